This is an optimization exercise on Yosys and OpenROAD, whose aim is small area, not a production implementation. Where RTL was checked, it was by simulation tests only, not by an equivalence proof against the original. Order is by start time. A run may have started before the one above it ended, and the first run may already hold edits. Not every run is shown, and edits may drop behaviour that the tests do not exercise. Function not checked in runs 5, 17 and 36: the RTL went through the layout flow alone. Power is estimated from default activity; no workload was simulated.

===== flow/config.mk =====
export PLATFORM = sky130hd
export DESIGN_NAME = LDST_SEQUENCER
export DESIGN_NICKNAME = LDST_SEQUENCER
export VERILOG_FILES = /design/flow/design.v
export SDC_FILE = /design/flow/constraint.sdc
export NUM_CORES = 4
export LEC_CHECK = 0
export CAP_MARGIN = 20
export CORE_MARGIN = 2
export CORE_UTILIZATION = 40
export SLEW_MARGIN = 20

===== flow/constraint.sdc =====
create_clock -name core_clock -period 3.5 [get_ports {clock}]
set_input_delay 0.7000 -clock core_clock [delete_from_list [all_inputs] [get_ports {clock}]]
set_output_delay 0.7000 -clock core_clock [all_outputs]
set_load 0.01 [all_outputs]

===== flow/design.v =====
module LDST_SEQUENCER (
    input           clock,
    input           clock_enable,
    input           reset,
    output  [15:0]  instruction_bus_address,
    input   [12:0]  instruction_bus_data,
    output  [7:0]   io_bus_address,
    output  [7:0]   io_bus_data_out,
    input   [7:0]   io_bus_data_in,
    output          io_bus_out,
    output          io_bus_in
);
    wire    transfer        = ~|instruction_bus_data[11:10];
    wire    immediate       = instruction_bus_data[9];
    wire    load            = transfer & ~instruction_bus_data[8];
    wire    store           = transfer &  instruction_bus_data[8];
    wire    subroutine      = ~instruction_bus_data[11] & instruction_bus_data[10];
    wire    call            = subroutine & ~instruction_bus_data[8];
    wire    ret             = subroutine &  instruction_bus_data[8];
    wire    jump            = instruction_bus_data[11];
    wire    internal_select = ~|instruction_bus_data[7:2];
    wire    select_reg_a    = internal_select & (instruction_bus_data[1:0] == 2'b00);
    wire    select_reg_b    = internal_select & (instruction_bus_data[1:0] == 2'b01);
    wire    select_flags    = internal_select & (instruction_bus_data[1:0] == 2'b10);
    wire    select_alu      = internal_select & (instruction_bus_data[1:0] == 2'b11);
    wire    [7:0]   load_data;
    reg     [7:0]   reg_work;
    always @(posedge clock, posedge reset) begin
        if (reset)
            reg_work    <= 8'h00;
        else if (clock_enable & load)
            reg_work    <= immediate ? instruction_bus_data[7:0] : load_data;
        else
            reg_work    <= reg_work;
    end
    reg     [7:0]   reg_a;
    reg     [7:0]   reg_b;
    reg             overflow_flag;
    reg             carry_flag;
    reg             zero_flag;
    reg     [7:0]   alu_op;
    wire            alu_wb;
    wire            alu_wb_overflow_flag;
    wire            alu_wb_carry_flag;
    wire            alu_wb_zero_flag;
    always @(posedge clock, posedge reset) begin
        if (reset)
            reg_a   <= 8'h00;
        else if (clock_enable & store & select_reg_a)
            reg_a   <= reg_work;
        else
            reg_a   <= reg_a;
    end
    wire    [7:0]   reg_a_load = select_reg_a ? reg_a : 8'h00;
    always @(posedge clock, posedge reset) begin
        if (reset)
            reg_b   <= 8'h00;
        else if (clock_enable & store & select_reg_b)
            reg_b   <= reg_work;
        else
            reg_b   <= reg_b;
    end
    wire    [7:0]   reg_b_load = select_reg_b ? reg_b : 8'h00;
    always @(posedge clock, posedge reset) begin
        if (reset)
            {overflow_flag, carry_flag, zero_flag} <= 3'b000;
        else if (clock_enable & store & select_flags)
            {overflow_flag, carry_flag, zero_flag} <= reg_work[2:0];
        else if (clock_enable & alu_wb)
            {overflow_flag, carry_flag, zero_flag} <= {alu_wb_overflow_flag, alu_wb_carry_flag, alu_wb_zero_flag};
        else
            {overflow_flag, carry_flag, zero_flag} <= {overflow_flag, carry_flag, zero_flag};
    end
    wire    [7:0]   flags       = {5'b00000, overflow_flag, carry_flag, zero_flag};
    wire    [7:0]   flags_load  = select_flags ? flags : 8'h00;
    always @(posedge clock, posedge reset) begin
        if (reset)
            alu_op  <= 8'h00;
        else if (clock_enable & store & select_alu)
            alu_op  <= reg_work;
        else
            alu_op  <= alu_op;
    end
    wire    alu_op_and                      = alu_op[7:5] == 3'b000;
    wire    alu_op_or                       = alu_op[7:5] == 3'b001;
    wire    alu_op_xor                      = alu_op[7:5] == 3'b010;
    wire    alu_op_add                      = alu_op[7:5] == 3'b100;
    wire    alu_op_shl                      = alu_op[7:5] == 3'b101;
    wire    alu_op_shr                      = alu_op[7:6] == 2'b11;
    wire    alu_opf_op2_zero                = alu_op[3];
    wire    alu_opf_not                     = alu_op[2];
    wire    alu_opf_neg                     = alu_op[1];
    wire    alu_opf_carry                   = alu_op[0];
    wire    update_carry                    = alu_op[7];
    wire    update_overflow                 = alu_op_add;
    wire    [7:0]   alu_op1                 = reg_a;
    wire    [7:0]   alu_op2_tmp             = alu_opf_op2_zero ? 8'h00 : reg_b;
    wire    [7:0]   alu_op2                 = alu_opf_neg ? ~alu_op2_tmp : alu_op2_tmp;
    wire            alu_carry               = alu_opf_neg ? ~(alu_opf_carry & ~carry_flag) : (alu_opf_carry & carry_flag);
    wire    [7:0]   alu_result_and          = alu_op_and  ? (alu_op1 & alu_op2) : 8'h00;
    wire    [7:0]   alu_result_or           = alu_op_or   ? (alu_op1 | alu_op2) : 8'h00;
    wire    [7:0]   alu_result_xor          = alu_op_xor  ? (alu_op1 ^ alu_op2) : 8'h00;
    wire    [7:0]   alu_result_add;
    wire            alu_result_add_carry;
    assign  {alu_result_add_carry, alu_result_add}  = alu_op_add ? ({1'b0, alu_op1} + {1'b0, alu_op2} + alu_carry) : 9'h000;
    wire    alu_result_add_overflow                 = alu_op_add & ~(alu_op1[7] ^ alu_op2[7]) & (alu_op1[7] ^ alu_result_add[7]);
    wire    [7:0]   alu_result_shl;
    wire            alu_result_shl_carry;
    assign  {alu_result_shl_carry, alu_result_shl}  = alu_op_shl ? {alu_op1, alu_carry} : 9'h000;
    wire    [7:0]   alu_result_shr;
    wire            alu_result_shr_carry;
    assign  {alu_result_shr, alu_result_shr_carry}  = alu_op_shr ? {(alu_carry | (alu_op[5] & alu_op1[7])), alu_op1} : 9'h000;
    wire    [7:0]   alu_result_mux          = alu_result_and | alu_result_or | alu_result_xor | alu_result_add | alu_result_shl | alu_result_shr;
    wire    [7:0]   alu_result              = alu_opf_not ? ~alu_result_mux : alu_result_mux;
    assign          alu_wb_carry_flag       = (~update_carry & carry_flag) | alu_result_add_carry | alu_result_shl_carry | alu_result_shr_carry;
    assign          alu_wb_overflow_flag    = (~update_overflow & overflow_flag) | alu_result_add_overflow;
    assign          alu_wb_zero_flag        = ~|alu_result;
    assign          alu_wb                  = io_bus_in & select_alu;
    wire    [7:0]   alu_load                = select_alu ? alu_result : 8'h00;
    reg     [15:0]  instruction_counter;
    wire    [15:0]  next_step;
    wire            jump_instruction;
    wire    [15:0]  jump_instruction_count;
    assign  next_step = instruction_counter + 1'b1;
    always @(posedge clock, posedge reset) begin
        if (reset)
            instruction_counter <= 16'h0000;
        else if (clock_enable)
            if (~jump_instruction)
                instruction_counter <= next_step;
            else
                instruction_counter <= jump_instruction_count;
        else
            instruction_counter <= instruction_counter;
    end
    reg     [15:0]  stack[0:3];
    always @(posedge clock, posedge reset) begin
        if (reset) begin
            stack[0]    <= 16'h0000;
            stack[1]    <= 16'h0000;
            stack[2]    <= 16'h0000;
            stack[3]    <= 16'h0000;
        end
        else if (clock_enable & call) begin
            stack[0]    <= next_step;
            stack[1]    <= stack[0];
            stack[2]    <= stack[1];
            stack[3]    <= stack[2];
        end
        else if (clock_enable & ret) begin
            stack[0]    <= stack[1];
            stack[1]    <= stack[2];
            stack[2]    <= stack[3];
            stack[3]    <= 16'h0000;
        end
        else begin
            stack[0]    <= stack[0];
            stack[1]    <= stack[1];
            stack[2]    <= stack[2];
            stack[3]    <= stack[3];
        end
    end
    assign  jump_instruction = (jump & (|(flags[2:0] & instruction_bus_data[10:8]) | ~|instruction_bus_data[10:8])) | call | ret;
    assign  jump_instruction_count = ret ? stack[0] : {reg_work, instruction_bus_data[7:0]};
    assign  instruction_bus_address = instruction_counter;
    assign  load_data               = internal_select ? (reg_a_load | reg_b_load | flags_load | alu_load) : io_bus_data_in;
    assign  io_bus_address          = instruction_bus_data[7:0];
    assign  io_bus_data_out         = reg_work;
    assign  io_bus_in               = load & ~immediate;
    assign  io_bus_out              = store;
endmodule

===== flow/run.sh =====
#!/bin/bash
# synth_recipe.tcl (not shown) runs the flow's synth.tcl, then flattens the netlist and writes it again
# the make line also repeats each setting of config.mk as NAME=value (left out here)
make -C /OpenROAD-flow-scripts/flow DESIGN_CONFIG=/design/flow/config.mk WORK_HOME=/design/flow/orfs CLKGATE_MAP_FILE= SYNTH_SCRIPT=/design/flow/synth_recipe.tcl finish

==> results of run 1 <==
[power groups by stage]
stage          Combinational (mW)  Clock, mW  Sequential (mW)
2_1_floorplan               0.411          0             1.70
3_3_place_gp                0.697          0             1.74
3_5_place_dp                0.706          0             1.74
4_1_cts                     0.710       1.84             1.72
5_1_grt                     0.790       1.91             1.75
6_report                    0.701       1.81             1.72
[per-layer routing]
metal | vias up | routed length, um | track usage (%)
met5 | - | 0 | 0
met4 | 0 | 267 | 6.35
met3 | 17 | 680 | 4.56
met2 | 95 | 8580 | 33.5
met1 | 2663 | 8600 | 27.3
li1 | 2907 | - | -
[flip-flops by register name, indices dropped and copies added, names as in the netlist]
signal and flops:
reg_b 8, stack 64, zero_flag 1, reg_work 8
overflow_flag 1, alu_op 7, carry_flag 1, reg_a 8
instruction_counter 16
[kinds of logic (layout without fill, tap and decap cells)]
logic type | count (synthesis) | in the layout | share of synthesized area [%]
buffers and inverters | 97 | 144 | 5.72
AO/OA/AOI/OAI | 208 | 208 | 17.7
adder cells (fa/ha/maj) | 19 | 19 | 3.53
AND/OR/NAND/NOR | 262 | 262 | 17.4
flip-flops | 114 | 114 | 39.9
XOR/XNOR | 33 | 33 | 4.04
multiplexers | 77 | 77 | 11.8
[layout make-up]
type                            instances  area share [%]
Multi-Input combinational cell        599            45.7
Sequential cell                       114            33.4
Timing Repair Buffer                   79            9.00
Clock buffer                           21            5.27
Tap cell                              225            3.30
Clock inverter                         11            1.86
Inverter                               33            1.49
[cell usage in the layout (no fill, tap or decap), drive strengths merged, types with 27 or more instances in the layout]
cell type      Yosys  layout
nand2b            28      28
dfrtp            114     114
nor2              32      32
mux2i             52      52
xnor2             27      27
o21ai            101     101
a21oi             37      37
clkdlybuf4s50      0      55
inv               33      33
nand2            126     126
[cell usage after synthesis, types with 3 or more instances]
cell type  number
nand3_1        22
a22o_1          4
xor2_1          6
inv_1          33
xnor2_1        27
or3_1           3
mux2_1         20
nand2_1       126
a221oi_1        5
a221o_1         4
dfrtp_1       114
nand2b_1       28
nor2b_1         8
nor2_1         32
o21ai_1         4
buf_2           6
nor3b_1         4
a31oi_1         4
clkbuf_1       44
and2_1          4
a22oi_1         4
mux2i_1        51
o21ai_0        97
o21a_1          4
ha_1           17
and3b_1         3
and3_1         12
a211oi_1        4
o211ai_1       12
nor3_1          7
o22ai_1         3
buf_1           5
a21oi_1        37
o2bb2ai_1       3
o31ai_1         4
buf_4           8
[critical path, delay by kind of cell, from the launching register on]
| kind | cells | cell delay, ps |
|---|---|---|
| adder cells (fa/ha/maj) | 2 | 840 |
| AO/OA/AOI/OAI | 3 | 800 |
| buffers and inverters | 1 | 80 |
| multiplexers | 1 | 470 |
| flip-flops | 1 | 370 |
| XOR/XNOR | 1 | 180 |
| AND/OR/NAND/NOR | 3 | 380 |
[worst paths after layout]
check	startpoint	end	slack, ps
min in group asynchronous	reset	stack[2][2]	760
min	stack[3][4]	stack[3][4]	480
max	alu_op[3]	zero_flag	290
max reg2reg	alu_op[3]	zero_flag	290
min reg2reg	stack[3][4]	stack[3][4]	480
max in group asynchronous	reset	zero_flag	2050
==> summary.txt, run 1 <==
Floorplanning
  • # rows: 48
  • Die Wd: between 100 and 150 um
  • Initial Utilization: around two fifths
  • Die outline area: 19000 sq um
  • I/O pin cnt: just under 60
  • DIE HEIGHT: ~140 um
  • Core area: roughly 17000 sq um

Drt
  • Routed len/inst: around 17 um
  • Drt pass-1 iters: 4
  • DRC viols: 0
  • Final wirelength: 18.1 mm
  • Via density: 5.25
  • DRT antenna net count: 0
  • Routed via count: 5682
  • Initial DRC count: between 300 and 400

Cells and area
  • Nets@finish: 887
  • Fillers: 1679
  • Core Util, Final: around half
  • Reg area: around 2900 sq um
  • Multi-input gate area: between 3000 and 4000 sq um
  • Area growth, synth to finish: 19.4%
  • ANT cells: 0
  • Design Area, Final: 8540 sq um
  • Share of post-route cells with drive strength above 1: between 7 and 8%
  • Non-Filler Instances: 1082

Timing
  • Setup WS post-layout: 293 ps
  • Final setup violation count: 0
  • Fmax: 0.312 GHz
  • Period minus WS final: 3210 ps
  • Clk_skew: about 18 ps
  • Hold Vio Cnt, Final: 0
  • Period utilisation layout: 91.6%
  • Unrepaired setup endpoints after global routing: no
  • Rel. slew slack: 35.4%
  • Slew @ Worst Pin: 969 ps
  • Setup TNS: 0 ps
  • Hold Slack: between 400 and 500 ps
  • Pins over their slew limit: 0

Place
  • Port bufs: 56
  • Cells after DPL: about 1100
  • GPL Wtd Cong: between 0.8 and 0.9
  • HPWL Detailed: around 13 mm
  • Pre-CTS WS: 212 ps
  • Placement-stage cell area: around 8000 sq um

Clock tree
  • # hold bufs at CTS: 0
  • Cts repair resizes: 0
  • Clock Sinks: 114
  • Post-CTS setup repair buffer count: 0
  • Num CTS Buffers: 17
  • Clk pin slew, worst setup/hold paths: 50 ps
  • Clock tree from TritonCTS: done
  • Clock latency on the worst-skew pair: roughly 420 ps
  • Clock buffer depth: 2
  • # H-tree levels: 4
  • Clock root buffer: clkbuf_16

Yosys
  • Top post-synthesis cells by area: dfrtp_1, mux2i_1, o21ai_0
  • Yosys cell types: between 60 and 70
  • Syn_nets: 853
  • Seq cells post-synth: roughly 110
  • Post-synth EDFFs: 0
  • Main flop type after synthesis: dfrtp_1
  • FFs w/ async S/R, synth: 100%
  • Synth Area per Inst: about 8.8 sq um
  • Synthesized area: a little over 7000 sq um
  • Syn Inst Count: 810
  • Sequential area share after synthesis: between 30 and 40%
  • Synth top area share: between 30% and 40%
  • Warnings, synthesis: 2
  • Leading area contributor after synthesis: dfrtp_1

Global route
  • GR Util All Layers: 20.5%
  • Antenna violations before repair: 1
  • Largest net degree at the start of global routing: a little over 80
  • Number of global-route vias before repair: approximately 5500
  • Global route overflow: 0
  • First-pass GRT wire length: 29.8 mm

Setup path
  • Crit path DAT: between 3000 and 4000 ps
  • Crit-path max cell delay: between 400 and 500 ps
  • Crit end category: flop
  • Crit-path max FO: 3
  • Crit path top cell by count: fa_1
  • Worst EP required: 3840 ps
  • Worst path slowest cell: mux4_2
  • Crit path cell chain: nand2b_1, xnor2_1, fa_1, inv_1, fa_1, mux4_2, a21oi_1, nand3_1, o32ai_1, o2111ai_1, nand2_1
  • Critical path type: flop to flop
  • Startpoint Class: flop
  • Worst reg2reg path depth: 11

Pwr
  • Clk pwr share: between 40% and 50%
  • Switching share of power: about 28%
  • Reg power frac: roughly two fifths
  • Pwr per Cell Area: between 400 and 500 nW/um^2
  • Logic gate share of total power: about 17%
  • Overall Power: roughly 4.2 mW
  • Internal: just over 3 mW
  • LEAKAGE: 3.72 nW
  • Switching power: approximately 1.2 mW
  • Maximum VDD drop: between 0.0003 and 0.0004 V

Hold path
  • Worst hold path depth: 2
  • Hold WC Path Type: flop to flop

Run status
  • Status: finished clean

Flow run
  • # Max-Cap Violations: 0
==> run 2, diff against run 1 <==
==> flow/design.v (replaced) <==
module LDST_SEQUENCER (
    input           clock,
    input           clock_enable,
    input           reset,
    output  [15:0]  instruction_bus_address,
    input   [12:0]  instruction_bus_data,
    output  [7:0]   io_bus_address,
    output  [7:0]   io_bus_data_out,
    input   [7:0]   io_bus_data_in,
    output          io_bus_out,
    output          io_bus_in
);
    wire    [11:0]  ins = instruction_bus_data[11:0];
    wire    [7:0]   d   = ins[7:0];
    wire    transfer    = ~ins[11] & ~ins[10];
    wire    load        = transfer & ~ins[8];
    wire    store       = transfer &  ins[8];
    wire    ld_bus      = load & ~ins[9];
    wire    subroutine  = ~ins[11] & ins[10];
    wire    call        = subroutine & ~ins[8];
    wire    ret         = subroutine &  ins[8];
    wire    internal    = ~|d[7:2];
    wire    sel_a       = internal & (d[1:0] == 2'd0);
    wire    sel_b       = internal & (d[1:0] == 2'd1);
    wire    sel_f       = internal & (d[1:0] == 2'd2);
    wire    sel_alu     = internal & (d[1:0] == 2'd3);
    wire    ex_store    = clock_enable & store;
    wire    ex_load     = clock_enable & load;
    reg     [7:0]   work;
    reg     [7:0]   reg_a;
    reg     [7:0]   reg_b;
    reg     [7:0]   alu_op;
    reg             flag_o, flag_c, flag_z;
    reg     [15:0]  pc;
    wire    [7:0]   op2     = alu_op[3] ? {8{alu_op[1]}} : (reg_b ^ {8{alu_op[1]}});
    wire            cin     = alu_op[1] ? ~(alu_op[0] & ~flag_c) : (alu_op[0] & flag_c);
    wire    [7:0]   g       = reg_a & op2;
    wire    [7:0]   p       = reg_a ^ op2;
    wire    [8:0]   sum     = {1'b0, reg_a} + {1'b0, op2} + {8'd0, cin};
    reg     [7:0]   res_mux;
    reg             c_out;
    always @(*) begin
        c_out = flag_c;
        case (alu_op[7:5])
            3'b000: res_mux = g;
            3'b001: res_mux = g | p;
            3'b010: res_mux = p;
            3'b011: res_mux = 8'h00;
            3'b100: begin res_mux = sum[7:0]; c_out = sum[8]; end
            3'b101: begin res_mux = {reg_a[6:0], cin}; c_out = reg_a[7]; end
            default: begin res_mux = {cin | (alu_op[5] & reg_a[7]), reg_a[7:1]}; c_out = reg_a[0]; end
        endcase
    end
    wire    [7:0]   alu_res = res_mux ^ {8{alu_op[2]}};
    wire            is_add  = alu_op[7:5] == 3'b100;
    wire            o_out   = is_add ? (~(reg_a[7] ^ op2[7]) & (reg_a[7] ^ sum[7])) : flag_o;
    wire            z_out   = ~|alu_res;
    wire    [7:0]   int_data =  ({8{sel_a}} & reg_a)
                              | ({8{sel_b}} & reg_b)
                              | ({8{sel_f}} & {5'd0, flag_o, flag_c, flag_z})
                              | ({8{sel_alu}} & alu_res);
    wire    [7:0]   load_data = ins[9] ? d : (internal ? int_data : io_bus_data_in);
    always @(posedge clock, posedge reset) begin
        if (reset)
            work <= 8'h00;
        else if (ex_load)
            work <= load_data;
    end
    always @(posedge clock, posedge reset) begin
        if (reset) begin
            reg_a  <= 8'h00;
            reg_b  <= 8'h00;
            alu_op <= 8'h00;
        end else begin
            if (ex_store & sel_a)   reg_a  <= work;
            if (ex_store & sel_b)   reg_b  <= work;
            if (ex_store & sel_alu) alu_op <= work;
        end
    end
    always @(posedge clock, posedge reset) begin
        if (reset)
            {flag_o, flag_c, flag_z} <= 3'b000;
        else if (ex_store & sel_f)
            {flag_o, flag_c, flag_z} <= work[2:0];
        else if (ex_load & ~ins[9] & sel_alu)
            {flag_o, flag_c, flag_z} <= {o_out, c_out, z_out};
    end
    reg     [15:0]  st0, st1, st2, st3;
    reg     [3:0]   valid;
    wire            push    = clock_enable & call;
    wire            pop     = clock_enable & ret;
    wire    [15:0]  pc_inc  = pc + {15'd0, clock_enable};
    wire            hold    = ~push & ~pop;
    always @(posedge clock) begin
        st0 <= ({16{push}} & pc_inc) | ({16{pop}} & st1) | ({16{hold}} & st0);
        st1 <= ({16{push}} & st0)    | ({16{pop}} & st2) | ({16{hold}} & st1);
        st2 <= ({16{push}} & st1)    | ({16{pop}} & st3) | ({16{hold}} & st2);
        if (push)
            st3 <= st2;
    end
    always @(posedge clock, posedge reset) begin
        if (reset)
            valid <= 4'd0;
        else if (push)
            valid <= {valid[2:0], 1'b1};
        else if (pop)
            valid <= {1'b0, valid[3:1]};
    end
    wire    taken   = ins[11] & (~|ins[10:8] | |(ins[10:8] & {flag_o, flag_c, flag_z}));
    wire    [15:0]  ret_addr = valid[0] ? st0 : 16'h0000;
    always @(posedge clock, posedge reset) begin
        if (reset)
            pc <= 16'h0000;
        else if (clock_enable & ret)
            pc <= ret_addr;
        else if (clock_enable & (call | taken))
            pc <= {work, d};
        else
            pc <= pc_inc;
    end
    assign  instruction_bus_address = pc;
    assign  io_bus_address          = d;
    assign  io_bus_data_out         = work;
    assign  io_bus_out              = store;
    assign  io_bus_in               = ld_bus;
endmodule
==> run 2 against run 1 <==
  * Final area is 6.2% lower
  * Non-clock buffer count is 2 lower
  * Sequential power is 11% higher
  * Combinational power is 16% higher
  * Sequential share of layout area is 1.4 points higher
  * Critical path type unchanged
  * First-iteration DRC count is 14% higher
  * Setup slack worse by 36 ps
==> summary.txt, run 2 <==
Timing
  • Clk_skew: 9.46 ps (-8.72 ps)
  • Setup WS post-layout: 257 ps (-36.0 ps)
  • Rel. slew slack: 37.0% (+1.7 points)
  • Unrepaired setup endpoints after global routing: no
  • Final setup violation count: 0 (unchanged)
  • Hold Vio Cnt, Final: 0 (unchanged)
  • Setup TNS: 0 ps (unchanged)
  • Fmax: 0.308 GHz (-1.1%)
  • Pins over their slew limit: 0 (unchanged)
  • Slew @ Worst Pin: 944 ps (-24.9 ps)
  • Period minus WS final: 3240 ps (+36.0 ps)
  • Period utilisation layout: 92.7% (+1.0 points)

Drt
  • Via density: 5.44 (+3.7%)
  • Final wirelength: 17.8 mm (-1.6%)
  • Routed via count: 5422 (-4.6%)
  • Routed len/inst: 17.9 um (+6.9%)
  • Drt pass-1 iters: 4 (unchanged)
  • Initial DRC count: 361 (+14%)
  • DRC viols: 0 (unchanged)
  • DRT antenna net count: 0 (unchanged)

Cells and area
  • Core Util, Final: 48.7% (-0.37 points)
  • ANT cells: 0 (unchanged)
  • Non-Filler Instances: 996 (-7.9%)
  • Commonest cells after routing, fill and taps aside: o21ai_0, nand2_1, mux2i_1
  • Area growth, synth to finish: 19.9%
  • Nets@finish: 807 (-9.0%)
  • Commonest non-fill, non-tap cell in the layout: o21ai_0
  • Fillers: 1559 (-7.1%)
  • Multi-input gate area: 3540 sq um (-9.1%)
  • Reg area: 2790 sq um (-2.1%)
  • Share of post-route cells with drive strength above 1: 11.2% (+3.3 points)

Setup path
  • Crit-path max cell delay: 490 ps (+20 ps)
  • Startpoint Class: flop
  • Crit-path max FO: 4 (+1)
  • Worst EP required: 3790 ps (-50 ps)
  • Crit end category: flop
  • Crit path cell chain: nand2b_1, xnor2_1, fa_1, fa_1, mux4_2, o21ai_2, xnor2_1, mux4_2, nor2_1, o21ai_1
  • Crit path DAT: 3540 ps (about the same)
  • Worst path slowest cell: mux4_2
  • Critical path type: flop to flop

Yosys
  • Commonest cells in the netlist: o21ai_0, nand2_1, mux2i_1
  • Sequential area share after synthesis: 41.8% (+1.9 points)
  • Yosys cell types: 61 (-7.6%)
  • FFs w/ async S/R, synth: 45.8% (-54 points)
  • Post-synth EDFFs: 16 (+16)
  • Top-count cell post-synth: o21ai_0
  • Top post-synthesis cells by area: dfrtp_1, dfxtp_1, mux2i_1
  • Main flop type after synthesis: dfrtp_1
  • Seq cells post-synth: 118 (+3.5%)
  • Synth Area per Inst: 9.28 sq um (+5.0%)
  • Synthesized area: 6680 sq um (-6.6%)
  • Warnings, synthesis: 1 (-1)
  • Syn_nets: 764 (-10%)
  • Syn Inst Count: 720 (-11%)
  • Leading area contributor after synthesis: dfrtp_1
  • Synth top area share: 20.2% (-20 points)

Global route
  • First-pass GRT wire length: 28.5 mm (-4.3%)
  • Antenna violations before repair: 0 (-1)
  • GR Util All Layers: 20.7% (+0.12 points)
  • Largest net degree at the start of global routing: 87 (+7.4%)
  • Number of global-route vias before repair: 5143 (-7.2%)
  • Global route overflow: 0 (unchanged)

Clock tree
  • Num CTS Buffers: 17 (unchanged)
  • Clock buffer depth: 2 (unchanged)
  • # hold bufs at CTS: 0 (unchanged)
  • # H-tree levels: 4 (unchanged)
  • Cts repair resizes: 0 (unchanged)
  • Clock root buffer: clkbuf_16
  • Clock Sinks: 118 (+3.5%)
  • Post-CTS setup repair buffer count: 0 (unchanged)
  • Clk pin slew, worst setup/hold paths: 50 ps (about the same)
  • Clock latency on the worst-skew pair: 420 ps (about the same)
  • Clock tree from TritonCTS: done

Floorplanning
  • # rows: 47 (-2.1%)
  • Initial Utilization: 40.6% (-0.51 points)
  • I/O pin cnt: 58 (unchanged)
  • DIE HEIGHT: 133 um (-3.3%)
  • Die Wd: 133 um (-3.3%)
  • Core area: 16500 sq um (-5.5%)
  • Die outline area: 17800 sq um (-6.4%)

Place
  • Pre-CTS WS: 265 ps (+53.7 ps)
  • Port bufs: 56 (unchanged)
  • GPL Wtd Cong: 0.913 (+6.6%)
  • HPWL Detailed: 12.7 mm (-1.8%)
  • Cells after DPL: 964 (-8.2%)

Pwr
  • Overall Power: 4.43 mW (+4.7%)
  • Maximum VDD drop: 0.000343 V (+2.4%)
  • LEAKAGE: 3.24 nW (-13%)
  • Pwr per Cell Area: 553 nW/um^2 (+12%)

Flow run
  • # Max-Cap Violations: 0 (unchanged)

Hold path
  • Hold WC Path Type: flop to flop

Run status
  • Status: finished clean
[run 2: cell types whose count changed after synthesis, moves of 15 or more]
| cell | change |
|---|---|
| mux2_2 | +16 |
| dfrtp_1 | -60 |
| mux2_1 | -20 |
| dfxtp_1 | +48 |
| edfxtp_1 | +16 |
| nand2_1 | -46 |
| nand2b_1 | -15 |
[run 2: final timing paths]
path | startpoint | endpoint | slack (ps) | cells after the start
worst max register to register | alu_op[3] | work[1] | 260 | 10
worst min register to register | st2[0] | st3[0] | 460 | 0
worst min-delay path | st2[0] | st3[0] | 460 | 0
max in group asynchronous | reset | alu_op[7] | 2200 | 3
worst max-delay path | alu_op[3] | work[1] | 260 | 10
min in group asynchronous | reset | alu_op[0] | 800 | 3
[run 2: layer usage]
metal / GRT usage (%) / part of all wire, % / up-vias
met5: 0 / 0 / -
met4: 6.03 / 1.4 / 0
met3: 4.34 / 4.6 / 16
met2: 30.5 / 44 / 132
met1: 30.5 / 51 / 2645
li1: - / - / 2629
[run 2: logic make-up after synthesis]
| family | after synthesis | share of synthesized area [%] |
|---|---|---|
| and+or+nand+nor | 214 | 15.3 |
| AOI/OAI and AO/OA | 172 | 15.1 |
| DFF | 118 | 41.8 |
| muxes | 87 | 14.3 |
| buffers and inverters | 77 | 5.28 |
| xor gates and xnor gates | 32 | 4.20 |
| adders and majority gates | 20 | 3.97 |
[run 2: cell type report]
class                           instances  area share, %
Inverter                               24           1.12
Clock buffer                           20           5.70
Tap cell                              220           3.44
Clock inverter                         12           1.61
Timing Repair Buffer                   77           9.06
Sequential cell                       118           34.9
Multi-Input combinational cell        525           44.2
[run 2: critical path, delay by kind of cell, from the launching register on]
family,cells,cell delay (ps)
multiplexers,2,970
adder cells (fa/ha/maj),2,910
flip-flops,1,410
AND/OR/NAND/NOR,2,290
XOR/XNOR,2,280
AO/OA/AOI/OAI,2,280
[run 2: report_power, final]
group          switching [mW]  internal, mW
Clock                   0.622          1.08
Combinational           0.391         0.423
Sequential              0.275          1.64
Total                    1.29          3.14
[run 2: through the flow]
stage               cell area [sq um]  hold slack, ps
global placement                 7430             440
global route                     8010             470
CTS                              8010             459
detailed placement               7430             445
floorplan                        6680             430
finish                           8010             463
==> run 3, diff against run 2 <==
==> flow/flow/run.sh (new file) <==
#!/bin/bash
# Own layout flow: the standard ORFS flow, with an area-oriented synthesis
# (no full/half-adder extraction, an area-mapping ABC script), small port
# buffers and a clock tree without dummy loads. Each tool's output goes to a
# log of its own in this folder.
set -euo pipefail
W=$(pwd)
F=$W/flow

# Synthesis script: ORFS's synth.tcl with the ABC script swapped for ours.
sed -e "s|log_cmd abc {\*}\$abc_args|log_cmd abc -script $F/area.abc {*}[lrange \$abc_args 2 end]|" \
    "$FLOW_HOME/scripts/synth.tcl" > "$W/own_synth_body.tcl"
grep -q "area.abc" "$W/own_synth_body.tcl"
sed -e "s|\$::env(SCRIPTS_DIR)/synth.tcl|$W/own_synth_body.tcl|" synth_recipe.tcl > "$W/own_synth.tcl"
grep -q own_synth_body "$W/own_synth.tcl"

# standard.sh with our synthesis script and extra knobs.
# flow/knobs.txt: one extra make variable assignment per line.
EXTRA="ADDER_MAP_FILE="
while IFS= read -r line; do
  [[ -z "$line" || "$line" == \#* ]] && continue
  EXTRA="$EXTRA '$line'"
done < "$F/knobs.txt"
sed -e "s|SYNTH_SCRIPT=[^ ]*|SYNTH_SCRIPT=$W/own_synth.tcl $EXTRA|" standard.sh > "$W/own_standard.sh"
grep -q own_synth "$W/own_standard.sh"

bash "$W/own_standard.sh" finish > "$W/flow_make.log" 2>&1
==> flow/flow/area.abc (new file) <==
strash
dch -f
amap
topo
stime -c
==> flow/flow/knobs.txt (new file) <==
BUFFER_PORTS_ARGS=-buffer_cell sky130_fd_sc_hd__buf_1
CTS_ARGS=-sink_clustering_enable -repair_clock_nets -dont_use_dummy_load -buf_list sky130_fd_sc_hd__clkbuf_4
==> flow/standard.sh (new file) <==
#!/bin/bash
# synth_recipe.tcl (not shown) runs the flow's synth.tcl, then flattens the netlist and writes it again
# the make line also repeats each setting of config.mk as NAME=value (left out here)
make -C /OpenROAD-flow-scripts/flow DESIGN_CONFIG=/design/flow/config.mk WORK_HOME=/design/flow/orfs CLKGATE_MAP_FILE= SYNTH_SCRIPT=/design/flow/synth_recipe.tcl "${@:-finish}"
--- a/flow/config.mk
+++ b/flow/config.mk
@@ -10,2 +10,3 @@
 export CORE_UTILIZATION = 40
+export SETUP_SLACK_MARGIN = 0.1
 export SLEW_MARGIN = 20
removed: flow/run.sh
==> run 3 against run 2 <==
  * The layout now fails its checks (negative setup slack)
  * Global-route usage rose by 2.8 points
  * Clock power is 63% lower
  * Routed wire length shrank 4.1%
  * Worst hold slack got worse by 87 ps
  * Count of clock-buffer cells in the layout is 3 lower
  * Highest routed layer unchanged
  * Non-clock buffer count rose by 40
  * Sequential share of layout area increased by 5.8 points
==> summary.txt, run 3 <==
Run status
  • Status: complete, but fails checks
  • Fail Reasons: negative setup slack

Place
  • GPL Wtd Cong: 0.843 (-7.7%)
  • Port bufs: 56 (unchanged)
  • Cells after DPL: 920 (-4.6%)
  • HPWL Detailed: 11.8 mm (-7.1%)

Timing
  • Fmax: 0.285 GHz (-7.6%)
  • Final setup violation count: 1 (+1)
  • Rel. slew slack: 53.0% (+16 points)
  • Slew @ Worst Pin: 706 ps (-239 ps)
  • Clk_skew: 44.2 ps (+34.8 ps)
  • Unrepaired setup endpoints after global routing: yes
  • Pins over their slew limit: 0 (unchanged)
  • Period minus WS final: 3510 ps (+266 ps)
  • Period utilisation layout: 100% (+7.6 points)
  • Hold Vio Cnt, Final: 0 (unchanged)
  • Setup WS post-layout: -9.37 ps (-266 ps)
  • Hold Slack: 376 ps (-86.7 ps)

Pwr
  • Reg power frac: 55.1% (+12 points)
  • Overall Power: 3.31 mW (-25%)
  • Internal: 2.23 mW (-29%)
  • Maximum VDD drop: 0.000342 V (-0.47%)
  • Pwr per Cell Area: 482 nW/um^2 (-13%)
  • Switching power: 1.08 mW (-16%)
  • LEAKAGE: 2.51 nW (-23%)
  • Switching share of power: 32.7% (+3.6 points)
  • Logic gate share of total power: 25.7% (+7.3 points)
  • Clk pwr share: 19.2% (-19 points)

Setup path
  • Critical path launch point: alu_op[1]
  • Critical path type: flop to flop
  • Startpoint Class: flop
  • Worst r2r dst: work[7]
  • R2R Path Start: alu_op[1]
  • Flop-to-flop setup slack: -9 ps (-270 ps)
  • Worst reg2reg path depth: 19 (+9)
  • Worst EP required: 3830 ps (+40 ps)
  • Crit-path max FO: 4 (unchanged)
  • Crit end category: flop
  • Setup crit end: work[7]
  • Crit path DAT: 3840 ps (+300 ps)

Floorplanning
  • I/O pin cnt: 58 (unchanged)
  • Initial Utilization: 40.6% (about the same)
  • Die Wd: 122 um (-8.3%)
  • Die outline area: 14900 sq um (-16%)
  • DIE HEIGHT: 122 um (-8.3%)
  • # rows: 43 (-8.5%)
  • Core area: 13800 sq um (-16%)

Global route
  • First-pass GRT wire length: 27.2 mm (-4.5%)
  • GR Util All Layers: 23.5% (+2.8 points)
  • Number of global-route vias before repair: 5374 (+4.5%)
  • Largest net degree at the start of global routing: 55 (-37%)
  • Global route overflow: 0 (unchanged)
  • Antenna violations before repair: 1 (+1)

Drt
  • Via density: 5.79 (+6.3%)
  • DRT antenna net count: 0 (unchanged)
  • Final wirelength: 17.1 mm (-4.1%)
  • Initial DRC count: 409 (+13%)
  • Routed len/inst: 18.0 um (+0.29%)
  • Drt pass-1 iters: 8 (+4)
  • DRC viols: 0 (unchanged)
  • Routed via count: 5509 (+1.6%)

Cells and area
  • Nets@finish: 797 (-1.2%)
  • Reg area: 2790 sq um (unchanged)
  • Area growth, synth to finish: 22.9%
  • Commonest cells after routing, fill and taps aside: clkinv_1, nor2_1, buf_4
  • Share of post-route cells with drive strength above 1: 17.3% (+6.0 points)
  • Fillers: 1389 (-11%)
  • Commonest non-fill, non-tap cell in the layout: clkinv_1
  • Multi-input gate area: 2660 sq um (-25%)
  • Non-Filler Instances: 952 (-4.4%)
  • Core Util, Final: 49.9% (+1.2 points)

Clock tree
  • Clk pin slew, worst setup/hold paths: 120 ps (+70 ps)
  • Clock tree from TritonCTS: done
  • Clock root buffer: clkbuf_4
  • Clock latency on the worst-skew pair: 500 ps (+80 ps)
  • # H-tree levels: 4 (unchanged)
  • Clock Sinks: 118 (unchanged)
  • # hold bufs at CTS: 0 (unchanged)
  • Clock buffer depth: 2 (unchanged)
  • Num CTS Buffers: 17 (unchanged)

Flow run
  • # Max-Cap Violations: 0 (unchanged)

Yosys
  • Synth top area share: 24.2% (+4.0 points)
  • Post-synth EDFFs: 16 (unchanged)
  • FFs w/ async S/R, synth: 45.8% (unchanged)
  • Syn Inst Count: 645 (-10%)
  • Synthesized area: 5590 sq um (-16%)
  • Syn_nets: 669 (-12%)
  • Commonest cells in the netlist: clkinv_1, nor2_1, o22ai_1
  • Yosys cell types: 35 (-43%)
  • Synth Area per Inst: 8.66 sq um (-6.6%)
  • Main flop type after synthesis: dfrtp_1
  • Sequential area share after synthesis: 50.0% (+8.2 points)
  • Top post-synthesis cells by area: dfrtp_1, dfxtp_1, edfxtp_1
  • Leading area contributor after synthesis: dfrtp_1
  • Top-count cell post-synth: clkinv_1
  • Seq cells post-synth: 118 (unchanged)
  • Warnings, synthesis: 1 (unchanged)

Hold path
  • Hold WC Path Type: input pin to asynchronous set/reset pin
==> run 3: cell count changes in the layout (fill, tap and decap cells not counted), moves of 33 or more <==
| cell | change |
|---|---|
| clkinv_1 | +92 |
| mux2i_1 | -64 |
| buf_1 | +56 |
| clkdlybuf4s50_1 | -55 |
| o21ai_0 | -48 |
| o22ai_1 | +47 |
| buf_4 | +39 |
| nand2_1 | -33 |
==> run 3: per-layer routing <==
metal	wire [um]	track usage (%)	vias up
li1	-	-	2635
met1	7380	30.0	2678
met2	8600	40.1	168
met3	787	4.21	28
met4	345	7.83	0
met5	0	0	-
==> run 3: how the worst min path moves through the flow <==
stage / startpoint / endpoint / slack (ps) / cells after the start
after floorplan: st2[0] / st3[0] / 430 / 0
after global placement: st2[13] / st3[13] / 440 / 0
after detailed placement: st2[3] / st3[3] / 450 / 0
after CTS: reset / pc[10] / 360 / 3
after global routing: reset / pc[14] / 380 / 3
final: reset / pc[14] / 380 / 3
==> run 3: cell type report <==
class	instances	area share (%)
timing repair buffer	117	9.84
tap	180	3.28
antenna	1	0.0364
multi-input combinational	419	38.8
inverter	100	5.54
sequential	118	40.7
clock buffer	17	1.86
==> run 3: cells by family (layout without fill, tap and decap cells) <==
logic type | count (synthesis) | in the layout | synth area share [%]
buffers and inverters | 108 | 234 | 7.79
DFF | 118 | 118 | 50.0
AOI/OAI and AO/OA | 258 | 258 | 30.3
xor gates and xnor gates | 2 | 2 | 0.314
and+or+nand+nor | 159 | 159 | 11.6
other | 0 | 1 | 0
==> run 3: critical path, cell delays in order (launching register included) <==
cell,delay (ps)
dfrtp_1,440
nor2_2,180
a21oi_4,80
o22ai_2,260
nand2_1,120
buf_4,150
buf_4,130
o221ai_2,250
a31oi_2,160
buf_4,170
a221oi_2,300
a2111oi_2,100
a22oi_2,270
nand2_1,100
o21ai_2,90
o221ai_1,130
a21oi_1,150
nor2_1,50
a21oi_1,120
o22ai_1,110
==> run 3: power by group through the flow <==
stage               Sequential [mW]  Clock [mW]  Combinational, mW
global route                   1.85       0.715              0.952
floorplan                      1.84           0              0.490
global placement               1.84           0              0.756
CTS                            1.82       0.657              0.829
detailed placement             1.85           0              0.782
finish                         1.82       0.637              0.849
==> run 3: metrics by stage <==
step	setup slack [ps]	area (sq um)	setup TNS, ps
final	-9.37	6870	-9.37
after global routing	-210	6870	-844
after CTS	62.6	6730	0
after detailed placement	-313	6360	-1470
after global placement	-166	6360	-672
after floorplan	110	5630	0
==> run 3: repair_timing <==
action | CTS | global route
gates resized for setup | 46 | 25
setup buffers | 10 | 4
pin swaps | 19 | 20
endpoints found under the setup margin | 6 | 7
==> run 4, diff against run 3 <==
--- a/flow/config.mk
+++ b/flow/config.mk
@@ -10,2 +10,3 @@
 export CORE_UTILIZATION = 40
+export GPL_TIMING_DRIVEN = 0
 export SETUP_SLACK_MARGIN = 0.1
==> run 4 against run 3 <==
  * Still fails the layout checks on negative setup slack
  * Synthesized cell count stayed put
  * Sequential power hardly changed
  * Routed wire length rose by 2.3%
  * Clock skew shrank 14 ps
  * Sequential cell count unchanged
  * Die area is the same
  * Global-route usage is 0.62 points higher
  * Count of clock-buffer cells in the layout unchanged
  * First-iteration DRC count up 11%
  * Critical path depth is 2 higher
  * Via count grew 0.22%
==> summary.txt, run 4 <==
Run status
  • Fail Reasons: negative setup slack
  • Status: complete, but fails checks

Pwr
  • Overall Power: 3.31 mW (about the same)
  • Pwr per Cell Area: 484 nW/um^2 (+0.33%)
  • Maximum VDD drop: 0.000325 V (-4.7%)
  • LEAKAGE: 2.43 nW (-3.3%)

Yosys
  • Synth top area share: 24.2% (unchanged)
  • Synthesized area: 5590 sq um (unchanged)
  • Commonest cells in the netlist: clkinv_1, nor2_1, o22ai_1
  • Syn_nets: 669 (unchanged)
  • Synth Area per Inst: 8.66 sq um (unchanged)
  • Leading area contributor after synthesis: dfrtp_1
  • Post-synth EDFFs: 16 (unchanged)
  • Top post-synthesis cells by area: dfrtp_1, dfxtp_1, edfxtp_1
  • Syn Inst Count: 645 (unchanged)
  • Sequential area share after synthesis: 50.0% (unchanged)
  • FFs w/ async S/R, synth: 45.8% (unchanged)
  • Yosys cell types: 35 (unchanged)
  • Top-count cell post-synth: clkinv_1
  • Seq cells post-synth: 118 (unchanged)
  • Main flop type after synthesis: dfrtp_1
  • Warnings, synthesis: 1 (unchanged)

Clock tree
  • Num CTS Buffers: 17 (unchanged)
  • Clock Sinks: 118 (unchanged)
  • # hold bufs at CTS: 0 (unchanged)
  • # H-tree levels: 4 (unchanged)
  • Clock buffer depth: 2 (unchanged)
  • Clock root buffer: clkbuf_4
  • Clock tree from TritonCTS: done
  • Clock latency on the worst-skew pair: 530 ps (+30 ps)
  • Clk pin slew, worst setup/hold paths: 110 ps (about the same)

Cells and area
  • Fillers: 1370 (-1.4%)
  • Area growth, synth to finish: 22.5%
  • Share of post-route cells with drive strength above 1: 16.5% (-0.74 points)
  • Multi-input gate area: 2740 sq um (+2.9%)
  • Commonest cells after routing, fill and taps aside: clkinv_1, nor2_1, buf_1
  • Commonest non-fill, non-tap cell in the layout: clkinv_1
  • Reg area: 2790 sq um (about the same)
  • Nets@finish: 777 (-2.5%)
  • Design Area, Final: 6840 sq um (-0.35%)

Setup path
  • Startpoint Class: flop
  • Worst reg2reg path depth: 21 (+2)
  • Crit path DAT: 3900 ps (+60 ps)
  • Worst EP required: 3870 ps (+40 ps)
  • Crit-path max FO: 7 (+3)
  • R2R Path Start: alu_op[1]
  • Worst r2r dst: work[7]
  • Critical path type: flop to flop
  • Flop-to-flop setup slack: -40 ps (-30 ps)
  • Crit end category: flop

Floorplanning
  • Die outline area: 14900 sq um (unchanged)
  • Die Wd: 122 um (unchanged)
  • I/O pin cnt: 58 (unchanged)
  • # rows: 43 (unchanged)
  • Core area: 13800 sq um (unchanged)
  • DIE HEIGHT: 122 um (unchanged)
  • Initial Utilization: 40.6% (unchanged)

Place
  • HPWL Detailed: 11.5 mm (-2.6%)
  • Placement-stage cell area: 6100 sq um (-4.0%)
  • Port bufs: 56 (unchanged)
  • GPL Wtd Cong: 0.906 (+7.5%)

Drt
  • Via density: 5.92 (+2.4%)
  • DRC viols: 0 (unchanged)
  • Final wirelength: 17.5 mm (+2.3%)
  • Drt pass-1 iters: 5 (-3)
  • Initial DRC count: 454 (+11%)
  • Routed via count: 5521 (+0.22%)
  • Routed len/inst: 18.8 um (+4.5%)
  • DRT antenna net count: 0 (unchanged)

Timing
  • Period utilisation layout: 101% (+0.78 points)
  • Setup WS post-layout: -36.8 ps (-27.4 ps)
  • Unrepaired setup endpoints after global routing: yes
  • Setup TNS: -49.3 ps (-40.0 ps)
  • Rel. slew slack: 29.4% (-24 points)
  • Hold Vio Cnt, Final: 0 (unchanged)
  • Clk_skew: 30.7 ps (-13.5 ps)
  • Pins over their slew limit: 0 (unchanged)
  • Fmax: 0.283 GHz (-0.77%)
  • Final setup violation count: 2 (+1)
  • Period minus WS final: 3540 ps (+27.4 ps)
  • Slew @ Worst Pin: 1050 ps (+348 ps)

Global route
  • Busiest grt layer: met2
  • Antenna violations before repair: 1 (unchanged)
  • GR Util met1: 30.6% (+0.53 points)
  • Number of global-route vias before repair: 5326 (-0.89%)
  • Met2 Usage GRT: 39.6% (-0.49 points)
  • First-pass GRT wire length: 27.3 mm (+0.33%)
  • GR Util All Layers: 24.1% (+0.62 points)
  • Met3 Use GR: 5.81% (+1.6 points)
  • Largest net degree at the start of global routing: 43 (-22%)
  • Global route overflow: 0 (unchanged)

Hold path
  • Hold WC Path Type: input pin to asynchronous set/reset pin

Flow run
  • # Max-Cap Violations: 0 (unchanged)
## run 4: cell types whose count changed in the layout (fill, tap and decap cells not counted), sizes merged
cell,previous run,this run
nor2,81,83
buf,117,95
inv,3,2
clkinvlp,0,1
## run 4: layout make-up
cell class / count / area share [%]
Sequential cell: 118 / 40.8
Multi-Input combinational cell: 421 / 40.1
Timing Repair Buffer: 87 / 7.31
Inverter: 100 / 5.74
Tap cell: 180 / 3.29
Clock buffer: 17 / 1.86
Buffer: 8 / 0.878
Antenna cell: 1 / 0.0366
## run 4: worst max path at each step
stage / startpoint / cells after the start / slack, ps / endpoint
2_1_floorplan: alu_op[1] / 22 / 110 / work[6]
3_3_place_gp: clock_enable / 7 / -2020 / valid[0]
3_5_place_dp: clock_enable / 10 / -1580 / pc[9]
4_1_cts: alu_op[1] / 22 / -30 / work[6]
5_1_grt: alu_op[1] / 23 / -270 / work[6]
6_report: alu_op[1] / 21 / -40 / work[7]
## run 4: repair_timing
action                                  in CTS  in global routing
gates resized for setup                     58                 34
setup buffers                               14                 15
endpoints found under the setup margin      91                 48
gates cloned                                 2                  0
pin swaps                                   34                 16
## run 4: per-stage QoR
stage	util [%]	cells	worst slack, ps	hold WS, ps
2_1_floorplan	-	645	110	430
3_3_place_gp	44.0	881	-2020	442
3_5_place_dp	44.3	883	-1580	447
4_1_cts	47.7	916	-30.7	70.7
5_1_grt	49.7	932	-272	81.2
6_report	49.7	932	-36.8	98.9
## run 4: worst max-delay path: stages, from the launching register on
cell,delay (ps)
dfrtp_2,450
buf_6,130
a21oi_4,150
buf_12,150
o22ai_4,80
o21ai_2,200
nor2_4,60
a21oi_4,140
buf_6,130
o221ai_4,120
a31oi_4,280
inv_2,70
a221oi_2,260
a2111oi_1,80
a22oi_1,270
nand2_1,80
o21ai_1,120
o221ai_1,150
a21oi_1,150
nor2_1,50
a21oi_1,160
o22ai_1,90
## run 4: kinds of logic after synthesis
logic type	Yosys count	share of synthesized area [%]
simple gates	159	11.6
flops	118	50.0
xor+xnor	2	0.314
buf+inv	108	7.79
compound gates	258	30.3
## run 4: report_power, final
part           switching (mW)  internal (mW)  leakage, nW
clock network           0.429          0.222       0.0782
logic                   0.500          0.342         1.20
registers               0.172           1.65         1.15
## run 4: metal layers
metal / share of wire (%) / vias to the layer above / wire length [um]
met1: 43 / 2708 / 7530
met2: 50 / 187 / 8690
met3: 5.5 / 25 / 961
met4: 1.9 / 0 / 330
met5: 0 / - / 0
li1: - / 2601 / -
==> run 5, diff against run 4 <==
--- a/flow/design.v
+++ b/flow/design.v
@@ -38,20 +38,23 @@
     wire    [7:0]   p       = reg_a ^ op2;
-    wire    [8:0]   sum     = {1'b0, reg_a} + {1'b0, op2} + {8'd0, cin};
-    reg     [7:0]   res_mux;
-    reg             c_out;
-    always @(*) begin
-        c_out = flag_c;
-        case (alu_op[7:5])
-            3'b000: res_mux = g;
-            3'b001: res_mux = g | p;
-            3'b010: res_mux = p;
-            3'b011: res_mux = 8'h00;
-            3'b100: begin res_mux = sum[7:0]; c_out = sum[8]; end
-            3'b101: begin res_mux = {reg_a[6:0], cin}; c_out = reg_a[7]; end
-            default: begin res_mux = {cin | (alu_op[5] & reg_a[7]), reg_a[7:1]}; c_out = reg_a[0]; end
-        endcase
-    end
-    wire    [7:0]   alu_res = res_mux ^ {8{alu_op[2]}};
-    wire            is_add  = alu_op[7:5] == 3'b100;
-    wire            o_out   = is_add ? (~(reg_a[7] ^ op2[7]) & (reg_a[7] ^ sum[7])) : flag_o;
+    wire    [8:0]   c;
+    assign  c[0] = cin;
+    genvar  i;
+    generate
+        for (i = 0; i < 8; i = i + 1) begin : carry_chain
+            assign c[i+1] = g[i] | (p[i] & c[i]);
+        end
+    endgenerate
+    wire    [2:0]   fn      = alu_op[7:5];
+    wire            sel_p   = (fn == 3'b001) | (fn == 3'b010) | (fn == 3'b100);
+    wire            sel_g   = (fn == 3'b000) | (fn == 3'b001);
+    wire            is_add  = (fn == 3'b100);
+    wire            is_shl  = (fn == 3'b101);
+    wire            is_shr  = fn[2] & fn[1];
+    wire    [7:0]   logic_res = ({8{sel_p}} & p) ^ (({8{sel_g}} & g) | ({8{is_add}} & c[7:0]));
+    wire    [7:0]   shl_res   = {reg_a[6:0], cin};
+    wire    [7:0]   shr_res   = {cin | (alu_op[5] & reg_a[7]), reg_a[7:1]};
+    wire    [7:0]   res_mux   = is_shl ? shl_res : (is_shr ? shr_res : logic_res);
+    wire    [7:0]   alu_res   = res_mux ^ {8{alu_op[2]}};
+    wire            c_out   = is_add ? c[8] : (is_shl ? reg_a[7] : (is_shr ? reg_a[0] : flag_c));
+    wire            o_out   = is_add ? (~(reg_a[7] ^ op2[7]) & (reg_a[7] ^ logic_res[7])) : flag_o;
     wire            z_out   = ~|alu_res;
--- a/flow/config.mk
+++ b/flow/config.mk
@@ -10,4 +10,3 @@
 export CORE_UTILIZATION = 40
-export GPL_TIMING_DRIVEN = 0
-export SETUP_SLACK_MARGIN = 0.1
+export SETUP_SLACK_MARGIN = 0.2
 export SLEW_MARGIN = 20
==> run 5 against run 4 <==
  * Still fails the layout checks on negative setup slack
  * Area after synthesis down 2.2%
  * Die area down 2.1%
  * Non-clock buffer count up 6
  * Critical path depth up 1
  * Synthesized cell count down 1.4%
  * Register-to-register slack worse by 40 ps
  * Largest power group unchanged
==> summary.txt, run 5 <==
Drt
  • DRC viols: 0 (unchanged)
  • Routed len/inst: 18.0 um (-4.4%)
  • Initial DRC count: 483 (+6.4%)
  • Routed via count: 5279 (-4.4%)
  • Via density: 5.73 (-3.3%)
  • Final wirelength: 16.6 mm (-5.4%)
  • Drt pass-1 iters: 5 (unchanged)
  • DRT antenna net count: 0 (unchanged)

Cells and area
  • ANT cells: 0 (-1)
  • Commonest cells after routing, fill and taps aside: clkinv_1, nor2_1, nand2_1
  • Reg area: 2790 sq um (about the same)
  • Nets@finish: 772 (-0.64%)
  • Area growth, synth to finish: 18.4%
  • Share of post-route cells with drive strength above 1: 12.9% (-3.6 points)
  • Commonest non-fill, non-tap cell in the layout: clkinv_1
  • Multi-input gate area: 2410 sq um (-12%)
  • Fillers: 1256 (-8.3%)
  • Core Util, Final: 48.7% (-1.0 points)

Global route
  • GR Util All Layers: 23.5% (-0.64 points)
  • Largest net degree at the start of global routing: 46 (+7.0%)
  • First-pass GRT wire length: 26.3 mm (-3.8%)
  • Global route overflow: 0 (unchanged)
  • Antenna violations before repair: 0 (-1)
  • Number of global-route vias before repair: 4975 (-6.6%)

Clock tree
  • Clock tree from TritonCTS: done
  • Clock latency on the worst-skew pair: 500 ps (-30 ps)
  • Clk pin slew, worst setup/hold paths: 90 ps (-20 ps)
  • Num CTS Buffers: 17 (unchanged)
  • Clock buffer depth: 2 (unchanged)
  • # H-tree levels: 4 (unchanged)
  • Clock root buffer: clkbuf_4
  • Clock Sinks: 118 (unchanged)

Yosys
  • Synthesized area: 5470 sq um (-2.2%)
  • FFs w/ async S/R, synth: 45.8% (unchanged)
  • Syn_nets: 660 (-1.3%)
  • Yosys cell types: 34 (-2.9%)
  • Seq cells post-synth: 118 (unchanged)
  • Synth top area share: 24.7% (+0.54 points)
  • Main flop type after synthesis: dfrtp_1
  • Synth Area per Inst: 8.60 sq um (-0.79%)
  • Warnings, synthesis: 1 (unchanged)
  • Top post-synthesis cells by area: dfrtp_1, dfxtp_1, edfxtp_1
  • Commonest cells in the netlist: clkinv_1, nor2_1, nand2_1
  • Leading area contributor after synthesis: dfrtp_1
  • Syn Inst Count: 636 (-1.4%)
  • Top-count cell post-synth: clkinv_1
  • Sequential area share after synthesis: 51.1% (+1.1 points)
  • Post-synth EDFFs: 16 (unchanged)

Timing
  • Period utilisation layout: 102% (+1.2 points)
  • Final setup violation count: 2 (unchanged)
  • Pins over their slew limit: 0 (unchanged)
  • Fmax: 0.280 GHz (-1.1%)
  • Hold Vio Cnt, Final: 0 (unchanged)
  • Setup WS post-layout: -77.6 ps (-40.8 ps)
  • Rel. slew slack: 26.3% (-3.1 points)
  • Clk_skew: 19.5 ps (-11.2 ps)
  • Unrepaired setup endpoints after global routing: yes
  • Slew @ Worst Pin: 1100 ps (+43.8 ps)
  • Period minus WS final: 3580 ps (+40.8 ps)
  • Hold Slack: 190 ps (+91.6 ps)

Setup path
  • Crit path cell chain: clkinv_2, a22oi_2, o22ai_2, nand2_1, a21o_1, a21o_1, a21o_1, a21o_1, a21o_1, a21o_1, a21oi_2, buf_4, buf_4, buf_4, buf_4, buf_4, buf_4, buf_4, nor2_1, o311ai_1, o211ai_1, o21ai_0
  • Flop-to-flop setup slack: -80 ps (-40 ps)
  • Crit path top cell by count: buf_4
  • Worst reg2reg path depth: 22 (+4.8%)
  • Largest delay share family, worst path: compound AO/OA/AOI/OAI gates
  • R2R Path Start: alu_op[1]
  • Crit end category: flop
  • Worst path slowest cell: dfrtp_1
  • Crit path DAT: 3980 ps (+80 ps)
  • Crit-path max cell delay: 430 ps (-20 ps)
  • Crit-path max FO: 3 (-4)
  • Critical path type: flop to flop
  • Startpoint Class: flop
  • Worst r2r dst: flag_c
  • Buf/Inv on CP: 8 (+4)
  • Worst EP required: 3910 ps (+40 ps)

Pwr
  • Internal: 2.10 mW (-4.8%)
  • LEAKAGE: 2.42 nW (-0.34%)
  • Clk pwr share: 21.1% (+1.5 points)
  • Pwr per Cell Area: 478 nW/um^2 (-1.1%)
  • Reg power frac: 57.6% (+2.7 points)
  • Maximum VDD drop: 0.000274 V (-16%)
  • Switching power: 991 uW (-10%)
  • Switching share of power: 32.0% (-1.2 points)
  • Logic gate share of total power: 21.3% (-4.1 points)

Run status
  • Fail Reasons: negative setup slack
  • Status: complete, but fails checks

Place
  • Pre-CTS WS: -144 ps (+1430 ps)
  • HPWL Detailed: 11.4 mm (-0.26%)
  • GPL Wtd Cong: 0.899 (-0.73%)
  • Port bufs: 56 (unchanged)

Floorplanning
  • Die Wd: 121 um (-1.1%)
  • I/O pin cnt: 58 (unchanged)
  • DIE HEIGHT: 121 um (-1.1%)
  • Initial Utilization: 41.1% (+0.55 points)
  • Core area: 13300 sq um (-3.5%)
  • Die outline area: 14600 sq um (-2.1%)
  • # rows: 42 (-2.3%)

Hold path
  • Hold WC Path Type: input pin to asynchronous set/reset pin

Flow run
  • # Max-Cap Violations: 0 (unchanged)
-- run 5: changes by cell type in the layout (fill, tap and decap cells not counted), moves of 5 or more --
| cell | change |
|---|---|
| o22ai_1 | +6 |
| nor2_2 | -5 |
| o21ai_2 | -5 |
| a21oi_1 | +8 |
| a21o_1 | +5 |
| o221ai_1 | +6 |
| buf_4 | +11 |
| nand2_1 | +18 |
| nor2_1 | +6 |
| a22oi_1 | -13 |
-- run 5: metrics by stage --
stage | cell area, sq um | cells | total power, mW | setup TNS [ps]
final | 6470 | 922 | 3.10 | -89.1
after global routing | 6470 | 922 | 3.28 | -1210
after CTS | 6350 | 920 | 3.10 | -18.5
after detailed placement | 6100 | 891 | 2.44 | -381
after global placement | 6100 | 891 | 2.41 | -180
after floorplan | 5490 | 636 | 2.20 | 0
-- run 5: worst max-delay path by stage --
stage                     startpoint     end  slack, ps  cells past startpoint
after floorplan            alu_op[1]  flag_z        200                     23
after global placement     alu_op[1]  flag_z        -90                     23
after detailed placement   alu_op[1]  flag_z       -140                     23
after CTS                  alu_op[1]  flag_z        -20                     23
after global routing       alu_op[1]  flag_c       -300                     22
final                      alu_op[1]  flag_c        -80                     22
-- run 5: final cells by class --
class,count,share of cell area [%]
clock buffers,17,1.97
inverters,97,5.68
multi-input cells,413,37.3
flip-flops and latches,118,43.1
well taps,176,3.40
repair buffers,101,8.53
-- run 5: power by group through the flow --
stage,registers (mW),logic [mW],clock network (mW)
6_report,1.78,0.660,0.652
5_1_grt,1.81,0.744,0.723
4_1_cts,1.77,0.645,0.680
3_5_place_dp,1.80,0.636,0
3_3_place_gp,1.79,0.617,0
2_1_floorplan,1.79,0.403,0
-- run 5: metal layers --
layer / global-route usage, % / wire, um
met1: 31.7 / 7290
met2: 36.0 / 7710
met3: 5.73 / 1140
met4: 9.59 / 415
met5: 0 / 0
-- run 5: repair_timing --
item / CTS / global route
cloned: 0 / 0
pin swaps: 17 / 10
buffers inserted: 12 / 2
hold buffers: 0 / 0
setup endpoints to repair: 4 / 17
hold endpoints to repair: 0 / 0
resized for setup: 13 / 23
-- run 5: worst register-to-register path, delay by kind of cell (launching register included) --
family / cells / cell delay (ps)
compound gates: 12 / 2180
simple gates: 2 / 120
buf+inv: 8 / 750
flops: 1 / 430
-- run 5: cell families after synthesis --
family          Yosys count  synth area share (%)
buf+inv                 105                  7.76
flops                   118                  51.1
simple gates            171                  12.6
xor+xnor                  1                 0.160
compound gates          241                  28.4
==> run 6, diff against run 5 <==
--- a/flow/design.v
+++ b/flow/design.v
@@ -42,4 +42,7 @@
     generate
-        for (i = 0; i < 8; i = i + 1) begin : carry_chain
-            assign c[i+1] = g[i] | (p[i] & c[i]);
+        for (i = 0; i < 8; i = i + 2) begin : carry_chain
+            wire    gg = g[i+1] | (p[i+1] & g[i]);
+            wire    pp = p[i+1] & p[i];
+            assign  c[i+1] = g[i] | (p[i] & c[i]);
+            assign  c[i+2] = gg | (pp & c[i]);
         end
@@ -52,9 +55,12 @@
     wire            is_shr  = fn[2] & fn[1];
-    wire    [7:0]   logic_res = ({8{sel_p}} & p) ^ (({8{sel_g}} & g) | ({8{is_add}} & c[7:0]));
+    wire    [7:0]   inv     = {8{alu_op[2]}};
+    wire    [7:0]   pre_res   = ({8{sel_p}} & p) ^ inv;
+    wire    [7:0]   k         = ({8{sel_g}} & g) | ({8{is_add}} & c[7:0]);
     wire    [7:0]   shl_res   = {reg_a[6:0], cin};
     wire    [7:0]   shr_res   = {cin | (alu_op[5] & reg_a[7]), reg_a[7:1]};
-    wire    [7:0]   res_mux   = is_shl ? shl_res : (is_shr ? shr_res : logic_res);
-    wire    [7:0]   alu_res   = res_mux ^ {8{alu_op[2]}};
+    wire    [7:0]   sh_res    = (is_shl ? shl_res : shr_res) ^ inv;
+    wire            is_sh     = is_shl | is_shr;
+    wire    [7:0]   alu_res   = is_sh ? sh_res : (pre_res ^ k);
     wire            c_out   = is_add ? c[8] : (is_shl ? reg_a[7] : (is_shr ? reg_a[0] : flag_c));
-    wire            o_out   = is_add ? (~(reg_a[7] ^ op2[7]) & (reg_a[7] ^ logic_res[7])) : flag_o;
+    wire            o_out   = is_add ? (~(reg_a[7] ^ op2[7]) & (reg_a[7] ^ p[7] ^ c[7])) : flag_o;
     wire            z_out   = ~|alu_res;
@@ -62,5 +68,5 @@
                               | ({8{sel_b}} & reg_b)
-                              | ({8{sel_f}} & {5'd0, flag_o, flag_c, flag_z})
-                              | ({8{sel_alu}} & alu_res);
+                              | ({8{sel_f}} & {5'd0, flag_o, flag_c, flag_z});
     wire    [7:0]   load_data = ins[9] ? d : (internal ? int_data : io_bus_data_in);
+    wire            ld_alu    = ex_load & ~ins[9] & sel_alu;
     always @(posedge clock, posedge reset) begin
@@ -68,2 +74,4 @@
             work <= 8'h00;
+        else if (ld_alu)
+            work <= alu_res;
         else if (ex_load)
@@ -87,3 +95,3 @@
             {flag_o, flag_c, flag_z} <= work[2:0];
-        else if (ex_load & ~ins[9] & sel_alu)
+        else if (ld_alu)
             {flag_o, flag_c, flag_z} <= {o_out, c_out, z_out};
--- a/flow/config.mk
+++ b/flow/config.mk
@@ -10,3 +10,3 @@
 export CORE_UTILIZATION = 40
-export SETUP_SLACK_MARGIN = 0.2
+export SETUP_SLACK_MARGIN = 0.1
 export SLEW_MARGIN = 20
==> run 6 against run 5 <==
  * The run now finishes clean
  * Non-clock buffer count is 6 higher
  * Routed wire length up 1.9%
  * Fmax rose by 5.7%
  * Setup slack improved by 190 ps
  * Count of clock-buffer cells in the layout stayed put
  * Sequential share of layout area is 1.5 points lower
  * Cell count up 3.9%
==> summary.txt, run 6 <==
Run status
  • Status: finished clean

Timing
  • Slew @ Worst Pin: 821 ps (-277 ps)
  • Fmax: 0.295 GHz (+5.7%)
  • Period minus WS final: 3380 ps (-193 ps)
  • Pins over their slew limit: 0 (unchanged)
  • Unrepaired setup endpoints after global routing: yes
  • Setup TNS: 0 ps (+89.1 ps)
  • Setup WS post-layout: 116 ps (+193 ps)
  • Hold Vio Cnt, Final: 0 (unchanged)
  • Clk_skew: 30.4 ps (+10.9 ps)
  • Period utilisation layout: 96.7% (-5.5 points)
  • Final setup violation count: 0 (-2)
  • Rel. slew slack: 43.9% (+18 points)

Clock tree
  • Clock Sinks: 118 (unchanged)
  • Clock latency on the worst-skew pair: 510 ps (about the same)
  • Clock tree from TritonCTS: done
  • # H-tree levels: 4 (unchanged)
  • # hold bufs at CTS: 0 (unchanged)
  • Clock root buffer: clkbuf_4
  • Clock buffer depth: 2 (unchanged)
  • Num CTS Buffers: 17 (unchanged)
  • Clk pin slew, worst setup/hold paths: 90 ps (about the same)

Floorplanning
  • Die outline area: 15000 sq um (+2.6%)
  • Initial Utilization: 40.8% (-0.35 points)
  • # rows: 43 (+2.4%)
  • Core area: 13800 sq um (+3.6%)
  • DIE HEIGHT: 122 um (+1.3%)
  • I/O pin cnt: 58 (unchanged)
  • Die Wd: 122 um (+1.3%)

Drt
  • Final wirelength: 16.9 mm (+1.9%)
  • Initial DRC count: 438 (-9.3%)
  • Routed via count: 5501 (+4.2%)
  • Via density: 5.74 (+0.29%)
  • Routed len/inst: 17.6 um (-1.9%)
  • DRC viols: 0 (unchanged)
  • Drt pass-1 iters: 5 (unchanged)
  • DRT antenna net count: 0 (unchanged)

Setup path
  • Crit path top cell by count: buf_4
  • Crit-path max FO: 4 (+1)
  • Crit path DAT: 3810 ps (-170 ps)
  • Startpoint Class: flop
  • Largest delay share family, worst path: compound AO/OA/AOI/OAI gates
  • Critical path type: flop to flop
  • Worst path slowest cell: or4_4
  • Crit path cell chain: buf_4, a22oi_2, buf_6, buf_4, o22ai_1, nand2_1, o21ai_1, o21ai_0, nor2_1, a21oi_2, nand2_1, o21ai_2, buf_4, nor2_1, a21oi_2, o22ai_2, or4_4, nor4_4, a221o_1
  • Buf/Inv on CP: 4 (-4)
  • Worst EP required: 3920 ps (about the same)
  • Crit end category: flop
  • Crit-path max cell delay: 510 ps (+80 ps)

Yosys
  • Syn Inst Count: 661 (+3.9%)
  • Leading area contributor after synthesis: dfrtp_1
  • Commonest cells in the netlist: clkinv_1, nor2_1, o21ai_0
  • FFs w/ async S/R, synth: 45.8% (unchanged)
  • Synthesized area: 5620 sq um (+2.7%)
  • Warnings, synthesis: 1 (unchanged)
  • Syn_nets: 685 (+3.8%)
  • Synth Area per Inst: 8.50 sq um (-1.2%)
  • Synth top area share: 24.1% (-0.66 points)
  • Sequential area share after synthesis: 49.7% (-1.4 points)
  • Post-synth EDFFs: 16 (unchanged)
  • Main flop type after synthesis: dfrtp_1
  • Top post-synthesis cells by area: dfrtp_1, dfxtp_1, edfxtp_1
  • Seq cells post-synth: 118 (unchanged)
  • Yosys cell types: 36 (+5.9%)
  • Top-count cell post-synth: clkinv_1

Cells and area
  • Commonest cells after routing, fill and taps aside: clkinv_1, nor2_1, o21ai_0
  • Design Area, Final: 6700 sq um (+3.5%)
  • Commonest non-fill, non-tap cell in the layout: clkinv_1
  • Core Util, Final: 48.6% (about the same)
  • Nets@finish: 803 (+4.0%)
  • Share of post-route cells with drive strength above 1: 13.6% (+0.77 points)
  • Non-Filler Instances: 958 (+3.9%)
  • Area growth, synth to finish: 19.3%
  • Fillers: 1369 (+9.0%)

Global route
  • Number of global-route vias before repair: 5214 (+4.8%)
  • First-pass GRT wire length: 26.6 mm (+1.4%)
  • Antenna violations before repair: 1 (+1)
  • Largest net degree at the start of global routing: 46 (unchanged)
  • Global route overflow: 0 (unchanged)
  • GR Util All Layers: 23.3% (-0.20 points)

Place
  • Placement-stage cell area: 6370 sq um (+4.5%)
  • Cells after DPL: 932 (+4.6%)
  • HPWL Detailed: 12.0 mm (+5.1%)
  • Pre-CTS WS: -69.2 ps (+75.0 ps)
  • Port bufs: 56 (unchanged)
  • GPL Wtd Cong: 1.01 (+12%)

Pwr
  • LEAKAGE: 2.46 nW (+1.8%)
  • Pwr per Cell Area: 465 nW/um^2 (-2.8%)
  • Maximum VDD drop: 0.000277 V (+1.3%)

Flow run
  • # Max-Cap Violations: 0 (unchanged)

Hold path
  • Hold WC Path Type: input pin to asynchronous set/reset pin
[run 6: cell count changes in the layout (fill, tap and decap cells not counted), sizes merged, moves of 4 or more]
cell / delta
nor3: +5
o21ai: +16
clkinv: +10
o221ai: -11
buf: +6
a222oi: +4
nor2: -4
nand2: -7
a21o: -6
[run 6: power breakdown]
part	switching [mW]	internal, mW	total [mW]	leakage (nW)
registers	0.170	1.62	1.79	1.13
logic	0.398	0.277	0.676	1.26
clock network	0.425	0.222	0.646	0.0782
total	0.993	2.12	3.11	2.46
[run 6: cell type report]
cell class	count	area [sq um]	share of cell area [%]
antenna	1	2.50	0.0373
clock buffer	17	128	1.90
inverter	107	415	6.20
multi-input combinational	428	2540	37.9
sequential	118	2790	41.7
tap	180	225	3.36
timing repair buffer	107	597	8.91
[run 6: worst paths after layout]
kind,startpoint,cells after the start,slack (ps),end
setup / recovery,alu_op[1],19,120,flag_z
hold / removal,reset,2,230,reg_a[1]
setup reg to reg,alu_op[1],19,120,flag_z
hold reg to reg,st2[11],0,470,st3[11]
max in group asynchronous,reset,3,2610,pc[12]
min in group core_clock,st2[11],0,470,st3[11]
[run 6: logic make-up after synthesis]
logic type	count (synthesis)	synth area share, %
buf+inv	115	8.22
simple gates	170	12.5
compound gates	254	28.9
flops	118	49.7
xor+xnor	4	0.624
[run 6: what timing repair did]
| item | in CTS | in global routing |
|---|---|---|
| resized for setup | 22 | 21 |
| setup buffers | 4 | 4 |
| setup endpoints to repair | 1 | 6 |
| pin swaps | 14 | 13 |
[run 6: layer usage]
metal | track usage (%) | routed length, um
met2 | 38.9 | 8200
met5 | 0 | 0
met4 | 8.76 | 311
met1 | 29.7 | 7070
met3 | 4.69 | 1290
[run 6: through the flow]
step	hold slack, ps	power [mW]
2_1_floorplan	430	2.21
3_3_place_gp	442	2.43
3_5_place_dp	442	2.47
4_1_cts	206	3.12
5_1_grt	229	3.30
6_report	232	3.11
==> run 7, diff against run 6 <==
==> flow/flow/area.abc (replaced) <==
strash; dch -f; map -D 3000; topo; stime -c; buffer -p; upsize -D 3000; dnsize -D 3000
==> run 7 against run 6 <==
  * Cell count increased by 3.5%
  * Synthesized cell count increased by 12%
  * Die area increased by 4.3%
  * Area after synthesis increased by 4.4%
  * Still clean on timing, DRC and antenna
  * Critical path type unchanged
  * Via count decreased by 0.31%
  * Routed wire length increased by 1.6%
  * Largest cell class unchanged
  * Fmax increased by 13%
  * First-iteration DRC count decreased by 8.7%
  * Critical path depth decreased by 1
  * Sequential cell count unchanged
  * Clock power about the same
==> summary.txt, run 7 <==
Run status
  • Status: finished clean

Drt
  • DRT antenna net count: 0 (unchanged)
  • Initial DRC count: 400 (-8.7%)
  • DRC viols: 0 (unchanged)
  • Routed via count: 5484 (-0.31%)
  • Drt pass-1 iters: 5 (unchanged)
  • Routed len/inst: 17.3 um (-1.9%)
  • Final wirelength: 17.1 mm (+1.6%)
  • Via density: 5.53 (-3.7%)

Setup path
  • Startpoint Class: flop
  • Critical path type: flop to flop
  • Crit path DAT: 3350 ps (-460 ps)
  • Crit-path max FO: 8 (+4)
  • Worst EP required: 3860 ps (-60 ps)
  • Crit end category: flop

Global route
  • GR Util met1: 28.8% (-0.85 points)
  • First-pass GRT wire length: 27.4 mm (+2.9%)
  • Met2 Usage GRT: 35.9% (-3.0 points)
  • Antenna violations before repair: 1 (unchanged)
  • Number of global-route vias before repair: 5285 (+1.4%)
  • Global route overflow: 0 (unchanged)
  • Busiest grt layer: met2
  • Met3 Use GR: 4.02% (-0.67 points)
  • Largest net degree at the start of global routing: 47 (+2.2%)
  • GR Util All Layers: 22.0% (-1.3 points)

Pwr
  • Maximum VDD drop: 0.000177 V (-36%)
  • Switching power: 982 uW (-1.1%)
  • LEAKAGE: 2.78 nW (+13%)
  • Clk pwr share: 21.1% (+0.3 points)
  • Pwr per Cell Area: 467 nW/um^2 (+0.40%)
  • Reg power frac: 58.7% (+1.2 points)
  • Logic gate share of total power: 20.1% (-1.6 points)
  • Switching share of power: 32.1% (+0.17 points)
  • Internal: 2.08 mW (-1.9%)

Floorplanning
  • Initial Utilization: 40.6% (-0.12 points)
  • # rows: 44 (+2.3%)
  • Die Wd: 125 um (+2.1%)
  • Core area: 14400 sq um (+4.7%)
  • DIE HEIGHT: 125 um (+2.1%)
  • Die outline area: 15600 sq um (+4.3%)
  • I/O pin cnt: 58 (unchanged)

Timing
  • Final setup violation count: 0 (unchanged)
  • Setup WS post-layout: 510 ps (+394 ps)
  • Setup TNS: 0 ps (unchanged)
  • Slew @ Worst Pin: 849 ps (+28.4 ps)
  • Clk_skew: 34.8 ps (+4.47 ps)
  • Period minus WS final: 2990 ps (-394 ps)
  • Fmax: 0.334 GHz (+13%)
  • Hold Vio Cnt, Final: 0 (unchanged)
  • Unrepaired setup endpoints after global routing: no
  • Period utilisation layout: 85.4% (-11 points)
  • Pins over their slew limit: 0 (unchanged)
  • Rel. slew slack: 43.3% (-0.56 points)

Clock tree
  • Clock latency on the worst-skew pair: 520 ps (about the same)
  • Clock tree from TritonCTS: done
  • Num CTS Buffers: 17 (unchanged)
  • Clk pin slew, worst setup/hold paths: 90 ps (about the same)
  • # hold bufs at CTS: 0 (unchanged)
  • # H-tree levels: 4 (unchanged)
  • Clock Sinks: 118 (unchanged)
  • Clock buffer depth: 2 (unchanged)
  • Clock root buffer: clkbuf_4

Flow run
  • # Max-Cap Violations: 0 (unchanged)

Yosys
  • Synth Area per Inst: 7.94 sq um (-6.5%)
  • Top-count cell post-synth: nand2_1
  • Synth top area share: 23.0% (-1.0 points)
  • Yosys cell types: 36 (unchanged)
  • Sequential area share after synthesis: 47.6% (-2.1 points)
  • Syn Inst Count: 738 (+12%)
  • Warnings, synthesis: 1 (unchanged)
  • Top post-synthesis cells by area: dfrtp_1, dfxtp_1, o21ai_0
  • Synthesized area: 5860 sq um (+4.4%)
  • Commonest cells in the netlist: nand2_1, o21ai_0, inv_1
  • Seq cells post-synth: 118 (unchanged)
  • Leading area contributor after synthesis: dfrtp_1
  • Main flop type after synthesis: dfrtp_1
  • Post-synth EDFFs: 16 (unchanged)
  • Syn_nets: 762 (+11%)
  • FFs w/ async S/R, synth: 45.8% (unchanged)

Place
  • Port bufs: 56 (unchanged)
  • GPL Wtd Cong: 0.995 (-1.7%)
  • Pre-CTS WS: 20.6 ps (+89.9 ps)
  • HPWL Detailed: 12.4 mm (+3.1%)

Cells and area
  • Commonest non-fill, non-tap cell in the layout: nand2_1
  • Commonest cells after routing, fill and taps aside: nand2_1, o21ai_0, inv_1
  • Core Util, Final: 45.5% (-3.1 points)
  • Nets@finish: 833 (+3.7%)
  • Area growth, synth to finish: 12.0%
  • Share of post-route cells with drive strength above 1: 8.05% (-5.6 points)

Hold path
  • Hold WC Path Type: input pin to asynchronous set/reset pin
==> run 7: cells by family after synthesis <==
| logic type | synth area share [%] |
|---|---|
| compound gates | 24.9 |
| xor+xnor | 3.14 |
| buf+inv | 9.16 |
| flops | 47.6 |
| simple gates | 15.2 |
==> run 7: per-stage QoR <==
stage	power [mW]	cells	cell area [sq um]	hold slack [ps]
finish	3.06	992	6570	336
global route	3.25	992	6570	385
detailed placement	2.44	974	6410	449
global placement	2.41	974	6410	443
floorplan	2.18	738	5860	431
CTS	3.08	991	6530	354
==> run 7: metal layers <==
| metal | vias up | routed length [um] | share of wire (%) |
|---|---|---|---|
| met4 | 0 | 481 | 2.8 |
| met2 | 188 | 8130 | 47 |
| met1 | 2619 | 7470 | 44 |
| li1 | 2642 | - | - |
| met3 | 35 | 1060 | 6.2 |
| met5 | - | 0 | 0 |
==> run 7: path summary, 6_finish.rpt <==
path                            from  endpoint  slack, ps  cells past startpoint
max in group asynchronous      reset  valid[2]       2460                      3
setup / recovery           alu_op[1]   work[7]        510                     18
min in group core_clock       st2[9]    st3[9]        440                      0
setup reg to reg           alu_op[1]   work[7]        510                     18
hold reg to reg               st2[9]    st3[9]        440                      0
hold / removal                 reset     pc[0]        340                      2
==> run 7: layout make-up <==
type | instances | area, sq um
Fill cell | 1486 | 7860
Sequential cell | 118 | 2790
Multi-Input combinational cell | 485 | 2580
Timing Repair Buffer | 90 | 465
Inverter | 97 | 364
Tap cell | 184 | 230
Clock buffer | 17 | 128
Antenna cell | 1 | 2.50
==> run 7: power by group through the flow <==
stage                     clock (mW)  sequential, mW  combinational [mW]
after floorplan                    0            1.79               0.394
after global placement             0            1.82               0.596
after detailed placement           0            1.82               0.613
after CTS                      0.666            1.79               0.616
after global routing           0.719            1.82               0.705
final                          0.647            1.80               0.617
==> run 7: timing repair <==
item                       4_1_cts  5_1_grt
setup endpoints to repair        0        5
gates resized for setup          0        7
setup buffers                    0        0
==> run 7: critical path, cell delays in order (launching register included) <==
cell and delay (ps):
dfrtp_1 410, xnor2_1 130, buf_4 160, a21oi_2 190, nor2_1 80, inv_1 100, nand2_1 100, o211ai_1 180
nand2_1 100, o21ai_1 200, a221oi_2 110, a21oi_1 180, nand2_1 60, o21ai_0 90, xor2_1 170, o22ai_1 80
buf_4 190, a221oi_1 220, o21ai_0 110
==> run 8, diff against run 7 <==
--- a/flow/config.mk
+++ b/flow/config.mk
@@ -10,2 +10,3 @@
 export CORE_UTILIZATION = 40
+export GPL_TIMING_DRIVEN = 0
 export SETUP_SLACK_MARGIN = 0.1
==> run 8 against run 7 <==
  * Still clean
  * Worst hold slack worse by 72 ps
  * Via count up 2.7%
  * Utilization down 0.26 points
  * Sequential power about the same
  * Fmax down 4.3%
  * Non-clock buffer count up 4
  * Routed wire length up 7.8%
  * Largest cell class unchanged
  * Highest routed layer unchanged
==> summary.txt, run 8 <==
Setup path
  • Critical path launch point: alu_op[1]
  • Critical path type: flop to flop
  • Worst EP required: 3910 ps (+50 ps)
  • Crit-path max FO: 8 (unchanged)
  • Crit end category: flop
  • Startpoint Class: flop
  • R2R Path Start: alu_op[1]
  • Crit path DAT: 3530 ps (+180 ps)

Global route
  • Number of global-route vias before repair: 5301 (+0.30%)
  • First-pass GRT wire length: 28.7 mm (+4.7%)
  • Largest net degree at the start of global routing: 55 (+17%)
  • GR Util All Layers: 23.7% (+1.6 points)
  • Antenna violations before repair: 1 (unchanged)
  • Global route overflow: 0 (unchanged)

Timing
  • Pins over their slew limit: 0 (unchanged)
  • Hold Vio Cnt, Final: 0 (unchanged)
  • Final setup violation count: 0 (unchanged)
  • Clk_skew: 45.1 ps (+10.3 ps)
  • Slew @ Worst Pin: 1060 ps (+210 ps)
  • Setup WS post-layout: 376 ps (-134 ps)
  • Setup TNS: 0 ps (unchanged)
  • Rel. slew slack: 28.8% (-14 points)
  • Unrepaired setup endpoints after global routing: no
  • Period utilisation layout: 89.3% (+3.8 points)
  • Fmax: 0.320 GHz (-4.3%)
  • Period minus WS final: 3120 ps (+134 ps)

Clock tree
  • Clock root buffer: clkbuf_4
  • # hold bufs at CTS: 0 (unchanged)
  • Clock tree from TritonCTS: done
  • Clock Sinks: 118 (unchanged)
  • Clk pin slew, worst setup/hold paths: 90 ps (about the same)
  • Num CTS Buffers: 17 (unchanged)
  • # H-tree levels: 4 (unchanged)
  • Clock latency on the worst-skew pair: 550 ps (+30 ps)
  • Clock buffer depth: 2 (unchanged)

Yosys
  • Compound-gate portion of the synthesized area: 24.9% (unchanged)
  • Post-synthesis simple-gate area fraction: 15.2% (unchanged)
  • Main flop type after synthesis: dfrtp_1
  • FFs w/ async S/R, synth: 45.8% (unchanged)
  • Leading area contributor after synthesis: dfrtp_1
  • Yosys cell types: 36 (unchanged)
  • Sequential area share after synthesis: 47.6% (unchanged)
  • Warnings, synthesis: 1 (unchanged)
  • Synthesized area: 5860 sq um (unchanged)
  • Synth Area per Inst: 7.94 sq um (unchanged)
  • Synth top area share: 23.0% (unchanged)
  • Largest family of logic cells by synthesized area: compound AO/OA/AOI/OAI gates
  • Post-synth EDFFs: 16 (unchanged)
  • Top post-synthesis cells by area: dfrtp_1, dfxtp_1, o21ai_0
  • Mux contribution to synthesized area: 0% (unchanged)
  • Synth Area in Adders: 0% (unchanged)
  • Commonest cells in the netlist: nand2_1, o21ai_0, inv_1
  • Xor-xnor portion of the synthesized cell area: 3.14% (unchanged)
  • Seq cells post-synth: 118 (unchanged)
  • Top-count cell post-synth: nand2_1
  • Syn_nets: 762 (unchanged)
  • Syn Inst Count: 738 (unchanged)

Pwr
  • Maximum VDD drop: 0.000160 V (-9.8%)
  • Pwr per Cell Area: 473 nW/um^2 (+1.5%)
  • Overall Power: 3.09 mW (+0.87%)
  • LEAKAGE: 2.69 nW (-3.2%)

Drt
  • Final wirelength: 18.5 mm (+7.8%)
  • DRC viols: 0 (unchanged)
  • Via density: 5.65 (+2.3%)
  • Routed len/inst: 18.6 um (+7.4%)
  • Routed via count: 5632 (+2.7%)
  • Drt pass-1 iters: 5 (unchanged)
  • DRT antenna net count: 0 (unchanged)
  • Initial DRC count: 417 (+4.3%)

Floorplanning
  • DIE HEIGHT: 125 um (unchanged)
  • Die Wd: 125 um (unchanged)
  • I/O pin cnt: 58 (unchanged)
  • Die outline area: 15600 sq um (unchanged)
  • Initial Utilization: 40.6% (unchanged)
  • # rows: 44 (unchanged)
  • Core area: 14400 sq um (unchanged)

Place
  • Port bufs: 55 (-1.8%)
  • HPWL Detailed: 13.6 mm (+10%)
  • Placement-stage cell area: 6300 sq um (-1.6%)
  • Pre-CTS WS: -837 ps (-857 ps)
  • GPL Wtd Cong: 0.943 (-5.2%)

Flow run
  • # Max-Cap Violations: 0 (unchanged)

Hold path
  • Hold WC Path Type: input pin to asynchronous set/reset pin

Cells and area
  • Commonest cells after routing, fill and taps aside: nand2_1, o21ai_0, inv_1
  • Area growth, synth to finish: 11.4%
  • Commonest non-fill, non-tap cell in the layout: nand2_1
  • Core Util, Final: 45.3% (-0.26 points)
  • Share of post-route cells with drive strength above 1: 5.80% (-2.3 points)
  • Nets@finish: 837 (+0.48%)
  • Design Area, Final: 6530 sq um (-0.57%)

Run status
  • Status: finished clean
## run 8: layout make-up
class	instances	area, sq um
inverter	97	367
tap	184	230
antenna	1	2.50
timing repair buffer	56	215
buffer	38	174
multi-input combinational	485	2620
sequential	118	2790
fill	1482	7900
clock buffer	17	128
## run 8: logic make-up (layout without fill, tap and decap cells)
logic type,after synthesis,after routing
xor gates and xnor gates,21,21
DFF,118,118
AOI/OAI and AO/OA,241,241
other,0,1
and+or+nand+nor,223,223
buffers and inverters,135,208
## run 8: final timing paths
path / cells past startpoint / slack (ps) / end
max: 14 / 380 / work[6]
min: 2 / 260 / flag_c
max reg2reg: 14 / 380 / work[6]
min reg2reg: 0 / 460 / st3[9]
max in group asynchronous: 2 / 2720 / alu_op[5]
min in group core_clock: 0 / 460 / st3[9]
## run 8: power by group
group          switching, mW  leakage, nW  internal (mW)
Sequential             0.180         1.22           1.61
Combinational          0.397         1.39          0.236
Clock                  0.441       0.0782          0.221
## run 8: worst max-delay path, stage by stage, from the launching register on
cell,delay (ps)
dfrtp_1,460
xnor2_4,310
nand2_1,70
o21ai_0,110
inv_1,70
nor2_1,200
nor2_1,120
a21oi_1,150
o21ai_1,130
a221oi_2,340
o22ai_1,140
o21ai_0,350
nand2_1,170
a221oi_1,270
o21ai_0,110
## run 8: timing repair
item | 4_1_cts | 5_1_grt
gates resized for setup | 7 | 16
pin swaps | 1 | 1
endpoints found under the setup margin | 11 | 17
buffers inserted | 0 | 1
## run 8: routing by layer
layer,track usage (%),share of wire [%],vias to the layer above
li1,-,-,2646
met1,29.9,43,2672
met2,37.7,46,252
met3,5.48,6.5,62
met4,12.7,4.4,0
met5,0,0,-
## run 8: through the flow
step,cells,hold WS (ps)
2_1_floorplan,738,431
3_3_place_gp,977,442
3_5_place_dp,977,449
4_1_cts,994,253
5_1_grt,996,296
6_report,996,264
==> run 9, diff against run 8 <==
==> flow/flow/area.abc (replaced) <==
strash; dch -f; map -D 4000; topo; stime -c; buffer -p; upsize -D 4000; dnsize -D 4000
==> run 9 against run 8 <==
  * Routed wire length is the same
  * Critical path depth is the same
  * Non-clock buffer count is the same
  * Sequential share of layout area is the same
  * Fmax is the same
  * Largest cell class unchanged
  * Still clean
  * Critical endpoint unchanged
==> summary.txt, run 9 <==
Run status
  • Status: finished clean

Yosys
  • Synthesized area: 5860 sq um (unchanged)
  • Leading area contributor after synthesis: dfrtp_1
  • Synth Area in Adders: 0% (unchanged)
  • Largest family of logic cells by synthesized area: compound AO/OA/AOI/OAI gates
  • Synth Area per Inst: 7.94 sq um (unchanged)
  • FFs w/ async S/R, synth: 45.8% (unchanged)
  • Post-synthesis simple-gate area fraction: 15.2% (unchanged)
  • Seq cells post-synth: 118 (unchanged)
  • Xor-xnor portion of the synthesized cell area: 3.14% (unchanged)
  • Commonest cells in the netlist: nand2_1, o21ai_0, inv_1
  • Compound-gate portion of the synthesized area: 24.9% (unchanged)
  • Top-count cell post-synth: nand2_1
  • Mux contribution to synthesized area: 0% (unchanged)
  • Synth top area share: 23.0% (unchanged)
  • Warnings, synthesis: 1 (unchanged)
  • Yosys cell types: 36 (unchanged)
  • Syn_nets: 762 (unchanged)
  • Post-synth EDFFs: 16 (unchanged)
  • Sequential area share after synthesis: 47.6% (unchanged)
  • Syn Inst Count: 738 (unchanged)
  • Top post-synthesis cells by area: dfrtp_1, dfxtp_1, o21ai_0
  • Main flop type after synthesis: dfrtp_1

Global route
  • Antenna violations before repair: 1 (unchanged)
  • Global route overflow: 0 (unchanged)
  • Number of global-route vias before repair: 5301 (unchanged)
  • First-pass GRT wire length: 28.7 mm (unchanged)
  • GR Util All Layers: 23.7% (unchanged)
  • Largest net degree at the start of global routing: 55 (unchanged)

Pwr
  • Maximum VDD drop: 0.000160 V (unchanged)
  • LEAKAGE: 2.69 nW (unchanged)
  • Clk pwr share: 21.4% (about the same)
  • Switching share of power: 32.9% (unchanged)
  • Internal: 2.07 mW (unchanged)
  • Pwr per Cell Area: 473 nW/um^2 (unchanged)
  • Logic gate share of total power: 20.5% (about the same)
  • Overall Power: 3.09 mW (unchanged)
  • Switching power: 1.02 mW (unchanged)
  • Reg power frac: 58.1% (about the same)

Timing
  • Slew @ Worst Pin: 1060 ps (unchanged)
  • Period minus WS final: 3120 ps (unchanged)
  • Clk_skew: 45.1 ps (unchanged)
  • Hold Slack: 264 ps (unchanged)
  • Final setup violation count: 0 (unchanged)
  • Period utilisation layout: 89.3% (unchanged)
  • Setup TNS: 0 ps (unchanged)
  • Hold Vio Cnt, Final: 0 (unchanged)
  • Pins over their slew limit: 0 (unchanged)
  • Rel. slew slack: 28.8% (unchanged)
  • Fmax: 0.320 GHz (unchanged)
  • Unrepaired setup endpoints after global routing: no

Clock tree
  • Clock root buffer: clkbuf_4
  • Num CTS Buffers: 17 (unchanged)
  • Clk pin slew, worst setup/hold paths: 90 ps (about the same)
  • # H-tree levels: 4 (unchanged)
  • Clock tree from TritonCTS: done
  • Clock Sinks: 118 (unchanged)
  • Clock latency on the worst-skew pair: 550 ps (about the same)
  • Clock buffer depth: 2 (unchanged)

Floorplanning
  • I/O pin cnt: 58 (unchanged)
  • Die Wd: 125 um (unchanged)
  • Core area: 14400 sq um (unchanged)
  • # rows: 44 (unchanged)
  • Initial Utilization: 40.6% (unchanged)
  • Die outline area: 15600 sq um (unchanged)
  • DIE HEIGHT: 125 um (unchanged)

Setup path
  • Startpoint Class: flop
  • Worst path slowest cell: dfrtp_1
  • Crit path top cell by count: o21ai_0
  • Crit path DAT: 3530 ps (about the same)
  • Critical path type: flop to flop
  • Buf/Inv on CP: 1 (unchanged)
  • Crit-path max cell delay: 460 ps (about the same)
  • Worst EP required: 3910 ps (about the same)
  • Crit end category: flop
  • Largest delay share family, worst path: compound AO/OA/AOI/OAI gates
  • Crit-path max FO: 8 (unchanged)
  • Crit path cell chain: xnor2_4, nand2_1, o21ai_0, inv_1, nor2_1, nor2_1, a21oi_1, o21ai_1, a221oi_2, o22ai_1, o21ai_0, nand2_1, a221oi_1, o21ai_0

Place
  • GPL Wtd Cong: 0.943 (unchanged)
  • HPWL Detailed: 13.6 mm (unchanged)
  • Port bufs: 55 (unchanged)

Drt
  • Final wirelength: 18.5 mm (unchanged)
  • DRT antenna net count: 0 (unchanged)
  • DRC viols: 0 (unchanged)
  • Via density: 5.65 (unchanged)
  • Drt pass-1 iters: 5 (unchanged)
  • Routed via count: 5632 (unchanged)
  • Initial DRC count: 417 (unchanged)
  • Routed len/inst: 18.6 um (unchanged)

Cells and area
  • Commonest non-fill, non-tap cell in the layout: nand2_1
  • Commonest cells after routing, fill and taps aside: nand2_1, o21ai_0, inv_1
  • Share of post-route cells with drive strength above 1: 5.80% (unchanged)
  • Nets@finish: 837 (unchanged)
  • Area growth, synth to finish: 11.4% (unchanged)
  • Core Util, Final: 45.3% (unchanged)

Hold path
  • Hold WC Path Type: input pin to asynchronous set/reset pin

Flow run
  • # Max-Cap Violations: 0 (unchanged)
## run 9: timing repair
item | 4_1_cts | 5_1_grt
pin swaps | 1 | 1
hold buffers | 0 | 0
endpoints found under the setup margin | 11 | 17
resized for setup | 7 | 16
buffers inserted | 0 | 1
## run 9: area by class of cell
cell class | instances | area (sq um)
antenna | 1 | 2.50
tap | 184 | 230
multi-input combinational | 485 | 2620
inverter | 97 | 367
timing repair buffer | 56 | 215
sequential | 118 | 2790
fill | 1482 | 7900
buffer | 38 | 174
clock buffer | 17 | 128
## run 9: power groups by stage
| stage | clock network, mW | registers (mW) | logic, mW |
|---|---|---|---|
| floorplan | 0 | 1.79 | 0.394 |
| global placement | 0 | 1.81 | 0.588 |
| detailed placement | 0 | 1.82 | 0.604 |
| CTS | 0.680 | 1.79 | 0.611 |
| global route | 0.736 | 1.82 | 0.713 |
| finish | 0.662 | 1.79 | 0.634 |
## run 9: path summary, 6_finish.rpt
path                                 from   endpoint  slack, ps  cells after the start
worst min register to register     st2[9]     st3[9]        460                      0
worst min-delay path                reset     flag_c        260                      2
worst max register to register  alu_op[1]    work[6]        380                     14
worst max-delay path            alu_op[1]    work[6]        380                     14
min in group core_clock            st2[9]     st3[9]        460                      0
max in group asynchronous           reset  alu_op[5]       2720                      2
## run 9: logic make-up after synthesis
group / Yosys count
buffers and inverters: 135
xor gates and xnor gates: 21
and+or+nand+nor: 223
DFF: 118
AOI/OAI and AO/OA: 241
## run 9: through the flow
step                instances  cell area (sq um)  setup slack [ps]
finish                    996               6530               376
global route              996               6530              62.1
CTS                       994               6460              90.3
detailed placement        977               6300              -837
global placement          977               6300              -730
floorplan                 738               5860               174
## run 9: layer usage
metal	wire, um	GRT usage [%]	vias to the layer above
met4	805	12.7	0
met3	1190	5.48	62
met1	7890	29.9	2672
met5	0	0	-
met2	8590	37.7	252
li1	-	-	2646
==> run 10, diff against run 9 <==
==> flow/flow/area.abc (replaced) <==
strash
dch -f
map -a
amap
topo
stime -c
==> run 10 against run 9 <==
  * Setup slack worse by 270 ps
  * Register-to-register slack worse by 230 ps
  * Critical path depth shrank 4
==> summary.txt, run 10 <==
Run status
  • Status: finished clean

Yosys
  • Leading area contributor after synthesis: dfrtp_1
  • Compound-gate portion of the synthesized area: 30.3% (+5.4 points)
  • Syn Inst Count: 616 (-17%)
  • Commonest cells in the netlist: clkinv_1, nor2_1, a222oi_1
  • Post-synthesis simple-gate area fraction: 9.68% (-5.5 points)
  • Synth Area in Adders: 0% (unchanged)
  • Top post-synthesis cells by area: dfrtp_1, dfxtp_1, a222oi_1
  • Seq cells post-synth: 118 (unchanged)
  • Top-count cell post-synth: clkinv_1
  • Largest family of logic cells by synthesized area: compound AO/OA/AOI/OAI gates
  • FFs w/ async S/R, synth: 45.8% (unchanged)
  • Warnings, synthesis: 1 (unchanged)
  • Xor-xnor portion of the synthesized cell area: 0% (-3.1 points)
  • Post-synth EDFFs: 16 (unchanged)
  • Mux contribution to synthesized area: 0% (unchanged)
  • Synth Area per Inst: 9.09 sq um (+14%)
  • Sequential area share after synthesis: 49.9% (+2.2 points)
  • Syn_nets: 640 (-16%)
  • Synth top area share: 24.1% (+1.1 points)
  • Main flop type after synthesis: dfrtp_1
  • Synthesized area: 5600 sq um (-4.5%)
  • Yosys cell types: 37 (+2.8%)

Floorplanning
  • I/O pin cnt: 58 (unchanged)
  • Core area: 13800 sq um (-4.5%)
  • # rows: 43 (-2.3%)
  • Die outline area: 15000 sq um (-4.4%)
  • Die Wd: 122 um (-2.2%)
  • Initial Utilization: 40.7% (about the same)
  • DIE HEIGHT: 122 um (-2.2%)

Cells and area
  • Commonest non-fill, non-tap cell in the layout: clkinv_1
  • Fillers: 1350 (-8.9%)
  • Nets@finish: 731 (-13%)
  • Share of post-route cells with drive strength above 1: 11.8% (+6.0 points)
  • Area growth, synth to finish: 17.7%
  • Commonest cells after routing, fill and taps aside: clkinv_1, nor2_1, a222oi_1, buf_1, dfrtp_1
  • Core Util, Final: 47.9% (+2.6 points)
  • ANT cells: 0 (-1)

Pwr
  • Overall Power: 3.10 mW (+0.28%)
  • Pwr per Cell Area: 470 nW/um^2 (-0.67%)
  • LEAKAGE: 2.33 nW (-13%)
  • Maximum VDD drop: 0.000272 V (+70%)

Setup path
  • Crit path cell chain: buf_1, or4_1, nor3_4, nand3_1, nor3_4, clkinv_1, nor3_2, or4b_4, nor4_4, a31o_1
  • R2R Path Start: alu_op[1]
  • Flop-to-flop setup slack: 150 ps (-230 ps)
  • Crit-path max cell delay: 600 ps (+140 ps)
  • Crit end category: flop
  • Crit path top cell by count: nor3_4
  • Worst reg2reg path depth: 15 (+1)
  • Worst path slowest cell: or4_1
  • Worst EP required: 3920 ps (about the same)
  • Crit path DAT: 3820 ps (+290 ps)
  • Startpoint Class: input pin
  • Worst r2r dst: flag_z
  • Crit-path max FO: 5 (-3)
  • Critical path type: input pin to flop

Global route
  • Global route overflow: 0 (unchanged)
  • GR Util All Layers: 21.7% (-1.9 points)
  • Antenna violations before repair: 0 (-1)
  • Largest net degree at the start of global routing: 54 (-1.8%)
  • Number of global-route vias before repair: 4947 (-6.7%)
  • First-pass GRT wire length: 25.3 mm (-12%)

Drt
  • Drt pass-1 iters: 6 (+1)
  • Via density: 5.96 (+5.4%)
  • DRT antenna net count: 0 (unchanged)
  • Routed via count: 5276 (-6.3%)
  • DRC viols: 0 (unchanged)
  • Initial DRC count: 560 (+34%)
  • Routed len/inst: 18.4 um (-0.91%)
  • Final wirelength: 16.3 mm (-12%)

Flow run
  • # Max-Cap Violations: 0 (unchanged)

Clock tree
  • Clk pin slew, worst setup/hold paths: 110 ps (+20 ps)
  • # hold bufs at CTS: 0 (unchanged)
  • Clock latency on the worst-skew pair: 510 ps (-40 ps)
  • Clock root buffer: clkbuf_4
  • Clock buffer depth: 2 (unchanged)
  • Clock tree from TritonCTS: done
  • # H-tree levels: 4 (unchanged)
  • Num CTS Buffers: 17 (unchanged)
  • Clock Sinks: 118 (unchanged)

Timing
  • Final setup violation count: 0 (unchanged)
  • Unrepaired setup endpoints after global routing: yes
  • Fmax: 0.295 GHz (-8.0%)
  • Period minus WS final: 3390 ps (+270 ps)
  • Slew @ Worst Pin: 750 ps (-309 ps)
  • Rel. slew slack: 49.8% (+21 points)
  • Clk_skew: 31.1 ps (-14.0 ps)
  • Hold Vio Cnt, Final: 0 (unchanged)
  • Pins over their slew limit: 0 (unchanged)
  • Period utilisation layout: 97.0% (+7.7 points)

Place
  • GPL Wtd Cong: 0.848 (-10%)
  • Port bufs: 56 (+1.8%)
  • HPWL Detailed: 11.3 mm (-17%)

Hold path
  • Hold WC Path Type: input pin to asynchronous set/reset pin
==> run 10: changes by cell type after synthesis, moves of 54 or more <==
cell / change
clkinv_1: +133
a22oi_1: -54
inv_1: -95
o21ai_0: -65
nand2_1: -85
a222oi_1: +56
==> run 10: timing repair <==
| action | in CTS | in global routing |
|---|---|---|
| gates cloned | 0 | 1 |
| gates resized for setup | 19 | 34 |
| setup endpoints to repair | 42 | 39 |
| pin swaps | 5 | 15 |
| setup buffers | 4 | 7 |
| endpoints found under the hold margin | 0 | 0 |
==> run 10: worst max path at each step <==
stage	cells past startpoint	slack, ps	to	from
6_report	10	110	flag_z	instruction_bus_data[3]
2_1_floorplan	9	140	flag_z	instruction_bus_data[2]
4_1_cts	18	40	work[7]	alu_op[1]
5_1_grt	20	-50	work[7]	alu_op[1]
3_3_place_gp	9	-1120	pc[6]	clock_enable
3_5_place_dp	10	-1030	flag_z	clock_enable
==> run 10: worst max-delay path: cells and delay by family <==
kind,cells,cell delay [ps]
AO/OA/AOI/OAI,1,200
buffers and inverters,2,420
AND/OR/NAND/NOR,7,2480
==> run 10: report_power, final <==
| group | leakage [nW] | internal, mW | switching (mW) |
|---|---|---|---|
| registers | 1.12 | 1.62 | 0.204 |
| clock network | 0.0782 | 0.222 | 0.414 |
| logic | 1.13 | 0.278 | 0.361 |
| total | 2.33 | 2.12 | 0.979 |
==> run 10: per-stage QoR <==
step | worst slack (ps) | hold slack, ps | TNS, ps | area (sq um) | cells
2_1_floorplan | 142 | 429 | 0 | 5640 | 616
3_5_place_dp | -1030 | 446 | -29160 | 6170 | 856
5_1_grt | -54.1 | 127 | -54.1 | 6590 | 885
3_3_place_gp | -1120 | 440 | -49340 | 6070 | 852
6_report | 105 | 132 | 0 | 6590 | 885
4_1_cts | 44.7 | 116 | 0 | 6390 | 877
==> run 10: kinds of logic (layout without fill, tap and decap cells) <==
group           Yosys count  in the layout
compound gates          228            228
flops                   118            118
buf+inv                 143            231
simple gates            127            128
==> run 10: area by class of cell <==
cell class	count	area, sq um	area share [%]
Multi-Input combinational cell	356	2470	37.4
Tap cell	180	225	3.42
Clock buffer	17	128	1.94
Buffer	8	60.1	0.911
Sequential cell	118	2790	42.4
Timing Repair Buffer	71	388	5.88
Inverter	135	529	8.03
==> run 10: layer usage <==
metal / global-route usage, % / share of wire, %
met5: 0 / 0
met3: 4.83 / 6.8
met2: 35.7 / 48
met1: 28.6 / 44
met4: 6.75 / 1.2
==> run 11, diff against run 10 <==
==> flow/flow/area.abc (replaced) <==
strash
dch -f
map -D 3000
topo
stime -c
buffer -p
upsize -D 3000
dnsize -D 3000
==> flow/flow/knobs.txt (replaced) <==
BUFFER_PORTS_ARGS=-buffer_cell sky130_fd_sc_hd__buf_1
CTS_ARGS=-sink_clustering_enable -repair_clock_nets -dont_use_dummy_load -buf_list sky130_fd_sc_hd__clkbuf_8 -sink_clustering_size 30 -sink_clustering_max_diameter 100
==> run 11 against run 10 <==
  * Largest cell class unchanged
  * Non-clock buffer count rose by 15
  * Final area rose by 0.78%
  * Clock skew fell by 3.8 ps
  * Cell count increased by 12%
  * Global-route usage grew 1.8 points
  * Area after synthesis up 4.7%
  * Total power rose by 7.4%
==> summary.txt, run 11 <==
Timing
  • Period minus WS final: 3160 ps (-234 ps)
  • Fmax: 0.316 GHz (+7.4%)
  • Pins over their slew limit: 0 (unchanged)
  • Period utilisation layout: 90.3% (-6.7 points)
  • Final setup violation count: 0 (unchanged)
  • Slew @ Worst Pin: 1110 ps (+364 ps)
  • Hold Vio Cnt, Final: 0 (unchanged)
  • Unrepaired setup endpoints after global routing: no
  • Rel. slew slack: 25.1% (-25 points)
  • Clk_skew: 27.3 ps (-3.77 ps)
  • Setup TNS: 0 ps (unchanged)

Yosys
  • Leading area contributor after synthesis: dfrtp_1
  • Synth Area per Inst: 7.94 sq um (-13%)
  • Syn Inst Count: 738 (+20%)
  • Top-count cell post-synth: nand2_1
  • Syn_nets: 762 (+19%)
  • FFs w/ async S/R, synth: 45.8% (unchanged)
  • Warnings, synthesis: 1 (unchanged)
  • Main flop type after synthesis: dfrtp_1
  • Sequential area share after synthesis: 47.6% (-2.2 points)
  • Synthesized area: 5860 sq um (+4.7%)
  • Yosys cell types: 36 (-2.7%)
  • Top post-synthesis cells by area: dfrtp_1, dfxtp_1, o21ai_0
  • Post-synth EDFFs: 16 (unchanged)
  • Seq cells post-synth: 118 (unchanged)
  • Synth top area share: 23.0% (-1.1 points)
  • Commonest cells in the netlist: nand2_1, o21ai_0, inv_1

Pwr
  • Logic gate share of total power: 19.1% (-1.5 points)
  • Switching share of power: 31.5% (-0.10 points)
  • Switching power: 1.05 mW (+7.0%)
  • Reg power frac: 54.0% (-4.8 points)
  • Pwr per Cell Area: 501 nW/um^2 (+6.6%)
  • Clk pwr share: 26.9% (+6.4 points)
  • Internal: 2.28 mW (+7.5%)
  • LEAKAGE: 2.73 nW (+17%)
  • Overall Power: 3.33 mW (+7.4%)
  • Maximum VDD drop: 0.000218 V (-20%)

Drt
  • Initial DRC count: 425 (-24%)
  • Via density: 5.69 (-4.5%)
  • Routed via count: 5665 (+7.4%)
  • Routed len/inst: 18.6 um (+1.2%)
  • Drt pass-1 iters: 5 (-1)
  • DRT antenna net count: 0 (unchanged)
  • DRC viols: 0 (unchanged)
  • Final wirelength: 18.5 mm (+14%)

Cells and area
  • Commonest cells after routing, fill and taps aside: nand2_1, o21ai_0, inv_1
  • Area growth, synth to finish: 13.3%
  • Share of post-route cells with drive strength above 1: 5.92% (-5.9 points)
  • ANT cells: 0 (unchanged)
  • Nets@finish: 837 (+15%)
  • Commonest non-fill, non-tap cell in the layout: nand2_1

Setup path
  • Worst EP required: 3800 ps (-120 ps)
  • Crit-path max FO: 8 (+3)
  • Crit end category: flop
  • Critical path type: flop to flop
  • Startpoint Class: flop
  • Crit path DAT: 3460 ps (-360 ps)

Floorplanning
  • Die outline area: 15600 sq um (+4.6%)
  • # rows: 44 (+2.3%)
  • Die Wd: 125 um (+2.3%)
  • Initial Utilization: 40.6% (about the same)
  • DIE HEIGHT: 125 um (+2.3%)
  • Core area: 14400 sq um (+4.7%)
  • I/O pin cnt: 58 (unchanged)

Global route
  • Busiest grt layer: met2
  • Largest net degree at the start of global routing: 55 (+1.9%)
  • Met3 Use GR: 5.52% (+0.69 points)
  • Met2 Usage GRT: 37.6% (+1.9 points)
  • GR Util met1: 29.6% (+0.98 points)
  • First-pass GRT wire length: 28.6 mm (+13%)
  • GR Util All Layers: 23.5% (+1.8 points)
  • Global route overflow: 0 (unchanged)
  • Number of global-route vias before repair: 5325 (+7.6%)
  • Antenna violations before repair: 0 (unchanged)

Clock tree
  • Clock latency on the worst-skew pair: 440 ps (-70 ps)
  • Clock buffer depth: 2 (unchanged)
  • Clk pin slew, worst setup/hold paths: 60 ps (-50 ps)
  • Num CTS Buffers: 17 (unchanged)
  • Clock Sinks: 118 (unchanged)
  • Clock root buffer: clkbuf_8
  • # H-tree levels: 4 (unchanged)
  • Clock tree from TritonCTS: done
  • # hold bufs at CTS: 0 (unchanged)

Place
  • Port bufs: 55 (-1.8%)
  • HPWL Detailed: 13.6 mm (+21%)
  • GPL Wtd Cong: 0.943 (+11%)

Run status
  • Status: finished clean

Hold path
  • Hold WC Path Type: input pin to asynchronous set/reset pin

Flow run
  • # Max-Cap Violations: 0 (unchanged)
## run 11: what timing repair did
action | CTS | global route
gates resized for setup | 10 | 15
setup buffers | 0 | 1
endpoints found under the setup margin | 15 | 15
pin swaps | 1 | 1
gates cloned | 0 | 0
## run 11: final cells by class
| cell class | instances | area [sq um] |
|---|---|---|
| tap | 184 | 230 |
| timing repair buffer | 56 | 215 |
| buffer | 38 | 174 |
| sequential | 118 | 2790 |
| inverter | 97 | 367 |
| clock buffer | 17 | 234 |
| multi-input combinational | 485 | 2630 |
| fill | 1463 | 7780 |
## run 11: final timing paths
check | slack (ps) | startpoint | cells past startpoint | endpoint
worst max-delay path | 340 | alu_op[1] | 14 | work[6]
worst min-delay path | 370 | reset | 2 | flag_c
worst max register to register | 340 | alu_op[1] | 14 | work[6]
worst min register to register | 460 | st3[7] | 2 | st2[7]
max in group asynchronous | 2630 | reset | 2 | alu_op[7]
min in group core_clock | 460 | st3[7] | 2 | st2[7]
## run 11: power by group through the flow
stage / clock network (mW) / logic [mW] / registers [mW]
floorplan: 0 / 0.394 / 1.79
global placement: 0 / 0.588 / 1.81
detailed placement: 0 / 0.604 / 1.82
CTS: 0.910 / 0.614 / 1.79
global route: 0.969 / 0.714 / 1.82
finish: 0.894 / 0.636 / 1.80
## run 11: per-stage QoR
stage	std cells	utilization [%]	hold WS (ps)	cell area [sq um]	worst slack, ps
2_1_floorplan	738	-	431	5860	174
3_3_place_gp	977	43.7	442	6300	-730
3_5_place_dp	977	43.7	449	6300	-837
4_1_cts	994	45.6	385	6570	110
5_1_grt	995	46.1	429	6640	103
6_report	995	46.1	369	6640	339
## run 11: logic make-up (layout without fill, tap and decap cells)
group	after synthesis	in the layout	share of synthesized area [%]
AOI/OAI and AO/OA	241	241	24.9
xor gates and xnor gates	21	21	3.14
buffers and inverters	135	208	9.16
DFF	118	118	47.6
and+or+nand+nor	223	223	15.2
## run 11: routing by layer
layer	wire, um	up-vias
li1	-	2646
met1	7820	2707
met2	8620	245
met3	1220	67
met4	849	0
met5	0	-
## run 11: critical path: stages (launching register included)
cell	delay [ps]
dfrtp_1	460
xnor2_4	300
nand2_1	70
o21ai_0	110
inv_1	70
nor2_1	200
nor2_1	120
a21oi_1	150
o21ai_1	130
a221oi_2	350
o22ai_1	140
o21ai_0	360
nand2_1	170
a221oi_1	290
o21ai_0	120
==> run 12, diff against run 11 <==
==> flow/flow/knobs.txt (replaced) <==
BUFFER_PORTS_ARGS=-buffer_cell sky130_fd_sc_hd__buf_1
CTS_ARGS=-sink_clustering_enable -repair_clock_nets -dont_use_dummy_load -buf_list sky130_fd_sc_hd__clkbuf_4 -sink_clustering_size 12 -sink_clustering_max_diameter 60
==> run 12 against run 11 <==
  * Routed wire length down 0.18%
  * Utilization shrank 0.79 points
  * Total power shrank 7.1%
  * Setup slack improved by 36 ps
  * Non-clock buffer count unchanged
  * Sequential power about the same
  * First-iteration DRC count is 1.9% lower
  * Clock power down 26%
  * Largest cell class unchanged
==> summary.txt, run 12 <==
Yosys
  • Xor-xnor portion of the synthesized cell area: 3.14% (unchanged)
  • Post-synthesis simple-gate area fraction: 15.2% (unchanged)
  • FFs w/ async S/R, synth: 45.8% (unchanged)
  • Top post-synthesis cells by area: dfrtp_1, dfxtp_1, o21ai_0
  • Sequential area share after synthesis: 47.6% (unchanged)
  • Main flop type after synthesis: dfrtp_1
  • Seq cells post-synth: 118 (unchanged)
  • Synth Area in Adders: 0% (unchanged)
  • Leading area contributor after synthesis: dfrtp_1
  • Commonest cells in the netlist: nand2_1, o21ai_0, inv_1
  • Synthesized area: 5860 sq um (unchanged)
  • Compound-gate portion of the synthesized area: 24.9% (unchanged)
  • Largest family of logic cells by synthesized area: compound AO/OA/AOI/OAI gates
  • Post-synth EDFFs: 16 (unchanged)
  • Syn Inst Count: 738 (unchanged)
  • Warnings, synthesis: 1 (unchanged)
  • Top-count cell post-synth: nand2_1
  • Synth Area per Inst: 7.94 sq um (unchanged)
  • Yosys cell types: 36 (unchanged)
  • Mux contribution to synthesized area: 0% (unchanged)
  • Syn_nets: 762 (unchanged)
  • Synth top area share: 23.0% (unchanged)

Setup path
  • Crit path top cell by count: o21ai_0
  • Crit path cell chain: xnor2_4, nand2_1, o21ai_0, inv_1, nor2_1, nor2_1, a21oi_1, o21ai_1, a221oi_2, o22ai_1, o21ai_0, nand2_1, a221oi_1, o21ai_0
  • Worst r2r dst: work[6]
  • Crit end category: flop
  • Flop-to-flop setup slack: 380 ps (+40 ps)
  • Crit path DAT: 3530 ps (+70 ps)
  • R2R Path Start: alu_op[1]
  • Crit-path max FO: 8 (unchanged)
  • Startpoint Class: flop
  • Critical path launch point: alu_op[1]
  • Critical path type: flop to flop
  • Worst path slowest cell: dfrtp_1
  • Crit-path max cell delay: 460 ps (about the same)
  • Worst EP required: 3910 ps (+110 ps)
  • Worst reg2reg path depth: 14 (unchanged)

Timing
  • Fmax: 0.320 GHz (+1.2%)
  • Clk_skew: 45.1 ps (+17.8 ps)
  • Unrepaired setup endpoints after global routing: no
  • Period utilisation layout: 89.3% (-1.0 points)
  • Slew @ Worst Pin: 1060 ps (-55.1 ps)
  • Rel. slew slack: 28.8% (+3.7 points)
  • Final setup violation count: 0 (unchanged)
  • Hold Vio Cnt, Final: 0 (unchanged)
  • Setup WS post-layout: 376 ps (+36.3 ps)
  • Period minus WS final: 3120 ps (-36.3 ps)
  • Pins over their slew limit: 0 (unchanged)

Floorplanning
  • Die outline area: 15600 sq um (unchanged)
  • DIE HEIGHT: 125 um (unchanged)
  • # rows: 44 (unchanged)
  • I/O pin cnt: 58 (unchanged)
  • Core area: 14400 sq um (unchanged)
  • Die Wd: 125 um (unchanged)
  • Initial Utilization: 40.6% (unchanged)

Clock tree
  • Clock root buffer: clkbuf_4
  • Clock latency on the worst-skew pair: 550 ps (+110 ps)
  • Clk pin slew, worst setup/hold paths: 90 ps (+30 ps)
  • Clock buffer depth: 2 (unchanged)
  • # H-tree levels: 4 (unchanged)
  • Num CTS Buffers: 17 (unchanged)
  • Clock tree from TritonCTS: done
  • Clock Sinks: 118 (unchanged)
  • # hold bufs at CTS: 0 (unchanged)

Cells and area
  • Share of post-route cells with drive strength above 1: 5.80% (-0.12 points)
  • Commonest non-fill, non-tap cell in the layout: nand2_1
  • Area growth, synth to finish: 11.4%
  • Fillers: 1482 (+1.3%)
  • Commonest cells after routing, fill and taps aside: nand2_1, o21ai_0, inv_1
  • Nets@finish: 837 (unchanged)
  • Non-Filler Instances: 996 (+0.10%)

Drt
  • Final wirelength: 18.5 mm (-0.18%)
  • Routed via count: 5632 (-0.58%)
  • Drt pass-1 iters: 5 (unchanged)
  • DRT antenna net count: 0 (unchanged)
  • Via density: 5.65 (-0.68%)
  • Routed len/inst: 18.6 um (-0.28%)
  • DRC viols: 0 (unchanged)
  • Initial DRC count: 417 (-1.9%)

Global route
  • Number of global-route vias before repair: 5301 (-0.45%)
  • Global route overflow: 0 (unchanged)
  • Antenna violations before repair: 1 (+1)
  • Largest net degree at the start of global routing: 55 (unchanged)
  • First-pass GRT wire length: 28.7 mm (+0.39%)
  • GR Util All Layers: 23.7% (+0.12 points)

Pwr
  • Maximum VDD drop: 0.000160 V (-27%)
  • LEAKAGE: 2.69 nW (-1.6%)
  • Pwr per Cell Area: 473 nW/um^2 (-5.5%)
  • Overall Power: 3.09 mW (-7.1%)

Place
  • HPWL Detailed: 13.6 mm (unchanged)
  • GPL Wtd Cong: 0.943 (unchanged)
  • Port bufs: 55 (unchanged)
  • Pre-CTS WS: -837 ps (unchanged)
  • Cells after DPL: 977 (unchanged)

Run status
  • Status: finished clean

Hold path
  • Hold WC Path Type: input pin to asynchronous set/reset pin

Flow run
  • # Max-Cap Violations: 0 (unchanged)
run 12: area by class of cell:
class	instances	area [sq um]	share of cell area, %
multi-input cells	485	2620	40.1
well taps	184	230	3.53
diodes	1	2.50	0.0383
clock buffers	17	128	1.95
flip-flops and latches	118	2790	42.8
plain buffers	38	174	2.66
repair buffers	56	215	3.30
inverters	97	367	5.62
run 12: worst max-delay path by stage:
stage / cells after the start / endpoint
finish: 14 / work[6]
global route: 24 / st0[15]
CTS: 24 / st0[15]
detailed placement: 25 / st0[15]
global placement: 25 / st0[15]
floorplan: 24 / st0[15]
run 12: stage by stage:
step | setup TNS, ps | cell area, sq um | hold slack, ps | util (%)
finish | 0 | 6530 | 264 | 45.3
global route | 0 | 6530 | 296 | 45.3
CTS | 0 | 6460 | 253 | 44.8
detailed placement | -8210 | 6300 | 449 | 43.7
global placement | -11970 | 6300 | 442 | 43.7
floorplan | 0 | 5860 | 431 | -
run 12: cell families (layout without fill, tap and decap cells):
| group | count (synthesis) | after routing |
|---|---|---|
| XOR/XNOR | 21 | 21 |
| AO/OA/AOI/OAI | 241 | 241 |
| buffers and inverters | 135 | 208 |
| other | 0 | 1 |
| flip-flops | 118 | 118 |
| AND/OR/NAND/NOR | 223 | 223 |
run 12: per-layer routing:
metal  global-route usage (%)  share of wire (%)  wire length [um]  vias to the layer above
met1                     29.9                 43              7890                     2672
met5                        0                  0                 0                        -
li1                         -                  -                 -                     2646
met4                     12.7                4.4               805                        0
met2                     37.7                 46              8590                      252
met3                     5.48                6.5              1190                       62
run 12: power breakdown:
group | total (mW) | leakage [nW] | internal, mW | switching, mW
sequential | 1.79 | 1.22 | 1.61 | 0.180
combinational | 0.634 | 1.39 | 0.236 | 0.397
clock | 0.662 | 0.0782 | 0.221 | 0.441
total | 3.09 | 2.69 | 2.07 | 1.02
run 12: repair_timing:
action	4_1_cts	5_1_grt
setup endpoints to repair	11	17
setup buffers	0	1
resized for setup	7	16
endpoints found under the hold margin	0	0
pin swaps	1	1
run 12: critical path, delay by kind of cell (launching register included):
family | cells | cell delay [ps]
AOI/OAI and AO/OA | 8 | 1600
and+or+nand+nor | 4 | 560
buffers and inverters | 1 | 70
DFF | 1 | 460
xor gates and xnor gates | 1 | 310
==> run 13, diff against run 12 <==
==> flow/flow/area.abc (replaced) <==
strash
dch -f
amap
topo
stime -c
buffer -p
upsize -D 3000
dnsize -D 3000
==> flow/flow/knobs.txt (replaced) <==
BUFFER_PORTS_ARGS=-buffer_cell sky130_fd_sc_hd__buf_1
CTS_ARGS=-sink_clustering_enable -repair_clock_nets -dont_use_dummy_load -buf_list sky130_fd_sc_hd__clkbuf_4
==> run 13 against run 12 <==
  * Highest routed layer unchanged
  * Worst hold slack improved by 25 ps
  * Area after synthesis is 2.7% lower
  * Critical endpoint is now flag_z
  * Register-to-register slack got worse by 320 ps
  * Final area rose by 1.2%
  * Still clean on timing, DRC and antenna
  * Sequential share of layout area decreased by 0.48 points
  * Synthesized cell count is 7.3% lower
  * Combinational power grew 5.2%
  * Setup slack got worse by 320 ps
  * Critical path depth is 7 higher
  * Utilization rose by 2.1 points
  * Largest cell class unchanged
  * Non-clock buffer count up 5
  * Die area is 2.6% lower
==> summary.txt, run 13 <==
Yosys
  • Commonest cells in the netlist: inv_1, nor2_1, o21ai_0
  • Synth top area share: 23.7% (+0.63 points)
  • Synthesized area: 5710 sq um (-2.7%)
  • Sequential area share after synthesis: 48.9% (+1.3 points)
  • Syn_nets: 708 (-7.1%)
  • Synth Area per Inst: 8.34 sq um (+5.0%)
  • Top-count cell post-synth: inv_1
  • Leading area contributor after synthesis: dfrtp_1
  • Post-synth EDFFs: 16 (unchanged)
  • Seq cells post-synth: 118 (unchanged)
  • Yosys cell types: 41 (+14%)
  • Top post-synthesis cells by area: dfrtp_1, dfxtp_1, edfxtp_1
  • Warnings, synthesis: 1 (unchanged)
  • Main flop type after synthesis: dfrtp_1
  • FFs w/ async S/R, synth: 45.8% (unchanged)
  • Syn Inst Count: 684 (-7.3%)

Timing
  • Final setup violation count: 0 (unchanged)
  • Fmax: 0.290 GHz (-9.3%)
  • Hold Vio Cnt, Final: 0 (unchanged)
  • Rel. slew slack: 40.2% (+11 points)
  • Clk_skew: 27.3 ps (-17.8 ps)
  • Unrepaired setup endpoints after global routing: yes
  • Setup TNS: 0 ps (unchanged)
  • Period minus WS final: 3440 ps (+320 ps)
  • Period utilisation layout: 98.4% (+9.1 points)
  • Pins over their slew limit: 0 (unchanged)
  • Slew @ Worst Pin: 890 ps (-169 ps)

Cells and area
  • Share of post-route cells with drive strength above 1: 11.0% (+5.2 points)
  • Area growth, synth to finish: 15.8%
  • Commonest non-fill, non-tap cell in the layout: inv_1
  • Fillers: 1401 (-5.5%)
  • Core Util, Final: 47.4% (+2.1 points)
  • Commonest cells after routing, fill and taps aside: inv_1, nor2_1, o21ai_0
  • Nets@finish: 796 (-4.9%)
  • Design Area, Final: 6610 sq um (+1.2%)

Pwr
  • Switching share of power: 31.9% (-1.1 points)
  • Internal: 2.11 mW (+1.7%)
  • Pwr per Cell Area: 468 nW/um^2 (-1.1%)
  • Reg power frac: 57.7% (-0.4 points)
  • Overall Power: 3.09 mW (about the same)
  • Logic gate share of total power: 21.6% (+1.1 points)
  • Clk pwr share: 20.7% (-0.7 points)
  • LEAKAGE: 2.75 nW (+2.2%)
  • Switching power: 985 uW (-3.3%)
  • Maximum VDD drop: 0.000260 V (+63%)

Setup path
  • Largest delay share family, worst path: simple AND/OR/NAND/NOR gates
  • Critical path type: flop to flop
  • Buf/Inv on CP: 4 (+3)
  • Crit-path max cell delay: 480 ps (+20 ps)
  • Crit-path max FO: 4 (-4)
  • Crit path cell chain: inv_6, a22oi_2, buf_6, o22ai_4, nand2_2, buf_4, nand2_1, o22ai_4, inv_2, a21oi_4, nor3_2, nor2_2, a21oi_2, nand2_1, o21ai_2, nor2_1, a21oi_2, o22ai_2, or4_4, nor4_4, a221o_1
  • Crit end category: flop
  • Worst path slowest cell: dfrtp_2
  • Worst EP required: 3930 ps (+20 ps)
  • Startpoint Class: flop
  • Crit path DAT: 3870 ps (+340 ps)

Drt
  • DRT antenna net count: 0 (unchanged)
  • Met2 Wirelength: 9.28 mm (+8.1%)
  • Initial DRC count: 537 (+29%)
  • Drt pass-1 iters: 6 (+1)
  • WL met3: 1.03 mm (-14%)
  • Final wirelength: 18.3 mm (-0.99%)
  • Routed len/inst: 19.2 um (+3.7%)
  • Top sig layer: met4
  • Via density: 5.79 (+2.4%)
  • DRC viols: 0 (unchanged)
  • Routed met1 length: 7.47 mm (-5.4%)
  • Routed via count: 5506 (-2.2%)

Hold path
  • Hold WC Path Type: input pin to asynchronous set/reset pin

Clock tree
  • Clock Sinks: 118 (unchanged)
  • Clock tree from TritonCTS: done
  • # hold bufs at CTS: 0 (unchanged)
  • Clk pin slew, worst setup/hold paths: 100 ps (about the same)
  • Num CTS Buffers: 17 (unchanged)
  • Clock latency on the worst-skew pair: 520 ps (-30 ps)
  • # H-tree levels: 4 (unchanged)
  • Clock root buffer: clkbuf_4
  • Clock buffer depth: 2 (unchanged)

Floorplanning
  • Initial Utilization: 41.0% (+0.30 points)
  • I/O pin cnt: 58 (unchanged)
  • Die outline area: 15200 sq um (-2.6%)
  • Core area: 13900 sq um (-3.4%)
  • Die Wd: 123 um (-1.3%)
  • # rows: 43 (-2.3%)
  • DIE HEIGHT: 123 um (-1.3%)

Global route
  • GR Util All Layers: 25.1% (+1.4 points)
  • Antenna violations before repair: 1 (unchanged)
  • First-pass GRT wire length: 28.7 mm (about the same)
  • Largest net degree at the start of global routing: 55 (unchanged)
  • Global route overflow: 0 (unchanged)
  • Number of global-route vias before repair: 5306 (+0.094%)

Place
  • GPL Wtd Cong: 0.953 (+1.1%)
  • Placement-stage cell area: 6150 sq um (-2.4%)
  • Port bufs: 55 (unchanged)
  • HPWL Detailed: 13.1 mm (-3.8%)

Flow run
  • # Max-Cap Violations: 0 (unchanged)

Run status
  • Status: finished clean
[run 13: changes by cell type in the layout (fill, tap and decap cells not counted), sizes merged, moves of 13 or more]
cell,delta
xor2,-15
a22oi,-40
o221ai,+13
buf,+13
o22ai,+42
o21ai,-37
a21oi,+15
nand2,-54
[run 13: through the flow]
step	hold WS (ps)	setup slack, ps	instances
final	289	55.6	951
after floorplan	430	317	684
after global routing	322	-76.8	951
after global placement	438	-1380	919
after CTS	298	0.229	948
after detailed placement	446	-896	919
[run 13: repair_timing]
| item | CTS | global route |
|---|---|---|
| buffers inserted | 11 | 2 |
| resized for setup | 31 | 29 |
| pin swaps | 16 | 13 |
| endpoints found under the setup margin | 19 | 25 |
| cloned | 1 | 0 |
[run 13: power groups by stage]
stage	Combinational [mW]	Clock, mW	Sequential [mW]
floorplan	0.415	0	1.79
global placement	0.619	0	1.80
detailed placement	0.634	0	1.81
CTS	0.657	0.656	1.78
global route	0.753	0.715	1.81
finish	0.667	0.640	1.78
[run 13: area by class of cell]
type / count / area (sq um) / share of cell area [%]
buffer: 31 / 149 / 2.25
timing repair buffer: 68 / 312 / 4.72
clock buffer: 17 / 128 / 1.93
multi-input combinational: 429 / 2580 / 39.1
tap: 180 / 225 / 3.41
inverter: 107 / 413 / 6.25
antenna: 1 / 2.50 / 0.0379
sequential: 118 / 2790 / 42.3
[run 13: cells by family (layout without fill, tap and decap cells)]
| logic type | Yosys count | after routing | share of synthesized area (%) |
|---|---|---|---|
| other cells | 0 | 1 | 0 |
| flops | 118 | 118 | 48.9 |
| xor+xnor | 4 | 4 | 0.614 |
| compound gates | 254 | 254 | 28.5 |
| simple gates | 170 | 171 | 12.3 |
| buf+inv | 138 | 223 | 9.60 |
[run 13: path summary, 6_finish.rpt]
check                          start         to  slack [ps]  cells past startpoint
max reg2reg                alu_op[1]     flag_z          60                     21
max in group asynchronous      reset  alu_op[1]        2700                      2
max                        alu_op[1]     flag_z          60                     21
min in group core_clock      st2[13]    st3[13]         470                      0
min                            reset     pc[12]         290                      2
min reg2reg                  st2[13]    st3[13]         470                      0
[run 13: worst register-to-register path, stage by stage, from the launching register on]
cell	delay (ps)
dfrtp_2	480
inv_6	100
a22oi_2	80
buf_6	150
o22ai_4	200
nand2_2	120
buf_4	160
nand2_1	90
o22ai_4	80
inv_2	80
a21oi_4	60
nor3_2	130
nor2_2	80
a21oi_2	230
nand2_1	110
o21ai_2	90
nor2_1	80
a21oi_2	180
o22ai_2	120
or4_4	470
nor4_4	140
a221o_1	140
[run 13: metal layers]
layer  vias up  GRT usage, %
met3        39          4.94
li1       2614             -
met2       210          43.3
met1      2643          30.5
met4         0          10.6
met5         -             0
==> run 14, diff against run 13 <==
==> flow/flow/area.abc (replaced) <==
strash
&get -n
&dch -f
&nf -R 1000
&put
topo
buffer -p
upsize -D 3000
dnsize -D 3000
==> run 14 against run 13 <==
  * Critical path depth down 6
  * Via count shrank 8.8%
  * Synthesized cell count is 12% lower
  * Fmax increased by 6.7%
  * Non-clock buffer count is 1 higher
  * Final area shrank 2.7%
  * Sequential cell count is the same
  * Combinational power fell by 7.9%
  * Setup slack better by 220 ps
  * Die area up 1.5%
  * Utilization fell by 1.5 points
  * Sequential power grew 8%
==> summary.txt, run 14 <==
Place
  • GPL Wtd Cong: 0.850 (-11%)
  • HPWL Detailed: 12.2 mm (-7.4%)
  • Port bufs: 54 (-1.8%)
  • Placement-stage cell area: 6230 sq um (+1.3%)
  • Pre-CTS WS: -213 ps (+683 ps)

Yosys
  • Top post-synthesis cells by area: dfrtp_1, dfxtp_1, edfxtp_1
  • Syn Inst Count: 602 (-12%)
  • Yosys cell types: 45 (+9.8%)
  • Post-synth EDFFs: 16 (unchanged)
  • Warnings, synthesis: 1 (unchanged)
  • Commonest cells in the netlist: nand2_1, o21ai_0, dfrtp_1
  • Leading area contributor after synthesis: dfrtp_1
  • Sequential area share after synthesis: 48.2% (-0.73 points)
  • Synth top area share: 23.3% (-0.35 points)
  • Synthesized area: 5790 sq um (+1.5%)
  • Main flop type after synthesis: dfrtp_1
  • Seq cells post-synth: 118 (unchanged)
  • Syn_nets: 626 (-12%)
  • FFs w/ async S/R, synth: 45.8% (unchanged)
  • Top-count cell post-synth: nand2_1
  • Synth Area per Inst: 9.62 sq um (+15%)

Floorplanning
  • I/O pin cnt: 58 (unchanged)
  • # rows: 43 (unchanged)
  • DIE HEIGHT: 124 um (+0.73%)
  • Core area: 14000 sq um (+0.39%)
  • Initial Utilization: 41.4% (+0.46 points)
  • Die Wd: 124 um (+0.73%)
  • Die outline area: 15500 sq um (+1.5%)

Cells and area
  • Commonest non-fill, non-tap cell in the layout: nand2_1
  • Multi-input gate area: 2700 sq um (+4.5%)
  • Area growth, synth to finish: 10.9%
  • Commonest cells after routing, fill and taps aside: nand2_1, o21ai_0, buf_1
  • Design Area, Final: 6420 sq um (-2.7%)
  • Fillers: 1418 (+1.2%)
  • Reg area: 2790 sq um (about the same)
  • ANT cells: 0 (-1)
  • Share of post-route cells with drive strength above 1: 10.7% (-0.37 points)
  • Nets@finish: 701 (-12%)

Timing
  • Period minus WS final: 3230 ps (-216 ps)
  • Pins over their slew limit: 0 (unchanged)
  • Slew @ Worst Pin: 836 ps (-54.3 ps)
  • Period utilisation layout: 92.2% (-6.2 points)
  • Hold Vio Cnt, Final: 0 (unchanged)
  • Setup TNS: 0 ps (unchanged)
  • Rel. slew slack: 44.0% (+3.8 points)
  • Clk_skew: 41.9 ps (+14.6 ps)
  • Unrepaired setup endpoints after global routing: no
  • Final setup violation count: 0 (unchanged)
  • Setup WS post-layout: 272 ps (+216 ps)
  • Fmax: 0.310 GHz (+6.7%)

Pwr
  • Internal: 2.15 mW (+2.1%)
  • Maximum VDD drop: 0.000243 V (-6.6%)
  • Logic gate share of total power: 19.3% (-2.3 points)
  • Clk pwr share: 20.3% (-0.4 points)
  • LEAKAGE: 2.80 nW (+1.9%)
  • Overall Power: 3.18 mW (+2.9%)
  • Switching share of power: 32.4% (+0.52 points)
  • Switching power: 1.03 mW (+4.6%)
  • Pwr per Cell Area: 495 nW/um^2 (+5.8%)
  • Reg power frac: 60.4% (+2.7 points)

Clock tree
  • Clock tree from TritonCTS: done
  • Clk pin slew, worst setup/hold paths: 110 ps (about the same)
  • Num CTS Buffers: 17 (unchanged)
  • Clock root buffer: clkbuf_4
  • Clock latency on the worst-skew pair: 530 ps (about the same)
  • # H-tree levels: 4 (unchanged)
  • Clock Sinks: 118 (unchanged)
  • Clock buffer depth: 2 (unchanged)

Run status
  • Status: finished clean

Drt
  • Routed via count: 5024 (-8.8%)
  • Via density: 5.88 (+1.5%)
  • Drt pass-1 iters: 8 (+2)
  • Routed len/inst: 19.9 um (+3.6%)
  • DRC viols: 0 (unchanged)
  • Final wirelength: 17.0 mm (-6.9%)
  • DRT antenna net count: 0 (unchanged)
  • Initial DRC count: 607 (+13%)

Setup path
  • Worst EP required: 3950 ps (+20 ps)
  • Crit path DAT: 3670 ps (-200 ps)
  • Crit end category: flop
  • Critical path type: flop to flop
  • Startpoint Class: flop
  • Flop-to-flop setup slack: 270 ps (+220 ps)
  • Crit-path max FO: 6 (+2)

Flow run
  • # Max-Cap Violations: 0 (unchanged)

Global route
  • GR Util All Layers: 22.3% (-2.8 points)
  • Antenna violations before repair: 0 (-1)
  • Global route overflow: 0 (unchanged)
  • Largest net degree at the start of global routing: 55 (unchanged)
  • Number of global-route vias before repair: 4803 (-9.5%)
  • First-pass GRT wire length: 27.0 mm (-5.8%)

Hold path
  • Hold WC Path Type: input pin to asynchronous set/reset pin
[run 14: cell types whose count changed after synthesis, moves of 16 or more]
cell	previous run	this run
xnor2_1	1	26
nor2_1	78	27
o221ai_1	16	0
a222oi_1	10	38
inv_1	99	43
o22ai_1	63	5
mux2_2	0	30
a21oi_1	46	26
[run 14: routing by layer]
metal  part of all wire, %  up-vias  global-route usage [%]
li1                      -     2335                       -
met1                    46     2471                    32.0
met2                    43      198                    32.0
met3                   8.6       20                    6.74
met4                   1.5        0                    7.34
met5                     0        -                       0
[run 14: layout make-up]
type / instances / share of cell area (%)
sequential: 118 / 43.5
timing repair buffer: 56 / 3.39
clock buffer: 17 / 1.99
multi-input combinational: 397 / 42.0
inverter: 43 / 2.55
tap: 180 / 3.51
buffer: 44 / 3.08
[run 14: power by group through the flow]
stage                     sequential, mW  clock, mW  combinational (mW)
after floorplan                     1.88          0               0.402
after global placement              1.94          0               0.601
after detailed placement            1.94          0               0.614
after CTS                           1.92      0.661               0.617
after global routing                1.96      0.718               0.693
final                               1.92      0.646               0.614
[run 14: cells by family (layout without fill, tap and decap cells)]
logic type / Yosys count / in the layout / synth area share [%]
buffers and inverters: 87 / 160 / 6.16
AND/OR/NAND/NOR: 139 / 139 / 10.9
flip-flops: 118 / 118 / 48.2
adder cells (fa/ha/maj): 1 / 1 / 0.173
XOR/XNOR: 39 / 39 / 5.90
multiplexers: 41 / 41 / 7.73
AO/OA/AOI/OAI: 177 / 177 / 20.9
[run 14: path summary, 6_finish.rpt]
path | startpoint | cells after the start | to
worst min register to register | st0[1] | 2 | pc[1]
max in group asynchronous | reset | 2 | pc[7]
min in group core_clock | st0[1] | 2 | pc[1]
worst max-delay path | alu_op[3] | 15 | flag_z
worst max register to register | alu_op[3] | 15 | flag_z
worst min-delay path | reset | 2 | pc[9]
[run 14: stage by stage]
stage,hold WS (ps),util (%),std cells
2_1_floorplan,425,-,602
3_3_place_gp,443,44.5,836
3_5_place_dp,452,44.6,836
4_1_cts,261,45.7,853
5_1_grt,296,45.9,855
6_report,278,45.9,855
[run 14: worst max-delay path, stage by stage, from the launching register on]
cell and delay (ps):
dfrtp_1 450, xnor2_4 290, mux2i_2 130, xor2_1 180, o211ai_1 220, o21ai_2 130, o31ai_2 280, nand2_1 80
o21ai_0 100, xnor2_1 100, nand2_1 60, o21ai_0 160, nor4_2 330, nand3_1 160, o2bb2a_1 320, o21ai_0 150
[run 14: timing repair]
item                                    4_1_cts  5_1_grt
setup buffers                                 0        2
endpoints found under the setup margin        6        2
pin swaps                                     1        2
hold buffers                                  0        0
gates resized for setup                       4        6
==> run 15, diff against run 14 <==
==> flow/flow/area.abc (replaced) <==
strash
&get -n
&dch -f
&nf -R 1000 -F 8 -A 4
&put
topo
buffer -p
upsize -D 3000
dnsize -D 3000
==> run 15 against run 14 <==
  * Critical path depth rose by 1
  * Combinational power about the same
  * Worst hold slack better by 17 ps
  * Utilization grew 0.38 points
  * Clock skew about the same
  * Total power barely moved
  * Highest routed layer unchanged
  * Final area increased by 0.82%
  * Still clean on timing, DRC and antenna
  * Synthesized cell count increased by 0.17%
==> summary.txt, run 15 <==
Yosys
  • Synth Area per Inst: 9.60 sq um (-0.25%)
  • Top post-synthesis cells by area: dfrtp_1, dfxtp_1, edfxtp_1
  • Leading area contributor after synthesis: dfrtp_1
  • Main flop type after synthesis: dfrtp_1
  • Synth top area share: 23.3% (about the same)
  • FFs w/ async S/R, synth: 45.8% (unchanged)
  • Synthesized area: 5790 sq um (about the same)
  • Top-count cell post-synth: nand2_1
  • Warnings, synthesis: 1 (unchanged)
  • Commonest cells in the netlist: nand2_1, o21ai_0, dfrtp_1
  • Syn_nets: 627 (+0.16%)
  • Post-synth EDFFs: 16 (unchanged)
  • Syn Inst Count: 603 (+0.17%)
  • Seq cells post-synth: 118 (unchanged)
  • Sequential area share after synthesis: 48.2% (about the same)
  • Yosys cell types: 43 (-4.4%)

Clock tree
  • Clock buffer depth: 2 (unchanged)
  • # hold bufs at CTS: 0 (unchanged)
  • Clock Sinks: 118 (unchanged)
  • Clk pin slew, worst setup/hold paths: 110 ps (about the same)
  • Clock tree from TritonCTS: done
  • # H-tree levels: 4 (unchanged)
  • Clock root buffer: clkbuf_4
  • Clock latency on the worst-skew pair: 520 ps (about the same)
  • Num CTS Buffers: 17 (unchanged)

Floorplanning
  • Die Wd: 124 um (about the same)
  • Core area: 14000 sq um (unchanged)
  • DIE HEIGHT: 124 um (about the same)
  • I/O pin cnt: 58 (unchanged)
  • # rows: 43 (unchanged)
  • Die outline area: 15400 sq um (about the same)
  • Initial Utilization: 41.4% (about the same)

Timing
  • Slew @ Worst Pin: 823 ps (-13.2 ps)
  • Unrepaired setup endpoints after global routing: no
  • Period utilisation layout: 94.7% (+2.5 points)
  • Rel. slew slack: 45.0% (+0.98 points)
  • Pins over their slew limit: 0 (unchanged)
  • Fmax: 0.302 GHz (-2.6%)
  • Period minus WS final: 3320 ps (+87.3 ps)
  • Final setup violation count: 0 (unchanged)
  • Clk_skew: 42.3 ps (+0.349 ps)
  • Hold Slack: 295 ps (+17.3 ps)
  • Hold Vio Cnt, Final: 0 (unchanged)

Drt
  • DRC viols: 0 (unchanged)
  • Final wirelength: 17.2 mm (+1.1%)
  • Drt pass-1 iters: 10 (+2)
  • DRT antenna net count: 0 (unchanged)
  • Via density: 5.87 (about the same)
  • Initial DRC count: 751 (+24%)
  • Routed len/inst: 20.0 um (+0.55%)
  • Routed via count: 5049 (+0.50%)

Cells and area
  • Fillers: 1397 (-1.5%)
  • Area growth, synth to finish: 11.9%
  • Commonest non-fill, non-tap cell in the layout: nand2_1
  • Commonest cells after routing, fill and taps aside: nand2_1, buf_1, o21ai_0
  • Reg area: 2790 sq um (about the same)
  • Nets@finish: 705 (+0.57%)
  • Share of post-route cells with drive strength above 1: 12.4% (+1.7 points)
  • Multi-input gate area: 2720 sq um (+0.70%)

Hold path
  • Hold WC Path Type: input pin to asynchronous set/reset pin

Place
  • HPWL Detailed: 12.1 mm (-0.83%)
  • GPL Wtd Cong: 0.941 (+11%)
  • Port bufs: 54 (unchanged)

Setup path
  • Crit end category: flop
  • Critical path type: flop to flop
  • Crit path DAT: 3770 ps (+100 ps)
  • Startpoint Class: flop
  • Worst EP required: 3960 ps (about the same)
  • Crit-path max FO: 4 (-2)

Global route
  • Busiest grt layer: met2
  • Global route overflow: 0 (unchanged)
  • Met3 Use GR: 5.41% (-1.3 points)
  • GR Util met1: 28.8% (-3.2 points)
  • Number of global-route vias before repair: 4888 (+1.8%)
  • Met2 Usage GRT: 35.7% (+3.7 points)
  • First-pass GRT wire length: 26.8 mm (-0.84%)
  • Largest net degree at the start of global routing: 55 (unchanged)
  • Antenna violations before repair: 1 (+1)
  • GR Util All Layers: 22.2% (-0.084 points)

Pwr
  • Overall Power: 3.18 mW (about the same)
  • Maximum VDD drop: 0.000176 V (-28%)
  • LEAKAGE: 2.81 nW (+0.50%)
  • Pwr per Cell Area: 491 nW/um^2 (-0.74%)

Run status
  • Status: finished clean

Flow run
  • # Max-Cap Violations: 0 (unchanged)
-- run 15: path summary, 6_finish.rpt --
kind | start | end | slack, ps | cells past startpoint
hold reg to reg | st3[13] | st2[13] | 440 | 2
hold / removal | reset | reg_a[7] | 300 | 2
max in group asynchronous | reset | alu_op[1] | 2710 | 2
min in group core_clock | st3[13] | st2[13] | 440 | 2
setup reg to reg | alu_op[1] | flag_z | 180 | 16
setup / recovery | alu_op[1] | flag_z | 180 | 16
-- run 15: where the power goes --
part	switching (mW)	total [mW]	internal, mW
combinational	0.334	0.617	0.282
sequential	0.260	1.91	1.65
clock	0.436	0.658	0.221
-- run 15: final cells by class --
| cell class | count | share of cell area (%) |
|---|---|---|
| sequential | 118 | 43.1 |
| timing repair buffer | 59 | 3.67 |
| inverter | 44 | 2.59 |
| multi-input combinational | 396 | 42.0 |
| buffer | 45 | 3.15 |
| clock buffer | 17 | 1.97 |
| antenna | 1 | 0.0386 |
| tap | 180 | 3.48 |
-- run 15: timing repair --
item | CTS | global route
setup buffers | 3 | 1
pin swaps | 3 | 12
hold endpoints to repair | 0 | 0
resized for setup | 8 | 16
setup endpoints to repair | 7 | 1
-- run 15: through the flow --
stage | setup TNS, ps | worst slack, ps | instances | utilization, % | area (sq um)
6_report | 0 | 185 | 860 | 46.3 | 6480
3_5_place_dp | -3440 | -621 | 838 | 44.5 | 6220
3_3_place_gp | -3680 | -438 | 837 | 44.4 | 6220
5_1_grt | 0 | 83.5 | 860 | 46.3 | 6480
4_1_cts | 0 | 101 | 858 | 45.8 | 6410
2_1_floorplan | 0 | 344 | 603 | - | 5790
-- run 15: cell families after synthesis --
logic type / share of synthesized area (%)
and+or+nand+nor: 10.8
buffers and inverters: 6.29
muxes: 7.57
AOI/OAI and AO/OA: 21.0
xor gates and xnor gates: 5.90
DFF: 48.2
adders and majority gates: 0.173
-- run 15: layer usage --
layer / wire length [um] / share of wire [%] / vias up
li1: - / - / 2343
met1: 7430 / 43 / 2459
met2: 8140 / 47 / 220
met3: 1270 / 7.4 / 27
met4: 395 / 2.3 / 0
met5: 0 / 0 / -
-- run 15: critical path, stage by stage (launching register included) --
cell      delay, ps
dfrtp_2         450
xnor2_4         250
mux2i_2         120
xor2_1          170
o211ai_1        220
o21ai_2         110
o31ai_2         320
buf_4           190
a21oi_1          70
o22ai_1         160
xnor2_1         100
a21oi_1         180
inv_1            90
or4_4           510
nor2_2          110
a21oi_1          50
o21ai_1         150
==> run 16, diff against run 15 <==
==> flow/flow/area.abc (replaced) <==
strash
&get -n
&dch -f
&nf -R 1000
&put
topo
stime -c
==> run 16 against run 15 <==
  * Fmax fell by 0.39%
  * Global-route usage is 1.1 points lower
  * Setup slack worse by 13 ps
  * Clock skew shrank 9.4 ps
  * Clock power fell by 3.6%
  * Critical path type unchanged
  * Largest cell class unchanged
==> summary.txt, run 16 <==
Global route
  • GR Util met1: 27.2% (-1.6 points)
  • GR Util All Layers: 21.1% (-1.1 points)
  • Global route overflow: 0 (unchanged)
  • First-pass GRT wire length: 24.2 mm (-9.6%)
  • Busiest grt layer: met2
  • Met2 Usage GRT: 33.9% (-1.8 points)
  • Antenna violations before repair: 1 (unchanged)
  • Largest net degree at the start of global routing: 57 (+3.6%)
  • Met3 Use GR: 4.80% (-0.62 points)
  • Number of global-route vias before repair: 4624 (-5.4%)

Pwr
  • Clk pwr share: 20.2% (-0.5 points)
  • Maximum VDD drop: 0.000186 V (+5.8%)
  • Switching power: 993 uW (-3.7%)
  • Switching share of power: 31.6% (-0.83 points)
  • LEAKAGE: 2.60 nW (-7.4%)
  • Internal: 2.15 mW (about the same)
  • Logic gate share of total power: 19.5% (about the same)
  • Pwr per Cell Area: 484 nW/um^2 (-1.4%)
  • Reg power frac: 60.3% (+0.3 points)

Clock tree
  • Clock latency on the worst-skew pair: 530 ps (about the same)
  • Num CTS Buffers: 17 (unchanged)
  • Clock buffer depth: 2 (unchanged)
  • Clock Sinks: 118 (unchanged)
  • # H-tree levels: 4 (unchanged)
  • Clock tree from TritonCTS: done
  • Clock root buffer: clkbuf_4
  • Clk pin slew, worst setup/hold paths: 100 ps (about the same)

Timing
  • Final setup violation count: 0 (unchanged)
  • Hold Vio Cnt, Final: 0 (unchanged)
  • Pins over their slew limit: 0 (unchanged)
  • Slew @ Worst Pin: 1000 ps (+179 ps)
  • Hold Slack: 107 ps (-188 ps)
  • Period minus WS final: 3330 ps (+13.0 ps)
  • Rel. slew slack: 32.7% (-12 points)
  • Fmax: 0.300 GHz (-0.39%)
  • Setup TNS: 0 ps (unchanged)
  • Period utilisation layout: 95.1% (+0.37 points)
  • Unrepaired setup endpoints after global routing: no
  • Clk_skew: 32.8 ps (-9.44 ps)

Setup path
  • R2R Path Start: alu_op[1]
  • Startpoint Class: flop
  • Worst path slowest cell: dfrtp_2
  • Crit end category: flop
  • Worst reg2reg path depth: 14 (-2)
  • Crit-path max cell delay: 490 ps (-20 ps)
  • Largest delay share family, worst path: compound AO/OA/AOI/OAI gates
  • Crit path cell chain: xnor2_4, mux2i_2, xor2_2, o211ai_1, o21ai_2, o22ai_1, xnor2_1, a21oi_1, clkinv_1, or3_1, nor4_1, nand3_1, o2bb2a_1, o21ai_0
  • Buf/Inv on CP: 1 (-1)
  • Worst r2r dst: flag_z
  • Worst EP required: 3940 ps (-20 ps)
  • Flop-to-flop setup slack: 170 ps (about the same)
  • Crit path DAT: 3770 ps (about the same)
  • Crit-path max FO: 6 (+2)
  • Critical path type: flop to flop

Yosys
  • Synth top area share: 23.9% (+0.54 points)
  • Seq cells post-synth: 118 (unchanged)
  • Top post-synthesis cells by area: dfrtp_1, dfxtp_1, edfxtp_1
  • Synth Area per Inst: 10.0 sq um (+4.1%)
  • Yosys cell types: 41 (-4.7%)
  • Sequential area share after synthesis: 49.4% (+1.1 points)
  • Post-synth EDFFs: 16 (unchanged)
  • Syn Inst Count: 566 (-6.1%)
  • Top-count cell post-synth: nand2_1
  • Main flop type after synthesis: dfrtp_1
  • Leading area contributor after synthesis: dfrtp_1
  • Synthesized area: 5660 sq um (-2.2%)
  • FFs w/ async S/R, synth: 45.8% (unchanged)
  • Syn_nets: 590 (-5.9%)
  • Warnings, synthesis: 1 (unchanged)
  • Commonest cells in the netlist: nand2_1, o21ai_0, dfrtp_1

Run status
  • Status: finished clean

Floorplanning
  • DIE HEIGHT: 123 um (-1.1%)
  • I/O pin cnt: 58 (unchanged)
  • Core area: 13800 sq um (-1.2%)
  • Initial Utilization: 40.9% (-0.46 points)
  • # rows: 43 (unchanged)
  • Die outline area: 15100 sq um (-2.2%)
  • Die Wd: 123 um (-1.1%)

Place
  • GPL Wtd Cong: 0.876 (-6.9%)
  • Port bufs: 56 (+3.7%)
  • HPWL Detailed: 10.4 mm (-14%)

Flow run
  • # Max-Cap Violations: 0 (unchanged)

Cells and area
  • Share of post-route cells with drive strength above 1: 9.15% (-3.2 points)
  • Fillers: 1271 (-9.0%)
  • Commonest non-fill, non-tap cell in the layout: nand2_1
  • Area growth, synth to finish: 14.8%
  • Commonest cells after routing, fill and taps aside: nand2_1, o21ai_0, buf_1
  • Nets@finish: 682 (-3.3%)

Hold path
  • Hold WC Path Type: input pin to asynchronous set/reset pin

Drt
  • Via density: 5.84 (-0.53%)
  • DRT antenna net count: 0 (unchanged)
  • Routed len/inst: 18.4 um (-8.1%)
  • Initial DRC count: 494 (-34%)
  • Routed via count: 4888 (-3.2%)
  • Final wirelength: 15.4 mm (-11%)
  • Drt pass-1 iters: 9 (-1)
  • DRC viols: 0 (unchanged)
-- run 16: cell count changes in the layout (fill, tap and decap cells not counted), moves of 3 or more --
cell and change:
and2_0 +5, and2_1 -4, buf_4 +5, buf_6 +3, clkbuf_1 -33, clkinv_1 +41, inv_1 -43, mux2_1 +30
mux2_2 -30, mux2i_1 +3, or2_0 +3, or2_2 -4
-- run 16: final cells by class --
cell class                 count  area [sq um]  share of cell area, %
tap                          180           225                   3.47
sequential                   118          2790                   43.0
clock buffer                  17           128                   1.96
antenna                        1          2.50                 0.0385
inverter                      43           168                   2.58
multi-input combinational    398          2750                   42.4
timing repair buffer          72           364                   5.61
buffer                         8          60.1                  0.925
-- run 16: layer usage --
metal	wire length [um]	vias to the layer above
met5	0	-
li1	-	2308
met1	6820	2376
met2	7360	174
met4	424	0
met3	813	30
-- run 16: worst max-delay path by stage --
| stage | slack (ps) | cells after the start | startpoint | end |
|---|---|---|---|---|
| after floorplan | 250 | 12 | alu_op[5] | flag_z |
| after global placement | -730 | 12 | alu_op[5] | flag_z |
| after detailed placement | -650 | 8 | clock_enable | pc[12] |
| after CTS | 120 | 15 | alu_op[1] | flag_z |
| after global routing | 80 | 14 | alu_op[1] | flag_z |
| final | 170 | 14 | alu_op[1] | flag_z |
-- run 16: power by group through the flow --
stage,Clock [mW],Sequential (mW),Combinational [mW]
after floorplan,0,1.89,0.398
after global placement,0,1.91,0.581
after detailed placement,0,1.92,0.611
after CTS,0.661,1.89,0.617
final,0.634,1.90,0.615
after global routing,0.715,1.93,0.699
-- run 16: timing repair --
action | CTS | global route
resized for setup | 7 | 7
endpoints found under the setup margin | 23 | 2
endpoints found under the hold margin | 0 | 0
hold buffers | 0 | 0
buffers inserted | 1 | 10
cloned | 1 | 0
pin swaps | 1 | 4
-- run 16: metrics by stage --
| step | cells | total power, mW | util (%) | worst slack [ps] | instance area [sq um] |
|---|---|---|---|---|---|
| after floorplan | 566 | 2.28 | - | 253 | 5670 |
| after global placement | 802 | 2.49 | 44.2 | -734 | 6110 |
| after detailed placement | 807 | 2.53 | 44.9 | -652 | 6200 |
| after CTS | 826 | 3.17 | 46.2 | 120 | 6380 |
| after global routing | 837 | 3.35 | 47.0 | 80.3 | 6490 |
| final | 837 | 3.15 | 47.0 | 172 | 6490 |
-- run 16: cells by family after synthesis --
kind of cell,share of synthesized area (%)
AOI/OAI and AO/OA,21.5
xor gates and xnor gates,6.04
adders and majority gates,0.177
buffers and inverters,3.91
DFF,49.4
muxes,7.92
and+or+nand+nor,11.1
==> run 17, diff against run 16 <==
--- a/flow/design.v
+++ b/flow/design.v
@@ -55,12 +55,9 @@
     wire            is_shr  = fn[2] & fn[1];
-    wire    [7:0]   inv     = {8{alu_op[2]}};
-    wire    [7:0]   pre_res   = ({8{sel_p}} & p) ^ inv;
-    wire    [7:0]   k         = ({8{sel_g}} & g) | ({8{is_add}} & c[7:0]);
+    wire    [7:0]   logic_res = ({8{sel_p}} & p) ^ (({8{sel_g}} & g) | ({8{is_add}} & c[7:0]));
     wire    [7:0]   shl_res   = {reg_a[6:0], cin};
     wire    [7:0]   shr_res   = {cin | (alu_op[5] & reg_a[7]), reg_a[7:1]};
-    wire    [7:0]   sh_res    = (is_shl ? shl_res : shr_res) ^ inv;
-    wire            is_sh     = is_shl | is_shr;
-    wire    [7:0]   alu_res   = is_sh ? sh_res : (pre_res ^ k);
+    wire    [7:0]   res_mux   = is_shl ? shl_res : (is_shr ? shr_res : logic_res);
+    wire    [7:0]   alu_res   = res_mux ^ {8{alu_op[2]}};
     wire            c_out   = is_add ? c[8] : (is_shl ? reg_a[7] : (is_shr ? reg_a[0] : flag_c));
-    wire            o_out   = is_add ? (~(reg_a[7] ^ op2[7]) & (reg_a[7] ^ p[7] ^ c[7])) : flag_o;
+    wire            o_out   = is_add ? (~(reg_a[7] ^ op2[7]) & (reg_a[7] ^ logic_res[7])) : flag_o;
     wire            z_out   = ~|alu_res;
@@ -68,5 +65,5 @@
                               | ({8{sel_b}} & reg_b)
-                              | ({8{sel_f}} & {5'd0, flag_o, flag_c, flag_z});
+                              | ({8{sel_f}} & {5'd0, flag_o, flag_c, flag_z})
+                              | ({8{sel_alu}} & alu_res);
     wire    [7:0]   load_data = ins[9] ? d : (internal ? int_data : io_bus_data_in);
-    wire            ld_alu    = ex_load & ~ins[9] & sel_alu;
     always @(posedge clock, posedge reset) begin
@@ -74,4 +71,2 @@
             work <= 8'h00;
-        else if (ld_alu)
-            work <= alu_res;
         else if (ex_load)
@@ -95,3 +90,3 @@
             {flag_o, flag_c, flag_z} <= work[2:0];
-        else if (ld_alu)
+        else if (ex_load & ~ins[9] & sel_alu)
             {flag_o, flag_c, flag_z} <= {o_out, c_out, z_out};
@@ -120,3 +115,8 @@
     wire    taken   = ins[11] & (~|ins[10:8] | |(ins[10:8] & {flag_o, flag_c, flag_z}));
-    wire    [15:0]  ret_addr = valid[0] ? st0 : 16'h0000;
+    wire            sel_ret = clock_enable & ret & valid[0];
+    wire            sel_jmp = clock_enable & (call | taken);
+    wire            sel_inc = ~(clock_enable & (ret | call | taken));
+    wire    [15:0]  pc_next = ({16{sel_ret}} & st0)
+                            | ({16{sel_jmp}} & {work, d})
+                            | ({16{sel_inc}} & pc_inc);
     always @(posedge clock, posedge reset) begin
@@ -124,8 +124,4 @@
             pc <= 16'h0000;
-        else if (clock_enable & ret)
-            pc <= ret_addr;
-        else if (clock_enable & (call | taken))
-            pc <= {work, d};
         else
-            pc <= pc_inc;
+            pc <= pc_next;
     end
==> flow/flow/area.abc (replaced) <==
strash
&get -n
&dch -f
&nf -R 1000
&put
topo
buffer -p
upsize -D 3000
dnsize -D 3000
==> run 17 against run 16 <==
  * The layout now fails its checks (negative setup slack)
  * Sequential cell count unchanged
  * Via count down 2.0%
  * First-iteration DRC count fell by 5.9%
  * Clock skew down 1.1 ps
  * Non-clock buffer count is 29 higher
  * Register-to-register slack worse by 290 ps
  * Count of clock-buffer cells in the layout is the same
  * Setup slack worse by 290 ps
  * Worst hold slack better by 180 ps
  * Sequential power decreased by 3%
  * Die area shrank 0.55%
  * Largest cell class unchanged
  * Highest routed layer unchanged
==> summary.txt, run 17 <==
Run status
  • Status: complete, but fails checks
  • Fail Reasons: negative setup slack

Yosys
  • Synth top area share: 24.0% (+0.14 points)
  • Commonest cells in the netlist: o21ai_0, dfrtp_1, dfxtp_1
  • Main flop type after synthesis: dfrtp_1
  • Top post-synthesis cells by area: dfrtp_1, dfxtp_1, edfxtp_1
  • Leading area contributor after synthesis: dfrtp_1
  • Post-synth EDFFs: 16 (unchanged)
  • Syn Inst Count: 574 (+1.4%)
  • Top-count cell post-synth: o21ai_0
  • Warnings, synthesis: 1 (unchanged)
  • Syn_nets: 598 (+1.4%)
  • Yosys cell types: 42 (+2.4%)
  • Synthesized area: 5630 sq um (-0.57%)
  • Synth Area per Inst: 9.80 sq um (-2.0%)
  • Seq cells post-synth: 118 (unchanged)
  • FFs w/ async S/R, synth: 45.8% (unchanged)
  • Sequential area share after synthesis: 49.6% (+0.29 points)

Cells and area
  • Commonest non-fill, non-tap cell in the layout: buf_1
  • ANT cells: 0 (-1)
  • Design Area, Final: 6410 sq um (-1.3%)
  • Non-Filler Instances: 841 (+0.48%)
  • Area growth, synth to finish: 13.9%
  • Nets@finish: 687 (+0.73%)
  • Share of post-route cells with drive strength above 1: 14.2% (+5.1 points)
  • Commonest cells after routing, fill and taps aside: buf_1, o21ai_0, dfrtp_1

Timing
  • Period utilisation layout: 103% (+8.3 points)
  • Period minus WS final: 3620 ps (+289 ps)
  • Pins over their slew limit: 0 (unchanged)
  • Rel. slew slack: 33.0% (+0.32 points)
  • Setup WS post-layout: -118 ps (-289 ps)
  • Hold Vio Cnt, Final: 0 (unchanged)
  • Clk_skew: 31.8 ps (-1.06 ps)
  • Slew @ Worst Pin: 998 ps (-4.11 ps)
  • Unrepaired setup endpoints after global routing: yes
  • Fmax: 0.276 GHz (-8.0%)
  • Final setup violation count: 2 (+2)

Drt
  • Final wirelength: 15.6 mm (+1.3%)
  • Routed via count: 4789 (-2.0%)
  • Routed len/inst: 18.6 um (+0.82%)
  • Initial DRC count: 465 (-5.9%)
  • DRT antenna net count: 0 (unchanged)
  • DRC viols: 0 (unchanged)
  • Via density: 5.69 (-2.5%)
  • Drt pass-1 iters: 6 (-3)

Floorplanning
  • # rows: 43 (unchanged)
  • Die Wd: 123 um (-0.28%)
  • DIE HEIGHT: 123 um (-0.28%)
  • Core area: 13800 sq um (unchanged)
  • Initial Utilization: 40.7% (-0.24 points)
  • I/O pin cnt: 58 (unchanged)
  • Die outline area: 15000 sq um (-0.55%)

Global route
  • First-pass GRT wire length: 24.8 mm (+2.6%)
  • GR Util All Layers: 21.7% (+0.63 points)
  • Global route overflow: 0 (unchanged)
  • Largest net degree at the start of global routing: 55 (-3.5%)
  • Antenna violations before repair: 0 (-1)
  • Number of global-route vias before repair: 4582 (-0.91%)

Place
  • HPWL Detailed: 11.7 mm (+12%)
  • Port bufs: 53 (-5.4%)
  • Cells after DPL: 808 (+0.12%)
  • GPL Wtd Cong: 0.938 (+7.1%)
  • Placement-stage cell area: 6070 sq um (-2.2%)

Pwr
  • Maximum VDD drop: 0.000326 V (+75%)
  • Internal: 2.05 mW (-5.0%)
  • Switching power: 907 uW (-8.7%)
  • Overall Power: 2.95 mW (-6.1%)
  • Switching share of power: 30.7% (-0.84 points)
  • LEAKAGE: 2.69 nW (+3.3%)
  • Reg power frac: 62.7% (+2.4 points)
  • Pwr per Cell Area: 461 nW/um^2 (-4.9%)
  • Logic gate share of total power: 16.0% (-3.5 points)
  • Clk pwr share: 21.3% (+1.1 points)

Clock tree
  • # H-tree levels: 4 (unchanged)
  • Num CTS Buffers: 17 (unchanged)
  • Clk pin slew, worst setup/hold paths: 90 ps (about the same)
  • Clock root buffer: clkbuf_4
  • Clock buffer depth: 2 (unchanged)
  • Clock Sinks: 118 (unchanged)
  • # hold bufs at CTS: 0 (unchanged)
  • Clock tree from TritonCTS: done
  • Clock latency on the worst-skew pair: 510 ps (-20 ps)

Setup path
  • Crit-path max FO: 6 (unchanged)
  • Crit end category: flop
  • Flop-to-flop setup slack: -120 ps (-290 ps)
  • Crit path DAT: 4040 ps (+270 ps)
  • Startpoint Class: flop
  • Critical path type: flop to flop
  • Worst reg2reg path depth: 22 (+8)
  • Worst EP required: 3920 ps (-20 ps)

Flow run
  • # Max-Cap Violations: 0 (unchanged)

Hold path
  • Hold WC Path Type: input pin to asynchronous set/reset pin
run 17: repair_timing:
| action | CTS | global route |
|---|---|---|
| cloned | 0 | 0 |
| gates resized for setup | 16 | 12 |
| pin swaps | 12 | 13 |
| setup endpoints to repair | 5 | 5 |
| setup buffers | 12 | 3 |
run 17: cell type report:
| type | count | area [sq um] |
|---|---|---|
| multi-input combinational | 375 | 2590 |
| timing repair buffer | 70 | 332 |
| buffer | 39 | 180 |
| fill | 1313 | 7420 |
| tap | 180 | 225 |
| inverter | 42 | 160 |
| clock buffer | 17 | 128 |
| sequential | 118 | 2790 |
run 17: critical path, stage by stage (launching register included):
cell,delay [ps]
dfrtp_2,450
xnor2_4,290
buf_6,140
buf_6,80
mux2_2,200
nand2_2,80
maj3_2,350
o31ai_4,80
a31oi_2,160
o21ai_1,150
inv_1,80
buf_4,140
buf_4,120
buf_4,120
buf_4,120
buf_4,120
buf_4,120
buf_4,120
buf_4,120
a21oi_1,150
a2bb2oi_1,90
o21ai_1,120
mux2_4,150
run 17: cells by family (layout without fill, tap and decap cells):
| kind of cell | after synthesis | in the layout | synth area share (%) |
|---|---|---|---|
| muxes | 35 | 35 | 6.89 |
| and+or+nand+nor | 117 | 117 | 9.48 |
| xor gates and xnor gates | 35 | 35 | 5.58 |
| buffers and inverters | 81 | 168 | 5.96 |
| DFF | 118 | 118 | 49.6 |
| adders and majority gates | 1 | 1 | 0.178 |
| AOI/OAI and AO/OA | 187 | 187 | 22.3 |
run 17: path summary, 6_finish.rpt:
kind | end | from
min in group core_clock | st3[11] | st2[11]
setup reg to reg | flag_c | alu_op[1]
hold reg to reg | st3[11] | st2[11]
hold / removal | valid[1] | reset
max in group asynchronous | alu_op[1] | reset
setup / recovery | flag_c | alu_op[1]
run 17: metrics by stage:
| step | TNS, ps | setup WS, ps | util (%) | hold WS [ps] |
|---|---|---|---|---|
| floorplan | 0 | 234 | - | 430 |
| finish | -167 | -118 | 46.3 | 290 |
| detailed placement | -648 | -525 | 43.9 | 453 |
| global placement | -2380 | -444 | 43.8 | 441 |
| CTS | 0 | 17.1 | 45.9 | 268 |
| global route | -593 | -315 | 46.3 | 294 |
run 17: power by group through the flow:
stage	registers (mW)	logic (mW)	clock network, mW
after floorplan	1.82	0.302	0
after global placement	1.86	0.457	0
after detailed placement	1.88	0.469	0
after CTS	1.85	0.474	0.661
after global routing	1.88	0.540	0.718
final	1.85	0.472	0.630
run 17: per-layer routing:
metal	global-route usage (%)	vias to the layer above	wire length (um)
met3	4.79	16	661
met4	6.68	0	228
met5	0	-	0
li1	-	2286	-
met2	36.3	119	7870
met1	28.1	2368	6850
==> run 18, diff against run 17 <==
--- a/flow/design.v
+++ b/flow/design.v
@@ -58,12 +58,23 @@
     wire    [7:0]   shr_res   = {cin | (alu_op[5] & reg_a[7]), reg_a[7:1]};
-    wire    [7:0]   res_mux   = is_shl ? shl_res : (is_shr ? shr_res : logic_res);
+    wire    [7:0]   res_mux   = ({8{is_shl}} & shl_res)
+                              | ({8{is_shr}} & shr_res)
+                              | ({8{~(is_shl | is_shr)}} & logic_res);
     wire    [7:0]   alu_res   = res_mux ^ {8{alu_op[2]}};
-    wire            c_out   = is_add ? c[8] : (is_shl ? reg_a[7] : (is_shr ? reg_a[0] : flag_c));
+    wire            c_out   = (is_add & c[8]) | (is_shl & reg_a[7]) | (is_shr & reg_a[0]) | (~alu_op[7] & flag_c);
     wire            o_out   = is_add ? (~(reg_a[7] ^ op2[7]) & (reg_a[7] ^ logic_res[7])) : flag_o;
     wire            z_out   = ~|alu_res;
-    wire    [7:0]   int_data =  ({8{sel_a}} & reg_a)
-                              | ({8{sel_b}} & reg_b)
-                              | ({8{sel_f}} & {5'd0, flag_o, flag_c, flag_z})
-                              | ({8{sel_alu}} & alu_res);
-    wire    [7:0]   load_data = ins[9] ? d : (internal ? int_data : io_bus_data_in);
+    wire            ld_reg  = ex_load & ~ins[9];
+    wire            w_imm   = ex_load & ins[9];
+    wire            w_io    = ld_reg & ~internal;
+    wire            w_a     = ld_reg & sel_a;
+    wire            w_b     = ld_reg & sel_b;
+    wire            w_f     = ld_reg & sel_f;
+    wire            w_alu   = ld_reg & sel_alu;
+    wire    [7:0]   work_next = ({8{w_imm}} & d)
+                              | ({8{w_io}}  & io_bus_data_in)
+                              | ({8{w_a}}   & reg_a)
+                              | ({8{w_b}}   & reg_b)
+                              | ({8{w_f}}   & {5'd0, flag_o, flag_c, flag_z})
+                              | ({8{w_alu}} & alu_res)
+                              | ({8{~ex_load}} & work);
     always @(posedge clock, posedge reset) begin
@@ -71,4 +82,4 @@
             work <= 8'h00;
-        else if (ex_load)
-            work <= load_data;
+        else
+            work <= work_next;
     end
@@ -90,3 +101,3 @@
             {flag_o, flag_c, flag_z} <= work[2:0];
-        else if (ex_load & ~ins[9] & sel_alu)
+        else if (w_alu)
             {flag_o, flag_c, flag_z} <= {o_out, c_out, z_out};
==> run 18 against run 17 <==
  * The run now finishes clean
  * Non-clock buffer count fell by 6
  * Total power rose by 1.6%
  * Sequential cell count did not move
  * Area after synthesis fell by 1.8%
  * Highest routed layer unchanged
==> summary.txt, run 18 <==
Run status
  • Status: finished clean

Setup path
  • Crit end category: flop
  • Crit path DAT: 3790 ps (-250 ps)
  • Worst EP required: 3930 ps (about the same)
  • Startpoint Class: flop
  • Worst path slowest cell: dfrtp_2
  • Critical path launch point: alu_op[1]
  • Crit path cell chain: xnor2_4, mux2i_4, xor2_2, o211ai_1, o21ai_2, o31ai_4, a31oi_2, o21ai_2, a21oi_2, xnor2_2, a221oi_2, xnor2_2, nor4_4, a21oi_1, o21ai_1
  • R2R Path Start: alu_op[1]
  • Crit-path max cell delay: 450 ps (about the same)
  • Largest delay share family, worst path: compound AO/OA/AOI/OAI gates
  • Crit-path max FO: 5 (-1)
  • Buf/Inv on CP: 0 (-11)
  • Critical path type: flop to flop

Yosys
  • Syn_nets: 565 (-5.5%)
  • Leading area contributor after synthesis: dfrtp_1
  • Post-synth EDFFs: 16 (unchanged)
  • Syn Inst Count: 541 (-5.7%)
  • Warnings, synthesis: 1 (unchanged)
  • Synthesized area: 5520 sq um (-1.8%)
  • Synth Area per Inst: 10.2 sq um (+4.2%)
  • Top post-synthesis cells by area: dfrtp_1, dfxtp_1, edfxtp_1
  • Seq cells post-synth: 118 (unchanged)
  • Commonest cells in the netlist: dfrtp_1, dfxtp_1, a222oi_1
  • Top-count cell post-synth: dfrtp_1
  • Main flop type after synthesis: dfrtp_1
  • Synth top area share: 24.5% (+0.45 points)
  • Yosys cell types: 46 (+9.5%)
  • FFs w/ async S/R, synth: 45.8% (unchanged)
  • Sequential area share after synthesis: 50.6% (+0.92 points)

Cells and area
  • Core Util, Final: 47.2% (+0.87 points)
  • Commonest cells after routing, fill and taps aside: buf_1, dfrtp_1, dfxtp_1
  • Multi-input gate area: 2530 sq um (-2.1%)
  • Design Area, Final: 6300 sq um (-1.7%)
  • Commonest non-fill, non-tap cell in the layout: buf_1
  • Nets@finish: 648 (-5.7%)
  • Reg area: 2790 sq um (unchanged)
  • Share of post-route cells with drive strength above 1: 13.0% (-1.2 points)
  • Fillers: 1315 (+0.15%)
  • ANT cells: 0 (unchanged)
  • Area growth, synth to finish: 14.1%

Pwr
  • Internal: 2.07 mW (+0.98%)
  • Logic gate share of total power: 16.4% (+0.4 points)
  • Pwr per Cell Area: 476 nW/um^2 (+3.4%)
  • Reg power frac: 62.1% (-0.6 points)
  • Maximum VDD drop: 0.000282 V (-13%)
  • Overall Power: 3.00 mW (+1.6%)
  • Clk pwr share: 21.4% (about the same)
  • Switching power: 936 uW (+3.1%)
  • Switching share of power: 31.2% (+0.45 points)
  • LEAKAGE: 2.65 nW (-1.5%)

Floorplanning
  • I/O pin cnt: 58 (unchanged)
  • DIE HEIGHT: 122 um (-0.89%)
  • Core area: 13300 sq um (-3.5%)
  • # rows: 42 (-2.3%)
  • Die outline area: 14800 sq um (-1.8%)
  • Initial Utilization: 41.4% (+0.69 points)
  • Die Wd: 122 um (-0.89%)

Timing
  • Fmax: 0.297 GHz (+7.6%)
  • Final setup violation count: 0 (-2)
  • Hold Vio Cnt, Final: 0 (unchanged)
  • Slew @ Worst Pin: 1090 ps (+93.7 ps)
  • Clk_skew: 32.8 ps (+1.02 ps)
  • Rel. slew slack: 26.7% (-6.3 points)
  • Period minus WS final: 3360 ps (-255 ps)
  • Pins over their slew limit: 0 (unchanged)
  • Period utilisation layout: 96.1% (-7.3 points)
  • Hold Slack: 265 ps (-24.5 ps)
  • Unrepaired setup endpoints after global routing: yes
  • Setup WS post-layout: 138 ps (+255 ps)

Clock tree
  • Clock root buffer: clkbuf_4
  • Clock Sinks: 118 (unchanged)
  • Num CTS Buffers: 17 (unchanged)
  • # hold bufs at CTS: 0 (unchanged)
  • Clk pin slew, worst setup/hold paths: 100 ps (about the same)
  • Clock buffer depth: 2 (unchanged)
  • Clock tree from TritonCTS: done
  • # H-tree levels: 4 (unchanged)
  • Clock latency on the worst-skew pair: 530 ps (+20 ps)

Global route
  • Antenna violations before repair: 0 (unchanged)
  • GR Util met1: 28.0% (-0.12 points)
  • Largest net degree at the start of global routing: 55 (unchanged)
  • GR Util All Layers: 21.7% (about the same)
  • Global route overflow: 0 (unchanged)
  • Met3 Use GR: 5.17% (+0.38 points)
  • Busiest grt layer: met2
  • First-pass GRT wire length: 24.4 mm (-1.6%)
  • Met2 Usage GRT: 34.4% (-1.8 points)
  • Number of global-route vias before repair: 4557 (-0.55%)

Place
  • HPWL Detailed: 11.2 mm (-4.1%)
  • Port bufs: 56 (+5.7%)
  • GPL Wtd Cong: 0.845 (-9.9%)
  • Placement-stage cell area: 5960 sq um (-1.8%)
  • Pre-CTS WS: -758 ps (-233 ps)

Drt
  • DRC viols: 0 (unchanged)
  • Initial DRC count: 501 (+7.7%)
  • Via density: 5.80 (+1.9%)
  • Routed via count: 4631 (-3.3%)
  • Final wirelength: 15.5 mm (-0.44%)
  • Routed len/inst: 19.5 um (+4.9%)
  • DRT antenna net count: 0 (unchanged)
  • Drt pass-1 iters: 5 (-1)

Flow run
  • # Max-Cap Violations: 0 (unchanged)

Hold path
  • Hold WC Path Type: input pin to asynchronous set/reset pin
## run 18: changes by cell type in the layout (fill, tap and decap cells not counted), sizes merged, moves of 6 or more
| cell | change |
|---|---|
| nor3 | +9 |
| nand2 | -6 |
| a221o | +8 |
| a22oi | -7 |
| o21ai | -30 |
| a222oi | +8 |
| a221oi | +10 |
| buf | -6 |
| a21oi | -17 |
## run 18: cell type report
cell class	instances	share of cell area (%)
flip-flops and latches	118	44.3
multi-input cells	342	40.2
repair buffers	64	4.49
well taps	176	3.49
plain buffers	39	2.90
inverters	42	2.54
clock buffers	17	2.03
## run 18: cells by family after synthesis
| group | share of synthesized area [%] |
|---|---|
| AO/OA/AOI/OAI | 21.2 |
| XOR/XNOR | 5.07 |
| adder cells (fa/ha/maj) | 0.181 |
| buffers and inverters | 6.05 |
| flip-flops | 50.6 |
| multiplexers | 6.18 |
| AND/OR/NAND/NOR | 10.7 |
## run 18: what timing repair did
action / 4_1_cts / 5_1_grt
pin swaps: 3 / 11
cloned: 0 / 0
buffers inserted: 3 / 5
setup endpoints to repair: 7 / 2
resized for setup: 14 / 15
## run 18: per-stage QoR
step / instances / setup TNS, ps
2_1_floorplan: 541 / 0
3_3_place_gp: 773 / -1100
3_5_place_dp: 773 / -1230
4_1_cts: 793 / 0
5_1_grt: 798 / 0
6_report: 798 / 0
## run 18: metal layers
metal	routed length (um)	part of all wire [%]
met5	0	0
met4	441	2.8
met2	7400	48
met3	834	5.4
met1	6870	44
## run 18: power groups by stage
stage	Combinational (mW)	Clock, mW	Sequential [mW]
after floorplan	0.312	0	1.83
after global placement	0.476	0	1.88
after detailed placement	0.486	0	1.89
after CTS	0.494	0.667	1.86
after global routing	0.557	0.714	1.89
final	0.493	0.643	1.87
## run 18: worst paths after layout
path	end	slack, ps	cells past startpoint
max in group asynchronous	alu_op[1]	2710	2
worst max register to register	flag_z	140	15
worst min register to register	st2[2]	470	2
worst min-delay path	valid[1]	270	2
worst max-delay path	flag_z	140	15
min in group core_clock	st2[2]	470	2
## run 18: worst register-to-register path, stage by stage (launching register included)
cell and delay [ps]:
dfrtp_2 450, xnor2_4 260, mux2i_4 130, xor2_2 170
o211ai_1 220, o21ai_2 130, o31ai_4 310, a31oi_2 170
o21ai_2 190, a21oi_2 90, xnor2_2 160, a221oi_2 270
xnor2_2 150, nor4_4 350, a21oi_1 70, o21ai_1 170
==> run 19, diff against run 18 <==
--- a/flow/config.mk
+++ b/flow/config.mk
@@ -7,3 +7,3 @@
 export LEC_CHECK = 0
-export CAP_MARGIN = 20
+export CAP_MARGIN = 0
 export CORE_MARGIN = 2
@@ -11,3 +11,3 @@
 export GPL_TIMING_DRIVEN = 0
-export SETUP_SLACK_MARGIN = 0.1
-export SLEW_MARGIN = 20
+export SETUP_SLACK_MARGIN = 0.05
+export SLEW_MARGIN = 0
==> run 19 against run 18 <==
  * Total power shrank 0.33%
  * Still clean
  * Count of clock-buffer cells in the layout is the same
  * Clock power shrank 0.9%
  * Critical path type unchanged
  * Sequential cell count is the same
  * Sequential power is essentially flat
  * Cell count shrank 0.38%
  * Critical path depth is the same
  * First-iteration DRC count shrank 21%
  * Fmax is essentially flat
  * Setup slack gained 1.6 ps
  * Area after synthesis is the same
==> summary.txt, run 19 <==
Run status
  • Status: finished clean

Setup path
  • Crit path cell chain: xnor2_4, mux2i_2, xor2_1, o211ai_1, o21ai_2, o31ai_4, buf_4, a22oi_1, xnor2_1, a221oi_2, xor2_1, nand3_1, nor4_4, a21oi_1, o21ai_1
  • R2R Path Start: alu_op[1]
  • Flop-to-flop setup slack: 140 ps (about the same)
  • Crit end category: flop
  • Crit path DAT: 3790 ps (about the same)
  • Worst r2r dst: flag_z
  • Worst reg2reg path depth: 15 (unchanged)
  • Critical path type: flop to flop
  • Startpoint Class: flop
  • Worst path slowest cell: dfrtp_2
  • Worst EP required: 3930 ps (about the same)
  • Crit path top cell by count: xor2_1
  • Crit-path max cell delay: 450 ps (about the same)
  • Crit-path max FO: 7 (+2)

Timing
  • Period utilisation layout: 96.0% (about the same)
  • Hold Vio Cnt, Final: 0 (unchanged)
  • Setup WS post-layout: 139 ps (+1.59 ps)
  • Clk_skew: 41.5 ps (+8.70 ps)
  • Unrepaired setup endpoints after global routing: no
  • Pins over their slew limit: 0 (unchanged)
  • Hold Slack: 170 ps (-95.1 ps)
  • Period minus WS final: 3360 ps (-1.59 ps)
  • Setup TNS: 0 ps (unchanged)
  • Final setup violation count: 0 (unchanged)
  • Rel. slew slack: 14.7% (-12 points)
  • Fmax: 0.298 GHz (about the same)
  • Slew @ Worst Pin: 1280 ps (+188 ps)

Global route
  • GR Util All Layers: 21.6% (-0.061 points)
  • First-pass GRT wire length: 24.4 mm (-0.20%)
  • Number of global-route vias before repair: 4474 (-1.8%)
  • Largest net degree at the start of global routing: 35 (-36%)
  • Antenna violations before repair: 0 (unchanged)
  • Global route overflow: 0 (unchanged)

Clock tree
  • Clock Sinks: 118 (unchanged)
  • Clock tree from TritonCTS: done
  • Clk pin slew, worst setup/hold paths: 110 ps (about the same)
  • # H-tree levels: 4 (unchanged)
  • Clock buffer depth: 2 (unchanged)
  • Clock root buffer: clkbuf_4
  • Num CTS Buffers: 17 (unchanged)
  • Clock latency on the worst-skew pair: 530 ps (about the same)

Drt
  • Routed via count: 4641 (+0.22%)
  • Initial DRC count: 396 (-21%)
  • DRT antenna net count: 0 (unchanged)
  • Routed len/inst: 19.2 um (-1.2%)
  • Final wirelength: 15.3 mm (-1.6%)
  • Drt pass-1 iters: 8 (+3)
  • Via density: 5.84 (+0.59%)
  • DRC viols: 0 (unchanged)

Floorplanning
  • DIE HEIGHT: 122 um (unchanged)
  • Die outline area: 14800 sq um (unchanged)
  • Initial Utilization: 41.4% (unchanged)
  • Core area: 13300 sq um (unchanged)
  • I/O pin cnt: 58 (unchanged)
  • # rows: 42 (unchanged)
  • Die Wd: 122 um (unchanged)

Cells and area
  • ANT cells: 0 (unchanged)
  • Commonest cells after routing, fill and taps aside: buf_1, dfrtp_1, dfxtp_1
  • Fillers: 1319 (+0.30%)
  • Share of post-route cells with drive strength above 1: 11.1% (-1.9 points)
  • Reg area: 2790 sq um (unchanged)
  • Area growth, synth to finish: 12.6%
  • Nets@finish: 645 (-0.46%)
  • Multi-input gate area: 2480 sq um (-2.0%)
  • Core Util, Final: 46.6% (-0.61 points)
  • Commonest non-fill, non-tap cell in the layout: buf_1

Yosys
  • Synthesized area: 5520 sq um (unchanged)
  • Seq cells post-synth: 118 (unchanged)
  • Syn Inst Count: 541 (unchanged)
  • Yosys cell types: 46 (unchanged)
  • Post-synth EDFFs: 16 (unchanged)
  • Sequential area share after synthesis: 50.6% (unchanged)
  • FFs w/ async S/R, synth: 45.8% (unchanged)
  • Leading area contributor after synthesis: dfrtp_1
  • Syn_nets: 565 (unchanged)
  • Commonest cells in the netlist: dfrtp_1, dfxtp_1, a222oi_1
  • Top-count cell post-synth: dfrtp_1
  • Warnings, synthesis: 1 (unchanged)
  • Synth Area per Inst: 10.2 sq um (unchanged)
  • Synth top area share: 24.5% (unchanged)
  • Main flop type after synthesis: dfrtp_1
  • Top post-synthesis cells by area: dfrtp_1, dfxtp_1, edfxtp_1

Pwr
  • Logic gate share of total power: 16.5% (about the same)
  • Clk pwr share: 21.3% (about the same)
  • Reg power frac: 62.2% (about the same)
  • Pwr per Cell Area: 481 nW/um^2 (+0.97%)
  • Maximum VDD drop: 0.000272 V (-3.8%)
  • Switching power: 924 uW (-1.2%)
  • Internal: 2.07 mW (about the same)
  • Switching share of power: 30.9% (-0.29 points)
  • LEAKAGE: 2.60 nW (-1.8%)

Place
  • GPL Wtd Cong: 0.845 (unchanged)
  • Pre-CTS WS: -770 ps (-11.6 ps)
  • Port bufs: 56 (unchanged)
  • HPWL Detailed: 11.3 mm (+1.2%)

Hold path
  • Hold WC Path Type: input pin to asynchronous set/reset pin

Flow run
  • # Max-Cap Violations: 0 (unchanged)
run 19: cell counts after synthesis:
Identical to the previous run, type by type.
run 19: how the worst max path moves through the flow:
stage | startpoint | end | slack, ps | depth (start not counted)
CTS | alu_op[1] | flag_z | 70 | 14
detailed placement | alu_op[1] | flag_z | -770 | 15
floorplan | alu_op[1] | flag_z | 310 | 15
global placement | alu_op[1] | flag_z | -760 | 15
global route | alu_op[1] | flag_z | 50 | 15
finish | alu_op[1] | flag_z | 140 | 15
run 19: power groups by stage:
stage	clock (mW)	combinational (mW)	sequential (mW)
2_1_floorplan	0	0.312	1.83
3_3_place_gp	0	0.476	1.88
3_5_place_dp	0	0.489	1.89
4_1_cts	0.668	0.497	1.86
5_1_grt	0.718	0.560	1.89
6_report	0.637	0.493	1.86
run 19: what timing repair did:
action	4_1_cts	5_1_grt
hold buffers	0	0
buffers inserted	2	2
setup endpoints to repair	7	1
resized for setup	11	8
pin swaps	3	3
gates cloned	0	0
run 19: kinds of logic (layout without fill, tap and decap cells):
kind of cell | count (synthesis) | count (layout) | share of synthesized area (%)
XOR/XNOR | 32 | 32 | 5.07
AND/OR/NAND/NOR | 125 | 125 | 10.7
AO/OA/AOI/OAI | 153 | 153 | 21.2
multiplexers | 31 | 31 | 6.18
flip-flops | 118 | 118 | 50.6
adder cells (fa/ha/maj) | 1 | 1 | 0.181
buffers and inverters | 81 | 159 | 6.05
run 19: worst max-delay path: cells and delay by family, from the launching register on:
family	cells	cell delay (ps)
AO/OA/AOI/OAI	7	1140
XOR/XNOR	4	870
buffers and inverters	1	160
flip-flops	1	450
multiplexers	1	140
AND/OR/NAND/NOR	2	490
run 19: stage by stage:
step | instances | area (sq um) | total power [mW]
after floorplan | 541 | 5520 | 2.14
after global placement | 773 | 5950 | 2.35
after detailed placement | 774 | 5970 | 2.38
after CTS | 793 | 6180 | 3.02
after global routing | 795 | 6220 | 3.17
final | 795 | 6220 | 2.99
run 19: cell type report:
class | instances | area share, %
clock buffers | 17 | 2.05
flip-flops and latches | 118 | 44.9
plain buffers | 39 | 2.86
well taps | 176 | 3.54
repair buffers | 61 | 4.18
inverters | 42 | 2.53
multi-input cells | 342 | 39.9
run 19: metal layers:
| metal | routed length [um] | GRT usage, % | share of wire, % |
|---|---|---|---|
| met1 | 6570 | 28.1 | 43 |
| met5 | 0 | 0 | 0 |
| met4 | 364 | 9.48 | 2.4 |
| met3 | 893 | 4.18 | 5.8 |
| met2 | 7470 | 35.3 | 49 |
==> run 20, diff against run 19 <==
--- a/flow/config.mk
+++ b/flow/config.mk
@@ -11,3 +11,3 @@
 export GPL_TIMING_DRIVEN = 0
-export SETUP_SLACK_MARGIN = 0.05
+export SETUP_SLACK_MARGIN = 0
 export SLEW_MARGIN = 0
==> run 20 against run 19 <==
  * Highest routed layer unchanged
  * Critical path depth is the same
  * Die area is the same
  * First-iteration DRC count grew 22%
  * Global-route usage is essentially flat
  * Critical endpoint unchanged
  * Sequential share of layout area grew 0.054 points
==> summary.txt, run 20 <==
Yosys
  • Seq cells post-synth: 118 (unchanged)
  • Top post-synthesis cells by area: dfrtp_1, dfxtp_1, edfxtp_1
  • Synthesized area: 5520 sq um (unchanged)
  • Synth top area share: 24.5% (unchanged)
  • Top-count cell post-synth: dfrtp_1
  • Warnings, synthesis: 1 (unchanged)
  • Syn Inst Count: 541 (unchanged)
  • FFs w/ async S/R, synth: 45.8% (unchanged)
  • Yosys cell types: 46 (unchanged)
  • Sequential area share after synthesis: 50.6% (unchanged)
  • Post-synth EDFFs: 16 (unchanged)
  • Syn_nets: 565 (unchanged)
  • Main flop type after synthesis: dfrtp_1
  • Leading area contributor after synthesis: dfrtp_1
  • Commonest cells in the netlist: dfrtp_1, dfxtp_1, a222oi_1
  • Synth Area per Inst: 10.2 sq um (unchanged)

Place
  • GPL Wtd Cong: 0.845 (unchanged)
  • Port bufs: 56 (unchanged)
  • Placement-stage cell area: 5970 sq um (unchanged)
  • HPWL Detailed: 11.3 mm (unchanged)

Setup path
  • Worst path slowest cell: dfrtp_2
  • Flop-to-flop setup slack: 120 ps (-20 ps)
  • Crit-path max FO: 7 (unchanged)
  • Crit path DAT: 3790 ps (about the same)
  • Crit path cell chain: xnor2_4, mux2i_2, xor2_1, o211ai_1, o21ai_2, o31ai_4, buf_4, a22oi_1, xnor2_1, a221oi_2, xor2_1, nand3_1, nor4_4, a21oi_1, o21ai_0
  • Crit path top cell by count: xor2_1
  • Startpoint Class: flop
  • Critical path type: flop to flop
  • Worst EP required: 3910 ps (-20 ps)
  • Crit-path max cell delay: 450 ps (about the same)
  • Crit end category: flop
  • Largest delay share family, worst path: compound AO/OA/AOI/OAI gates
  • Buf/Inv on CP: 1 (unchanged)

Cells and area
  • Area growth, synth to finish: 12.5%
  • Core Util, Final: 46.5% (-0.056 points)
  • Nets@finish: 644 (-0.16%)
  • Fillers: 1318 (-0.076%)
  • ANT cells: 0 (unchanged)
  • Commonest non-fill, non-tap cell in the layout: buf_1
  • Commonest cells after routing, fill and taps aside: buf_1, dfrtp_1, dfxtp_1
  • Share of post-route cells with drive strength above 1: 11.0% (-0.14 points)
  • Design Area, Final: 6210 sq um (-0.12%)

Pwr
  • Pwr per Cell Area: 482 nW/um^2 (+0.18%)
  • Maximum VDD drop: 0.000273 V (+0.43%)
  • LEAKAGE: 2.60 nW (-0.17%)

Global route
  • Global route overflow: 0 (unchanged)
  • First-pass GRT wire length: 24.4 mm (+0.11%)
  • Number of global-route vias before repair: 4474 (unchanged)
  • GR Util All Layers: 21.6% (about the same)
  • Antenna violations before repair: 0 (unchanged)
  • Largest net degree at the start of global routing: 35 (unchanged)

Hold path
  • Hold WC Path Type: input pin to asynchronous set/reset pin

Timing
  • Pins over their slew limit: 0 (unchanged)
  • Period minus WS final: 3380 ps (+17.7 ps)
  • Fmax: 0.296 GHz (-0.52%)
  • Clk_skew: 43.3 ps (+1.84 ps)
  • Rel. slew slack: 14.9% (+0.13 points)
  • Hold Vio Cnt, Final: 0 (unchanged)
  • Hold Slack: 176 ps (+6.58 ps)
  • Final setup violation count: 0 (unchanged)
  • Setup TNS: 0 ps (unchanged)
  • Period utilisation layout: 96.5% (+0.51 points)
  • Slew @ Worst Pin: 1280 ps (-2.00 ps)

Floorplanning
  • Core area: 13300 sq um (unchanged)
  • Die Wd: 122 um (unchanged)
  • Die outline area: 14800 sq um (unchanged)
  • Initial Utilization: 41.4% (unchanged)
  • I/O pin cnt: 58 (unchanged)
  • DIE HEIGHT: 122 um (unchanged)
  • # rows: 42 (unchanged)

Drt
  • Final wirelength: 15.4 mm (+0.46%)
  • DRC viols: 0 (unchanged)
  • Drt pass-1 iters: 8 (unchanged)
  • Routed via count: 4617 (-0.52%)
  • DRT antenna net count: 0 (unchanged)
  • Routed len/inst: 19.4 um (+0.59%)
  • Via density: 5.81 (-0.39%)
  • Initial DRC count: 485 (+22%)

Clock tree
  • Clock root buffer: clkbuf_4
  • Clock tree from TritonCTS: done
  • Num CTS Buffers: 17 (unchanged)
  • Clock latency on the worst-skew pair: 530 ps (about the same)
  • # H-tree levels: 4 (unchanged)
  • Clk pin slew, worst setup/hold paths: 110 ps (about the same)
  • Clock Sinks: 118 (unchanged)
  • Clock buffer depth: 2 (unchanged)

Flow run
  • # Max-Cap Violations: 0 (unchanged)

Run status
  • Status: finished clean
run 20: cell count changes in the layout (fill, tap and decap cells not counted):
cell     delta
o21ai_1     -1
buf_4       -1
o21ai_0     +1
run 20: metrics by stage:
stage	cells	worst slack [ps]	total power [mW]
2_1_floorplan	541	312	2.14
3_3_place_gp	773	-765	2.35
3_5_place_dp	774	-770	2.38
4_1_cts	793	38.0	3.02
5_1_grt	794	-5.75	3.17
6_report	794	122	2.99
run 20: power by group:
group / switching, mW / internal [mW] / leakage [nW]
combinational: 0.264 / 0.229 / 1.26
clock: 0.415 / 0.221 / 0.0782
sequential: 0.247 / 1.62 / 1.26
run 20: worst register-to-register path: stages (launching register included):
cell and delay (ps):
dfrtp_2 450, xnor2_4 280, mux2i_2 140, xor2_1 180
o211ai_1 220, o21ai_2 120, o31ai_4 280, buf_4 160
a22oi_1 80, xnor2_1 200, a221oi_2 210, xor2_1 220
nand3_1 150, nor4_4 330, a21oi_1 60, o21ai_0 190
run 20: layout make-up:
class                   instances  area (sq um)  share of cell area (%)
repair buffers                 60           253                    4.07
multi-input cells             342          2480                    40.0
clock buffers                  17           128                    2.05
inverters                      42           158                    2.54
well taps                     176           220                    3.54
plain buffers                  39           178                    2.86
flip-flops and latches        118          2790                    45.0
run 20: timing repair:
item | CTS | global route
endpoints found under the hold margin | 0 | 0
gates resized for setup | 10 | 8
endpoints found under the setup margin | 5 | 1
hold buffers | 0 | 0
setup buffers | 2 | 1
pin swaps | 3 | 2
run 20: cell families (layout without fill, tap and decap cells):
group	count (synthesis)	after routing	share of synthesized area, %
AOI/OAI and AO/OA	153	153	21.2
xor gates and xnor gates	32	32	5.07
adders and majority gates	1	1	0.181
buffers and inverters	81	158	6.05
DFF	118	118	50.6
muxes	31	31	6.18
and+or+nand+nor	125	125	10.7
run 20: layer usage:
layer  vias to the layer above  GRT usage [%]  routed length (um)
li1                       2178              -                   -
met1                      2262           28.1                6580
met2                       156           35.3                7570
met3                        21           4.23                 908
met4                         0           9.48                 305
met5                         -              0                   0
run 20: final timing paths:
kind,end,start,cells past startpoint
worst max-delay path,flag_z,alu_op[1],15
worst min-delay path,pc[6],reset,2
worst max register to register,flag_z,alu_op[1],15
min in group core_clock,st3[7],st2[7],0
max in group asynchronous,reg_a[1],reset,3
worst min register to register,st3[7],st2[7],0
==> run 21, diff against run 20 <==
==> flow/flow/area.abc (replaced) <==
strash
&get -n
&dch -f
&nf -R 1000
&put
topo
stime -c
--- a/flow/config.mk
+++ b/flow/config.mk
@@ -11,3 +11,3 @@
 export GPL_TIMING_DRIVEN = 0
-export SETUP_SLACK_MARGIN = 0
+export SETUP_SLACK_MARGIN = 0.05
 export SLEW_MARGIN = 0
==> run 21 against run 20 <==
  * Sequential power barely moved
  * Area after synthesis down 2.1%
  * Final area down 0.32%
  * Die area shrank 2.0%
  * Worst hold slack worse by 79 ps
  * Critical path type unchanged
==> summary.txt, run 21 <==
Run status
  • Status: finished clean

Clock tree
  • Clk pin slew, worst setup/hold paths: 100 ps (about the same)
  • Clock buffer depth: 2 (unchanged)
  • Num CTS Buffers: 17 (unchanged)
  • # hold bufs at CTS: 0 (unchanged)
  • Clock Sinks: 118 (unchanged)
  • Clock latency on the worst-skew pair: 530 ps (about the same)
  • Clock root buffer: clkbuf_4
  • Clock tree from TritonCTS: done
  • # H-tree levels: 4 (unchanged)

Floorplanning
  • Die outline area: 14500 sq um (-2.0%)
  • Initial Utilization: 40.8% (-0.55 points)
  • DIE HEIGHT: 120 um (-1.0%)
  • Die Wd: 120 um (-1.0%)
  • I/O pin cnt: 58 (unchanged)
  • Core area: 13200 sq um (-0.79%)
  • # rows: 42 (unchanged)

Setup path
  • Buf/Inv on CP: 1 (unchanged)
  • Crit-path max cell delay: 510 ps (+60 ps)
  • Worst reg2reg path depth: 13 (-2)
  • Crit path cell chain: nor2_1, and2_0, a211oi_4, buf_4, nor2_1, xor2_1, a221oi_1, xnor2_1, nor4_1, nand3_1, nor4_2, a21oi_1, o21ai_1
  • Crit path DAT: 3750 ps (-40 ps)
  • Cell count along the critical path: 13 (-2)
  • Worst path slowest cell: dfrtp_1
  • Critical path type: flop to flop
  • Crit-path max FO: 8 (+1)
  • Crit path top cell by count: nor2_1
  • Largest delay share family, worst path: simple AND/OR/NAND/NOR gates
  • Worst EP required: 3940 ps (+30 ps)
  • Crit end category: flop
  • Startpoint Class: flop

Yosys
  • Synth Area per Inst: 10.6 sq um (+3.8%)
  • Sequential area share after synthesis: 51.7% (+1.1 points)
  • Synth top area share: 25.0% (+0.53 points)
  • Syn Inst Count: 510 (-5.7%)
  • Warnings, synthesis: 1 (unchanged)
  • Main flop type after synthesis: dfrtp_1
  • Post-synthesis simple-gate area fraction: 11.0% (+0.23 points)
  • Compound-gate portion of the synthesized area: 21.7% (+0.46 points)
  • FFs w/ async S/R, synth: 45.8% (unchanged)
  • Seq cells post-synth: 118 (unchanged)
  • Largest family of logic cells by synthesized area: compound AO/OA/AOI/OAI gates
  • Syn_nets: 534 (-5.5%)
  • Synth Area in Adders: 0.185% (+0.0039 points)
  • Xor-xnor portion of the synthesized cell area: 5.18% (+0.11 points)
  • Post-synth EDFFs: 16 (unchanged)
  • Top-count cell post-synth: dfrtp_1
  • Synthesized area: 5410 sq um (-2.1%)
  • Top post-synthesis cells by area: dfrtp_1, dfxtp_1, edfxtp_1
  • Yosys cell types: 42 (-8.7%)
  • Leading area contributor after synthesis: dfrtp_1
  • Mux contribution to synthesized area: 6.32% (+0.13 points)
  • Commonest cells in the netlist: dfrtp_1, dfxtp_1, a222oi_1, clkinv_1, nand2_1

Cells and area
  • Fillers: 1289 (-2.2%)
  • Share of post-route cells with drive strength above 1: 9.06% (-1.9 points)
  • Commonest non-fill, non-tap cell in the layout: buf_1
  • Nets@finish: 622 (-3.4%)
  • Commonest cells after routing, fill and taps aside: buf_1, dfrtp_1, dfxtp_1
  • ANT cells: 0 (unchanged)
  • Core Util, Final: 46.8% (+0.22 points)
  • Area growth, synth to finish: 14.5%

Global route
  • Antenna violations before repair: 0 (unchanged)
  • GR Util All Layers: 21.1% (-0.57 points)
  • Largest net degree at the start of global routing: 53 (+51%)
  • Global route overflow: 0 (unchanged)
  • Number of global-route vias before repair: 4467 (-0.16%)
  • First-pass GRT wire length: 23.7 mm (-3.0%)

Drt
  • Drt pass-1 iters: 9 (+1)
  • Routed len/inst: 18.8 um (-2.6%)
  • Via density: 5.98 (+2.8%)
  • Initial DRC count: 434 (-11%)
  • Routed via count: 4616 (-0.022%)
  • DRT antenna net count: 0 (unchanged)
  • Final wirelength: 14.5 mm (-5.3%)
  • DRC viols: 0 (unchanged)

Timing
  • Pins over their slew limit: 0 (unchanged)
  • Period minus WS final: 3310 ps (-67.5 ps)
  • Clk_skew: 24.3 ps (-19.1 ps)
  • Period utilisation layout: 94.6% (-1.9 points)
  • Slew @ Worst Pin: 1130 ps (-142 ps)
  • Hold Vio Cnt, Final: 0 (unchanged)
  • Fmax: 0.302 GHz (+2.0%)
  • Rel. slew slack: 24.2% (+9.3 points)
  • Final setup violation count: 0 (unchanged)

Place
  • Port bufs: 56 (unchanged)
  • HPWL Detailed: 9.75 mm (-14%)
  • GPL Wtd Cong: 0.858 (+1.5%)

Hold path
  • Hold WC Path Type: input pin to asynchronous set/reset pin

Pwr
  • Pwr per Cell Area: 480 nW/um^2 (-0.41%)
  • Maximum VDD drop: 0.000341 V (+25%)
  • Overall Power: 2.97 mW (-0.73%)
  • LEAKAGE: 2.41 nW (-7.3%)

Flow run
  • # Max-Cap Violations: 0 (unchanged)
==> run 21: cell types whose count changed after synthesis, sizes merged <==
cell	previous run	this run
buf	9	8
clkbuf	30	0
clkinv	1	42
inv	41	0
==> run 21: through the flow <==
| stage | setup WS [ps] | instances | instance area, sq um | hold WS [ps] | TNS, ps |
|---|---|---|---|---|---|
| final | 189 | 772 | 6190 | 97.1 | 0 |
| after global routing | -3.19 | 772 | 6190 | 91.6 | -3.19 |
| after CTS | 83.4 | 764 | 6080 | 71.1 | 0 |
| after detailed placement | -801 | 745 | 5910 | 453 | -4150 |
| after global placement | -1730 | 742 | 5850 | 442 | -103220 |
| after floorplan | 72.4 | 510 | 5420 | 430 | 0 |
==> run 21: path summary, 6_finish.rpt <==
kind / to / slack, ps / start
max: flag_z / 190 / alu_op[6]
min: pc[2] / 100 / reset
max reg2reg: flag_z / 190 / alu_op[6]
min reg2reg: st2[2] / 460 / st3[2]
max in group asynchronous: alu_op[3] / 2870 / reset
min in group core_clock: work[4] / 450 / io_bus_data_in[4]
==> run 21: kinds of logic after synthesis <==
family,Yosys count
simple gates,125
flops,118
compound gates,153
fa+ha+maj,1
xor+xnor,32
buf+inv,50
mux,31
==> run 21: cell type report <==
type | count | area [sq um] | share of cell area (%)
sequential | 118 | 2790 | 45.1
multi-input combinational | 342 | 2490 | 40.2
timing repair buffer | 69 | 339 | 5.48
tap | 176 | 220 | 3.56
inverter | 42 | 164 | 2.65
clock buffer | 17 | 128 | 2.06
buffer | 8 | 60.1 | 0.970
==> run 21: power breakdown <==
group	switching [mW]	internal, mW	leakage (nW)	total [mW]
combinational	0.264	0.230	1.07	0.494
clock	0.415	0.221	0.0782	0.636
sequential	0.224	1.62	1.26	1.84
==> run 21: routing by layer <==
metal | vias up | wire [um] | track usage [%] | part of all wire [%]
met2 | 164 | 6890 | 33.9 | 47
met1 | 2289 | 6500 | 28.2 | 45
li1 | 2146 | - | - | -
met4 | 0 | 210 | 6.76 | 1.4
met5 | - | 0 | 0 | 0
met3 | 17 | 949 | 4.95 | 6.5
==> run 21: repair_timing <==
action | 4_1_cts | 5_1_grt
pin swaps | 2 | 8
gates cloned | 0 | 0
gates resized for setup | 7 | 11
endpoints found under the setup margin | 7 | 1
setup buffers | 2 | 8
==> run 22, diff against run 21 <==
--- a/flow/config.mk
+++ b/flow/config.mk
@@ -9,3 +9,3 @@
 export CORE_MARGIN = 2
-export CORE_UTILIZATION = 40
+export CORE_UTILIZATION = 55
 export GPL_TIMING_DRIVEN = 0
==> run 22 against run 21 <==
  * Area after synthesis unchanged
  * Clock skew up 12 ps
  * Via count down 1.9%
  * Count of clock-buffer cells in the layout unchanged
  * Critical path type unchanged
  * Critical endpoint unchanged
==> summary.txt, run 22 <==
Place
  • Cells after DPL: 702 (-5.8%)
  • Port bufs: 56 (unchanged)
  • GPL Wtd Cong: 0.908 (+5.8%)
  • HPWL Detailed: 9.48 mm (-2.7%)

Cells and area
  • Area growth, synth to finish: 13.0%
  • Commonest non-fill, non-tap cell in the layout: buf_1
  • Core Util, Final: 63.4% (+17 points)
  • Share of post-route cells with drive strength above 1: 8.26% (-0.80 points)
  • Nets@finish: 619 (-0.48%)
  • Non-Filler Instances: 726 (-6.0%)
  • ANT cells: 0 (unchanged)
  • Fillers: 867 (-33%)
  • Commonest cells after routing, fill and taps aside: buf_1, dfrtp_1, dfxtp_1

Floorplanning
  • Die outline area: 10600 sq um (-26%)
  • Die Wd: 103 um (-14%)
  • Initial Utilization: 56.1% (+15 points)
  • # rows: 36 (-14%)
  • DIE HEIGHT: 103 um (-14%)
  • I/O pin cnt: 58 (unchanged)
  • Core area: 9640 sq um (-27%)

Global route
  • First-pass GRT wire length: 22.0 mm (-7.0%)
  • GR Util All Layers: 27.8% (+6.7 points)
  • Antenna violations before repair: 0 (unchanged)
  • Global route overflow: 0 (unchanged)
  • Largest net degree at the start of global routing: 53 (unchanged)
  • Number of global-route vias before repair: 4257 (-4.7%)

Timing
  • Clk_skew: 36.1 ps (+11.9 ps)
  • Slew @ Worst Pin: 1100 ps (-33.4 ps)
  • Final setup violation count: 0 (unchanged)
  • Fmax: 0.305 GHz (+1.1%)
  • Unrepaired setup endpoints after global routing: yes
  • Period minus WS final: 3270 ps (-36.5 ps)
  • Pins over their slew limit: 0 (unchanged)
  • Hold Vio Cnt, Final: 0 (unchanged)
  • Rel. slew slack: 26.5% (+2.3 points)
  • Hold Slack: 110 ps (+12.9 ps)
  • Period utilisation layout: 93.6% (-1.0 points)

Drt
  • Initial DRC count: 377 (-13%)
  • Drt pass-1 iters: 5 (-4)
  • Routed len/inst: 19.7 um (+4.7%)
  • Final wirelength: 14.3 mm (-1.5%)
  • DRC viols: 0 (unchanged)
  • Routed via count: 4530 (-1.9%)
  • DRT antenna net count: 0 (unchanged)
  • Via density: 6.24 (+4.4%)

Setup path
  • Critical path launch point: alu_op[1]
  • Worst EP required: 3930 ps (about the same)
  • Crit path DAT: 3700 ps (-50 ps)
  • Worst reg2reg path depth: 15 (+2)
  • Crit path cell chain: xnor2_4, mux2i_2, xor2_1, o211ai_1, o21ai_2, o31ai_2, buf_4, a22oi_1, xnor2_1, a221oi_2, xor2_1, nand3_1, nor4_4, a21oi_1, o21ai_0
  • Largest delay share family, worst path: compound AO/OA/AOI/OAI gates
  • Crit end category: flop
  • Crit path top cell by count: xor2_1
  • Flop-to-flop setup slack: 230 ps (+40 ps)
  • Buf/Inv on CP: 1 (unchanged)
  • Worst path slowest cell: dfrtp_2
  • Setup crit end: flag_z
  • Worst r2r dst: flag_z
  • R2R Path Start: alu_op[1]
  • Critical path type: flop to flop
  • Cell count along the critical path: 15 (+2)
  • Crit-path max FO: 5 (-3)
  • Startpoint Class: flop
  • Crit-path max cell delay: 470 ps (-40 ps)

Yosys
  • Post-synth EDFFs: 16 (unchanged)
  • Syn_nets: 534 (unchanged)
  • Synth Area per Inst: 10.6 sq um (unchanged)
  • Top post-synthesis cells by area: dfrtp_1, dfxtp_1, edfxtp_1
  • Sequential area share after synthesis: 51.7% (unchanged)
  • Synthesized area: 5410 sq um (unchanged)
  • Yosys cell types: 42 (unchanged)
  • Syn Inst Count: 510 (unchanged)
  • Leading area contributor after synthesis: dfrtp_1
  • Seq cells post-synth: 118 (unchanged)
  • FFs w/ async S/R, synth: 45.8% (unchanged)
  • Warnings, synthesis: 1 (unchanged)
  • Synth top area share: 25.0% (unchanged)
  • Main flop type after synthesis: dfrtp_1
  • Top-count cell post-synth: dfrtp_1
  • Commonest cells in the netlist: dfrtp_1, dfxtp_1, a222oi_1, clkinv_1, nand2_1

Run status
  • Status: finished clean

Pwr
  • LEAKAGE: 2.38 nW (-0.95%)
  • Pwr per Cell Area: 486 nW/um^2 (+1.4%)
  • Maximum VDD drop: 0.000450 V (+32%)

Clock tree
  • Clk pin slew, worst setup/hold paths: 90 ps (about the same)
  • Clock latency on the worst-skew pair: 520 ps (about the same)
  • Num CTS Buffers: 17 (unchanged)
  • Clock root buffer: clkbuf_4
  • # H-tree levels: 4 (unchanged)
  • Clock buffer depth: 2 (unchanged)
  • Clock tree from TritonCTS: done
  • Clock Sinks: 118 (unchanged)

Flow run
  • # Max-Cap Violations: 0 (unchanged)

Hold path
  • Hold WC Path Type: input pin to asynchronous set/reset pin
==> run 22: cell counts after synthesis <==
Identical to the previous run, type by type.
==> run 22: area by class of cell <==
type / count / area, sq um / share of cell area (%)
tap: 133 / 166 / 2.72
buffer: 8 / 60.1 / 0.983
multi-input combinational: 343 / 2490 / 40.8
timing repair buffer: 65 / 305 / 5.00
clock buffer: 17 / 128 / 2.09
inverter: 42 / 164 / 2.68
sequential: 118 / 2790 / 45.7
==> run 22: what timing repair did <==
action,in CTS,in global routing
setup endpoints to repair,7,9
gates resized for setup,7,8
cloned,0,1
hold endpoints to repair,0,0
setup buffers,2,4
pin swaps,3,3
hold buffers,0,0
==> run 22: worst min path at each step <==
stage,startpoint,end,slack (ps),cells past startpoint
6_report,reset,pc[14],110,2
4_1_cts,reset,pc[14],80,2
3_5_place_dp,st2[0],st3[0],450,0
2_1_floorplan,st2[15],st3[15],430,0
5_1_grt,reset,pc[14],80,2
3_3_place_gp,st2[8],st3[8],440,0
==> run 22: kinds of logic after synthesis <==
kind of cell             count (synthesis)  synth area share [%]
adder cells (fa/ha/maj)                  1                 0.185
multiplexers                            31                  6.32
AND/OR/NAND/NOR                        125                  11.0
XOR/XNOR                                32                  5.18
flip-flops                             118                  51.7
AO/OA/AOI/OAI                          153                  21.7
buffers and inverters                   50                  4.03
==> run 22: per-layer routing <==
layer | wire length, um | GRT usage [%] | vias up
met3 | 746 | 7.46 | 18
met4 | 249 | 11.5 | 0
met5 | 0 | 0 | -
li1 | - | - | 2138
met1 | 6370 | 36.1 | 2253
met2 | 6960 | 44.2 | 121
==> run 22: through the flow <==
stage	setup WS [ps]	power [mW]	instance area [sq um]	TNS [ps]
global placement	-1710	2.32	5800	-100990
finish	226	2.97	6110	0
CTS	76.8	2.99	6030	0
floorplan	72.4	2.14	5420	0
global route	3.12	3.15	6110	0
detailed placement	-973	2.35	5850	-8070
==> run 22: worst register-to-register path: stages, from the launching register on <==
cell and delay (ps):
dfrtp_2 470, xnor2_4 250, mux2i_2 110, xor2_1 180, o211ai_1 230, o21ai_2 120
o31ai_2 290, buf_4 170, a22oi_1 90, xnor2_1 180, a221oi_2 190, xor2_1 210
nand3_1 140, nor4_4 340, a21oi_1 70, o21ai_0 170
==> run 22: power breakdown <==
| group | total [mW] | internal (mW) | switching, mW |
|---|---|---|---|
| clock | 0.635 | 0.221 | 0.414 |
| sequential | 1.84 | 1.62 | 0.221 |
| combinational | 0.499 | 0.230 | 0.269 |
| total | 2.97 | 2.07 | 0.904 |
==> run 23, diff against run 22 <==
--- a/flow/config.mk
+++ b/flow/config.mk
@@ -9,3 +9,3 @@
 export CORE_MARGIN = 2
-export CORE_UTILIZATION = 55
+export CORE_UTILIZATION = 70
 export GPL_TIMING_DRIVEN = 0
==> run 23 against run 22 <==
  * Still clean on timing, DRC and antenna
  * Final area shrank 0.33%
  * Routed wire length shrank 0.28%
  * Sequential share of layout area grew 0.15 points
  * Sequential power is essentially flat
  * Utilization grew 17 points
  * Clock power shrank 2%
  * Non-clock buffer count shrank 1
  * Critical path depth is the same
  * Critical endpoint unchanged
  * Highest routed layer unchanged
==> summary.txt, run 23 <==
Global route
  • First-pass GRT wire length: 22.7 mm (+2.9%)
  • Number of global-route vias before repair: 4450 (+4.5%)
  • GR Util All Layers: 34.9% (+7.1 points)
  • Global route overflow: 0 (unchanged)
  • Antenna violations before repair: 0 (unchanged)
  • Largest net degree at the start of global routing: 53 (unchanged)

Pwr
  • Internal: 2.07 mW (about the same)
  • LEAKAGE: 2.39 nW (+0.20%)
  • Logic gate share of total power: 17.1% (+0.3 points)
  • Clk pwr share: 21.0% (-0.4 points)
  • Reg power frac: 61.9% (about the same)
  • Maximum VDD drop: 0.000411 V (-8.6%)
  • Switching power: 902 uW (-0.18%)
  • Pwr per Cell Area: 488 nW/um^2 (+0.34%)
  • Switching share of power: 30.4% (-0.058 points)

Timing
  • Setup WS post-layout: 134 ps (-92.0 ps)
  • Fmax: 0.297 GHz (-2.7%)
  • Clk_skew: 48.6 ps (+12.4 ps)
  • Hold Vio Cnt, Final: 0 (unchanged)
  • Final setup violation count: 0 (unchanged)
  • Rel. slew slack: 21.0% (-5.5 points)
  • Pins over their slew limit: 0 (unchanged)
  • Period utilisation layout: 96.2% (+2.6 points)
  • Hold Slack: 158 ps (+48.5 ps)
  • Slew @ Worst Pin: 1180 ps (+80.7 ps)
  • Period minus WS final: 3370 ps (+92.0 ps)
  • Unrepaired setup endpoints after global routing: no

Floorplanning
  • Die outline area: 8440 sq um (-21%)
  • I/O pin cnt: 58 (unchanged)
  • Core area: 7610 sq um (-21%)
  • # rows: 32 (-11%)
  • Initial Utilization: 71.1% (+15 points)
  • Die Wd: 91.9 um (-11%)
  • DIE HEIGHT: 91.9 um (-11%)

Hold path
  • Hold WC Path Type: input pin to asynchronous set/reset pin

Flow run
  • # Max-Cap Violations: 0 (unchanged)

Run status
  • Status: finished clean

Setup path
  • Setup crit end: flag_z
  • Largest delay share family, worst path: compound AO/OA/AOI/OAI gates
  • Worst reg2reg path depth: 15 (unchanged)
  • Critical path launch point: alu_op[1]
  • Cell count along the critical path: 15 (unchanged)
  • Crit path cell chain: xnor2_4, mux2i_2, xor2_1, o211ai_1, o21ai_2, o31ai_4, a31oi_2, o21ai_1, a21oi_1, xnor2_1, a221oi_2, xnor2_2, nor4_4, a21oi_1, o21ai_1
  • Worst EP required: 3890 ps (-40 ps)
  • Startpoint Class: flop
  • Worst path slowest cell: dfrtp_2
  • R2R Path Start: alu_op[1]
  • Flop-to-flop setup slack: 130 ps (-90 ps)
  • Crit-path max FO: 5 (unchanged)
  • Crit path DAT: 3760 ps (+60 ps)
  • Buf/Inv on CP: 0 (-1)
  • Crit-path max cell delay: 450 ps (-20 ps)
  • Critical path type: flop to flop
  • Crit end category: flop
  • Worst r2r dst: flag_z

Clock tree
  • Clk pin slew, worst setup/hold paths: 110 ps (+20 ps)
  • Clock latency on the worst-skew pair: 500 ps (-20 ps)
  • Clock tree from TritonCTS: done
  • Clock buffer depth: 2 (unchanged)
  • Clock root buffer: clkbuf_4
  • # H-tree levels: 4 (unchanged)
  • Num CTS Buffers: 17 (unchanged)
  • Clock Sinks: 118 (unchanged)
  • # hold bufs at CTS: 0 (unchanged)

Drt
  • Via density: 6.90 (+11%)
  • Final wirelength: 14.3 mm (-0.28%)
  • Initial DRC count: 613 (+63%)
  • Drt pass-1 iters: 6 (+1)
  • Routed len/inst: 20.6 um (+4.5%)
  • DRC viols: 0 (unchanged)
  • DRT antenna net count: 0 (unchanged)
  • Routed via count: 4780 (+5.5%)

Yosys
  • Main flop type after synthesis: dfrtp_1
  • Synthesized area: 5410 sq um (unchanged)
  • Commonest cells in the netlist: dfrtp_1, dfxtp_1, a222oi_1, clkinv_1, nand2_1
  • Synth Area per Inst: 10.6 sq um (unchanged)
  • Sequential area share after synthesis: 51.7% (unchanged)
  • Top post-synthesis cells by area: dfrtp_1, dfxtp_1, edfxtp_1
  • Syn Inst Count: 510 (unchanged)
  • Seq cells post-synth: 118 (unchanged)
  • FFs w/ async S/R, synth: 45.8% (unchanged)
  • Synth top area share: 25.0% (unchanged)
  • Warnings, synthesis: 1 (unchanged)
  • Syn_nets: 534 (unchanged)
  • Top-count cell post-synth: dfrtp_1
  • Leading area contributor after synthesis: dfrtp_1
  • Yosys cell types: 42 (unchanged)
  • Post-synth EDFFs: 16 (unchanged)

Place
  • HPWL Detailed: 9.49 mm (about the same)
  • Pre-CTS WS: -984 ps (-10.5 ps)
  • Port bufs: 56 (unchanged)
  • GPL Wtd Cong: 0.947 (+4.4%)

Cells and area
  • Commonest cells after routing, fill and taps aside: buf_1, dfrtp_1, dfxtp_1
  • Core Util, Final: 80.0% (+17 points)
  • Commonest non-fill, non-tap cell in the layout: buf_1
  • Share of post-route cells with drive strength above 1: 8.63% (+0.37 points)
  • Area growth, synth to finish: 12.6%
  • Nets@finish: 617 (-0.32%)
  • ANT cells: 0 (unchanged)
## run 23: area by class of cell
cell class | count | area (sq um)
sequential | 118 | 2790
multi-input combinational | 342 | 2510
fill | 500 | 1520
timing repair buffer | 64 | 305
inverter | 42 | 164
clock buffer | 17 | 128
tap | 102 | 128
buffer | 8 | 60.1
## run 23: worst register-to-register path: stages, from the launching register on
cell	delay, ps
dfrtp_2	450
xnor2_4	280
mux2i_2	120
xor2_1	180
o211ai_1	230
o21ai_2	130
o31ai_4	290
a31oi_2	160
o21ai_1	190
a21oi_1	100
xnor2_1	200
a221oi_2	280
xnor2_2	140
nor4_4	340
a21oi_1	70
o21ai_1	140
## run 23: kinds of logic after synthesis
logic type	Yosys count	synth area share (%)
XOR/XNOR	32	5.18
adder cells (fa/ha/maj)	1	0.185
buffers and inverters	50	4.03
AND/OR/NAND/NOR	125	11.0
multiplexers	31	6.32
AO/OA/AOI/OAI	153	21.7
flip-flops	118	51.7
## run 23: power by group through the flow
stage          registers [mW]  clock network [mW]  logic, mW
2_1_floorplan            1.83                   0      0.314
3_3_place_gp             1.84                   0      0.464
3_5_place_dp             1.86                   0      0.496
4_1_cts                  1.83               0.634      0.505
5_1_grt                  1.87               0.692      0.565
6_report                 1.84               0.625      0.507
## run 23: worst min path at each step
stage / cells past startpoint / from / end / slack, ps
after floorplan: 0 / st2[15] / st3[15] / 430
after global placement: 0 / st2[14] / st3[14] / 440
after detailed placement: 0 / st2[13] / st3[13] / 450
after CTS: 2 / reset / pc[11] / 150
after global routing: 2 / reset / pc[11] / 140
final: 2 / reset / pc[11] / 160
## run 23: what timing repair did
action / 4_1_cts / 5_1_grt
gates resized for setup: 8 / 13
endpoints found under the hold margin: 0 / 0
pin swaps: 3 / 6
setup buffers: 3 / 1
setup endpoints to repair: 8 / 2
## run 23: through the flow
step                power, mW  cell area, sq um  instances  setup TNS (ps)
floorplan                2.14              5420        510               0
global placement         2.30              5760        668          -97060
detailed placement       2.35              5820        672           -4460
CTS                      2.97              6020        692               0
global route             3.13              6090        693               0
finish                   2.97              6090        693               0
## run 23: routing by layer
layer	track usage [%]	vias up	part of all wire (%)
met4	9.95	0	1.8
met5	0	-	0
met3	7.97	28	8.9
met1	47.3	2356	41
li1	-	2127	-
met2	57.1	269	49
==> run 24, diff against run 23 <==
==> flow/flow/area.abc (replaced) <==
strash
&get -n
&dc2
&dch -f
&nf -R 1000 -p
&put
topo
--- a/flow/config.mk
+++ b/flow/config.mk
@@ -9,3 +9,3 @@
 export CORE_MARGIN = 2
-export CORE_UTILIZATION = 70
+export CORE_UTILIZATION = 55
 export GPL_TIMING_DRIVEN = 0
==> run 24 against run 23 <==
  * Utilization fell by 15 points
  * Final area fell by 0.86%
  * First-iteration DRC count fell by 14%
  * Fmax increased by 3.2%
  * Critical path type unchanged
  * Register-to-register slack improved by 100 ps
  * Clock power about the same
  * Sequential cell count is the same
  * Cell count increased by 3.3%
==> summary.txt, run 24 <==
Setup path
  • R2R Path Start: alu_op[1]
  • Crit path DAT: 3700 ps (-60 ps)
  • Setup crit end: work[7]
  • Critical path launch point: alu_op[1]
  • Worst r2r dst: work[7]
  • Crit end category: flop
  • Cell count along the critical path: 16 (+1)
  • Largest delay share family, worst path: compound AO/OA/AOI/OAI gates
  • Startpoint Class: flop
  • Buf/Inv on CP: 0 (unchanged)
  • Worst EP required: 3940 ps (+50 ps)
  • Worst path slowest cell: dfrtp_2
  • Crit-path max FO: 4 (-1)
  • Crit-path max cell delay: 490 ps (+40 ps)
  • Flop-to-flop setup slack: 240 ps (+100 ps)
  • Worst reg2reg path depth: 16 (+1)
  • Crit path cell chain: xor2_4, a21oi_4, maj3_2, o21ai_2, a21o_1, a21oi_2, o21bai_1, nor2_1, nor3_1, nor2_2, a221oi_1, a31oi_1, a221oi_2, xnor2_1, nand2_1, nand3_1
  • Critical path type: flop to flop

Floorplanning
  • Initial Utilization: 57.3% (-14 points)
  • DIE HEIGHT: 103 um (+12%)
  • I/O pin cnt: 58 (unchanged)
  • Core area: 9330 sq um (+23%)
  • Die Wd: 103 um (+12%)
  • # rows: 35 (+9.4%)
  • Die outline area: 10500 sq um (+25%)

Clock tree
  • Clk pin slew, worst setup/hold paths: 110 ps (about the same)
  • # hold bufs at CTS: 0 (unchanged)
  • Num CTS Buffers: 17 (unchanged)
  • Clock Sinks: 118 (unchanged)
  • Clock buffer depth: 2 (unchanged)
  • Clock latency on the worst-skew pair: 520 ps (+20 ps)
  • # H-tree levels: 4 (unchanged)
  • Clock tree from TritonCTS: done
  • Clock root buffer: clkbuf_4

Drt
  • Via density: 6.45 (-6.5%)
  • Drt pass-1 iters: 8 (+2)
  • DRT antenna net count: 0 (unchanged)
  • Final wirelength: 14.0 mm (-2.0%)
  • Routed len/inst: 19.6 um (-5.1%)
  • DRC viols: 0 (unchanged)
  • Initial DRC count: 525 (-14%)
  • Routed via count: 4617 (-3.4%)

Run status
  • Status: finished clean

Yosys
  • Top post-synthesis cells by area: dfrtp_1, dfxtp_1, edfxtp_1
  • Leading area contributor after synthesis: dfrtp_1
  • FFs w/ async S/R, synth: 45.8% (unchanged)
  • Compound-gate portion of the synthesized area: 23.7% (+2.1 points)
  • Post-synthesis simple-gate area fraction: 11.5% (+0.56 points)
  • Synth top area share: 25.3% (+0.27 points)
  • Warnings, synthesis: 1 (unchanged)
  • Post-synth EDFFs: 16 (unchanged)
  • Syn Inst Count: 504 (-1.2%)
  • Synth Area per Inst: 10.6 sq um (+0.11%)
  • Main flop type after synthesis: dfrtp_1
  • Commonest cells in the netlist: dfrtp_1, dfxtp_1, a222oi_1
  • Synthesized area: 5350 sq um (-1.1%)
  • Mux contribution to synthesized area: 5.03% (-1.3 points)
  • Largest family of logic cells by synthesized area: compound AO/OA/AOI/OAI gates
  • Top-count cell post-synth: dfrtp_1
  • Seq cells post-synth: 118 (unchanged)
  • Syn_nets: 528 (-1.1%)
  • Synth Area in Adders: 0.187% (+0.0020 points)
  • Yosys cell types: 41 (-2.4%)
  • Xor-xnor portion of the synthesized cell area: 3.60% (-1.6 points)
  • Sequential area share after synthesis: 52.2% (+0.56 points)

Timing
  • Fmax: 0.307 GHz (+3.2%)
  • Final setup violation count: 0 (unchanged)
  • Rel. slew slack: 23.6% (+2.6 points)
  • Period utilisation layout: 93.2% (-3.0 points)
  • Pins over their slew limit: 0 (unchanged)
  • Unrepaired setup endpoints after global routing: no
  • Period minus WS final: 3260 ps (-105 ps)
  • Hold Vio Cnt, Final: 0 (unchanged)
  • Setup WS post-layout: 238 ps (+105 ps)
  • Clk_skew: 35.9 ps (-12.7 ps)
  • Slew @ Worst Pin: 1140 ps (-46.3 ps)
  • Setup TNS: 0 ps (unchanged)

Pwr
  • Clk pwr share: 20.4% (-0.6 points)
  • LEAKAGE: 2.38 nW (-0.43%)
  • Switching share of power: 30.4% (+0.095 points)
  • Maximum VDD drop: 0.000373 V (-9.3%)
  • Reg power frac: 61.5% (-0.4 points)
  • Pwr per Cell Area: 505 nW/um^2 (+3.4%)
  • Internal: 2.12 mW (+2.4%)
  • Switching power: 928 uW (+2.9%)
  • Logic gate share of total power: 18.1% (+1.0 points)

Place
  • Pre-CTS WS: -463 ps (+521 ps)
  • Placement-stage cell area: 5770 sq um (-0.90%)
  • GPL Wtd Cong: 0.904 (-4.6%)
  • Port bufs: 56 (unchanged)
  • Cells after DPL: 691 (+2.8%)
  • HPWL Detailed: 9.52 mm (+0.41%)

Flow run
  • # Max-Cap Violations: 0 (unchanged)

Cells and area
  • Commonest cells after routing, fill and taps aside: buf_1, dfrtp_1, dfxtp_1
  • ANT cells: 0 (unchanged)
  • Nets@finish: 613 (-0.65%)
  • Non-Filler Instances: 716 (+3.3%)
  • Design Area, Final: 6040 sq um (-0.86%)
  • Reg area: 2800 sq um (about the same)
  • Commonest non-fill, non-tap cell in the layout: buf_1
  • Fillers: 789 (+58%)
  • Area growth, synth to finish: 12.9%
  • Multi-input gate area: 2430 sq um (-3.3%)
  • Share of post-route cells with drive strength above 1: 9.03% (+0.40 points)

Hold path
  • Hold WC Path Type: input pin to asynchronous set/reset pin

Global route
  • Largest net degree at the start of global routing: 51 (-3.8%)
  • Number of global-route vias before repair: 4317 (-3.0%)
  • First-pass GRT wire length: 21.9 mm (-3.2%)
  • Global route overflow: 0 (unchanged)
  • Antenna violations before repair: 0 (unchanged)
  • GR Util All Layers: 27.5% (-7.4 points)
## run 24: cell count changes in the layout (fill, tap and decap cells not counted), sizes merged, moves of 6 or more
| cell | previous run | this run |
|---|---|---|
| a21oi | 11 | 17 |
| xnor2 | 21 | 9 |
| nor2b | 1 | 7 |
| nand2 | 41 | 25 |
| a21o | 2 | 8 |
| nor2 | 25 | 37 |
## run 24: repair_timing
item	4_1_cts	5_1_grt
pin swaps	1	11
setup buffers	4	4
cloned	0	0
setup endpoints to repair	6	5
gates resized for setup	3	17
## run 24: worst register-to-register path: cells and delay by family (launching register included)
kind	cells	cell delay, ps
XOR/XNOR	2	440
flip-flops	1	490
AND/OR/NAND/NOR	5	550
adder cells (fa/ha/maj)	1	340
AO/OA/AOI/OAI	8	1410
## run 24: stage by stage
step / hold WS, ps / util (%) / power [mW]
2_1_floorplan: 430 / - / 2.22
3_3_place_gp: 440 / 61.3 / 2.41
3_5_place_dp: 445 / 61.9 / 2.44
4_1_cts: 56.9 / 63.8 / 3.06
5_1_grt: 73.9 / 64.7 / 3.22
6_report: 75.9 / 64.7 / 3.05
## run 24: how the worst min path moves through the flow
stage,endpoint,slack [ps]
2_1_floorplan,st3[15],430
3_3_place_gp,st3[13],440
3_5_place_dp,st3[14],450
4_1_cts,pc[7],60
5_1_grt,pc[7],70
6_report,pc[7],80
## run 24: routing by layer
| layer | GRT usage [%] | part of all wire [%] | up-vias |
|---|---|---|---|
| met5 | 0 | 0 | - |
| met3 | 6.31 | 7.3 | 24 |
| li1 | - | - | 2128 |
| met2 | 45.2 | 49 | 184 |
| met4 | 11.2 | 1.9 | 0 |
| met1 | 35.4 | 42 | 2281 |
## run 24: cell type report
| class | count | share of cell area [%] |
|---|---|---|
| flip-flops and latches | 118 | 46.3 |
| multi-input cells | 341 | 40.2 |
| repair buffers | 66 | 5.39 |
| well taps | 129 | 2.67 |
| inverters | 37 | 2.32 |
| clock buffers | 17 | 2.11 |
| plain buffers | 8 | 0.995 |
## run 24: cell families (layout without fill, tap and decap cells)
kind of cell,count (synthesis),in the layout
buf+inv,45,128
compound gates,167,167
mux,24,24
flops,118,118
xor+xnor,22,22
simple gates,127,127
fa+ha+maj,1,1
## run 24: power groups by stage
stage	combinational [mW]	sequential [mW]	clock, mW
final	0.551	1.87	0.623
after global routing	0.619	1.91	0.696
after CTS	0.554	1.87	0.642
after detailed placement	0.549	1.90	0
after global placement	0.527	1.88	0
after floorplan	0.357	1.87	0
==> run 25, diff against run 24 <==
==> flow/flow/knobs.txt (replaced) <==
BUFFER_PORTS_ARGS=-buffer_cell sky130_fd_sc_hd__buf_1
CTS_ARGS=-sink_clustering_enable -repair_clock_nets -dont_use_dummy_load -buf_list sky130_fd_sc_hd__clkbuf_4
RECOVER_POWER=100
--- a/flow/config.mk
+++ b/flow/config.mk
@@ -7,3 +7,3 @@
 export LEC_CHECK = 0
-export CAP_MARGIN = 0
+export CAP_MARGIN = 10
 export CORE_MARGIN = 2
@@ -12,2 +12,2 @@
 export SETUP_SLACK_MARGIN = 0.05
-export SLEW_MARGIN = 0
+export SLEW_MARGIN = 10
==> run 25 against run 24 <==
  * Clock power about the same
  * Register-to-register slack improved by 30 ps
  * Final area decreased by 0.10%
  * Largest cell class unchanged
  * Total power increased by 0.22%
  * Largest power group unchanged
  * Non-clock buffer count unchanged
  * Synthesized cell count unchanged
  * The layout now fails its checks (max-capacitance violations, max-slew violations)
  * Clock skew decreased by 2.4 ps
==> summary.txt, run 25 <==
Yosys
  • Synthesized area: 5350 sq um (unchanged)
  • Warnings, synthesis: 1 (unchanged)
  • Post-synth EDFFs: 16 (unchanged)
  • Compound-gate portion of the synthesized area: 23.7% (unchanged)
  • Syn_nets: 528 (unchanged)
  • Syn Inst Count: 504 (unchanged)
  • Post-synthesis simple-gate area fraction: 11.5% (unchanged)
  • Leading area contributor after synthesis: dfrtp_1
  • Top-count cell post-synth: dfrtp_1
  • Seq cells post-synth: 118 (unchanged)
  • FFs w/ async S/R, synth: 45.8% (unchanged)
  • Mux contribution to synthesized area: 5.03% (unchanged)
  • Largest family of logic cells by synthesized area: compound AO/OA/AOI/OAI gates
  • Top post-synthesis cells by area: dfrtp_1, dfxtp_1, edfxtp_1
  • Synth Area in Adders: 0.187% (unchanged)
  • Sequential area share after synthesis: 52.2% (unchanged)
  • Main flop type after synthesis: dfrtp_1
  • Synth Area per Inst: 10.6 sq um (unchanged)
  • Yosys cell types: 41 (unchanged)
  • Commonest cells in the netlist: dfrtp_1, dfxtp_1, a222oi_1
  • Xor-xnor portion of the synthesized cell area: 3.60% (unchanged)
  • Synth top area share: 25.3% (unchanged)

Clock tree
  • Num CTS Buffers: 17 (unchanged)
  • # hold bufs at CTS: 0 (unchanged)
  • Clock root buffer: clkbuf_4
  • Clock latency on the worst-skew pair: 500 ps (-20 ps)
  • Clock Sinks: 118 (unchanged)
  • # H-tree levels: 4 (unchanged)
  • Clock buffer depth: 2 (unchanged)
  • Clk pin slew, worst setup/hold paths: 110 ps (about the same)
  • Clock tree from TritonCTS: done

Timing
  • Final setup violation count: 0 (unchanged)
  • Setup TNS: 0 ps (unchanged)
  • Unrepaired setup endpoints after global routing: no
  • Period minus WS final: 3230 ps (-27.9 ps)
  • Hold Vio Cnt, Final: 0 (unchanged)
  • Pins over their slew limit: 93 (+93)
  • Clk_skew: 33.5 ps (-2.39 ps)
  • Hold Slack: 234 ps (+159 ps)
  • Fmax: 0.309 GHz (+0.86%)
  • Slew @ Worst Pin: 1700 ps (+566 ps)
  • Period utilisation layout: 92.4% (-0.80 points)
  • Rel. slew slack: -13.6% (-37 points)

Cells and area
  • Commonest non-fill, non-tap cell in the layout: dfrtp_1
  • Multi-input gate area: 2430 sq um (+0.21%)
  • Nets@finish: 613 (unchanged)
  • Fillers: 793 (+0.51%)
  • Reg area: 2790 sq um (about the same)
  • ANT cells: 0 (unchanged)
  • Commonest cells after routing, fill and taps aside: dfrtp_1, buf_1, dfxtp_1
  • Core Util, Final: 64.7% (-0.067 points)
  • Share of post-route cells with drive strength above 1: 8.35% (-0.68 points)
  • Area growth, synth to finish: 12.7%
  • Non-Filler Instances: 716 (unchanged)
  • Design Area, Final: 6030 sq um (-0.10%)

Global route
  • Number of global-route vias before repair: 4247 (-1.6%)
  • First-pass GRT wire length: 21.8 mm (-0.47%)
  • Antenna violations before repair: 0 (unchanged)
  • Global route overflow: 0 (unchanged)
  • GR Util All Layers: 27.4% (-0.19 points)
  • Largest net degree at the start of global routing: 50 (-2.0%)

Place
  • GPL Wtd Cong: 0.904 (unchanged)
  • Placement-stage cell area: 5790 sq um (+0.35%)
  • HPWL Detailed: 9.43 mm (-1.0%)
  • Cells after DPL: 692 (+0.14%)
  • Port bufs: 56 (unchanged)

Setup path
  • Worst path slowest cell: dfrtp_2
  • Crit-path max FO: 6 (+2)
  • Largest delay share family, worst path: compound AO/OA/AOI/OAI gates
  • Flop-to-flop setup slack: 270 ps (+30 ps)
  • Startpoint Class: flop
  • Critical path type: flop to flop
  • Buf/Inv on CP: 1 (+1)
  • Crit path cell chain: xor2_4, buf_4, a21oi_1, nand2_1, a21o_1, a21oi_2, o21bai_1, nor2_1, nor3_2, nor2_1, a221oi_2, a31oi_1, a221oi_2, xnor2_1, nand2_1, nand3_1
  • Crit end category: flop
  • Worst EP required: 3940 ps (about the same)
  • Cell count along the critical path: 16 (unchanged)
  • Crit path DAT: 3670 ps (-30 ps)
  • Worst reg2reg path depth: 16 (unchanged)
  • Crit-path max cell delay: 480 ps (about the same)

Drt
  • Routed via count: 4609 (-0.17%)
  • DRT antenna net count: 0 (unchanged)
  • DRC viols: 0 (unchanged)
  • Drt pass-1 iters: 7 (-1)
  • Via density: 6.44 (-0.17%)
  • Final wirelength: 13.9 mm (-0.71%)
  • Routed len/inst: 19.4 um (-0.71%)
  • Initial DRC count: 498 (-5.1%)

Pwr
  • LEAKAGE: 2.40 nW (+0.86%)
  • Maximum VDD drop: 0.000296 V (-21%)
  • Pwr per Cell Area: 506 nW/um^2 (+0.33%)

Floorplanning
  • Die Wd: 103 um (unchanged)
  • Core area: 9330 sq um (unchanged)
  • Initial Utilization: 57.3% (unchanged)
  • # rows: 35 (unchanged)
  • Die outline area: 10500 sq um (unchanged)
  • I/O pin cnt: 58 (unchanged)
  • DIE HEIGHT: 103 um (unchanged)

Run status
  • Fail Reasons: max-capacitance violations, max-slew violations
  • Status: complete, but fails checks

Flow run
  • # Max-Cap Violations: 2 (+2)

Hold path
  • Hold WC Path Type: input pin to asynchronous set/reset pin
==> run 25: cell counts after synthesis <==
No cell type changed its count.
==> run 25: kinds of logic (layout without fill, tap and decap cells) <==
logic type | Yosys count | in the layout
AOI/OAI and AO/OA | 167 | 167
xor gates and xnor gates | 22 | 22
adders and majority gates | 1 | 1
buffers and inverters | 45 | 128
DFF | 118 | 118
muxes | 24 | 24
and+or+nand+nor | 127 | 127
==> run 25: what timing repair did <==
| action | CTS | global route |
|---|---|---|
| resized for setup | 4 | 14 |
| buffers inserted | 3 | 4 |
| endpoints found under the setup margin | 6 | 5 |
| pin swaps | 1 | 12 |
==> run 25: area by class of cell <==
type	count	share of cell area [%]
Sequential cell	118	46.3
Multi-Input combinational cell	341	40.3
Timing Repair Buffer	66	5.23
Tap cell	129	2.68
Inverter	37	2.32
Clock buffer	17	2.12
Buffer	8	0.996
==> run 25: through the flow <==
stage	worst slack, ps	power, mW
final	266	3.05
after CTS	105	3.07
after global placement	-1200	2.41
after detailed placement	-459	2.45
after floorplan	198	2.22
after global routing	39.5	3.23
==> run 25: routing by layer <==
metal	share of wire [%]	routed length [um]	global-route usage [%]	vias to the layer above
li1	-	-	-	2128
met1	41	5750	35.3	2270
met2	50	6940	44.3	189
met3	7.3	1010	7.73	22
met4	1.5	208	9.74	0
met5	0	0	0	-
==> run 25: path summary, 6_finish.rpt <==
check                      startpoint         to
min reg2reg                    st3[7]     st2[7]
min in group core_clock        st3[7]     st2[7]
max                         alu_op[1]    work[7]
max in group asynchronous       reset  alu_op[1]
min                             reset      pc[5]
max reg2reg                 alu_op[1]    work[7]
==> run 25: where the power goes <==
| part | total, mW | leakage (nW) | internal (mW) | switching [mW] |
|---|---|---|---|---|
| sequential | 1.88 | 1.25 | 1.64 | 0.238 |
| combinational | 0.552 | 1.07 | 0.262 | 0.290 |
| clock | 0.626 | 0.0782 | 0.221 | 0.405 |
==> run 26, diff against run 25 <==
==> flow/flow/area.abc (replaced) <==
strash
&get -n
&dc2
&dch -f
&nf -R 1000
&put
topo
==> flow/flow/knobs.txt (replaced) <==
BUFFER_PORTS_ARGS=-buffer_cell sky130_fd_sc_hd__buf_1
CTS_ARGS=-sink_clustering_enable -repair_clock_nets -dont_use_dummy_load -buf_list sky130_fd_sc_hd__clkbuf_4
==> run 26 against run 25 <==
  * Now clean on timing, DRC and antenna
  * Synthesized cell count grew 0.60%
  * Die area barely moved
  * Count of clock-buffer cells in the layout unchanged
  * Non-clock buffer count shrank 4
  * First-iteration DRC count is 6.8% lower
  * Fmax decreased by 1.4%
  * Cell count increased by 0.42%
  * Setup slack worse by 45 ps
  * Area after synthesis about the same
  * Critical path depth rose by 1
  * Routed wire length is 2.8% lower
  * Via count down 2.6%
  * Largest power group unchanged
==> summary.txt, run 26 <==
Drt
  • Final wirelength: 13.5 mm (-2.8%)
  • Via density: 6.24 (-3.0%)
  • Routed len/inst: 18.8 um (-3.2%)
  • Drt pass-1 iters: 7 (unchanged)
  • DRC viols: 0 (unchanged)
  • Routed via count: 4489 (-2.6%)
  • DRT antenna net count: 0 (unchanged)
  • Initial DRC count: 464 (-6.8%)

Global route
  • First-pass GRT wire length: 21.2 mm (-2.8%)
  • Global route overflow: 0 (unchanged)
  • GR Util All Layers: 26.6% (-0.78 points)
  • Number of global-route vias before repair: 4177 (-1.6%)
  • Largest net degree at the start of global routing: 49 (-2.0%)
  • Antenna violations before repair: 0 (unchanged)

Yosys
  • Post-synth EDFFs: 16 (unchanged)
  • Compound-gate portion of the synthesized area: 23.8% (+0.059 points)
  • Yosys cell types: 42 (+2.4%)
  • Synth Area per Inst: 10.6 sq um (-0.55%)
  • FFs w/ async S/R, synth: 45.8% (unchanged)
  • Xor-xnor portion of the synthesized cell area: 3.60% (about the same)
  • Commonest cells in the netlist: dfrtp_1, dfxtp_1, a222oi_1
  • Mux contribution to synthesized area: 5.03% (about the same)
  • Sequential area share after synthesis: 52.2% (about the same)
  • Syn Inst Count: 507 (+0.60%)
  • Largest family of logic cells by synthesized area: compound AO/OA/AOI/OAI gates
  • Top post-synthesis cells by area: dfrtp_1, dfxtp_1, edfxtp_1
  • Leading area contributor after synthesis: dfrtp_1
  • Synth Area in Adders: 0.187% (about the same)
  • Seq cells post-synth: 118 (unchanged)
  • Top-count cell post-synth: dfrtp_1
  • Main flop type after synthesis: dfrtp_1
  • Synthesized area: 5350 sq um (about the same)
  • Syn_nets: 531 (+0.57%)
  • Post-synthesis simple-gate area fraction: 11.2% (-0.31 points)
  • Warnings, synthesis: 1 (unchanged)
  • Synth top area share: 25.3% (about the same)

Floorplanning
  • Core area: 9590 sq um (+2.9%)
  • DIE HEIGHT: 103 um (about the same)
  • Die outline area: 10500 sq um (about the same)
  • # rows: 36 (+2.9%)
  • Die Wd: 103 um (about the same)
  • I/O pin cnt: 58 (unchanged)
  • Initial Utilization: 55.8% (-1.6 points)

Pwr
  • Overall Power: 3.06 mW (+0.13%)
  • LEAKAGE: 2.37 nW (-1.3%)
  • Maximum VDD drop: 0.000303 V (+2.4%)
  • Pwr per Cell Area: 509 nW/um^2 (+0.59%)

Run status
  • Status: finished clean

Timing
  • Final setup violation count: 0 (unchanged)
  • Hold Vio Cnt, Final: 0 (unchanged)
  • Clk_skew: 38.9 ps (+5.39 ps)
  • Unrepaired setup endpoints after global routing: no
  • Pins over their slew limit: 0 (-100%)
  • Period utilisation layout: 93.7% (+1.3 points)
  • Slew @ Worst Pin: 1110 ps (-588 ps)
  • Rel. slew slack: 25.1% (+39 points)
  • Fmax: 0.305 GHz (-1.4%)
  • Period minus WS final: 3280 ps (+45.3 ps)

Cells and area
  • Commonest cells after routing, fill and taps aside: buf_1, dfrtp_1, dfxtp_1
  • Share of post-route cells with drive strength above 1: 8.19% (-0.16 points)
  • Area growth, synth to finish: 12.2%
  • Core Util, Final: 62.6% (-2.1 points)
  • Commonest non-fill, non-tap cell in the layout: buf_1
  • ANT cells: 0 (unchanged)
  • Nets@finish: 612 (-0.16%)

Clock tree
  • Clock tree from TritonCTS: done
  • # H-tree levels: 4 (unchanged)
  • Clk pin slew, worst setup/hold paths: 100 ps (about the same)
  • Num CTS Buffers: 17 (unchanged)
  • Clock Sinks: 118 (unchanged)
  • # hold bufs at CTS: 0 (unchanged)
  • Clock latency on the worst-skew pair: 510 ps (about the same)
  • Clock root buffer: clkbuf_4
  • Clock buffer depth: 2 (unchanged)

Place
  • Port bufs: 56 (unchanged)
  • HPWL Detailed: 9.32 mm (-1.1%)
  • GPL Wtd Cong: 0.967 (+7.0%)

Setup path
  • Worst EP required: 3870 ps (-70 ps)
  • Crit path DAT: 3650 ps (-20 ps)
  • Critical path type: flop to flop
  • Crit-path max FO: 7 (+1)
  • Crit end category: flop
  • Startpoint Class: flop

Hold path
  • Hold WC Path Type: input pin to asynchronous set/reset pin

Flow run
  • # Max-Cap Violations: 0 (-2)
## run 26: cell count changes in the layout (fill, tap and decap cells not counted), moves of 2 or more
cell	previous run	this run
nor2b_1	7	2
clkbuf_4	19	17
xnor2_1	9	13
buf_1	48	56
buf_4	13	11
xor2_1	12	8
and2_0	10	8
clkinv_2	0	2
clkinv_1	35	39
clkbuf_1	8	0
nor2_1	36	41
or2_0	2	0
## run 26: critical path: stages (launching register included)
cell	delay, ps
dfrtp_2	470
xor2_4	180
buf_4	180
a21oi_1	180
and2_4	180
o21ai_2	70
a21o_1	190
a21oi_2	200
o21bai_1	120
nor2_1	140
nor2_1	60
nor2_1	130
a21oi_1	80
xnor2_1	180
a221oi_2	200
xor2_1	220
o31ai_1	100
a221o_1	270
## run 26: final cells by class
type | count | area (sq um)
inverters | 41 | 156
well taps | 133 | 166
multi-input cells | 340 | 2400
clock buffers | 17 | 128
fillers | 821 | 3590
repair buffers | 62 | 293
plain buffers | 8 | 60.1
flip-flops and latches | 118 | 2800
## run 26: worst paths after layout
kind,cells past startpoint,slack [ps],startpoint,endpoint
min in group core_clock,2,450,st3[7],st2[7]
min reg2reg,2,450,st3[7],st2[7]
max in group asynchronous,3,2810,reset,alu_op[3]
min,2,140,reset,pc[2]
max,17,220,alu_op[1],work[6]
max reg2reg,17,220,alu_op[1],work[6]
## run 26: layer usage
metal | wire length, um | share of wire (%) | global-route usage [%] | vias to the layer above
met3 | 721 | 5.3 | 6.31 | 19
met2 | 6620 | 49 | 43.2 | 160
met5 | 0 | 0 | 0 | -
li1 | - | - | - | 2138
met1 | 5980 | 44 | 34.8 | 2172
met4 | 197 | 1.5 | 9.85 | 0
## run 26: power breakdown
| part | total [mW] | switching (mW) | internal, mW |
|---|---|---|---|
| Sequential | 1.87 | 0.233 | 1.64 |
| Clock | 0.626 | 0.404 | 0.222 |
| Combinational | 0.560 | 0.295 | 0.265 |
| Total | 3.06 | 0.933 | 2.13 |
## run 26: metrics by stage
step,worst slack [ps],std cells,instance area [sq um],setup TNS (ps),hold WS (ps)
finish,221,719,6000,0,141
global route,43.4,719,6000,0,118
CTS,94.5,719,5960,0,123
detailed placement,-584,699,5790,-2780,445
global placement,-1200,696,5730,-41380,443
floorplan,198,507,5350,0,430
## run 26: cell families (layout without fill, tap and decap cells)
logic type               after synthesis  count (layout)
AND/OR/NAND/NOR                      126             126
multiplexers                          24              24
buffers and inverters                 49             128
XOR/XNOR                              22              22
flip-flops                           118             118
adder cells (fa/ha/maj)                1               1
AO/OA/AOI/OAI                        167             167
## run 26: what timing repair did
item / 4_1_cts / 5_1_grt
endpoints found under the hold margin: 0 / 0
setup endpoints to repair: 8 / 5
gates resized for setup: 4 / 12
buffers inserted: 3 / 0
pin swaps: 1 / 3
==> run 27, diff against run 26 <==
--- a/flow/config.mk
+++ b/flow/config.mk
@@ -11,3 +11,3 @@
 export GPL_TIMING_DRIVEN = 0
-export SETUP_SLACK_MARGIN = 0.05
+export SETUP_SLACK_MARGIN = 0
 export SLEW_MARGIN = 10
==> run 27 against run 26 <==
  * Still clean on timing, DRC and antenna
  * Total power about the same
  * Clock power barely moved
  * Combinational power barely moved
  * Worst hold slack worse by 3.8 ps
  * Die area did not move
  * Sequential power hardly changed
  * Critical path type unchanged
  * Critical endpoint unchanged
==> summary.txt, run 27 <==
Hold path
  • Hold WC Path Type: input pin to asynchronous set/reset pin

Pwr
  • LEAKAGE: 2.36 nW (-0.18%)
  • Switching power: 934 uW (+0.11%)
  • Maximum VDD drop: 0.000303 V (-0.24%)
  • Switching share of power: 30.5% (about the same)
  • Clk pwr share: 20.5% (about the same)
  • Pwr per Cell Area: 510 nW/um^2 (about the same)
  • Internal: 2.12 mW (about the same)
  • Reg power frac: 61.2% (about the same)
  • Logic gate share of total power: 18.3% (about the same)

Global route
  • Antenna violations before repair: 0 (unchanged)
  • GR Util All Layers: 26.6% (about the same)
  • First-pass GRT wire length: 21.2 mm (about the same)
  • Global route overflow: 0 (unchanged)
  • Largest net degree at the start of global routing: 49 (unchanged)
  • Number of global-route vias before repair: 4175 (-0.048%)

Setup path
  • Crit-path max cell delay: 470 ps (about the same)
  • Crit path cell chain: mux2_1, maj3_1, o21ai_2, a21o_1, a21oi_2, o21bai_1, nor2_1, nor2_1, nor2_1, a21oi_1, xnor2_1, a221oi_2, xor2_1, o31ai_1, a221o_1
  • Worst r2r dst: work[6]
  • Setup crit end: work[6]
  • Crit path DAT: 3670 ps (+20 ps)
  • Critical path type: flop to flop
  • Worst path slowest cell: dfrtp_2
  • Critical path launch point: alu_op[1]
  • Crit end category: flop
  • Crit-path max FO: 4 (-3)
  • Startpoint Class: flop
  • Worst reg2reg path depth: 15 (-2)
  • Worst EP required: 3880 ps (about the same)
  • R2R Path Start: alu_op[1]
  • Crit path top cell by count: nor2_1
  • Flop-to-flop setup slack: 210 ps (about the same)

Floorplanning
  • Core area: 9590 sq um (unchanged)
  • I/O pin cnt: 58 (unchanged)
  • Die outline area: 10500 sq um (unchanged)
  • Die Wd: 103 um (unchanged)
  • Initial Utilization: 55.8% (unchanged)
  • # rows: 36 (unchanged)
  • DIE HEIGHT: 103 um (unchanged)

Drt
  • Drt pass-1 iters: 10 (+3)
  • Routed via count: 4477 (-0.27%)
  • Via density: 6.23 (-0.27%)
  • Initial DRC count: 557 (+20%)
  • DRC viols: 0 (unchanged)
  • Final wirelength: 13.5 mm (+0.11%)
  • Routed len/inst: 18.8 um (+0.11%)
  • DRT antenna net count: 0 (unchanged)

Place
  • GPL Wtd Cong: 0.967 (unchanged)
  • HPWL Detailed: 9.32 mm (unchanged)
  • Port bufs: 56 (unchanged)
  • Cells after DPL: 699 (unchanged)

Timing
  • Rel. slew slack: 22.6% (-2.6 points)
  • Period utilisation layout: 94.1% (+0.42 points)
  • Pins over their slew limit: 0 (unchanged)
  • Clk_skew: 37.4 ps (-1.53 ps)
  • Fmax: 0.304 GHz (-0.45%)
  • Period minus WS final: 3290 ps (+14.9 ps)
  • Slew @ Worst Pin: 1150 ps (+38.1 ps)
  • Final setup violation count: 0 (unchanged)
  • Hold Vio Cnt, Final: 0 (unchanged)
  • Hold Slack: 137 ps (-3.82 ps)

Clock tree
  • Clock buffer depth: 2 (unchanged)
  • # H-tree levels: 4 (unchanged)
  • Clk pin slew, worst setup/hold paths: 100 ps (about the same)
  • Num CTS Buffers: 17 (unchanged)
  • Clock root buffer: clkbuf_4
  • Clock Sinks: 118 (unchanged)
  • Clock latency on the worst-skew pair: 510 ps (about the same)
  • Clock tree from TritonCTS: done

Cells and area
  • Commonest non-fill, non-tap cell in the layout: buf_1
  • Core Util, Final: 62.5% (about the same)
  • Commonest cells after routing, fill and taps aside: buf_1, dfrtp_1, dfxtp_1
  • Nets@finish: 612 (unchanged)
  • Multi-input gate area: 2400 sq um (-0.16%)
  • Reg area: 2800 sq um (unchanged)
  • Fillers: 817 (-0.49%)
  • Area growth, synth to finish: 12.1% (about the same)
  • Share of post-route cells with drive strength above 1: 7.68% (-0.51 points)
  • Non-Filler Instances: 719 (unchanged)
  • ANT cells: 0 (unchanged)

Yosys
  • Seq cells post-synth: 118 (unchanged)
  • Synth Area per Inst: 10.6 sq um (unchanged)
  • Commonest cells in the netlist: dfrtp_1, dfxtp_1, a222oi_1
  • Main flop type after synthesis: dfrtp_1
  • Syn_nets: 531 (unchanged)
  • Sequential area share after synthesis: 52.2% (unchanged)
  • Post-synth EDFFs: 16 (unchanged)
  • Leading area contributor after synthesis: dfrtp_1
  • Top-count cell post-synth: dfrtp_1
  • Syn Inst Count: 507 (unchanged)
  • FFs w/ async S/R, synth: 45.8% (unchanged)
  • Yosys cell types: 42 (unchanged)
  • Top post-synthesis cells by area: dfrtp_1, dfxtp_1, edfxtp_1
  • Synth top area share: 25.3% (unchanged)
  • Warnings, synthesis: 1 (unchanged)
  • Synthesized area: 5350 sq um (unchanged)

Run status
  • Status: finished clean

Flow run
  • # Max-Cap Violations: 0 (unchanged)
-- run 27: kinds of logic (layout without fill, tap and decap cells) --
group | Yosys count | after routing | share of synthesized area [%]
xor gates and xnor gates | 22 | 22 | 3.60
AOI/OAI and AO/OA | 167 | 167 | 23.8
muxes | 24 | 24 | 5.03
DFF | 118 | 118 | 52.2
buffers and inverters | 49 | 128 | 4.00
adders and majority gates | 1 | 1 | 0.187
and+or+nand+nor | 126 | 126 | 11.2
-- run 27: cell type report --
cell class	instances	area share, %
sequential	118	46.6
multi-input combinational	340	40.0
timing repair buffer	62	4.88
tap	133	2.77
inverter	41	2.61
clock buffer	17	2.13
buffer	8	1.00
-- run 27: metrics by stage --
step	cell area (sq um)	setup TNS, ps	power [mW]	setup slack, ps
2_1_floorplan	5350	0	2.23	198
3_3_place_gp	5730	-41380	2.42	-1200
3_5_place_dp	5790	-2780	2.45	-584
4_1_cts	5960	0	3.08	12.5
5_1_grt	6000	-29.5	3.25	-12.7
6_report	6000	0	3.06	206
-- run 27: power groups by stage --
stage / Combinational [mW] / Sequential (mW) / Clock, mW
finish: 0.560 / 1.87 / 0.628
CTS: 0.565 / 1.86 / 0.650
global placement: 0.537 / 1.88 / 0
floorplan: 0.367 / 1.87 / 0
detailed placement: 0.562 / 1.89 / 0
global route: 0.637 / 1.90 / 0.708
-- run 27: layer usage --
| metal | vias up | part of all wire (%) | track usage, % |
|---|---|---|---|
| met2 | 152 | 49 | 43.2 |
| li1 | 2132 | - | - |
| met5 | - | 0 | 0 |
| met4 | 0 | 1.4 | 9.85 |
| met3 | 18 | 5.9 | 6.31 |
| met1 | 2175 | 43 | 34.8 |
-- run 27: worst min path at each step --
stage                     slack [ps]       to    start  depth (start not counted)
after floorplan                  430  st3[15]  st2[15]                          0
after global placement           440  st3[10]  st2[10]                          0
after detailed placement         440   st3[0]   st2[0]                          0
after CTS                        120    pc[2]    reset                          2
after global routing             120    pc[2]    reset                          2
final                            140    pc[2]    reset                          2
-- run 27: worst max-delay path: cells and delay by family, from the launching register on --
family / cells / cell delay [ps]
AOI/OAI and AO/OA: 8 / 1360
xor gates and xnor gates: 2 / 330
adders and majority gates: 1 / 430
DFF: 1 / 470
muxes: 1 / 360
and+or+nand+nor: 3 / 230
-- run 27: repair_timing --
action / CTS / global route
gates resized for setup: 3 / 9
hold buffers: 0 / 0
pin swaps: 1 / 0
setup buffers: 3 / 0
setup endpoints to repair: 8 / 5
==> run 28, diff against run 27 <==
--- a/flow/config.mk
+++ b/flow/config.mk
@@ -9,5 +9,5 @@
 export CORE_MARGIN = 2
-export CORE_UTILIZATION = 55
+export CORE_UTILIZATION = 65
 export GPL_TIMING_DRIVEN = 0
-export SETUP_SLACK_MARGIN = 0
+export SETUP_SLACK_MARGIN = 0.05
 export SLEW_MARGIN = 10
==> run 28 against run 27 <==
  * Sequential share of layout area shrank 0.14 points
  * Die area shrank 15%
  * Area after synthesis unchanged
  * Routed wire length grew 0.35%
  * Via count is 4.4% higher
  * First-iteration DRC count shrank 13%
  * Clock power increased by 0.8%
  * Still clean on timing, DRC and antenna
  * Highest routed layer unchanged
  * Largest power group unchanged
==> summary.txt, run 28 <==
Global route
  • First-pass GRT wire length: 21.3 mm (+0.32%)
  • Busiest grt layer: met2
  • GR Util met1: 38.8% (+4.0 points)
  • Antenna violations before repair: 0 (unchanged)
  • Global route overflow: 0 (unchanged)
  • Number of global-route vias before repair: 4337 (+3.9%)
  • Met3 Use GR: 6.70% (+0.40 points)
  • Largest net degree at the start of global routing: 49 (unchanged)
  • Met2 Usage GRT: 51.4% (+8.2 points)
  • GR Util All Layers: 31.0% (+4.4 points)

Drt
  • Routed via count: 4675 (+4.4%)
  • DRT antenna net count: 0 (unchanged)
  • Routed len/inst: 19.5 um (+3.8%)
  • Drt pass-1 iters: 9 (-1)
  • Final wirelength: 13.6 mm (+0.35%)
  • DRC viols: 0 (unchanged)
  • Initial DRC count: 487 (-13%)
  • Via density: 6.73 (+8.0%)

Yosys
  • Yosys cell types: 42 (unchanged)
  • Syn_nets: 531 (unchanged)
  • Synth Area per Inst: 10.6 sq um (unchanged)
  • Syn Inst Count: 507 (unchanged)
  • Seq cells post-synth: 118 (unchanged)
  • Synthesized area: 5350 sq um (unchanged)
  • Top-count cell post-synth: dfrtp_1
  • Leading area contributor after synthesis: dfrtp_1
  • Main flop type after synthesis: dfrtp_1
  • Top post-synthesis cells by area: dfrtp_1, dfxtp_1, edfxtp_1
  • Commonest cells in the netlist: dfrtp_1, dfxtp_1, a222oi_1
  • Sequential area share after synthesis: 52.2% (unchanged)
  • Warnings, synthesis: 1 (unchanged)
  • Post-synth EDFFs: 16 (unchanged)
  • Synth top area share: 25.3% (unchanged)
  • FFs w/ async S/R, synth: 45.8% (unchanged)

Setup path
  • Startpoint Class: flop
  • Worst EP required: 3860 ps (-20 ps)
  • Crit-path max cell delay: 480 ps (about the same)
  • Crit path top cell by count: nor2_1
  • R2R Path Start: alu_op[1]
  • Critical path launch point: alu_op[1]
  • Crit end category: flop
  • Buf/Inv on CP: 0 (unchanged)
  • Crit path DAT: 3660 ps (about the same)
  • Crit path cell chain: xor2_4, a21oi_4, maj3_2, o21ai_2, a21o_1, a21oi_2, o21bai_2, nor2_2, nor2_1, nor2_1, a21oi_1, xnor2_1, a221oi_2, xor2_1, o31ai_1, a221o_1
  • Worst path slowest cell: dfrtp_2
  • Largest delay share family, worst path: compound AO/OA/AOI/OAI gates
  • Crit-path max FO: 6 (+2)
  • Critical path type: flop to flop

Pwr
  • LEAKAGE: 2.38 nW (+0.63%)
  • Pwr per Cell Area: 511 nW/um^2 (+0.15%)
  • Maximum VDD drop: 0.000355 V (+17%)
  • Overall Power: 3.07 mW (+0.41%)

Clock tree
  • Clock Sinks: 118 (unchanged)
  • # H-tree levels: 4 (unchanged)
  • Clock root buffer: clkbuf_4
  • Clock buffer depth: 2 (unchanged)
  • Num CTS Buffers: 17 (unchanged)
  • Clk pin slew, worst setup/hold paths: 120 ps (+20 ps)
  • Clock tree from TritonCTS: done
  • Clock latency on the worst-skew pair: 520 ps (about the same)
  • # hold bufs at CTS: 0 (unchanged)

Flow run
  • # Max-Cap Violations: 0 (unchanged)

Hold path
  • Hold WC Path Type: input pin to asynchronous set/reset pin

Cells and area
  • Share of post-route cells with drive strength above 1: 9.15% (+1.5 points)
  • Commonest cells after routing, fill and taps aside: buf_1, dfrtp_1, dfxtp_1
  • ANT cells: 0 (unchanged)
  • Area growth, synth to finish: 12.4%
  • Commonest non-fill, non-tap cell in the layout: buf_1
  • Design Area, Final: 6010 sq um (+0.25%)
  • Nets@finish: 616 (+0.65%)

Timing
  • Hold Slack: 68.2 ps (-68.8 ps)
  • Final setup violation count: 0 (unchanged)
  • Rel. slew slack: 34.4% (+12 points)
  • Clk_skew: 41.1 ps (+3.71 ps)
  • Setup TNS: 0 ps (unchanged)
  • Slew @ Worst Pin: 977 ps (-174 ps)
  • Period utilisation layout: 94.2% (+0.12 points)
  • Hold Vio Cnt, Final: 0 (unchanged)
  • Fmax: 0.303 GHz (-0.13%)
  • Pins over their slew limit: 0 (unchanged)
  • Period minus WS final: 3300 ps (+4.31 ps)

Floorplanning
  • # rows: 33 (-8.3%)
  • Core area: 8090 sq um (-16%)
  • Die outline area: 8970 sq um (-15%)
  • Die Wd: 94.7 um (-7.7%)
  • I/O pin cnt: 58 (unchanged)
  • Initial Utilization: 66.1% (+10 points)
  • DIE HEIGHT: 94.7 um (-7.7%)

Place
  • GPL Wtd Cong: 0.895 (-7.5%)
  • Port bufs: 56 (unchanged)
  • Placement-stage cell area: 5760 sq um (-0.60%)
  • HPWL Detailed: 9.22 mm (-1.1%)

Run status
  • Status: finished clean
==> run 28: timing repair <==
| item | in CTS | in global routing |
|---|---|---|
| setup buffers | 2 | 5 |
| resized for setup | 5 | 12 |
| hold endpoints to repair | 0 | 0 |
| setup endpoints to repair | 6 | 5 |
| pin swaps | 1 | 7 |
==> run 28: worst reg2reg max path, cell delays in order (launching register included) <==
cell,delay (ps)
dfrtp_2,480
xor2_4,300
a21oi_4,110
maj3_2,340
o21ai_2,180
a21o_1,200
a21oi_2,90
o21bai_2,170
nor2_2,70
nor2_1,80
nor2_1,40
a21oi_1,170
xnor2_1,100
a221oi_2,230
xor2_1,220
o31ai_1,100
a221o_1,270
==> run 28: routing by layer <==
layer	vias up	part of all wire, %
met3	42	7.6
met1	2258	39
li1	2142	-
met5	-	0
met4	0	3.3
met2	233	50
==> run 28: power by group <==
part           leakage [nW]  internal [mW]  switching, mW
Combinational          1.05          0.266          0.300
Clock                0.0782          0.221          0.412
Sequential             1.25           1.64          0.234
Total                  2.38           2.13          0.946
==> run 28: final cells by class <==
cell class                      count  area [sq um]
Buffer                              8          60.1
Clock buffer                       17           128
Fill cell                         616          2080
Inverter                           41           156
Multi-Input combinational cell    340          2420
Sequential cell                   118          2790
Tap cell                          105           131
Timing Repair Buffer               66           323
==> run 28: worst paths after layout <==
path	cells after the start	slack (ps)	to
hold reg to reg	0	440	st3[3]
min in group core_clock	0	440	st3[3]
hold / removal	2	70	pc[4]
setup / recovery	16	200	work[6]
max in group asynchronous	3	2880	reg_b[6]
setup reg to reg	16	200	work[6]
==> run 28: stage by stage <==
| step | worst slack (ps) | cells | util (%) |
|---|---|---|---|
| finish | 202 | 695 | 74.3 |
| global route | -37.6 | 695 | 74.3 |
| CTS | 76.2 | 690 | 73.2 |
| detailed placement | -440 | 671 | 71.1 |
| global placement | -1110 | 668 | 70.3 |
| floorplan | 198 | 507 | - |
==> run 28: logic make-up after synthesis <==
group / after synthesis / share of synthesized area, %
and+or+nand+nor: 126 / 11.2
AOI/OAI and AO/OA: 167 / 23.8
buffers and inverters: 49 / 4.00
xor gates and xnor gates: 22 / 3.60
DFF: 118 / 52.2
adders and majority gates: 1 / 0.187
muxes: 24 / 5.03
==> run 29, diff against run 28 <==
--- a/flow/config.mk
+++ b/flow/config.mk
@@ -9,3 +9,3 @@
 export CORE_MARGIN = 2
-export CORE_UTILIZATION = 65
+export CORE_UTILIZATION = 45
 export GPL_TIMING_DRIVEN = 0
==> run 29 against run 28 <==
  * Worst hold slack better by 0.92 ps
  * Sequential cell count unchanged
  * Synthesized cell count did not move
  * Critical path type unchanged
  * Still clean
  * Die area up 42%
  * Count of clock-buffer cells in the layout did not move
  * Total power is 0.20% higher
  * Fmax rose by 1.9%
  * Final area up 1.1%
  * Critical endpoint is now work[5]
==> summary.txt, run 29 <==
Setup path
  • Crit path DAT: 3620 ps (-40 ps)
  • Crit end category: flop
  • Crit-path max FO: 5 (-1)
  • Startpoint Class: flop
  • Critical path type: flop to flop
  • Worst EP required: 3880 ps (+20 ps)

Timing
  • Final setup violation count: 0 (unchanged)
  • Period minus WS final: 3240 ps (-61.4 ps)
  • Clk_skew: 41.2 ps (+0.0690 ps)
  • Hold Slack: 69.1 ps (+0.917 ps)
  • Slew @ Worst Pin: 1110 ps (+131 ps)
  • Period utilisation layout: 92.5% (-1.8 points)
  • Hold Vio Cnt, Final: 0 (unchanged)
  • Rel. slew slack: 25.6% (-8.8 points)
  • Fmax: 0.309 GHz (+1.9%)
  • Unrepaired setup endpoints after global routing: yes
  • Pins over their slew limit: 0 (unchanged)

Place
  • HPWL Detailed: 9.73 mm (+5.6%)
  • GPL Wtd Cong: 0.877 (-2.0%)
  • Port bufs: 56 (unchanged)

Clock tree
  • Clock root buffer: clkbuf_4
  • Clock tree from TritonCTS: done
  • # hold bufs at CTS: 0 (unchanged)
  • Clk pin slew, worst setup/hold paths: 110 ps (about the same)
  • Clock buffer depth: 2 (unchanged)
  • Clock latency on the worst-skew pair: 530 ps (about the same)
  • # H-tree levels: 4 (unchanged)
  • Num CTS Buffers: 17 (unchanged)
  • Clock Sinks: 118 (unchanged)

Floorplanning
  • Die outline area: 12800 sq um (+42%)
  • DIE HEIGHT: 113 um (+19%)
  • Initial Utilization: 46.5% (-20 points)
  • # rows: 39 (+18%)
  • Die Wd: 113 um (+19%)
  • I/O pin cnt: 58 (unchanged)
  • Core area: 11500 sq um (+42%)

Cells and area
  • Commonest non-fill, non-tap cell in the layout: buf_1
  • Area growth, synth to finish: 13.6%
  • Commonest cells after routing, fill and taps aside: buf_1, dfrtp_1, dfxtp_1
  • Reg area: 2800 sq um (about the same)
  • Multi-input gate area: 2420 sq um (-0.10%)
  • Nets@finish: 616 (unchanged)
  • Fillers: 1094 (+78%)
  • Share of post-route cells with drive strength above 1: 9.32% (+0.17 points)

Pwr
  • LEAKAGE: 2.40 nW (+0.78%)
  • Maximum VDD drop: 0.000188 V (-47%)
  • Pwr per Cell Area: 506 nW/um^2 (-0.85%)
  • Overall Power: 3.08 mW (+0.20%)

Yosys
  • Syn Inst Count: 507 (unchanged)
  • Top-count cell post-synth: dfrtp_1
  • Syn_nets: 531 (unchanged)
  • Leading area contributor after synthesis: dfrtp_1
  • Synth top area share: 25.3% (unchanged)
  • Post-synth EDFFs: 16 (unchanged)
  • Yosys cell types: 42 (unchanged)
  • Synth Area per Inst: 10.6 sq um (unchanged)
  • Main flop type after synthesis: dfrtp_1
  • Commonest cells in the netlist: dfrtp_1, dfxtp_1, a222oi_1
  • Seq cells post-synth: 118 (unchanged)
  • Warnings, synthesis: 1 (unchanged)
  • Sequential area share after synthesis: 52.2% (unchanged)
  • Top post-synthesis cells by area: dfrtp_1, dfxtp_1, edfxtp_1
  • FFs w/ async S/R, synth: 45.8% (unchanged)
  • Synthesized area: 5350 sq um (unchanged)

Global route
  • Global route overflow: 0 (unchanged)
  • Largest net degree at the start of global routing: 49 (unchanged)
  • First-pass GRT wire length: 23.7 mm (+11%)
  • Antenna violations before repair: 1 (+1)
  • GR Util All Layers: 23.8% (-7.2 points)
  • Number of global-route vias before repair: 4421 (+1.9%)

Hold path
  • Hold WC Path Type: input pin to asynchronous set/reset pin

Flow run
  • # Max-Cap Violations: 0 (unchanged)

Drt
  • Drt pass-1 iters: 19 (+10)
  • Routed len/inst: 19.8 um (+1.6%)
  • Via density: 6.28 (-6.6%)
  • DRT antenna net count: 0 (unchanged)
  • Final wirelength: 14.6 mm (+7.3%)
  • DRC viols: 0 (unchanged)
  • Initial DRC count: 617 (+27%)
  • Routed via count: 4612 (-1.3%)

Run status
  • Status: finished clean
-- run 29: cell counts after synthesis --
No cell type changed its count.
-- run 29: where the power goes --
group / leakage [nW] / total [mW] / internal (mW) / switching [mW]
Combinational: 1.07 / 0.564 / 0.267 / 0.297
Clock: 0.0782 / 0.633 / 0.221 / 0.412
Sequential: 1.25 / 1.88 / 1.64 / 0.242
-- run 29: critical path, cell delays in order, from the launching register on --
cell and delay [ps]:
dfrtp_2 480, buf_4 180, nor2_1 130, a21oi_2 70, maj3_2 340, o21ai_2 150
a21o_1 180, a21oi_2 80, o21bai_1 170, nor2_1 80, a211o_1 280, a222oi_1 380
xor2_1 250, o31ai_1 90, a221o_1 260
-- run 29: path summary, 6_finish.rpt --
path / start / to / slack (ps) / cells past startpoint
setup / recovery: alu_op[1] / work[5] / 260 / 14
hold / removal: reset / pc[5] / 70 / 2
setup reg to reg: alu_op[1] / work[5] / 260 / 14
hold reg to reg: st2[14] / st3[14] / 440 / 0
max in group asynchronous: reset / alu_op[1] / 2860 / 3
min in group core_clock: st2[14] / st3[14] / 440 / 0
-- run 29: per-stage QoR --
step	area (sq um)	utilization [%]	setup TNS (ps)	worst slack (ps)	std cells
floorplan	5350	-	0	198	507
global placement	5740	49.8	-46280	-1410	706
detailed placement	5830	50.6	-2620	-574	709
CTS	6010	52.2	0	75.0	731
global route	6080	52.8	0	47.1	734
finish	6080	52.8	0	263	734
-- run 29: routing by layer --
layer / wire, um / part of all wire (%) / global-route usage [%]
met1: 6340 / 44 / 31.9
met2: 6960 / 48 / 38.0
met3: 1030 / 7.1 / 6.43
met4: 230 / 1.6 / 7.32
met5: 0 / 0 / 0
-- run 29: cells by family (layout without fill, tap and decap cells) --
logic type | Yosys count | in the layout | share of synthesized area (%)
compound gates | 167 | 167 | 23.8
simple gates | 126 | 126 | 11.2
flops | 118 | 118 | 52.2
mux | 24 | 24 | 5.03
buf+inv | 49 | 132 | 4.00
other cells | 0 | 1 | 0
fa+ha+maj | 1 | 1 | 0.187
xor+xnor | 22 | 22 | 3.60
-- run 29: cell type report --
cell class                      instances  area share, %
Sequential cell                       118           46.0
Multi-Input combinational cell        340           39.8
Timing Repair Buffer                   66           5.56
Tap cell                              143           2.94
Inverter                               41           2.57
Clock buffer                           17           2.10
Buffer                                  8          0.988
Antenna cell                            1         0.0412
-- run 29: what timing repair did --
item	4_1_cts	5_1_grt
pin swaps	1	6
setup endpoints to repair	8	5
setup buffers	5	2
gates resized for setup	4	15
==> run 30, diff against run 29 <==
--- a/flow/design.v
+++ b/flow/design.v
@@ -105,3 +105,3 @@
     reg     [15:0]  st0, st1, st2, st3;
-    reg     [3:0]   valid;
+    wire    [3:0]   valid;
     wire            push    = clock_enable & call;
@@ -117,10 +117,12 @@
     end
+    reg     [2:0]   depth;
     always @(posedge clock, posedge reset) begin
         if (reset)
-            valid <= 4'd0;
-        else if (push)
-            valid <= {valid[2:0], 1'b1};
-        else if (pop)
-            valid <= {1'b0, valid[3:1]};
+            depth <= 3'd0;
+        else if (push & ~depth[2])
+            depth <= depth + 3'd1;
+        else if (pop & (depth != 3'd0))
+            depth <= depth - 3'd1;
     end
+    assign  valid = {depth[2], depth[2] | (depth[1] & depth[0]), depth[2] | depth[1], depth != 3'd0};
     wire    taken   = ins[11] & (~|ins[10:8] | |(ins[10:8] & {flag_o, flag_c, flag_z}));
--- a/flow/config.mk
+++ b/flow/config.mk
@@ -9,5 +9,5 @@
 export CORE_MARGIN = 2
-export CORE_UTILIZATION = 45
+export CORE_UTILIZATION = 55
 export GPL_TIMING_DRIVEN = 0
-export SETUP_SLACK_MARGIN = 0.05
+export SETUP_SLACK_MARGIN = 0.15
 export SLEW_MARGIN = 10
==> run 30 against run 29 <==
  * Non-clock buffer count up 7
  * Largest cell class unchanged
  * Combinational power is 8.2% higher
  * Clock skew is 2.5 ps higher
  * Sequential power about the same
  * Highest routed layer unchanged
  * Sequential cell count is 1 lower
  * First-iteration DRC count fell by 17%
  * Cell count down 1.1%
  * Sequential share of layout area shrank 1.1 points
  * Global-route usage rose by 3.5 points
  * Still clean on timing, DRC and antenna
  * Register-to-register slack worse by 60 ps
  * Count of clock-buffer cells in the layout is the same
  * Area after synthesis is 0.87% lower
==> summary.txt, run 30 <==
Hold path
  • Hold WC Path Type: input pin to asynchronous set/reset pin

Cells and area
  • Non-Filler Instances: 726 (-1.1%)
  • Fillers: 779 (-29%)
  • Area growth, synth to finish: 16.3%
  • Design Area, Final: 6170 sq um (+1.5%)
  • Commonest cells after routing, fill and taps aside: buf_1, dfrtp_1, dfxtp_1
  • Share of post-route cells with drive strength above 1: 12.6% (+3.2 points)
  • ANT cells: 0 (-1)
  • Commonest non-fill, non-tap cell in the layout: buf_1
  • Nets@finish: 623 (+1.1%)

Setup path
  • Worst reg2reg path depth: 13 (-1)
  • Crit end category: flop
  • Crit path DAT: 3700 ps (+80 ps)
  • Critical path launch point: alu_op[1]
  • Startpoint Class: flop
  • Crit-path max FO: 4 (-1)
  • Setup crit end: flag_z
  • Critical path type: flop to flop
  • R2R Path Start: alu_op[1]
  • Flop-to-flop setup slack: 200 ps (-60 ps)
  • Worst r2r dst: flag_z
  • Worst EP required: 3900 ps (+20 ps)

Yosys
  • Syn Inst Count: 506 (-0.20%)
  • Yosys cell types: 42 (unchanged)
  • Synth Area per Inst: 10.5 sq um (-0.67%)
  • Main flop type after synthesis: dfrtp_1
  • Sequential area share after synthesis: 52.2% (about the same)
  • Synth top area share: 25.0% (-0.25 points)
  • FFs w/ async S/R, synth: 45.3% (-0.46 points)
  • Synthesized area: 5310 sq um (-0.87%)
  • Warnings, synthesis: 1 (unchanged)
  • Leading area contributor after synthesis: dfrtp_1
  • Top-count cell post-synth: dfrtp_1
  • Commonest cells in the netlist: dfrtp_1, dfxtp_1, a222oi_1
  • Post-synth EDFFs: 16 (unchanged)
  • Top post-synthesis cells by area: dfrtp_1, dfxtp_1, edfxtp_1
  • Syn_nets: 530 (-0.19%)
  • Seq cells post-synth: 117 (-0.85%)

Pwr
  • Pwr per Cell Area: 505 nW/um^2 (-0.26%)
  • Switching share of power: 31.1% (+0.20 points)
  • Reg power frac: 60.6% (-0.5 points)
  • Logic gate share of total power: 19.6% (+1.3 points)
  • Internal: 2.15 mW (+0.94%)
  • Switching power: 969 uW (+1.9%)
  • Maximum VDD drop: 0.000227 V (+21%)
  • Clk pwr share: 19.8% (-0.8 points)
  • LEAKAGE: 2.37 nW (-0.91%)

Timing
  • Hold Slack: 65.9 ps (-3.23 ps)
  • Pins over their slew limit: 0 (unchanged)
  • Fmax: 0.303 GHz (-1.9%)
  • Period minus WS final: 3300 ps (+62.1 ps)
  • Final setup violation count: 0 (unchanged)
  • Slew @ Worst Pin: 1220 ps (+108 ps)
  • Unrepaired setup endpoints after global routing: yes
  • Setup WS post-layout: 201 ps (-62.1 ps)
  • Rel. slew slack: 18.9% (-6.7 points)
  • Hold Vio Cnt, Final: 0 (unchanged)
  • Clk_skew: 43.7 ps (+2.49 ps)
  • Period utilisation layout: 94.3% (+1.8 points)

Floorplanning
  • Die outline area: 10400 sq um (-18%)
  • DIE HEIGHT: 102 um (-9.6%)
  • Die Wd: 102 um (-9.6%)
  • Core area: 9280 sq um (-19%)
  • I/O pin cnt: 58 (unchanged)
  • # rows: 35 (-10%)
  • Initial Utilization: 57.1% (+11 points)

Clock tree
  • Clk pin slew, worst setup/hold paths: 110 ps (about the same)
  • Clock Sinks: 117 (-0.85%)
  • # H-tree levels: 4 (unchanged)
  • # hold bufs at CTS: 0 (unchanged)
  • Clock buffer depth: 2 (unchanged)
  • Clock tree from TritonCTS: done
  • Clock root buffer: clkbuf_4
  • Num CTS Buffers: 17 (unchanged)
  • Clock latency on the worst-skew pair: 520 ps (about the same)

Drt
  • Routed len/inst: 19.3 um (-2.8%)
  • DRT antenna net count: 0 (unchanged)
  • Drt pass-1 iters: 6 (-13)
  • Final wirelength: 14.0 mm (-3.8%)
  • DRC viols: 0 (unchanged)
  • Via density: 6.40 (+1.9%)
  • Initial DRC count: 510 (-17%)
  • Routed via count: 4648 (+0.78%)

Place
  • Cells after DPL: 694 (-2.1%)
  • GPL Wtd Cong: 0.916 (+4.4%)
  • HPWL Detailed: 9.11 mm (-6.4%)
  • Port bufs: 56 (unchanged)
  • Placement-stage cell area: 5760 sq um (-1.1%)
  • Pre-CTS WS: -362 ps (+211 ps)

Flow run
  • # Max-Cap Violations: 0 (unchanged)

Global route
  • Antenna violations before repair: 0 (-1)
  • Number of global-route vias before repair: 4181 (-5.4%)
  • GR Util All Layers: 27.3% (+3.5 points)
  • Global route overflow: 0 (unchanged)
  • First-pass GRT wire length: 21.7 mm (-8.6%)
  • Largest net degree at the start of global routing: 50 (+2.0%)

Run status
  • Status: finished clean
run 30: worst max-delay path, stage by stage (launching register included):
cell and delay, ps:
dfrtp_2 480, xor2_4 190, buf_6 140, a21oi_4 150, and2_4 190, o21bai_4 90
a21oi_4 210, a22oi_2 110, xnor2_1 160, a221oi_2 230, xnor2_1 130, or4_1 520
or4_1 480, o21ai_1 130
run 30: how the worst min path moves through the flow:
stage                  from  endpoint  slack, ps  depth (start not counted)
floorplan           st2[15]   st3[15]        430                          0
CTS                   reset     pc[4]         50                          2
finish                reset     pc[4]         70                          2
global route          reset     pc[4]         20                          2
global placement     st2[1]    st3[1]        440                          0
detailed placement   st2[5]    st3[5]        450                          0
run 30: timing repair:
action / CTS / global route
buffers inserted: 8 / 6
hold endpoints to repair: 0 / 0
resized for setup: 20 / 20
gates cloned: 0 / 1
pin swaps: 12 / 13
setup endpoints to repair: 4 / 23
run 30: power groups by stage:
stage / logic [mW] / clock network, mW / registers, mW
after global routing: 0.693 / 0.699 / 1.92
after floorplan: 0.396 / 0 / 1.88
after global placement: 0.571 / 0 / 1.89
after CTS: 0.604 / 0.633 / 1.88
final: 0.610 / 0.618 / 1.89
after detailed placement: 0.594 / 0 / 1.91
run 30: per-stage QoR:
step / util, % / power (mW) / setup TNS (ps)
finish: 66.5 / 3.12 / 0
global route: 66.5 / 3.31 / 0
CTS: 65.1 / 3.12 / 0
detailed placement: 62.1 / 2.50 / -5920
global placement: 61.5 / 2.46 / -82300
floorplan: - / 2.27 / 0
run 30: layer usage:
| metal | GRT usage, % | up-vias | share of wire [%] |
|---|---|---|---|
| li1 | - | 2149 | - |
| met1 | 36.8 | 2280 | 44 |
| met2 | 43.4 | 197 | 48 |
| met3 | 7.39 | 22 | 6.5 |
| met4 | 8.72 | 0 | 1.9 |
| met5 | 0 | - | 0 |
run 30: kinds of logic after synthesis:
group | Yosys count | synth area share, %
AO/OA/AOI/OAI | 170 | 24.2
multiplexers | 20 | 4.25
adder cells (fa/ha/maj) | 1 | 0.189
buffers and inverters | 50 | 4.10
AND/OR/NAND/NOR | 120 | 10.5
flip-flops | 117 | 52.2
XOR/XNOR | 28 | 4.62
run 30: area by class of cell:
type | count | area [sq um] | share of cell area [%]
plain buffers | 8 | 60.1 | 0.973
flip-flops and latches | 117 | 2770 | 44.9
well taps | 129 | 161 | 2.62
inverters | 42 | 164 | 2.66
multi-input cells | 340 | 2510 | 40.7
repair buffers | 73 | 373 | 6.04
clock buffers | 17 | 128 | 2.07
==> run 31, diff against run 30 <==
--- a/flow/config.mk
+++ b/flow/config.mk
@@ -11,3 +11,3 @@
 export GPL_TIMING_DRIVEN = 0
-export SETUP_SLACK_MARGIN = 0.15
+export SETUP_SLACK_MARGIN = 0.1
 export SLEW_MARGIN = 10
==> run 31 against run 30 <==
  * Largest cell class unchanged
  * Total power is 0.45% higher
  * Global-route usage is 0.68 points higher
  * Sequential cell count stayed put
  * Routed wire length is 0.69% higher
  * Worst hold slack worse by 14 ps
  * Largest power group unchanged
  * Combinational power is 1% lower
  * Fmax is 2.3% lower
  * Cell count is 1.4% lower
==> summary.txt, run 31 <==
Run status
  • Status: finished clean

Floorplanning
  • DIE HEIGHT: 102 um (unchanged)
  • Initial Utilization: 57.1% (unchanged)
  • Die outline area: 10400 sq um (unchanged)
  • Core area: 9280 sq um (unchanged)
  • Die Wd: 102 um (unchanged)
  • I/O pin cnt: 58 (unchanged)
  • # rows: 35 (unchanged)

Setup path
  • Flop-to-flop setup slack: 120 ps (-80 ps)
  • Worst path slowest cell: or4_1
  • Buf/Inv on CP: 0 (-1)
  • Crit-path max FO: 4 (unchanged)
  • Largest delay share family, worst path: compound AO/OA/AOI/OAI gates
  • Critical path type: flop to flop
  • Crit end category: flop
  • Setup crit end: flag_z
  • Crit path DAT: 3810 ps (+110 ps)
  • Worst r2r dst: flag_z
  • Worst EP required: 3930 ps (+30 ps)
  • Worst reg2reg path depth: 13 (unchanged)
  • Critical path launch point: alu_op[1]
  • R2R Path Start: alu_op[1]
  • Startpoint Class: flop
  • Crit-path max cell delay: 520 ps (about the same)
  • Crit path cell chain: xor2_4, a21oi_4, maj3_2, o21bai_4, a21oi_2, o21bai_2, o32ai_2, xnor2_1, a221oi_2, xnor2_1, or4_1, or4_1, o21ai_1
  • Cell count along the critical path: 13 (unchanged)

Timing
  • Pins over their slew limit: 0 (unchanged)
  • Slew @ Worst Pin: 1160 ps (-60.7 ps)
  • Rel. slew slack: 22.8% (+4.0 points)
  • Fmax: 0.296 GHz (-2.3%)
  • Unrepaired setup endpoints after global routing: yes
  • Period minus WS final: 3380 ps (+78.4 ps)
  • Hold Vio Cnt, Final: 0 (unchanged)
  • Period utilisation layout: 96.5% (+2.2 points)
  • Clk_skew: 46.9 ps (+3.24 ps)
  • Final setup violation count: 0 (unchanged)

Yosys
  • Commonest cells in the netlist: dfrtp_1, dfxtp_1, a222oi_1
  • Synth Area per Inst: 10.5 sq um (unchanged)
  • Seq cells post-synth: 117 (unchanged)
  • Top post-synthesis cells by area: dfrtp_1, dfxtp_1, edfxtp_1
  • Leading area contributor after synthesis: dfrtp_1
  • Sequential area share after synthesis: 52.2% (unchanged)
  • Warnings, synthesis: 1 (unchanged)
  • Main flop type after synthesis: dfrtp_1
  • Synthesized area: 5310 sq um (unchanged)
  • Synth top area share: 25.0% (unchanged)
  • Syn Inst Count: 506 (unchanged)
  • Post-synth EDFFs: 16 (unchanged)
  • Top-count cell post-synth: dfrtp_1
  • Yosys cell types: 42 (unchanged)
  • FFs w/ async S/R, synth: 45.3% (unchanged)
  • Syn_nets: 530 (unchanged)

Clock tree
  • Clock buffer depth: 2 (unchanged)
  • Clock latency on the worst-skew pair: 540 ps (+20 ps)
  • # hold bufs at CTS: 0 (unchanged)
  • # H-tree levels: 4 (unchanged)
  • Clock root buffer: clkbuf_4
  • Clock tree from TritonCTS: done
  • Clock Sinks: 117 (unchanged)
  • Num CTS Buffers: 17 (unchanged)
  • Clk pin slew, worst setup/hold paths: 120 ps (about the same)

Pwr
  • LEAKAGE: 2.31 nW (-2.8%)
  • Overall Power: 3.13 mW (+0.45%)
  • Maximum VDD drop: 0.000189 V (-17%)
  • Pwr per Cell Area: 520 nW/um^2 (+2.9%)

Drt
  • Drt pass-1 iters: 5 (-1)
  • Initial DRC count: 487 (-4.5%)
  • Via density: 6.43 (+0.39%)
  • DRT antenna net count: 0 (unchanged)
  • DRC viols: 0 (unchanged)
  • Routed via count: 4602 (-0.99%)
  • Final wirelength: 14.1 mm (+0.69%)
  • Routed len/inst: 19.7 um (+2.1%)

Hold path
  • Hold WC Path Type: input pin to asynchronous set/reset pin

Cells and area
  • Commonest cells after routing, fill and taps aside: buf_1, dfrtp_1, dfxtp_1
  • Nets@finish: 613 (-1.6%)
  • Area growth, synth to finish: 13.5%
  • Share of post-route cells with drive strength above 1: 9.37% (-3.2 points)
  • Non-Filler Instances: 716 (-1.4%)
  • ANT cells: 0 (unchanged)
  • Fillers: 802 (+3.0%)
  • Commonest non-fill, non-tap cell in the layout: buf_1

Global route
  • Global route overflow: 0 (unchanged)
  • Largest net degree at the start of global routing: 50 (unchanged)
  • GR Util All Layers: 28.0% (+0.68 points)
  • Number of global-route vias before repair: 4332 (+3.6%)
  • First-pass GRT wire length: 22.0 mm (+1.5%)
  • Antenna violations before repair: 0 (unchanged)

Place
  • HPWL Detailed: 9.57 mm (+5.1%)
  • GPL Wtd Cong: 0.931 (+1.6%)
  • Port bufs: 56 (unchanged)
  • Cells after DPL: 694 (unchanged)

Flow run
  • # Max-Cap Violations: 0 (unchanged)
==> run 31: worst min-delay path by stage <==
stage	start	endpoint	slack, ps	cells after the start
floorplan	st2[15]	st3[15]	430	0
global placement	st2[8]	st3[8]	440	0
detailed placement	st2[14]	st3[14]	450	0
CTS	reset	pc[4]	50	2
global route	reset	pc[4]	40	2
finish	reset	pc[4]	50	2
==> run 31: stage by stage <==
step	cell area [sq um]	setup slack [ps]	hold WS, ps	TNS, ps	utilization [%]
2_1_floorplan	5330	104	430	0	-
3_3_place_gp	5700	-1380	439	-93540	61.4
3_5_place_dp	5760	-485	446	-13750	62.0
4_1_cts	6000	100	47.0	0	64.7
5_1_grt	6020	-24.6	36.8	-24.6	64.9
6_report	6020	123	51.6	0	64.9
==> run 31: logic make-up after synthesis <==
group / count (synthesis) / synth area share, %
AO/OA/AOI/OAI: 170 / 24.2
AND/OR/NAND/NOR: 120 / 10.5
flip-flops: 117 / 52.2
buffers and inverters: 50 / 4.10
XOR/XNOR: 28 / 4.62
multiplexers: 20 / 4.25
adder cells (fa/ha/maj): 1 / 0.189
==> run 31: layout make-up <==
type | count | area, sq um | area share, %
buffer | 8 | 60.1 | 0.998
timing repair buffer | 64 | 302 | 5.01
clock buffer | 17 | 128 | 2.12
sequential | 117 | 2770 | 46.0
inverter | 42 | 161 | 2.68
tap | 129 | 161 | 2.68
multi-input combinational | 339 | 2440 | 40.5
==> run 31: worst reg2reg max path, stage by stage (launching register included) <==
cell and delay [ps]:
dfrtp_2 480, xor2_4 240, a21oi_4 100, maj3_2 360, o21bai_4 160, a21oi_2 80
o21bai_2 200, o32ai_2 100, xnor2_1 150, a221oi_2 210, xnor2_1 130, or4_1 520
or4_1 410, o21ai_1 140
==> run 31: what timing repair did <==
| action | 4_1_cts | 5_1_grt |
|---|---|---|
| resized for setup | 19 | 5 |
| endpoints found under the setup margin | 4 | 34 |
| setup buffers | 5 | 0 |
| pin swaps | 5 | 0 |
==> run 31: power by group <==
part           total (mW)  internal (mW)  switching [mW]
sequential           1.90           1.64           0.259
combinational       0.604          0.283           0.321
clock               0.629          0.221           0.408
total                3.13           2.14           0.988
==> run 31: metal layers <==
layer  routed length [um]  track usage (%)  vias to the layer above
li1                     -                -                     2126
met2                 6980             47.5                      196
met5                    0                0                        -
met1                 5780             34.6                     2246
met4                  362             11.4                        0
met3                  983             6.70                       34
==> run 32, diff against run 31 <==
--- a/flow/design.v
+++ b/flow/design.v
@@ -105,3 +105,3 @@
     reg     [15:0]  st0, st1, st2, st3;
-    wire    [3:0]   valid;
+    reg     [3:0]   valid;
     wire            push    = clock_enable & call;
@@ -117,12 +117,10 @@
     end
-    reg     [2:0]   depth;
     always @(posedge clock, posedge reset) begin
         if (reset)
-            depth <= 3'd0;
-        else if (push & ~depth[2])
-            depth <= depth + 3'd1;
-        else if (pop & (depth != 3'd0))
-            depth <= depth - 3'd1;
+            valid <= 4'd0;
+        else if (push)
+            valid <= {valid[2:0], 1'b1};
+        else if (pop)
+            valid <= {1'b0, valid[3:1]};
     end
-    assign  valid = {depth[2], depth[2] | (depth[1] & depth[0]), depth[2] | depth[1], depth != 3'd0};
     wire    taken   = ins[11] & (~|ins[10:8] | |(ins[10:8] & {flag_o, flag_c, flag_z}));
==> run 32 against run 31 <==
  * Still clean
  * Count of clock-buffer cells in the layout is the same
  * Largest power group unchanged
  * Final area grew 0.37%
  * Non-clock buffer count grew 2
  * Cell count grew 0.98%
  * Fmax grew 3.4%
  * Routed wire length shrank 3.5%
  * Highest routed layer unchanged
  * Register-to-register slack gained 110 ps
==> summary.txt, run 32 <==
Run status
  • Status: finished clean

Drt
  • DRT antenna net count: 0 (unchanged)
  • Drt pass-1 iters: 8 (+3)
  • Routed via count: 4541 (-1.3%)
  • Routed len/inst: 18.8 um (-4.4%)
  • DRC viols: 0 (unchanged)
  • Initial DRC count: 513 (+5.3%)
  • Final wirelength: 13.6 mm (-3.5%)
  • Via density: 6.28 (-2.3%)

Cells and area
  • Fillers: 819 (+2.1%)
  • Commonest non-fill, non-tap cell in the layout: buf_1
  • Nets@finish: 616 (+0.49%)
  • ANT cells: 0 (unchanged)
  • Area growth, synth to finish: 12.9%
  • Commonest cells after routing, fill and taps aside: buf_1, dfrtp_1, dfxtp_1
  • Share of post-route cells with drive strength above 1: 9.15% (-0.22 points)

Floorplanning
  • Initial Utilization: 55.8% (-1.4 points)
  • Core area: 9590 sq um (+3.3%)
  • DIE HEIGHT: 103 um (+0.42%)
  • Die Wd: 103 um (+0.42%)
  • Die outline area: 10500 sq um (+0.84%)
  • I/O pin cnt: 58 (unchanged)
  • # rows: 36 (+2.9%)

Pwr
  • Switching share of power: 30.5% (-1.1 points)
  • LEAKAGE: 2.39 nW (+3.5%)
  • Reg power frac: 61.2% (+0.6 points)
  • Switching power: 933 uW (-5.6%)
  • Clk pwr share: 20.5% (+0.4 points)
  • Maximum VDD drop: 0.000299 V (+58%)
  • Logic gate share of total power: 18.3% (-1.0 points)
  • Pwr per Cell Area: 506 nW/um^2 (-2.6%)
  • Internal: 2.13 mW (-0.74%)
  • Overall Power: 3.06 mW (-2.3%)

Clock tree
  • Num CTS Buffers: 17 (unchanged)
  • Clk pin slew, worst setup/hold paths: 100 ps (-20 ps)
  • # H-tree levels: 4 (unchanged)
  • Clock Sinks: 118 (+0.85%)
  • Clock buffer depth: 2 (unchanged)
  • Clock latency on the worst-skew pair: 510 ps (-30 ps)
  • Clock tree from TritonCTS: done
  • Clock root buffer: clkbuf_4
  • # hold bufs at CTS: 0 (unchanged)

Setup path
  • Flop-to-flop setup slack: 230 ps (+110 ps)
  • Critical path type: flop to flop
  • Worst reg2reg path depth: 16 (+3)
  • Crit path DAT: 3620 ps (-190 ps)
  • Crit-path max FO: 4 (unchanged)
  • Worst EP required: 3850 ps (-80 ps)
  • Worst r2r dst: flag_z
  • Startpoint Class: flop
  • R2R Path Start: alu_op[1]
  • Crit end category: flop

Timing
  • Rel. slew slack: 23.6% (+0.82 points)
  • Pins over their slew limit: 0 (unchanged)
  • Clk_skew: 35.8 ps (-11.1 ps)
  • Hold Slack: 134 ps (+82.1 ps)
  • Period utilisation layout: 93.3% (-3.2 points)
  • Unrepaired setup endpoints after global routing: no
  • Setup TNS: 0 ps (unchanged)
  • Slew @ Worst Pin: 1140 ps (-19.2 ps)
  • Setup WS post-layout: 234 ps (+111 ps)
  • Hold Vio Cnt, Final: 0 (unchanged)
  • Period minus WS final: 3270 ps (-111 ps)
  • Fmax: 0.306 GHz (+3.4%)
  • Final setup violation count: 0 (unchanged)

Yosys
  • Seq cells post-synth: 118 (+0.85%)
  • FFs w/ async S/R, synth: 45.8% (+0.46 points)
  • Syn Inst Count: 507 (+0.20%)
  • Synth Area in Adders: 0.187% (-0.0016 points)
  • Warnings, synthesis: 1 (unchanged)
  • Leading area contributor after synthesis: dfrtp_1
  • Top post-synthesis cells by area: dfrtp_1, dfxtp_1, edfxtp_1
  • Post-synthesis simple-gate area fraction: 11.2% (+0.75 points)
  • Compound-gate portion of the synthesized area: 23.8% (-0.42 points)
  • Post-synth EDFFs: 16 (unchanged)
  • Syn_nets: 531 (+0.19%)
  • Yosys cell types: 42 (unchanged)
  • Sequential area share after synthesis: 52.2% (about the same)
  • Commonest cells in the netlist: dfrtp_1, dfxtp_1, a222oi_1
  • Largest family of logic cells by synthesized area: compound AO/OA/AOI/OAI gates
  • Xor-xnor portion of the synthesized cell area: 3.60% (-1.0 points)
  • Synth top area share: 25.3% (+0.25 points)
  • Mux contribution to synthesized area: 5.03% (+0.78 points)
  • Top-count cell post-synth: dfrtp_1
  • Synth Area per Inst: 10.6 sq um (+0.67%)
  • Main flop type after synthesis: dfrtp_1
  • Synthesized area: 5350 sq um (+0.87%)

Global route
  • Antenna violations before repair: 0 (unchanged)
  • Number of global-route vias before repair: 4172 (-3.7%)
  • Largest net degree at the start of global routing: 49 (-2.0%)
  • GR Util All Layers: 26.6% (-1.4 points)
  • Global route overflow: 0 (unchanged)
  • First-pass GRT wire length: 21.2 mm (-3.3%)

Hold path
  • Hold WC Path Type: input pin to asynchronous set/reset pin

Place
  • Port bufs: 56 (unchanged)
  • GPL Wtd Cong: 0.967 (+3.9%)
  • HPWL Detailed: 9.32 mm (-2.6%)
  • Pre-CTS WS: -584 ps (-99.1 ps)

Flow run
  • # Max-Cap Violations: 0 (unchanged)
## run 32: changes by cell type after synthesis, sizes merged, moves of 3 or more
cell   previous run  this run
a21o              5         8
a21oi            19        16
a22oi            35        32
and2              6        10
mux2             20        23
nand2            31        25
nor3             10        13
o31ai             2         5
xnor2            24        13
xor2              4         9
## run 32: cell type report
cell class	instances	area (sq um)	area share, %
Sequential cell	118	2800	46.3
Multi-Input combinational cell	340	2410	39.9
Timing Repair Buffer	66	327	5.40
Tap cell	133	166	2.75
Inverter	41	156	2.59
Clock buffer	17	128	2.11
Buffer	8	60.1	0.994
## run 32: worst max path at each step
stage	from	to	slack [ps]
3_5_place_dp	alu_op[1]	flag_z	-580
4_1_cts	alu_op[3]	work[6]	120
2_1_floorplan	alu_op[1]	flag_z	200
6_report	alu_op[1]	flag_z	230
5_1_grt	alu_op[1]	work[5]	50
3_3_place_gp	clock_enable	pc[15]	-1200
## run 32: metal layers
metal	vias up	GRT usage, %	share of wire, %
met4	0	9.74	1.8
met3	24	6.31	4.9
met1	2218	34.8	44
li1	2143	-	-
met5	-	0	0
met2	156	43.2	49
## run 32: metrics by stage
| step | instances | area [sq um] | util [%] |
|---|---|---|---|
| 6_report | 723 | 6040 | 63.0 |
| 3_3_place_gp | 696 | 5730 | 59.7 |
| 4_1_cts | 719 | 5970 | 62.2 |
| 3_5_place_dp | 699 | 5790 | 60.4 |
| 5_1_grt | 723 | 6040 | 63.0 |
| 2_1_floorplan | 507 | 5350 | - |
## run 32: worst max-delay path: stages, from the launching register on
cell,delay [ps]
dfrtp_2,480
buf_6,150
nor2_2,120
a21oi_2,70
maj3_2,360
o21ai_2,190
a21o_1,180
a21oi_2,80
o21bai_1,200
nor2_1,80
nor3_1,150
nor2_1,110
a221oi_2,280
a31oi_1,110
a221oi_2,270
xnor2_1,170
o21ai_0,120
## run 32: cell families (layout without fill, tap and decap cells)
kind of cell | Yosys count | after routing
muxes | 24 | 24
AOI/OAI and AO/OA | 167 | 167
buffers and inverters | 49 | 132
adders and majority gates | 1 | 1
and+or+nand+nor | 126 | 126
xor gates and xnor gates | 22 | 22
DFF | 118 | 118
## run 32: power groups by stage
stage          clock, mW  combinational, mW  sequential [mW]
2_1_floorplan          0              0.367             1.87
6_report           0.626              0.561             1.87
3_3_place_gp           0              0.537             1.88
3_5_place_dp           0              0.562             1.89
5_1_grt            0.708              0.637             1.90
4_1_cts            0.650              0.565             1.86
## run 32: timing repair
| action | CTS | global route |
|---|---|---|
| endpoints found under the setup margin | 8 | 5 |
| pin swaps | 1 | 8 |
| resized for setup | 5 | 14 |
| setup buffers | 3 | 4 |
==> run 33, diff against run 32 <==
--- a/flow/flow/run.sh
+++ b/flow/flow/run.sh
@@ -2,4 +2,5 @@
 # Own layout flow: the standard ORFS flow, with an area-oriented synthesis
-# (no full/half-adder extraction, an area-mapping ABC script), small port
-# buffers and a clock tree without dummy loads. Each tool's output goes to a
+# (no full/half-adder extraction, an area-mapping ABC script), synthesis's
+# pass-through buffers removed before port buffering, small port buffers and
+# a clock tree without dummy loads. Each tool's output goes to a
 # log of its own in this folder.
@@ -18,3 +19,3 @@
 # flow/knobs.txt: one extra make variable assignment per line.
-EXTRA="ADDER_MAP_FILE="
+EXTRA="ADDER_MAP_FILE= PRE_GLOBAL_PLACE_TCL=$F/pre_gpl.tcl"
 while IFS= read -r line; do
==> flow/flow/pre_gpl.tcl (new file) <==
# Before port buffering and global placement: remove the buffers synthesis
# put on pass-through wires (instruction_bus_data[7:0] to io_bus_address),
# as the standard flow's timing-driven placement does; buffer_ports then
# gives every port its own buffer.
remove_buffers
--- a/flow/config.mk
+++ b/flow/config.mk
@@ -11,3 +11,3 @@
 export GPL_TIMING_DRIVEN = 0
-export SETUP_SLACK_MARGIN = 0.1
+export SETUP_SLACK_MARGIN = 0.05
 export SLEW_MARGIN = 10
==> run 33 against run 32 <==
  * Fmax increased by 1.2%
  * Area after synthesis unchanged
  * Clock power increased by 2%
  * Total power about the same
  * Critical endpoint is now work[6]
==> summary.txt, run 33 <==
Yosys
  • Compound-gate portion of the synthesized area: 23.8% (unchanged)
  • FFs w/ async S/R, synth: 45.8% (unchanged)
  • Sequential area share after synthesis: 52.2% (unchanged)
  • Largest family of logic cells by synthesized area: compound AO/OA/AOI/OAI gates
  • Seq cells post-synth: 118 (unchanged)
  • Mux contribution to synthesized area: 5.03% (unchanged)
  • Main flop type after synthesis: dfrtp_1
  • Warnings, synthesis: 1 (unchanged)
  • Post-synthesis simple-gate area fraction: 11.2% (unchanged)
  • Top-count cell post-synth: dfrtp_1
  • Synth Area in Adders: 0.187% (unchanged)
  • Leading area contributor after synthesis: dfrtp_1
  • Top post-synthesis cells by area: dfrtp_1, dfxtp_1, edfxtp_1
  • Yosys cell types: 42 (unchanged)
  • Synth Area per Inst: 10.6 sq um (unchanged)
  • Syn_nets: 531 (unchanged)
  • Commonest cells in the netlist: dfrtp_1, dfxtp_1, a222oi_1
  • Syn Inst Count: 507 (unchanged)
  • Xor-xnor portion of the synthesized cell area: 3.60% (unchanged)
  • Synth top area share: 25.3% (unchanged)
  • Post-synth EDFFs: 16 (unchanged)
  • Synthesized area: 5350 sq um (unchanged)

Pwr
  • Maximum VDD drop: 0.000296 V (-0.91%)
  • Pwr per Cell Area: 514 nW/um^2 (+1.6%)
  • Overall Power: 3.06 mW (about the same)
  • LEAKAGE: 2.34 nW (-2.2%)

Flow run
  • # Max-Cap Violations: 0 (unchanged)

Floorplanning
  • Die outline area: 10500 sq um (unchanged)
  • Core area: 9590 sq um (unchanged)
  • # rows: 36 (unchanged)
  • DIE HEIGHT: 103 um (unchanged)
  • I/O pin cnt: 58 (unchanged)
  • Die Wd: 103 um (unchanged)
  • Initial Utilization: 55.8% (unchanged)

Setup path
  • Worst r2r dst: work[6]
  • Critical path launch point: alu_op[3]
  • Crit path cell chain: xor2_4, buf_4, a21oi_1, and2_1, o21ai_2, a21o_1, a21oi_2, o21bai_1, nor2_1, nor2_1, nor2_1, a21oi_1, xnor2_1, a221oi_2, xor2_1, o31ai_1, a221o_1
  • Crit path top cell by count: nor2_1
  • Crit-path max FO: 7 (+3)
  • Worst EP required: 3890 ps (+40 ps)
  • Flop-to-flop setup slack: 270 ps (+40 ps)
  • R2R Path Start: alu_op[3]
  • Crit end category: flop
  • Startpoint Class: flop
  • Critical path type: flop to flop
  • Crit-path max cell delay: 440 ps (-40 ps)
  • Worst reg2reg path depth: 17 (+1)
  • Worst path slowest cell: dfrtp_1
  • Crit path DAT: 3620 ps (about the same)

Timing
  • Fmax: 0.310 GHz (+1.2%)
  • Period utilisation layout: 92.3% (-1.1 points)
  • Slew @ Worst Pin: 1040 ps (-91.1 ps)
  • Unrepaired setup endpoints after global routing: no
  • Rel. slew slack: 29.8% (+6.2 points)
  • Hold Vio Cnt, Final: 0 (unchanged)
  • Clk_skew: 27.3 ps (-8.41 ps)
  • Final setup violation count: 0 (unchanged)
  • Pins over their slew limit: 0 (unchanged)
  • Period minus WS final: 3230 ps (-37.3 ps)

Place
  • GPL Wtd Cong: 0.935 (-3.4%)
  • Port bufs: 56 (unchanged)
  • Cells after DPL: 691 (-1.1%)
  • HPWL Detailed: 9.14 mm (-2.0%)

Global route
  • Number of global-route vias before repair: 4145 (-0.65%)
  • Largest net degree at the start of global routing: 49 (unchanged)
  • Antenna violations before repair: 0 (unchanged)
  • GR Util All Layers: 26.9% (+0.29 points)
  • First-pass GRT wire length: 21.5 mm (+1.3%)
  • Global route overflow: 0 (unchanged)

Hold path
  • Hold WC Path Type: input pin to asynchronous set/reset pin

Drt
  • DRC viols: 0 (unchanged)
  • Routed len/inst: 19.1 um (+1.3%)
  • Drt pass-1 iters: 9 (+1)
  • Final wirelength: 13.6 mm (-0.27%)
  • Via density: 6.39 (+1.7%)
  • Routed via count: 4548 (+0.15%)
  • DRT antenna net count: 0 (unchanged)
  • Initial DRC count: 442 (-14%)

Cells and area
  • Non-Filler Instances: 712 (-1.5%)
  • Nets@finish: 605 (-1.8%)
  • Area growth, synth to finish: 11.3%
  • Commonest cells after routing, fill and taps aside: buf_1, dfrtp_1, dfxtp_1
  • ANT cells: 0 (unchanged)
  • Share of post-route cells with drive strength above 1: 6.74% (-2.4 points)
  • Commonest non-fill, non-tap cell in the layout: buf_1

Clock tree
  • Clk pin slew, worst setup/hold paths: 90 ps (about the same)
  • # hold bufs at CTS: 0 (unchanged)
  • Clock root buffer: clkbuf_4
  • Clock buffer depth: 2 (unchanged)
  • Clock tree from TritonCTS: done
  • Clock latency on the worst-skew pair: 500 ps (about the same)
  • Clock Sinks: 118 (unchanged)
  • Num CTS Buffers: 17 (unchanged)
  • # H-tree levels: 4 (unchanged)

Run status
  • Status: finished clean
## run 33: timing repair
item	in CTS	in global routing
setup endpoints to repair	8	5
setup buffers	3	1
pin swaps	1	4
gates resized for setup	4	10
endpoints found under the hold margin	0	0
## run 33: how the worst max path moves through the flow
stage | to | cells after the start | slack, ps
floorplan | flag_z | 15 | 200
global placement | pc[14] | 5 | -1180
detailed placement | flag_z | 15 | -720
CTS | flag_z | 14 | 80
global route | work[6] | 17 | 30
finish | work[6] | 17 | 270
## run 33: critical path: cells and delay by family (launching register included)
family / cells / cell delay, ps
compound gates: 9 / 1380
xor+xnor: 3 / 620
buf+inv: 1 / 180
flops: 1 / 440
simple gates: 4 / 480
## run 33: through the flow
stage | cell area [sq um] | hold slack, ps | util (%) | setup TNS (ps) | setup WS, ps
5_1_grt | 5950 | 156 | 62.1 | 0 | 33.0
2_1_floorplan | 5350 | 430 | - | 0 | 198
4_1_cts | 5910 | 140 | 61.6 | 0 | 79.7
3_5_place_dp | 5730 | 445 | 59.7 | -3490 | -719
3_3_place_gp | 5670 | 441 | 59.1 | -42920 | -1180
6_report | 5950 | 157 | 62.1 | 0 | 271
## run 33: layout make-up
| cell class | instances | area, sq um |
|---|---|---|
| clock buffer | 17 | 128 |
| timing repair buffer | 63 | 300 |
| inverter | 41 | 156 |
| sequential | 118 | 2790 |
| fill | 841 | 3640 |
| tap | 133 | 166 |
| multi-input combinational | 340 | 2410 |
## run 33: logic make-up after synthesis
kind of cell	count (synthesis)
DFF	118
and+or+nand+nor	126
buffers and inverters	49
xor gates and xnor gates	22
adders and majority gates	1
muxes	24
AOI/OAI and AO/OA	167
## run 33: where the power goes
part	switching, mW	internal (mW)	total, mW
Sequential	0.230	1.64	1.87
Clock	0.418	0.222	0.640
Combinational	0.293	0.260	0.553
Total	0.941	2.12	3.06
## run 33: routing by layer
layer  global-route usage (%)  share of wire, %  vias to the layer above
li1                         -                 -                     2130
met1                     35.2                43                     2235
met2                     43.7                49                      166
met3                     6.78               7.0                       17
met4                     9.23               1.4                        0
met5                        0                 0                        -
==> run 34, diff against run 33 <==
--- a/flow/design.v
+++ b/flow/design.v
@@ -105,3 +105,3 @@
     reg     [15:0]  st0, st1, st2, st3;
-    reg     [3:0]   valid;
+    wire    [3:0]   valid;
     wire            push    = clock_enable & call;
@@ -117,10 +117,12 @@
     end
+    reg     [2:0]   depth;
     always @(posedge clock, posedge reset) begin
         if (reset)
-            valid <= 4'd0;
-        else if (push)
-            valid <= {valid[2:0], 1'b1};
-        else if (pop)
-            valid <= {1'b0, valid[3:1]};
+            depth <= 3'd0;
+        else if (push & ~depth[2])
+            depth <= depth + 3'd1;
+        else if (pop & (depth != 3'd0))
+            depth <= depth - 3'd1;
     end
+    assign  valid = {depth[2], depth[2] | (depth[1] & depth[0]), depth[2] | depth[1], depth != 3'd0};
     wire    taken   = ins[11] & (~|ins[10:8] | |(ins[10:8] & {flag_o, flag_c, flag_z}));
--- a/flow/config.mk
+++ b/flow/config.mk
@@ -11,3 +11,3 @@
 export GPL_TIMING_DRIVEN = 0
-export SETUP_SLACK_MARGIN = 0.05
+export SETUP_SLACK_MARGIN = 0.1
 export SLEW_MARGIN = 10
==> run 34 against run 33 <==
  * Count of clock-buffer cells in the layout unchanged
  * Sequential cell count decreased by 1
  * Critical path depth decreased by 3
  * Die area decreased by 0.84%
  * Final area increased by 0.13%
  * Setup slack got worse by 120 ps
  * Fmax decreased by 3.6%
  * Still clean
  * Critical endpoint is now flag_z
  * Total power increased by 2.3%
  * Via count decreased by 0.79%
  * Register-to-register slack got worse by 120 ps
  * Global-route usage increased by 1.9 points
==> summary.txt, run 34 <==
Cells and area
  • Area growth, synth to finish: 12.4%
  • Share of post-route cells with drive strength above 1: 8.12% (+1.4 points)
  • Multi-input gate area: 2440 sq um (+1.1%)
  • Reg area: 2770 sq um (-0.90%)
  • Design Area, Final: 5960 sq um (+0.13%)
  • Commonest cells after routing, fill and taps aside: buf_1, dfrtp_1, dfxtp_1
  • ANT cells: 0 (unchanged)
  • Commonest non-fill, non-tap cell in the layout: buf_1
  • Fillers: 795 (-5.5%)
  • Nets@finish: 605 (unchanged)

Timing
  • Setup TNS: 0 ps (unchanged)
  • Hold Slack: 79.7 ps (-77.0 ps)
  • Period minus WS final: 3350 ps (+119 ps)
  • Slew @ Worst Pin: 1180 ps (+134 ps)
  • Clk_skew: 44.6 ps (+17.2 ps)
  • Unrepaired setup endpoints after global routing: yes
  • Final setup violation count: 0 (unchanged)
  • Rel. slew slack: 21.2% (-8.6 points)
  • Hold Vio Cnt, Final: 0 (unchanged)
  • Period utilisation layout: 95.7% (+3.4 points)
  • Pins over their slew limit: 0 (unchanged)
  • Fmax: 0.299 GHz (-3.6%)

Setup path
  • Crit-path max FO: 7 (unchanged)
  • Crit-path max cell delay: 510 ps (+70 ps)
  • Cell count along the critical path: 14 (-3)
  • Critical path type: flop to flop
  • Worst reg2reg path depth: 14 (-3)
  • Largest delay share family, worst path: simple AND/OR/NAND/NOR gates
  • Worst path slowest cell: or4_1
  • Buf/Inv on CP: 1 (unchanged)
  • Crit path cell chain: xor2_4, buf_6, a21oi_2, and2_4, o21bai_4, a21oi_2, o21bai_1, o32ai_2, xnor2_1, a221oi_2, xnor2_1, or4_1, or4_1, o21ai_1
  • Worst EP required: 3920 ps (+30 ps)
  • Startpoint Class: flop
  • Crit path DAT: 3770 ps (+150 ps)
  • Crit end category: flop

Pwr
  • Overall Power: 3.13 mW (+2.3%)
  • Pwr per Cell Area: 525 nW/um^2 (+2.2%)
  • LEAKAGE: 2.28 nW (-2.3%)
  • Maximum VDD drop: 0.000230 V (-22%)

Yosys
  • Main flop type after synthesis: dfrtp_1
  • FFs w/ async S/R, synth: 45.3% (-0.46 points)
  • Top-count cell post-synth: dfrtp_1
  • Warnings, synthesis: 1 (unchanged)
  • Synth Area per Inst: 10.5 sq um (-0.67%)
  • Post-synth EDFFs: 16 (unchanged)
  • Sequential area share after synthesis: 52.2% (about the same)
  • Yosys cell types: 42 (unchanged)
  • Leading area contributor after synthesis: dfrtp_1
  • Top post-synthesis cells by area: dfrtp_1, dfxtp_1, edfxtp_1
  • Syn Inst Count: 506 (-0.20%)
  • Commonest cells in the netlist: dfrtp_1, dfxtp_1, a222oi_1
  • Syn_nets: 530 (-0.19%)
  • Synthesized area: 5310 sq um (-0.87%)
  • Synth top area share: 25.0% (-0.25 points)
  • Seq cells post-synth: 117 (-0.85%)

Global route
  • First-pass GRT wire length: 22.6 mm (+4.9%)
  • Largest net degree at the start of global routing: 50 (+2.0%)
  • Antenna violations before repair: 1 (+1)
  • GR Util All Layers: 28.7% (+1.9 points)
  • Global route overflow: 0 (unchanged)
  • Number of global-route vias before repair: 4368 (+5.4%)

Place
  • GPL Wtd Cong: 0.975 (+4.3%)
  • HPWL Detailed: 9.49 mm (+3.8%)
  • Placement-stage cell area: 5700 sq um (-0.57%)
  • Port bufs: 56 (unchanged)

Clock tree
  • Clock root buffer: clkbuf_4
  • Clock Sinks: 117 (-0.85%)
  • # H-tree levels: 4 (unchanged)
  • Clock latency on the worst-skew pair: 530 ps (+30 ps)
  • Clock tree from TritonCTS: done
  • Clk pin slew, worst setup/hold paths: 120 ps (+30 ps)
  • Num CTS Buffers: 17 (unchanged)
  • Clock buffer depth: 2 (unchanged)

Floorplanning
  • DIE HEIGHT: 102 um (-0.42%)
  • Initial Utilization: 57.1% (+1.4 points)
  • Die outline area: 10400 sq um (-0.84%)
  • I/O pin cnt: 58 (unchanged)
  • # rows: 35 (-2.8%)
  • Core area: 9280 sq um (-3.2%)
  • Die Wd: 102 um (-0.42%)

Drt
  • Via density: 6.37 (-0.23%)
  • Final wirelength: 14.2 mm (+4.5%)
  • Drt pass-1 iters: 8 (-1)
  • DRC viols: 0 (unchanged)
  • Routed len/inst: 20.0 um (+5.1%)
  • Initial DRC count: 466 (+5.4%)
  • Routed via count: 4512 (-0.79%)
  • DRT antenna net count: 0 (unchanged)

Run status
  • Status: finished clean

Hold path
  • Hold WC Path Type: input pin to asynchronous set/reset pin

Flow run
  • # Max-Cap Violations: 0 (unchanged)
run 34: where the power goes:
part	switching, mW	total, mW	internal (mW)	leakage [nW]
Combinational	0.321	0.599	0.278	0.961
Sequential	0.260	1.90	1.64	1.24
Clock	0.415	0.636	0.221	0.0782
run 34: path summary, 6_finish.rpt:
check | from | slack [ps] | endpoint
worst min-delay path | reset | 80 | pc[11]
worst min register to register | st2[14] | 430 | st3[14]
max in group asynchronous | reset | 2850 | reg_b[6]
worst max register to register | alu_op[1] | 150 | flag_z
worst max-delay path | alu_op[1] | 150 | flag_z
min in group core_clock | st2[14] | 430 | st3[14]
run 34: layout make-up:
class	count	area share, %
tap	129	2.71
inverter	42	2.71
timing repair buffer	64	5.12
multi-input combinational	339	40.9
sequential	117	46.4
clock buffer	17	2.14
run 34: cell families (layout without fill, tap and decap cells):
family | Yosys count | count (layout) | share of synthesized area (%)
XOR/XNOR | 28 | 28 | 4.62
adder cells (fa/ha/maj) | 1 | 1 | 0.189
AO/OA/AOI/OAI | 170 | 170 | 24.2
AND/OR/NAND/NOR | 120 | 120 | 10.5
multiplexers | 20 | 20 | 4.25
buffers and inverters | 50 | 123 | 4.10
flip-flops | 117 | 117 | 52.2
run 34: through the flow:
| step | util (%) | cells | setup WS (ps) |
|---|---|---|---|
| final | 64.2 | 708 | 151 |
| after global placement | 60.8 | 683 | -1390 |
| after detailed placement | 61.4 | 686 | -462 |
| after floorplan | - | 506 | 104 |
| after global routing | 64.2 | 708 | 27.4 |
| after CTS | 64.0 | 708 | 111 |
run 34: layer usage:
layer / share of wire, % / vias to the layer above / global-route usage (%)
met5: 0.092 / - / 0
met4: 1.7 / 2 / 11.0
met3: 6.8 / 15 / 8.14
met2: 50 / 179 / 47.1
met1: 41 / 2218 / 36.3
li1: - / 2098 / -
run 34: what timing repair did:
item                                    CTS  global route
setup buffers                             5             0
hold buffers                              0             0
resized for setup                        20             6
gates cloned                              0             0
endpoints found under the setup margin    4            34
pin swaps                                 8             4
==> run 35, diff against run 34 <==
--- a/flow/config.mk
+++ b/flow/config.mk
@@ -11,3 +11,3 @@
 export GPL_TIMING_DRIVEN = 0
-export SETUP_SLACK_MARGIN = 0.1
+export SETUP_SLACK_MARGIN = 0.05
 export SLEW_MARGIN = 10
==> run 35 against run 34 <==
  * Sequential power about the same
  * Register-to-register slack got worse by 90 ps
  * Count of clock-buffer cells in the layout unchanged
  * Critical endpoint unchanged
  * Setup slack got worse by 86 ps
  * Synthesized cell count unchanged
  * Sequential share of layout area increased by 0.45 points
  * Fmax decreased by 2.5%
  * Final area decreased by 0.97%
  * Via count decreased by 0.78%
  * Die area unchanged
  * Still clean
==> summary.txt, run 35 <==
Drt
  • Routed len/inst: 19.3 um (-3.9%)
  • DRC viols: 0 (unchanged)
  • Initial DRC count: 504 (+8.2%)
  • Drt pass-1 iters: 9 (+1)
  • Final wirelength: 13.6 mm (-4.2%)
  • Routed via count: 4477 (-0.78%)
  • Via density: 6.34 (-0.49%)
  • DRT antenna net count: 0 (unchanged)

Clock tree
  • Clock latency on the worst-skew pair: 490 ps (-40 ps)
  • # H-tree levels: 4 (unchanged)
  • Clock root buffer: clkbuf_4
  • # hold bufs at CTS: 0 (unchanged)
  • Clock Sinks: 117 (unchanged)
  • Clock buffer depth: 2 (unchanged)
  • Clock tree from TritonCTS: done
  • Clk pin slew, worst setup/hold paths: 90 ps (-30 ps)
  • Num CTS Buffers: 17 (unchanged)

Setup path
  • Worst path slowest cell: or4_1
  • Worst reg2reg path depth: 14 (unchanged)
  • Crit-path max cell delay: 520 ps (about the same)
  • Crit end category: flop
  • Startpoint Class: flop
  • Worst EP required: 3910 ps (about the same)
  • Crit path cell chain: buf_4, nor2_1, a21oi_2, maj3_2, o21bai_4, a21oi_1, o21bai_1, o32ai_1, xnor2_1, a221oi_2, xnor2_1, or4_1, or4_1, o21ai_0
  • Critical path type: flop to flop
  • Crit path DAT: 3840 ps (+70 ps)
  • Crit-path max FO: 8 (+1)

Global route
  • Global route overflow: 0 (unchanged)
  • Busiest grt layer: met2
  • GR Util met1: 35.7% (-0.60 points)
  • Number of global-route vias before repair: 4214 (-3.5%)
  • Met2 Usage GRT: 44.9% (-2.2 points)
  • First-pass GRT wire length: 21.6 mm (-4.2%)
  • Antenna violations before repair: 0 (-1)
  • Largest net degree at the start of global routing: 50 (unchanged)
  • Met3 Use GR: 5.75% (-2.4 points)
  • GR Util All Layers: 27.2% (-1.6 points)

Floorplanning
  • Die outline area: 10400 sq um (unchanged)
  • # rows: 35 (unchanged)
  • I/O pin cnt: 58 (unchanged)
  • Die Wd: 102 um (unchanged)
  • DIE HEIGHT: 102 um (unchanged)
  • Initial Utilization: 57.1% (unchanged)
  • Core area: 9280 sq um (unchanged)

Timing
  • Slew @ Worst Pin: 1110 ps (-71.2 ps)
  • Fmax: 0.291 GHz (-2.5%)
  • Pins over their slew limit: 0 (unchanged)
  • Final setup violation count: 0 (unchanged)
  • Clk_skew: 27.3 ps (-17.3 ps)
  • Setup TNS: 0 ps (unchanged)
  • Unrepaired setup endpoints after global routing: yes
  • Period minus WS final: 3430 ps (+85.8 ps)
  • Rel. slew slack: 26.1% (+4.9 points)
  • Hold Slack: 196 ps (+116 ps)
  • Hold Vio Cnt, Final: 0 (unchanged)
  • Period utilisation layout: 98.1% (+2.5 points)

Cells and area
  • Commonest cells after routing, fill and taps aside: buf_1, dfrtp_1, dfxtp_1
  • ANT cells: 0 (unchanged)
  • Commonest non-fill, non-tap cell in the layout: buf_1
  • Reg area: 2770 sq um (unchanged)
  • Share of post-route cells with drive strength above 1: 7.11% (-1.0 points)
  • Nets@finish: 603 (-0.33%)
  • Multi-input gate area: 2410 sq um (-1.2%)
  • Core Util, Final: 63.6% (-0.62 points)
  • Fillers: 811 (+2.0%)
  • Area growth, synth to finish: 11.3%

Pwr
  • Maximum VDD drop: 0.000365 V (+59%)
  • LEAKAGE: 2.25 nW (-1.2%)
  • Pwr per Cell Area: 525 nW/um^2 (about the same)

Hold path
  • Hold WC Path Type: input pin to asynchronous set/reset pin

Flow run
  • # Max-Cap Violations: 0 (unchanged)

Yosys
  • Yosys cell types: 42 (unchanged)
  • Leading area contributor after synthesis: dfrtp_1
  • Synthesized area: 5310 sq um (unchanged)
  • Main flop type after synthesis: dfrtp_1
  • Seq cells post-synth: 117 (unchanged)
  • Syn_nets: 530 (unchanged)
  • Post-synth EDFFs: 16 (unchanged)
  • Sequential area share after synthesis: 52.2% (unchanged)
  • Top-count cell post-synth: dfrtp_1
  • Synth top area share: 25.0% (unchanged)
  • Top post-synthesis cells by area: dfrtp_1, dfxtp_1, edfxtp_1
  • Warnings, synthesis: 1 (unchanged)
  • Syn Inst Count: 506 (unchanged)
  • Synth Area per Inst: 10.5 sq um (unchanged)
  • FFs w/ async S/R, synth: 45.3% (unchanged)
  • Commonest cells in the netlist: dfrtp_1, dfxtp_1, a222oi_1

Place
  • HPWL Detailed: 9.36 mm (-1.3%)
  • Port bufs: 56 (unchanged)
  • GPL Wtd Cong: 0.871 (-11%)

Run status
  • Status: finished clean
[run 35: cell counts after synthesis]
No cell type changed its count.
[run 35: layout make-up]
type,count,share of cell area [%]
timing repair buffer,61,4.66
tap,129,2.73
sequential,117,46.9
multi-input combinational,340,40.8
clock buffer,17,2.16
inverter,42,2.78
[run 35: layer usage]
layer | routed length, um | vias up
met3 | 823 | 21
li1 | - | 2108
met5 | 0 | -
met4 | 276 | 0
met1 | 5910 | 2189
met2 | 6580 | 159
[run 35: path summary, 6_finish.rpt]
check	start	to	slack, ps
max reg2reg	alu_op[1]	flag_z	70
min in group core_clock	st2[1]	st3[1]	470
max in group asynchronous	reset	work[2]	2770
max	alu_op[1]	flag_z	70
min reg2reg	st2[1]	st3[1]	470
min	reset	work[4]	200
[run 35: critical path: cells and delay by family (launching register included)]
| family | cells | cell delay (ps) |
|---|---|---|
| fa+ha+maj | 1 | 360 |
| simple gates | 3 | 1060 |
| flops | 1 | 490 |
| xor+xnor | 2 | 260 |
| compound gates | 7 | 980 |
| buf+inv | 1 | 200 |
[run 35: cell families after synthesis]
kind of cell	after synthesis	synth area share [%]
AOI/OAI and AO/OA	170	24.2
and+or+nand+nor	120	10.5
DFF	117	52.2
buffers and inverters	50	4.10
xor gates and xnor gates	28	4.62
muxes	20	4.25
adders and majority gates	1	0.189
[run 35: where the power goes]
group	internal (mW)	leakage (nW)	switching, mW
logic	0.276	0.934	0.312
registers	1.64	1.24	0.251
clock network	0.222	0.0782	0.402
total	2.14	2.25	0.965
[run 35: per-stage QoR]
step,cells,area [sq um],worst slack [ps],total power [mW]
floorplan,506,5320,41.1,2.27
global route,706,5900,-110,3.29
detailed placement,686,5690,-565,2.50
finish,706,5900,65.7,3.10
CTS,705,5870,3.73,3.12
global placement,683,5630,-1530,2.46
[run 35: timing repair]
item                                   CTS  global route
endpoints found under the hold margin    0             0
cloned                                   0             1
setup endpoints to repair               19             6
setup buffers                            2             0
pin swaps                                1             3
gates resized for setup                  6            10
==> run 36, diff against run 35 <==
--- a/flow/design.v
+++ b/flow/design.v
@@ -64,3 +64,3 @@
     wire            o_out   = is_add ? (~(reg_a[7] ^ op2[7]) & (reg_a[7] ^ logic_res[7])) : flag_o;
-    wire            z_out   = ~|alu_res;
+    wire            z_out   = alu_op[2] ? &res_mux : ~|res_mux;
     wire            ld_reg  = ex_load & ~ins[9];
==> run 36 against run 35 <==
  * Count of clock-buffer cells in the layout unchanged
  * Via count up 1.8%
  * Non-clock buffer count rose by 1
  * Critical path depth increased by 6
  * Sequential cell count unchanged
  * Final area grew 0.83%
  * Die area up 0.53%
  * Highest routed layer unchanged
  * Synthesized cell count grew 3.4%
  * Still clean on timing, DRC and antenna
  * Cell count grew 2.5%
  * Total power increased by 0.82%
==> summary.txt, run 36 <==
Yosys
  • Commonest cells in the netlist: nor2_1, dfrtp_1, dfxtp_1
  • Main flop type after synthesis: dfrtp_1
  • Warnings, synthesis: 1 (unchanged)
  • FFs w/ async S/R, synth: 45.3% (unchanged)
  • Seq cells post-synth: 117 (unchanged)
  • Top post-synthesis cells by area: dfrtp_1, dfxtp_1, edfxtp_1
  • Leading area contributor after synthesis: dfrtp_1
  • Synthesized area: 5330 sq um (+0.54%)
  • Sequential area share after synthesis: 51.9% (-0.28 points)
  • Top-count cell post-synth: nor2_1
  • Synth Area per Inst: 10.2 sq um (-2.7%)
  • Post-synth EDFFs: 16 (unchanged)
  • Synth top area share: 24.9% (-0.13 points)
  • Syn Inst Count: 523 (+3.4%)
  • Syn_nets: 547 (+3.2%)
  • Yosys cell types: 39 (-7.1%)

Setup path
  • Crit end category: flop
  • Crit-path max FO: 4 (-4)
  • Largest delay share family, worst path: compound AO/OA/AOI/OAI gates
  • Crit path top cell by count: nor2_1
  • Crit path cell chain: buf_4, nor2_1, a21oi_1, and2_4, nor2_2, nor2_2, nor2_1, nor2_1, nor2_1, nor2_2, nor2_1, nor2_2, o21ai_2, a21o_1, a21oi_4, a221oi_2, a31oi_2, a211oi_2, a21boi_2, o21ai_0
  • Buf/Inv on CP: 1 (unchanged)
  • Worst EP required: 3860 ps (-50 ps)
  • Worst path slowest cell: dfrtp_2
  • Startpoint Class: flop
  • Crit-path max cell delay: 470 ps (-50 ps)
  • Crit path DAT: 3600 ps (-240 ps)
  • Critical path type: flop to flop

Pwr
  • Maximum VDD drop: 0.000273 V (-25%)
  • Switching share of power: 31.6% (+0.49 points)
  • Reg power frac: 60.4% (-0.5 points)
  • Overall Power: 3.13 mW (+0.82%)
  • Logic gate share of total power: 19.2% (+0.2 points)
  • LEAKAGE: 2.24 nW (-0.60%)
  • Pwr per Cell Area: 525 nW/um^2 (about the same)
  • Switching power: 989 uW (+2.4%)
  • Clk pwr share: 20.4% (+0.3 points)
  • Internal: 2.14 mW (+0.11%)

Global route
  • First-pass GRT wire length: 22.1 mm (+2.1%)
  • GR Util All Layers: 28.2% (+1.0 points)
  • Antenna violations before repair: 0 (unchanged)
  • Number of global-route vias before repair: 4216 (+0.047%)
  • Global route overflow: 0 (unchanged)
  • Largest net degree at the start of global routing: 50 (unchanged)

Timing
  • Slew @ Worst Pin: 1200 ps (+94.7 ps)
  • Setup TNS: 0 ps (unchanged)
  • Period minus WS final: 3240 ps (-191 ps)
  • Setup WS post-layout: 257 ps (+191 ps)
  • Final setup violation count: 0 (unchanged)
  • Hold Vio Cnt, Final: 0 (unchanged)
  • Unrepaired setup endpoints after global routing: yes
  • Fmax: 0.308 GHz (+5.9%)
  • Period utilisation layout: 92.7% (-5.5 points)
  • Rel. slew slack: 19.7% (-6.4 points)
  • Hold Slack: 144 ps (-51.9 ps)
  • Pins over their slew limit: 0 (unchanged)
  • Clk_skew: 36.7 ps (+9.46 ps)

Cells and area
  • Design Area, Final: 5950 sq um (+0.83%)
  • Core Util, Final: 63.8% (+0.22 points)
  • Area growth, synth to finish: 11.6%
  • Reg area: 2770 sq um (about the same)
  • Share of post-route cells with drive strength above 1: 7.90% (+0.79 points)
  • Commonest non-fill, non-tap cell in the layout: buf_1
  • Multi-input gate area: 2450 sq um (+1.7%)
  • Commonest cells after routing, fill and taps aside: buf_1, dfrtp_1, nor2_1
  • Non-Filler Instances: 724 (+2.5%)
  • Nets@finish: 621 (+3.0%)
  • ANT cells: 0 (unchanged)
  • Fillers: 806 (-0.62%)

Place
  • HPWL Detailed: 9.48 mm (+1.3%)
  • Placement-stage cell area: 5710 sq um (+0.31%)
  • Cells after DPL: 703 (+2.5%)
  • Port bufs: 56 (unchanged)
  • GPL Wtd Cong: 0.885 (+1.6%)
  • Pre-CTS WS: -675 ps (-110 ps)

Clock tree
  • # H-tree levels: 4 (unchanged)
  • Clock latency on the worst-skew pair: 520 ps (+30 ps)
  • Clock Sinks: 117 (unchanged)
  • Clock buffer depth: 2 (unchanged)
  • Num CTS Buffers: 17 (unchanged)
  • Clock root buffer: clkbuf_4
  • Clock tree from TritonCTS: done
  • # hold bufs at CTS: 0 (unchanged)
  • Clk pin slew, worst setup/hold paths: 90 ps (about the same)

Flow run
  • # Max-Cap Violations: 0 (unchanged)

Floorplanning
  • Core area: 9330 sq um (+0.47%)
  • Initial Utilization: 57.2% (about the same)
  • Die outline area: 10500 sq um (+0.53%)
  • DIE HEIGHT: 102 um (+0.26%)
  • # rows: 35 (unchanged)
  • I/O pin cnt: 58 (unchanged)
  • Die Wd: 102 um (+0.26%)

Drt
  • Initial DRC count: 453 (-10%)
  • Final wirelength: 14.2 mm (+4.4%)
  • Routed len/inst: 19.6 um (+1.8%)
  • Via density: 6.30 (-0.72%)
  • DRT antenna net count: 0 (unchanged)
  • DRC viols: 0 (unchanged)
  • Drt pass-1 iters: 9 (unchanged)
  • Routed via count: 4558 (+1.8%)

Run status
  • Status: finished clean

Hold path
  • Hold WC Path Type: input pin to asynchronous set/reset pin
==> run 36: cell count changes after synthesis, sizes merged, moves of 3 or more <==
| cell | previous run | this run |
|---|---|---|
| o21ai | 38 | 44 |
| nor2 | 42 | 55 |
| xor2 | 4 | 7 |
| nand2 | 31 | 38 |
| a31oi | 0 | 3 |
| xnor2 | 24 | 17 |
| a22oi | 35 | 31 |
==> run 36: cell families after synthesis <==
logic type	share of synthesized area (%)
XOR/XNOR	3.94
AND/OR/NAND/NOR	11.5
AO/OA/AOI/OAI	24.3
multiplexers	4.20
buffers and inverters	4.15
flip-flops	51.9
==> run 36: layout make-up <==
class / instances / share of cell area (%)
Clock buffer: 17 / 2.14
Tap cell: 129 / 2.71
Sequential cell: 117 / 46.5
Timing Repair Buffer: 62 / 4.69
Multi-Input combinational cell: 356 / 41.1
Inverter: 43 / 2.82
==> run 36: path summary, 6_finish.rpt <==
path	start	to	slack [ps]	depth (start not counted)
max in group asynchronous	reset	work[1]	2840	3
hold reg to reg	st3[2]	st2[2]	450	2
hold / removal	reset	flag_c	140	2
min in group core_clock	st3[2]	st2[2]	450	2
setup / recovery	alu_op[1]	flag_z	260	20
setup reg to reg	alu_op[1]	flag_z	260	20
==> run 36: timing repair <==
item                                   4_1_cts  5_1_grt
gates resized for setup                      8       16
endpoints found under the hold margin        0        0
setup endpoints to repair                   39       20
pin swaps                                    3        7
setup buffers                                3        0
gates cloned                                 1        0
==> run 36: metal layers <==
layer  part of all wire (%)  routed length [um]  vias to the layer above  track usage, %
li1                       -                   -                     2152               -
met1                     44                6180                     2236            35.4
met2                     48                6860                      147            47.5
met3                    6.2                 873                       23            7.73
met4                    2.0                 282                        0            8.72
met5                      0                   0                        -               0
==> run 36: power by group through the flow <==
stage          registers [mW]  logic [mW]  clock network, mW
2_1_floorplan            1.87       0.403                  0
3_3_place_gp             1.90       0.572                  0
3_5_place_dp             1.91       0.595                  0
4_1_cts                  1.88       0.603              0.653
5_1_grt                  1.92       0.678              0.709
6_report                 1.89       0.600              0.638
==> run 37, diff against run 36 <==
--- a/flow/design.v
+++ b/flow/design.v
@@ -64,3 +64,3 @@
     wire            o_out   = is_add ? (~(reg_a[7] ^ op2[7]) & (reg_a[7] ^ logic_res[7])) : flag_o;
-    wire            z_out   = alu_op[2] ? &res_mux : ~|res_mux;
+    wire            z_out   = ~|alu_res;
     wire            ld_reg  = ex_load & ~ins[9];
--- a/flow/config.mk
+++ b/flow/config.mk
@@ -9,3 +9,3 @@
 export CORE_MARGIN = 2
-export CORE_UTILIZATION = 55
+export CORE_UTILIZATION = 50
 export GPL_TIMING_DRIVEN = 0
==> run 37 against run 36 <==
  * Worst hold slack got worse by 52 ps
  * Total power rose by 0.15%
  * Die area rose by 9.0%
  * Clock power barely moved
  * Sequential cell count did not move
  * First-iteration DRC count rose by 45%
==> summary.txt, run 37 <==
Timing
  • Period utilisation layout: 96.8% (+4.1 points)
  • Slew @ Worst Pin: 1180 ps (-24.9 ps)
  • Rel. slew slack: 21.4% (+1.7 points)
  • Period minus WS final: 3390 ps (+143 ps)
  • Setup TNS: 0 ps (unchanged)
  • Unrepaired setup endpoints after global routing: yes
  • Pins over their slew limit: 0 (unchanged)
  • Hold Vio Cnt, Final: 0 (unchanged)
  • Fmax: 0.295 GHz (-4.2%)
  • Final setup violation count: 0 (unchanged)
  • Clk_skew: 28.6 ps (-8.12 ps)

Yosys
  • Top-count cell post-synth: dfrtp_1
  • Warnings, synthesis: 1 (unchanged)
  • Top post-synthesis cells by area: dfrtp_1, dfxtp_1, edfxtp_1
  • Synth top area share: 25.0% (+0.13 points)
  • FFs w/ async S/R, synth: 45.3% (unchanged)
  • Leading area contributor after synthesis: dfrtp_1
  • Synthesized area: 5310 sq um (-0.54%)
  • Syn Inst Count: 506 (-3.3%)
  • Yosys cell types: 42 (+7.7%)
  • Commonest cells in the netlist: dfrtp_1, dfxtp_1, a222oi_1
  • Syn_nets: 530 (-3.1%)
  • Seq cells post-synth: 117 (unchanged)
  • Main flop type after synthesis: dfrtp_1
  • Post-synth EDFFs: 16 (unchanged)
  • Synth Area per Inst: 10.5 sq um (+2.8%)
  • Sequential area share after synthesis: 52.2% (+0.28 points)

Floorplanning
  • # rows: 37 (+5.7%)
  • Die Wd: 107 um (+4.4%)
  • Core area: 10300 sq um (+11%)
  • DIE HEIGHT: 107 um (+4.4%)
  • Die outline area: 11500 sq um (+9.0%)
  • Initial Utilization: 51.4% (-5.8 points)
  • I/O pin cnt: 58 (unchanged)

Global route
  • Largest net degree at the start of global routing: 50 (unchanged)
  • GR Util All Layers: 26.2% (-2.0 points)
  • Antenna violations before repair: 0 (unchanged)
  • Global route overflow: 0 (unchanged)
  • First-pass GRT wire length: 22.8 mm (+3.3%)
  • Number of global-route vias before repair: 4326 (+2.6%)

Setup path
  • Crit end category: flop
  • Worst reg2reg path depth: 13 (-35%)
  • Crit path DAT: 3820 ps (+220 ps)
  • Critical path type: flop to flop
  • Flop-to-flop setup slack: 110 ps (-140 ps)
  • Worst EP required: 3930 ps (+70 ps)
  • R2R Path Start: alu_op[1]
  • Startpoint Class: flop
  • Setup crit end: flag_z
  • Crit-path max FO: 3 (-1)
  • Worst r2r dst: flag_z
  • Critical path launch point: alu_op[1]

Drt
  • DRC viols: 0 (unchanged)
  • Routed via count: 4655 (+2.1%)
  • Via density: 6.47 (+2.7%)
  • Drt pass-1 iters: 7 (-2)
  • Routed len/inst: 20.4 um (+4.1%)
  • Initial DRC count: 658 (+45%)
  • DRT antenna net count: 0 (unchanged)
  • Final wirelength: 14.7 mm (+3.5%)

Flow run
  • # Max-Cap Violations: 0 (unchanged)

Place
  • HPWL Detailed: 9.57 mm (+0.91%)
  • Port bufs: 56 (unchanged)
  • Cells after DPL: 693 (-1.4%)
  • GPL Wtd Cong: 0.862 (-2.6%)

Clock tree
  • Clock tree from TritonCTS: done
  • Clock root buffer: clkbuf_4
  • Clk pin slew, worst setup/hold paths: 90 ps (about the same)
  • Clock buffer depth: 2 (unchanged)
  • Num CTS Buffers: 17 (unchanged)
  • Clock Sinks: 117 (unchanged)
  • Clock latency on the worst-skew pair: 520 ps (about the same)
  • # H-tree levels: 4 (unchanged)

Cells and area
  • Nets@finish: 610 (-1.8%)
  • Commonest non-fill, non-tap cell in the layout: buf_1
  • Fillers: 911 (+13%)
  • Core Util, Final: 58.6% (-5.2 points)
  • ANT cells: 0 (unchanged)
  • Commonest cells after routing, fill and taps aside: buf_1, dfrtp_1, dfxtp_1
  • Share of post-route cells with drive strength above 1: 10.1% (+2.2 points)
  • Non-Filler Instances: 720 (-0.55%)
  • Area growth, synth to finish: 14.1%

Run status
  • Status: finished clean

Hold path
  • Hold WC Path Type: input pin to asynchronous set/reset pin

Pwr
  • LEAKAGE: 2.30 nW (+2.7%)
  • Maximum VDD drop: 0.000278 V (+2.0%)
  • Pwr per Cell Area: 517 nW/um^2 (-1.5%)
==> run 37: changes by cell type after synthesis, sizes merged, moves of 2 or more <==
| cell | before | now |
|---|---|---|
| a22oi | 31 | 35 |
| a31oi | 3 | 0 |
| nand2 | 38 | 31 |
| nor2 | 55 | 42 |
| nor2b | 0 | 2 |
| o21ai | 44 | 38 |
| o21bai | 0 | 2 |
| or4 | 1 | 3 |
| xnor2 | 17 | 24 |
| xor2 | 7 | 4 |
==> run 37: worst min-delay path by stage <==
stage	end	slack, ps	start
final	alu_op[0]	90	reset
after global routing	alu_op[6]	80	reset
after CTS	alu_op[0]	60	reset
after detailed placement	st3[6]	450	st2[6]
after global placement	st3[0]	440	st2[0]
after floorplan	st3[15]	430	st2[15]
==> run 37: power breakdown <==
part	internal, mW	switching [mW]
logic	0.279	0.320
registers	1.64	0.257
clock network	0.221	0.416
total	2.14	0.994
==> run 37: layout make-up <==
class / instances / area [sq um] / share of cell area [%]
Clock buffer: 17 / 128 / 2.11
Inverter: 42 / 164 / 2.71
Multi-Input combinational cell: 340 / 2490 / 41.2
Sequential cell: 117 / 2770 / 45.7
Tap cell: 136 / 170 / 2.81
Timing Repair Buffer: 68 / 328 / 5.42
==> run 37: logic make-up (layout without fill, tap and decap cells) <==
family / after synthesis / in the layout / share of synthesized area, %
AOI/OAI and AO/OA: 170 / 170 / 24.2
xor gates and xnor gates: 28 / 28 / 4.62
adders and majority gates: 1 / 1 / 0.189
buffers and inverters: 50 / 127 / 4.10
DFF: 117 / 117 / 52.2
muxes: 20 / 20 / 4.25
and+or+nand+nor: 120 / 121 / 10.5
==> run 37: layer usage <==
layer	global-route usage, %	up-vias	wire (um)
li1	-	2116	-
met1	34.7	2315	6410
met2	41.2	196	6810
met3	7.11	28	1160
met4	9.74	0	308
met5	0	-	0
==> run 37: critical path: stages (launching register included) <==
cell and delay [ps]:
dfrtp_2 500, xor2_4 250, a21oi_4 90, maj3_2 350, o21bai_4 180, a21oi_4 100
o21bai_4 140, o32ai_2 100, xnor2_1 150, a221oi_2 220, xnor2_1 120, or4_1 540
or4_4 430, o21ai_2 110
==> run 37: what timing repair did <==
action / in CTS / in global routing
pin swaps: 4 / 7
hold buffers: 0 / 0
buffers inserted: 5 / 4
endpoints found under the setup margin: 20 / 21
resized for setup: 13 / 24
gates cloned: 0 / 1
==> run 37: through the flow <==
stage | instance area, sq um | worst slack, ps | hold slack (ps) | total power [mW]
after floorplan | 5320 | 41.1 | 430 | 2.27
after global placement | 5640 | -1570 | 441 | 2.46
after detailed placement | 5700 | -649 | 445 | 2.50
after CTS | 5910 | 43.9 | 64.2 | 3.13
after global routing | 6050 | 28.5 | 82.9 | 3.31
final | 6050 | 114 | 92.4 | 3.13

-- re-timing with driven ports --
Ports are ideal in the flow. The routed layouts listed here were re-timed in OpenROAD.
Step 1 (the two cells are an assumption about what drives the block):
set clk [get_ports {clock}]
set_driving_cell -lib_cell sky130_fd_sc_hd__clkbuf_16 $clk
set_driving_cell -lib_cell sky130_fd_sc_hd__buf_2 [delete_from_list [all_inputs] $clk]
Step 2 adds t to the input delays and takes it off the output delays; t is the mean of the earliest and latest rising clock arrival at the registers after step 1. Input paths then give back, and output paths get back, about the clock's delay inside the block.
a / b / c = no drivers / after step 1 / after step 2; a / b = the first two.
run | t (ns) | slack for setup (ns) | clock arrival spread, ns
run 1 | 0.456 | 0.293 / 0.292 / 0.201 | 0.019 / 0.019
run 2 | 0.456 | 0.257 / 0.257 / 0.257 | 0.009 / 0.010
run 3 | 0.516 | -0.009 / -0.009 / -0.009 | 0.045 / 0.045
run 4 | 0.545 | -0.037 / -0.037 / -0.312 | 0.034 / 0.034
run 5 | 0.525 | -0.078 / -0.078 / -0.078 | 0.024 / 0.024
run 6 | 0.535 | 0.116 / 0.116 / 0.014 | 0.038 / 0.038
run 7 | 0.534 | 0.510 / 0.510 / 0.133 | 0.048 / 0.048
run 8 | 0.563 | 0.376 / 0.376 / -0.130 | 0.046 / 0.046
run 9 | 0.563 | 0.376 / 0.376 / -0.130 | 0.046 / 0.046
run 10 | 0.522 | 0.105 / 0.116 / -0.406 | 0.035 / 0.035
run 11 | 0.465 | 0.339 / 0.339 / -0.084 | 0.028 / 0.028
run 12 | 0.563 | 0.376 / 0.376 / -0.130 | 0.046 / 0.046
run 13 | 0.534 | 0.056 / 0.056 / -0.115 | 0.030 / 0.030
run 14 | 0.546 | 0.272 / 0.272 / -0.058 | 0.042 / 0.043
run 15 | 0.541 | 0.185 / 0.185 / -0.071 | 0.043 / 0.042
run 16 | 0.551 | 0.172 / 0.172 / -0.124 | 0.033 / 0.033
run 17 | 0.528 | -0.118 / -0.118 / -0.118 | 0.044 / 0.043
run 18 | 0.542 | 0.138 / 0.138 / -0.138 | 0.035 / 0.035
run 19 | 0.545 | 0.139 / 0.139 / -0.160 | 0.041 / 0.042
run 20 | 0.540 | 0.122 / 0.122 / -0.181 | 0.043 / 0.044
run 21 | 0.548 | 0.189 / 0.189 / -0.220 | 0.024 / 0.024
run 22 | 0.536 | 0.226 / 0.226 / -0.204 | 0.037 / 0.037
run 23 | 0.514 | 0.134 / 0.134 / -0.136 | 0.049 / 0.049
run 24 | 0.528 | 0.238 / 0.238 / -0.221 | 0.048 / 0.048
run 25 | 0.524 | 0.266 / 0.266 / -0.198 | 0.049 / 0.049
run 26 | 0.522 | 0.221 / 0.221 / 0.123 | 0.039 / 0.039
run 27 | 0.526 | 0.206 / 0.206 / 0.124 | 0.038 / 0.037
run 28 | 0.530 | 0.202 / 0.202 / -0.015 | 0.050 / 0.050
run 29 | 0.544 | 0.263 / 0.263 / 0.099 | 0.042 / 0.042
run 30 | 0.529 | 0.201 / 0.201 / -0.125 | 0.044 / 0.044
run 31 | 0.548 | 0.123 / 0.123 / -0.347 | 0.048 / 0.048
run 32 | 0.528 | 0.234 / 0.234 / 0.131 | 0.036 / 0.036
run 33 | 0.524 | 0.271 / 0.271 / 0.183 | 0.029 / 0.029
run 34 | 0.535 | 0.151 / 0.151 / -0.171 | 0.054 / 0.054
run 35 | 0.510 | 0.066 / 0.066 / -0.342 | 0.032 / 0.032
run 36 | 0.534 | 0.257 / 0.257 / -0.245 | 0.042 / 0.041
run 37 | 0.543 | 0.114 / 0.114 / -0.216 | 0.029 / 0.028
For run 10, which loses most, drivers alone change the setup slack by +0.011 ns; drivers and shift together by -0.511 ns.
